What follows belongs to an exercise in optimizing a design on an open flow for small area, a short achievable clock period and few clock cycles per item; a production flow would make more cautious choices.
RTL that was checked went through simulation tests only; none was proved equivalent to the original.
Order is by start time. A run may have started before the one above it ended, and the first run may already hold edits.
Some runs may be left out. An edit can pass the tests and still lose a function that they never use.
The RTL of runs 2 to 8, 18 to 22, 25, 29, 30, 34, 47 and 48 was laid out without a check of its function.
No activity file was given, so power comes from the tool's default toggle rates.

==> flow/design.v <==
`timescale 1ns / 1ps
module Final_p(quotient, remainder, done, rowk, columnk, equal, clk, rst);
output[15:0] quotient,remainder;
output done;
input equal,clk,rst;
input[3:0] rowk, columnk;
wire[3:0] value;
wire[15:0] dividend, divisor;
wire enable;
keypad keypad_main(value ,enable ,rowk ,columnk ,clk ,rst);
FSM FSM_main(dividend, divisor, enable, value, clk, rst);
divider divider_main(dividend, divisor, quotient,remainder,done, clk, rst, equal);
endmodule
module FSM(out_dividend, out_divisor, keyevent, keyvalue, clk, rst);
output reg [15:0] out_dividend, out_divisor ;
input[3:0]keyvalue;
input keyevent,clk,rst;
reg[3:0]state;
reg[4:0]keycount;
reg[3:0]buffer[7:0];
integer i ;
parameter init 		= 2'd0;
parameter waitkey 	= 2'd1;
parameter checkinput = 2'd2;
parameter out_value	= 2'd3;
always@(posedge clk or posedge rst)begin
	if(rst)begin
		state <= init;
		keycount <= 4'd0;
		for(i = 0;i<8;i = i+1)
			buffer[i]<=4'd0;
	end
	else begin
		case(state)
			init:begin
					state<=waitkey;
				end
			waitkey:begin
				if(keyevent)begin
					buffer[keycount] <= keyvalue;
					keycount <= keycount+1;
					state<=checkinput;
				end
				else
					state <= waitkey;
			end
			checkinput:begin
				if(keycount < 4'd8 && ~keyevent)
					state<=waitkey;
				else if(keycount == 4'd8)begin
					state<=out_value;
					keycount <= 4'd0;
				end
				else
					state<=checkinput;
				end
			out_value:begin
				state<=checkinput;
				end
			default:begin
				keycount <= 4'd0;
			end
		endcase
	end
end
always@(posedge clk)begin
	case(state)
		out_value:begin
			out_dividend <= {buffer[0],buffer[1],buffer[2],buffer[3]};
			out_divisor <= {buffer[4],buffer[5],buffer[6],buffer[7]};
			end
		init, waitkey, checkinput: ;
		default:begin
			out_dividend <= 16'd0;
			out_divisor	<= 16'd0;
		end
	endcase
end
endmodule
module keypad(value ,enable ,rowk ,columnk ,clk ,rst);
output reg[3:0] value;
output reg enable;
input [3:0] rowk,columnk;
input clk,rst;
always@(posedge clk or posedge rst)
begin
	if(rst)begin
		value <= 4'd0;
		enable <= 1'd0;
	end
	else begin
		case(rowk)
		4'd8:begin
			case(columnk)
				4'd8:begin value<=4'd15; enable<=1; end
				4'd4:begin value<=4'd14; enable<=1; end
				4'd2:begin value<=4'd13; enable<=1; end
				4'd1:begin value<=4'd12; enable<=1; end
				default:begin value<=4'd0; enable<=0; end
			endcase
		end
		4'd4:begin
			case(columnk)
				4'd8:begin value<=4'd11; enable<=1; end
				4'd4:begin value<=4'd10; enable<=1; end
				4'd2:begin value<=4'd0; enable<=1; end
				4'd1:begin value<=4'd9; enable<=1; end
				default:begin value<=4'd0; enable<=0; end
			endcase
		end
		4'd2:begin
			case(columnk)
				4'd8:begin value<=4'd8; enable<=1; end
				4'd4:begin value<=4'd7; enable<=1; end
				4'd2:begin value<=4'd6; enable<=1; end
				4'd1:begin value<=4'd5; enable<=1; end
				default:begin value<=4'd0; enable<=0; end
			endcase
		end
		4'd1:begin
			case(columnk)
				4'd8:begin value<=4'd4; enable<=1; end
				4'd4:begin value<=4'd3; enable<=1; end
				4'd2:begin value<=4'd2; enable<=1; end
				4'd1:begin value<=4'd1; enable<=1; end
				default:begin value<=4'd0; enable<=0; end
			endcase
		end
		default:
			begin
				value<=value;
				enable<=0;
			end
		endcase
	end
end
endmodule
module divider(dividend, divisor, quotient,remainder,done, clk, rst, equal);
input clk,rst,equal;
input [15:0] divisor;								 
input [15:0] dividend;								 
output reg[15:0] quotient,remainder;
output done;
reg[32:0] reg_remainder;
reg[3:0] c_state;
reg[3:0] n_state;
reg[4:0] counter_r;
parameter Idle          =4'd0;
parameter Set				=4'd1;
parameter Prepare			=4'd2;
parameter SUB           =4'd3;
parameter Control_R0_S	=4'd4;
parameter ADD           =4'd5;
parameter Control_R0_A	=4'd6;
parameter Finish        =4'd7;
parameter Load        	=4'd8;
assign done = (c_state == Load);
always@(*)begin
		case(c_state)
			Idle:begin	
				if(equal)
					n_state = Set;
				else
					n_state = c_state;
			end
			Set:begin	
				n_state = Prepare;
			end
			Prepare:begin
				n_state = SUB;
			end
			SUB:begin
				if(reg_remainder[32])
					n_state = ADD;
				else
					n_state = Control_R0_S	;
			end	
			Control_R0_S:begin
				if(counter_r == 16)
					n_state = Finish;
				else
					n_state = SUB;
			end
			ADD:begin
				n_state = Control_R0_A;
			end
			Control_R0_A:begin
				if(counter_r == 16)
					n_state = Finish;
				else
					n_state = SUB;
			end
			Finish:begin
					n_state = Load;
			end
			Load:begin
				if(~equal)
					n_state = Idle;
				else
					n_state = c_state;
			end
			default: n_state = Idle;
		endcase
end
always@(posedge clk or posedge rst)begin
	if(rst)begin
		c_state <= Idle;
		reg_remainder <= 33'd0;
		counter_r <= 5'd0;
		remainder <= 16'd0;
		quotient <= 16'd0;
	end
	else begin
	c_state <= n_state;
	if(n_state != c_state)
	case(n_state)
		Idle:begin	
			reg_remainder <= 33'd0;
			counter_r <= 5'd0;
			remainder <= 16'd0;
			quotient <= 16'd0;
		end
		Set:begin	
			reg_remainder <= reg_remainder + {17'd0, dividend};
		end
		Prepare:begin
			reg_remainder <= reg_remainder<<1;
		end
		SUB:begin
			reg_remainder[32:16] <= reg_remainder[32:16] - {1'b0, divisor};
		end
		Control_R0_S:begin
			reg_remainder <= {reg_remainder[31:0] , 1'b1};
			counter_r <= counter_r + 1;
		end
		ADD:begin
			reg_remainder[32:16] <= reg_remainder[32:16] + {1'b0, divisor};
		end
		Control_R0_A:begin
			reg_remainder <= {reg_remainder[31:0] , 1'b0};
			counter_r <= counter_r + 1;
		end
		Finish:begin
			reg_remainder[32:16] <= reg_remainder[32:16]>>1;
		end
		Load:begin
			remainder <= reg_remainder[31:16];
			quotient <= reg_remainder[15:0];
		end
		default:begin
			remainder <= 16'd0;
			quotient <= 16'd0;
		end
	endcase
	end
end
endmodule
==> flow/run.sh <==
#!/bin/bash
# synth_recipe.tcl (not shown) runs the flow's synth.tcl, then flattens the netlist and writes it again
# the make line also repeats each setting of config.mk as NAME=value (left out here)
make -C /OpenROAD-flow-scripts/flow DESIGN_CONFIG=/design/flow/config.mk WORK_HOME=/design/flow/orfs CLKGATE_MAP_FILE= SYNTH_SCRIPT=/design/flow/synth_recipe.tcl finish
==> flow/config.mk <==
export PLATFORM = sky130hd
export DESIGN_NAME = Final_p
export DESIGN_NICKNAME = Final_p
export VERILOG_FILES = /design/flow/design.v
export SDC_FILE = /design/flow/constraint.sdc
export NUM_CORES = 4
export LEC_CHECK = 0
export CAP_MARGIN = 20
export CORE_MARGIN = 2
export CORE_UTILIZATION = 40
export SLEW_MARGIN = 20
==> flow/constraint.sdc <==
create_clock -name core_clock -period 4.0 [get_ports {clk}]
set_input_delay 0.8000 -clock core_clock [delete_from_list [all_inputs] [get_ports {clk}]]
set_output_delay 0.8000 -clock core_clock [all_outputs]
set_load 0.01 [all_outputs]
==> results.json, run 1 <==
{
  "status": "complete, no violations",
  "final_common_cell": "nand2_1",
  "crit_top_cell": "a21oi_1",
  "hold_path_class": "flip-flop to flip-flop",
  "drt_iter0_markers": 621,
  "regToRegSetupSlack_ps": 400,
  "synth-seq-cells": 150,
  "layout-drive-gt1-share_pct": 8.85,
  "cts_hold_buf": 0,
  "crit_chain": "nor2b_1 -> and3_1 -> a21oi_1 -> xor2_1 -> ha_1 -> a21oi_1 -> o22ai_1 -> a311o_1 -> a41oi_1 -> or4b_1 -> nand4_1 -> or3_1",
  "setup_viol": 0,
  "final-instance-count-excl-fill": 1263,
  "syn2layout_area_growth_pct": 14.5,
  "synth.net_count": 1009,
  "cts_tree": "done",
  "hpwl_um": 14600,
  "cts_buffer_depth": 2,
  "hold_slack_ps": 472,
  "core-area_sq_mm": 0.0219,
  "cts_buffers": 17,
  "slew_viol_final": 0,
  "start_util_pct": 41.0,
  "synth_cells": 951,
  "fin_area_sq_mm": 0.0103,
  "worstPathMaxFanout": 8,
  "synth_edf_count": 32,
  "synth_top_area_share_pct": 32.9,
  "ir_drop_mv": 0.388,
  "gr-usage-all-layers_pct": 18.2,
  "period_minus_slack_ps": 3600,
  "wirelength_um": 20500,
  "synthArstFlopShare_pct": 78.7,
  "fin_crit_sh_pct": 90.0,
  "syn_area_sq_mm": 0.00896,
  "p_per_area_mw_per_mm2": 709,
  "r2r_start": "divider_main.c_state[0]",
  "rr_worst_depth": 12,
  "design.die.area_sq_mm": 0.0236,
  "die_x_um": 154,
  "grt_remaining_overflow": 0,
  "yosysWarnings": 4,
  "min_to": "FSM_main.buffer[6][1]",
  "synth_area_per_cell_sq_um": 9.43,
  "drv_cap": 0,
  "fin_tns_setup_ps": 0,
  "rsz0062_at_grt": "no",
  "htreeDepth": 4,
  "worst_ep_required_time_ps": 4310,
  "slew-limit-headroom_pct": 45.3,
  "skew_ps": 9.90,
  "worst_setup_path_end_kind": "flip-flop",
  "critPathArrivalTime_ps": 3900,
  "post_drt_wl_per_cell_um": 16.2,
  "globalplace.congestion": 0.877,
  "clkTransAtPathRegs_ps": 60,
  "antenna_found_initial": 0,
  "drc": 0,
  "cts_root_buffer": "clkbuf_16",
  "max_freq_mhz": 278,
  "multiInputGateArea_sq_mm": 0.00478,
  "area.sequential_sq_mm": 0.00391,
  "grt_pass1_wl_um": 35400,
  "post_cts_buffers": 0,
  "min_from": "FSM_main.buffer[6][1]",
  "cts_sinks": 150,
  "synth_cell_types": 69,
  "io_buffers": 43,
  "startpoint_type": "flip-flop",
  "cp_slowest_stage_delay_ps": 490,
  "clk_latency_ps": 430,
  "grt_start_max_net_pins": 66,
  "diodes": 0,
  "holdPathStages": 2,
  "ant_nets": 0,
  "nNetsFinal": 1028,
  "crit_slowest_cell": "dfrtp_1",
  "crit_type": "flip-flop to flip-flop",
  "synth_flop_cell": "dfrtp_1",
  "fill_cells": 2065,
  "worst_pin_slew_ps": 819,
  "io_pins": 44,
  "grt_pass1_vias": 6814,
  "leakage_nw": 4.26,
  "post_cts_resized": 0,
  "synth_largest_area_cell": "dfrtp_1",
  "via_per_inst": 5.64,
  "placed_area_sq_mm": 0.00967,
  "seq_area_frac_synth_pct": 43.7,
  "row_count": 54,
  "r2r_end": "divider_main.reg_remainder[29]",
  "hold_viol_final": 0,
  "dr.pass1.iters": 5,
  "die_h_um": 154,
  "vias": 7122,
  "dp.cells": 1231,
  "final_cell_mix": "nand2_1 (127), dfrtp_1 (118), o21ai_0 (93), a21oi_1 (46), ha_1 (44)",
  "synth_area_leaders": "dfrtp_1 (33%), edfxtp_1 (11%), ha_1 (6.3%)"
}
-- through the flow --
step	power (W)	setup slack [ps]	utilization (%)
finish	0.00728	401	46.9
global route	0.00785	52.3	46.9
CTS	0.00729	426	46.9
detailed placement	0.00564	436	44.2
global placement	0.00562	557	44.2
floorplan	0.00466	70.9	-
-- worst max-delay path: cells and delay by family (launching register included) --
family                   cells  cell delay [ps]
AO/OA/AOI/OAI                5             1210
XOR/XNOR                     1              160
adder cells (fa/ha/maj)      1              330
flip-flops                   1              490
AND/OR/NAND/NOR              5             1300
-- metal layers --
metal | vias to the layer above | GRT usage, % | wire, um
met3 | 24 | 2.40 | 774
met2 | 186 | 28.4 | 9300
li1 | 3529 | - | -
met1 | 3383 | 26.4 | 10100
met4 | 0 | 5.85 | 306
met5 | - | 0 | 0
-- state kept, by name (all words and copies together), names as in the netlist --
| name | flops |
|---|---|
| divider_main.reg_remainder | 33 |
| FSM_main.buffer | 32 |
| FSM_main.out_dividend | 16 |
| FSM_main.out_divisor | 16 |
| divider_main.quotient | 16 |
| divider_main.remainder | 16 |
| FSM_main.keycount | 5 |
| divider_main.counter_r | 5 |
| divider_main.c_state | 4 |
| keypad_main.value | 4 |
| FSM_main.state | 2 |
| keypad_main.enable | 1 |
-- cells by family (layout without fill, tap and decap cells) --
logic type	after synthesis	in the layout	synth area share, %
adders and majority gates	47	47	6.73
xor gates and xnor gates	50	50	4.88
DFF	150	150	43.7
buffers and inverters	81	113	3.41
and+or+nand+nor	312	312	17.0
AOI/OAI and AO/OA	277	277	20.2
muxes	34	34	4.15
-- Yosys cell counts (4+ instances only) --
cell	instances
mux2i_1	9
a222oi_1	10
a22oi_1	21
buf_1	4
or2_2	4
a311o_1	4
nand3_1	26
a31oi_1	13
o21ai_0	93
o22ai_1	4
a22o_1	5
o21bai_1	4
ha_1	45
and3_1	10
a211oi_1	6
xor2_1	20
xnor2_1	30
nor3_1	19
nand2_1	127
dfrtp_1	118
nor2b_1	11
or3_1	4
o21a_1	7
a21o_1	9
a21oi_1	46
o31ai_1	9
o211ai_1	9
inv_1	25
edfxtp_1	32
and2_1	38
nor2_1	44
nand4_1	12
clkbuf_1	51
a221o_1	4
mux2_2	25
-- worst max-delay path by stage --
stage	from	end	cells after the start
detailed placement	divider_main.c_state[0]	divider_main.reg_remainder[29]	12
global placement	divider_main.c_state[0]	divider_main.reg_remainder[29]	12
global route	divider_main.c_state[0]	divider_main.reg_remainder[29]	11
floorplan	rst	FSM_main.buffer[0][0]	1
finish	divider_main.c_state[0]	divider_main.reg_remainder[29]	12
CTS	divider_main.c_state[0]	divider_main.reg_remainder[29]	12
-- report_power, final --
part / switching, W / internal (W)
clock: 0.000691 / 0.000935
combinational: 0.00185 / 0.00139
sequential: 0.000464 / 0.00195
-- cell type report --
class                      instances  area share, %
timing repair buffer              56           5.26
clock buffer                      17           4.14
multi-input combinational        720           46.5
clock inverter                    15           1.62
tap                              280           3.41
sequential                       150           38.1
inverter                          25          0.938
Testbench counts, summed over its fixed seeds: cycles 86,862, divisions 1,600.
==> run 2: changes to the inputs <==
==> flow/design.v (replaced) <==
`timescale 1ns / 1ps
module Final_p(quotient, remainder, done, rowk, columnk, equal, clk, rst);
output [15:0] quotient, remainder;
output done;
input equal, clk, rst;
input [3:0] rowk, columnk;
wire row_ok = (rowk == 4'd1) | (rowk == 4'd2) | (rowk == 4'd4) | (rowk == 4'd8);
wire col_ok = (columnk == 4'd1) | (columnk == 4'd2) | (columnk == 4'd4) | (columnk == 4'd8);
wire kv = row_ok & col_ok;
wire [1:0] ri = {rowk[3] | rowk[2], rowk[3] | rowk[1]};
wire [1:0] ci = {columnk[3] | columnk[2], columnk[3] | columnk[1]};
reg [3:0] d;
always @(*) begin
	case ({ri, ci})
		4'b1111: d = 4'd15;
		4'b1110: d = 4'd14;
		4'b1101: d = 4'd13;
		4'b1100: d = 4'd12;
		4'b1011: d = 4'd11;
		4'b1010: d = 4'd10;
		4'b1001: d = 4'd0;
		4'b1000: d = 4'd9;
		4'b0111: d = 4'd8;
		4'b0110: d = 4'd7;
		4'b0101: d = 4'd6;
		4'b0100: d = 4'd5;
		4'b0011: d = 4'd4;
		4'b0010: d = 4'd3;
		4'b0001: d = 4'd2;
		default: d = 4'd1;
	endcase
end
reg prev_kv;
wire press = kv & ~prev_kv;
reg [2:0] cnt;		 
reg full;		 
reg [15:0] r;		 
reg [15:0] dv;		 
reg [15:0] q;		 
reg [4:0] p;		 
reg nz;			 
reg [4:0] wa;
integer k;
always @(*) begin
	wa = 5'd0;
	for (k = 0; k < 16; k = k + 1)
		if (r[k]) wa = k + 1;
end
wire [2:0] bl = d[3] ? 3'd4 : d[2] ? 3'd3 : d[1] ? 3'd2 : d[0] ? 3'd1 : 3'd0;
wire [3:0] nd = d[3] ? d : d[2] ? {d[2:0], 1'b0} : d[1] ? {d[1:0], 2'b0} : {d[0], 3'b0};
wire first = (cnt == 3'd4);
wire nzp = nz & ~first;					 
wire [3:0] val = nzp ? d : nd;
wire [4:0] off = nzp ? p : (wa - 5'd4);			 
wire [4:0] ro = nzp ? p : (wa - {2'b0, bl});		 
reg [15:0] placed;
integer i, j;
always @(*) begin
	placed = 16'd0;
	for (i = 0; i < 16; i = i + 1)
		for (j = 0; j < 4; j = j + 1)
			if (off == ((i - j) & 31))
				placed[i] = placed[i] | val[j];
end
wire nz_n = nzp | (d != 4'd0);
wire step = full & nz & ~p[4];
wire [16:0] diff = {1'b0, r} - {1'b0, dv};
wire ge = ~diff[16];
assign done = equal & full & ~(nz & ~p[4]);
assign quotient = q;
assign remainder = r;
always @(posedge clk or posedge rst) begin
	if (rst) begin
		prev_kv <= 1'b0;
		cnt <= 3'd0;
		full <= 1'b0;
	end
	else begin
		prev_kv <= kv;
		if (press) begin
			cnt <= cnt + 3'd1;
			full <= (cnt == 3'd7);
		end
	end
end
always @(posedge clk) begin
	if (press & ~cnt[2])
		r <= {r[11:0], d};
	else if (step & ge)
		r <= diff[15:0];
	if (press & cnt[2]) begin
		dv <= (first ? 16'd0 : dv) | placed;
		nz <= nz_n;
		p <= (cnt == 3'd7) ? ro : ro - 5'd4;
		if (cnt == 3'd7)
			q <= {16{~nz_n}};
	end
	else if (step) begin
		dv <= {1'b0, dv[15:1]};
		p <= p - 5'd1;
		q <= {q[14:0], ge};
	end
end
endmodule
==> run 2 against run 1 <==
Global-route usage is 3.5 points higher. Hold slack improved by 31 ps. Clock power fell by 51%. Sequential share of layout area shrank 7.3 points. Flip-flop and latch count is 91 lower. Sequential power down 66%. First-iteration DRC count down 59%. Core utilization grew 3.1 points. Worst setup slack got worse by 210 ps. Maximum frequency is 5.4% lower. Cell count decreased by 41%.
==> results.json, run 2 <==
{
  "hold_viol_final": 0,
  "syn2layout_area_growth_pct": 22.7,
  "worst_ep_required_time_ps": 4080,
  "post_drt_wl_per_cell_um": 17.3,
  "rr_worst_depth": 10,
  "grt_start_max_net_pins": 44,
  "hold_path_class": "flip-flop to flip-flop",
  "synth_flop_cell": "edfxtp_1",
  "final_cell_mix": "nand2_1 (65), edfxtp_1 (54), o21ai_0 (45), clkdlybuf4s50_1 (43), inv_1 (42)",
  "cts_root_buffer": "clkbuf_16",
  "sw_frac_of_total_pct": 34.5,
  "fin_crit_sh_pct": 95.1,
  "dr.pass1.iters": 4,
  "setup_viol": 0,
  "worst_setup_path_end_kind": "flip-flop",
  "worstPathMaxFanout": 4,
  "antenna_found_initial": 0,
  "min_to": "cnt[0]",
  "globalplace.congestion": 0.860,
  "critPathArrivalTime_ps": 3890,
  "die_x_um": 111,
  "final_core_util_pct": 50.0,
  "crit_chain": "clkdlybuf4s50_1 -> or2_2 -> ha_4 -> nor3b_2 -> o21bai_1 -> nand2_1 -> a21oi_1 -> nor2_1 -> ha_1 -> fa_2 -> xor2_1 -> nand2_1 -> o21ai_0 -> ha_1 -> nor2_1 -> a211oi_2 -> a21oi_1",
  "synth_cells": 529,
  "start_util_pct": 40.8,
  "synth_common_cells": "nand2_1 (65), edfxtp_1 (54), o21ai_0 (48), inv_1 (42), a21oi_1 (32)",
  "ir_drop_mv": 0.233,
  "synthArstFlopShare_pct": 8.47,
  "top_regs": "dv x16, q x16, r x16",
  "cts_hold_buf": 0,
  "nNetsFinal": 631,
  "r2r_start": "r[9]",
  "drv_cap": 0,
  "syn_area_sq_mm": 0.00462,
  "skew_ps": 7.60,
  "slew_viol_final": 0,
  "diodes": 0,
  "crit_slowest_cell": "clkdlybuf4s50_1",
  "min_from": "cnt[0]",
  "grt_pass1_wl_um": 21200,
  "holdPathStages": 1,
  "hpwl_um": 9480,
  "clkTransAtPathRegs_ps": 60,
  "synth-seq-cells": 59,
  "p_per_area_mw_per_mm2": 420,
  "slew-limit-headroom_pct": 27.6,
  "synth_top_area_share_pct": 35.1,
  "period_minus_slack_ps": 3810,
  "row_count": 39,
  "design.die.area_sq_mm": 0.0124,
  "p_int_w": 0.00156,
  "wirelength_um": 12800,
  "seq_power_share_pct": 34.2,
  "hold_slack_ps": 503,
  "cts_tree": "done",
  "combinationalPowerShare_pct": 32.0,
  "drc": 0,
  "synth_area_leaders": "edfxtp_1 (35%), ha_1 (7.3%), nand2_1 (5.3%)",
  "cp_slowest_stage_delay_ps": 440,
  "cpLargestDelayFamily": "adder cells",
  "cts_buffers": 9,
  "startpoint_type": "input pin",
  "yosysWarnings": 1,
  "pwr-share-clk_pct": 33.7,
  "crit_type": "input pin to flip-flop",
  "htreeDepth": 3,
  "status": "complete, no violations",
  "fin_ws_ps": 195,
  "switchingPower_w": 0.000821,
  "seq_area_frac_synth_pct": 37.8,
  "regToRegSetupSlack_ps": 530,
  "synth.net_count": 569,
  "ant_nets": 0,
  "leakage_nw": 2.26,
  "grt_remaining_overflow": 0,
  "clk_latency_ps": 350,
  "synth.most_common_cell": "nand2_1",
  "layout-drive-gt1-share_pct": 11.1,
  "grt_pass1_vias": 4123,
  "cts_buffer_depth": 2,
  "max_freq_mhz": 263,
  "synth_largest_area_cell": "edfxtp_1",
  "drt_iter0_markers": 252,
  "core-area_sq_mm": 0.0113,
  "worst_pin_slew_ps": 1070,
  "die_h_um": 111,
  "synth_edf_count": 54,
  "io_buffers": 43,
  "fin_tns_setup_ps": 0,
  "place_ws_ps": -254,
  "synth_area_per_cell_sq_um": 8.73,
  "gr-usage-all-layers_pct": 21.7,
  "cts_sinks": 59,
  "vias": 4170,
  "cp.buffers_inverters": 1,
  "fill_cells": 1109,
  "io_pins": 44,
  "via_per_inst": 5.64,
  "r2r_end": "dv[6]",
  "synth_cell_types": 66,
  "final_common_cell": "nand2_1"
}
## run 2: layer usage
layer	vias to the layer above	track usage [%]	routed length, um
met2	103	34.8	6070
met5	-	0	0
li1	2060	-	-
met4	0	7.16	238
met3	15	4.41	547
met1	1992	29.6	5900
## run 2: worst max path at each step
stage / from / slack, ps / cells past startpoint / end
3_3_place_gp: columnk[3] / -130 / 17 / p[3]
3_5_place_dp: columnk[3] / -250 / 17 / p[3]
6_report: columnk[3] / 190 / 17 / p[3]
5_1_grt: columnk[3] / -10 / 17 / p[3]
2_1_floorplan: r[0] / 280 / 10 / r[0]
4_1_cts: columnk[3] / 110 / 17 / p[3]
## run 2: cell type report
class / instances / area, sq um / share of cell area [%]
Clock buffer: 9 / 225 / 3.98
Multi-Input combinational cell: 404 / 2600 / 46.0
Inverter: 44 / 165 / 2.92
Clock inverter: 7 / 76.3 / 1.35
Timing Repair Buffer: 73 / 668 / 11.8
Sequential cell: 59 / 1750 / 30.8
Tap cell: 143 / 179 / 3.16
## run 2: kinds of logic after synthesis
logic type	Yosys count	share of synthesized area (%)
and+or+nand+nor	186	19.4
AOI/OAI and AO/OA	158	21.8
buffers and inverters	66	6.48
DFF	59	37.8
adders and majority gates	29	8.19
xor gates and xnor gates	24	4.55
muxes	7	1.65
## run 2: timing repair
item	4_1_cts	5_1_grt
gates resized for setup	0	7
setup endpoints to repair	0	2
buffers inserted	0	1
## run 2: worst reg2reg max path, stage by stage (launching register included)
cell      delay [ps]
edfxtp_1         500
or4_1            610
or2_2            320
a21o_1           200
ha_1             210
xnor2_1          230
nand3_1          140
nand2_1          220
nor4b_1          530
a31oi_1          190
o22ai_1          180
## run 2: power by group through the flow
| stage | clock network [W] | registers, W | logic [W] |
|---|---|---|---|
| 2_1_floorplan | 0 | 0.000818 | 0.000496 |
| 3_3_place_gp | 0 | 0.000825 | 0.000732 |
| 3_5_place_dp | 0 | 0.000827 | 0.000745 |
| 4_1_cts | 0.000820 | 0.000815 | 0.000750 |
| 5_1_grt | 0.000847 | 0.000822 | 0.000851 |
| 6_report | 0.000802 | 0.000814 | 0.000761 |
## run 2: per-stage QoR
step / power (W) / std cells / area [sq um]
floorplan: 0.00131 / 529 / 4620
global placement: 0.00156 / 722 / 5320
detailed placement: 0.00157 / 722 / 5320
CTS: 0.00238 / 738 / 5620
global route: 0.00252 / 739 / 5660
finish: 0.00238 / 739 / 5660
==> run 3: changes to the inputs <==
--- a/flow/config.mk
+++ b/flow/config.mk
@@ -6,6 +6,8 @@
 export NUM_CORES = 4
 export LEC_CHECK = 0
+export ABC_CLOCK_PERIOD_IN_PS = 2000
 export CAP_MARGIN = 20
 export CORE_MARGIN = 2
 export CORE_UTILIZATION = 40
+export SETUP_SLACK_MARGIN = 1.8
 export SLEW_MARGIN = 20
==> run 3 against run 2 <==
Non-clock buffer count up 74. Global-route usage up 3.6 points. Total power up 10%. Synthesized cell count unchanged. Sequential power about the same. Count of clock-buffer cells in the layout up 4. Critical path type unchanged. Critical endpoint unchanged. Largest cell class unchanged. Highest routed layer unchanged.
==> results.json, run 3 <==
{
  "status": "complete, no violations",
  "final_common_cell": "buf_4",
  "switchingPower_w": 0.000951,
  "holdPathStages": 1,
  "cts_tree": "done",
  "worst_pin_slew_ps": 812,
  "start_util_pct": 40.8,
  "hold_viol_final": 0,
  "ir_drop_mv": 0.232,
  "fin_tns_setup_ps": 0,
  "cts_buffers": 9,
  "syn_area_sq_mm": 0.00462,
  "worstPathMaxFanout": 4,
  "synth_area_per_cell_sq_um": 8.73,
  "globalplace.congestion": 0.900,
  "grtUsageMet2_pct": 41.1,
  "cts_hold_buf": 0,
  "synth_top_area_share_pct": 35.1,
  "total_power_w": 0.00262,
  "rr_worst_depth": 14,
  "rsz0062_at_grt": "yes",
  "diodes": 0,
  "clkTransAtPathRegs_ps": 50,
  "layout-drive-gt1-share_pct": 36.4,
  "synth_cell_types": 66,
  "worst_setup_path_end_kind": "flip-flop",
  "yosysWarnings": 1,
  "top_regs": "dv x16, q x16, r x16",
  "r2r_end": "p[3]",
  "dr.pass1.iters": 5,
  "die_x_um": 111,
  "cts_buffer_depth": 2,
  "core-area_sq_mm": 0.0113,
  "synth_flop_cell": "edfxtp_1",
  "hold_slack_ps": 515,
  "min_from": "cnt[0]",
  "synth-seq-cells": 59,
  "gr-usage-all-layers_pct": 25.3,
  "met1_usage_pct": 34.1,
  "grt_start_max_net_pins": 26,
  "syn2layout_area_growth_pct": 53.6,
  "post_drt_wl_per_cell_um": 20.2,
  "startpoint_type": "input pin",
  "drc": 0,
  "drt_iter0_markers": 403,
  "vias": 4899,
  "final_core_util_pct": 62.6,
  "placed_area_sq_mm": 0.00538,
  "cts_sinks": 59,
  "hold_path_class": "flip-flop to flip-flop",
  "period_minus_slack_ps": 3360,
  "synth_common_cells": "nand2_1 (65), edfxtp_1 (54), o21ai_0 (48), inv_1 (42), a21oi_1 (32)",
  "clk_latency_ps": 330,
  "die_h_um": 111,
  "p_int_w": 0.00167,
  "crit_type": "input pin to flip-flop",
  "synth_area_leaders": "edfxtp_1 (35%), ha_1 (7.3%), nand2_1 (5.3%)",
  "synth_edf_count": 54,
  "setup_viol": 0,
  "hpwl_um": 9570,
  "fin_area_sq_mm": 0.00709,
  "slew_viol_final": 0,
  "design.die.area_sq_mm": 0.0124,
  "ant_nets": 0,
  "fill_cells": 922,
  "wirelength_um": 16600,
  "skew_ps": 7.92,
  "r2r_start": "r[1]",
  "synth_cells": 529,
  "nNetsFinal": 711,
  "slew-limit-headroom_pct": 45.3,
  "final_cell_mix": "buf_4 (71), nand2_1 (59), edfxtp_1 (54), inv_1 (38), buf_6 (26)",
  "critPathArrivalTime_ps": 3430,
  "io_buffers": 43,
  "p_per_area_mw_per_mm2": 369,
  "synth.net_count": 569,
  "grt_pass1_vias": 4738,
  "row_count": 39,
  "htreeDepth": 3,
  "grt_pass1_wl_um": 25000,
  "cts_root_buffer": "clkbuf_16",
  "sw_frac_of_total_pct": 36.3,
  "min_to": "cnt[0]",
  "regToRegSetupSlack_ps": 760,
  "leakage_nw": 2.95,
  "fin_crit_sh_pct": 83.9,
  "seq_power_share_pct": 31.2,
  "synth_largest_area_cell": "edfxtp_1",
  "top_usage_layer": "met2",
  "worst_ep_required_time_ps": 4080,
  "drv_cap": 0,
  "grt_remaining_overflow": 0,
  "max_freq_mhz": 298,
  "combinationalPowerShare_pct": 42.7,
  "via_per_inst": 5.98,
  "pwr-share-clk_pct": 26.2,
  "synth.most_common_cell": "nand2_1",
  "grt_use_met3_pct": 4.41,
  "antenna_found_initial": 0,
  "synthArstFlopShare_pct": 8.47,
  "io_pins": 44,
  "seq_area_frac_synth_pct": 37.8
}
[run 3: cell types whose count changed in the layout (fill, tap and decap cells not counted), sizes merged, moves of 3 or more]
cell	previous run	this run
clkdlybuf4s50	43	22
buf	30	109
nand2	65	68
dlymetal6s2s	0	5
clkbuf	9	15
dlygate4sd2	0	7
[run 3: cell families after synthesis]
logic type / share of synthesized area [%]
AND/OR/NAND/NOR: 19.4
AO/OA/AOI/OAI: 21.8
buffers and inverters: 6.48
flip-flops: 37.8
adder cells (fa/ha/maj): 8.19
XOR/XNOR: 4.55
multiplexers: 1.65
[run 3: power by group through the flow]
stage / registers [W] / logic, W / clock network, W
after floorplan: 0.000818 / 0.000543 / 0
after global placement: 0.000828 / 0.000760 / 0
after CTS: 0.000813 / 0.000974 / 0.000693
after detailed placement: 0.000831 / 0.000773 / 0
final: 0.000816 / 0.00112 / 0.000685
after global routing: 0.000824 / 0.00120 / 0.000716
[run 3: how the worst max path moves through the flow]
stage | slack, ps | start | end
finish | 640 | columnk[3] | p[3]
global route | 500 | columnk[3] | p[3]
CTS | 650 | columnk[2] | p[3]
detailed placement | -100 | columnk[3] | p[3]
global placement | 30 | columnk[3] | p[3]
floorplan | 580 | columnk[3] | p[3]
[run 3: critical path, cell delays in order]
cell and delay, ps:
buf_8 100, or2_4 280, ha_4 280, nor3b_2 40
o21bai_1 170, nand2_1 120, a21oi_2 140, nor2_1 50
ha_2 190, fa_2 370, xor2_2 160, nand2_1 100
o21ai_2 70, ha_1 280, nor2_1 40, a211oi_1 180
a21oi_1 60
[run 3: what timing repair did]
action	in CTS	in global routing
cloned	11	2
setup buffers	55	23
pin swaps	52	35
resized for setup	141	65
endpoints found under the setup margin	123	115
hold endpoints to repair	0	0
[run 3: layout make-up]
cell class              instances  area (sq um)  share of cell area [%]
clock buffers                  13           240                    3.39
clock inverters                 3          17.5                   0.247
inverters                      44           180                    2.54
multi-input cells             409          3270                    46.1
flip-flops and latches         59          1750                    24.6
well taps                     143           179                    2.52
repair buffers                147          1450                    20.4
repair inverters                1          11.3                   0.159
[run 3: routing by layer]
metal | wire length (um) | vias to the layer above | share of wire (%)
met4 | 380 | 0 | 2.3
met3 | 1290 | 51 | 7.8
met2 | 8020 | 241 | 48
li1 | - | 2242 | -
met1 | 6870 | 2365 | 41
met5 | 0 | - | 0
[run 3: per-stage QoR]
| step | worst slack [ps] | std cells |
|---|---|---|
| floorplan | 580 | 529 |
| global placement | 26.2 | 712 |
| detailed placement | -105 | 712 |
| CTS | 655 | 794 |
| global route | 504 | 819 |
| finish | 643 | 819 |
==> run 4: changes to the inputs <==
--- a/flow/config.mk
+++ b/flow/config.mk
@@ -6,5 +6,4 @@
 export NUM_CORES = 4
 export LEC_CHECK = 0
-export ABC_CLOCK_PERIOD_IN_PS = 2000
 export CAP_MARGIN = 20
 export CORE_MARGIN = 2
==> run 4 against run 3 <==
Still clean on timing, DRC and antenna. First-iteration DRC count stayed put. Sequential power hardly changed. Total power stayed put. Critical path depth stayed put. Non-clock buffer count stayed put. Count of clock-buffer cells in the layout stayed put. Design area stayed put. Via count stayed put. Combinational power hardly changed. Global-route usage stayed put. Maximum frequency stayed put. Register-to-register slack hardly changed. Critical endpoint unchanged.
==> results.json, run 4 <==
{
  "synth_common_cells": "nand2_1 (65), edfxtp_1 (54), o21ai_0 (48), inv_1 (42), a21oi_1 (32)",
  "htreeDepth": 3,
  "slew-limit-headroom_pct": 45.3,
  "skew_ps": 7.92,
  "ant_nets": 0,
  "yosysWarnings": 1,
  "total_power_w": 0.00262,
  "core-area_sq_mm": 0.0113,
  "worstPathMaxFanout": 4,
  "io_buffers": 43,
  "final_core_util_pct": 62.6,
  "grt_pass1_vias": 4738,
  "design.die.area_sq_mm": 0.0124,
  "p_int_w": 0.00167,
  "worst_ep_required_time_ps": 4080,
  "crit_type": "input pin to flip-flop",
  "synth.most_common_cell": "nand2_1",
  "wirelength_um": 16600,
  "critPathArrivalTime_ps": 3430,
  "synthArstFlopShare_pct": 8.47,
  "clkTransAtPathRegs_ps": 50,
  "dr.pass1.iters": 5,
  "final-instance-count-excl-fill": 819,
  "nNetsFinal": 711,
  "hold_path_class": "flip-flop to flip-flop",
  "drt_iter0_markers": 403,
  "synth-seq-cells": 59,
  "globalplace.congestion": 0.900,
  "synth_largest_area_cell": "edfxtp_1",
  "synth_cell_types": 66,
  "startpoint_type": "input pin",
  "status": "complete, no violations",
  "cts_tree": "done",
  "cts_buffers": 9,
  "cts_hold_buf": 0,
  "place_ws_ps": -105,
  "final_common_cell": "buf_4",
  "hpwl_um": 9570,
  "fin_tns_setup_ps": 0,
  "post_drt_wl_per_cell_um": 20.2,
  "via_per_inst": 5.98,
  "row_count": 39,
  "syn2layout_area_growth_pct": 53.6,
  "seq_power_share_pct": 31.2,
  "max_freq_mhz": 298,
  "io_pins": 44,
  "leakage_nw": 2.95,
  "grt_remaining_overflow": 0,
  "rsz0062_at_grt": "yes",
  "fin_ws_ps": 643,
  "die_h_um": 111,
  "cts_root_buffer": "clkbuf_16",
  "antenna_found_initial": 0,
  "clk_latency_ps": 330,
  "worst_setup_path_end_kind": "flip-flop",
  "hold_viol_final": 0,
  "setup_viol": 0,
  "synth_edf_count": 54,
  "synth_area_leaders": "edfxtp_1 (35%), ha_1 (7.3%), nand2_1 (5.3%)",
  "pwr-share-clk_pct": 26.2,
  "p_per_area_mw_per_mm2": 369,
  "period_minus_slack_ps": 3360,
  "layout-drive-gt1-share_pct": 36.4,
  "seq_area_frac_synth_pct": 37.8,
  "dp.cells": 712,
  "cts_sinks": 59,
  "gr-usage-all-layers_pct": 25.3,
  "top_regs": "dv x16, q x16, r x16",
  "drc": 0,
  "drv_cap": 0,
  "slew_viol_final": 0,
  "grt_start_max_net_pins": 26,
  "synth_area_per_cell_sq_um": 8.73,
  "combinationalPowerShare_pct": 42.7,
  "synth.net_count": 569,
  "synth_top_area_share_pct": 35.1,
  "fin_crit_sh_pct": 83.9,
  "start_util_pct": 40.8,
  "synth_cells": 529,
  "vias": 4899,
  "ir_drop_mv": 0.232,
  "sw_frac_of_total_pct": 36.3,
  "fill_cells": 922,
  "syn_area_sq_mm": 0.00462,
  "final_cell_mix": "buf_4 (71), nand2_1 (59), edfxtp_1 (54), inv_1 (38), buf_6 (26)",
  "synth_flop_cell": "edfxtp_1",
  "die_x_um": 111,
  "cts_buffer_depth": 2,
  "worst_pin_slew_ps": 812,
  "grt_pass1_wl_um": 25000,
  "diodes": 0,
  "switchingPower_w": 0.000951
}
==> run 4: worst paths after layout <==
kind                            startpoint      end  slack (ps)  cells past startpoint
worst max-delay path            columnk[3]     p[3]         640                     17
worst min-delay path                cnt[0]   cnt[0]         510                      1
worst max register to register        r[1]     p[3]         760                     14
worst min register to register      cnt[0]   cnt[0]         510                      1
max in group asynchronous              rst     full        3170                      2
min in group asynchronous              rst  prev_kv         660                      2
==> run 4: kinds of logic (layout without fill, tap and decap cells) <==
logic type	Yosys count	count (layout)	synth area share, %
buffers and inverters	66	208	6.48
AND/OR/NAND/NOR	186	190	19.4
AO/OA/AOI/OAI	158	159	21.8
adder cells (fa/ha/maj)	29	29	8.19
flip-flops	59	59	37.8
multiplexers	7	7	1.65
XOR/XNOR	24	24	4.55
==> run 4: cell type report <==
cell class | instances | area (sq um) | share of cell area (%)
repair inverters | 1 | 11.3 | 0.159
clock inverters | 3 | 17.5 | 0.247
flip-flops and latches | 59 | 1750 | 24.6
multi-input cells | 409 | 3270 | 46.1
inverters | 44 | 180 | 2.54
repair buffers | 147 | 1450 | 20.4
well taps | 143 | 179 | 2.52
clock buffers | 13 | 240 | 3.39
==> run 4: layer usage <==
layer,global-route usage (%),share of wire (%)
met1,34.1,41
met2,41.1,48
met3,4.41,7.8
met4,9.05,2.3
met5,0,0
==> run 4: power by group through the flow <==
stage	Combinational (W)	Sequential, W	Clock (W)
after global placement	0.000760	0.000828	0
after global routing	0.00120	0.000824	0.000716
final	0.00112	0.000816	0.000685
after detailed placement	0.000773	0.000831	0
after floorplan	0.000543	0.000818	0
after CTS	0.000974	0.000813	0.000693
==> run 4: repair_timing <==
action / CTS / global route
endpoints found under the setup margin: 123 / 115
endpoints found under the hold margin: 0 / 0
setup buffers: 55 / 23
resized for setup: 141 / 65
gates cloned: 11 / 2
pin swaps: 52 / 35
==> run 4: through the flow <==
stage / cell area [sq um] / hold slack [ps]
after floorplan: 4830 / 473
after global placement: 5380 / 491
after detailed placement: 5380 / 506
after CTS: 6610 / 516
after global routing: 7090 / 545
final: 7090 / 515
==> run 4: worst max-delay path, cell delays in order <==
cell and delay, ps:
buf_8 100, or2_4 280, ha_4 280, nor3b_2 40, o21bai_1 170, nand2_1 120, a21oi_2 140, nor2_1 50
ha_2 190, fa_2 370, xor2_2 160, nand2_1 100, o21ai_2 70, ha_1 280, nor2_1 40, a211oi_1 180
a21oi_1 60
==> run 5: changes to the inputs <==
==> flow/design.v (replaced) <==
`timescale 1ns / 1ps
module Final_p(quotient, remainder, done, rowk, columnk, equal, clk, rst);
output [15:0] quotient, remainder;
output done;
input equal, clk, rst;
input [3:0] rowk, columnk;
function [4:0] dec5;			 
	input [4:0] x;
	integer n;
	reg b;
	begin
		b = 1'b1;
		for (n = 0; n < 5; n = n + 1) begin
			dec5[n] = x[n] ^ b;
			b = b & ~x[n];
		end
	end
endfunction
function [2:0] dec3;			 
	input [2:0] x;
	begin
		dec3 = {x[2] ^ ~(x[1] | x[0]), x[1] ^ ~x[0], ~x[0]};
	end
endfunction
function [2:0] inc3;			 
	input [2:0] x;
	begin
		inc3 = {x[2] ^ (x[1] & x[0]), x[1] ^ x[0], ~x[0]};
	end
endfunction
wire row_ok = (rowk == 4'd1) | (rowk == 4'd2) | (rowk == 4'd4) | (rowk == 4'd8);
wire col_ok = (columnk == 4'd1) | (columnk == 4'd2) | (columnk == 4'd4) | (columnk == 4'd8);
wire kv = row_ok & col_ok;
wire [1:0] ri = {rowk[3] | rowk[2], rowk[3] | rowk[1]};
wire [1:0] ci = {columnk[3] | columnk[2], columnk[3] | columnk[1]};
reg [3:0] d;
always @(*) begin
	case ({ri, ci})
		4'b1111: d = 4'd15;
		4'b1110: d = 4'd14;
		4'b1101: d = 4'd13;
		4'b1100: d = 4'd12;
		4'b1011: d = 4'd11;
		4'b1010: d = 4'd10;
		4'b1001: d = 4'd0;
		4'b1000: d = 4'd9;
		4'b0111: d = 4'd8;
		4'b0110: d = 4'd7;
		4'b0101: d = 4'd6;
		4'b0100: d = 4'd5;
		4'b0011: d = 4'd4;
		4'b0010: d = 4'd3;
		4'b0001: d = 4'd2;
		default: d = 4'd1;
	endcase
end
reg prev_kv;
wire press = kv & ~prev_kv;
reg [2:0] cnt;		 
reg full;		 
reg [15:0] r;		 
reg [15:0] dv;		 
reg [15:0] q;		 
reg [4:0] p;		 
reg nz;			 
wire dnz = (d != 4'd0);
wire first = (cnt == 3'd4);
wire last = (cnt == 3'd7);
wire nzp = nz & ~first;					 
wire [3:0] nd = d[3] ? d : d[2] ? {d[2:0], 1'b0} : d[1] ? {d[1:0], 2'b0} : {d[0], 3'b0};
wire [3:0] val = nzp ? d : nd;
wire [4:0] pm4 = {dec3(p[4:2]), p[1:0]};
wire [4:0] pb = last ? p : pm4;
wire [4:0] pb4 = {inc3(pb[4:2]), pb[1:0]};
wire [4:0] pb3 = dec5(pb4);
wire [4:0] pb2 = dec5(pb3);
wire [4:0] pb1 = dec5(pb2);
wire [4:0] pl = d[3] ? pb : d[2] ? pb1 : d[1] ? pb2 : pb3;
reg [4:0] pa;
always @(*) begin
	case ({cnt[1:0], d[3], d[2], d[1]})
		5'b00100, 5'b00101, 5'b00110, 5'b00111: pa = 5'd12;
		5'b00010, 5'b00011: pa = 5'd11;
		5'b00001: pa = 5'd10;
		5'b00000: pa = 5'd9;
		5'b01100, 5'b01101, 5'b01110, 5'b01111: pa = 5'd8;
		5'b01010, 5'b01011: pa = 5'd7;
		5'b01001: pa = 5'd6;
		5'b01000: pa = 5'd5;
		5'b10100, 5'b10101, 5'b10110, 5'b10111: pa = 5'd4;
		5'b10010, 5'b10011: pa = 5'd3;
		5'b10001: pa = 5'd2;
		5'b10000: pa = 5'd1;
		5'b11100, 5'b11101, 5'b11110, 5'b11111: pa = 5'd0;
		5'b11010, 5'b11011: pa = 5'd31;
		5'b11001: pa = 5'd30;
		default: pa = 5'd29;
	endcase
end
reg [15:0] placed;
integer i, j;
always @(*) begin
	placed = 16'd0;
	for (i = 0; i < 16; i = i + 1)
		for (j = 0; j < 4; j = j + 1)
			if (p == ((i - j) & 31))
				placed[i] = placed[i] | val[j];
end
wire run = nz & ~p[4];
wire step = full & run;
wire [16:0] diff = {1'b0, r} - {1'b0, dv};
wire ge = ~diff[16];
assign done = equal & full & ~run;
assign quotient = q;
assign remainder = r;
always @(posedge clk or posedge rst) begin
	if (rst) begin
		prev_kv <= 1'b0;
		cnt <= 3'd0;
		full <= 1'b0;
	end
	else begin
		prev_kv <= kv;
		if (press) begin
			cnt <= {cnt[2] ^ (cnt[1] & cnt[0]), cnt[1] ^ cnt[0], ~cnt[0]};
			full <= last;
		end
	end
end
always @(posedge clk) begin
	if (press & ~cnt[2])
		r <= {r[11:0], d};
	else if (step & ge)
		r <= diff[15:0];
	if (press) begin
		if (~cnt[2]) begin
			if (cnt[1:0] == 2'd0)
				p <= dnz ? pa : 5'b11100;
			else if (~nz & dnz)
				p <= pa;
			nz <= (nz & (cnt[1:0] != 2'd0)) | dnz;
		end
		else begin
			dv <= (first ? 16'd0 : dv) | placed;
			nz <= nzp | dnz;
			if (nzp)
				p <= pb;
			else if (dnz)
				p <= pl;
			if (last)
				q <= {16{~(nzp | dnz)}};
		end
	end
	else if (step) begin
		dv <= {1'b0, dv[15:1]};
		p <= dec5(p);
		q <= {q[14:0], ge};
	end
end
endmodule
==> flow/flow/run.sh (new file) <==
#!/bin/bash
# Standard ORFS layout, with plain buffers on the ports and the resizer free to
# swap any cell for another of the same function.
set -u
bash standard.sh finish \
  'BUFFER_PORTS_ARGS=-buffer_cell sky130_fd_sc_hd__buf_2' \
  MATCH_CELL_FOOTPRINT=0 > standard.log 2>&1
==> flow/standard.sh (new file) <==
#!/bin/bash
# synth_recipe.tcl (not shown) runs the flow's synth.tcl, then flattens the netlist and writes it again
# the make line also repeats each setting of config.mk as NAME=value (left out here)
make -C /OpenROAD-flow-scripts/flow DESIGN_CONFIG=/design/flow/config.mk WORK_HOME=/design/flow/orfs CLKGATE_MAP_FILE= SYNTH_SCRIPT=/design/flow/synth_recipe.tcl "${@:-finish}"
--- a/flow/config.mk
+++ b/flow/config.mk
@@ -9,4 +9,3 @@
 export CORE_MARGIN = 2
 export CORE_UTILIZATION = 40
-export SETUP_SLACK_MARGIN = 1.8
 export SLEW_MARGIN = 20
removed: flow/run.sh
==> run 5 against run 4 <==
Routed wire length decreased by 24%. Worst setup slack lost 340 ps. Register-to-register slack worse by 450 ps.
==> results.json, run 5 <==
{
  "synth_cells": 526,
  "critPathArrivalTime_ps": 3760,
  "rsz0062_at_grt": "no",
  "synthAdderAreaFrac_pct": 11.7,
  "cp_slowest_stage_delay_ps": 620,
  "leakage_nw": 2.25,
  "slew-limit-headroom_pct": 31.3,
  "cts_buffers": 9,
  "synth_top_family_by_area": "compound AO/OA/AOI/OAI gates",
  "fin_tns_setup_ps": 0,
  "dr.pass1.iters": 4,
  "synth_compound_area_share_pct": 26.2,
  "clk_latency_ps": 330,
  "synth_edf_count": 54,
  "grt_pass1_vias": 4191,
  "startpoint_type": "flip-flop",
  "crit_cells": 13,
  "syn2layout_area_growth_pct": 12.4,
  "worst_ep_required_time_ps": 4070,
  "top_regs": "dv x16, q x16, r x16",
  "cts_sinks": 59,
  "cts_hold_buf": 0,
  "fill_cells": 1155,
  "io_buffers": 43,
  "cp.buffers_inverters": 1,
  "setup_viol": 0,
  "seq_area_frac_synth_pct": 35.9,
  "drc": 0,
  "worstPathMaxFanout": 14,
  "worst_pin_slew_ps": 1000,
  "cts_buffer_depth": 2,
  "via_per_inst": 6.07,
  "skew_ps": 3.36,
  "fin_crit_sh_pct": 92.4,
  "p_per_area_mw_per_mm2": 427,
  "synth_top_area_share_pct": 33.3,
  "crit_chain": "ha_1 -> o21ai_0 -> ha_1 -> inv_1 -> ha_1 -> ha_1 -> ha_1 -> xor2_1 -> and2_1 -> o21ai_0 -> a31oi_1 -> xnor2_1 -> o221ai_1",
  "synth_largest_area_cell": "edfxtp_1",
  "design.die.area_sq_mm": 0.0131,
  "grt_remaining_overflow": 0,
  "crit_type": "flip-flop to flip-flop",
  "slew_viol_final": 0,
  "gr-usage-all-layers_pct": 20.0,
  "total_power_w": 0.00234,
  "globalplace.congestion": 0.972,
  "rr_worst_depth": 13,
  "vias": 4341,
  "hpwl_um": 9300,
  "post_cts_buffers": 0,
  "layout-drive-gt1-share_pct": 13.9,
  "synth_common_cells": "edfxtp_1 (54), nand2_1 (52), ha_1 (44), nor2_1 (36), inv_1 (33)",
  "hold_path_class": "input pin to async pin",
  "grt_start_max_net_pins": 33,
  "syn_area_sq_mm": 0.00486,
  "ir_drop_mv": 0.183,
  "synthSimpleGateAreaFrac_pct": 16.3,
  "crit_top_cell": "ha_1",
  "synth_flop_cell": "edfxtp_1",
  "muxShareOfSynthArea_pct": 1.08,
  "yosysWarnings": 1,
  "drv_cap": 0,
  "cpLargestDelayFamily": "adder cells",
  "cts_tree": "done",
  "synth_area_leaders": "edfxtp_1 (33%), ha_1 (11%), nand2_1 (4.0%)",
  "crit_slowest_cell": "dfrtp_1",
  "cts_root_buffer": "clkbuf_16",
  "period_minus_slack_ps": 3690,
  "diodes": 0,
  "synth.net_count": 582,
  "die_h_um": 114,
  "wirelength_um": 12600,
  "grt_pass1_wl_um": 20500,
  "synth-seq-cells": 59,
  "die_x_um": 114,
  "post_drt_wl_per_cell_um": 17.7,
  "synthArstFlopShare_pct": 8.47,
  "synth_area_per_cell_sq_um": 9.25,
  "nNetsFinal": 619,
  "clkTransAtPathRegs_ps": 60,
  "worst_setup_path_end_kind": "flip-flop",
  "core-area_sq_mm": 0.0120,
  "status": "complete, no violations",
  "drt_iter0_markers": 298,
  "htreeDepth": 3,
  "max_freq_mhz": 271,
  "final_common_cell": "edfxtp_1",
  "start_util_pct": 40.7,
  "hold_viol_final": 0,
  "ant_nets": 0,
  "antenna_found_initial": 0,
  "row_count": 40,
  "synth_cell_types": 71,
  "final_cell_mix": "edfxtp_1 (54), nand2_1 (52), ha_1 (44), buf_2 (43), nor2_1 (36)",
  "yosys.area_share.xor_xnor_pct": 3.60,
  "synth.most_common_cell": "edfxtp_1",
  "io_pins": 44,
  "post_cts_resized": 0
}
==> run 5: final timing paths <==
kind | from | to | slack (ps)
min | rst | prev_kv | 390
min reg2reg | full | full | 500
max reg2reg | cnt[2] | p[4] | 310
min in group core_clock | full | full | 500
max in group asynchronous | rst | cnt[1] | 3400
max | cnt[2] | p[4] | 310
==> run 5: layout make-up <==
class | instances | area [sq um] | share of cell area [%]
clock buffer | 9 | 225 | 4.12
clock inverter | 7 | 43.8 | 0.801
inverter | 35 | 131 | 2.40
multi-input combinational | 407 | 2860 | 52.4
sequential | 59 | 1750 | 31.9
tap | 147 | 184 | 3.36
timing repair buffer | 51 | 275 | 5.03
==> run 5: power breakdown <==
| group | switching, W | internal (W) | total, W |
|---|---|---|---|
| clock network | 0.000298 | 0.000415 | 0.000713 |
| registers | 0.0000664 | 0.000777 | 0.000843 |
| logic | 0.000469 | 0.000312 | 0.000781 |
==> run 5: per-stage QoR <==
| stage | cells | hold WS [ps] | util (%) | instance area (sq um) | setup slack (ps) |
|---|---|---|---|---|---|
| 5_1_grt | 715 | 398 | 45.7 | 5470 | 10.5 |
| 6_report | 715 | 388 | 45.7 | 5470 | 305 |
| 4_1_cts | 715 | 395 | 45.7 | 5470 | 329 |
| 3_3_place_gp | 699 | 483 | 43.5 | 5200 | 388 |
| 3_5_place_dp | 699 | 488 | 43.5 | 5200 | 362 |
| 2_1_floorplan | 526 | 460 | - | 4860 | 728 |
==> run 5: cells by family after synthesis <==
family | after synthesis
adders and majority gates | 45
muxes | 5
buffers and inverters | 60
and+or+nand+nor | 159
xor gates and xnor gates | 20
DFF | 59
AOI/OAI and AO/OA | 178
==> run 5: metal layers <==
metal / wire, um / GRT usage (%) / vias to the layer above
li1: - / - / 2071
met1: 5640 / 24.9 / 2079
met2: 6100 / 33.4 / 157
met3: 597 / 4.55 / 34
met4: 301 / 8.21 / 0
met5: 0 / 0 / -
==> run 6: changes to the inputs <==
==> flow/run.sh (new file) <==
#!/bin/bash
# synth_recipe.tcl (not shown) runs the flow's synth.tcl, then flattens the netlist and writes it again
# the make line also repeats each setting of config.mk as NAME=value (left out here)
make -C /OpenROAD-flow-scripts/flow DESIGN_CONFIG=/design/flow/config.mk WORK_HOME=/design/flow/orfs CLKGATE_MAP_FILE= SYNTH_SCRIPT=/design/flow/synth_recipe.tcl finish
removed: flow/flow/run.sh
removed: flow/standard.sh
==> run 6 against run 5 <==
Still clean on timing, DRC and antenna. Largest power group is now combinational logic. Total power is 9.2% higher. Combinational power grew 11%. Global-route usage rose by 1.7 points. Sequential share of layout area decreased by 2.0 points. First-iteration DRC count grew 37%. Die area unchanged. Cell count increased by 1.5%. Register-to-register slack better by 90 ps.
==> results.json, run 6 <==
{
  "synth_common_cells": "edfxtp_1 (54), nand2_1 (52), ha_1 (44), nor2_1 (36), inv_1 (33)",
  "slew-limit-headroom_pct": 63.7,
  "drc": 0,
  "design.die.area_sq_mm": 0.0131,
  "cts_sinks": 59,
  "top_usage_layer": "met2",
  "holdPathStages": 2,
  "clk_latency_ps": 350,
  "max_freq_mhz": 277,
  "cp_slowest_stage_delay_ps": 420,
  "row_count": 40,
  "regToRegSetupSlack_ps": 390,
  "die_h_um": 114,
  "critPathArrivalTime_ps": 3680,
  "worst_ep_required_time_ps": 4070,
  "synth_area_leaders": "edfxtp_1 (33%), ha_1 (11%), nand2_1 (4.0%)",
  "hpwl_um": 10200,
  "layout-drive-gt1-share_pct": 8.46,
  "status": "complete, no violations",
  "worst_setup_path_end_kind": "flip-flop",
  "synth_cell_types": 71,
  "vias": 4414,
  "drt_iter0_markers": 408,
  "htreeDepth": 3,
  "r2r_start": "cnt[0]",
  "p_per_area_mw_per_mm2": 437,
  "cts_buffers": 9,
  "top_regs": "dv x16, q x16, r x16",
  "ir_drop_mv": 0.220,
  "skew_ps": 6.98,
  "synth_edf_count": 54,
  "seq_area_frac_synth_pct": 35.9,
  "clkTransAtPathRegs_ps": 60,
  "synth_cells": 526,
  "crit_chain": "ha_1 -> ha_1 -> o21ai_0 -> ha_1 -> inv_1 -> ha_1 -> ha_1 -> ha_1 -> xor2_1 -> and2_1 -> o21ai_0 -> a31oi_1 -> xnor2_1 -> o221ai_1",
  "gr-usage-all-layers_pct": 21.6,
  "cts_tree": "done",
  "min_to": "full",
  "synth.most_common_cell": "edfxtp_1",
  "antenna_found_initial": 0,
  "crit_slowest_cell": "dfrtp_1",
  "final_cell_mix": "edfxtp_1 (54), nand2_1 (52), ha_1 (44), clkdlybuf4s50_1 (43), nor2_1 (36)",
  "final_common_cell": "edfxtp_1",
  "hold_path_class": "flip-flop to flip-flop",
  "fin_ws_ps": 391,
  "grt_start_max_net_pins": 28,
  "nNetsFinal": 630,
  "place_ws_ps": 329,
  "syn2layout_area_growth_pct": 20.0,
  "cpLargestDelayFamily": "adder cells",
  "hold_viol_final": 0,
  "synthArstFlopShare_pct": 8.47,
  "cts_buffer_depth": 2,
  "synth_largest_area_cell": "edfxtp_1",
  "worstPathMaxFanout": 6,
  "io_pins": 44,
  "crit_type": "flip-flop to flip-flop",
  "synth-seq-cells": 59,
  "worst_pin_slew_ps": 529,
  "io_buffers": 43,
  "grt_pass1_wl_um": 22000,
  "cts_hold_buf": 0,
  "setup_viol": 0,
  "start_util_pct": 40.7,
  "ant_nets": 0,
  "leakage_nw": 2.35,
  "rsz0062_at_grt": "no",
  "crit_top_cell": "ha_1",
  "via_per_inst": 6.08,
  "synth.net_count": 582,
  "post_cts_resized": 0,
  "r2r_end": "p[4]",
  "synth_top_area_share_pct": 33.3,
  "diodes": 0,
  "grt_remaining_overflow": 0,
  "wirelength_um": 13700,
  "post_drt_wl_per_cell_um": 18.8,
  "rr_worst_depth": 14,
  "synth_area_per_cell_sq_um": 9.25,
  "grt_pass1_vias": 4381,
  "dr.pass1.iters": 5,
  "syn_area_sq_mm": 0.00486,
  "fin_tns_setup_ps": 0,
  "period_minus_slack_ps": 3610,
  "globalplace.congestion": 0.945,
  "post_cts_buffers": 0,
  "startpoint_type": "flip-flop",
  "met1_usage_pct": 26.5,
  "grt_use_met3_pct": 4.82,
  "core-area_sq_mm": 0.0120,
  "cts_root_buffer": "clkbuf_16",
  "min_from": "full",
  "yosysWarnings": 1,
  "cp.buffers_inverters": 1,
  "slew_viol_final": 0,
  "drv_cap": 0,
  "die_x_um": 114,
  "fin_crit_sh_pct": 90.2,
  "synth_flop_cell": "edfxtp_1",
  "grtUsageMet2_pct": 35.5
}
run 6: worst max-delay path by stage:
stage               start     end  slack [ps]  depth (start not counted)
6_report           cnt[0]    p[4]         390                         14
2_1_floorplan     rowk[3]    q[0]         730                          9
3_3_place_gp   columnk[3]  dv[14]         380                         10
3_5_place_dp   columnk[3]  dv[14]         330                         10
5_1_grt            cnt[0]    p[4]         190                         14
4_1_cts            cnt[0]    p[4]         390                         14
run 6: logic make-up after synthesis:
family                     after synthesis  share of synthesized area, %
AOI/OAI and AO/OA                      178                          26.2
and+or+nand+nor                        159                          16.3
buffers and inverters                   60                          5.22
DFF                                     59                          35.9
adders and majority gates               45                          11.7
xor gates and xnor gates                20                          3.60
muxes                                    5                          1.08
run 6: power breakdown:
part	leakage [nW]	switching (W)	internal [W]
sequential	0.553	0.0000518	0.000777
combinational	1.63	0.000502	0.000363
clock	0.160	0.000311	0.000549
run 6: layer usage:
layer | share of wire, % | vias to the layer above
met5 | 0 | -
li1 | - | 2088
met2 | 47 | 178
met3 | 5.4 | 47
met4 | 4.0 | 0
met1 | 44 | 2101
run 6: worst min-delay path: cells and delay by family, from the launching register on:
| family | cells | cell delay [ps] |
|---|---|---|
| flip-flops | 1 | 360 |
| AND/OR/NAND/NOR | 2 | 120 |
run 6: area by class of cell:
class / count / area, sq um
Fill cell: 1112 / 6120
Multi-Input combinational cell: 407 / 2860
Tap cell: 147 / 184
Sequential cell: 59 / 1750
Timing Repair Buffer: 62 / 586
Inverter: 35 / 131
Clock buffer: 9 / 225
Clock inverter: 7 / 100
run 6: per-stage QoR:
step	util, %	instance area, sq um	hold slack [ps]	total power (W)	cells
finish	48.8	5840	510	0.00255	726
floorplan	-	4860	460	0.00143	526
global placement	46.1	5510	483	0.00168	710
global route	48.8	5840	563	0.00271	726
CTS	48.8	5840	509	0.00256	726
detailed placement	46.1	5510	496	0.00170	710
==> run 7: changes to the inputs <==
==> flow/flow/run.sh (new file) <==
#!/bin/bash
# Standard ORFS layout, with plain buffers on the ports and the resizer free to
# swap any cell for another of the same function.
set -u
bash standard.sh finish \
  'BUFFER_PORTS_ARGS=-buffer_cell sky130_fd_sc_hd__buf_2' \
  MATCH_CELL_FOOTPRINT=0 > standard.log 2>&1
==> flow/standard.sh (new file) <==
#!/bin/bash
# synth_recipe.tcl (not shown) runs the flow's synth.tcl, then flattens the netlist and writes it again
# the make line also repeats each setting of config.mk as NAME=value (left out here)
make -C /OpenROAD-flow-scripts/flow DESIGN_CONFIG=/design/flow/config.mk WORK_HOME=/design/flow/orfs CLKGATE_MAP_FILE= SYNTH_SCRIPT=/design/flow/synth_recipe.tcl "${@:-finish}"
--- a/flow/config.mk
+++ b/flow/config.mk
@@ -9,3 +9,4 @@
 export CORE_MARGIN = 2
 export CORE_UTILIZATION = 40
+export SETUP_SLACK_MARGIN = 2.0
 export SLEW_MARGIN = 20
removed: flow/run.sh
==> run 7 against run 6 <==
Still clean on timing, DRC and antenna. Worst setup slack improved by 550 ps. Design area increased by 25%. Combinational power increased by 53%. Sequential power about the same. Non-clock buffer count increased by 58. Maximum frequency increased by 18%. Clock power increased by 9.4%. Critical path depth unchanged. Largest cell class unchanged. Largest power group unchanged. Highest routed layer unchanged.
==> results.json, run 7 <==
{
  "die_x_um": 114,
  "period_minus_slack_ps": 3060,
  "core-area_sq_mm": 0.0120,
  "skew_ps": 7.93,
  "area.sequential_sq_mm": 0.00175,
  "setup_viol": 0,
  "wirelength_um": 16500,
  "synth_flop_cell": "edfxtp_1",
  "fin_tns_setup_ps": 0,
  "seq_area_frac_synth_pct": 35.9,
  "row_count": 40,
  "synth_largest_area_cell": "edfxtp_1",
  "fin_area_sq_mm": 0.00732,
  "drv_cap": 0,
  "synth_cells": 526,
  "r2r_end": "p[4]",
  "worst_ep_required_time_ps": 4060,
  "synth-seq-cells": 59,
  "grt_pass1_wl_um": 25300,
  "synth_cell_types": 71,
  "synthArstFlopShare_pct": 8.47,
  "io_pins": 44,
  "globalplace.congestion": 0.919,
  "final_common_cell": "edfxtp_1",
  "combinationalPowerShare_pct": 42.7,
  "crit_top_cell": "ha_4",
  "drt_iter0_markers": 454,
  "cp_slowest_stage_delay_ps": 420,
  "leakage_nw": 2.90,
  "io_buffers": 43,
  "worst_setup_path_end_kind": "flip-flop",
  "crit_slowest_cell": "dfrtp_2",
  "yosysWarnings": 1,
  "cts_root_buffer": "clkbuf_16",
  "synth.net_count": 582,
  "syn2layout_area_growth_pct": 50.4,
  "start_util_pct": 40.7,
  "gr-usage-all-layers_pct": 25.0,
  "top_usage_layer": "met2",
  "top_regs": "dv x16, q x16, r x16",
  "cts_tree": "done",
  "synth_top_area_share_pct": 33.3,
  "post_drt_wl_per_cell_um": 20.8,
  "via_per_inst": 6.18,
  "crit_type": "flip-flop to flip-flop",
  "regToRegSetupSlack_ps": 940,
  "grt_remaining_overflow": 0,
  "crit_chain": "ha_4 -> ha_4 -> xnor2_4 -> ha_1 -> inv_2 -> ha_4 -> ha_4 -> ha_4 -> xor2_1 -> and2_1 -> o21ai_2 -> a31oi_2 -> xnor2_1 -> o221ai_1",
  "worst_pin_slew_ps": 668,
  "synth_edf_count": 54,
  "critPathArrivalTime_ps": 3120,
  "grt_use_met3_pct": 5.19,
  "slew-limit-headroom_pct": 55.2,
  "grtUsageMet2_pct": 41.0,
  "rsz0062_at_grt": "yes",
  "dr.pass1.iters": 6,
  "cts_sinks": 59,
  "htreeDepth": 3,
  "layout-drive-gt1-share_pct": 43.6,
  "startpoint_type": "flip-flop",
  "drc": 0,
  "seq_power_share_pct": 26.9,
  "ant_nets": 0,
  "r2r_start": "cnt[0]",
  "clkTransAtPathRegs_ps": 60,
  "fill_cells": 937,
  "cts_buffers": 9,
  "syn_area_sq_mm": 0.00486,
  "hpwl_um": 9750,
  "p_per_area_mw_per_mm2": 423,
  "synth.most_common_cell": "edfxtp_1",
  "multiInputGateArea_sq_mm": 0.00382,
  "clk_latency_ps": 330,
  "rr_worst_depth": 14,
  "slew_viol_final": 0,
  "fin_crit_sh_pct": 76.5,
  "grt_pass1_vias": 4835,
  "placed_area_sq_mm": 0.00557,
  "final_cell_mix": "edfxtp_1 (54), buf_4 (49), nand2_1 (38), buf_2 (37), inv_1 (26)",
  "nNetsFinal": 697,
  "max_freq_mhz": 327,
  "antenna_found_initial": 0,
  "design.die.area_sq_mm": 0.0131,
  "met1_usage_pct": 31.9,
  "vias": 4893,
  "synth_common_cells": "edfxtp_1 (54), nand2_1 (52), ha_1 (44), nor2_1 (36), inv_1 (33)",
  "ir_drop_mv": 0.314,
  "hold_viol_final": 0,
  "cts_buffer_depth": 2,
  "switchingPower_w": 0.00105,
  "sw_frac_of_total_pct": 33.8,
  "worstPathMaxFanout": 4,
  "die_h_um": 114,
  "status": "complete, no violations",
  "grt_start_max_net_pins": 24,
  "diodes": 0,
  "p_int_w": 0.00205,
  "synth_area_per_cell_sq_um": 9.25,
  "pwr-share-clk_pct": 30.4,
  "synth_area_leaders": "edfxtp_1 (33%), ha_1 (11%), nand2_1 (4.0%)",
  "hold_path_class": "input pin to async pin"
}
[run 7: worst max-delay path, delay by kind of cell, from the launching register on]
kind                       cells  cell delay, ps
and+or+nand+nor                1             160
xor gates and xnor gates       3             510
buffers and inverters          1              40
adders and majority gates      6            1280
DFF                            1             420
AOI/OAI and AO/OA              3             380
[run 7: routing by layer]
metal	wire (um)	vias to the layer above
li1	-	2245
met4	605	0
met3	1190	62
met1	6740	2341
met5	0	-
met2	7920	245
[run 7: worst max-delay path by stage]
stage,startpoint,slack (ps),end
floorplan,cnt[0],1110,p[4]
global placement,p[2],800,p[4]
detailed placement,p[2],720,p[4]
CTS,cnt[0],880,p[4]
global route,cnt[1],850,p[4]
finish,cnt[0],940,p[4]
[run 7: repair_timing]
| action | in CTS | in global routing |
|---|---|---|
| pin swaps | 47 | 36 |
| setup endpoints to repair | 113 | 113 |
| buffers inserted | 53 | 15 |
| cloned | 10 | 1 |
| hold buffers | 0 | 0 |
| endpoints found under the hold margin | 0 | 0 |
| gates resized for setup | 102 | 63 |
[run 7: cells by family (layout without fill, tap and decap cells)]
group                    after synthesis  count (layout)  synth area share (%)
XOR/XNOR                              20              20                  3.60
flip-flops                            59              59                  35.9
AND/OR/NAND/NOR                      159             162                  16.3
adder cells (fa/ha/maj)               45              45                  11.7
buffers and inverters                 60             172                  5.22
multiplexers                           5               6                  1.08
AO/OA/AOI/OAI                        178             181                  26.2
[run 7: metrics by stage]
| stage | total power, W | cells | setup slack, ps | util [%] | hold WS [ps] |
|---|---|---|---|---|---|
| 5_1_grt | 0.00324 | 792 | 847 | 61.2 | 404 |
| 4_1_cts | 0.00298 | 776 | 884 | 57.8 | 392 |
| 3_3_place_gp | 0.00175 | 698 | 803 | 46.5 | 484 |
| 3_5_place_dp | 0.00177 | 698 | 724 | 46.5 | 493 |
| 6_report | 0.00309 | 792 | 939 | 61.2 | 383 |
| 2_1_floorplan | 0.00157 | 526 | 1110 | - | 457 |
[run 7: power by group through the flow]
| stage | sequential, W | clock (W) | combinational (W) |
|---|---|---|---|
| 3_3_place_gp | 0.000853 | 0 | 0.000898 |
| 6_report | 0.000831 | 0.000941 | 0.00132 |
| 4_1_cts | 0.000829 | 0.000953 | 0.00120 |
| 5_1_grt | 0.000839 | 0.000971 | 0.00143 |
| 3_5_place_dp | 0.000855 | 0 | 0.000918 |
| 2_1_floorplan | 0.000854 | 0 | 0.000715 |
[run 7: layout make-up]
| cell class | instances | area share, % |
|---|---|---|
| Multi-Input combinational cell | 414 | 52.2 |
| Inverter | 35 | 2.19 |
| Timing Repair Buffer | 120 | 14.0 |
| Timing Repair inverter | 2 | 0.376 |
| Tap cell | 147 | 2.51 |
| Clock buffer | 9 | 3.08 |
| Clock inverter | 6 | 1.76 |
| Sequential cell | 59 | 23.9 |
==> run 8: changes to the inputs <==
--- a/flow/config.mk
+++ b/flow/config.mk
@@ -9,4 +9,4 @@
 export CORE_MARGIN = 2
 export CORE_UTILIZATION = 40
-export SETUP_SLACK_MARGIN = 2.0
+export SETUP_SLACK_MARGIN = 1.5
 export SLEW_MARGIN = 20
==> run 8 against run 7 <==
Area after synthesis did not move. Register-to-register slack better by 30 ps. Cell count fell by 0.63%. Design area decreased by 5.1%. Total power decreased by 7.5%. Count of clock-buffer cells in the layout increased by 2. Via count decreased by 2.9%. Still clean on timing, DRC and antenna. Routed wire length is 6.6% lower. Worst setup slack improved by 33 ps. Clock power down 11%. First-iteration DRC count down 13%. Critical path type unchanged. Synthesized cell count unchanged.
==> results.json, run 8 <==
{
  "crit_type": "flip-flop to flip-flop",
  "synth_top_family_by_area": "compound AO/OA/AOI/OAI gates",
  "synth.net_count": 582,
  "wirelength_um": 15400,
  "endpoint": "p[4]",
  "fin_crit_sh_pct": 75.7,
  "diodes": 0,
  "place_ws_ps": 672,
  "synth_flop_cell": "edfxtp_1",
  "die_x_um": 114,
  "syn_area_sq_mm": 0.00486,
  "slew-limit-headroom_pct": 63.6,
  "grt_remaining_overflow": 0,
  "cts_hold_buf": 0,
  "crit_slowest_cell": "dfrtp_2",
  "globalplace.congestion": 0.911,
  "nNetsFinal": 691,
  "grt_pass1_wl_um": 23900,
  "regToRegSetupSlack_ps": 970,
  "cts_sinks": 59,
  "crit_chain": "ha_4 -> ha_4 -> xnor2_4 -> ha_4 -> inv_2 -> ha_4 -> ha_4 -> ha_4 -> xor2_1 -> and2_1 -> o21ai_2 -> a31oi_2 -> xnor2_1 -> o221ai_1",
  "grt_start_max_net_pins": 21,
  "hold_path_class": "input pin to async pin",
  "cts_tree": "done",
  "synth_edf_count": 54,
  "io_buffers": 43,
  "io_pins": 44,
  "synthSimpleGateAreaFrac_pct": 16.3,
  "drc": 0,
  "synth-seq-cells": 59,
  "synth_cells": 526,
  "synthAdderAreaFrac_pct": 11.7,
  "dr.pass1.iters": 5,
  "die_h_um": 114,
  "syn2layout_area_growth_pct": 42.7,
  "clk_latency_ps": 350,
  "grt_pass1_vias": 4520,
  "synth_common_cells": "edfxtp_1 (54), nand2_1 (52), ha_1 (44), nor2_1 (36), inv_1 (33)",
  "gr-usage-all-layers_pct": 23.7,
  "hpwl_um": 10100,
  "htreeDepth": 3,
  "crit_top_cell": "ha_4",
  "startpoint_type": "flip-flop",
  "worstPathMaxFanout": 4,
  "row_count": 40,
  "setup_viol": 0,
  "p_per_area_mw_per_mm2": 412,
  "ant_nets": 0,
  "fin_ws_ps": 972,
  "skew_ps": 6.60,
  "slew_viol_final": 0,
  "status": "complete, no violations",
  "final_common_cell": "edfxtp_1",
  "synth_top_area_share_pct": 33.3,
  "synth_cell_types": 71,
  "yosys.area_share.xor_xnor_pct": 3.60,
  "critPathArrivalTime_ps": 3110,
  "fin_tns_setup_ps": 0,
  "hold_viol_final": 0,
  "vias": 4751,
  "synth_area_leaders": "edfxtp_1 (33%), ha_1 (11%), nand2_1 (4.0%)",
  "drv_cap": 0,
  "start_util_pct": 40.7,
  "cts_buffers": 9,
  "synth_compound_area_share_pct": 26.2,
  "post_drt_wl_per_cell_um": 19.5,
  "drt_iter0_markers": 396,
  "top_regs": "dv x16, q x16, r x16",
  "seq_area_frac_synth_pct": 35.9,
  "cts_root_buffer": "clkbuf_16",
  "cp_slowest_stage_delay_ps": 430,
  "max_freq_mhz": 330,
  "design.die.area_sq_mm": 0.0131,
  "yosysWarnings": 1,
  "worst_setup_path_end_kind": "flip-flop",
  "antenna_found_initial": 0,
  "leakage_nw": 2.77,
  "ir_drop_mv": 0.305,
  "via_per_inst": 6.04,
  "core-area_sq_mm": 0.0120,
  "r2r_end": "p[4]",
  "r2r_start": "cnt[1]",
  "critical_path.startpoint": "cnt[1]",
  "muxShareOfSynthArea_pct": 1.08,
  "synth_largest_area_cell": "edfxtp_1",
  "rsz0062_at_grt": "yes",
  "worst_pin_slew_ps": 544,
  "final_cell_mix": "edfxtp_1 (54), buf_4 (50), nand2_1 (44), buf_2 (40), a21oi_1 (30)",
  "worst_ep_required_time_ps": 4080,
  "rr_worst_depth": 14,
  "synth_area_per_cell_sq_um": 9.25,
  "cts_buffer_depth": 2,
  "period_minus_slack_ps": 3030,
  "clkTransAtPathRegs_ps": 60,
  "synthArstFlopShare_pct": 8.47,
  "layout-drive-gt1-share_pct": 37.2,
  "synth.most_common_cell": "edfxtp_1"
}
==> run 8: cell count changes in the layout (fill, tap and decap cells not counted), moves of 4 or more <==
cell | before | now
a21oi_1 | 25 | 30
a21oi_2 | 7 | 2
buf_8 | 5 | 1
ha_1 | 25 | 29
nand2_1 | 38 | 44
nand2_4 | 6 | 2
nand2b_4 | 6 | 2
nor2_4 | 12 | 7
o22ai_1 | 1 | 6
o22ai_2 | 9 | 2
==> run 8: cell type report <==
class	count	area, sq um
Clock inverter	5	77.6
Tap cell	147	184
Timing Repair Buffer	119	977
Fill cell	997	5020
Sequential cell	59	1750
Clock buffer	11	233
Multi-Input combinational cell	411	3580
Inverter	35	141
==> run 8: kinds of logic after synthesis <==
| kind of cell | count (synthesis) |
|---|---|
| adders and majority gates | 45 |
| muxes | 5 |
| buffers and inverters | 60 |
| and+or+nand+nor | 159 |
| AOI/OAI and AO/OA | 178 |
| xor gates and xnor gates | 20 |
| DFF | 59 |
==> run 8: repair_timing <==
action	4_1_cts	5_1_grt
buffers inserted	37	29
gates cloned	4	2
setup endpoints to repair	78	81
endpoints found under the hold margin	0	0
pin swaps	23	47
gates resized for setup	54	56
==> run 8: power by group <==
group	leakage [nW]	internal, W	switching [W]
Combinational	2.07	0.000541	0.000652
Clock	0.150	0.000543	0.000294
Sequential	0.551	0.000779	0.0000522
Total	2.77	0.00186	0.000998
==> run 8: per-layer routing <==
metal / global-route usage [%] / vias to the layer above / part of all wire (%)
li1: - / 2217 / -
met1: 29.0 / 2333 / 43
met2: 40.4 / 157 / 49
met3: 5.51 / 44 / 5.5
met4: 9.59 / 0 / 3.0
met5: 0 / - / 0
==> run 8: stage by stage <==
step	instance area, sq um	std cells	total power (W)	hold slack, ps	utilization [%]
2_1_floorplan	5200	526	0.00154	459	-
3_3_place_gp	5510	699	0.00174	481	46.1
3_5_place_dp	5510	699	0.00176	486	46.1
4_1_cts	6430	756	0.00274	377	53.7
5_1_grt	6940	787	0.00303	391	58.0
6_report	6940	787	0.00286	357	58.0
==> run 8: worst min-delay path by stage <==
stage	end	slack [ps]
floorplan	full	460
global placement	full	480
detailed placement	full	490
CTS	prev_kv	380
global route	prev_kv	390
finish	prev_kv	360
==> run 8: critical path: cells and delay by family (launching register included) <==
kind	cells	cell delay, ps
fa+ha+maj	6	1160
xor+xnor	3	570
flops	1	430
compound gates	3	380
simple gates	1	160
buf+inv	1	60
==> run 9: changes to the inputs <==
--- a/flow/design.v
+++ b/flow/design.v
@@ -5,26 +5,13 @@
 input equal, clk, rst;
 input [3:0] rowk, columnk;
-function [4:0] dec5;			 
+function [4:0] add5;
 	input [4:0] x;
-	integer n;
-	reg b;
+	input [4:0] k;
+	integer v;
 	begin
-		b = 1'b1;
-		for (n = 0; n < 5; n = n + 1) begin
-			dec5[n] = x[n] ^ b;
-			b = b & ~x[n];
-		end
-	end
-endfunction
-function [2:0] dec3;			 
-	input [2:0] x;
-	begin
-		dec3 = {x[2] ^ ~(x[1] | x[0]), x[1] ^ ~x[0], ~x[0]};
-	end
-endfunction
-function [2:0] inc3;			 
-	input [2:0] x;
-	begin
-		inc3 = {x[2] ^ (x[1] & x[0]), x[1] ^ x[0], ~x[0]};
+		add5 = 5'd0;
+		for (v = 0; v < 32; v = v + 1)
+			if (x == v)
+				add5 = v + k;
 	end
 endfunction
@@ -32,27 +19,11 @@
 wire col_ok = (columnk == 4'd1) | (columnk == 4'd2) | (columnk == 4'd4) | (columnk == 4'd8);
 wire kv = row_ok & col_ok;
-wire [1:0] ri = {rowk[3] | rowk[2], rowk[3] | rowk[1]};
-wire [1:0] ci = {columnk[3] | columnk[2], columnk[3] | columnk[1]};
-reg [3:0] d;
-always @(*) begin
-	case ({ri, ci})
-		4'b1111: d = 4'd15;
-		4'b1110: d = 4'd14;
-		4'b1101: d = 4'd13;
-		4'b1100: d = 4'd12;
-		4'b1011: d = 4'd11;
-		4'b1010: d = 4'd10;
-		4'b1001: d = 4'd0;
-		4'b1000: d = 4'd9;
-		4'b0111: d = 4'd8;
-		4'b0110: d = 4'd7;
-		4'b0101: d = 4'd6;
-		4'b0100: d = 4'd5;
-		4'b0011: d = 4'd4;
-		4'b0010: d = 4'd3;
-		4'b0001: d = 4'd2;
-		default: d = 4'd1;
-	endcase
-end
+wire [3:0] d;
+assign d[3] = rowk[3] | (rowk[2] & ~columnk[1]) | (rowk[1] & columnk[3]);
+assign d[2] = rowk[3] | (rowk[1] & ~columnk[3]) | (rowk[0] & columnk[3]);
+assign d[1] = ((rowk[3] | rowk[2]) & (columnk[3] | columnk[2])) |
+              ((rowk[1] | rowk[0]) & (columnk[2] | columnk[1]));
+assign d[0] = (rowk[3] & (columnk[3] | columnk[1])) | (rowk[2] & (columnk[3] | columnk[0])) |
+              ((rowk[1] | rowk[0]) & (columnk[2] | columnk[0]));
 reg prev_kv;
 wire press = kv & ~prev_kv;
@@ -69,12 +40,13 @@
 wire nzp = nz & ~first;					 
 wire [3:0] nd = d[3] ? d : d[2] ? {d[2:0], 1'b0} : d[1] ? {d[1:0], 2'b0} : {d[0], 3'b0};
-wire [3:0] val = nzp ? d : nd;
-wire [4:0] pm4 = {dec3(p[4:2]), p[1:0]};
-wire [4:0] pb = last ? p : pm4;
-wire [4:0] pb4 = {inc3(pb[4:2]), pb[1:0]};
-wire [4:0] pb3 = dec5(pb4);
-wire [4:0] pb2 = dec5(pb3);
-wire [4:0] pb1 = dec5(pb2);
-wire [4:0] pl = d[3] ? pb : d[2] ? pb1 : d[1] ? pb2 : pb3;
+wire [4:0] pm1 = add5(p, 5'd31);
+wire [4:0] pm2 = add5(p, 5'd30);
+wire [4:0] pm3 = add5(p, 5'd29);
+wire [4:0] pm4 = add5(p, 5'd28);
+wire [4:0] pp1 = add5(p, 5'd1);
+wire [4:0] pp2 = add5(p, 5'd2);
+wire [4:0] pp3 = add5(p, 5'd3);
+wire [4:0] pl = last ? (d[3] ? p : d[2] ? pp1 : d[1] ? pp2 : pp3)
+                     : (d[3] ? pm4 : d[2] ? pm3 : d[1] ? pm2 : pm1);
 reg [4:0] pa;
 always @(*) begin
@@ -105,5 +77,5 @@
 		for (j = 0; j < 4; j = j + 1)
 			if (p == ((i - j) & 31))
-				placed[i] = placed[i] | val[j];
+				placed[i] = placed[i] | (nzp ? d[j] : nd[j]);
 end
 wire run = nz & ~p[4];
@@ -133,4 +105,8 @@
 	else if (step & ge)
 		r <= diff[15:0];
+	if ((press & cnt[2]) | step)
+		dv <= cnt[2] ? ((first ? 16'd0 : dv) | placed) : {1'b0, dv[15:1]};
+	if ((press & last) | step)
+		q <= cnt[2] ? {16{~(nzp | dnz)}} : {q[14:0], ge};
 	if (press) begin
 		if (~cnt[2]) begin
@@ -142,19 +118,13 @@
 		end
 		else begin
-			dv <= (first ? 16'd0 : dv) | placed;
 			nz <= nzp | dnz;
 			if (nzp)
-				p <= pb;
+				p <= last ? p : pm4;
 			else if (dnz)
 				p <= pl;
-			if (last)
-				q <= {16{~(nzp | dnz)}};
 		end
 	end
-	else if (step) begin
-		dv <= {1'b0, dv[15:1]};
-		p <= dec5(p);
-		q <= {q[14:0], ge};
-	end
+	else if (step)
+		p <= pm1;
 end
 endmodule
--- a/flow/config.mk
+++ b/flow/config.mk
@@ -9,4 +9,4 @@
 export CORE_MARGIN = 2
 export CORE_UTILIZATION = 40
-export SETUP_SLACK_MARGIN = 1.5
+export SETUP_SLACK_MARGIN = 1.0
 export SLEW_MARGIN = 20
==> run 9 against run 8 <==
Routed wire length fell by 5.2%. First-iteration DRC count increased by 24%. Clock power fell by 2%. Combinational power up 13%. Clock skew up 1.3 ps. Critical endpoint is now dv[15].
==> results.json, run 9 <==
{
  "final_cell_mix": "nand2_1 (59), o21ai_0 (56), edfxtp_1 (54), inv_1 (51), buf_2 (43)",
  "seq_area_frac_synth_pct": 34.5,
  "cts_tree": "done",
  "rr_worst_depth": 8,
  "globalplace.congestion": 0.920,
  "fill_cells": 1257,
  "post_drt_wl_per_cell_um": 18.6,
  "gr-usage-all-layers_pct": 22.2,
  "wirelength_um": 14600,
  "worst_ep_required_time_ps": 4090,
  "top_regs": "dv x16, q x16, r x16",
  "synth_cell_types": 76,
  "post_cts_buffers": 0,
  "slew_viol_final": 0,
  "clk_latency_ps": 340,
  "cp.buffers_inverters": 1,
  "synth_area_leaders": "edfxtp_1 (32%), ha_1 (6.4%), o21ai_0 (5.6%)",
  "cts_root_buffer": "clkbuf_16",
  "crit_slowest_cell": "mux4_2",
  "fin_crit_sh_pct": 71.1,
  "syn_area_sq_mm": 0.00506,
  "drv_cap": 0,
  "io_buffers": 43,
  "io_pins": 44,
  "period_minus_slack_ps": 2840,
  "yosysWarnings": 1,
  "start_util_pct": 40.6,
  "nNetsFinal": 647,
  "regToRegSetupSlack_ps": 1180,
  "grt_remaining_overflow": 0,
  "worstPathMaxFanout": 12,
  "synth.most_common_cell": "nand2_1",
  "skew_ps": 7.94,
  "final_common_cell": "nand2_1",
  "crit_chain": "buf_2 -> mux2i_2 -> nand2_1 -> o22a_1 -> mux4_2 -> a32o_1",
  "max_freq_mhz": 352,
  "dr.pass1.iters": 8,
  "cts_hold_buf": 0,
  "vias": 4816,
  "hold_viol_final": 0,
  "row_count": 41,
  "cts_buffer_depth": 2,
  "critPathArrivalTime_ps": 2940,
  "crit_type": "input pin to flip-flop",
  "synth_cells": 587,
  "layout-drive-gt1-share_pct": 14.0,
  "setup_viol": 0,
  "hold_path_class": "input pin to async pin",
  "r2r_start": "cnt[0]",
  "synth.net_count": 625,
  "ir_drop_mv": 0.340,
  "antenna_found_initial": 0,
  "ant_nets": 0,
  "drc": 0,
  "synthArstFlopShare_pct": 8.47,
  "synth-seq-cells": 59,
  "startpoint_type": "input pin",
  "rsz0062_at_grt": "no",
  "synth_flop_cell": "edfxtp_1",
  "synth_edf_count": 54,
  "drt_iter0_markers": 491,
  "total_power_w": 0.00312,
  "grt_start_max_net_pins": 46,
  "htreeDepth": 3,
  "synth_area_per_cell_sq_um": 8.62,
  "cp_slowest_stage_delay_ps": 510,
  "cts_buffers": 9,
  "r2r_end": "dv[15]",
  "cpLargestDelayFamily": "multiplexers",
  "die_h_um": 117,
  "grt_pass1_vias": 4459,
  "hpwl_um": 10300,
  "core-area_sq_mm": 0.0125,
  "worst_setup_path_end_kind": "flip-flop",
  "status": "complete, no violations",
  "diodes": 0,
  "slew-limit-headroom_pct": 32.6,
  "fin_tns_setup_ps": 0,
  "syn2layout_area_growth_pct": 12.3,
  "grt_pass1_wl_um": 23300,
  "cts_sinks": 59,
  "die_x_um": 117,
  "synth_common_cells": "nand2_1 (59), o21ai_0 (57), edfxtp_1 (54), inv_1 (51), a21oi_1 (34)",
  "p_per_area_mw_per_mm2": 549,
  "leakage_nw": 2.17,
  "synth_top_area_share_pct": 32.0,
  "via_per_inst": 6.13,
  "worst_pin_slew_ps": 1000,
  "synth_largest_area_cell": "edfxtp_1",
  "design.die.area_sq_mm": 0.0136,
  "clkTransAtPathRegs_ps": 50
}
## run 9: where the power goes
| group | switching, W | total (W) | leakage [nW] | internal [W] |
|---|---|---|---|---|
| sequential | 0.0000846 | 0.000954 | 0.559 | 0.000869 |
| combinational | 0.000837 | 0.00135 | 1.46 | 0.000512 |
| clock | 0.000284 | 0.000820 | 0.146 | 0.000536 |
## run 9: cell families after synthesis
group / count (synthesis) / synth area share (%)
fa+ha+maj: 27 / 6.82
xor+xnor: 12 / 2.08
compound gates: 221 / 30.1
mux: 4 / 1.11
simple gates: 169 / 17.0
flops: 59 / 34.5
buf+inv: 95 / 8.43
## run 9: worst max path at each step
stage / slack (ps) / from / end / depth (start not counted)
global route: 1010 / columnk[3] / dv[13] / 6
floorplan: 1170 / columnk[3] / p[0] / 7
global placement: 870 / rowk[3] / dv[15] / 6
CTS: 1030 / r[0] / r[0] / 9
detailed placement: 830 / columnk[3] / dv[9] / 6
finish: 1160 / columnk[3] / dv[15] / 6
## run 9: through the flow
stage	hold WS, ps	instance area (sq um)	worst slack, ps	utilization [%]	instances
global placement	563	5340	869	42.8	769
floorplan	526	5060	1170	-	587
global route	369	5690	1010	45.6	786
detailed placement	577	5340	827	42.8	769
finish	355	5690	1160	45.6	786
CTS	352	5650	1030	45.4	785
## run 9: routing by layer
| metal | track usage [%] | part of all wire (%) | vias up |
|---|---|---|---|
| met4 | 8.73 | 2.4 | 0 |
| li1 | - | - | 2277 |
| met2 | 34.0 | 45 | 204 |
| met1 | 30.7 | 46 | 2306 |
| met3 | 4.72 | 7.0 | 29 |
| met5 | 0 | 0 | - |
## run 9: repair_timing
| action | CTS | global route |
|---|---|---|
| pin swaps | 0 | 1 |
| setup endpoints to repair | 16 | 24 |
| gates resized for setup | 1 | 7 |
| gates cloned | 0 | 1 |
## run 9: area by class of cell
type | instances | area [sq um] | share of cell area (%)
Multi-Input combinational cell | 434 | 2930 | 51.5
Sequential cell | 59 | 1750 | 30.7
Timing Repair Buffer | 53 | 290 | 5.11
Clock buffer | 9 | 225 | 3.96
Tap cell | 172 | 215 | 3.79
Inverter | 52 | 195 | 3.43
Clock inverter | 7 | 82.6 | 1.45
## run 9: worst register-to-register path: stages (launching register included)
cell and delay [ps]:
dfrtp_1 420, inv_1 120, ha_1 170, buf_4 250, a21bo_2 210, nand3_1 170, o21a_1 430, mux4_2 540
a32o_1 260
Testbench counts for the RTL of run 9, summed over its fixed seeds: cycles 9,363, divisions 1,600.
==> run 10: changes to the inputs <==
--- a/flow/config.mk
+++ b/flow/config.mk
@@ -9,4 +9,3 @@
 export CORE_MARGIN = 2
 export CORE_UTILIZATION = 40
-export SETUP_SLACK_MARGIN = 1.0
 export SLEW_MARGIN = 20
==> run 10 against run 9 <==
Count of clock-buffer cells in the layout grew 1. Critical path type is now flip-flop to flip-flop. Area after synthesis is the same. Via count decreased by 1.7%. Clock power up 8.0%. Hold slack better by 33 ps. Sequential share of layout area fell by 0.074 points. Highest routed layer unchanged. Still clean on timing, DRC and antenna. Critical path depth increased by 4. Clock skew fell by 1.6 ps. Global-route usage up 1.3 points. Worst setup slack got worse by 210 ps.
==> results.json, run 10 <==
{
  "status": "complete, no violations",
  "diodes": 0,
  "crit_type": "flip-flop to flip-flop",
  "globalplace.congestion": 0.941,
  "grt_pass1_wl_um": 24300,
  "slew-limit-headroom_pct": 40.2,
  "htreeDepth": 3,
  "grt_start_max_net_pins": 48,
  "syn2layout_area_growth_pct": 12.6,
  "synthArstFlopShare_pct": 8.47,
  "cts_sinks": 59,
  "fin_tns_setup_ps": 0,
  "rsz0062_at_grt": "no",
  "fill_cells": 1279,
  "cts_root_buffer": "clkbuf_16",
  "place_ws_ps": 778,
  "antenna_found_initial": 0,
  "synth_cells": 587,
  "synth_cell_types": 76,
  "top_regs": "dv x16, q x16, r x16",
  "synth_largest_area_cell": "edfxtp_1",
  "max_freq_mhz": 328,
  "cp.buffers_inverters": 2,
  "synth_flop_cell": "edfxtp_1",
  "crit_slowest_cell": "a2111o_1",
  "clk_latency_ps": 340,
  "yosysWarnings": 1,
  "final_cell_mix": "nand2_1 (59), o21ai_0 (57), edfxtp_1 (54), inv_1 (51), buf_2 (43)",
  "final_common_cell": "nand2_1",
  "ir_drop_mv": 0.198,
  "die_h_um": 117,
  "io_pins": 44,
  "crit_chain": "inv_1 -> ha_1 -> fa_1 -> nor2b_1 -> o21ai_0 -> a2111o_1 -> a21oi_1 -> o21a_1 -> o41a_1 -> buf_4",
  "fin_crit_sh_pct": 76.2,
  "row_count": 41,
  "dr.pass1.iters": 5,
  "drt_iter0_markers": 468,
  "cts_buffers": 9,
  "synth_area_leaders": "edfxtp_1 (32%), ha_1 (6.4%), o21ai_0 (5.6%)",
  "seq_area_frac_synth_pct": 34.5,
  "synth.most_common_cell": "nand2_1",
  "post_cts_buffers": 0,
  "gr-usage-all-layers_pct": 23.5,
  "die_x_um": 117,
  "io_buffers": 43,
  "cts_buffer_depth": 2,
  "start_util_pct": 40.6,
  "synth-seq-cells": 59,
  "p_per_area_mw_per_mm2": 560,
  "ant_nets": 0,
  "synth.net_count": 625,
  "core-area_sq_mm": 0.0125,
  "synth_edf_count": 54,
  "wirelength_um": 15100,
  "cp_slowest_stage_delay_ps": 440,
  "clkTransAtPathRegs_ps": 50,
  "drv_cap": 0,
  "worst_setup_path_end_kind": "flip-flop",
  "synth_common_cells": "nand2_1 (59), o21ai_0 (57), edfxtp_1 (54), inv_1 (51), a21oi_1 (34)",
  "worstPathMaxFanout": 16,
  "synth_area_per_cell_sq_um": 8.62,
  "via_per_inst": 6.00,
  "cts_hold_buf": 0,
  "worst_pin_slew_ps": 897,
  "cpLargestDelayFamily": "compound AO/OA/AOI/OAI gates",
  "hpwl_um": 10700,
  "fin_ws_ps": 950,
  "syn_area_sq_mm": 0.00506,
  "drc": 0,
  "grt_remaining_overflow": 0,
  "setup_viol": 0,
  "post_drt_wl_per_cell_um": 19.1,
  "layout-drive-gt1-share_pct": 13.9,
  "cts_tree": "done",
  "startpoint_type": "flip-flop",
  "critPathArrivalTime_ps": 3070,
  "slew_viol_final": 0,
  "period_minus_slack_ps": 3050,
  "skew_ps": 6.33,
  "nNetsFinal": 650,
  "worst_ep_required_time_ps": 4020,
  "vias": 4733,
  "post_cts_resized": 0,
  "leakage_nw": 2.20,
  "design.die.area_sq_mm": 0.0136,
  "hold_viol_final": 0,
  "grt_pass1_vias": 4466,
  "hold_path_class": "input pin to async pin",
  "synth_top_area_share_pct": 32.0
}
[run 10: cell families (layout without fill, tap and decap cells)]
family                   after synthesis  in the layout  synth area share (%)
multiplexers                           4              4                  1.11
AO/OA/AOI/OAI                        221            221                  30.1
adder cells (fa/ha/maj)               27             27                  6.82
buffers and inverters                 95            125                  8.43
AND/OR/NAND/NOR                      169            169                  17.0
XOR/XNOR                              12             12                  2.08
flip-flops                            59             59                  34.5
[run 10: path summary, 6_finish.rpt]
path	start	endpoint	slack [ps]	cells after the start
max in group asynchronous	rst	full	3420	2
min	rst	prev_kv	390	2
min reg2reg	dv[15]	dv[15]	580	1
min in group core_clock	dv[15]	dv[15]	580	1
max	r[0]	r[1]	950	10
max reg2reg	r[0]	r[1]	950	10
[run 10: final cells by class]
type | count | area [sq um] | area share (%)
Clock inverter | 6 | 104 | 1.82
Clock buffer | 10 | 229 | 4.02
Sequential cell | 59 | 1750 | 30.6
Multi-Input combinational cell | 433 | 2890 | 50.7
Inverter | 52 | 195 | 3.42
Tap cell | 172 | 215 | 3.78
Timing Repair Buffer | 57 | 320 | 5.62
[run 10: per-stage QoR]
stage | hold slack [ps] | instance area [sq um] | utilization [%] | std cells | power (W)
2_1_floorplan | 526 | 5060 | - | 587 | 0.00193
3_3_place_gp | 553 | 5370 | 43.0 | 773 | 0.00228
3_5_place_dp | 565 | 5370 | 43.0 | 773 | 0.00229
4_1_cts | 379 | 5700 | 45.7 | 789 | 0.00320
5_1_grt | 385 | 5700 | 45.7 | 789 | 0.00340
6_report | 388 | 5700 | 45.7 | 789 | 0.00319
[run 10: layer usage]
| layer | vias to the layer above | GRT usage (%) | share of wire [%] |
|---|---|---|---|
| met3 | 18 | 5.45 | 6.4 |
| met5 | - | 0 | 0 |
| li1 | 2275 | - | - |
| met2 | 167 | 34.7 | 43 |
| met1 | 2273 | 34.1 | 49 |
| met4 | 0 | 7.30 | 1.6 |
[run 10: power by group]
part | total [W] | internal, W | switching, W
Combinational | 0.00136 | 0.000513 | 0.000842
Clock | 0.000886 | 0.000604 | 0.000282
Sequential | 0.000948 | 0.000869 | 0.0000792
==> run 11: changes to the inputs <==
--- a/flow/flow/run.sh
+++ b/flow/flow/run.sh
@@ -4,4 +4,4 @@
 set -u
 bash standard.sh finish \
-  'BUFFER_PORTS_ARGS=-buffer_cell sky130_fd_sc_hd__buf_2' \
+  'BUFFER_PORTS_ARGS=-buffer_cell sky130_fd_sc_hd__buf_1' \
   MATCH_CELL_FOOTPRINT=0 > standard.log 2>&1
--- a/flow/config.mk
+++ b/flow/config.mk
@@ -9,3 +9,6 @@
 export CORE_MARGIN = 2
 export CORE_UTILIZATION = 40
+export CTS_BUF_LIST = sky130_fd_sc_hd__clkbuf_4
+export CTS_CLUSTER_DIAMETER = 200
+export CTS_CLUSTER_SIZE = 40
 export SLEW_MARGIN = 20
==> run 11 against run 10 <==
Clock skew up 13 ps. Die area unchanged. Hold slack lost 140 ps. Highest routed layer unchanged.
==> results.json, run 11 <==
{
  "synth_area_leaders": "edfxtp_1 (32%), ha_1 (6.4%), o21ai_0 (5.6%)",
  "combinationalPowerShare_pct": 49.9,
  "via_per_inst": 6.14,
  "grt_pass1_wl_um": 23300,
  "ant_nets": 0,
  "skew_ps": 19.2,
  "clk_latency_ps": 460,
  "sw_frac_of_total_pct": 44.2,
  "final_common_cell": "nand2_1",
  "synth_edf_count": 54,
  "worstPathMaxFanout": 12,
  "top_regs": "dv x16, q x16, r x16",
  "leakage_nw": 1.97,
  "fin_area_sq_mm": 0.00543,
  "seq_power_share_pct": 35.5,
  "synth_flop_cell": "edfxtp_1",
  "nNetsFinal": 651,
  "pwr-share-clk_pct": 14.5,
  "p_int_w": 0.00149,
  "fin_crit_sh_pct": 79.6,
  "worst_setup_path_end_kind": "flip-flop",
  "placed_area_sq_mm": 0.00532,
  "hold_viol_final": 0,
  "cts_buffer_depth": 2,
  "drv_cap": 0,
  "synth_largest_area_cell": "edfxtp_1",
  "antenna_found_initial": 0,
  "vias": 4847,
  "layout-drive-gt1-share_pct": 7.44,
  "rr_worst_depth": 8,
  "period_minus_slack_ps": 3180,
  "seq_area_frac_synth_pct": 34.5,
  "start_util_pct": 40.6,
  "synth.most_common_cell": "nand2_1",
  "startpoint_type": "flip-flop",
  "io_pins": 44,
  "htreeDepth": 3,
  "synth_cell_types": 76,
  "cts_hold_buf": 0,
  "die_x_um": 117,
  "synth_common_cells": "nand2_1 (59), o21ai_0 (57), edfxtp_1 (54), inv_1 (51), a21oi_1 (34)",
  "synthArstFlopShare_pct": 8.47,
  "switchingPower_w": 0.00118,
  "fin_ws_ps": 816,
  "fin_tns_setup_ps": 0,
  "core-area_sq_mm": 0.0125,
  "io_buffers": 43,
  "fill_cells": 1268,
  "synth_area_per_cell_sq_um": 8.62,
  "drt_iter0_markers": 629,
  "design.die.area_sq_mm": 0.0136,
  "clkTransAtPathRegs_ps": 130,
  "synth-seq-cells": 59,
  "row_count": 41,
  "grt_remaining_overflow": 0,
  "yosysWarnings": 1,
  "hpwl_um": 10600,
  "slew-limit-headroom_pct": 39.0,
  "status": "complete, no violations",
  "max_freq_mhz": 314,
  "die_h_um": 117,
  "synth_cells": 587,
  "p_per_area_mw_per_mm2": 492,
  "synth_top_area_share_pct": 32.0,
  "setup_viol": 0,
  "cts_buffers": 9,
  "dr.pass1.iters": 6,
  "synth.net_count": 625,
  "slew_viol_final": 0,
  "worst_ep_required_time_ps": 4230,
  "crit_type": "flip-flop to flip-flop",
  "total_power_w": 0.00267,
  "drc": 0,
  "post_drt_wl_per_cell_um": 18.7,
  "place_ws_ps": 613,
  "post_cts_resized": 0,
  "globalplace.congestion": 0.970,
  "hold_path_class": "input pin to async pin",
  "final_cell_mix": "nand2_1 (59), o21ai_0 (57), edfxtp_1 (54), inv_1 (51), buf_1 (43)",
  "cts_root_buffer": "clkbuf_4",
  "cts_tree": "done",
  "grt_start_max_net_pins": 48,
  "rsz0062_at_grt": "no",
  "critPathArrivalTime_ps": 3410,
  "cts_sinks": 59,
  "post_cts_buffers": 0,
  "worst_pin_slew_ps": 913,
  "syn2layout_area_growth_pct": 7.32,
  "ir_drop_mv": 0.198,
  "wirelength_um": 14800,
  "syn_area_sq_mm": 0.00506,
  "grt_pass1_vias": 4282,
  "gr-usage-all-layers_pct": 22.4,
  "diodes": 0,
  "final_core_util_pct": 43.6
}
[run 11: changes by cell type in the layout (fill, tap and decap cells not counted)]
cell,previous run,this run
buf_1,0,43
buf_2,43,0
clkbuf_16,9,0
clkbuf_4,0,9
clkinvlp_4,0,4
bufinv_16,3,0
buf_4,14,15
clkbuf_1,1,0
clkinv_1,2,1
clkinv_2,2,3
[run 11: worst paths after layout]
kind	slack, ps	to	from
setup / recovery	820	dv[15]	cnt[0]
hold / removal	250	prev_kv	rst
setup reg to reg	820	dv[15]	cnt[0]
hold reg to reg	590	dv[15]	dv[15]
max in group asynchronous	3480	full	rst
min in group core_clock	590	dv[15]	dv[15]
[run 11: kinds of logic (layout without fill, tap and decap cells)]
logic type,count (synthesis),in the layout,synth area share [%]
compound gates,221,221,30.1
xor+xnor,12,12,2.08
fa+ha+maj,27,27,6.82
buf+inv,95,126,8.43
flops,59,59,34.5
mux,4,4,1.11
simple gates,169,169,17.0
[run 11: worst max-delay path, cell delays in order (launching register included)]
cell       delay (ps)
dfrtp_1           430
inv_1              90
ha_1              220
a21boi_0          640
a2111oi_0         220
buf_4             200
o22a_1            360
mux4_2            520
a32o_1            260
[run 11: stage by stage]
step	std cells	hold WS (ps)
floorplan	587	526
global placement	774	555
detailed placement	774	561
CTS	790	222
global route	790	234
finish	790	252
[run 11: layout make-up]
type,instances,area [sq um],area share (%)
clock buffer,9,67.6,1.24
clock inverter,7,45.0,0.829
inverter,52,195,3.59
multi-input combinational,433,2890,53.2
sequential,59,1750,32.2
tap,172,215,3.96
timing repair buffer,58,274,5.04
[run 11: power groups by stage]
| stage | Sequential, W | Combinational, W | Clock [W] |
|---|---|---|---|
| 2_1_floorplan | 0.000947 | 0.000987 | 0 |
| 3_3_place_gp | 0.000960 | 0.00129 | 0 |
| 3_5_place_dp | 0.000962 | 0.00131 | 0 |
| 4_1_cts | 0.000949 | 0.00132 | 0.000401 |
| 5_1_grt | 0.000963 | 0.00149 | 0.000426 |
| 6_report | 0.000950 | 0.00134 | 0.000388 |
[run 11: per-layer routing]
| metal | up-vias | part of all wire, % | GRT usage (%) |
|---|---|---|---|
| met5 | - | 0 | 0 |
| li1 | 2265 | - | - |
| met3 | 37 | 8.5 | 5.35 |
| met2 | 235 | 42 | 31.7 |
| met4 | 0 | 2.3 | 7.86 |
| met1 | 2310 | 47 | 33.2 |
==> run 12: changes to the inputs <==
--- a/flow/flow/run.sh
+++ b/flow/flow/run.sh
@@ -4,4 +4,4 @@
 set -u
 bash standard.sh finish \
-  'BUFFER_PORTS_ARGS=-buffer_cell sky130_fd_sc_hd__buf_1' \
+  'BUFFER_PORTS_ARGS=-buffer_cell sky130_fd_sc_hd__buf_2' \
   MATCH_CELL_FOOTPRINT=0 > standard.log 2>&1
--- a/flow/config.mk
+++ b/flow/config.mk
@@ -9,6 +9,4 @@
 export CORE_MARGIN = 2
 export CORE_UTILIZATION = 40
-export CTS_BUF_LIST = sky130_fd_sc_hd__clkbuf_4
-export CTS_CLUSTER_DIAMETER = 200
-export CTS_CLUSTER_SIZE = 40
+export SETUP_SLACK_MARGIN = 1.5
 export SLEW_MARGIN = 20
==> run 12 against run 11 <==
Still clean. Global-route usage rose by 1.9 points. Synthesized cell count did not move. Area after synthesis did not move. Maximum frequency rose by 27%. Routed wire length rose by 9.9%. First-iteration DRC count fell by 17%. Count of clock-buffer cells in the layout did not move. Critical path depth fell by 1. Core utilization rose by 8.8 points. Largest power group unchanged.
==> results.json, run 12 <==
{
  "drt_iter0_markers": 523,
  "synth_area_per_cell_sq_um": 8.62,
  "syn_area_sq_mm": 0.00506,
  "synth_cells": 587,
  "worst_pin_slew_ps": 539,
  "period_minus_slack_ps": 2510,
  "synth_edf_count": 54,
  "synth_top_area_share_pct": 32.0,
  "worst_ep_required_time_ps": 4080,
  "synthArstFlopShare_pct": 8.47,
  "crit_chain": "ha_4 -> a21o_1 -> a21o_1 -> a221oi_2 -> a21oi_2 -> o21a_2 -> o41a_4",
  "p_per_area_mw_per_mm2": 527,
  "vias": 5004,
  "crit_top_cell": "a21o_1",
  "grt_start_max_net_pins": 28,
  "cts_buffers": 9,
  "leakage_nw": 2.46,
  "antenna_found_initial": 0,
  "wirelength_um": 16300,
  "critPathArrivalTime_ps": 2590,
  "synth_cell_types": 76,
  "die_h_um": 117,
  "status": "complete, no violations",
  "fin_crit_sh_pct": 62.7,
  "seq_area_frac_synth_pct": 34.5,
  "drc": 0,
  "diodes": 0,
  "r2r_start": "r[9]",
  "cts_hold_buf": 0,
  "via_per_inst": 6.04,
  "fill_cells": 1156,
  "grt_pass1_wl_um": 25100,
  "start_util_pct": 40.6,
  "design.die.area_sq_mm": 0.0136,
  "slew_viol_final": 0,
  "grt_remaining_overflow": 0,
  "cts_sinks": 59,
  "drv_cap": 0,
  "ir_drop_mv": 0.271,
  "final_cell_mix": "edfxtp_1 (54), o21ai_0 (53), nand2_1 (52), inv_1 (48), buf_4 (47)",
  "dr.pass1.iters": 5,
  "setup_viol": 0,
  "ant_nets": 0,
  "layout-drive-gt1-share_pct": 29.1,
  "hold_viol_final": 0,
  "crit_slowest_cell": "o41a_4",
  "hold_path_class": "input pin to async pin",
  "htreeDepth": 3,
  "max_freq_mhz": 398,
  "cts_buffer_depth": 2,
  "skew_ps": 7.65,
  "synth.net_count": 625,
  "clk_latency_ps": 350,
  "synth_area_leaders": "edfxtp_1 (32%), ha_1 (6.4%), o21ai_0 (5.6%)",
  "final_common_cell": "edfxtp_1",
  "clkTransAtPathRegs_ps": 60,
  "hold_slack_ps": 411,
  "rsz0062_at_grt": "yes",
  "gr-usage-all-layers_pct": 24.3,
  "core-area_sq_mm": 0.0125,
  "crit_type": "flip-flop to flip-flop",
  "synth.most_common_cell": "nand2_1",
  "worst_setup_path_end_kind": "flip-flop",
  "fin_tns_setup_ps": 0,
  "syn2layout_area_growth_pct": 29.1,
  "critical_path.startpoint": "r[9]",
  "slew-limit-headroom_pct": 63.7,
  "globalplace.congestion": 0.947,
  "nNetsFinal": 689,
  "top_regs": "dv x16, q x16, r x16",
  "cts_root_buffer": "clkbuf_16",
  "grt_pass1_vias": 4636,
  "io_pins": 44,
  "startpoint_type": "flip-flop",
  "synth_common_cells": "nand2_1 (59), o21ai_0 (57), edfxtp_1 (54), inv_1 (51), a21oi_1 (34)",
  "io_buffers": 43,
  "hpwl_um": 10900,
  "worstPathMaxFanout": 8,
  "synth_flop_cell": "edfxtp_1",
  "row_count": 41,
  "cp_slowest_stage_delay_ps": 520,
  "synth_largest_area_cell": "edfxtp_1",
  "synth-seq-cells": 59,
  "yosysWarnings": 1,
  "cts_tree": "done",
  "die_x_um": 117,
  "post_drt_wl_per_cell_um": 19.7
}
[run 12: what timing repair did]
item / 4_1_cts / 5_1_grt
endpoints found under the setup margin: 104 / 98
hold endpoints to repair: 0 / 0
setup buffers: 19 / 15
gates cloned: 1 / 1
pin swaps: 12 / 22
resized for setup: 57 / 49
[run 12: layout make-up]
type / count / area [sq um] / area share, %
sequential: 59 / 1750 / 26.8
multi-input combinational: 434 / 3370 / 51.6
clock buffer: 9 / 225 / 3.45
inverter: 52 / 195 / 2.99
clock inverter: 7 / 100 / 1.53
timing repair buffer: 95 / 674 / 10.3
tap: 172 / 215 / 3.29
[run 12: worst max-delay path: cells and delay by family, from the launching register on]
kind	cells	cell delay [ps]
AO/OA/AOI/OAI	6	1500
flip-flops	1	450
adder cells (fa/ha/maj)	1	290
[run 12: per-stage QoR]
step                worst slack [ps]  util (%)  std cells  total power, W  instance area (sq um)
CTS                             1430      49.5        812         0.00332                   6170
detailed placement               733      43.8        776         0.00230                   5460
global route                    1400      52.4        828         0.00364                   6530
finish                          1490      52.4        828         0.00344                   6530
floorplan                       1360         -        587         0.00195                   5150
global placement                 668      43.8        776         0.00228                   5460
[run 12: final timing paths]
check	endpoint	slack, ps	cells after the start
worst max register to register	r[3]	1490	7
max in group asynchronous	cnt[0]	3300	2
worst max-delay path	r[3]	1490	7
worst min-delay path	full	410	2
worst min register to register	dv[15]	580	1
min in group core_clock	dv[15]	580	1
[run 12: metal layers]
layer / vias up / share of wire [%] / track usage [%]
met5: - / 0 / 0
met4: 0 / 3.1 / 9.68
met3: 38 / 8.3 / 5.35
met2: 263 / 44 / 36.3
met1: 2346 / 44 / 34.1
li1: 2357 / - / -
[run 12: kinds of logic (layout without fill, tap and decap cells)]
family          Yosys count  count (layout)  share of synthesized area (%)
simple gates            169             169                           17.0
compound gates          221             222                           30.1
fa+ha+maj                27              27                           6.82
mux                       4               4                           1.11
flops                    59              59                           34.5
xor+xnor                 12              12                           2.08
buf+inv                  95             163                           8.43
[run 12: where the power goes]
group,leakage (nW),internal (W),switching [W]
clock network,0.160,0.000549,0.000321
logic,1.75,0.000662,0.000953
registers,0.557,0.000869,0.0000867
==> run 13: changes to the inputs <==
--- a/flow/flow/run.sh
+++ b/flow/flow/run.sh
@@ -4,4 +4,4 @@
 set -u
 bash standard.sh finish \
-  'BUFFER_PORTS_ARGS=-buffer_cell sky130_fd_sc_hd__buf_2' \
+  'BUFFER_PORTS_ARGS=-buffer_cell sky130_fd_sc_hd__buf_1' \
   MATCH_CELL_FOOTPRINT=0 > standard.log 2>&1
--- a/flow/config.mk
+++ b/flow/config.mk
@@ -9,4 +9,7 @@
 export CORE_MARGIN = 2
 export CORE_UTILIZATION = 40
+export CTS_BUF_LIST = sky130_fd_sc_hd__clkbuf_8
+export CTS_CLUSTER_DIAMETER = 200
+export CTS_CLUSTER_SIZE = 40
 export SETUP_SLACK_MARGIN = 1.5
 export SLEW_MARGIN = 20
==> run 13 against run 12 <==
Sequential share of layout area up 1.1 points. Core utilization down 2.1 points. Via count up 0.72%. Design area down 4.0%. Non-clock buffer count up 1. Worst setup slack worse by 63 ps. First-iteration DRC count down 1.1%. Sequential power up 0.4%. Total power down 9.9%. Critical path type is now input pin to flip-flop.
==> results.json, run 13 <==
{
  "skew_ps": 8.86,
  "final_cell_mix": "nand2_1 (54), edfxtp_1 (54), o21ai_0 (52), inv_1 (48), buf_4 (45)",
  "cts_sinks": 59,
  "post_drt_wl_per_cell_um": 19.6,
  "grt_pass1_wl_um": 25300,
  "crit_top_cell": "buf_4",
  "combinationalPowerShare_pct": 51.3,
  "crit_chain": "buf_4 -> mux2i_4 -> nand2_4 -> nor3_1 -> o21ai_1 -> buf_4 -> mux4_2 -> a32o_1",
  "r2r_start": "cnt[1]",
  "gr-usage-all-layers_pct": 24.1,
  "dp.cells": 774,
  "hpwl_um": 11000,
  "rr_worst_depth": 9,
  "synthArstFlopShare_pct": 8.47,
  "vias": 5040,
  "p_int_w": 0.00182,
  "crit_slowest_cell": "mux4_2",
  "crit_type": "input pin to flip-flop",
  "grt_pass1_vias": 4650,
  "synth_top_area_share_pct": 32.0,
  "die_x_um": 117,
  "synth_cells": 587,
  "via_per_inst": 6.08,
  "sw_frac_of_total_pct": 41.3,
  "seq_area_frac_synth_pct": 34.5,
  "synth.net_count": 625,
  "synth_flop_cell": "edfxtp_1",
  "drv_cap": 0,
  "cts_buffer_depth": 2,
  "antenna_found_initial": 0,
  "critical_path.startpoint": "columnk[3]",
  "synth_largest_area_cell": "edfxtp_1",
  "io_pins": 44,
  "synth_area_per_cell_sq_um": 8.62,
  "synth-seq-cells": 59,
  "grt_remaining_overflow": 0,
  "layout-drive-gt1-share_pct": 22.5,
  "cp_slowest_stage_delay_ps": 460,
  "start_util_pct": 40.6,
  "die_h_um": 117,
  "dr.pass1.iters": 6,
  "grt_start_max_net_pins": 38,
  "worst_pin_slew_ps": 609,
  "synth_area_leaders": "edfxtp_1 (32%), ha_1 (6.4%), o21ai_0 (5.6%)",
  "nNetsFinal": 690,
  "syn_area_sq_mm": 0.00506,
  "pwr-share-clk_pct": 17.7,
  "ant_nets": 0,
  "cts_buffers": 9,
  "core-area_sq_mm": 0.0125,
  "worstPathMaxFanout": 16,
  "startpoint_type": "input pin",
  "io_buffers": 43,
  "worst_setup_path_end_kind": "flip-flop",
  "diodes": 0,
  "regToRegSetupSlack_ps": 1450,
  "design.die.area_sq_mm": 0.0136,
  "rsz0062_at_grt": "yes",
  "period_minus_slack_ps": 2570,
  "seq_power_share_pct": 31.0,
  "synth_edf_count": 54,
  "status": "complete, no violations",
  "switchingPower_w": 0.00128,
  "hold_path_class": "input pin to async pin",
  "r2r_end": "dv[15]",
  "cts_tree": "done",
  "p_per_area_mw_per_mm2": 494,
  "cts_hold_buf": 0,
  "cts_root_buffer": "clkbuf_8",
  "clkTransAtPathRegs_ps": 70,
  "fin_ws_ps": 1430,
  "setup_viol": 0,
  "ir_drop_mv": 0.194,
  "hold_viol_final": 0,
  "worst_ep_required_time_ps": 4110,
  "slew-limit-headroom_pct": 58.9,
  "critPathArrivalTime_ps": 2680,
  "fin_crit_sh_pct": 64.3,
  "synth_common_cells": "nand2_1 (59), o21ai_0 (57), edfxtp_1 (54), inv_1 (51), a21oi_1 (34)",
  "total_power_w": 0.00310,
  "globalplace.congestion": 1.01,
  "place_ws_ps": 660,
  "synth.most_common_cell": "nand2_1",
  "top_regs": "dv x16, q x16, r x16",
  "drc": 0,
  "yosysWarnings": 1,
  "htreeDepth": 3,
  "slew_viol_final": 0,
  "drt_iter0_markers": 517,
  "wirelength_um": 16300,
  "max_freq_mhz": 389,
  "row_count": 41,
  "fin_tns_setup_ps": 0,
  "final-instance-count-excl-fill": 829,
  "clk_latency_ps": 350,
  "syn2layout_area_growth_pct": 23.9,
  "leakage_nw": 2.29,
  "synth_cell_types": 76
}
-- run 13: cell families (layout without fill, tap and decap cells) --
| kind of cell | after synthesis | count (layout) | synth area share [%] |
|---|---|---|---|
| XOR/XNOR | 12 | 12 | 2.08 |
| buffers and inverters | 95 | 164 | 8.43 |
| multiplexers | 4 | 4 | 1.11 |
| AND/OR/NAND/NOR | 169 | 169 | 17.0 |
| AO/OA/AOI/OAI | 221 | 222 | 30.1 |
| flip-flops | 59 | 59 | 34.5 |
| adder cells (fa/ha/maj) | 27 | 27 | 6.82 |
-- run 13: final cells by class --
type	count	area, sq um
fill	1170	6190
multi-input combinational	434	3270
sequential	59	1750
timing repair buffer	96	648
tap	172	215
inverter	52	199
clock buffer	10	138
clock inverter	6	55.1
-- run 13: how the worst max path moves through the flow --
stage,end,slack (ps),cells past startpoint
2_1_floorplan,r[0],1360,7
3_3_place_gp,dv[1],670,7
3_5_place_dp,dv[3],660,7
4_1_cts,dv[15],1380,8
5_1_grt,r[15],1340,8
6_report,dv[15],1430,8
-- run 13: metrics by stage --
| step | hold WS (ps) | utilization [%] | cell area (sq um) |
|---|---|---|---|
| after floorplan | 525 | - | 5150 |
| after global placement | 558 | 43.2 | 5390 |
| after detailed placement | 567 | 43.2 | 5390 |
| after CTS | 361 | 47.3 | 5900 |
| after global routing | 372 | 50.3 | 6270 |
| final | 381 | 50.3 | 6270 |
-- run 13: routing by layer --
metal	wire length (um)	vias up	GRT usage, %
li1	-	2350	-
met1	7360	2409	35.0
met2	7230	254	36.4
met3	1380	27	4.36
met4	285	0	7.78
met5	0	-	0
-- run 13: power by group through the flow --
stage	logic [W]	clock network (W)	registers (W)
4_1_cts	0.00144	0.000571	0.000968
2_1_floorplan	0.00101	0	0.000946
6_report	0.00159	0.000549	0.000960
5_1_grt	0.00174	0.000593	0.000973
3_3_place_gp	0.00128	0	0.000976
3_5_place_dp	0.00131	0	0.000978
-- run 13: worst max-delay path: cells and delay by family --
| family | cells | cell delay [ps] |
|---|---|---|
| buffers and inverters | 2 | 390 |
| AO/OA/AOI/OAI | 2 | 370 |
| AND/OR/NAND/NOR | 2 | 330 |
| multiplexers | 2 | 790 |
-- run 13: timing repair --
item | 4_1_cts | 5_1_grt
endpoints found under the hold margin | 0 | 0
endpoints found under the setup margin | 102 | 85
resized for setup | 51 | 47
gates cloned | 2 | 1
pin swaps | 11 | 6
buffers inserted | 15 | 21
==> run 14: changes to the inputs <==
==> flow/flow/run.sh (replaced) <==
#!/bin/bash
# ORFS layout with standard.sh.  Differences from the standard layout:
#  - synthesis maps the logic with flow/abc_map.script (ABC's delay-oriented
#    mapping without its buffering and upsizing passes; sizing is left to the
#    resizer later in the flow).  Registers are mapped exactly as before.
#  - plain buffers on the ports, and the resizer may swap any cell for
#    another of the same function.
set -u
here=$(pwd)
rm -rf "$here/scripts"
cp -r "$FLOW_HOME/scripts" "$here/scripts"
cp "$here/flow/abc_map.script" "$here/scripts/abc_speed.script"
bash standard.sh finish \
  SCRIPTS_DIR="$here/scripts" \
  'BUFFER_PORTS_ARGS=-buffer_cell sky130_fd_sc_hd__buf_2' \
  MATCH_CELL_FOOTPRINT=0 > standard.log 2>&1
==> flow/flow/abc_map.script (new file) <==
&get -n
&st
&dch
&nf
&st
&syn2
&if -g -K 6
&synch2
&nf
&st
&syn2
&if -g -K 6
&synch2
&nf
&st
&syn2
&if -g -K 6
&synch2
&nf
&st
&syn2
&if -g -K 6
&synch2
&nf
&st
&syn2
&if -g -K 6
&synch2
&nf
&put
topo
stime -c
dnsize -c
--- a/flow/config.mk
+++ b/flow/config.mk
@@ -9,7 +9,4 @@
 export CORE_MARGIN = 2
 export CORE_UTILIZATION = 40
-export CTS_BUF_LIST = sky130_fd_sc_hd__clkbuf_8
-export CTS_CLUSTER_DIAMETER = 200
-export CTS_CLUSTER_SIZE = 40
-export SETUP_SLACK_MARGIN = 1.5
+export SETUP_SLACK_MARGIN = 1.0
 export SLEW_MARGIN = 20
==> run 14 against run 13 <==
Design area is 10% lower. Critical endpoint unchanged. Hold slack worse by 62 ps. Largest power group unchanged. Global-route usage is 1.5 points lower. Count of clock-buffer cells in the layout is 1 higher. Sequential share of layout area is 3.1 points higher.
==> results.json, run 14 <==
{
  "synth-seq-cells": 59,
  "cp_slowest_stage_delay_ps": 450,
  "synth_cell_types": 60,
  "fill_cells": 1112,
  "synth.net_count": 582,
  "cts_buffers": 9,
  "drv_cap": 0,
  "hold_path_class": "input pin to async pin",
  "design.die.area_sq_mm": 0.0128,
  "worst_ep_required_time_ps": 4090,
  "antenna_found_initial": 0,
  "top_regs": "dv x16, q x16, r x16",
  "nNetsFinal": 649,
  "total_power_w": 0.00304,
  "cts_hold_buf": 0,
  "leakage_nw": 1.97,
  "synthArstFlopShare_pct": 8.47,
  "worst_pin_slew_ps": 962,
  "grt_remaining_overflow": 0,
  "final_cell_mix": "nand2_1 (57), o21ai_0 (57), clkinv_1 (54), edfxtp_1 (54), buf_2 (43)",
  "fin_crit_sh_pct": 71.9,
  "critPathArrivalTime_ps": 2970,
  "synth_common_cells": "nand2_1 (59), o21ai_0 (59), edfxtp_1 (54), clkinv_1 (52), a21oi_1 (35)",
  "ant_nets": 0,
  "crit_chain": "buf_2 -> o22ai_1 -> nand2_1 -> nor3_1 -> o21ai_0 -> buf_4 -> mux4_2 -> a32o_1",
  "die_x_um": 113,
  "layout-drive-gt1-share_pct": 13.5,
  "p_per_area_mw_per_mm2": 540,
  "slew-limit-headroom_pct": 35.3,
  "cts_root_buffer": "clkbuf_16",
  "grt_pass1_wl_um": 23000,
  "grt_pass1_vias": 4371,
  "wirelength_um": 14200,
  "cts_buffer_depth": 2,
  "cts_tree": "done",
  "dr.pass1.iters": 16,
  "max_freq_mhz": 348,
  "period_minus_slack_ps": 2880,
  "synth_flop_cell": "edfxtp_1",
  "synth_area_per_cell_sq_um": 8.78,
  "regToRegSetupSlack_ps": 1170,
  "seq_area_frac_synth_pct": 36.6,
  "core-area_sq_mm": 0.0115,
  "gr-usage-all-layers_pct": 22.7,
  "fin_tns_setup_ps": 0,
  "final_core_util_pct": 48.9,
  "clk_latency_ps": 340,
  "status": "complete, no violations",
  "ir_drop_mv": 0.461,
  "r2r_end": "r[9]",
  "grt_start_max_net_pins": 48,
  "slew_viol_final": 0,
  "globalplace.congestion": 0.943,
  "io_buffers": 43,
  "start_util_pct": 41.5,
  "synth_top_area_share_pct": 34.0,
  "syn2layout_area_growth_pct": 18.0,
  "drc": 0,
  "hpwl_um": 10200,
  "syn_area_sq_mm": 0.00478,
  "hold_viol_final": 0,
  "clkTransAtPathRegs_ps": 60,
  "cts_sinks": 59,
  "vias": 4763,
  "post_drt_wl_per_cell_um": 18.8,
  "worst_setup_path_end_kind": "flip-flop",
  "htreeDepth": 3,
  "rr_worst_depth": 9,
  "setup_viol": 0,
  "skew_ps": 9.33,
  "row_count": 39,
  "synth_area_leaders": "edfxtp_1 (34%), ha_1 (6.8%), o21ai_0 (6.2%)",
  "synth_edf_count": 54,
  "rsz0062_at_grt": "no",
  "r2r_start": "r[0]",
  "crit_type": "input pin to flip-flop",
  "worstPathMaxFanout": 16,
  "crit_slowest_cell": "mux4_2",
  "synth_cells": 544,
  "die_h_um": 113,
  "io_pins": 44,
  "diodes": 0,
  "via_per_inst": 6.28,
  "synth_largest_area_cell": "edfxtp_1",
  "yosysWarnings": 1,
  "drt_iter0_markers": 564,
  "startpoint_type": "input pin"
}
[run 14: cell count changes after synthesis, sizes merged]
cell,previous run,this run
clkinv,1,52
inv,51,0
clkbuf,23,0
buf,20,0
[run 14: timing repair]
| action | CTS | global route |
|---|---|---|
| pin swaps | 1 | 1 |
| setup endpoints to repair | 28 | 48 |
| gates cloned | 0 | 1 |
| resized for setup | 1 | 15 |
| setup buffers | 2 | 0 |
[run 14: how the worst max path moves through the flow]
stage                     from     end  slack [ps]  cells after the start
floorplan           columnk[3]  dv[15]        1000                      6
global placement    columnk[3]    p[2]         720                      6
detailed placement  columnk[3]    p[2]         630                      6
CTS                       r[0]    r[6]        1000                      9
global route           rowk[1]  dv[15]        1010                      8
finish                 rowk[3]  dv[15]        1120                      8
[run 14: power breakdown]
group / switching (W) / internal, W
logic: 0.000842 / 0.000513
registers: 0.0000738 / 0.000870
clock network: 0.000269 / 0.000472
[run 14: cell families after synthesis]
logic type | synth area share, %
AO/OA/AOI/OAI | 31.4
XOR/XNOR | 2.20
adder cells (fa/ha/maj) | 7.23
multiplexers | 1.10
buffers and inverters | 4.09
flip-flops | 36.6
AND/OR/NAND/NOR | 17.4
[run 14: worst max-delay path, delay by kind of cell]
family                 cells  cell delay (ps)
and+or+nand+nor            2              610
muxes                      1              450
AOI/OAI and AO/OA          3              730
buffers and inverters      2              360
[run 14: area by class of cell]
type,count,area [sq um],area share [%]
Multi-Input combinational cell,434,2920,51.8
Sequential cell,59,1750,31.0
Inverter,52,195,3.46
Tap cell,143,179,3.17
Clock buffer,11,233,4.13
Clock inverter,4,42.5,0.755
Timing Repair Buffer,55,318,5.64
[run 14: metal layers]
layer	vias to the layer above	share of wire [%]	global-route usage, %
li1	2279	-	-
met1	2233	47	33.0
met2	227	43	32.4
met3	24	7.6	5.41
met4	0	2.5	9.02
met5	-	0	0
[run 14: through the flow]
step           setup slack (ps)  cell area [sq um]  cells  hold WS, ps
3_5_place_dp                633               5290    740          567
4_1_cts                     999               5590    757          313
2_1_floorplan              1000               4820    544          526
3_3_place_gp                718               5290    740          561
6_report                   1120               5640    758          319
5_1_grt                    1010               5640    758          325
==> run 15: changes to the inputs <==
--- a/flow/config.mk
+++ b/flow/config.mk
@@ -9,4 +9,4 @@
 export CORE_MARGIN = 2
 export CORE_UTILIZATION = 40
-export SETUP_SLACK_MARGIN = 1.0
+export SETUP_SLACK_MARGIN = 1.5
 export SLEW_MARGIN = 20
==> run 15 against run 14 <==
Combinational power rose by 18%. Routed wire length increased by 6.5%. Synthesized cell count unchanged. Die area unchanged. Non-clock buffer count rose by 33. Global-route usage grew 0.92 points. Register-to-register slack improved by 310 ps. Largest cell class unchanged. Largest power group unchanged. Highest routed layer unchanged.
==> results.json, run 15 <==
{
  "synth.net_count": 582,
  "crit_type": "input pin to flip-flop",
  "final_cell_mix": "edfxtp_1 (54), nand2_1 (53), o21ai_0 (51), clkinv_1 (44), buf_2 (40)",
  "fin_crit_sh_pct": 64.6,
  "cts_sinks": 59,
  "antenna_found_initial": 0,
  "htreeDepth": 3,
  "io_buffers": 43,
  "post_drt_wl_per_cell_um": 19.1,
  "drc": 0,
  "design.die.area_sq_mm": 0.0128,
  "synth_area_per_cell_sq_um": 8.78,
  "grt_start_max_net_pins": 28,
  "p_int_w": 0.00196,
  "seq_power_share_pct": 28.7,
  "crit_chain": "buf_2 -> nor4b_1 -> a211oi_1 -> a311oi_4 -> and2_4 -> o41a_4",
  "placed_area_sq_mm": 0.00536,
  "fin_ws_ps": 1420,
  "switchingPower_w": 0.00134,
  "synth_top_area_share_pct": 34.0,
  "critPathArrivalTime_ps": 2650,
  "row_count": 39,
  "worst_ep_required_time_ps": 4060,
  "leakage_nw": 2.24,
  "startpoint_type": "input pin",
  "synth_cells": 544,
  "fin_area_sq_mm": 0.00632,
  "place_ws_ps": 848,
  "syn2layout_area_growth_pct": 32.4,
  "cts_root_buffer": "clkbuf_16",
  "layout-drive-gt1-share_pct": 26.7,
  "ant_nets": 0,
  "hpwl_um": 10200,
  "gr-usage-all-layers_pct": 23.6,
  "cts_hold_buf": 0,
  "wirelength_um": 15100,
  "die_x_um": 113,
  "start_util_pct": 41.5,
  "grt_remaining_overflow": 0,
  "globalplace.congestion": 0.928,
  "max_freq_mhz": 387,
  "p_per_area_mw_per_mm2": 521,
  "cp_slowest_stage_delay_ps": 580,
  "ir_drop_mv": 0.210,
  "worstPathMaxFanout": 27,
  "rsz0062_at_grt": "yes",
  "dr.pass1.iters": 16,
  "die_h_um": 113,
  "cts_buffer_depth": 2,
  "io_pins": 44,
  "fin_tns_setup_ps": 0,
  "yosysWarnings": 1,
  "grt_pass1_wl_um": 23900,
  "diodes": 0,
  "total_power_w": 0.00330,
  "slew_viol_final": 0,
  "synth-seq-cells": 59,
  "sw_frac_of_total_pct": 40.6,
  "drv_cap": 0,
  "drt_iter0_markers": 482,
  "combinationalPowerShare_pct": 48.9,
  "cts_tree": "done",
  "setup_viol": 0,
  "synth_cell_types": 60,
  "clk_latency_ps": 340,
  "synth_largest_area_cell": "edfxtp_1",
  "via_per_inst": 6.30,
  "hold_viol_final": 0,
  "grt_pass1_vias": 4555,
  "synth_area_leaders": "edfxtp_1 (34%), ha_1 (6.8%), o21ai_0 (6.2%)",
  "vias": 4990,
  "core-area_sq_mm": 0.0115,
  "clkTransAtPathRegs_ps": 60,
  "top_regs": "dv x16, q x16, r x16",
  "seq_area_frac_synth_pct": 36.6,
  "hold_path_class": "input pin to async pin",
  "status": "complete, no violations",
  "synth_flop_cell": "edfxtp_1",
  "syn_area_sq_mm": 0.00478,
  "synthArstFlopShare_pct": 8.47,
  "synth_edf_count": 54,
  "pwr-share-clk_pct": 22.4,
  "nNetsFinal": 682,
  "period_minus_slack_ps": 2580,
  "crit_slowest_cell": "o41a_4",
  "cts_buffers": 9,
  "worst_pin_slew_ps": 700,
  "synth_common_cells": "nand2_1 (59), o21ai_0 (59), edfxtp_1 (54), clkinv_1 (52), a21oi_1 (35)",
  "final_common_cell": "edfxtp_1",
  "slew-limit-headroom_pct": 53.0,
  "worst_setup_path_end_kind": "flip-flop",
  "skew_ps": 11.2
}
run 15: kinds of logic after synthesis:
group | synth area share, %
compound gates | 31.4
xor+xnor | 2.20
fa+ha+maj | 7.23
buf+inv | 4.09
flops | 36.6
mux | 1.10
simple gates | 17.4
run 15: critical path: cells and delay by family:
family | cells | cell delay, ps
AND/OR/NAND/NOR | 2 | 450
AO/OA/AOI/OAI | 3 | 1220
buffers and inverters | 1 | 170
run 15: what timing repair did:
| item | in CTS | in global routing |
|---|---|---|
| setup buffers | 13 | 24 |
| gates resized for setup | 54 | 38 |
| pin swaps | 13 | 10 |
| cloned | 1 | 0 |
| setup endpoints to repair | 94 | 56 |
run 15: final timing paths:
| check | start | end | depth (start not counted) | slack [ps] |
|---|---|---|---|---|
| max | rowk[1] | r[3] | 6 | 1420 |
| min | rst | prev_kv | 2 | 320 |
| max reg2reg | dv[0] | r[3] | 8 | 1480 |
| min reg2reg | full | full | 2 | 580 |
| max in group asynchronous | rst | cnt[1] | 2 | 3530 |
| min in group core_clock | full | full | 2 | 580 |
run 15: per-layer routing:
metal  vias up  track usage [%]  part of all wire [%]
li1       2361                -                     -
met4         0             10.3                   4.0
met1      2353             32.2                    44
met2       234             35.9                    45
met5         -                0                     0
met3        42             5.41                   7.2
run 15: power by group through the flow:
stage	combinational (W)	sequential (W)	clock, W
floorplan	0.000894	0.00101	0
global placement	0.00128	0.000982	0
detailed placement	0.00129	0.000984	0
CTS	0.00147	0.000952	0.000754
global route	0.00176	0.000959	0.000781
finish	0.00161	0.000946	0.000739
run 15: area by class of cell:
type                    instances  area [sq um]
well taps                     143           179
inverters                      52           199
fillers                      1023          5190
repair buffers                 88           591
flip-flops and latches         59          1750
clock inverters                 7          58.8
multi-input cells             434          3320
clock buffers                   9           225
run 15: metrics by stage:
step / std cells / hold WS [ps] / util (%)
after floorplan: 544 / 526 / -
after global placement: 738 / 565 / 46.5
after detailed placement: 738 / 574 / 46.5
after CTS: 768 / 318 / 51.9
after global routing: 792 / 329 / 54.9
final: 792 / 319 / 54.9
==> run 16: changes to the inputs <==
--- a/flow/design.v
+++ b/flow/design.v
@@ -44,9 +44,5 @@
 wire [4:0] pm3 = add5(p, 5'd29);
 wire [4:0] pm4 = add5(p, 5'd28);
-wire [4:0] pp1 = add5(p, 5'd1);
-wire [4:0] pp2 = add5(p, 5'd2);
-wire [4:0] pp3 = add5(p, 5'd3);
-wire [4:0] pl = last ? (d[3] ? p : d[2] ? pp1 : d[1] ? pp2 : pp3)
-                     : (d[3] ? pm4 : d[2] ? pm3 : d[1] ? pm2 : pm1);
+wire [4:0] pl = d[3] ? pm4 : d[2] ? pm3 : d[1] ? pm2 : pm1;
 reg [4:0] pa;
 always @(*) begin
@@ -79,5 +75,5 @@
 				placed[i] = placed[i] | (nzp ? d[j] : nd[j]);
 end
-wire run = nz & ~p[4];
+wire run = nz & ~((p[4:2] == 3'b011) | (p[4:2] == 3'b100) | (p[4:2] == 3'b101) | (p[4:2] == 3'b110));
 wire step = full & run;
 wire [16:0] diff = {1'b0, r} - {1'b0, dv};
@@ -120,5 +116,5 @@
 			nz <= nzp | dnz;
 			if (nzp)
-				p <= last ? p : pm4;
+				p <= pm4;
 			else if (dnz)
 				p <= pl;
==> flow/flow/run.sh (replaced) <==
#!/bin/bash
# Standard ORFS layout, with plain buffers on the ports and the resizer free to
# swap any cell for another of the same function.
set -u
bash standard.sh finish \
  'BUFFER_PORTS_ARGS=-buffer_cell sky130_fd_sc_hd__buf_2' \
  MATCH_CELL_FOOTPRINT=0 > standard.log 2>&1
--- a/flow/config.mk
+++ b/flow/config.mk
@@ -9,4 +9,4 @@
 export CORE_MARGIN = 2
 export CORE_UTILIZATION = 40
-export SETUP_SLACK_MARGIN = 1.5
+export SETUP_SLACK_MARGIN = 1.0
 export SLEW_MARGIN = 20
removed: flow/flow/abc_map.script
==> run 16 against run 15 <==
Routed wire length down 22%. Worst setup slack got worse by 310 ps. Area after synthesis fell by 3.6%. Clock power grew 29%. Cell count shrank 12%. Flip-flop and latch count stayed put. Via count decreased by 19%. Critical path depth is 4 higher. Combinational power shrank 32%. Count of clock-buffer cells in the layout unchanged. Hold slack improved by 40 ps. Critical path type unchanged. Highest routed layer unchanged.
==> results.json, run 16 <==
{
  "status": "complete, no violations",
  "dr.pass1.iters": 5,
  "startpoint_type": "input pin",
  "slew_viol_final": 0,
  "period_minus_slack_ps": 2890,
  "vias": 4048,
  "cts_buffers": 9,
  "grt_start_max_net_pins": 63,
  "crit_slowest_cell": "or4_1",
  "fin_tns_setup_ps": 0,
  "via_per_inst": 5.80,
  "layout-drive-gt1-share_pct": 18.0,
  "hold_viol_final": 0,
  "cts_tree": "done",
  "p_per_area_mw_per_mm2": 553,
  "drv_cap": 0,
  "synth.most_common_cell": "edfxtp_1",
  "top_regs": "dv x16, q x16, r x16",
  "synth_common_cells": "edfxtp_1 (54), nor2_1 (51), inv_1 (46), o21ai_0 (42), nand2_1 (39)",
  "fin_crit_sh_pct": 72.4,
  "synth_flop_cell": "edfxtp_1",
  "syn2layout_area_growth_pct": 16.4,
  "rsz0062_at_grt": "no",
  "start_util_pct": 40.7,
  "final_common_cell": "edfxtp_1",
  "worstPathMaxFanout": 25,
  "drt_iter0_markers": 323,
  "antenna_found_initial": 0,
  "hpwl_um": 8310,
  "synth_largest_area_cell": "edfxtp_1",
  "cts_root_buffer": "clkbuf_16",
  "synth.net_count": 553,
  "syn_area_sq_mm": 0.00460,
  "crit_chain": "buf_2 -> inv_1 -> or4_1 -> a221oi_2 -> buf_6 -> nor2b_1 -> buf_6 -> nor4b_1 -> a211oi_1 -> nand2_1",
  "worst_ep_required_time_ps": 4080,
  "seq_area_frac_synth_pct": 37.9,
  "globalplace.congestion": 0.846,
  "synth-seq-cells": 59,
  "synth_cell_types": 71,
  "gr-usage-all-layers_pct": 19.4,
  "clk_latency_ps": 330,
  "io_buffers": 43,
  "final-instance-count-excl-fill": 698,
  "max_freq_mhz": 345,
  "leakage_nw": 2.12,
  "synthArstFlopShare_pct": 8.47,
  "grt_pass1_vias": 3856,
  "worst_setup_path_end_kind": "flip-flop",
  "core-area_sq_mm": 0.0113,
  "grt_pass1_wl_um": 19500,
  "crit_type": "input pin to flip-flop",
  "htreeDepth": 3,
  "dp.cells": 678,
  "diodes": 0,
  "synth_top_area_share_pct": 35.2,
  "wirelength_um": 11800,
  "synth_edf_count": 54,
  "die_h_um": 111,
  "cts_sinks": 59,
  "skew_ps": 4.11,
  "drc": 0,
  "critPathArrivalTime_ps": 2980,
  "clkTransAtPathRegs_ps": 50,
  "io_pins": 44,
  "worst_pin_slew_ps": 934,
  "slew-limit-headroom_pct": 37.7,
  "design.die.area_sq_mm": 0.0124,
  "synth_area_leaders": "edfxtp_1 (35%), ha_1 (6.8%), o21ai_0 (4.6%)",
  "row_count": 39,
  "ant_nets": 0,
  "synth_cells": 516,
  "setup_viol": 0,
  "grt_remaining_overflow": 0,
  "crit_top_cell": "buf_6",
  "post_drt_wl_per_cell_um": 16.9,
  "cp_slowest_stage_delay_ps": 570,
  "nNetsFinal": 587,
  "cts_buffer_depth": 2,
  "yosysWarnings": 1,
  "hold_path_class": "input pin to async pin",
  "synth_area_per_cell_sq_um": 8.92,
  "die_x_um": 111,
  "final_cell_mix": "edfxtp_1 (54), nor2_1 (51), inv_1 (46), buf_2 (43), o21ai_0 (42)",
  "ir_drop_mv": 0.213
}
run 16: changes by cell type after synthesis, moves of 12 or more:
cell | previous run | this run
clkinv_1 | 52 | 0
nand2_1 | 59 | 39
inv_1 | 0 | 46
o21ai_0 | 59 | 42
clkbuf_1 | 0 | 21
o221ai_1 | 3 | 15
a221oi_1 | 13 | 1
nor2_1 | 28 | 51
run 16: stage by stage:
| stage | utilization, % | hold slack (ps) | instance area [sq um] | power, W | worst slack, ps |
|---|---|---|---|---|---|
| after CTS | 47.1 | 366 | 5330 | 0.00297 | 1060 |
| after global placement | 43.5 | 536 | 4930 | 0.00197 | 780 |
| after floorplan | - | 522 | 4620 | 0.00173 | 1020 |
| after global routing | 47.3 | 378 | 5360 | 0.00315 | 1010 |
| final | 47.3 | 359 | 5360 | 0.00297 | 1110 |
| after detailed placement | 43.5 | 550 | 4930 | 0.00199 | 715 |
run 16: final cells by class:
class	count	area, sq um
well taps	143	179
flip-flops and latches	59	1750
fillers	1098	5960
inverters	46	173
repair buffers	56	337
multi-input cells	378	2560
clock inverters	7	140
clock buffers	9	225
run 16: worst paths after layout:
check,start,end,slack [ps],depth (start not counted)
worst min register to register,dv[14],dv[13],570,1
worst max-delay path,columnk[0],r[15],1110,10
max in group asynchronous,rst,full,3460,2
worst min-delay path,rst,prev_kv,360,2
min in group core_clock,dv[14],dv[13],570,1
worst max register to register,r[0],r[8],1210,11
run 16: metal layers:
metal | global-route usage (%) | wire length, um
met5 | 0 | 0
met4 | 7.49 | 265
met3 | 3.77 | 686
met2 | 29.2 | 5400
met1 | 27.6 | 5420
run 16: where the power goes:
| part | total, W | internal [W] | switching (W) |
|---|---|---|---|
| logic | 0.00109 | 0.000452 | 0.000639 |
| registers | 0.000917 | 0.000841 | 0.0000755 |
| clock network | 0.000957 | 0.000670 | 0.000287 |
run 16: cell families after synthesis:
family          after synthesis  synth area share [%]
compound gates              171                  25.4
buf+inv                      79                  7.09
fa+ha+maj                    26                  7.23
flops                        59                  37.9
xor+xnor                     16                  3.04
simple gates                154                  16.5
mux                          11                  2.77
run 16: critical path: cells and delay by family:
kind / cells / cell delay (ps)
AND/OR/NAND/NOR: 4 / 910
AO/OA/AOI/OAI: 2 / 620
buffers and inverters: 4 / 630
run 16: repair_timing:
| item | in CTS | in global routing |
|---|---|---|
| setup buffers | 4 | 0 |
| resized for setup | 0 | 7 |
| hold buffers | 0 | 0 |
| cloned | 0 | 0 |
| pin swaps | 2 | 2 |
| endpoints found under the setup margin | 20 | 29 |
Testbench counts for the RTL of run 16, summed over its fixed seeds: cycles 9,363, divisions 1,600.
==> run 17: changes to the inputs <==
--- a/flow/flow/run.sh
+++ b/flow/flow/run.sh
@@ -4,4 +4,4 @@
 set -u
 bash standard.sh finish \
-  'BUFFER_PORTS_ARGS=-buffer_cell sky130_fd_sc_hd__buf_2' \
+  'BUFFER_PORTS_ARGS=-buffer_cell sky130_fd_sc_hd__buf_1' \
   MATCH_CELL_FOOTPRINT=0 > standard.log 2>&1
--- a/flow/config.mk
+++ b/flow/config.mk
@@ -9,4 +9,7 @@
 export CORE_MARGIN = 2
 export CORE_UTILIZATION = 40
-export SETUP_SLACK_MARGIN = 1.0
+export CTS_BUF_LIST = sky130_fd_sc_hd__clkbuf_8
+export CTS_CLUSTER_DIAMETER = 200
+export CTS_CLUSTER_SIZE = 40
+export SETUP_SLACK_MARGIN = 1.2
 export SLEW_MARGIN = 20
==> run 17 against run 16 <==
Design area about the same. Critical endpoint is now q[1]. Largest power group unchanged. Via count up 2.3%. Non-clock buffer count up 10. Highest routed layer unchanged. Die area unchanged. Largest cell class unchanged. Critical path type unchanged.
==> results.json, run 17 <==
{
  "final_cell_mix": "edfxtp_1 (54), nor2_1 (51), inv_1 (46), o21ai_0 (41), buf_1 (41)",
  "fin_tns_setup_ps": 0,
  "synthArstFlopShare_pct": 8.47,
  "cts_buffers": 9,
  "status": "complete, no violations",
  "layout-drive-gt1-share_pct": 14.0,
  "hold_slack_ps": 299,
  "syn2layout_area_growth_pct": 16.5,
  "synth_cells": 516,
  "synth_largest_area_cell": "edfxtp_1",
  "start_util_pct": 40.7,
  "skew_ps": 10.6,
  "grt_remaining_overflow": 0,
  "worst_ep_required_time_ps": 4010,
  "leakage_nw": 2.05,
  "diodes": 0,
  "synthSimpleGateAreaFrac_pct": 16.5,
  "synth_cell_types": 71,
  "rsz0062_at_grt": "yes",
  "ant_nets": 0,
  "synth_compound_area_share_pct": 25.4,
  "regToRegSetupSlack_ps": 1370,
  "syn_area_sq_mm": 0.00460,
  "cts_root_buffer": "clkbuf_8",
  "worst_setup_path_end_kind": "flip-flop",
  "grt_start_max_net_pins": 63,
  "design.die.area_sq_mm": 0.0124,
  "yosys.area_share.xor_xnor_pct": 3.04,
  "r2r_end": "r[6]",
  "core-area_sq_mm": 0.0113,
  "gr-usage-all-layers_pct": 20.1,
  "synth_top_family_by_area": "compound AO/OA/AOI/OAI gates",
  "cts_buffer_depth": 2,
  "clkTransAtPathRegs_ps": 70,
  "crit_type": "input pin to flip-flop",
  "cts_sinks": 59,
  "hpwl_um": 8310,
  "dr.pass1.iters": 5,
  "synth-seq-cells": 59,
  "vias": 4140,
  "die_x_um": 111,
  "synth_area_per_cell_sq_um": 8.92,
  "post_drt_wl_per_cell_um": 17.3,
  "grt_pass1_wl_um": 20100,
  "drt_iter0_markers": 306,
  "setup_viol": 0,
  "synth_edf_count": 54,
  "rr_worst_depth": 11,
  "globalplace.congestion": 0.872,
  "final_core_util_pct": 47.4,
  "fin_crit_sh_pct": 69.4,
  "fill_cells": 1119,
  "synth_flop_cell": "edfxtp_1",
  "ir_drop_mv": 0.256,
  "slew_viol_final": 0,
  "via_per_inst": 5.85,
  "top_regs": "dv x16, q x16, r x16",
  "hold_path_class": "input pin to async pin",
  "clk_latency_ps": 360,
  "antenna_found_initial": 0,
  "max_freq_mhz": 360,
  "r2r_start": "r[0]",
  "area.sequential_sq_mm": 0.00175,
  "final_common_cell": "edfxtp_1",
  "io_pins": 44,
  "place_ws_ps": 573,
  "cts_hold_buf": 0,
  "htreeDepth": 3,
  "multiInputGateArea_sq_mm": 0.00261,
  "final-instance-count-excl-fill": 708,
  "muxShareOfSynthArea_pct": 2.77,
  "row_count": 39,
  "io_buffers": 43,
  "synth_top_area_share_pct": 35.2,
  "synthAdderAreaFrac_pct": 7.23,
  "wirelength_um": 12300,
  "drc": 0,
  "seq_area_frac_synth_pct": 37.9,
  "dp.cells": 678,
  "hold_viol_final": 0,
  "synth_area_leaders": "edfxtp_1 (35%), ha_1 (6.8%), o21ai_0 (4.6%)",
  "cts_tree": "done",
  "period_minus_slack_ps": 2770,
  "startpoint_type": "input pin",
  "nNetsFinal": 597,
  "worstPathMaxFanout": 16,
  "slew-limit-headroom_pct": 39.7,
  "critPathArrivalTime_ps": 2790,
  "drv_cap": 0,
  "synth.most_common_cell": "edfxtp_1",
  "synth_common_cells": "edfxtp_1 (54), nor2_1 (51), inv_1 (46), o21ai_0 (42), nand2_1 (39)",
  "synth.net_count": 553,
  "grt_pass1_vias": 3926,
  "p_per_area_mw_per_mm2": 516,
  "worst_pin_slew_ps": 904,
  "yosysWarnings": 1,
  "die_h_um": 111,
  "fin_ws_ps": 1230
}
-- run 17: how the worst max path moves through the flow --
stage / startpoint / endpoint / slack, ps / cells past startpoint
2_1_floorplan: columnk[3] / q[0] / 1210 / 7
3_3_place_gp: columnk[0] / r[1] / 670 / 7
3_5_place_dp: columnk[0] / r[5] / 570 / 7
4_1_cts: columnk[0] / r[15] / 1180 / 10
5_1_grt: columnk[0] / r[15] / 1140 / 10
6_report: columnk[0] / q[1] / 1230 / 9
-- run 17: through the flow --
step	cell area, sq um	total power (W)
finish	5360	0.00277
global route	5360	0.00295
CTS	5270	0.00275
detailed placement	4870	0.00197
global placement	4870	0.00196
floorplan	4620	0.00174
-- run 17: cell families (layout without fill, tap and decap cells) --
kind of cell / count (synthesis) / after routing
compound gates: 171 / 171
xor+xnor: 16 / 16
flops: 59 / 59
fa+ha+maj: 26 / 26
simple gates: 154 / 154
mux: 11 / 11
buf+inv: 79 / 128
-- run 17: routing by layer --
| metal | up-vias | wire length, um | global-route usage (%) |
|---|---|---|---|
| li1 | 1992 | - | - |
| met1 | 1978 | 5590 | 27.0 |
| met2 | 146 | 5720 | 32.1 |
| met3 | 24 | 635 | 3.88 |
| met4 | 0 | 304 | 7.82 |
| met5 | - | 0 | 0 |
-- run 17: final cells by class --
class	instances	share of cell area, %
inverters	46	3.22
multi-input cells	378	48.7
clock buffers	9	2.31
well taps	143	3.34
clock inverters	7	2.61
flip-flops and latches	59	32.6
repair buffers	66	7.23
-- run 17: timing repair --
item,CTS,global route
setup buffers,7,5
gates cloned,2,0
pin swaps,4,3
endpoints found under the setup margin,18,49
gates resized for setup,6,18
-- run 17: power breakdown --
group	internal [W]	switching (W)
Clock	0.000475	0.000259
Combinational	0.000464	0.000653
Sequential	0.000840	0.0000767
Total	0.00178	0.000989
-- run 17: critical path: stages --
cell      delay, ps
buf_1           130
inv_1            70
or4_4           560
a221oi_4        420
buf_6           160
buf_4           130
buf_4           120
nand2_1          80
nand2_2         310
==> run 18: changes to the inputs <==
--- a/flow/design.v
+++ b/flow/design.v
@@ -1,3 +1,4 @@
 `timescale 1ns / 1ps
+`default_nettype none
 module Final_p(quotient, remainder, done, rowk, columnk, equal, clk, rst);
 output [15:0] quotient, remainder;
@@ -66,18 +67,30 @@
 	endcase
 end
-reg [15:0] placed;
-integer i, j;
-always @(*) begin
-	placed = 16'd0;
-	for (i = 0; i < 16; i = i + 1)
-		for (j = 0; j < 4; j = j + 1)
-			if (p == ((i - j) & 31))
-				placed[i] = placed[i] | (nzp ? d[j] : nd[j]);
-end
-wire run = nz & ~((p[4:2] == 3'b011) | (p[4:2] == 3'b100) | (p[4:2] == 3'b101) | (p[4:2] == 3'b110));
-wire step = full & run;
+wire [3:0] val = nzp ? d : nd;
+wire [6:0] t = {3'b000, val} << p[1:0];
+wire [4:0] nib;				 
+assign nib[0] = (p[4:2] == 3'b111);
+assign nib[1] = (p[4:2] == 3'b000);
+assign nib[2] = (p[4:2] == 3'b001);
+assign nib[3] = (p[4:2] == 3'b010);
+assign nib[4] = (p[4:2] == 3'b011);
+wire [15:0] placed;
+genvar gi;
+generate
+	for (gi = 0; gi < 16; gi = gi + 1) begin : pl_bits
+		if (gi % 4 == 3) begin : hi
+			assign placed[gi] = nib[gi / 4 + 1] & t[3];
+		end
+		else begin : lo
+			assign placed[gi] = (nib[gi / 4 + 1] & t[gi % 4]) | (nib[gi / 4] & t[gi % 4 + 4]);
+		end
+	end
+endgenerate
+wire run = ~((p[4:2] == 3'b011) | (p[4:2] == 3'b100) | (p[4:2] == 3'b101) | (p[4:2] == 3'b110));
+reg busy;
+wire step = full & busy & run;
 wire [16:0] diff = {1'b0, r} - {1'b0, dv};
 wire ge = ~diff[16];
-assign done = equal & full & ~run;
+assign done = equal & full & ~busy;
 assign quotient = q;
 assign remainder = r;
@@ -103,6 +116,10 @@
 	if ((press & cnt[2]) | step)
 		dv <= cnt[2] ? ((first ? 16'd0 : dv) | placed) : {1'b0, dv[15:1]};
-	if ((press & last) | step)
-		q <= cnt[2] ? {16{~(nzp | dnz)}} : {q[14:0], ge};
+	if (cnt[2] | step | (full & ~nz))
+		q <= cnt[2] ? 16'd0 : nz ? {q[14:0], ge} : 16'hFFFF;
+	if (press & last)
+		busy <= nzp | dnz;
+	else if (full)
+		busy <= busy & run & (p != 5'b11100);
 	if (press) begin
 		if (~cnt[2]) begin
@@ -125,2 +142,3 @@
 end
 endmodule
+`default_nettype wire
==> run 18 against run 17 <==
Still clean. Worst setup slack better by 30 ps. Design area shrank 6.4%. Cell count fell by 5.4%. Synthesized cell count shrank 5.2%. Critical path type is now flip-flop to flip-flop. Critical endpoint is now r[11].
==> results.json, run 18 <==
{
  "drt_iter0_markers": 273,
  "cts_tree": "done",
  "crit_slowest_cell": "edfxtp_1",
  "rsz0062_at_grt": "yes",
  "antenna_found_initial": 0,
  "startpoint_type": "flip-flop",
  "worst_ep_required_time_ps": 4070,
  "ir_drop_mv": 0.242,
  "grt_start_max_net_pins": 34,
  "post_drt_wl_per_cell_um": 17.0,
  "max_freq_mhz": 364,
  "vias": 3874,
  "fin_area_sq_mm": 0.00502,
  "synth_top_area_share_pct": 37.2,
  "synth-seq-cells": 60,
  "final_cell_mix": "edfxtp_1 (55), o21ai_0 (47), a21oi_1 (45), buf_1 (42), inv_1 (35)",
  "cts_sinks": 60,
  "hold_path_class": "input pin to async pin",
  "synth_area_leaders": "edfxtp_1 (37%), ha_1 (7.1%), o21ai_0 (5.6%)",
  "p_per_area_mw_per_mm2": 572,
  "synth.most_common_cell": "edfxtp_1",
  "leakage_nw": 1.88,
  "syn_area_sq_mm": 0.00443,
  "cts_hold_buf": 0,
  "dr.pass1.iters": 5,
  "worst_pin_slew_ps": 622,
  "hpwl_um": 8130,
  "critPathArrivalTime_ps": 2820,
  "period_minus_slack_ps": 2740,
  "slew_viol_final": 0,
  "critical_path.startpoint": "dv[0]",
  "fin_crit_sh_pct": 68.6,
  "top_regs": "dv x16, q x16, r x16",
  "grt_pass1_vias": 3579,
  "design.die.area_sq_mm": 0.0119,
  "nNetsFinal": 562,
  "clkTransAtPathRegs_ps": 70,
  "wirelength_um": 11400,
  "grt_remaining_overflow": 0,
  "htreeDepth": 3,
  "row_count": 38,
  "cp_slowest_stage_delay_ps": 400,
  "skew_ps": 11.1,
  "synthArstFlopShare_pct": 8.33,
  "die_x_um": 109,
  "synth_edf_count": 55,
  "r2r_start": "dv[0]",
  "synth_cells": 489,
  "start_util_pct": 40.9,
  "drc": 0,
  "place_ws_ps": 847,
  "io_buffers": 43,
  "gr-usage-all-layers_pct": 19.6,
  "cp.buffers_inverters": 1,
  "die_h_um": 109,
  "final_common_cell": "edfxtp_1",
  "status": "complete, no violations",
  "crit_type": "flip-flop to flip-flop",
  "seq_area_frac_synth_pct": 40.1,
  "placed_area_sq_mm": 0.00468,
  "via_per_inst": 5.78,
  "fin_ws_ps": 1260,
  "setup_viol": 0,
  "synth.net_count": 526,
  "synth_cell_types": 58,
  "cts_root_buffer": "clkbuf_8",
  "synth_area_per_cell_sq_um": 9.07,
  "crit_chain": "ha_2 -> fa_2 -> nor2b_1 -> o21a_1 -> o21ai_2 -> a211o_1 -> a211oi_2 -> o22ai_2 -> o21ai_4 -> clkbuf_16",
  "slew-limit-headroom_pct": 58.2,
  "syn2layout_area_growth_pct": 13.2,
  "core-area_sq_mm": 0.0108,
  "cpLargestDelayFamily": "compound AO/OA/AOI/OAI gates",
  "cts_buffers": 9,
  "synth_largest_area_cell": "edfxtp_1",
  "fin_tns_setup_ps": 0,
  "synth_common_cells": "edfxtp_1 (55), o21ai_0 (50), a21oi_1 (45), inv_1 (33), nand2_1 (32)",
  "diodes": 0,
  "clk_latency_ps": 350,
  "synth_flop_cell": "edfxtp_1",
  "hold_viol_final": 0,
  "drv_cap": 0,
  "layout-drive-gt1-share_pct": 9.06,
  "worst_setup_path_end_kind": "flip-flop",
  "yosysWarnings": 1,
  "globalplace.congestion": 0.906,
  "grt_pass1_wl_um": 17900,
  "worstPathMaxFanout": 6,
  "io_pins": 44,
  "ant_nets": 0,
  "cts_buffer_depth": 2
}
run 18: layout make-up:
class / instances / area (sq um)
clock inverter: 7 / 83.8
inverter: 34 / 128
tap: 140 / 175
timing repair buffer: 54 / 279
fill: 1064 / 5820
multi-input combinational: 366 / 2450
clock buffer: 9 / 124
sequential: 60 / 1780
run 18: kinds of logic after synthesis:
family | Yosys count | share of synthesized area (%)
multiplexers | 7 | 1.69
adder cells (fa/ha/maj) | 26 | 7.51
XOR/XNOR | 15 | 2.96
AO/OA/AOI/OAI | 193 | 27.6
buffers and inverters | 63 | 5.95
flip-flops | 60 | 40.1
AND/OR/NAND/NOR | 125 | 14.2
run 18: per-stage QoR:
| step | utilization (%) | hold slack, ps | total power, W | instances |
|---|---|---|---|---|
| global route | 46.3 | 338 | 0.00308 | 670 |
| finish | 46.3 | 319 | 0.00287 | 670 |
| detailed placement | 43.2 | 535 | 0.00222 | 647 |
| floorplan | - | 541 | 0.00190 | 489 |
| CTS | 46.0 | 318 | 0.00287 | 668 |
| global placement | 43.2 | 526 | 0.00219 | 647 |
run 18: final timing paths:
kind,end,slack [ps],cells after the start
worst max register to register,r[11],1260,10
max in group asynchronous,full,3490,2
worst max-delay path,r[11],1260,10
worst min register to register,q[8],550,1
worst min-delay path,prev_kv,320,2
min in group core_clock,q[8],550,1
run 18: report_power, final:
group	internal (W)	switching [W]
Clock	0.000343	0.000252
Sequential	0.000947	0.0000960
Combinational	0.000472	0.000764
run 18: metal layers:
| metal | routed length (um) | global-route usage (%) |
|---|---|---|
| met1 | 5070 | 24.3 |
| met2 | 5420 | 32.2 |
| met3 | 518 | 4.51 |
| met4 | 393 | 9.22 |
| met5 | 0 | 0 |
run 18: timing repair:
action                     4_1_cts  5_1_grt
gates resized for setup          8        8
pin swaps                        3        5
cloned                           1        0
setup endpoints to repair       32       49
buffers inserted                 4        2
==> run 19: changes to the inputs <==
--- a/flow/config.mk
+++ b/flow/config.mk
@@ -12,4 +12,4 @@
 export CTS_CLUSTER_DIAMETER = 200
 export CTS_CLUSTER_SIZE = 40
-export SETUP_SLACK_MARGIN = 1.2
+export SETUP_SLACK_MARGIN = 1.5
 export SLEW_MARGIN = 20
==> run 19 against run 18 <==
Register-to-register slack improved by 60 ps. Total power is 0.49% lower. Still clean. Worst setup slack better by 62 ps. Clock power shrank 22%. First-iteration DRC count rose by 23%. Combinational power up 6%. Core utilization grew 1.8 points. Synthesized cell count unchanged. Critical path depth unchanged. Highest routed layer unchanged.
==> results.json, run 19 <==
{
  "status": "complete, no violations",
  "grt_pass1_vias": 3769,
  "synth_cell_types": 58,
  "hold_path_class": "input pin to async pin",
  "grt_pass1_wl_um": 19400,
  "grt_remaining_overflow": 0,
  "leakage_nw": 1.97,
  "synth.net_count": 526,
  "synth_area_leaders": "edfxtp_1 (37%), ha_1 (7.1%), o21ai_0 (5.6%)",
  "max_freq_mhz": 373,
  "seq_area_frac_synth_pct": 40.1,
  "wirelength_um": 12200,
  "top_regs": "dv x16, q x16, r x16",
  "die_x_um": 109,
  "synthArstFlopShare_pct": 8.33,
  "synth_area_per_cell_sq_um": 9.07,
  "syn_area_sq_mm": 0.00443,
  "drc": 0,
  "final_common_cell": "edfxtp_1",
  "setup_viol": 0,
  "startpoint_type": "flip-flop",
  "cts_sinks": 60,
  "slew-limit-headroom_pct": 45.0,
  "hold_viol_final": 0,
  "crit_type": "flip-flop to flip-flop",
  "area.sequential_sq_mm": 0.00178,
  "multiInputGateArea_sq_mm": 0.00261,
  "final_cell_mix": "edfxtp_1 (55), o21ai_0 (43), a21oi_1 (41), buf_1 (39)",
  "io_pins": 44,
  "fin_crit_sh_pct": 67.1,
  "ir_drop_mv": 0.234,
  "io_buffers": 43,
  "p_per_area_mw_per_mm2": 548,
  "cts_buffers": 9,
  "clkTransAtPathRegs_ps": 70,
  "regToRegSetupSlack_ps": 1320,
  "worst_ep_required_time_ps": 4060,
  "critPathArrivalTime_ps": 2740,
  "synth_edf_count": 55,
  "antenna_found_initial": 0,
  "dr.pass1.iters": 7,
  "skew_ps": 4.94,
  "htreeDepth": 3,
  "synth_common_cells": "edfxtp_1 (55), o21ai_0 (50), a21oi_1 (45), inv_1 (33), nand2_1 (32)",
  "start_util_pct": 40.9,
  "synth-seq-cells": 60,
  "nNetsFinal": 574,
  "diodes": 0,
  "hpwl_um": 8710,
  "row_count": 38,
  "worst_pin_slew_ps": 819,
  "synth_cells": 489,
  "drt_iter0_markers": 336,
  "cts_root_buffer": "clkbuf_8",
  "rsz0062_at_grt": "yes",
  "cts_hold_buf": 0,
  "layout-drive-gt1-share_pct": 17.2,
  "vias": 4031,
  "worstPathMaxFanout": 16,
  "placed_area_sq_mm": 0.00479,
  "globalplace.congestion": 0.885,
  "synth_largest_area_cell": "edfxtp_1",
  "drv_cap": 0,
  "synth_top_area_share_pct": 37.2,
  "fin_tns_setup_ps": 0,
  "synth_flop_cell": "edfxtp_1",
  "design.die.area_sq_mm": 0.0119,
  "fin_area_sq_mm": 0.00522,
  "synth.most_common_cell": "edfxtp_1",
  "core-area_sq_mm": 0.0108,
  "grt_start_max_net_pins": 35,
  "period_minus_slack_ps": 2680,
  "ant_nets": 0,
  "via_per_inst": 5.91,
  "yosysWarnings": 1,
  "worst_setup_path_end_kind": "flip-flop",
  "cts_tree": "done",
  "fill_cells": 1037,
  "slew_viol_final": 0,
  "syn2layout_area_growth_pct": 17.7,
  "cts_buffer_depth": 2,
  "post_drt_wl_per_cell_um": 17.8,
  "rr_worst_depth": 10,
  "gr-usage-all-layers_pct": 21.0,
  "die_h_um": 109,
  "clk_latency_ps": 340
}
run 19: cell counts after synthesis:
Identical to the previous run, type by type.
run 19: area by class of cell:
class	instances	share of cell area, %
clock buffers	9	2.37
clock inverters	7	0.671
inverters	34	2.45
multi-input cells	366	50.0
flip-flops and latches	60	34.1
well taps	140	3.36
repair buffers	66	7.07
run 19: layer usage:
metal	track usage, %	routed length (um)	vias to the layer above
met1	28.0	5520	1957
li1	-	-	1924
met2	33.9	5790	133
met4	8.41	239	0
met3	3.68	622	17
met5	0	0	-
run 19: repair_timing:
action / 4_1_cts / 5_1_grt
resized for setup: 16 / 30
pin swaps: 2 / 6
endpoints found under the setup margin: 62 / 61
setup buffers: 4 / 12
run 19: per-stage QoR:
step	hold WS, ps	std cells	worst slack (ps)	util [%]	total power (W)
2_1_floorplan	541	489	1390	-	0.00194
3_3_place_gp	527	650	912	44.2	0.00226
3_5_place_dp	535	650	864	44.2	0.00229
4_1_cts	340	670	1290	46.4	0.00278
5_1_grt	356	682	1230	48.1	0.00305
6_report	336	682	1320	48.1	0.00286
run 19: cell families after synthesis:
kind of cell             after synthesis  share of synthesized area [%]
adder cells (fa/ha/maj)               26                           7.51
buffers and inverters                 63                           5.95
multiplexers                           7                           1.69
AND/OR/NAND/NOR                      125                           14.2
flip-flops                            60                           40.1
AO/OA/AOI/OAI                        193                           27.6
XOR/XNOR                              15                           2.96
run 19: critical path: stages (launching register included):
cell and delay [ps]:
edfxtp_1 420, ha_2 210, fa_2 360, nor2b_1 120, o21a_1 190, o21ai_2 90
a211o_1 320, a211oi_2 220, o22ai_2 140, o21ai_4 160, buf_12 170
run 19: where the power goes:
part | switching, W | leakage, nW | total (W) | internal, W
clock | 0.000246 | 0.0890 | 0.000462 | 0.000216
sequential | 0.000125 | 0.569 | 0.00107 | 0.000948
combinational | 0.000802 | 1.31 | 0.00132 | 0.000523
total | 0.00117 | 1.97 | 0.00286 | 0.00169
run 19: final timing paths:
check	start	to
hold reg to reg	q[6]	q[7]
setup / recovery	dv[0]	r[5]
max in group asynchronous	rst	cnt[2]
setup reg to reg	dv[0]	r[5]
hold / removal	rst	prev_kv
min in group core_clock	q[6]	q[7]
==> run 20: changes to the inputs <==
--- a/flow/config.mk
+++ b/flow/config.mk
@@ -12,4 +12,4 @@
 export CTS_CLUSTER_DIAMETER = 200
 export CTS_CLUSTER_SIZE = 40
-export SETUP_SLACK_MARGIN = 1.5
+export SETUP_SLACK_MARGIN = 1.8
 export SLEW_MARGIN = 20
==> run 20 against run 19 <==
Still clean on timing, DRC and antenna. Area after synthesis unchanged. Critical path depth unchanged. Register-to-register slack got worse by 40 ps. Total power up 9.7%. First-iteration DRC count decreased by 16%. Non-clock buffer count is 48 higher. Hold slack got worse by 15 ps. Die area unchanged. Critical path type unchanged.
==> results.json, run 20 <==
{
  "cts_root_buffer": "clkbuf_8",
  "cts_sinks": 60,
  "die_x_um": 109,
  "crit_chain": "ha_2 -> fa_2 -> nor2b_1 -> o21a_1 -> o21ai_2 -> a211o_1 -> a211oi_2 -> o22ai_2 -> o21ai_4 -> clkbuf_16",
  "wirelength_um": 13200,
  "grt_start_max_net_pins": 22,
  "design.die.area_sq_mm": 0.0119,
  "synth_largest_area_cell": "edfxtp_1",
  "ir_drop_mv": 0.207,
  "drv_cap": 0,
  "drc": 0,
  "worst_pin_slew_ps": 675,
  "pwr-share-clk_pct": 15.0,
  "cts_hold_buf": 0,
  "p_per_area_mw_per_mm2": 517,
  "crit_type": "flip-flop to flip-flop",
  "cp.buffers_inverters": 1,
  "grt_pass1_wl_um": 19400,
  "grt_remaining_overflow": 0,
  "dr.pass1.iters": 4,
  "leakage_nw": 2.34,
  "fill_cells": 937,
  "cts_tree": "done",
  "io_pins": 44,
  "hold_viol_final": 0,
  "seq_area_frac_synth_pct": 40.1,
  "slew_viol_final": 0,
  "crit_slowest_cell": "edfxtp_1",
  "startpoint_type": "flip-flop",
  "synth_common_cells": "edfxtp_1 (55), o21ai_0 (50), a21oi_1 (45), inv_1 (33), nand2_1 (32)",
  "synth_cell_types": 58,
  "synth_area_leaders": "edfxtp_1 (37%), ha_1 (7.1%), o21ai_0 (5.6%)",
  "fin_ws_ps": 1280,
  "skew_ps": 13.4,
  "globalplace.congestion": 0.867,
  "layout-drive-gt1-share_pct": 32.7,
  "final-instance-count-excl-fill": 730,
  "top_regs": "dv x16, q x16, r x16",
  "yosysWarnings": 1,
  "combinationalPowerShare_pct": 51.2,
  "syn_area_sq_mm": 0.00443,
  "core-area_sq_mm": 0.0108,
  "htreeDepth": 3,
  "period_minus_slack_ps": 2720,
  "io_buffers": 43,
  "worstPathMaxFanout": 8,
  "ant_nets": 0,
  "grt_pass1_vias": 3946,
  "total_power_w": 0.00314,
  "synth_top_area_share_pct": 37.2,
  "rsz0062_at_grt": "yes",
  "place_ws_ps": 950,
  "diodes": 0,
  "seq_power_share_pct": 33.7,
  "cts_buffer_depth": 2,
  "fin_crit_sh_pct": 68.0,
  "gr-usage-all-layers_pct": 21.2,
  "fin_area_sq_mm": 0.00606,
  "hpwl_um": 8360,
  "via_per_inst": 5.79,
  "critPathArrivalTime_ps": 2790,
  "cp_slowest_stage_delay_ps": 410,
  "setup_viol": 0,
  "nNetsFinal": 622,
  "final_common_cell": "buf_4",
  "synth.net_count": 526,
  "placed_area_sq_mm": 0.00483,
  "status": "complete, no violations",
  "cts_buffers": 9,
  "synth_cells": 489,
  "antenna_found_initial": 0,
  "start_util_pct": 40.9,
  "dp.cells": 651,
  "synth-seq-cells": 60,
  "max_freq_mhz": 367,
  "sw_frac_of_total_pct": 40.6,
  "row_count": 38,
  "p_int_w": 0.00186,
  "worst_setup_path_end_kind": "flip-flop",
  "post_drt_wl_per_cell_um": 18.1,
  "clkTransAtPathRegs_ps": 80,
  "synth_area_per_cell_sq_um": 9.07,
  "synth_edf_count": 55,
  "die_h_um": 109,
  "synthArstFlopShare_pct": 8.33,
  "cpLargestDelayFamily": "compound AO/OA/AOI/OAI gates",
  "vias": 4227,
  "slew-limit-headroom_pct": 54.6,
  "switchingPower_w": 0.00127,
  "syn2layout_area_growth_pct": 36.7,
  "synth_flop_cell": "edfxtp_1",
  "worst_ep_required_time_ps": 4070,
  "hold_path_class": "input pin to async pin",
  "fin_tns_setup_ps": 0,
  "drt_iter0_markers": 283,
  "final_cell_mix": "buf_4 (60), edfxtp_1 (55), a21oi_1 (39), buf_1 (35)",
  "synth.most_common_cell": "edfxtp_1",
  "clk_latency_ps": 360
}
==> run 20: cell counts after synthesis <==
No cell type changed its count.
==> run 20: timing repair <==
| item | in CTS | in global routing |
|---|---|---|
| setup endpoints to repair | 94 | 92 |
| endpoints found under the hold margin | 0 | 0 |
| buffers inserted | 31 | 30 |
| gates cloned | 2 | 0 |
| pin swaps | 13 | 21 |
| resized for setup | 65 | 93 |
==> run 20: path summary, 6_finish.rpt <==
path | from | to | slack, ps | cells after the start
min | rst | prev_kv | 320 | 2
min in group core_clock | q[4] | q[5] | 550 | 1
max in group asynchronous | rst | cnt[2] | 3440 | 2
min reg2reg | q[4] | q[5] | 550 | 1
max reg2reg | dv[0] | r[11] | 1280 | 10
max | dv[0] | r[11] | 1280 | 10
==> run 20: worst register-to-register path, stage by stage (launching register included) <==
cell	delay, ps
edfxtp_1	410
ha_2	200
fa_2	340
nor2b_1	130
o21a_1	170
o21ai_2	80
a211o_1	320
a211oi_2	230
o22ai_2	130
o21ai_4	210
clkbuf_16	200
==> run 20: metal layers <==
| metal | share of wire (%) | track usage [%] | up-vias |
|---|---|---|---|
| li1 | - | - | 2025 |
| met5 | 0 | 0 | - |
| met3 | 5.3 | 4.86 | 35 |
| met4 | 3.2 | 10.4 | 0 |
| met1 | 41 | 26.0 | 2028 |
| met2 | 51 | 35.0 | 139 |
==> run 20: cell families (layout without fill, tap and decap cells) <==
family	after synthesis	count (layout)	synth area share (%)
buffers and inverters	63	164	5.95
adders and majority gates	26	26	7.51
AOI/OAI and AO/OA	193	193	27.6
DFF	60	60	40.1
and+or+nand+nor	125	125	14.2
muxes	7	7	1.69
xor gates and xnor gates	15	15	2.96
==> run 20: layout make-up <==
type	instances	area [sq um]	area share (%)
sequential	60	1780	29.3
timing repair buffer	114	837	13.8
clock inverter	7	35.0	0.578
multi-input combinational	366	2980	49.2
tap	140	175	2.89
inverter	34	128	2.11
clock buffer	9	124	2.04
==> run 20: per-stage QoR <==
step | util [%] | hold slack (ps)
after detailed placement | 44.6 | 537
after floorplan | - | 541
after global routing | 55.9 | 351
after global placement | 44.6 | 525
after CTS | 50.7 | 326
final | 55.9 | 320
==> run 20: power groups by stage <==
stage,clock network (W),registers [W],logic [W]
5_1_grt,0.000506,0.00107,0.00176
3_5_place_dp,0,0.00108,0.00120
4_1_cts,0.000482,0.00105,0.00138
3_3_place_gp,0,0.00107,0.00118
6_report,0.000472,0.00106,0.00161
2_1_floorplan,0,0.00107,0.000877
==> run 21: changes to the inputs <==
==> flow/flow/run.sh (replaced) <==
#!/bin/bash
# The standard layout (standard.sh), with three make settings changed:
#  - ADDER_MAP_FILE empty: synthesis skips extract_fa and the adder cell
#    mapping, so ABC maps the arithmetic as plain logic.  Everything else in
#    synthesis (synth_recipe.tcl, flip-flop mapping, flatten, renames) is as in
#    the standard synthesis, so the registers come out the same.
#  - plain sky130_fd_sc_hd__buf_1 cells as the port buffers (every port still gets one).
#  - MATCH_CELL_FOOTPRINT=0: the resizer may swap a cell for any other of the
#    same function.
# The full make output goes to standard.log.
set -u
bash standard.sh finish \
  ADDER_MAP_FILE= \
  'BUFFER_PORTS_ARGS=-buffer_cell sky130_fd_sc_hd__buf_1' \
  MATCH_CELL_FOOTPRINT=0 > standard.log 2>&1
--- a/flow/config.mk
+++ b/flow/config.mk
@@ -12,4 +12,4 @@
 export CTS_CLUSTER_DIAMETER = 200
 export CTS_CLUSTER_SIZE = 40
-export SETUP_SLACK_MARGIN = 1.8
+export SETUP_SLACK_MARGIN = 1.5
 export SLEW_MARGIN = 20
==> run 21 against run 20 <==
Still clean. Non-clock buffer count shrank 10. Routed wire length shrank 14%. Global-route usage shrank 1.1 points. Combinational power shrank 13%. Hold slack lost 20 ps. Count of clock-buffer cells in the layout is the same. Area after synthesis shrank 6.4%. Total power grew 1.2%. Critical endpoint is now r[6].
==> results.json, run 21 <==
{
  "crit_top_cell": "buf_4",
  "syn2layout_area_growth_pct": 32.8,
  "multiInputGateArea_sq_mm": 0.00260,
  "grt_pass1_wl_um": 17800,
  "globalplace.congestion": 0.849,
  "worst_ep_required_time_ps": 4120,
  "slew_viol_final": 0,
  "ir_drop_mv": 0.240,
  "die_h_um": 106,
  "fin_tns_setup_ps": 0,
  "crit_type": "flip-flop to flip-flop",
  "top_regs": "dv x16, q x16, r x16",
  "diodes": 0,
  "design.die.area_sq_mm": 0.0112,
  "yosysWarnings": 1,
  "synth-seq-cells": 60,
  "cts_sinks": 60,
  "rsz0062_at_grt": "yes",
  "start_util_pct": 40.7,
  "grt_pass1_vias": 3628,
  "layout-drive-gt1-share_pct": 28.5,
  "synth.most_common_cell": "edfxtp_1",
  "worstPathMaxFanout": 16,
  "status": "complete, no violations",
  "synthArstFlopShare_pct": 8.33,
  "antenna_found_initial": 0,
  "final_cell_mix": "edfxtp_1 (55), buf_4 (54), nand2_1 (48), nor2_1 (37), buf_1 (37)",
  "skew_ps": 6.50,
  "nNetsFinal": 561,
  "cts_root_buffer": "clkbuf_8",
  "period_minus_slack_ps": 2900,
  "syn_area_sq_mm": 0.00415,
  "crit_slowest_cell": "edfxtp_1",
  "die_x_um": 106,
  "drc": 0,
  "synth_common_cells": "edfxtp_1 (55), nand2_1 (50), nor2_1 (43), o21ai_0 (43), a21oi_1 (33)",
  "final_common_cell": "edfxtp_1",
  "cts_buffers": 9,
  "synth_cells": 462,
  "startpoint_type": "flip-flop",
  "p_per_area_mw_per_mm2": 575,
  "seq_area_frac_synth_pct": 42.8,
  "hold_path_class": "input pin to async pin",
  "drv_cap": 0,
  "cts_buffer_depth": 2,
  "hold_slack_ps": 301,
  "synth_area_leaders": "edfxtp_1 (40%), xnor2_1 (5.5%), o21ai_0 (5.2%)",
  "clk_latency_ps": 350,
  "htreeDepth": 3,
  "synth_edf_count": 55,
  "max_freq_mhz": 344,
  "cts_tree": "done",
  "row_count": 37,
  "worst_pin_slew_ps": 772,
  "worst_setup_path_end_kind": "flip-flop",
  "via_per_inst": 5.54,
  "drt_iter0_markers": 202,
  "synth_top_area_share_pct": 39.8,
  "area.sequential_sq_mm": 0.00178,
  "hpwl_um": 7140,
  "clkTransAtPathRegs_ps": 80,
  "core-area_sq_mm": 0.0102,
  "fill_cells": 917,
  "fin_crit_sh_pct": 72.6,
  "synth_cell_types": 54,
  "slew-limit-headroom_pct": 48.1,
  "critPathArrivalTime_ps": 3020,
  "wirelength_um": 11300,
  "gr-usage-all-layers_pct": 20.1,
  "synth_largest_area_cell": "edfxtp_1",
  "hold_viol_final": 0,
  "grt_start_max_net_pins": 33,
  "cp_slowest_stage_delay_ps": 400,
  "crit_chain": "nand2b_4 -> maj3_2 -> o21a_1 -> o41ai_4 -> buf_4 -> nor3_4 -> o211ai_1 -> a2111oi_2 -> o41ai_2 -> buf_4 -> o21bai_4 -> buf_12",
  "post_drt_wl_per_cell_um": 16.4,
  "vias": 3826,
  "io_buffers": 43,
  "ant_nets": 0,
  "leakage_nw": 2.03,
  "io_pins": 44,
  "setup_viol": 0,
  "synth.net_count": 473,
  "dr.pass1.iters": 5,
  "grt_remaining_overflow": 0,
  "synth_flop_cell": "edfxtp_1",
  "synth_area_per_cell_sq_um": 8.98
}
## run 21: cell types whose count changed after synthesis, sizes merged, moves of 8 or more
cell,previous run,this run
o21ai,54,45
nor2,31,43
xnor2,7,26
a21oi,45,33
ha,25,0
maj3,0,10
nand2,33,50
nand2b,4,12
inv,33,17
## run 21: final timing paths
| check | from | to | slack, ps | depth (start not counted) |
|---|---|---|---|---|
| max | r[0] | r[6] | 1100 | 12 |
| min | rst | prev_kv | 300 | 2 |
| max reg2reg | r[0] | r[6] | 1100 | 12 |
| min reg2reg | q[6] | q[7] | 550 | 1 |
| max in group asynchronous | rst | cnt[2] | 3500 | 2 |
| min in group core_clock | q[6] | q[7] | 550 | 1 |
## run 21: kinds of logic (layout without fill, tap and decap cells)
family	count (synthesis)	in the layout	synth area share [%]
AO/OA/AOI/OAI	152	152	24.1
XOR/XNOR	40	40	8.44
adder cells (fa/ha/maj)	10	10	2.53
buffers and inverters	46	138	4.19
flip-flops	60	60	42.8
multiplexers	4	4	1.03
AND/OR/NAND/NOR	150	151	16.9
## run 21: what timing repair did
item                                    in CTS  in global routing
resized for setup                           37                 57
hold buffers                                 0                  0
pin swaps                                   13                 15
endpoints found under the setup margin      48                 59
cloned                                       0                  1
setup buffers                               25                 30
## run 21: where the power goes
group	switching [W]	internal [W]	leakage (nW)
Combinational	0.000765	0.000633	1.34
Clock	0.000285	0.000354	0.110
Sequential	0.000168	0.000966	0.587
## run 21: per-stage QoR
stage	area [sq um]	cells	power [W]	util (%)	worst slack, ps
after CTS	5030	660	0.00300	49.4	1150
after detailed placement	4490	619	0.00223	44.1	660
final	5510	691	0.00317	54.1	1100
after global routing	5510	691	0.00338	54.1	979
after floorplan	4250	462	0.00195	-	1080
after global placement	4490	619	0.00221	44.1	906
## run 21: area by class of cell
| type | instances | share of cell area [%] |
|---|---|---|
| Multi-Input combinational cell | 357 | 47.2 |
| Sequential cell | 60 | 32.3 |
| Timing Repair Buffer | 104 | 12.1 |
| Tap cell | 136 | 3.09 |
| Clock buffer | 9 | 2.25 |
| Clock inverter | 7 | 1.79 |
| Inverter | 18 | 1.23 |
## run 21: critical path: cells and delay by family, from the launching register on
kind | cells | cell delay [ps]
flops | 1 | 400
fa+ha+maj | 1 | 340
buf+inv | 3 | 550
simple gates | 2 | 210
compound gates | 6 | 1150
## run 21: routing by layer
metal	wire length, um	GRT usage [%]	vias up
met3	515	3.77	18
li1	-	-	1862
met5	0	0	-
met2	5540	34.0	101
met1	5090	26.0	1845
met4	196	6.30	0
==> run 22: changes to the inputs <==
--- a/flow/config.mk
+++ b/flow/config.mk
@@ -12,4 +12,4 @@
 export CTS_CLUSTER_DIAMETER = 200
 export CTS_CLUSTER_SIZE = 40
-export SETUP_SLACK_MARGIN = 1.5
+export SETUP_SLACK_MARGIN = 1.2
 export SLEW_MARGIN = 20
==> run 22 against run 21 <==
Critical path depth is 1 higher. Clock skew rose by 7.4 ps. Clock power is 9.5% lower. Combinational power is 14% lower. Die area is the same. Via count is 4.8% lower. Cell count decreased by 3.6%. Design area fell by 8.7%. Sequential power about the same. Global-route usage decreased by 0.27 points. Flip-flop and latch count stayed put.
==> results.json, run 22 <==
{
  "worst_pin_slew_ps": 830,
  "muxShareOfSynthArea_pct": 1.03,
  "gr-usage-all-layers_pct": 19.8,
  "slew_viol_final": 0,
  "top_regs": "dv x16, q x16, r x16",
  "synth_common_cells": "edfxtp_1 (55), nand2_1 (50), nor2_1 (43), o21ai_0 (43), a21oi_1 (33)",
  "die_x_um": 106,
  "synth_flop_cell": "edfxtp_1",
  "synth_cell_types": 54,
  "core-area_sq_mm": 0.0102,
  "hold_viol_final": 0,
  "crit_type": "flip-flop to flip-flop",
  "synth_compound_area_share_pct": 24.1,
  "seq_area_frac_synth_pct": 42.8,
  "via_per_inst": 5.47,
  "placed_area_sq_mm": 0.00448,
  "vias": 3643,
  "slew-limit-headroom_pct": 44.1,
  "io_pins": 44,
  "yosys.area_share.xor_xnor_pct": 8.44,
  "p_per_area_mw_per_mm2": 581,
  "synth.net_count": 473,
  "die_h_um": 106,
  "cts_buffers": 9,
  "synth.most_common_cell": "edfxtp_1",
  "rr_worst_depth": 13,
  "clkTransAtPathRegs_ps": 80,
  "drt_iter0_markers": 177,
  "setup_viol": 0,
  "regToRegSetupSlack_ps": 1070,
  "grt_pass1_wl_um": 17500,
  "grt_remaining_overflow": 0,
  "r2r_start": "dv[6]",
  "startpoint_type": "flip-flop",
  "ir_drop_mv": 0.256,
  "leakage_nw": 1.80,
  "final_common_cell": "edfxtp_1",
  "drc": 0,
  "max_freq_mhz": 341,
  "hpwl_um": 7290,
  "cts_buffer_depth": 2,
  "antenna_found_initial": 0,
  "synth_top_family_by_area": "compound AO/OA/AOI/OAI gates",
  "grt_pass1_vias": 3604,
  "dr.pass1.iters": 5,
  "wirelength_um": 10600,
  "cts_sinks": 60,
  "cts_hold_buf": 0,
  "row_count": 37,
  "synth_top_area_share_pct": 39.8,
  "fin_area_sq_mm": 0.00503,
  "post_drt_wl_per_cell_um": 16.0,
  "synthSimpleGateAreaFrac_pct": 16.9,
  "globalplace.congestion": 0.869,
  "hold_path_class": "input pin to async pin",
  "dp.cells": 622,
  "io_buffers": 43,
  "syn2layout_area_growth_pct": 21.3,
  "cts_root_buffer": "clkbuf_8",
  "synthArstFlopShare_pct": 8.33,
  "drv_cap": 0,
  "worstPathMaxFanout": 9,
  "ant_nets": 0,
  "synthAdderAreaFrac_pct": 2.53,
  "synth-seq-cells": 60,
  "diodes": 0,
  "start_util_pct": 40.7,
  "worst_ep_required_time_ps": 4070,
  "cts_tree": "done",
  "yosysWarnings": 1,
  "rsz0062_at_grt": "yes",
  "layout-drive-gt1-share_pct": 16.6,
  "grt_start_max_net_pins": 30,
  "clk_latency_ps": 360,
  "status": "complete, no violations",
  "synth_area_per_cell_sq_um": 8.98,
  "nNetsFinal": 536,
  "synth_area_leaders": "edfxtp_1 (40%), xnor2_1 (5.5%), o21ai_0 (5.2%)",
  "period_minus_slack_ps": 2930,
  "fin_crit_sh_pct": 73.2,
  "r2r_end": "r[5]",
  "htreeDepth": 3,
  "critPathArrivalTime_ps": 3000,
  "synth_edf_count": 55,
  "fin_tns_setup_ps": 0,
  "syn_area_sq_mm": 0.00415,
  "final_cell_mix": "edfxtp_1 (55), nand2_1 (49), nor2_1 (42), buf_1 (41), o21ai_0 (40)",
  "synth_cells": 462,
  "skew_ps": 13.9,
  "final-instance-count-excl-fill": 666,
  "design.die.area_sq_mm": 0.0112,
  "synth_largest_area_cell": "edfxtp_1",
  "worst_setup_path_end_kind": "flip-flop"
}
==> run 22: cell types whose count changed in the layout (fill, tap and decap cells not counted), sizes merged <==
| cell | delta |
|---|---|
| clkinvlp | +1 |
| clkinv | -2 |
| and2 | -1 |
| clkbuf | -4 |
| inv | +2 |
| buf | -20 |
| bufinv | -1 |
==> run 22: where the power goes <==
| part | switching, W | internal [W] |
|---|---|---|
| Combinational | 0.000685 | 0.000523 |
| Clock | 0.000284 | 0.000295 |
| Sequential | 0.000174 | 0.000964 |
==> run 22: per-layer routing <==
metal / wire length, um / track usage (%)
met1: 4900 / 25.4
met2: 5180 / 33.5
met3: 401 / 4.08
met5: 0 / 0
met4: 150 / 6.39
==> run 22: how the worst max path moves through the flow <==
stage	from	cells past startpoint	slack, ps	to
CTS	dv[0]	11	1150	r[5]
finish	dv[6]	13	1070	r[5]
detailed placement	r[0]	9	560	r[6]
floorplan	r[0]	9	1080	r[0]
global route	dv[6]	13	920	r[5]
global placement	r[0]	9	600	r[7]
==> run 22: worst max-delay path, stage by stage, from the launching register on <==
cell and delay (ps):
edfxtp_1 470, nor2b_4 170, o31ai_1 250, or3_4 190, o41ai_4 60, buf_4 170, nor3_4 280, o211ai_1 120
buf_4 160, a2111oi_4 190, o41ai_2 100, buf_4 150, o21bai_4 180, buf_12 160
==> run 22: cells by family (layout without fill, tap and decap cells) <==
kind of cell	count (synthesis)	count (layout)
AO/OA/AOI/OAI	152	152
multiplexers	4	4
AND/OR/NAND/NOR	150	150
XOR/XNOR	40	40
buffers and inverters	46	114
flip-flops	60	60
adder cells (fa/ha/maj)	10	10
==> run 22: final cells by class <==
cell class,instances,area [sq um]
Sequential cell,60,1780
Tap cell,136,170
Timing Repair Buffer,80,470
Clock buffer,9,124
Fill cell,973,5150
Multi-Input combinational cell,356,2340
Clock inverter,7,80.1
Inverter,18,67.6
==> run 22: what timing repair did <==
item	4_1_cts	5_1_grt
pin swaps	6	5
setup endpoints to repair	19	42
resized for setup	11	19
cloned	0	0
buffers inserted	21	7
==> run 22: stage by stage <==
step | setup slack [ps] | utilization [%] | hold slack (ps) | total power, W
2_1_floorplan | 1080 | - | 554 | 0.00194
3_3_place_gp | 602 | 44.0 | 525 | 0.00222
3_5_place_dp | 562 | 44.0 | 531 | 0.00224
4_1_cts | 1150 | 48.3 | 340 | 0.00289
5_1_grt | 919 | 49.4 | 344 | 0.00313
6_report | 1070 | 49.4 | 345 | 0.00292
==> run 23: changes to the inputs <==
--- a/flow/design.v
+++ b/flow/design.v
@@ -87,10 +87,9 @@
 	end
 endgenerate
-wire run = ~((p[4:2] == 3'b011) | (p[4:2] == 3'b100) | (p[4:2] == 3'b101) | (p[4:2] == 3'b110));
-reg busy;
-wire step = full & busy & run;
+wire run = nz & ~((p[4:2] == 3'b011) | (p[4:2] == 3'b100) | (p[4:2] == 3'b101) | (p[4:2] == 3'b110));
+wire step = full & run;
 wire [16:0] diff = {1'b0, r} - {1'b0, dv};
 wire ge = ~diff[16];
-assign done = equal & full & ~busy;
+assign done = equal & full & ~run;
 assign quotient = q;
 assign remainder = r;
@@ -116,10 +115,6 @@
 	if ((press & cnt[2]) | step)
 		dv <= cnt[2] ? ((first ? 16'd0 : dv) | placed) : {1'b0, dv[15:1]};
-	if (cnt[2] | step | (full & ~nz))
-		q <= cnt[2] ? 16'd0 : nz ? {q[14:0], ge} : 16'hFFFF;
-	if (press & last)
-		busy <= nzp | dnz;
-	else if (full)
-		busy <= busy & run & (p != 5'b11100);
+	if ((press & last) | step)
+		q <= cnt[2] ? {16{~(nzp | dnz)}} : {q[14:0], ge};
 	if (press) begin
 		if (~cnt[2]) begin
==> flow/flow/run.sh (replaced) <==
#!/bin/bash
# Standard ORFS layout, with plain buffers on the ports and the resizer free to
# swap any cell for another of the same function.
set -u
bash standard.sh finish \
  'BUFFER_PORTS_ARGS=-buffer_cell sky130_fd_sc_hd__buf_1' \
  MATCH_CELL_FOOTPRINT=0 > standard.log 2>&1
==> run 23 against run 22 <==
Still clean. Critical path depth is 3 lower. Count of clock-buffer cells in the layout stayed put. Synthesized cell count is 7.1% higher. Register-to-register slack better by 210 ps.
==> results.json, run 23 <==
{
  "slew-limit-headroom_pct": 50.3,
  "yosys.area_share.xor_xnor_pct": 2.98,
  "yosysWarnings": 1,
  "die_x_um": 109,
  "crit_chain": "ha_4 -> fa_2 -> nor2b_4 -> o2111ai_4 -> a21oi_2 -> o22ai_2 -> o21ai_2 -> a31oi_4 -> o21ai_4 -> clkbuf_16",
  "drt_iter0_markers": 373,
  "fin_area_sq_mm": 0.00500,
  "cts_hold_buf": 0,
  "clk_latency_ps": 360,
  "worst_pin_slew_ps": 745,
  "worstPathMaxFanout": 8,
  "max_freq_mhz": 368,
  "hpwl_um": 8220,
  "startpoint_type": "flip-flop",
  "grt_pass1_wl_um": 18600,
  "synth_top_family_by_area": "compound AO/OA/AOI/OAI gates",
  "hold_path_class": "input pin to async pin",
  "vias": 3923,
  "synthAdderAreaFrac_pct": 7.55,
  "synth_common_cells": "o21ai_0 (62), edfxtp_1 (54), a21oi_1 (51), inv_1 (51), nand2_1 (39)",
  "setup_viol": 0,
  "synth_compound_area_share_pct": 27.1,
  "final_common_cell": "o21ai_0",
  "syn2layout_area_growth_pct": 13.5,
  "nNetsFinal": 566,
  "cp_slowest_stage_delay_ps": 430,
  "grt_pass1_vias": 3660,
  "dr.pass1.iters": 6,
  "grt_start_max_net_pins": 45,
  "antenna_found_initial": 0,
  "cts_tree": "done",
  "worst_ep_required_time_ps": 4070,
  "synth_edf_count": 54,
  "synth_top_area_share_pct": 36.8,
  "slew_viol_final": 0,
  "row_count": 38,
  "synth.most_common_cell": "o21ai_0",
  "seq_area_frac_synth_pct": 39.6,
  "grt_remaining_overflow": 0,
  "period_minus_slack_ps": 2720,
  "synth_flop_cell": "edfxtp_1",
  "cts_root_buffer": "clkbuf_8",
  "muxShareOfSynthArea_pct": 1.14,
  "leakage_nw": 1.93,
  "synth_cell_types": 66,
  "wirelength_um": 11500,
  "placed_area_sq_mm": 0.00463,
  "hold_slack_ps": 291,
  "fin_crit_sh_pct": 68.0,
  "via_per_inst": 5.82,
  "core-area_sq_mm": 0.0108,
  "drv_cap": 0,
  "io_pins": 44,
  "worst_setup_path_end_kind": "flip-flop",
  "layout-drive-gt1-share_pct": 9.74,
  "p_per_area_mw_per_mm2": 574,
  "synthArstFlopShare_pct": 8.47,
  "synth-seq-cells": 59,
  "diodes": 0,
  "status": "complete, no violations",
  "synth_largest_area_cell": "edfxtp_1",
  "cp.buffers_inverters": 1,
  "htreeDepth": 3,
  "critPathArrivalTime_ps": 2800,
  "synth.net_count": 532,
  "clkTransAtPathRegs_ps": 80,
  "synth_area_per_cell_sq_um": 8.90,
  "synthSimpleGateAreaFrac_pct": 13.9,
  "rsz0062_at_grt": "yes",
  "die_h_um": 109,
  "skew_ps": 11.8,
  "post_drt_wl_per_cell_um": 17.1,
  "cts_buffer_depth": 2,
  "synth_cells": 495,
  "start_util_pct": 40.8,
  "syn_area_sq_mm": 0.00441,
  "ant_nets": 0,
  "io_buffers": 43,
  "drc": 0,
  "ir_drop_mv": 0.315,
  "cts_sinks": 59,
  "cpLargestDelayFamily": "compound AO/OA/AOI/OAI gates",
  "synth_area_leaders": "edfxtp_1 (37%), ha_1 (7.1%), o21ai_0 (7.0%)",
  "top_regs": "dv x16, q x16, r x16",
  "design.die.area_sq_mm": 0.0119,
  "globalplace.congestion": 0.914,
  "hold_viol_final": 0,
  "cts_buffers": 9,
  "final_cell_mix": "o21ai_0 (59), edfxtp_1 (54), inv_1 (50), a21oi_1 (50), buf_1 (43)",
  "crit_slowest_cell": "edfxtp_1",
  "crit_type": "flip-flop to flip-flop",
  "gr-usage-all-layers_pct": 20.0,
  "fin_tns_setup_ps": 0
}
-- run 23: cell count changes in the layout (fill, tap and decap cells not counted), moves of 7 or more --
cell	change
ha_1	+24
o21ai_0	+19
xnor2_1	-18
inv_1	+34
nand2_1	-13
nor2_1	-15
xor2_1	-7
nand2b_1	-7
o211ai_1	-9
o21a_1	-12
a21oi_1	+18
buf_4	-28
-- run 23: kinds of logic (layout without fill, tap and decap cells) --
family	after synthesis	after routing
AO/OA/AOI/OAI	191	191
buffers and inverters	79	118
adder cells (fa/ha/maj)	26	26
AND/OR/NAND/NOR	120	120
multiplexers	5	5
XOR/XNOR	15	15
flip-flops	59	59
-- run 23: path summary, 6_finish.rpt --
path / start / to / slack [ps] / cells after the start
setup reg to reg: dv[0] / r[7] / 1280 / 10
hold reg to reg: dv[4] / dv[3] / 600 / 2
min in group core_clock: dv[4] / dv[3] / 600 / 2
hold / removal: rst / cnt[0] / 290 / 2
max in group asynchronous: rst / cnt[1] / 3530 / 2
setup / recovery: dv[0] / r[7] / 1280 / 10
-- run 23: what timing repair did --
action                     4_1_cts  5_1_grt
pin swaps                        1        5
setup endpoints to repair       16       67
gates resized for setup          1       18
gates cloned                     0        1
buffers inserted                 1        3
-- run 23: worst reg2reg max path, cell delays in order, from the launching register on --
cell and delay (ps):
edfxtp_1 430, ha_4 190, fa_2 410, nor2b_4 160
o2111ai_4 130, a21oi_2 190, o22ai_2 100, o21ai_2 240
a31oi_4 140, o21ai_4 240, clkbuf_16 210
-- run 23: metal layers --
metal | track usage [%] | vias up | share of wire [%]
li1 | - | 1899 | -
met1 | 26.9 | 1861 | 45
met2 | 32.6 | 140 | 47
met3 | 2.99 | 23 | 5.5
met4 | 7.33 | 0 | 2.0
met5 | 0 | - | 0
-- run 23: area by class of cell --
type,count,area (sq um)
fillers,1064,5790
multi-input cells,357,2410
flip-flops and latches,59,1750
repair buffers,51,251
inverters,51,191
well taps,140,175
clock buffers,9,124
clock inverters,7,103
-- run 23: report_power, final --
group          switching [W]  internal (W)  leakage (nW)  total, W
Clock               0.000281      0.000355         0.110  0.000636
Combinational       0.000788      0.000478          1.26   0.00127
Sequential         0.0000842      0.000884         0.556  0.000968
Total                0.00115       0.00172          1.93   0.00287
-- run 23: per-stage QoR --
step / total power, W / util [%] / instances / setup slack (ps)
after global placement: 0.00215 / 42.9 / 653 / 962
after CTS: 0.00281 / 45.2 / 670 / 1250
after global routing: 0.00308 / 46.4 / 674 / 1160
after detailed placement: 0.00217 / 42.9 / 653 / 886
after floorplan: 0.00187 / - / 495 / 1240
final: 0.00287 / 46.4 / 674 / 1280
Testbench counts for the RTL of run 23, summed over its fixed seeds: cycles 9,363, divisions 1,600.
==> run 24: changes to the inputs <==
--- a/flow/config.mk
+++ b/flow/config.mk
@@ -8,8 +8,9 @@
 export CAP_MARGIN = 20
 export CORE_MARGIN = 2
-export CORE_UTILIZATION = 40
+export CORE_UTILIZATION = 65
 export CTS_BUF_LIST = sky130_fd_sc_hd__clkbuf_8
 export CTS_CLUSTER_DIAMETER = 200
 export CTS_CLUSTER_SIZE = 40
+export PLACE_DENSITY = 0.8
 export SETUP_SLACK_MARGIN = 1.2
 export SLEW_MARGIN = 20
==> run 24 against run 23 <==
Maximum frequency up 1.5%. Non-clock buffer count fell by 3. Via count increased by 0.84%. Total power fell by 4.4%. Still clean on timing, DRC and antenna.
==> results.json, run 24 <==
{
  "die_h_um": 86.3,
  "wirelength_um": 10900,
  "hpwl_um": 7620,
  "globalplace.congestion": 0.970,
  "synth_area_leaders": "edfxtp_1 (37%), ha_1 (7.1%), o21ai_0 (7.0%)",
  "synth_area_per_cell_sq_um": 8.90,
  "core-area_sq_mm": 0.00668,
  "setup_viol": 0,
  "vias": 3956,
  "dp.cells": 593,
  "fin_tns_setup_ps": 0,
  "period_minus_slack_ps": 2680,
  "synth_common_cells": "o21ai_0 (62), edfxtp_1 (54), a21oi_1 (51), inv_1 (51), nand2_1 (39)",
  "post_drt_wl_per_cell_um": 17.8,
  "final-instance-count-excl-fill": 611,
  "crit_type": "flip-flop to flip-flop",
  "cts_tree": "done",
  "p_per_area_mw_per_mm2": 572,
  "cts_buffers": 9,
  "regToRegSetupSlack_ps": 1320,
  "drc": 0,
  "synth_cells": 495,
  "crit_chain": "ha_1 -> a21oi_1 -> o21ai_0 -> a211o_1 -> o22ai_1 -> o21ai_2 -> a31oi_2 -> o21ai_4 -> buf_12",
  "startpoint_type": "flip-flop",
  "row_count": 30,
  "synth_flop_cell": "edfxtp_1",
  "syn2layout_area_growth_pct": 8.94,
  "fill_cells": 520,
  "slew_viol_final": 0,
  "rsz0062_at_grt": "no",
  "htreeDepth": 3,
  "worst_ep_required_time_ps": 4120,
  "slew-limit-headroom_pct": 48.9,
  "nNetsFinal": 563,
  "cts_buffer_depth": 2,
  "synth_edf_count": 54,
  "via_per_inst": 6.47,
  "grt_remaining_overflow": 0,
  "area.sequential_sq_mm": 0.00175,
  "synth_largest_area_cell": "edfxtp_1",
  "cts_hold_buf": 0,
  "layout-drive-gt1-share_pct": 8.29,
  "hold_path_class": "input pin to async pin",
  "multiInputGateArea_sq_mm": 0.00237,
  "synth.most_common_cell": "o21ai_0",
  "ir_drop_mv": 0.311,
  "yosysWarnings": 1,
  "worst_setup_path_end_kind": "flip-flop",
  "antenna_found_initial": 0,
  "hold_viol_final": 0,
  "cp_slowest_stage_delay_ps": 430,
  "synth_cell_types": 66,
  "synth_top_area_share_pct": 36.8,
  "synth-seq-cells": 59,
  "drv_cap": 0,
  "worst_pin_slew_ps": 766,
  "syn_area_sq_mm": 0.00441,
  "grt_pass1_wl_um": 16900,
  "dr.pass1.iters": 5,
  "grt_pass1_vias": 3497,
  "design.die.area_sq_mm": 0.00745,
  "max_freq_mhz": 373,
  "start_util_pct": 66.0,
  "critical_path.startpoint": "r[9]",
  "cts_root_buffer": "clkbuf_8",
  "final_cell_mix": "o21ai_0 (59), edfxtp_1 (54), inv_1 (52), a21oi_1 (50), buf_1 (43)",
  "synth.net_count": 532,
  "r2r_start": "r[9]",
  "diodes": 0,
  "worstPathMaxFanout": 16,
  "io_buffers": 43,
  "synthArstFlopShare_pct": 8.47,
  "crit_slowest_cell": "edfxtp_1",
  "leakage_nw": 1.89,
  "fin_crit_sh_pct": 67.0,
  "ant_nets": 0,
  "grt_start_max_net_pins": 26,
  "clkTransAtPathRegs_ps": 70,
  "hold_slack_ps": 309,
  "io_pins": 44,
  "die_x_um": 86.3,
  "clk_latency_ps": 360,
  "top_regs": "dv x16, q x16, r x16",
  "cts_sinks": 59,
  "gr-usage-all-layers_pct": 29.2,
  "status": "complete, no violations",
  "final_common_cell": "o21ai_0",
  "seq_area_frac_synth_pct": 39.6,
  "critPathArrivalTime_ps": 2800,
  "skew_ps": 12.8,
  "drt_iter0_markers": 361
}
## run 24: kinds of logic (layout without fill, tap and decap cells)
group / Yosys count / count (layout) / share of synthesized area (%)
fa+ha+maj: 26 / 26 / 7.55
compound gates: 191 / 191 / 27.1
mux: 5 / 5 / 1.14
buf+inv: 79 / 115 / 7.64
flops: 59 / 59 / 39.6
simple gates: 120 / 120 / 13.9
xor+xnor: 15 / 15 / 2.98
## run 24: cell type report
class / instances / share of cell area [%]
inverters: 51 / 3.99
multi-input cells: 357 / 49.3
repair buffers: 48 / 4.40
flip-flops and latches: 59 / 36.4
clock inverters: 7 / 1.25
well taps: 80 / 2.08
clock buffers: 9 / 2.58
## run 24: routing by layer
metal  vias to the layer above  global-route usage [%]  part of all wire [%]
li1                       1891                       -                     -
met1                      1823                    40.6                    43
met2                       210                    44.4                    46
met3                        32                    7.52                   8.3
met4                         0                    10.4                   2.3
met5                         -                       0                     0
## run 24: what timing repair did
item	4_1_cts	5_1_grt
setup endpoints to repair	16	45
pin swaps	1	2
setup buffers	1	1
resized for setup	2	10
## run 24: final timing paths
| kind | to | cells past startpoint |
|---|---|---|
| min in group core_clock | full | 2 |
| worst min register to register | full | 2 |
| max in group asynchronous | cnt[2] | 2 |
| worst min-delay path | prev_kv | 2 |
| worst max register to register | r[6] | 9 |
| worst max-delay path | r[6] | 9 |
## run 24: worst max-delay path, delay by kind of cell (launching register included)
family	cells	cell delay (ps)
flops	1	430
buf+inv	1	170
compound gates	7	1440
fa+ha+maj	1	390
## run 24: where the power goes
group	switching (W)	total, W	internal [W]
Sequential	0.000106	0.000990	0.000884
Clock	0.000254	0.000534	0.000280
Combinational	0.000765	0.00122	0.000456
Total	0.00112	0.00274	0.00162
## run 24: through the flow
step | cell area, sq um | util [%] | setup slack (ps) | total power (W)
global placement | 4560 | 68.2 | 1020 | 0.00212
detailed placement | 4560 | 68.2 | 839 | 0.00215
global route | 4800 | 71.9 | 1120 | 0.00291
floorplan | 4420 | - | 1240 | 0.00187
finish | 4800 | 71.9 | 1320 | 0.00274
CTS | 4760 | 71.3 | 1230 | 0.00269
==> run 25: changes to the inputs <==
--- a/flow/design.v
+++ b/flow/design.v
@@ -87,9 +87,10 @@
 	end
 endgenerate
-wire run = nz & ~((p[4:2] == 3'b011) | (p[4:2] == 3'b100) | (p[4:2] == 3'b101) | (p[4:2] == 3'b110));
-wire step = full & run;
+wire run = ~((p[4:2] == 3'b011) | (p[4:2] == 3'b100) | (p[4:2] == 3'b101) | (p[4:2] == 3'b110));
+reg busy;
+wire step = full & busy & run;
 wire [16:0] diff = {1'b0, r} - {1'b0, dv};
 wire ge = ~diff[16];
-assign done = equal & full & ~run;
+assign done = equal & full & ~busy;
 assign quotient = q;
 assign remainder = r;
@@ -115,6 +116,10 @@
 	if ((press & cnt[2]) | step)
 		dv <= cnt[2] ? ((first ? 16'd0 : dv) | placed) : {1'b0, dv[15:1]};
-	if ((press & last) | step)
-		q <= cnt[2] ? {16{~(nzp | dnz)}} : {q[14:0], ge};
+	if (cnt[2] | step | (full & ~nz))
+		q <= cnt[2] ? 16'd0 : nz ? {q[14:0], ge} : 16'hFFFF;
+	if (press & last)
+		busy <= nzp | dnz;
+	else if (full)
+		busy <= busy & run & (p != 5'b11100);
 	if (press) begin
 		if (~cnt[2]) begin
--- a/flow/config.mk
+++ b/flow/config.mk
@@ -13,4 +13,4 @@
 export CTS_CLUSTER_SIZE = 40
 export PLACE_DENSITY = 0.8
-export SETUP_SLACK_MARGIN = 1.2
+export SETUP_SLACK_MARGIN = 1.3
 export SLEW_MARGIN = 20
==> run 25 against run 24 <==
Synthesized cell count is 1.2% lower. Sequential power is 7% higher. Highest routed layer unchanged. Clock skew is 4.3 ps higher. Area after synthesis is 0.62% higher. Register-to-register slack worse by 130 ps. First-iteration DRC count is 16% lower. Largest cell class unchanged. Largest power group unchanged. Die area is 0.59% higher. Still clean on timing, DRC and antenna. Clock power is 5.2% higher. Worst setup slack worse by 130 ps. Sequential share of layout area is 0.65 points lower. Core utilization is 2.6 points higher.
==> results.json, run 25 <==
{
  "area.sequential_sq_mm": 0.00178,
  "synth_edf_count": 55,
  "top_regs": "dv x16, q x16, r x16",
  "worst_setup_path_end_kind": "flip-flop",
  "total_power_w": 0.00286,
  "die_x_um": 86.6,
  "ant_nets": 0,
  "worst_ep_required_time_ps": 4070,
  "post_drt_wl_per_cell_um": 18.1,
  "slew-limit-headroom_pct": 58.8,
  "synthSimpleGateAreaFrac_pct": 14.2,
  "hpwl_um": 7680,
  "status": "complete, no violations",
  "cts_buffer_depth": 2,
  "diodes": 0,
  "p_int_w": 0.00172,
  "fin_crit_sh_pct": 70.2,
  "synth_compound_area_share_pct": 27.6,
  "seq_power_share_pct": 37.1,
  "period_minus_slack_ps": 2810,
  "synth-seq-cells": 60,
  "start_util_pct": 66.4,
  "design.die.area_sq_mm": 0.00750,
  "cts_root_buffer": "clkbuf_8",
  "slew_viol_final": 0,
  "synth_common_cells": "edfxtp_1 (55), o21ai_0 (50), a21oi_1 (45), inv_1 (33), nand2_1 (32)",
  "synth.net_count": 526,
  "core-area_sq_mm": 0.00668,
  "antenna_found_initial": 0,
  "grt_remaining_overflow": 0,
  "ir_drop_mv": 0.333,
  "worst_pin_slew_ps": 614,
  "nNetsFinal": 564,
  "hold_viol_final": 0,
  "globalplace.congestion": 0.919,
  "worstPathMaxFanout": 8,
  "synth.most_common_cell": "edfxtp_1",
  "pwr-share-clk_pct": 19.7,
  "synth_top_area_share_pct": 37.2,
  "synthAdderAreaFrac_pct": 7.51,
  "drt_iter0_markers": 305,
  "leakage_nw": 1.90,
  "syn_area_sq_mm": 0.00443,
  "synth_cell_types": 58,
  "sw_frac_of_total_pct": 39.9,
  "grt_pass1_vias": 3652,
  "yosys.area_share.xor_xnor_pct": 2.96,
  "wirelength_um": 11100,
  "p_per_area_mw_per_mm2": 575,
  "critPathArrivalTime_ps": 2880,
  "dr.pass1.iters": 6,
  "skew_ps": 17.0,
  "clk_latency_ps": 350,
  "placed_area_sq_mm": 0.00462,
  "syn2layout_area_growth_pct": 12.1,
  "synth_area_per_cell_sq_um": 9.07,
  "fin_ws_ps": 1190,
  "synth_flop_cell": "edfxtp_1",
  "combinationalPowerShare_pct": 43.3,
  "htreeDepth": 3,
  "cts_tree": "done",
  "place_ws_ps": 827,
  "synth_largest_area_cell": "edfxtp_1",
  "grt_pass1_wl_um": 17400,
  "seq_area_frac_synth_pct": 40.1,
  "setup_viol": 0,
  "via_per_inst": 6.51,
  "fin_tns_setup_ps": 0,
  "crit_type": "flip-flop to flip-flop",
  "vias": 3985,
  "clkTransAtPathRegs_ps": 80,
  "yosysWarnings": 1,
  "layout-drive-gt1-share_pct": 10.9,
  "io_pins": 44,
  "final_common_cell": "edfxtp_1",
  "synth_area_leaders": "edfxtp_1 (37%), ha_1 (7.1%), o21ai_0 (5.6%)",
  "muxShareOfSynthArea_pct": 1.69,
  "synthArstFlopShare_pct": 8.33,
  "die_h_um": 86.6,
  "cts_buffers": 9,
  "multiInputGateArea_sq_mm": 0.00248,
  "fin_area_sq_mm": 0.00497,
  "hold_path_class": "input pin to async pin",
  "synth_top_family_by_area": "compound AO/OA/AOI/OAI gates",
  "gr-usage-all-layers_pct": 29.9,
  "max_freq_mhz": 356,
  "fill_cells": 489,
  "drv_cap": 0,
  "cts_sinks": 60,
  "rsz0062_at_grt": "yes",
  "io_buffers": 43,
  "startpoint_type": "flip-flop",
  "final_cell_mix": "edfxtp_1 (55), o21ai_0 (47), a21oi_1 (45), buf_1 (41), inv_1 (33)",
  "synth_cells": 489,
  "grt_start_max_net_pins": 34,
  "row_count": 30,
  "switchingPower_w": 0.00114,
  "drc": 0
}
## run 25: changes by cell type after synthesis, sizes merged, moves of 4 or more
cell    previous run  this run
clkbuf            17        22
nand2             39        33
nand3              9        13
o21a               5        22
inv               51        33
a21oi             51        45
nor2b              6        10
o21ai             69        54
buf               11         7
nor2              27        31
nor3               5        13
## run 25: worst max-delay path: stages, from the launching register on
cell       delay, ps
edfxtp_1         420
ha_2             210
fa_2             350
nor2b_1          140
o21a_1           170
o21ai_2           80
a211o_1          330
a211oi_2         240
o22ai_2          140
o21ai_4          250
clkbuf_16        210
## run 25: area by class of cell
type                       count  area share, %
tap                           80           2.01
multi-input combinational    366           49.8
inverter                      34           2.57
clock inverter                 7           1.51
timing repair buffer          56           5.86
clock buffer                   9           2.49
sequential                    60           35.7
## run 25: path summary, 6_finish.rpt
check | from | endpoint | slack, ps | cells past startpoint
max | dv[0] | r[3] | 1190 | 10
min | rst | cnt[0] | 330 | 2
max reg2reg | dv[0] | r[3] | 1190 | 10
min reg2reg | q[1] | q[2] | 550 | 1
max in group asynchronous | rst | prev_kv | 3440 | 2
min in group core_clock | q[1] | q[2] | 550 | 1
## run 25: repair_timing
| action | 4_1_cts | 5_1_grt |
|---|---|---|
| hold buffers | 0 | 0 |
| setup buffers | 5 | 3 |
| resized for setup | 6 | 11 |
| gates cloned | 1 | 0 |
| setup endpoints to repair | 48 | 59 |
| pin swaps | 3 | 0 |
## run 25: cells by family (layout without fill, tap and decap cells)
| group | Yosys count | after routing |
|---|---|---|
| buf+inv | 63 | 106 |
| mux | 7 | 7 |
| compound gates | 193 | 193 |
| simple gates | 125 | 125 |
| fa+ha+maj | 26 | 26 |
| xor+xnor | 15 | 15 |
| flops | 60 | 60 |
## run 25: routing by layer
layer | GRT usage, % | vias up | wire, um
li1 | - | 1903 | -
met1 | 38.9 | 1863 | 4540
met2 | 49.0 | 184 | 5470
met3 | 5.33 | 35 | 740
met4 | 13.5 | 0 | 358
met5 | 0 | - | 0
## run 25: power groups by stage
stage | Clock, W | Combinational, W | Sequential [W]
6_report | 0.000562 | 0.00124 | 0.00106
5_1_grt | 0.000585 | 0.00136 | 0.00108
4_1_cts | 0.000562 | 0.00118 | 0.00106
3_5_place_dp | 0 | 0.00113 | 0.00107
3_3_place_gp | 0 | 0.00109 | 0.00107
2_1_floorplan | 0 | 0.000835 | 0.00107
## run 25: metrics by stage
step                util (%)  std cells  hold slack [ps]
global placement        69.2        587              525
detailed placement      69.2        587              537
floorplan                  -        489              541
finish                  74.4        612              329
global route            74.4        612              343
CTS                     73.6        609              327
==> run 26: changes to the inputs <==
--- a/flow/design.v
+++ b/flow/design.v
@@ -87,10 +87,9 @@
 	end
 endgenerate
-wire run = ~((p[4:2] == 3'b011) | (p[4:2] == 3'b100) | (p[4:2] == 3'b101) | (p[4:2] == 3'b110));
-reg busy;
-wire step = full & busy & run;
+wire run = nz & ~((p[4:2] == 3'b011) | (p[4:2] == 3'b100) | (p[4:2] == 3'b101) | (p[4:2] == 3'b110));
+wire step = full & run;
 wire [16:0] diff = {1'b0, r} - {1'b0, dv};
 wire ge = ~diff[16];
-assign done = equal & full & ~busy;
+assign done = equal & full & ~run;
 assign quotient = q;
 assign remainder = r;
@@ -116,10 +115,6 @@
 	if ((press & cnt[2]) | step)
 		dv <= cnt[2] ? ((first ? 16'd0 : dv) | placed) : {1'b0, dv[15:1]};
-	if (cnt[2] | step | (full & ~nz))
-		q <= cnt[2] ? 16'd0 : nz ? {q[14:0], ge} : 16'hFFFF;
-	if (press & last)
-		busy <= nzp | dnz;
-	else if (full)
-		busy <= busy & run & (p != 5'b11100);
+	if ((press & last) | step)
+		q <= cnt[2] ? {16{~(nzp | dnz)}} : {q[14:0], ge};
 	if (press) begin
 		if (~cnt[2]) begin
--- a/flow/config.mk
+++ b/flow/config.mk
@@ -9,8 +9,8 @@
 export CORE_MARGIN = 2
 export CORE_UTILIZATION = 65
-export CTS_BUF_LIST = sky130_fd_sc_hd__clkbuf_8
-export CTS_CLUSTER_DIAMETER = 200
-export CTS_CLUSTER_SIZE = 40
+export CTS_BUF_LIST = sky130_fd_sc_hd__clkbuf_16
+export CTS_CLUSTER_DIAMETER = 500
+export CTS_CLUSTER_SIZE = 100
 export PLACE_DENSITY = 0.8
-export SETUP_SLACK_MARGIN = 1.3
+export SETUP_SLACK_MARGIN = 1.2
 export SLEW_MARGIN = 20
==> run 26 against run 25 <==
Still clean on timing, DRC and antenna. Critical path depth decreased by 3. Worst setup slack gained 120 ps. Sequential power fell by 7%. Sequential share of layout area fell by 0.15 points. Total power grew 3.7%. Critical path type is now input pin to flip-flop. Critical endpoint is now p[3].
==> results.json, run 26 <==
{
  "worst_pin_slew_ps": 739,
  "crit_type": "input pin to flip-flop",
  "ant_nets": 0,
  "cts_buffer_depth": 2,
  "switchingPower_w": 0.00115,
  "p_per_area_mw_per_mm2": 604,
  "ir_drop_mv": 0.385,
  "vias": 3970,
  "die_x_um": 86.3,
  "dr.pass1.iters": 7,
  "grt_pass1_vias": 3562,
  "synth.net_count": 532,
  "critPathArrivalTime_ps": 2650,
  "fin_crit_sh_pct": 67.3,
  "synth_largest_area_cell": "edfxtp_1",
  "top_regs": "dv x16, q x16, r x16",
  "fill_cells": 498,
  "skew_ps": 8.50,
  "via_per_inst": 6.50,
  "clkTransAtPathRegs_ps": 50,
  "combinationalPowerShare_pct": 41.6,
  "synth_flop_cell": "edfxtp_1",
  "clk_latency_ps": 330,
  "p_int_w": 0.00182,
  "synth_edf_count": 54,
  "syn_area_sq_mm": 0.00441,
  "synth_top_area_share_pct": 36.8,
  "max_freq_mhz": 371,
  "hold_path_class": "input pin to async pin",
  "layout-drive-gt1-share_pct": 8.47,
  "design.die.area_sq_mm": 0.00745,
  "synth_area_per_cell_sq_um": 8.90,
  "cts_tree": "done",
  "hpwl_um": 7620,
  "row_count": 30,
  "hold_viol_final": 0,
  "drt_iter0_markers": 367,
  "leakage_nw": 1.94,
  "synth_area_leaders": "edfxtp_1 (37%), ha_1 (7.1%), o21ai_0 (7.0%)",
  "place_ws_ps": 839,
  "nNetsFinal": 563,
  "cp_slowest_stage_delay_ps": 520,
  "synth-seq-cells": 59,
  "post_drt_wl_per_cell_um": 17.8,
  "syn2layout_area_growth_pct": 11.4,
  "io_pins": 44,
  "sw_frac_of_total_pct": 38.7,
  "globalplace.congestion": 0.970,
  "diodes": 0,
  "worstPathMaxFanout": 8,
  "final_core_util_pct": 73.5,
  "final_cell_mix": "o21ai_0 (59), edfxtp_1 (54), inv_1 (52), a21oi_1 (50), buf_1 (43)",
  "startpoint_type": "input pin",
  "slew-limit-headroom_pct": 50.7,
  "cts_hold_buf": 0,
  "rsz0062_at_grt": "no",
  "status": "complete, no violations",
  "yosysWarnings": 1,
  "io_buffers": 43,
  "htreeDepth": 3,
  "slew_viol_final": 0,
  "grt_remaining_overflow": 0,
  "cts_sinks": 59,
  "start_util_pct": 66.0,
  "worst_setup_path_end_kind": "flip-flop",
  "drv_cap": 0,
  "seq_area_frac_synth_pct": 39.6,
  "synth_common_cells": "o21ai_0 (62), edfxtp_1 (54), a21oi_1 (51), inv_1 (51), nand2_1 (39)",
  "crit_slowest_cell": "mux2i_1",
  "grt_start_max_net_pins": 26,
  "die_h_um": 86.3,
  "wirelength_um": 10900,
  "gr-usage-all-layers_pct": 29.5,
  "pwr-share-clk_pct": 25.0,
  "fin_tns_setup_ps": 0,
  "core-area_sq_mm": 0.00668,
  "synthArstFlopShare_pct": 8.47,
  "drc": 0,
  "cts_buffers": 9,
  "fin_ws_ps": 1310,
  "cts_root_buffer": "clkbuf_16",
  "worst_ep_required_time_ps": 3960,
  "grt_pass1_wl_um": 17200,
  "final_common_cell": "o21ai_0",
  "setup_viol": 0,
  "synth_cell_types": 66,
  "crit_chain": "buf_1 -> o21ai_0 -> and3_1 -> nand4_4 -> a21o_1 -> a21oi_1 -> mux2i_1",
  "synth.most_common_cell": "o21ai_0",
  "seq_power_share_pct": 33.4,
  "antenna_found_initial": 0,
  "synth_cells": 495,
  "period_minus_slack_ps": 2690,
  "total_power_w": 0.00296
}
run 26: cell count changes after synthesis, sizes merged, moves of 5 or more:
cell / previous run / this run
inv: 33 / 51
o21a: 22 / 5
o21ai: 54 / 69
nor3: 13 / 5
a21oi: 45 / 51
nand2: 33 / 39
clkbuf: 22 / 17
run 26: layout make-up:
class                   instances  area [sq um]  share of cell area, %
multi-input cells             357          2370                   48.4
flip-flops and latches         59          1750                   35.6
clock buffers                   9           225                   4.59
repair buffers                 48           211                   4.31
inverters                      51           191                   3.90
well taps                      80           100                   2.04
clock inverters                 7          60.1                   1.22
run 26: worst max-delay path: cells and delay by family:
kind | cells | cell delay (ps)
multiplexers | 1 | 520
buffers and inverters | 1 | 260
AO/OA/AOI/OAI | 3 | 620
AND/OR/NAND/NOR | 2 | 440
run 26: routing by layer:
metal / wire length (um) / track usage (%)
met1: 4700 / 40.3
met2: 5130 / 46.0
met3: 835 / 6.29
met4: 231 / 11.5
met5: 0 / 0
run 26: cells by family after synthesis:
family	synth area share (%)
AO/OA/AOI/OAI	27.1
AND/OR/NAND/NOR	13.9
buffers and inverters	7.64
flip-flops	39.6
adder cells (fa/ha/maj)	7.55
XOR/XNOR	2.98
multiplexers	1.14
run 26: stage by stage:
step	instance area (sq um)	cells	hold slack [ps]
2_1_floorplan	4420	495	528
3_3_place_gp	4560	593	553
3_5_place_dp	4560	593	553
4_1_cts	4870	610	353
5_1_grt	4910	611	376
6_report	4910	611	347
run 26: power groups by stage:
stage               Clock [W]  Combinational, W  Sequential [W]
floorplan                   0          0.000896        0.000975
global placement            0           0.00112        0.000995
detailed placement          0           0.00116        0.000998
CTS                  0.000746           0.00118        0.000988
global route         0.000772           0.00136         0.00100
finish               0.000741           0.00123        0.000990
run 26: final timing paths:
path                            startpoint       to  slack, ps  depth (start not counted)
worst max-delay path               rowk[3]     p[3]       1310                          7
worst min-delay path                   rst  prev_kv        350                          2
worst max register to register       dv[0]     r[0]       1320                         10
worst min register to register        full     full        560                          2
max in group asynchronous              rst   cnt[2]       3470                          2
min in group core_clock               full     full        560                          2
run 26: what timing repair did:
item,in CTS,in global routing
pin swaps,1,2
resized for setup,3,10
hold endpoints to repair,0,0
setup endpoints to repair,16,46
setup buffers,1,1
Testbench counts for the RTL of run 26, summed over its fixed seeds: cycles 9,363, divisions 1,600.
==> run 27: changes to the inputs <==
==> flow/flow/run.sh (replaced) <==
#!/bin/bash
# The standard layout (standard.sh), with three make settings changed:
#  - ADDER_MAP_FILE empty: synthesis skips extract_fa and the adder cell
#    mapping, so ABC maps the arithmetic as plain logic.  Everything else in
#    synthesis (synth_recipe.tcl, flip-flop mapping, flatten, renames) is as in
#    the standard synthesis, so the registers come out the same.
#  - plain sky130_fd_sc_hd__buf_1 cells as the port buffers (every port still gets one).
#  - MATCH_CELL_FOOTPRINT=0: the resizer may swap a cell for any other of the
#    same function.
# The full make output goes to standard.log.
set -u
bash standard.sh finish \
  ADDER_MAP_FILE= \
  'BUFFER_PORTS_ARGS=-buffer_cell sky130_fd_sc_hd__buf_1' \
  MATCH_CELL_FOOTPRINT=0 > standard.log 2>&1
--- a/flow/config.mk
+++ b/flow/config.mk
@@ -9,7 +9,7 @@
 export CORE_MARGIN = 2
 export CORE_UTILIZATION = 65
-export CTS_BUF_LIST = sky130_fd_sc_hd__clkbuf_16
-export CTS_CLUSTER_DIAMETER = 500
-export CTS_CLUSTER_SIZE = 100
+export CTS_BUF_LIST = sky130_fd_sc_hd__clkbuf_8
+export CTS_CLUSTER_DIAMETER = 200
+export CTS_CLUSTER_SIZE = 40
 export PLACE_DENSITY = 0.8
 export SETUP_SLACK_MARGIN = 1.2
==> run 27 against run 26 <==
Clock power is 17% lower. Critical endpoint is now r[8]. Core utilization is 3.6 points higher. Clock skew is 2.5 ps higher. Critical path type is now flip-flop to flip-flop. Critical path depth is 2 higher. Hold slack worse by 38 ps. Largest power group is now registers. Maximum frequency is 10% lower. Register-to-register slack worse by 320 ps. Still clean. Global-route usage is 1.4 points higher. Sequential power is 12% lower.
==> results.json, run 27 <==
{
  "status": "complete, no violations",
  "synth_largest_area_cell": "edfxtp_1",
  "grt_pass1_wl_um": 17200,
  "die_x_um": 83.6,
  "placed_area_sq_mm": 0.00434,
  "drv_cap": 0,
  "synth-seq-cells": 59,
  "die_h_um": 83.6,
  "wirelength_um": 11000,
  "seq_area_frac_synth_pct": 42.4,
  "diodes": 0,
  "clkTransAtPathRegs_ps": 70,
  "p_per_area_mw_per_mm2": 461,
  "cts_buffer_depth": 2,
  "cpLargestDelayFamily": "simple AND/OR/NAND/NOR gates",
  "startpoint_type": "flip-flop",
  "worst_setup_path_end_kind": "flip-flop",
  "leakage_nw": 1.81,
  "io_buffers": 43,
  "critPathArrivalTime_ps": 3050,
  "total_power_w": 0.00222,
  "worst_pin_slew_ps": 810,
  "crit_type": "flip-flop to flip-flop",
  "cts_root_buffer": "clkbuf_8",
  "vias": 3946,
  "synth_top_area_share_pct": 39.3,
  "synth_cell_types": 59,
  "grt_start_max_net_pins": 52,
  "rsz0062_at_grt": "yes",
  "syn_area_sq_mm": 0.00412,
  "nNetsFinal": 539,
  "core-area_sq_mm": 0.00624,
  "clk_latency_ps": 340,
  "hold_viol_final": 0,
  "r2r_end": "r[8]",
  "worstPathMaxFanout": 8,
  "hold_path_class": "input pin to async pin",
  "gr-usage-all-layers_pct": 30.8,
  "fin_crit_sh_pct": 75.0,
  "hpwl_um": 7210,
  "synthSimpleGateAreaFrac_pct": 20.1,
  "r2r_start": "dv[2]",
  "rr_worst_depth": 9,
  "final_cell_mix": "edfxtp_1 (54), nand2_1 (48), o21ai_0 (44), buf_1 (42), nor2_1 (39)",
  "yosysWarnings": 1,
  "cts_buffers": 9,
  "slew_viol_final": 0,
  "synth_area_per_cell_sq_um": 8.72,
  "start_util_pct": 66.1,
  "grt_remaining_overflow": 0,
  "muxShareOfSynthArea_pct": 1.46,
  "synthAdderAreaFrac_pct": 2.06,
  "grt_pass1_vias": 3489,
  "worst_ep_required_time_ps": 4050,
  "synth_area_leaders": "edfxtp_1 (39%), o21ai_0 (5.5%), nand2_1 (4.7%)",
  "synth.most_common_cell": "edfxtp_1",
  "cts_tree": "done",
  "htreeDepth": 3,
  "dp.cells": 571,
  "io_pins": 44,
  "via_per_inst": 6.47,
  "synthArstFlopShare_pct": 8.47,
  "max_freq_mhz": 333,
  "row_count": 29,
  "design.die.area_sq_mm": 0.00700,
  "regToRegSetupSlack_ps": 1000,
  "top_regs": "dv x16, q x16, r x16",
  "ant_nets": 0,
  "dr.pass1.iters": 6,
  "synth_flop_cell": "edfxtp_1",
  "crit_chain": "buf_4 -> nor2b_1 -> or4b_4 -> a31oi_4 -> maj3_4 -> a221o_1 -> nand2_2 -> o41ai_4 -> buf_6",
  "synth_compound_area_share_pct": 21.7,
  "syn2layout_area_growth_pct": 16.7,
  "period_minus_slack_ps": 3000,
  "synth_edf_count": 54,
  "fin_area_sq_mm": 0.00481,
  "fin_tns_setup_ps": 0,
  "synth_top_family_by_area": "compound AO/OA/AOI/OAI gates",
  "synth_cells": 473,
  "drc": 0,
  "setup_viol": 0,
  "crit_slowest_cell": "or4b_4",
  "globalplace.congestion": 0.888,
  "cts_sinks": 59,
  "ir_drop_mv": 0.328,
  "synth.net_count": 484,
  "final-instance-count-excl-fill": 610,
  "post_drt_wl_per_cell_um": 18.0,
  "layout-drive-gt1-share_pct": 13.1,
  "slew-limit-headroom_pct": 45.9,
  "final_common_cell": "edfxtp_1",
  "antenna_found_initial": 0,
  "yosys.area_share.xor_xnor_pct": 7.01,
  "drt_iter0_markers": 464,
  "skew_ps": 11.0,
  "synth_common_cells": "edfxtp_1 (54), nand2_1 (52), o21ai_0 (45), nor2_1 (42), a21oi_1 (36)",
  "cp_slowest_stage_delay_ps": 570,
  "cp.buffers_inverters": 2
}
run 27: cell count changes after synthesis, moves of 10 or more:
cell and change:
xnor2_1 +10, nor2_1 +15, inv_1 -21, nand2_1 +13, o21ai_0 -17, nand2b_1 +17, ha_1 -25, a21oi_1 -15
run 27: cell families (layout without fill, tap and decap cells):
group	after synthesis	after routing
AOI/OAI and AO/OA	141	141
buffers and inverters	58	118
DFF	59	59
xor gates and xnor gates	33	33
adders and majority gates	8	8
and+or+nand+nor	168	168
muxes	6	6
run 27: worst max path at each step:
stage                     from    end  slack (ps)  cells past startpoint
detailed placement  columnk[3]   p[1]         740                     11
CTS                       r[0]  r[15]        1110                      9
finish                   dv[2]   r[8]        1000                      9
global route             dv[2]   r[8]         920                      9
floorplan                 r[1]   r[0]         990                      8
global placement       rowk[3]  r[13]         830                     10
run 27: area by class of cell:
class / instances / area, sq um
tap: 77 / 96.3
timing repair buffer: 72 / 395
multi-input combinational: 356 / 2240
clock inverter: 6 / 80.1
sequential: 59 / 1750
inverter: 30 / 113
fill: 433 / 1430
clock buffer: 10 / 138
run 27: through the flow:
stage | util, % | hold slack [ps] | worst slack, ps
2_1_floorplan | - | 518 | 987
3_3_place_gp | 69.6 | 553 | 829
3_5_place_dp | 69.6 | 572 | 742
4_1_cts | 74.7 | 307 | 1110
5_1_grt | 77.1 | 336 | 923
6_report | 77.1 | 309 | 998
run 27: worst reg2reg max path, cell delays in order (launching register included):
cell,delay (ps)
edfxtp_1,500
buf_4,190
nor2b_1,140
or4b_4,570
a31oi_4,220
maj3_4,240
a221o_1,260
nand2_2,110
o41ai_4,280
buf_6,200
run 27: what timing repair did:
item                       4_1_cts  5_1_grt
resized for setup                7       17
buffers inserted                10       13
pin swaps                        2        4
setup endpoints to repair       52       69
hold buffers                     0        0
run 27: where the power goes:
part / leakage [nW] / switching [W] / internal, W
combinational: 1.14 / 0.000449 / 0.000290
clock: 0.111 / 0.000249 / 0.000362
sequential: 0.555 / 0.0000833 / 0.000785
total: 1.81 / 0.000782 / 0.00144
run 27: layer usage:
metal,track usage [%],routed length (um),vias up
met2,48.7,5190,259
met4,10.1,240,0
li1,-,-,1806
met1,43.2,4380,1848
met5,0,0,-
met3,5.93,1150,33
==> run 28: changes to the inputs <==
==> flow/flow/run.sh (replaced) <==
#!/bin/bash
# The standard layout (standard.sh), with these make settings changed:
#  - plain sky130_fd_sc_hd__buf_1 cells as the port buffers (every port still gets one);
#  - MATCH_CELL_FOOTPRINT=0: the resizer may swap a cell for any other of the
#    same function;
#  - CTS_ARGS: clock tree synthesis without dummy loads.
# Synthesis is the standard one.  The full make output goes to standard.log.
set -u
bash standard.sh finish \
  'BUFFER_PORTS_ARGS=-buffer_cell sky130_fd_sc_hd__buf_1' \
  MATCH_CELL_FOOTPRINT=0 \
  'CTS_ARGS=-sink_clustering_enable -repair_clock_nets -dont_use_dummy_load -buf_list sky130_fd_sc_hd__clkbuf_8 -sink_clustering_size 40 -sink_clustering_max_diameter 200' > standard.log 2>&1
--- a/flow/config.mk
+++ b/flow/config.mk
@@ -9,7 +9,4 @@
 export CORE_MARGIN = 2
 export CORE_UTILIZATION = 65
-export CTS_BUF_LIST = sky130_fd_sc_hd__clkbuf_8
-export CTS_CLUSTER_DIAMETER = 200
-export CTS_CLUSTER_SIZE = 40
 export PLACE_DENSITY = 0.8
 export SETUP_SLACK_MARGIN = 1.2
==> run 28 against run 27 <==
Maximum frequency grew 12%. Clock skew rose by 6.1 ps. Cell count down 0.98%. Register-to-register slack better by 320 ps. Clock power fell by 33%. Combinational power rose by 64%. Global-route usage shrank 1.9 points. Critical path depth did not move. First-iteration DRC count shrank 23%. Synthesized cell count increased by 4.7%. Critical endpoint is now r[0].
==> results.json, run 28 <==
{
  "yosys.area_share.xor_xnor_pct": 2.98,
  "status": "complete, no violations",
  "pwr-share-clk_pct": 15.7,
  "switchingPower_w": 0.00107,
  "io_buffers": 43,
  "worst_setup_path_end_kind": "flip-flop",
  "wirelength_um": 10600,
  "start_util_pct": 66.0,
  "htreeDepth": 3,
  "crit_slowest_cell": "edfxtp_1",
  "seq_power_share_pct": 37.8,
  "top_regs": "dv x16, q x16, r x16",
  "rr_worst_depth": 9,
  "sw_frac_of_total_pct": 41.0,
  "synth_top_area_share_pct": 36.8,
  "synth-seq-cells": 59,
  "synth_area_per_cell_sq_um": 8.90,
  "hold_path_class": "input pin to async pin",
  "hold_viol_final": 0,
  "setup_viol": 0,
  "drt_iter0_markers": 357,
  "combinationalPowerShare_pct": 46.4,
  "grt_start_max_net_pins": 26,
  "rsz0062_at_grt": "no",
  "crit_type": "flip-flop to flip-flop",
  "fin_crit_sh_pct": 67.1,
  "yosysWarnings": 1,
  "p_int_w": 0.00154,
  "core-area_sq_mm": 0.00668,
  "synthAdderAreaFrac_pct": 7.55,
  "synth.net_count": 532,
  "synth_compound_area_share_pct": 27.1,
  "vias": 3909,
  "io_pins": 44,
  "clkTransAtPathRegs_ps": 60,
  "max_freq_mhz": 373,
  "seq_area_frac_synth_pct": 39.6,
  "antenna_found_initial": 0,
  "grt_remaining_overflow": 0,
  "synth_largest_area_cell": "edfxtp_1",
  "r2r_end": "r[0]",
  "crit_chain": "ha_1 -> a21oi_1 -> o21ai_0 -> a211o_1 -> o22ai_1 -> o21ai_2 -> a31oi_2 -> o21ai_4 -> buf_12",
  "syn_area_sq_mm": 0.00441,
  "synth_cell_types": 66,
  "drc": 0,
  "p_per_area_mw_per_mm2": 551,
  "synth_common_cells": "o21ai_0 (62), edfxtp_1 (54), a21oi_1 (51), inv_1 (51), nand2_1 (39)",
  "slew_viol_final": 0,
  "gr-usage-all-layers_pct": 29.0,
  "cts_buffer_depth": 2,
  "synth.most_common_cell": "o21ai_0",
  "globalplace.congestion": 0.970,
  "synth_area_leaders": "edfxtp_1 (37%), ha_1 (7.1%), o21ai_0 (7.0%)",
  "slew-limit-headroom_pct": 50.1,
  "critical_path.startpoint": "r[9]",
  "synth_cells": 495,
  "leakage_nw": 1.85,
  "synth_edf_count": 54,
  "ant_nets": 0,
  "row_count": 30,
  "synth_top_family_by_area": "compound AO/OA/AOI/OAI gates",
  "startpoint_type": "flip-flop",
  "grt_pass1_wl_um": 16800,
  "final_common_cell": "o21ai_0",
  "die_h_um": 86.3,
  "fin_tns_setup_ps": 0,
  "die_x_um": 86.3,
  "via_per_inst": 6.47,
  "syn2layout_area_growth_pct": 7.58,
  "total_power_w": 0.00261,
  "nNetsFinal": 563,
  "post_drt_wl_per_cell_um": 17.5,
  "multiInputGateArea_sq_mm": 0.00237,
  "muxShareOfSynthArea_pct": 1.14,
  "final_cell_mix": "o21ai_0 (59), edfxtp_1 (54), inv_1 (51), a21oi_1 (50), buf_1 (43)",
  "fill_cells": 531,
  "cts_buffers": 9,
  "grt_pass1_vias": 3493,
  "hold_slack_ps": 334,
  "clk_latency_ps": 340,
  "design.die.area_sq_mm": 0.00745,
  "synthSimpleGateAreaFrac_pct": 13.9,
  "drv_cap": 0,
  "worst_ep_required_time_ps": 4100,
  "skew_ps": 17.1,
  "dr.pass1.iters": 5,
  "layout-drive-gt1-share_pct": 7.44,
  "regToRegSetupSlack_ps": 1320,
  "critPathArrivalTime_ps": 2780,
  "cts_root_buffer": "clkbuf_8",
  "synth_flop_cell": "edfxtp_1",
  "hpwl_um": 7620,
  "area.sequential_sq_mm": 0.00175,
  "diodes": 0,
  "cp_slowest_stage_delay_ps": 430,
  "ir_drop_mv": 0.303,
  "cts_tree": "done",
  "r2r_start": "r[9]",
  "worst_pin_slew_ps": 748,
  "worstPathMaxFanout": 16,
  "cts_sinks": 59,
  "synthArstFlopShare_pct": 8.47,
  "period_minus_slack_ps": 2680
}
-- run 28: cell count changes after synthesis, moves of 6 or more --
| cell | previous run | this run |
|---|---|---|
| a21oi_1 | 36 | 51 |
| clkbuf_1 | 24 | 17 |
| ha_1 | 0 | 25 |
| inv_1 | 30 | 51 |
| maj3_1 | 6 | 0 |
| nand2_1 | 52 | 39 |
| nand2b_1 | 21 | 4 |
| nor2_1 | 42 | 27 |
| nor2b_1 | 12 | 6 |
| o21ai_0 | 45 | 62 |
| xnor2_1 | 18 | 8 |
| xor2_1 | 15 | 7 |
-- run 28: final cells by class --
class	instances	share of cell area (%)
clock buffer	9	2.61
inverter	51	4.04
multi-input combinational	357	49.9
sequential	59	36.8
tap	80	2.11
timing repair buffer	48	4.46
-- run 28: repair_timing --
action	in CTS	in global routing
setup endpoints to repair	16	46
pin swaps	1	2
hold buffers	0	0
setup buffers	1	1
resized for setup	2	10
-- run 28: per-layer routing --
layer	track usage, %	wire length [um]	up-vias
li1	-	-	1890
met1	40.5	4620	1805
met2	44.1	4920	185
met3	7.05	792	29
met4	10.5	219	0
met5	0	0	-
-- run 28: cells by family (layout without fill, tap and decap cells) --
kind of cell / after synthesis / count (layout)
xor+xnor: 15 / 15
flops: 59 / 59
fa+ha+maj: 26 / 26
compound gates: 191 / 191
buf+inv: 79 / 108
simple gates: 120 / 120
mux: 5 / 5
-- run 28: worst max path at each step --
stage          cells after the start  endpoint
3_5_place_dp                       9      r[3]
6_report                           9      r[0]
5_1_grt                            9      r[0]
3_3_place_gp                       6      r[1]
2_1_floorplan                      8      q[0]
4_1_cts                           10      r[0]
-- run 28: worst max-delay path: cells and delay by family (launching register included) --
family | cells | cell delay (ps)
compound gates | 7 | 1430
fa+ha+maj | 1 | 390
buf+inv | 1 | 170
flops | 1 | 430
-- run 28: power groups by stage --
stage | logic, W | clock network [W] | registers, W
floorplan | 0.000896 | 0 | 0.000975
global placement | 0.00112 | 0 | 0.000995
detailed placement | 0.00116 | 0 | 0.000998
CTS | 0.00117 | 0.000416 | 0.000987
global route | 0.00135 | 0.000439 | 0.00100
finish | 0.00121 | 0.000411 | 0.000988
-- run 28: stage by stage --
stage	worst slack, ps	cell area [sq um]	utilization, %	std cells
after floorplan	1240	4420	-	495
after global placement	1020	4560	68.2	593
after detailed placement	839	4560	68.2	593
after CTS	1230	4700	70.4	603
after global routing	1110	4740	71.0	604
final	1320	4740	71.0	604
==> run 29: changes to the inputs <==
--- a/flow/design.v
+++ b/flow/design.v
@@ -87,9 +87,10 @@
 	end
 endgenerate
-wire run = nz & ~((p[4:2] == 3'b011) | (p[4:2] == 3'b100) | (p[4:2] == 3'b101) | (p[4:2] == 3'b110));
-wire step = full & run;
+wire run = ~((p[4:2] == 3'b011) | (p[4:2] == 3'b100) | (p[4:2] == 3'b101) | (p[4:2] == 3'b110));
+reg busy;
+wire step = full & busy & run;
 wire [16:0] diff = {1'b0, r} - {1'b0, dv};
 wire ge = ~diff[16];
-assign done = equal & full & ~run;
+assign done = equal & full & ~busy;
 assign quotient = q;
 assign remainder = r;
@@ -115,6 +116,10 @@
 	if ((press & cnt[2]) | step)
 		dv <= cnt[2] ? ((first ? 16'd0 : dv) | placed) : {1'b0, dv[15:1]};
-	if ((press & last) | step)
-		q <= cnt[2] ? {16{~(nzp | dnz)}} : {q[14:0], ge};
+	if (cnt[2] | step | (full & ~nz))
+		q <= cnt[2] ? 16'd0 : nz ? {q[14:0], ge} : 16'hFFFF;
+	if (press & last)
+		busy <= nzp | dnz;
+	else if (full)
+		busy <= busy & run & (p != 5'b11100);
 	if (press) begin
 		if (~cnt[2]) begin
==> flow/flow/run.sh (replaced) <==
#!/bin/bash
# Standard ORFS layout, with plain buffers on the ports and the resizer free to
# swap any cell for another of the same function.
set -u
bash standard.sh finish \
  'BUFFER_PORTS_ARGS=-buffer_cell sky130_fd_sc_hd__buf_1' \
  MATCH_CELL_FOOTPRINT=0 > standard.log 2>&1
--- a/flow/config.mk
+++ b/flow/config.mk
@@ -9,4 +9,7 @@
 export CORE_MARGIN = 2
 export CORE_UTILIZATION = 65
+export CTS_BUF_LIST = sky130_fd_sc_hd__clkbuf_8
+export CTS_CLUSTER_DIAMETER = 200
+export CTS_CLUSTER_SIZE = 40
 export PLACE_DENSITY = 0.8
 export SETUP_SLACK_MARGIN = 1.2
==> run 29 against run 28 <==
Clock power increased by 35%. Flip-flop and latch count increased by 1. Clock skew decreased by 8.3 ps. Combinational power about the same. Routed wire length increased by 2.5%. Global-route usage decreased by 0.14 points. Largest cell class unchanged.
==> results.json, run 29 <==
{
  "synth_common_cells": "edfxtp_1 (55), o21ai_0 (50), a21oi_1 (45), inv_1 (33), nand2_1 (32)",
  "synth_area_leaders": "edfxtp_1 (37%), ha_1 (7.1%), o21ai_0 (5.6%)",
  "rsz0062_at_grt": "yes",
  "core-area_sq_mm": 0.00668,
  "clkTransAtPathRegs_ps": 70,
  "final_core_util_pct": 73.8,
  "synth_top_area_share_pct": 37.2,
  "drt_iter0_markers": 379,
  "synth_cell_types": 58,
  "cts_hold_buf": 0,
  "grt_remaining_overflow": 0,
  "syn2layout_area_growth_pct": 11.2,
  "fin_ws_ps": 1230,
  "layout-drive-gt1-share_pct": 9.62,
  "synth.net_count": 526,
  "total_power_w": 0.00281,
  "fin_crit_sh_pct": 69.3,
  "row_count": 30,
  "vias": 3991,
  "globalplace.congestion": 0.881,
  "hold_viol_final": 0,
  "drc": 0,
  "worst_pin_slew_ps": 615,
  "synthArstFlopShare_pct": 8.33,
  "antenna_found_initial": 0,
  "crit_chain": "ha_2 -> fa_2 -> nor2b_1 -> o21a_1 -> o21ai_2 -> a211o_1 -> a211oi_2 -> o22ai_2 -> o21ai_4 -> clkbuf_16",
  "period_minus_slack_ps": 2770,
  "io_buffers": 43,
  "synth_area_per_cell_sq_um": 9.07,
  "fin_tns_setup_ps": 0,
  "drv_cap": 0,
  "cp_slowest_stage_delay_ps": 400,
  "critPathArrivalTime_ps": 2840,
  "hold_path_class": "input pin to async pin",
  "hpwl_um": 7690,
  "cts_sinks": 60,
  "synth-seq-cells": 60,
  "worstPathMaxFanout": 8,
  "ir_drop_mv": 0.228,
  "gr-usage-all-layers_pct": 28.8,
  "cts_tree": "done",
  "final_common_cell": "edfxtp_1",
  "crit_slowest_cell": "edfxtp_1",
  "max_freq_mhz": 361,
  "nNetsFinal": 562,
  "cpLargestDelayFamily": "compound AO/OA/AOI/OAI gates",
  "post_drt_wl_per_cell_um": 17.7,
  "final_cell_mix": "edfxtp_1 (55), o21ai_0 (48), a21oi_1 (45), buf_1 (42), inv_1 (33)",
  "yosysWarnings": 1,
  "diodes": 0,
  "leakage_nw": 1.87,
  "cp.buffers_inverters": 1,
  "clk_latency_ps": 340,
  "htreeDepth": 3,
  "p_per_area_mw_per_mm2": 571,
  "skew_ps": 8.75,
  "worst_setup_path_end_kind": "flip-flop",
  "via_per_inst": 6.54,
  "cts_root_buffer": "clkbuf_8",
  "worst_ep_required_time_ps": 4070,
  "grt_start_max_net_pins": 35,
  "place_ws_ps": 864,
  "dr.pass1.iters": 6,
  "die_x_um": 86.6,
  "grt_pass1_vias": 3559,
  "die_h_um": 86.6,
  "cts_buffer_depth": 2,
  "cts_buffers": 9,
  "synth_largest_area_cell": "edfxtp_1",
  "slew-limit-headroom_pct": 57.9,
  "crit_type": "flip-flop to flip-flop",
  "grt_pass1_wl_um": 16900,
  "ant_nets": 0,
  "synth_flop_cell": "edfxtp_1",
  "synth_cells": 489,
  "wirelength_um": 10800,
  "design.die.area_sq_mm": 0.00750,
  "startpoint_type": "flip-flop",
  "seq_area_frac_synth_pct": 40.1,
  "synth_edf_count": 55,
  "start_util_pct": 66.4,
  "io_pins": 44,
  "syn_area_sq_mm": 0.00443,
  "setup_viol": 0,
  "slew_viol_final": 0,
  "top_regs": "dv x16, q x16, r x16",
  "status": "complete, no violations",
  "synth.most_common_cell": "edfxtp_1"
}
run 29: logic make-up (layout without fill, tap and decap cells):
group	after synthesis	in the layout	synth area share [%]
buffers and inverters	63	104	5.95
DFF	60	60	40.1
xor gates and xnor gates	15	15	2.96
adders and majority gates	26	26	7.51
muxes	7	7	1.69
and+or+nand+nor	125	125	14.2
AOI/OAI and AO/OA	193	193	27.6
run 29: stage by stage:
step / cell area [sq um] / hold slack (ps) / instances
floorplan: 4450 / 541 / 489
finish: 4930 / 355 / 610
CTS: 4880 / 361 / 607
detailed placement: 4600 / 540 / 586
global placement: 4600 / 526 / 586
global route: 4930 / 377 / 610
run 29: final timing paths:
check | startpoint | endpoint | slack (ps) | depth (start not counted)
max in group asynchronous | rst | prev_kv | 3410 | 2
min reg2reg | q[10] | q[11] | 550 | 1
min | rst | cnt[2] | 360 | 2
max | dv[0] | r[6] | 1230 | 10
min in group core_clock | q[10] | q[11] | 550 | 1
max reg2reg | dv[0] | r[6] | 1230 | 10
run 29: layout make-up:
cell class / instances / area, sq um
Fill cell: 514 / 1750
Multi-Input combinational cell: 366 / 2450
Sequential cell: 60 / 1780
Clock inverter: 7 / 75.1
Inverter: 34 / 128
Tap cell: 80 / 100
Timing Repair Buffer: 54 / 275
Clock buffer: 9 / 124
run 29: worst reg2reg max path, cell delays in order (launching register included):
cell and delay, ps:
edfxtp_1 400, ha_2 200, fa_2 340, nor2b_1 120, o21a_1 180, o21ai_2 80
a211o_1 340, a211oi_2 250, o22ai_2 140, o21ai_4 240, clkbuf_16 210
run 29: per-layer routing:
layer	up-vias	GRT usage, %	wire, um
li1	1896	-	-
met1	1874	36.4	4350
met2	195	49.0	5380
met3	26	4.86	825
met4	0	12.4	267
met5	-	0	0
run 29: report_power, final:
| part | internal [W] | switching (W) | leakage [nW] |
|---|---|---|---|
| sequential | 0.000946 | 0.000107 | 0.570 |
| clock | 0.000292 | 0.000263 | 0.104 |
| combinational | 0.000465 | 0.000743 | 1.20 |
| total | 0.00170 | 0.00111 | 1.87 |
run 29: repair_timing:
item                                    in CTS  in global routing
buffers inserted                             4                  3
gates cloned                                 1                  0
gates resized for setup                      5                  9
pin swaps                                    4                  1
endpoints found under the setup margin      31                 60
==> run 30: changes to the inputs <==
--- a/flow/design.v
+++ b/flow/design.v
@@ -87,10 +87,10 @@
 	end
 endgenerate
-wire run = ~((p[4:2] == 3'b011) | (p[4:2] == 3'b100) | (p[4:2] == 3'b101) | (p[4:2] == 3'b110));
-reg busy;
-wire step = full & busy & run;
+wire run = nz & ~((p[4:2] == 3'b011) | (p[4:2] == 3'b100) | (p[4:2] == 3'b101) | (p[4:2] == 3'b110));
+wire step = full & run;
 wire [16:0] diff = {1'b0, r} - {1'b0, dv};
-wire ge = ~diff[16];
-assign done = equal & full & ~busy;
+wire ge;
+cmp16 u_cmp(.a(r), .b(dv), .ge(ge));		 
+assign done = equal & full & ~run;
 assign quotient = q;
 assign remainder = r;
@@ -116,10 +116,6 @@
 	if ((press & cnt[2]) | step)
 		dv <= cnt[2] ? ((first ? 16'd0 : dv) | placed) : {1'b0, dv[15:1]};
-	if (cnt[2] | step | (full & ~nz))
-		q <= cnt[2] ? 16'd0 : nz ? {q[14:0], ge} : 16'hFFFF;
-	if (press & last)
-		busy <= nzp | dnz;
-	else if (full)
-		busy <= busy & run & (p != 5'b11100);
+	if ((press & last) | step)
+		q <= cnt[2] ? {16{~(nzp | dnz)}} : {q[14:0], ge};
 	if (press) begin
 		if (~cnt[2]) begin
@@ -142,3 +138,28 @@
 end
 endmodule
+module cmp16(a, b, ge);
+input [15:0] a, b;
+output ge;
+wire [15:0] g0 = a & ~b;
+wire [15:0] e0 = ~(a ^ b);
+wire [7:0] g1, e1;
+wire [3:0] g2, e2;
+wire [1:0] g3, e3;
+genvar i;
+generate
+	for (i = 0; i < 8; i = i + 1) begin : l1
+		assign g1[i] = g0[2*i+1] | (e0[2*i+1] & g0[2*i]);
+		assign e1[i] = e0[2*i+1] & e0[2*i];
+	end
+	for (i = 0; i < 4; i = i + 1) begin : l2
+		assign g2[i] = g1[2*i+1] | (e1[2*i+1] & g1[2*i]);
+		assign e2[i] = e1[2*i+1] & e1[2*i];
+	end
+	for (i = 0; i < 2; i = i + 1) begin : l3
+		assign g3[i] = g2[2*i+1] | (e2[2*i+1] & g2[2*i]);
+		assign e3[i] = e2[2*i+1] & e2[2*i];
+	end
+endgenerate
+assign ge = g3[1] | (e3[1] & (g3[0] | e3[0]));
+endmodule
 `default_nettype wire
==> run 30 against run 29 <==
Still clean. Core utilization barely moved. Count of clock-buffer cells in the layout did not move. Synthesized cell count rose by 19%. Critical path type is now flip-flop to primary output. Critical endpoint is now done. Hold slack got worse by 30 ps. Sequential share of layout area fell by 3.4 points. Flip-flop and latch count fell by 1. Clock power rose by 13%. Highest routed layer unchanged. Largest cell class unchanged. Sequential power fell by 6%. Area after synthesis rose by 9.7%. Largest power group unchanged.
==> results.json, run 30 <==
{
  "status": "complete, no violations",
  "synth.net_count": 621,
  "sw_frac_of_total_pct": 40.7,
  "ant_nets": 0,
  "globalplace.congestion": 0.966,
  "final_common_cell": "o21ai_0",
  "seq_area_frac_synth_pct": 35.9,
  "vias": 4677,
  "synth-seq-cells": 59,
  "post_drt_wl_per_cell_um": 17.8,
  "clkTransAtPathRegs_ps": 70,
  "period_minus_slack_ps": 2780,
  "nNetsFinal": 640,
  "synth_edf_count": 54,
  "dp.cells": 688,
  "start_util_pct": 67.1,
  "area.sequential_sq_mm": 0.00175,
  "syn_area_sq_mm": 0.00486,
  "synth_flop_cell": "edfxtp_1",
  "cpLargestDelayFamily": "flip-flops",
  "hold_viol_final": 0,
  "dr.pass1.iters": 5,
  "cts_sinks": 59,
  "synth_area_leaders": "edfxtp_1 (33%), o21ai_0 (6.9%), ha_1 (6.7%)",
  "multiInputGateArea_sq_mm": 0.00284,
  "p_per_area_mw_per_mm2": 545,
  "final-instance-count-excl-fill": 706,
  "critical_path.startpoint": "p[2]",
  "slew-limit-headroom_pct": 36.5,
  "design.die.area_sq_mm": 0.00819,
  "grt_use_met3_pct": 4.67,
  "cts_buffer_depth": 2,
  "synth_cells": 583,
  "crit_chain": "inv_1 -> ha_2 -> or3_1 -> a21oi_2 -> a21oi_1 -> buf_1",
  "critPathArrivalTime_ps": 1980,
  "grt_remaining_overflow": 0,
  "layout-drive-gt1-share_pct": 10.0,
  "cts_tree": "done",
  "grt_pass1_vias": 4241,
  "die_h_um": 90.5,
  "grtUsageMet2_pct": 50.6,
  "slew_viol_final": 0,
  "fin_crit_sh_pct": 69.4,
  "ir_drop_mv": 0.634,
  "cts_buffers": 9,
  "io_pins": 44,
  "core-area_sq_mm": 0.00725,
  "crit_type": "flip-flop to primary output",
  "fin_tns_setup_ps": 0,
  "seq_power_share_pct": 33.7,
  "fill_cells": 587,
  "cts_root_buffer": "clkbuf_8",
  "grt_pass1_wl_um": 20600,
  "setup_viol": 0,
  "syn2layout_area_growth_pct": 10.1,
  "pwr-share-clk_pct": 21.4,
  "synth_top_area_share_pct": 33.3,
  "top_usage_layer": "met2",
  "grt_start_max_net_pins": 74,
  "worstPathMaxFanout": 12,
  "hpwl_um": 8700,
  "via_per_inst": 6.62,
  "htreeDepth": 3,
  "p_int_w": 0.00173,
  "startpoint_type": "flip-flop",
  "r2r_start": "p[2]",
  "synth_common_cells": "o21ai_0 (67), edfxtp_1 (54), a21oi_1 (49), inv_1 (48), nor2_1 (48)",
  "die_x_um": 90.5,
  "cp_slowest_stage_delay_ps": 410,
  "top_regs": "dv x16, q x16, r x16",
  "synth_area_per_cell_sq_um": 8.34,
  "diodes": 0,
  "drt_iter0_markers": 550,
  "final_cell_mix": "o21ai_0 (65), edfxtp_1 (54), inv_1 (48), nor2_1 (48), a21oi_1 (48)",
  "yosysWarnings": 1,
  "leakage_nw": 2.06,
  "combinationalPowerShare_pct": 44.9,
  "synth.most_common_cell": "o21ai_0",
  "rsz0062_at_grt": "yes",
  "skew_ps": 9.50,
  "antenna_found_initial": 0,
  "max_freq_mhz": 360,
  "drv_cap": 0,
  "synth_largest_area_cell": "edfxtp_1",
  "worst_ep_required_time_ps": 3200,
  "io_buffers": 43,
  "synth_cell_types": 69,
  "clk_latency_ps": 350,
  "wirelength_um": 12600,
  "switchingPower_w": 0.00119,
  "worst_setup_path_end_kind": "primary output",
  "crit_slowest_cell": "edfxtp_1",
  "cp.buffers_inverters": 2,
  "worst_pin_slew_ps": 952,
  "gr-usage-all-layers_pct": 30.7,
  "synthArstFlopShare_pct": 8.47,
  "row_count": 31,
  "hold_path_class": "input pin to async pin",
  "cts_hold_buf": 0,
  "drc": 0,
  "met1_usage_pct": 41.3
}
[run 30: path summary, 6_finish.rpt]
path / end / slack [ps] / cells past startpoint
setup / recovery: done / 1220 / 6
hold / removal: cnt[1] / 330 / 2
setup reg to reg: r[1] / 1320 / 7
hold reg to reg: full / 570 / 2
max in group asynchronous: cnt[2] / 3470 / 2
min in group core_clock: full / 570 / 2
[run 30: what timing repair did]
action                     in CTS  in global routing
setup endpoints to repair      42                 79
buffers inserted                1                  0
gates resized for setup         5                 16
pin swaps                       1                  1
gates cloned                    0                  1
[run 30: power by group through the flow]
stage	clock network, W	logic (W)	registers, W
after floorplan	0	0.000993	0.000964
after global placement	0	0.00121	0.000987
after detailed placement	0	0.00126	0.000992
after CTS	0.000630	0.00128	0.000979
after global routing	0.000658	0.00147	0.000997
final	0.000625	0.00131	0.000983
[run 30: cell families after synthesis]
family | after synthesis | share of synthesized area, %
flip-flops | 59 | 35.9
AND/OR/NAND/NOR | 180 | 18.8
buffers and inverters | 93 | 8.13
XOR/XNOR | 7 | 1.26
AO/OA/AOI/OAI | 211 | 27.3
multiplexers | 6 | 1.54
adder cells (fa/ha/maj) | 27 | 7.10
[run 30: worst reg2reg max path: stages (launching register included)]
cell and delay (ps):
edfxtp_1 410, inv_1 100, ha_2 260, or3_1 410
a21oi_2 220, nand3_1 390, o31ai_4 400, buf_12 190
[run 30: final cells by class]
class,instances,share of cell area [%]
clock buffers,9,2.31
repair buffers,51,4.49
flip-flops and latches,59,32.6
multi-input cells,432,52.9
clock inverters,7,1.87
well taps,99,2.31
inverters,49,3.43
[run 30: metrics by stage]
stage	power, W	instance area, sq um	util, %	setup slack (ps)	hold slack, ps
floorplan	0.00196	4880	-	1240	528
global placement	0.00220	5020	69.2	921	551
detailed placement	0.00225	5020	69.2	776	563
CTS	0.00289	5280	72.8	1100	325
global route	0.00312	5360	73.8	1180	340
finish	0.00292	5360	73.8	1220	325
[run 30: routing by layer]
layer / share of wire (%) / vias to the layer above / wire, um
met5: 0 / - / 0
met4: 2.8 / 0 / 350
met3: 6.4 / 37 / 807
met2: 49 / 219 / 6160
met1: 42 / 2237 / 5240
li1: - / 2184 / -
==> run 31: changes to the inputs <==
--- a/flow/design.v
+++ b/flow/design.v
@@ -90,6 +90,5 @@
 wire step = full & run;
 wire [16:0] diff = {1'b0, r} - {1'b0, dv};
-wire ge;
-cmp16 u_cmp(.a(r), .b(dv), .ge(ge));		 
+wire ge = ~diff[16];
 assign done = equal & full & ~run;
 assign quotient = q;
@@ -138,28 +137,3 @@
 end
 endmodule
-module cmp16(a, b, ge);
-input [15:0] a, b;
-output ge;
-wire [15:0] g0 = a & ~b;
-wire [15:0] e0 = ~(a ^ b);
-wire [7:0] g1, e1;
-wire [3:0] g2, e2;
-wire [1:0] g3, e3;
-genvar i;
-generate
-	for (i = 0; i < 8; i = i + 1) begin : l1
-		assign g1[i] = g0[2*i+1] | (e0[2*i+1] & g0[2*i]);
-		assign e1[i] = e0[2*i+1] & e0[2*i];
-	end
-	for (i = 0; i < 4; i = i + 1) begin : l2
-		assign g2[i] = g1[2*i+1] | (e1[2*i+1] & g1[2*i]);
-		assign e2[i] = e1[2*i+1] & e1[2*i];
-	end
-	for (i = 0; i < 2; i = i + 1) begin : l3
-		assign g3[i] = g2[2*i+1] | (e2[2*i+1] & g2[2*i]);
-		assign e3[i] = e2[2*i+1] & e2[2*i];
-	end
-endgenerate
-assign ge = g3[1] | (e3[1] & (g3[0] | e3[0]));
-endmodule
 `default_nettype wire
==> flow/flow/run.sh (replaced) <==
#!/bin/bash
# The standard layout (standard.sh), with these make settings changed:
#  - plain sky130_fd_sc_hd__buf_1 cells as the port buffers (every port still gets one);
#  - MATCH_CELL_FOOTPRINT=0: the resizer may swap a cell for any other of the
#    same function;
#  - CTS_ARGS: clock tree synthesis without dummy loads.
# Synthesis is the standard one.  The full make output goes to standard.log.
set -u
bash standard.sh finish \
  'BUFFER_PORTS_ARGS=-buffer_cell sky130_fd_sc_hd__buf_1' \
  MATCH_CELL_FOOTPRINT=0 \
  'CTS_ARGS=-sink_clustering_enable -repair_clock_nets -dont_use_dummy_load -buf_list sky130_fd_sc_hd__clkbuf_8 -sink_clustering_size 40 -sink_clustering_max_diameter 200' > standard.log 2>&1
--- a/flow/config.mk
+++ b/flow/config.mk
@@ -9,8 +9,5 @@
 export CORE_MARGIN = 2
 export CORE_UTILIZATION = 65
-export CTS_BUF_LIST = sky130_fd_sc_hd__clkbuf_8
-export CTS_CLUSTER_DIAMETER = 200
-export CTS_CLUSTER_SIZE = 40
 export PLACE_DENSITY = 0.8
-export SETUP_SLACK_MARGIN = 1.2
+export SETUP_SLACK_MARGIN = 1.4
 export SLEW_MARGIN = 20
==> run 31 against run 30 <==
Clock skew up 2.4 ps. Sequential power up 1%. Worst setup slack improved by 36 ps. Non-clock buffer count grew 14. Combinational power up 5%. Die area shrank 9.0%. Largest cell class unchanged.
==> results.json, run 31 <==
{
  "core-area_sq_mm": 0.00668,
  "rsz0062_at_grt": "yes",
  "synth_flop_cell": "edfxtp_1",
  "slew_viol_final": 0,
  "cts_sinks": 59,
  "htreeDepth": 3,
  "synth_area_per_cell_sq_um": 8.90,
  "nNetsFinal": 581,
  "hold_path_class": "input pin to async pin",
  "io_pins": 44,
  "critical_path.startpoint": "r[1]",
  "io_buffers": 43,
  "cpLargestDelayFamily": "compound AO/OA/AOI/OAI gates",
  "via_per_inst": 6.59,
  "worst_ep_required_time_ps": 4060,
  "clkTransAtPathRegs_ps": 60,
  "synth_cells": 495,
  "hold_viol_final": 0,
  "synth_common_cells": "o21ai_0 (62), edfxtp_1 (54), a21oi_1 (51), inv_1 (51), nand2_1 (39)",
  "vias": 4101,
  "final_common_cell": "o21ai_0",
  "fill_cells": 486,
  "synth_largest_area_cell": "edfxtp_1",
  "synthArstFlopShare_pct": 8.47,
  "place_ws_ps": 966,
  "clk_latency_ps": 340,
  "grt_remaining_overflow": 0,
  "synth_edf_count": 54,
  "fin_crit_sh_pct": 68.5,
  "leakage_nw": 1.98,
  "setup_viol": 0,
  "synth_top_area_share_pct": 36.8,
  "p_per_area_mw_per_mm2": 551,
  "cts_buffers": 9,
  "crit_slowest_cell": "edfxtp_1",
  "fin_ws_ps": 1260,
  "grt_pass1_wl_um": 17800,
  "die_x_um": 86.3,
  "slew-limit-headroom_pct": 48.2,
  "period_minus_slack_ps": 2740,
  "cp_slowest_stage_delay_ps": 480,
  "gr-usage-all-layers_pct": 30.4,
  "seq_area_frac_synth_pct": 39.6,
  "dr.pass1.iters": 5,
  "skew_ps": 11.9,
  "final_cell_mix": "o21ai_0 (59), edfxtp_1 (54), inv_1 (49), a21oi_1 (47), buf_1 (40)",
  "synth_area_leaders": "edfxtp_1 (37%), ha_1 (7.1%), o21ai_0 (7.0%)",
  "die_h_um": 86.3,
  "syn_area_sq_mm": 0.00441,
  "synth.most_common_cell": "o21ai_0",
  "grt_start_max_net_pins": 25,
  "critPathArrivalTime_ps": 2800,
  "ant_nets": 0,
  "hpwl_um": 7820,
  "post_drt_wl_per_cell_um": 18.9,
  "layout-drive-gt1-share_pct": 15.7,
  "grt_pass1_vias": 3639,
  "drt_iter0_markers": 472,
  "startpoint_type": "flip-flop",
  "globalplace.congestion": 0.952,
  "cts_root_buffer": "clkbuf_8",
  "drv_cap": 0,
  "ir_drop_mv": 0.327,
  "r2r_start": "r[1]",
  "crit_type": "flip-flop to flip-flop",
  "drc": 0,
  "cp.buffers_inverters": 2,
  "row_count": 30,
  "worst_pin_slew_ps": 777,
  "design.die.area_sq_mm": 0.00745,
  "cts_tree": "done",
  "wirelength_um": 11700,
  "yosysWarnings": 1,
  "top_regs": "dv x16, q x16, r x16",
  "max_freq_mhz": 365,
  "worst_setup_path_end_kind": "flip-flop",
  "syn2layout_area_growth_pct": 15.1,
  "crit_chain": "inv_1 -> fa_2 -> nor2b_4 -> o2111ai_4 -> a21oi_2 -> o22ai_2 -> o21ai_2 -> a31oi_4 -> o21ai_4 -> clkbuf_16",
  "diodes": 0,
  "status": "complete, no violations",
  "synth_cell_types": 66,
  "fin_tns_setup_ps": 0,
  "cts_buffer_depth": 2,
  "start_util_pct": 66.0,
  "worstPathMaxFanout": 8,
  "synth.net_count": 532,
  "antenna_found_initial": 0,
  "synth-seq-cells": 59
}
==> run 31: changes by cell type in the layout (fill, tap and decap cells not counted), moves of 6 or more <==
| cell | before | now |
|---|---|---|
| a221oi_1 | 6 | 13 |
| nand2_1 | 44 | 35 |
| nand2b_1 | 11 | 4 |
| or2_2 | 7 | 1 |
| o21ai_0 | 65 | 59 |
| buf_4 | 6 | 19 |
| nor2_1 | 48 | 26 |
==> run 31: routing by layer <==
metal	global-route usage [%]	up-vias	part of all wire [%]
met4	12.2	0	2.5
met1	42.8	1901	44
li1	-	1919	-
met2	46.9	251	46
met3	5.33	30	7.6
met5	0	-	0
==> run 31: metrics by stage <==
stage	std cells	utilization, %	area, sq um	hold WS [ps]	power (W)
6_report	622	75.9	5070	332	0.00279
5_1_grt	622	75.9	5070	355	0.00295
4_1_cts	611	72.3	4830	336	0.00264
3_5_place_dp	595	68.6	4580	570	0.00217
3_3_place_gp	595	68.6	4580	567	0.00213
2_1_floorplan	495	-	4430	528	0.00188
==> run 31: logic make-up (layout without fill, tap and decap cells) <==
group / Yosys count / after routing / share of synthesized area [%]
and+or+nand+nor: 120 / 120 / 13.9
muxes: 5 / 5 / 1.14
DFF: 59 / 59 / 39.6
buffers and inverters: 79 / 125 / 7.64
xor gates and xnor gates: 15 / 15 / 2.98
adders and majority gates: 26 / 26 / 7.55
AOI/OAI and AO/OA: 191 / 192 / 27.1
==> run 31: final timing paths <==
path	to	slack, ps	depth (start not counted)
max	r[10]	1260	10
min	prev_kv	330	2
max reg2reg	r[10]	1260	10
min reg2reg	full	580	2
max in group asynchronous	full	3490	2
min in group core_clock	full	580	2
==> run 31: what timing repair did <==
action	in CTS	in global routing
gates cloned	1	1
pin swaps	3	10
gates resized for setup	11	35
setup buffers	6	10
hold buffers	0	0
hold endpoints to repair	0	0
setup endpoints to repair	38	43
==> run 31: layout make-up <==
cell class	count	area (sq um)	area share, %
clock buffer	9	124	2.44
inverter	51	191	3.77
multi-input combinational	358	2540	50.2
sequential	59	1750	34.4
tap	80	100	1.97
timing repair buffer	65	364	7.18
==> run 31: power by group <==
group          internal [W]  total [W]  switching (W)
registers          0.000885   0.000996       0.000111
clock network      0.000200   0.000414       0.000214
logic              0.000548    0.00138       0.000836
total               0.00163    0.00279        0.00116
Testbench counts for the RTL of run 31, summed over its fixed seeds: cycles 9,363, divisions 1,600.
==> run 32: changes to the inputs <==
--- a/flow/config.mk
+++ b/flow/config.mk
@@ -8,6 +8,6 @@
 export CAP_MARGIN = 20
 export CORE_MARGIN = 2
-export CORE_UTILIZATION = 65
-export PLACE_DENSITY = 0.8
-export SETUP_SLACK_MARGIN = 1.4
+export CORE_UTILIZATION = 70
+export PLACE_DENSITY = 0.85
+export SETUP_SLACK_MARGIN = 1.2
 export SLEW_MARGIN = 20
==> run 32 against run 31 <==
Register-to-register slack better by 70 ps. Worst setup slack improved by 70 ps. Count of clock-buffer cells in the layout did not move. Non-clock buffer count decreased by 14. Critical path depth is the same. Core utilization rose by 3.6 points. Global-route usage increased by 1.7 points. Sequential power hardly changed. Critical endpoint is now r[2]. Largest cell class unchanged.
==> results.json, run 32 <==
{
  "hold_path_class": "input pin to async pin",
  "start_util_pct": 73.6,
  "synth_cells": 495,
  "row_count": 28,
  "synthAdderAreaFrac_pct": 7.55,
  "cp_slowest_stage_delay_ps": 410,
  "syn_area_sq_mm": 0.00441,
  "synth.net_count": 532,
  "final-instance-count-excl-fill": 602,
  "drc": 0,
  "cts_buffer_depth": 2,
  "slew_viol_final": 0,
  "synth_flop_cell": "edfxtp_1",
  "synth_area_per_cell_sq_um": 8.90,
  "worst_setup_path_end_kind": "flip-flop",
  "synth_area_leaders": "edfxtp_1 (37%), ha_1 (7.1%), o21ai_0 (7.0%)",
  "leakage_nw": 1.87,
  "post_drt_wl_per_cell_um": 18.3,
  "drv_cap": 0,
  "p_per_area_mw_per_mm2": 556,
  "top_regs": "dv x16, q x16, r x16",
  "grt_pass1_vias": 3699,
  "die_x_um": 83.3,
  "cts_buffers": 9,
  "crit_chain": "ha_1 -> fa_2 -> nor2b_2 -> o2111ai_2 -> a21oi_2 -> o22ai_2 -> o21ai_1 -> a31oi_2 -> o21ai_4 -> buf_12",
  "status": "complete, no violations",
  "yosys.area_share.xor_xnor_pct": 2.98,
  "ir_drop_mv": 0.345,
  "worst_pin_slew_ps": 703,
  "fin_crit_sh_pct": 66.8,
  "period_minus_slack_ps": 2670,
  "gr-usage-all-layers_pct": 32.1,
  "synth.most_common_cell": "o21ai_0",
  "antenna_found_initial": 0,
  "fin_tns_setup_ps": 0,
  "synth_top_area_share_pct": 36.8,
  "nNetsFinal": 566,
  "cts_hold_buf": 0,
  "critPathArrivalTime_ps": 2710,
  "dr.pass1.iters": 8,
  "grt_pass1_wl_um": 18000,
  "design.die.area_sq_mm": 0.00695,
  "worstPathMaxFanout": 16,
  "syn2layout_area_growth_pct": 8.12,
  "grt_start_max_net_pins": 28,
  "layout-drive-gt1-share_pct": 8.16,
  "grt_remaining_overflow": 0,
  "crit_type": "flip-flop to flip-flop",
  "cts_sinks": 59,
  "hold_viol_final": 0,
  "wirelength_um": 11000,
  "seq_area_frac_synth_pct": 39.6,
  "startpoint_type": "flip-flop",
  "final_cell_mix": "o21ai_0 (60), edfxtp_1 (54), inv_1 (51), a21oi_1 (50), buf_1 (43)",
  "synthArstFlopShare_pct": 8.47,
  "worst_ep_required_time_ps": 4040,
  "synth_common_cells": "o21ai_0 (62), edfxtp_1 (54), a21oi_1 (51), inv_1 (51), nand2_1 (39)",
  "multiInputGateArea_sq_mm": 0.00237,
  "clkTransAtPathRegs_ps": 70,
  "muxShareOfSynthArea_pct": 1.14,
  "dp.cells": 590,
  "cts_root_buffer": "clkbuf_8",
  "setup_viol": 0,
  "htreeDepth": 3,
  "io_pins": 44,
  "io_buffers": 43,
  "core-area_sq_mm": 0.00599,
  "total_power_w": 0.00265,
  "via_per_inst": 6.76,
  "skew_ps": 12.8,
  "synth_cell_types": 66,
  "die_h_um": 83.3,
  "synth_compound_area_share_pct": 27.1,
  "area.sequential_sq_mm": 0.00175,
  "slew-limit-headroom_pct": 53.2,
  "ant_nets": 0,
  "clk_latency_ps": 340,
  "synth-seq-cells": 59,
  "final_core_util_pct": 79.5,
  "drt_iter0_markers": 501,
  "synth_top_family_by_area": "compound AO/OA/AOI/OAI gates",
  "fill_cells": 413,
  "crit_slowest_cell": "edfxtp_1",
  "synthSimpleGateAreaFrac_pct": 13.9,
  "diodes": 0,
  "synth_edf_count": 54,
  "final_common_cell": "o21ai_0",
  "cts_tree": "done",
  "globalplace.congestion": 0.909,
  "rsz0062_at_grt": "no",
  "hpwl_um": 7800,
  "synth_largest_area_cell": "edfxtp_1",
  "yosysWarnings": 1,
  "vias": 4072,
  "max_freq_mhz": 374
}
[run 32: final cells by class]
class	count	area share, %
clock buffer	9	2.60
inverter	51	4.02
multi-input combinational	357	49.8
sequential	59	36.7
tap	75	1.97
timing repair buffer	51	4.91
[run 32: through the flow]
stage / setup WS, ps / hold slack [ps] / instance area, sq um
floorplan: 1240 / 528 / 4420
global placement: 1010 / 571 / 4570
detailed placement: 860 / 580 / 4570
CTS: 1210 / 342 / 4720
global route: 1180 / 370 / 4760
finish: 1330 / 328 / 4760
[run 32: final timing paths]
path / startpoint / to / slack (ps) / cells after the start
setup / recovery: dv[0] / r[2] / 1330 / 10
min in group core_clock: full / full / 590 / 2
max in group asynchronous: rst / cnt[2] / 3450 / 2
hold / removal: rst / cnt[1] / 330 / 2
hold reg to reg: full / full / 590 / 2
setup reg to reg: dv[0] / r[2] / 1330 / 10
[run 32: repair_timing]
item                                    CTS  global route
cloned                                    0             0
setup buffers                             2             1
hold endpoints to repair                  0             0
endpoints found under the setup margin   16            47
pin swaps                                 3             2
resized for setup                         1            11
[run 32: per-layer routing]
layer / vias up / GRT usage, % / share of wire (%)
met5: - / 0 / 0
met3: 45 / 6.16 / 9.6
met1: 1877 / 45.0 / 41
met4: 0 / 9.99 / 2.6
li1: 1899 / - / -
met2: 251 / 50.7 / 46
[run 32: kinds of logic (layout without fill, tap and decap cells)]
group           count (synthesis)  after routing
compound gates                191            191
flops                          59             59
xor+xnor                       15             15
mux                             5              5
fa+ha+maj                      26             26
buf+inv                        79            111
simple gates                  120            120
[run 32: where the power goes]
part | total (W) | switching, W | internal (W) | leakage, nW
registers | 0.00100 | 0.000115 | 0.000886 | 0.555
clock network | 0.000412 | 0.000212 | 0.000200 | 0.0647
logic | 0.00124 | 0.000768 | 0.000469 | 1.25
total | 0.00265 | 0.00109 | 0.00156 | 1.87
[run 32: critical path: cells and delay by family (launching register included)]
family,cells,cell delay (ps)
buf+inv,1,180
simple gates,1,170
compound gates,6,1000
flops,1,410
fa+ha+maj,2,610
==> run 33: changes to the inputs <==
--- a/flow/config.mk
+++ b/flow/config.mk
@@ -8,6 +8,6 @@
 export CAP_MARGIN = 20
 export CORE_MARGIN = 2
-export CORE_UTILIZATION = 70
-export PLACE_DENSITY = 0.85
-export SETUP_SLACK_MARGIN = 1.2
+export CORE_UTILIZATION = 65
+export PLACE_DENSITY = 0.8
+export SETUP_SLACK_MARGIN = 1.1
 export SLEW_MARGIN = 20
==> run 33 against run 32 <==
Register-to-register slack lost 100 ps. Sequential power about the same. Critical path depth increased by 1. Die area is 7.3% higher. Maximum frequency is 3.7% lower. Sequential share of layout area is essentially flat. Design area about the same. Flip-flop and latch count unchanged. Highest routed layer unchanged. Worst setup slack got worse by 100 ps.
==> results.json, run 33 <==
{
  "nNetsFinal": 566,
  "crit_type": "flip-flop to flip-flop",
  "synth_largest_area_cell": "edfxtp_1",
  "synth_top_area_share_pct": 36.8,
  "synth_cells": 495,
  "die_x_um": 86.3,
  "clkTransAtPathRegs_ps": 60,
  "grt_pass1_wl_um": 17800,
  "r2r_start": "r[0]",
  "top_regs": "dv x16, q x16, r x16",
  "cts_buffer_depth": 2,
  "design.die.area_sq_mm": 0.00745,
  "slew_viol_final": 0,
  "final_core_util_pct": 71.3,
  "worst_setup_path_end_kind": "flip-flop",
  "hpwl_um": 7910,
  "die_h_um": 86.3,
  "io_pins": 44,
  "final_common_cell": "o21ai_0",
  "io_buffers": 43,
  "drv_cap": 0,
  "start_util_pct": 66.0,
  "ir_drop_mv": 0.278,
  "critPathArrivalTime_ps": 2840,
  "synth_area_leaders": "edfxtp_1 (37%), ha_1 (7.1%), o21ai_0 (7.0%)",
  "placed_area_sq_mm": 0.00457,
  "worstPathMaxFanout": 8,
  "diodes": 0,
  "synth.net_count": 532,
  "grt_remaining_overflow": 0,
  "synth_flop_cell": "edfxtp_1",
  "p_per_area_mw_per_mm2": 555,
  "syn2layout_area_growth_pct": 8.18,
  "fin_crit_sh_pct": 69.4,
  "synthArstFlopShare_pct": 8.47,
  "leakage_nw": 1.88,
  "total_power_w": 0.00264,
  "synth_edf_count": 54,
  "yosysWarnings": 1,
  "cts_buffers": 9,
  "clk_latency_ps": 340,
  "synth_area_per_cell_sq_um": 8.90,
  "grt_start_max_net_pins": 24,
  "ant_nets": 0,
  "period_minus_slack_ps": 2770,
  "worst_pin_slew_ps": 715,
  "synth_cell_types": 66,
  "antenna_found_initial": 0,
  "rsz0062_at_grt": "no",
  "dr.pass1.iters": 5,
  "status": "complete, no violations",
  "fin_tns_setup_ps": 0,
  "via_per_inst": 6.66,
  "hold_slack_ps": 333,
  "grt_pass1_vias": 3588,
  "drc": 0,
  "gr-usage-all-layers_pct": 30.3,
  "cts_tree": "done",
  "wirelength_um": 11000,
  "synth.most_common_cell": "o21ai_0",
  "final_cell_mix": "o21ai_0 (60), edfxtp_1 (54), inv_1 (51), a21oi_1 (50), buf_1 (43)",
  "skew_ps": 18.0,
  "cts_sinks": 59,
  "layout-drive-gt1-share_pct": 7.40,
  "hold_viol_final": 0,
  "synth_common_cells": "o21ai_0 (62), edfxtp_1 (54), a21oi_1 (51), inv_1 (51), nand2_1 (39)",
  "critical_path.startpoint": "r[0]",
  "post_drt_wl_per_cell_um": 18.1,
  "syn_area_sq_mm": 0.00441,
  "row_count": 30,
  "drt_iter0_markers": 454,
  "cts_root_buffer": "clkbuf_8",
  "slew-limit-headroom_pct": 52.2,
  "htreeDepth": 3,
  "globalplace.congestion": 0.965,
  "seq_area_frac_synth_pct": 39.6,
  "synth-seq-cells": 59,
  "worst_ep_required_time_ps": 4070,
  "max_freq_mhz": 360,
  "startpoint_type": "flip-flop",
  "hold_path_class": "input pin to async pin",
  "vias": 4045,
  "setup_viol": 0,
  "core-area_sq_mm": 0.00668,
  "fin_area_sq_mm": 0.00477
}
==> run 33: where the power goes <==
group / switching [W] / internal [W]
registers: 0.000109 / 0.000886
logic: 0.000770 / 0.000469
clock network: 0.000210 / 0.000199
total: 0.00109 / 0.00155
==> run 33: path summary, 6_finish.rpt <==
path | to | slack [ps] | cells after the start
hold reg to reg | full | 580 | 2
setup / recovery | r[0] | 1230 | 11
min in group core_clock | full | 580 | 2
max in group asynchronous | full | 3470 | 2
hold / removal | cnt[1] | 330 | 2
setup reg to reg | r[0] | 1230 | 11
==> run 33: cell type report <==
cell class	count	area [sq um]
clock buffer	9	124
fill	553	1910
inverter	51	191
multi-input combinational	357	2360
sequential	59	1750
tap	80	100
timing repair buffer	51	246
==> run 33: logic make-up (layout without fill, tap and decap cells) <==
logic type,count (synthesis),in the layout,share of synthesized area [%]
adder cells (fa/ha/maj),26,26,7.55
multiplexers,5,5,1.14
AO/OA/AOI/OAI,191,191,27.1
XOR/XNOR,15,15,2.98
AND/OR/NAND/NOR,120,120,13.9
buffers and inverters,79,111,7.64
flip-flops,59,59,39.6
==> run 33: what timing repair did <==
item | CTS | global route
pin swaps | 0 | 3
endpoints found under the setup margin | 16 | 16
setup buffers | 0 | 1
gates resized for setup | 3 | 7
cloned | 0 | 1
hold buffers | 0 | 0
==> run 33: routing by layer <==
layer	track usage, %	vias to the layer above	wire length [um]
met2	47.0	231	4940
met1	42.5	1897	4890
met4	10.2	0	281
li1	-	1884	-
met5	0	-	0
met3	6.19	33	870
==> run 33: through the flow <==
step	worst slack (ps)	cells
final	1230	607
after global routing	1110	607
after CTS	1140	605
after detailed placement	955	596
after global placement	1010	596
after floorplan	1160	495
==> run 33: critical path: stages, from the launching register on <==
cell and delay [ps]:
edfxtp_1 360, inv_1 60, ha_1 220, fa_2 370, nor2b_2 160, o2111ai_2 170
a21oi_2 220, o22ai_2 110, o21ai_2 190, a31oi_2 150, o21ai_2 260, clkbuf_16 220
==> run 34: changes to the inputs <==
--- a/flow/design.v
+++ b/flow/design.v
@@ -6,15 +6,4 @@
 input equal, clk, rst;
 input [3:0] rowk, columnk;
-function [4:0] add5;
-	input [4:0] x;
-	input [4:0] k;
-	integer v;
-	begin
-		add5 = 5'd0;
-		for (v = 0; v < 32; v = v + 1)
-			if (x == v)
-				add5 = v + k;
-	end
-endfunction
 wire row_ok = (rowk == 4'd1) | (rowk == 4'd2) | (rowk == 4'd4) | (rowk == 4'd8);
 wire col_ok = (columnk == 4'd1) | (columnk == 4'd2) | (columnk == 4'd4) | (columnk == 4'd8);
@@ -41,30 +30,15 @@
 wire nzp = nz & ~first;					 
 wire [3:0] nd = d[3] ? d : d[2] ? {d[2:0], 1'b0} : d[1] ? {d[1:0], 2'b0} : {d[0], 3'b0};
-wire [4:0] pm1 = add5(p, 5'd31);
-wire [4:0] pm2 = add5(p, 5'd30);
-wire [4:0] pm3 = add5(p, 5'd29);
-wire [4:0] pm4 = add5(p, 5'd28);
-wire [4:0] pl = d[3] ? pm4 : d[2] ? pm3 : d[1] ? pm2 : pm1;
-reg [4:0] pa;
+wire [4:0] pbase = (press & (cnt == 3'd0)) ? 5'd12 : p;
+reg [2:0] pdec;
 always @(*) begin
-	case ({cnt[1:0], d[3], d[2], d[1]})
-		5'b00100, 5'b00101, 5'b00110, 5'b00111: pa = 5'd12;
-		5'b00010, 5'b00011: pa = 5'd11;
-		5'b00001: pa = 5'd10;
-		5'b00000: pa = 5'd9;
-		5'b01100, 5'b01101, 5'b01110, 5'b01111: pa = 5'd8;
-		5'b01010, 5'b01011: pa = 5'd7;
-		5'b01001: pa = 5'd6;
-		5'b01000: pa = 5'd5;
-		5'b10100, 5'b10101, 5'b10110, 5'b10111: pa = 5'd4;
-		5'b10010, 5'b10011: pa = 5'd3;
-		5'b10001: pa = 5'd2;
-		5'b10000: pa = 5'd1;
-		5'b11100, 5'b11101, 5'b11110, 5'b11111: pa = 5'd0;
-		5'b11010, 5'b11011: pa = 5'd31;
-		5'b11001: pa = 5'd30;
-		default: pa = 5'd29;
-	endcase
+	if (press & ~cnt[2])
+		pdec = d[3] ? 3'd0 : d[2] ? 3'd1 : d[1] ? 3'd2 : d[0] ? 3'd3 : 3'd4;
+	else if (press)
+		pdec = (nzp | d[3]) ? 3'd4 : d[2] ? 3'd3 : d[1] ? 3'd2 : 3'd1;
+	else
+		pdec = 3'd1;
 end
+wire [4:0] pn = pbase - {2'b00, pdec};
 wire [3:0] val = nzp ? d : nd;
 wire [6:0] t = {3'b000, val} << p[1:0];
@@ -119,20 +93,16 @@
 	if (press) begin
 		if (~cnt[2]) begin
-			if (cnt[1:0] == 2'd0)
-				p <= dnz ? pa : 5'b11100;
-			else if (~nz & dnz)
-				p <= pa;
+			if ((cnt[1:0] == 2'd0) | ~nz)
+				p <= pn;
 			nz <= (nz & (cnt[1:0] != 2'd0)) | dnz;
 		end
 		else begin
 			nz <= nzp | dnz;
-			if (nzp)
-				p <= pm4;
-			else if (dnz)
-				p <= pl;
+			if (nzp | dnz)
+				p <= pn;
 		end
 	end
 	else if (step)
-		p <= pm1;
+		p <= pn;
 end
 endmodule
--- a/flow/config.mk
+++ b/flow/config.mk
@@ -10,4 +10,4 @@
 export CORE_UTILIZATION = 65
 export PLACE_DENSITY = 0.8
-export SETUP_SLACK_MARGIN = 1.1
+export SETUP_SLACK_MARGIN = 1.2
 export SLEW_MARGIN = 20
==> run 34 against run 33 <==
Routed wire length fell by 7.6%. Via count fell by 6.9%. Maximum frequency fell by 2.5%. Non-clock buffer count rose by 9. Critical endpoint is now p[4]. Count of clock-buffer cells in the layout did not move. Largest cell class unchanged. Area after synthesis fell by 5.1%. Sequential power fell by 8.0%.
==> results.json, run 34 <==
{
  "design.die.area_sq_mm": 0.00709,
  "place_ws_ps": 602,
  "regToRegSetupSlack_ps": 1260,
  "synth.most_common_cell": "o21ai_0",
  "cts_buffers": 9,
  "p_per_area_mw_per_mm2": 491,
  "io_pins": 44,
  "cts_buffer_depth": 2,
  "wirelength_um": 10100,
  "htreeDepth": 3,
  "worst_pin_slew_ps": 849,
  "drc": 0,
  "start_util_pct": 66.6,
  "skew_ps": 18.5,
  "slew_viol_final": 0,
  "sw_frac_of_total_pct": 38.6,
  "die_h_um": 84.2,
  "crit_type": "input pin to flip-flop",
  "p_int_w": 0.00143,
  "post_drt_wl_per_cell_um": 17.1,
  "synth_cells": 470,
  "yosysWarnings": 1,
  "nNetsFinal": 554,
  "syn_area_sq_mm": 0.00418,
  "fin_crit_sh_pct": 71.2,
  "worst_setup_path_end_kind": "flip-flop",
  "grt_start_max_net_pins": 67,
  "synth_largest_area_cell": "edfxtp_1",
  "row_count": 29,
  "top_regs": "dv x16, q x16, r x16",
  "synth_cell_types": 57,
  "io_buffers": 43,
  "final_cell_mix": "o21ai_0 (55), edfxtp_1 (54), a21oi_1 (45), inv_1 (44), nor2_1 (44)",
  "synth-seq-cells": 59,
  "vias": 3766,
  "drv_cap": 0,
  "switchingPower_w": 0.000901,
  "startpoint_type": "input pin",
  "die_x_um": 84.2,
  "dp.cells": 574,
  "setup_viol": 0,
  "synth_area_leaders": "edfxtp_1 (39%), ha_1 (6.6%), o21ai_0 (6.6%)",
  "synth_common_cells": "o21ai_0 (55), edfxtp_1 (54), a21oi_1 (47), nor2_1 (46), inv_1 (45)",
  "fin_ws_ps": 1150,
  "final-instance-count-excl-fill": 594,
  "rsz0062_at_grt": "yes",
  "endpoint": "p[4]",
  "antenna_found_initial": 0,
  "gr-usage-all-layers_pct": 29.1,
  "via_per_inst": 6.34,
  "pwr-share-clk_pct": 17.9,
  "slew-limit-headroom_pct": 43.3,
  "r2r_end": "p[4]",
  "hold_path_class": "input pin to async pin",
  "hpwl_um": 7000,
  "core-area_sq_mm": 0.00628,
  "seq_area_frac_synth_pct": 41.8,
  "grt_pass1_vias": 3292,
  "hold_viol_final": 0,
  "dr.pass1.iters": 5,
  "globalplace.congestion": 0.926,
  "grt_pass1_wl_um": 16200,
  "grt_remaining_overflow": 0,
  "critical_path.startpoint": "columnk[3]",
  "max_freq_mhz": 351,
  "synth_top_area_share_pct": 38.8,
  "layout-drive-gt1-share_pct": 13.2,
  "synthArstFlopShare_pct": 8.47,
  "synth_flop_cell": "edfxtp_1",
  "diodes": 0,
  "fin_tns_setup_ps": 0,
  "final_common_cell": "o21ai_0",
  "cts_sinks": 59,
  "critPathArrivalTime_ps": 2930,
  "clk_latency_ps": 350,
  "worstPathMaxFanout": 4,
  "cts_root_buffer": "clkbuf_8",
  "clkTransAtPathRegs_ps": 60,
  "seq_power_share_pct": 39.2,
  "ant_nets": 0,
  "worst_ep_required_time_ps": 4090,
  "hold_slack_ps": 319,
  "combinationalPowerShare_pct": 42.9,
  "rr_worst_depth": 10,
  "period_minus_slack_ps": 2850,
  "syn2layout_area_growth_pct": 13.6,
  "synth_edf_count": 54,
  "drt_iter0_markers": 384,
  "leakage_nw": 1.83,
  "cts_tree": "done",
  "synth_area_per_cell_sq_um": 8.90,
  "synth.net_count": 505,
  "r2r_start": "cnt[0]",
  "status": "complete, no violations",
  "ir_drop_mv": 0.433,
  "total_power_w": 0.00233
}
run 34: cell count changes in the layout (fill, tap and decap cells not counted), moves of 5 or more:
| cell | change |
|---|---|
| o211ai_1 | +6 |
| o21ai_0 | -5 |
| buf_1 | -8 |
| nor2_1 | +17 |
| inv_1 | -7 |
| a221oi_1 | -12 |
| a21oi_1 | -5 |
| nand3_1 | +5 |
| ha_1 | -5 |
| buf_4 | +9 |
run 34: worst min-delay path by stage:
stage               startpoint  endpoint  slack (ps)
floorplan                 full      full         530
global placement          full      full         550
detailed placement        full      full         550
CTS                        rst      full         320
global route               rst      full         330
finish                     rst   prev_kv         320
run 34: cell type report:
| cell class | instances | area [sq um] |
|---|---|---|
| Tap cell | 77 | 96.3 |
| Fill cell | 478 | 1530 |
| Multi-Input combinational cell | 344 | 2280 |
| Sequential cell | 59 | 1750 |
| Timing Repair Buffer | 60 | 334 |
| Inverter | 45 | 169 |
| Clock buffer | 9 | 124 |
run 34: what timing repair did:
action / in CTS / in global routing
buffers inserted: 8 / 2
gates resized for setup: 29 / 12
hold buffers: 0 / 0
pin swaps: 4 / 2
cloned: 0 / 1
setup endpoints to repair: 19 / 37
run 34: layer usage:
layer  share of wire (%)  up-vias  GRT usage (%)
li1                    -     1787              -
met1                  44     1806           41.9
met2                  49      159           45.3
met3                 6.3       14           5.80
met4                 1.4        0           8.06
met5                   0        -              0
run 34: through the flow:
| step | area (sq um) | util [%] |
|---|---|---|
| floorplan | 4220 | - |
| global placement | 4410 | 70.2 |
| finish | 4750 | 75.6 |
| CTS | 4680 | 74.5 |
| global route | 4750 | 75.6 |
| detailed placement | 4410 | 70.2 |
run 34: cell families after synthesis:
kind of cell / after synthesis / share of synthesized area, %
compound gates: 162 / 24.0
xor+xnor: 15 / 3.14
fa+ha+maj: 24 / 7.54
buf+inv: 67 / 6.52
flops: 59 / 41.8
mux: 6 / 1.50
simple gates: 137 / 15.6
run 34: power groups by stage:
stage | sequential, W | combinational (W) | clock [W]
CTS | 0.000913 | 0.000959 | 0.000418
detailed placement | 0.000925 | 0.000935 | 0
global route | 0.000928 | 0.00112 | 0.000438
global placement | 0.000921 | 0.000907 | 0
finish | 0.000915 | 0.00100 | 0.000417
floorplan | 0.000915 | 0.000725 | 0
run 34: critical path, cell delays in order:
cell	delay (ps)
buf_8	110
xnor2_2	120
or3_4	360
a2111oi_4	330
nand2_1	110
nand2_1	80
ha_2	170
inv_2	40
fa_2	390
a211oi_2	220
xnor2_1	140
a21oi_1	50
==> run 35: changes to the inputs <==
--- a/flow/design.v
+++ b/flow/design.v
@@ -30,15 +30,27 @@
 wire nzp = nz & ~first;					 
 wire [3:0] nd = d[3] ? d : d[2] ? {d[2:0], 1'b0} : d[1] ? {d[1:0], 2'b0} : {d[0], 3'b0};
-wire [4:0] pbase = (press & (cnt == 3'd0)) ? 5'd12 : p;
-reg [2:0] pdec;
+wire [2:0] pdec = ~cnt[2] ? 3'd1 : (nzp | d[3]) ? 3'd4 : d[2] ? 3'd3 : d[1] ? 3'd2 : 3'd1;
+wire [4:0] pn = p - {2'b00, pdec};
+reg [4:0] pa;
 always @(*) begin
-	if (press & ~cnt[2])
-		pdec = d[3] ? 3'd0 : d[2] ? 3'd1 : d[1] ? 3'd2 : d[0] ? 3'd3 : 3'd4;
-	else if (press)
-		pdec = (nzp | d[3]) ? 3'd4 : d[2] ? 3'd3 : d[1] ? 3'd2 : 3'd1;
-	else
-		pdec = 3'd1;
+	case ({cnt[1:0], d[3], d[2], d[1]})
+		5'b00100, 5'b00101, 5'b00110, 5'b00111: pa = 5'd12;
+		5'b00010, 5'b00011: pa = 5'd11;
+		5'b00001: pa = 5'd10;
+		5'b00000: pa = 5'd9;
+		5'b01100, 5'b01101, 5'b01110, 5'b01111: pa = 5'd8;
+		5'b01010, 5'b01011: pa = 5'd7;
+		5'b01001: pa = 5'd6;
+		5'b01000: pa = 5'd5;
+		5'b10100, 5'b10101, 5'b10110, 5'b10111: pa = 5'd4;
+		5'b10010, 5'b10011: pa = 5'd3;
+		5'b10001: pa = 5'd2;
+		5'b10000: pa = 5'd1;
+		5'b11100, 5'b11101, 5'b11110, 5'b11111: pa = 5'd0;
+		5'b11010, 5'b11011: pa = 5'd31;
+		5'b11001: pa = 5'd30;
+		default: pa = 5'd29;
+	endcase
 end
-wire [4:0] pn = pbase - {2'b00, pdec};
 wire [3:0] val = nzp ? d : nd;
 wire [6:0] t = {3'b000, val} << p[1:0];
@@ -93,6 +105,8 @@
 	if (press) begin
 		if (~cnt[2]) begin
-			if ((cnt[1:0] == 2'd0) | ~nz)
-				p <= pn;
+			if (cnt[1:0] == 2'd0)
+				p <= dnz ? pa : 5'b11100;
+			else if (~nz & dnz)
+				p <= pa;
 			nz <= (nz & (cnt[1:0] != 2'd0)) | dnz;
 		end
==> run 35 against run 34 <==
Still clean. Sequential share of layout area rose by 0.98 points. Via count decreased by 3.8%. Cell count shrank 3.5%. Design area fell by 2.7%. Count of clock-buffer cells in the layout unchanged. Critical path type is now flip-flop to flip-flop. Largest cell class unchanged.
==> results.json, run 35 <==
{
  "ant_nets": 0,
  "synth_cell_types": 64,
  "syn2layout_area_growth_pct": 11.1,
  "vias": 3624,
  "wirelength_um": 9890,
  "grt_remaining_overflow": 0,
  "die_h_um": 84,
  "synthArstFlopShare_pct": 8.47,
  "synth_flop_cell": "edfxtp_1",
  "crit_cells": 10,
  "cp_slowest_stage_delay_ps": 450,
  "total_power_w": 0.00233,
  "io_pins": 44,
  "cts_sinks": 59,
  "rsz0062_at_grt": "yes",
  "gr-usage-all-layers_pct": 28.9,
  "drc": 0,
  "setup_viol": 0,
  "fin_area_sq_mm": 0.00462,
  "syn_area_sq_mm": 0.00416,
  "drt_iter0_markers": 329,
  "design.die.area_sq_mm": 0.00706,
  "startpoint_type": "flip-flop",
  "via_per_inst": 6.32,
  "cp.buffers_inverters": 2,
  "cpLargestDelayFamily": "compound AO/OA/AOI/OAI gates",
  "status": "complete, no violations",
  "diodes": 0,
  "seq_area_frac_synth_pct": 42.0,
  "htreeDepth": 3,
  "hold_viol_final": 0,
  "final_common_cell": "edfxtp_1",
  "start_util_pct": 66.3,
  "crit_type": "flip-flop to flip-flop",
  "synth_area_leaders": "edfxtp_1 (39%), ha_1 (7.5%), o21ai_0 (5.9%)",
  "cts_buffers": 9,
  "synth_area_per_cell_sq_um": 9.16,
  "cts_tree": "done",
  "p_int_w": 0.00144,
  "synth_cells": 454,
  "clk_latency_ps": 350,
  "switchingPower_w": 0.000894,
  "skew_ps": 24.1,
  "fin_crit_sh_pct": 68.0,
  "top_regs": "dv x16, q x16, r x16",
  "yosysWarnings": 1,
  "grt_start_max_net_pins": 62,
  "pwr-share-clk_pct": 17.9,
  "core-area_sq_mm": 0.00628,
  "seq_power_share_pct": 39.0,
  "hpwl_um": 7100,
  "slew_viol_final": 0,
  "worst_setup_path_end_kind": "flip-flop",
  "synth_edf_count": 54,
  "drv_cap": 0,
  "worstPathMaxFanout": 16,
  "nNetsFinal": 536,
  "fill_cells": 479,
  "routed-wl-met3_um": 816,
  "fin_tns_setup_ps": 0,
  "row_count": 29,
  "clkTransAtPathRegs_ps": 60,
  "synth.net_count": 492,
  "antenna_found_initial": 0,
  "synth-seq-cells": 59,
  "top_layer": "met4",
  "die_x_um": 84,
  "synth.most_common_cell": "edfxtp_1",
  "globalplace.congestion": 0.977,
  "cts_root_buffer": "clkbuf_8",
  "rr_worst_depth": 10,
  "crit_slowest_cell": "o41ai_4",
  "hold_path_class": "input pin to async pin",
  "grt_pass1_vias": 3428,
  "combinationalPowerShare_pct": 43.1,
  "layout-drive-gt1-share_pct": 8.87,
  "dr_wl_met2_um": 4640,
  "worst_pin_slew_ps": 760,
  "slew-limit-headroom_pct": 49.2,
  "ir_drop_mv": 0.291,
  "p_per_area_mw_per_mm2": 504,
  "synth_top_area_share_pct": 39.0,
  "max_freq_mhz": 368,
  "cts_buffer_depth": 2,
  "synth_common_cells": "edfxtp_1 (54), o21ai_0 (49), inv_1 (45), nand2_1 (40), a21oi_1 (33)",
  "final_core_util_pct": 73.6,
  "placed_area_sq_mm": 0.00436,
  "critPathArrivalTime_ps": 2810,
  "post_drt_wl_per_cell_um": 17.3,
  "dr.pass1.iters": 5,
  "final_cell_mix": "edfxtp_1 (54), o21ai_0 (48), inv_1 (44), buf_1 (42), nand2_1 (39)",
  "crit_chain": "inv_1 -> ha_4 -> nor2b_2 -> o31a_1 -> o41ai_4 -> o221ai_1 -> a21o_1 -> nand2_2 -> a21oi_4 -> buf_12",
  "io_buffers": 43,
  "leakage_nw": 1.83,
  "period_minus_slack_ps": 2720,
  "sw_frac_of_total_pct": 38.4,
  "worst_ep_required_time_ps": 4090,
  "grt_pass1_wl_um": 16100,
  "wl_met1_um": 4270,
  "synth_largest_area_cell": "edfxtp_1"
}
## run 35: cell count changes after synthesis, moves of 4 or more
| cell | before | now |
|---|---|---|
| a31oi_1 | 5 | 10 |
| nor3_1 | 7 | 11 |
| or3_1 | 2 | 6 |
| nor2_1 | 46 | 31 |
| xor2_1 | 3 | 9 |
| a21oi_1 | 47 | 33 |
| nor3b_1 | 5 | 0 |
| o22ai_1 | 8 | 4 |
| o21ai_0 | 55 | 49 |
## run 35: cells by family (layout without fill, tap and decap cells)
kind of cell	after synthesis	after routing	synth area share, %
flops	59	59	42.0
xor+xnor	18	18	3.79
buf+inv	67	109	6.50
mux	3	3	0.752
compound gates	152	152	23.6
simple gates	128	128	14.9
fa+ha+maj	27	27	8.48
## run 35: metrics by stage
stage / std cells / worst slack, ps / hold WS [ps]
finish: 573 / 1280 / 320
global route: 573 / 1180 / 339
CTS: 567 / 1230 / 323
detailed placement: 557 / 761 / 556
global placement: 557 / 865 / 551
floorplan: 454 / 1200 / 525
## run 35: power groups by stage
stage / combinational, W / clock (W) / sequential, W
3_5_place_dp: 0.000925 / 0 / 0.000919
3_3_place_gp: 0.000888 / 0 / 0.000915
6_report: 0.00100 / 0.000418 / 0.000909
2_1_floorplan: 0.000707 / 0 / 0.000907
4_1_cts: 0.000952 / 0.000413 / 0.000906
5_1_grt: 0.00111 / 0.000438 / 0.000920
## run 35: layout make-up
type | count | area [sq um] | share of cell area, %
timing repair buffer | 54 | 262 | 5.66
inverter | 46 | 173 | 3.74
tap | 77 | 96.3 | 2.08
clock buffer | 9 | 124 | 2.68
sequential | 59 | 1750 | 37.8
multi-input combinational | 328 | 2220 | 48.1
## run 35: per-layer routing
metal  global-route usage, %  up-vias
met4                    9.38        0
met2                    46.3      186
met3                    6.33       21
li1                        -     1735
met1                    39.2     1682
met5                       0        -
## run 35: path summary, 6_finish.rpt
check                          end  slack (ps)   from
max                           r[3]        1280  dv[2]
min                        prev_kv         320    rst
max reg2reg                   r[3]        1280  dv[2]
min reg2reg                   full         570   full
max in group asynchronous     full        3520    rst
min in group core_clock       full         570   full
## run 35: worst register-to-register path, stage by stage, from the launching register on
cell and delay (ps):
edfxtp_1 370, inv_1 160, ha_4 240, nor2b_2 160, o31a_1 320, o41ai_4 450, o221ai_1 210, a21o_1 220
nand2_2 110, a21oi_4 70, buf_12 170
## run 35: what timing repair did
action	CTS	global route
pin swaps	1	6
buffers inserted	1	6
endpoints found under the setup margin	17	36
resized for setup	5	10
hold buffers	0	0
Testbench counts for the RTL of run 35, summed over its fixed seeds: cycles 9,363, divisions 1,600.
==> run 36: changes to the inputs <==
--- a/flow/config.mk
+++ b/flow/config.mk
@@ -10,4 +10,4 @@
 export CORE_UTILIZATION = 65
 export PLACE_DENSITY = 0.8
-export SETUP_SLACK_MARGIN = 1.2
+export SETUP_SLACK_MARGIN = 1.3
 export SLEW_MARGIN = 20
==> run 36 against run 35 <==
Still clean on timing, DRC and antenna. Via count increased by 1.2%. Flip-flop and latch count unchanged. First-iteration DRC count decreased by 6.4%. Combinational power about the same. Routed wire length increased by 0.73%. Clock skew about the same. Die area unchanged. Critical path type unchanged.
==> results.json, run 36 <==
{
  "grt_pass1_wl_um": 16000,
  "cts_root_buffer": "clkbuf_8",
  "pwr-share-clk_pct": 17.5,
  "drt_iter0_markers": 308,
  "vias": 3667,
  "switchingPower_w": 0.000889,
  "core-area_sq_mm": 0.00628,
  "cp.buffers_inverters": 2,
  "ant_nets": 0,
  "cts_sinks": 59,
  "worstPathMaxFanout": 3,
  "rr_worst_depth": 11,
  "die_h_um": 84,
  "skew_ps": 23.7,
  "cts_tree": "done",
  "design.die.area_sq_mm": 0.00706,
  "fin_tns_setup_ps": 0,
  "status": "complete, no violations",
  "crit_type": "flip-flop to flip-flop",
  "globalplace.congestion": 0.936,
  "gr-usage-all-layers_pct": 28.3,
  "syn2layout_area_growth_pct": 13.3,
  "cts_buffers": 9,
  "placed_area_sq_mm": 0.00441,
  "grt_pass1_vias": 3317,
  "syn_area_sq_mm": 0.00416,
  "synthArstFlopShare_pct": 8.47,
  "diodes": 0,
  "max_freq_mhz": 372,
  "worst_setup_path_end_kind": "flip-flop",
  "p_per_area_mw_per_mm2": 497,
  "hold_viol_final": 0,
  "antenna_found_initial": 0,
  "via_per_inst": 6.37,
  "grt_remaining_overflow": 0,
  "synth_edf_count": 54,
  "clk_latency_ps": 340,
  "fill_cells": 458,
  "seq_power_share_pct": 38.5,
  "die_x_um": 84,
  "synth_cells": 454,
  "final_common_cell": "edfxtp_1",
  "fin_crit_sh_pct": 67.1,
  "hold_path_class": "input pin to async pin",
  "nNetsFinal": 539,
  "worst_pin_slew_ps": 724,
  "combinationalPowerShare_pct": 44.0,
  "period_minus_slack_ps": 2690,
  "synth.most_common_cell": "edfxtp_1",
  "slew_viol_final": 0,
  "final_cell_mix": "edfxtp_1 (54), o21ai_0 (48), inv_1 (43), buf_1 (40), nand2_1 (37)",
  "synth_common_cells": "edfxtp_1 (54), o21ai_0 (49), inv_1 (45), nand2_1 (40), a21oi_1 (33)",
  "synth_flop_cell": "edfxtp_1",
  "cp_slowest_stage_delay_ps": 440,
  "htreeDepth": 3,
  "synth-seq-cells": 59,
  "hpwl_um": 6840,
  "top_regs": "dv x16, q x16, r x16",
  "sw_frac_of_total_pct": 37.9,
  "rsz0062_at_grt": "yes",
  "grt_start_max_net_pins": 62,
  "crit_cells": 11,
  "drc": 0,
  "leakage_nw": 1.88,
  "setup_viol": 0,
  "ir_drop_mv": 0.336,
  "synth.net_count": 492,
  "startpoint_type": "flip-flop",
  "crit_slowest_cell": "o41ai_4",
  "critPathArrivalTime_ps": 2760,
  "worst_ep_required_time_ps": 4070,
  "p_int_w": 0.00146,
  "post_drt_wl_per_cell_um": 17.3,
  "wirelength_um": 9970,
  "start_util_pct": 66.3,
  "synth_largest_area_cell": "edfxtp_1",
  "clkTransAtPathRegs_ps": 80,
  "fin_area_sq_mm": 0.00471,
  "crit_chain": "inv_2 -> ha_2 -> fa_2 -> nor2b_2 -> o31a_1 -> o41ai_4 -> o221ai_2 -> a21o_1 -> buf_4 -> xnor2_1 -> o21ai_0",
  "slew-limit-headroom_pct": 51.7,
  "yosysWarnings": 1,
  "layout-drive-gt1-share_pct": 12.2,
  "synth_area_per_cell_sq_um": 9.16,
  "row_count": 29,
  "synth_area_leaders": "edfxtp_1 (39%), ha_1 (7.5%), o21ai_0 (5.9%)",
  "synth_cell_types": 64,
  "seq_area_frac_synth_pct": 42.0,
  "cts_buffer_depth": 2,
  "dr.pass1.iters": 5,
  "synth_top_area_share_pct": 39.0,
  "io_buffers": 43,
  "io_pins": 44,
  "cpLargestDelayFamily": "compound AO/OA/AOI/OAI gates",
  "drv_cap": 0
}
run 36: cell counts after synthesis:
Identical to the previous run, type by type.
run 36: layout make-up:
class / count / area, sq um / area share (%)
Multi-Input combinational cell: 328 / 2290 / 48.5
Inverter: 46 / 173 / 3.66
Clock buffer: 9 / 124 / 2.63
Timing Repair Buffer: 57 / 287 / 6.08
Tap cell: 77 / 96.3 / 2.04
Sequential cell: 59 / 1750 / 37.0
run 36: per-stage QoR:
step / total power [W] / setup slack (ps) / hold slack [ps] / std cells / utilization, %
floorplan: 0.00163 / 1310 / 525 / 454 / -
global placement: 0.00180 / 925 / 563 / 557 / 70.3
detailed placement: 0.00184 / 866 / 569 / 557 / 70.3
CTS: 0.00227 / 1300 / 319 / 569 / 73.2
global route: 0.00251 / 1250 / 325 / 576 / 75.1
finish: 0.00235 / 1310 / 311 / 576 / 75.1
run 36: worst register-to-register path: stages, from the launching register on:
cell and delay [ps]:
edfxtp_1 400, inv_2 90, ha_2 210, fa_2 230, nor2b_2 50, o31a_1 290, o41ai_4 450, o221ai_2 160
a21o_1 200, buf_4 140, xnor2_1 130, o21ai_0 90
run 36: routing by layer:
metal | GRT usage, % | part of all wire (%) | vias up | wire length [um]
met3 | 5.24 | 7.2 | 19 | 715
met1 | 41.3 | 44 | 1728 | 4430
met2 | 44.4 | 47 | 170 | 4700
met5 | 0 | 0 | - | 0
li1 | - | - | 1750 | -
met4 | 6.30 | 1.2 | 0 | 122
run 36: final timing paths:
path,from,endpoint,slack (ps)
hold reg to reg,cnt[0],cnt[0],580
setup / recovery,r[0],r[14],1310
setup reg to reg,r[0],r[14],1310
hold / removal,rst,full,310
min in group core_clock,cnt[0],cnt[0],580
max in group asynchronous,rst,cnt[2],3510
run 36: cell families (layout without fill, tap and decap cells):
family / after synthesis / after routing / share of synthesized area, %
AND/OR/NAND/NOR: 128 / 128 / 14.9
buffers and inverters: 67 / 112 / 6.50
AO/OA/AOI/OAI: 152 / 152 / 23.6
XOR/XNOR: 18 / 18 / 3.79
adder cells (fa/ha/maj): 27 / 27 / 8.48
flip-flops: 59 / 59 / 42.0
multiplexers: 3 / 3 / 0.752
run 36: timing repair:
item	in CTS	in global routing
hold buffers	0	0
cloned	0	0
gates resized for setup	5	18
buffers inserted	3	7
pin swaps	3	6
endpoints found under the setup margin	19	56
run 36: power by group through the flow:
stage / Combinational [W] / Sequential (W) / Clock [W]
final: 0.00103 / 0.000904 / 0.000410
after global routing: 0.00115 / 0.000913 / 0.000441
after CTS: 0.000954 / 0.000906 / 0.000410
after detailed placement: 0.000920 / 0.000918 / 0
after global placement: 0.000889 / 0.000914 / 0
after floorplan: 0.000717 / 0.000910 / 0
==> run 37: changes to the inputs <==
--- a/flow/config.mk
+++ b/flow/config.mk
@@ -12,2 +12,3 @@
 export SETUP_SLACK_MARGIN = 1.3
 export SLEW_MARGIN = 20
+export TNS_END_PERCENT = 10
==> run 37 against run 36 <==
Still clean. Design area rose by 0.29%. Worst setup slack improved by 45 ps. Maximum frequency rose by 1.7%. Core utilization rose by 0.22 points. Total power barely moved. Combinational power barely moved. Via count fell by 0.82%. Routed wire length fell by 1.6%. Synthesized cell count did not move. Count of clock-buffer cells in the layout did not move. Critical endpoint is now r[0]. Largest cell class unchanged.
==> results.json, run 37 <==
{
  "status": "complete, no violations",
  "max_freq_mhz": 379,
  "switchingPower_w": 0.000881,
  "top_usage_layer": "met2",
  "syn_area_sq_mm": 0.00416,
  "synth.most_common_cell": "edfxtp_1",
  "cpLargestDelayFamily": "compound AO/OA/AOI/OAI gates",
  "sw_frac_of_total_pct": 37.5,
  "yosysWarnings": 1,
  "crit_slowest_cell": "edfxtp_1",
  "io_buffers": 43,
  "htreeDepth": 3,
  "post_drt_wl_per_cell_um": 17.0,
  "combinationalPowerShare_pct": 43.0,
  "grt_remaining_overflow": 0,
  "crit_cells": 9,
  "synth_area_per_cell_sq_um": 9.16,
  "ir_drop_mv": 0.287,
  "vias": 3637,
  "rsz0062_at_grt": "yes",
  "synthArstFlopShare_pct": 8.47,
  "cts_sinks": 59,
  "top_regs": "dv x16, q x16, r x16",
  "hold_slack_ps": 330,
  "clkTransAtPathRegs_ps": 60,
  "worstPathMaxFanout": 16,
  "worst_ep_required_time_ps": 4080,
  "crit_type": "flip-flop to flip-flop",
  "core-area_sq_mm": 0.00628,
  "hpwl_um": 6870,
  "die_x_um": 84,
  "ant_nets": 0,
  "hold_viol_final": 0,
  "die_h_um": 84,
  "grt_pass1_wl_um": 16000,
  "worst_pin_slew_ps": 720,
  "grt_use_met3_pct": 4.65,
  "rr_worst_depth": 9,
  "nNetsFinal": 541,
  "antenna_found_initial": 0,
  "synth_common_cells": "edfxtp_1 (54), o21ai_0 (49), inv_1 (45), nand2_1 (40), a21oi_1 (33)",
  "synth_top_area_share_pct": 39.0,
  "startpoint_type": "flip-flop",
  "regToRegSetupSlack_ps": 1360,
  "wirelength_um": 9810,
  "slew-limit-headroom_pct": 51.9,
  "synth_edf_count": 54,
  "synth_flop_cell": "edfxtp_1",
  "grt_start_max_net_pins": 43,
  "cts_root_buffer": "clkbuf_8",
  "globalplace.congestion": 0.924,
  "p_int_w": 0.00147,
  "synth_cells": 454,
  "hold_path_class": "input pin to async pin",
  "crit_chain": "ha_4 -> nor2b_2 -> o31a_1 -> o41ai_4 -> o221ai_2 -> a21o_1 -> nand2_2 -> a21oi_4 -> buf_12",
  "clk_latency_ps": 340,
  "final_cell_mix": "edfxtp_1 (54), o21ai_0 (48), inv_1 (42), buf_1 (40), nand2_1 (38)",
  "cp.buffers_inverters": 1,
  "synth_area_leaders": "edfxtp_1 (39%), ha_1 (7.5%), o21ai_0 (5.9%)",
  "cp_slowest_stage_delay_ps": 470,
  "final-instance-count-excl-fill": 578,
  "met1_usage_pct": 40.1,
  "cts_tree": "done",
  "design.die.area_sq_mm": 0.00706,
  "fill_cells": 466,
  "skew_ps": 20.9,
  "seq_power_share_pct": 39.7,
  "worst_setup_path_end_kind": "flip-flop",
  "syn2layout_area_growth_pct": 13.7,
  "dr.pass1.iters": 5,
  "drc": 0,
  "period_minus_slack_ps": 2640,
  "synth-seq-cells": 59,
  "diodes": 0,
  "dp.cells": 557,
  "synth_largest_area_cell": "edfxtp_1",
  "row_count": 29,
  "drv_cap": 0,
  "slew_viol_final": 0,
  "fin_tns_setup_ps": 0,
  "synth.net_count": 492,
  "grt_pass1_vias": 3335,
  "critPathArrivalTime_ps": 2720,
  "setup_viol": 0,
  "cts_buffer_depth": 2,
  "seq_area_frac_synth_pct": 42.0,
  "gr-usage-all-layers_pct": 28.4,
  "drt_iter0_markers": 314,
  "fin_ws_ps": 1360,
  "leakage_nw": 1.89,
  "layout-drive-gt1-share_pct": 12.6,
  "start_util_pct": 66.3,
  "grtUsageMet2_pct": 43.8,
  "io_pins": 44,
  "place_ws_ps": 686,
  "via_per_inst": 6.29,
  "final_common_cell": "edfxtp_1",
  "p_per_area_mw_per_mm2": 496,
  "pwr-share-clk_pct": 17.2,
  "cts_buffers": 9,
  "fin_crit_sh_pct": 66.0,
  "synth_cell_types": 64,
  "cts_hold_buf": 0
}
[run 37: metal layers]
| layer | up-vias | share of wire (%) |
|---|---|---|
| li1 | 1749 | - |
| met2 | 158 | 47 |
| met1 | 1711 | 45 |
| met4 | 0 | 1.6 |
| met5 | - | 0 |
| met3 | 19 | 6.7 |
[run 37: repair_timing]
action | CTS | global route
resized for setup | 5 | 21
buffers inserted | 3 | 9
endpoints found under the setup margin | 19 | 49
pin swaps | 3 | 9
[run 37: final timing paths]
check,startpoint,endpoint
max in group asynchronous,rst,cnt[2]
min in group core_clock,full,full
worst min-delay path,rst,prev_kv
worst min register to register,full,full
worst max register to register,r[2],r[0]
worst max-delay path,r[2],r[0]
[run 37: worst reg2reg max path, stage by stage, from the launching register on]
cell	delay, ps
edfxtp_1	470
ha_4	290
nor2b_2	160
o31a_1	290
o41ai_4	430
o221ai_2	170
a21o_1	220
nand2_2	110
a21oi_4	70
buf_12	160
[run 37: stage by stage]
| stage | util (%) | area, sq um | total power, W |
|---|---|---|---|
| 5_1_grt | 75.3 | 4730 | 0.00250 |
| 3_3_place_gp | 70.1 | 4400 | 0.00181 |
| 4_1_cts | 73.0 | 4580 | 0.00227 |
| 2_1_floorplan | - | 4210 | 0.00162 |
| 6_report | 75.3 | 4730 | 0.00235 |
| 3_5_place_dp | 70.1 | 4400 | 0.00184 |
[run 37: logic make-up (layout without fill, tap and decap cells)]
| family | Yosys count | count (layout) | share of synthesized area, % |
|---|---|---|---|
| mux | 3 | 3 | 0.752 |
| xor+xnor | 18 | 18 | 3.79 |
| simple gates | 128 | 128 | 14.9 |
| buf+inv | 67 | 114 | 6.50 |
| compound gates | 152 | 152 | 23.6 |
| fa+ha+maj | 27 | 27 | 8.48 |
| flops | 59 | 59 | 42.0 |
[run 37: area by class of cell]
cell class / instances / area [sq um] / area share, %
Tap cell: 77 / 96.3 / 2.04
Clock buffer: 9 / 124 / 2.62
Timing Repair Buffer: 59 / 302 / 6.38
Multi-Input combinational cell: 328 / 2290 / 48.3
Sequential cell: 59 / 1750 / 37.0
Inverter: 46 / 173 / 3.65
[run 37: power by group through the flow]
| stage | logic [W] | registers, W | clock network (W) |
|---|---|---|---|
| global route | 0.00112 | 0.000944 | 0.000437 |
| finish | 0.00101 | 0.000933 | 0.000404 |
| detailed placement | 0.000901 | 0.000939 | 0 |
| global placement | 0.000873 | 0.000936 | 0 |
| floorplan | 0.000715 | 0.000907 | 0 |
| CTS | 0.000932 | 0.000928 | 0.000411 |
==> run 38: changes to the inputs <==
--- a/flow/design.v
+++ b/flow/design.v
@@ -73,5 +73,5 @@
 	end
 endgenerate
-wire run = nz & ~((p[4:2] == 3'b011) | (p[4:2] == 3'b100) | (p[4:2] == 3'b101) | (p[4:2] == 3'b110));
+wire run = ~((p[4:2] == 3'b011) | (p[4:2] == 3'b100) | (p[4:2] == 3'b101) | (p[4:2] == 3'b110));
 wire step = full & run;
 wire [16:0] diff = {1'b0, r} - {1'b0, dv};
@@ -102,5 +102,5 @@
 		dv <= cnt[2] ? ((first ? 16'd0 : dv) | placed) : {1'b0, dv[15:1]};
 	if ((press & last) | step)
-		q <= cnt[2] ? {16{~(nzp | dnz)}} : {q[14:0], ge};
+		q <= cnt[2] ? 16'd0 : {q[14:0], ge};
 	if (press) begin
 		if (~cnt[2]) begin
@@ -115,4 +115,6 @@
 			if (nzp | dnz)
 				p <= pn;
+			else if (last)
+				p <= 5'd11;		 
 		end
 	end
--- a/flow/config.mk
+++ b/flow/config.mk
@@ -10,5 +10,4 @@
 export CORE_UTILIZATION = 65
 export PLACE_DENSITY = 0.8
-export SETUP_SLACK_MARGIN = 1.3
+export SETUP_SLACK_MARGIN = 1.2
 export SLEW_MARGIN = 20
-export TNS_END_PERCENT = 10
==> run 38 against run 37 <==
Still clean. Routed wire length is 2.9% lower. Worst setup slack worse by 35 ps. Core utilization up 1.0 points. Sequential power rose by 17%. Hold slack improved by 5.7 ps. Combinational power rose by 64%. First-iteration DRC count up 12%.
==> results.json, run 38 <==
{
  "slew_viol_final": 0,
  "grt_pass1_vias": 3198,
  "fin_crit_sh_pct": 66.9,
  "htreeDepth": 3,
  "crit_slowest_cell": "fa_2",
  "dp.cells": 534,
  "synth_area_per_cell_sq_um": 9.47,
  "hold_viol_final": 0,
  "synthArstFlopShare_pct": 8.47,
  "syn_area_sq_mm": 0.00408,
  "synth_largest_area_cell": "edfxtp_1",
  "ir_drop_mv": 0.475,
  "rsz0062_at_grt": "no",
  "synth_edf_count": 54,
  "io_pins": 44,
  "hold_path_class": "input pin to async pin",
  "globalplace.congestion": 0.860,
  "ant_nets": 0,
  "fin_tns_setup_ps": 0,
  "diodes": 0,
  "yosysWarnings": 1,
  "drv_cap": 0,
  "antenna_found_initial": 0,
  "top_regs": "dv x16, q x16, r x16",
  "worst_pin_slew_ps": 850,
  "cts_root_buffer": "clkbuf_8",
  "period_minus_slack_ps": 2670,
  "skew_ps": 24.9,
  "slew-limit-headroom_pct": 42.8,
  "cts_sinks": 59,
  "clk_latency_ps": 350,
  "fill_cells": 449,
  "seq_area_frac_synth_pct": 42.8,
  "clkTransAtPathRegs_ps": 60,
  "fin_area_sq_mm": 0.00457,
  "synth_flop_cell": "edfxtp_1",
  "placed_area_sq_mm": 0.00427,
  "synth_cell_types": 57,
  "crit_top_cell": "ha_4",
  "gr-usage-all-layers_pct": 27.3,
  "vias": 3449,
  "design.die.area_sq_mm": 0.00693,
  "synth.most_common_cell": "edfxtp_1",
  "leakage_nw": 1.78,
  "dr.pass1.iters": 5,
  "r2r_end": "p[4]",
  "post_drt_wl_per_cell_um": 17.3,
  "worstPathMaxFanout": 12,
  "row_count": 28,
  "core-area_sq_mm": 0.00599,
  "hpwl_um": 6590,
  "layout-drive-gt1-share_pct": 11.1,
  "r2r_start": "cnt[0]",
  "drc": 0,
  "cts_buffer_depth": 2,
  "synth.net_count": 469,
  "final_common_cell": "edfxtp_1",
  "fin_ws_ps": 1330,
  "grt_start_max_net_pins": 61,
  "final-instance-count-excl-fill": 552,
  "cts_hold_buf": 0,
  "wirelength_um": 9530,
  "final_cell_mix": "edfxtp_1 (54), nor2_1 (51), buf_1 (40), a21oi_1 (35), o21ai_0 (34)",
  "crit_type": "flip-flop to flip-flop",
  "rr_worst_depth": 13,
  "setup_viol": 0,
  "grt_pass1_wl_um": 15100,
  "synth_common_cells": "edfxtp_1 (54), nor2_1 (51), a21oi_1 (37), o21ai_0 (36), inv_1 (29)",
  "nNetsFinal": 517,
  "cts_buffers": 9,
  "syn2layout_area_growth_pct": 12.0,
  "die_h_um": 83.3,
  "cp_slowest_stage_delay_ps": 370,
  "p_per_area_mw_per_mm2": 693,
  "io_buffers": 43,
  "cts_tree": "done",
  "max_freq_mhz": 374,
  "synth_top_area_share_pct": 39.7,
  "synth-seq-cells": 59,
  "die_x_um": 83.3,
  "synth_area_leaders": "edfxtp_1 (40%), ha_1 (7.7%), nor2_1 (4.7%)",
  "critical_path.startpoint": "cnt[0]",
  "status": "complete, no violations",
  "synth_cells": 431,
  "drt_iter0_markers": 351,
  "regToRegSetupSlack_ps": 1330,
  "startpoint_type": "flip-flop",
  "worst_setup_path_end_kind": "flip-flop",
  "place_ws_ps": 789,
  "cpLargestDelayFamily": "adder cells",
  "crit_chain": "inv_2 -> ha_4 -> buf_12 -> a21bo_4 -> and3_4 -> o21ai_1 -> nand2_1 -> ha_4 -> fa_2 -> nor2b_1 -> nor3_1 -> xor2_1 -> o2bb2ai_1",
  "grt_remaining_overflow": 0,
  "critPathArrivalTime_ps": 2740,
  "via_per_inst": 6.25,
  "start_util_pct": 68.1,
  "cp.buffers_inverters": 2,
  "worst_ep_required_time_ps": 4070
}
==> run 38: cells by family after synthesis <==
group | count (synthesis) | share of synthesized area (%)
and+or+nand+nor | 143 | 17.3
AOI/OAI and AO/OA | 125 | 19.1
DFF | 59 | 42.8
buffers and inverters | 49 | 5.36
adders and majority gates | 27 | 8.64
xor gates and xnor gates | 19 | 4.08
muxes | 9 | 2.79
==> run 38: repair_timing <==
item | CTS | global route
resized for setup | 6 | 18
hold endpoints to repair | 0 | 0
endpoints found under the setup margin | 18 | 20
cloned | 0 | 1
buffers inserted | 4 | 4
pin swaps | 1 | 3
==> run 38: per-stage QoR <==
stage               total power, W  util, %  hold WS (ps)
floorplan                  0.00222        -           528
global placement           0.00251     71.2           542
detailed placement         0.00257     71.2           555
CTS                        0.00303     74.3           336
global route               0.00340     76.4           351
finish                     0.00317     76.4           335
==> run 38: how the worst max path moves through the flow <==
| stage | slack [ps] | depth (start not counted) | endpoint |
|---|---|---|---|
| finish | 1330 | 13 | p[4] |
| detailed placement | 790 | 11 | p[4] |
| floorplan | 1240 | 11 | p[4] |
| CTS | 1210 | 13 | p[4] |
| global placement | 860 | 11 | p[4] |
| global route | 1180 | 11 | r[2] |
==> run 38: worst register-to-register path: stages, from the launching register on <==
cell	delay (ps)
dfrtp_1	360
inv_2	70
ha_4	170
buf_12	140
a21bo_4	230
and3_4	200
o21ai_1	80
nand2_1	110
ha_4	220
fa_2	370
nor2b_1	110
nor3_1	60
xor2_1	150
o2bb2ai_1	140
==> run 38: layout make-up <==
cell class / instances / area [sq um] / area share, %
Multi-Input combinational cell: 323 / 2190 / 47.9
Sequential cell: 59 / 1750 / 38.2
Tap cell: 75 / 93.8 / 2.05
Inverter: 30 / 113 / 2.46
Clock buffer: 9 / 124 / 2.71
Timing Repair Buffer: 56 / 305 / 6.67
==> run 38: power breakdown <==
group          switching (W)  internal (W)
Clock               0.000217      0.000200
Sequential          0.000121      0.000972
Combinational       0.000952      0.000709
==> run 38: routing by layer <==
layer	routed length (um)	track usage (%)
met2	4570	43.4
met3	597	5.57
met1	4130	36.3
met5	0	0
met4	225	11.8
Testbench counts for the RTL of run 38, summed over its fixed seeds: cycles 9,363, divisions 1,600.
==> run 39: changes to the inputs <==
--- a/flow/config.mk
+++ b/flow/config.mk
@@ -10,4 +10,5 @@
 export CORE_UTILIZATION = 65
 export PLACE_DENSITY = 0.8
-export SETUP_SLACK_MARGIN = 1.2
+export SETUP_SLACK_MARGIN = 1.3
 export SLEW_MARGIN = 20
+export TNS_END_PERCENT = 10
==> run 39 against run 38 <==
Still clean. Maximum frequency increased by 1.0%. Routed wire length down 1.3%. Die area unchanged. Sequential power about the same. First-iteration DRC count up 19%. Combinational power shrank 3%. Worst setup slack gained 27 ps. Non-clock buffer count fell by 4. Total power fell by 1.6%. Via count up 0.26%. Cell count shrank 0.72%. Critical endpoint unchanged.
==> results.json, run 39 <==
{
  "p_per_area_mw_per_mm2": 687,
  "layout-drive-gt1-share_pct": 10.4,
  "clkTransAtPathRegs_ps": 60,
  "synth_edf_count": 54,
  "rr_worst_depth": 13,
  "switchingPower_w": 0.00127,
  "syn2layout_area_growth_pct": 11.2,
  "leakage_nw": 1.75,
  "synth_top_area_share_pct": 39.7,
  "pwr-share-clk_pct": 13.2,
  "max_freq_mhz": 378,
  "drc": 0,
  "critical_path.startpoint": "cnt[1]",
  "grt_start_max_net_pins": 61,
  "startpoint_type": "flip-flop",
  "crit_slowest_cell": "dfrtp_1",
  "dr.pass1.iters": 5,
  "fin_area_sq_mm": 0.00454,
  "seq_area_frac_synth_pct": 42.8,
  "grt_pass1_vias": 3268,
  "r2r_end": "p[4]",
  "p_int_w": 0.00185,
  "diodes": 0,
  "post_drt_wl_per_cell_um": 17.2,
  "htreeDepth": 3,
  "skew_ps": 20.1,
  "via_per_inst": 6.31,
  "combinationalPowerShare_pct": 51.7,
  "antenna_found_initial": 0,
  "drv_cap": 0,
  "cts_sinks": 59,
  "hold_path_class": "input pin to async pin",
  "slew-limit-headroom_pct": 41.3,
  "worst_setup_path_end_kind": "flip-flop",
  "nNetsFinal": 513,
  "syn_area_sq_mm": 0.00408,
  "hold_viol_final": 0,
  "cpLargestDelayFamily": "adder cells",
  "wirelength_um": 9410,
  "die_x_um": 83.3,
  "cts_buffers": 9,
  "io_pins": 44,
  "ir_drop_mv": 0.584,
  "synth_flop_cell": "edfxtp_1",
  "placed_area_sq_mm": 0.00428,
  "worstPathMaxFanout": 24,
  "regToRegSetupSlack_ps": 1350,
  "final_cell_mix": "edfxtp_1 (54), nor2_1 (51), buf_1 (42), o21ai_0 (35), a21oi_1 (34)",
  "synth.most_common_cell": "edfxtp_1",
  "yosysWarnings": 1,
  "critPathArrivalTime_ps": 2730,
  "gr-usage-all-layers_pct": 26.8,
  "crit_top_cell": "ha_2",
  "io_buffers": 43,
  "fin_crit_sh_pct": 66.2,
  "cts_root_buffer": "clkbuf_8",
  "clk_latency_ps": 340,
  "cts_buffer_depth": 2,
  "vias": 3458,
  "synth.net_count": 469,
  "die_h_um": 83.3,
  "final_common_cell": "edfxtp_1",
  "top_regs": "dv x16, q x16, r x16",
  "hpwl_um": 6680,
  "grt_pass1_wl_um": 15000,
  "cts_hold_buf": 0,
  "globalplace.congestion": 0.887,
  "rsz0062_at_grt": "yes",
  "design.die.area_sq_mm": 0.00693,
  "synth_cells": 431,
  "slew_viol_final": 0,
  "row_count": 28,
  "drt_iter0_markers": 416,
  "synthArstFlopShare_pct": 8.47,
  "start_util_pct": 68.1,
  "status": "complete, no violations",
  "period_minus_slack_ps": 2650,
  "grt_remaining_overflow": 0,
  "sw_frac_of_total_pct": 40.7,
  "fin_tns_setup_ps": 0,
  "synth_largest_area_cell": "edfxtp_1",
  "seq_power_share_pct": 35.1,
  "core-area_sq_mm": 0.00599,
  "synth-seq-cells": 59,
  "cp.buffers_inverters": 2,
  "worst_ep_required_time_ps": 4090,
  "crit_cells": 13,
  "cp_slowest_stage_delay_ps": 350,
  "worst_pin_slew_ps": 873,
  "crit_chain": "inv_1 -> ha_2 -> buf_12 -> a21bo_2 -> and3_4 -> o21ai_0 -> nand2_1 -> ha_2 -> fa_2 -> nor2b_1 -> nor3_1 -> xor2_1 -> o2bb2ai_1",
  "cts_tree": "done",
  "r2r_start": "cnt[1]",
  "synth_common_cells": "edfxtp_1 (54), nor2_1 (51), a21oi_1 (37), o21ai_0 (36), inv_1 (29)",
  "synth_cell_types": 57,
  "ant_nets": 0,
  "crit_type": "flip-flop to flip-flop",
  "synth_area_per_cell_sq_um": 9.47,
  "synth_area_leaders": "edfxtp_1 (40%), ha_1 (7.7%), nor2_1 (4.7%)",
  "setup_viol": 0
}
==> run 39: cell types whose count changed in the layout (fill, tap and decap cells not counted), moves of 2 or more <==
cell / change
buf_1: +2
ha_4: -2
buf_4: -4
ha_2: +2
==> run 39: worst max-delay path by stage <==
stage	to	slack, ps
after floorplan	p[4]	1290
after global placement	p[4]	930
after detailed placement	p[4]	870
after CTS	r[2]	1260
after global routing	dv[0]	1170
final	p[4]	1350
==> run 39: layer usage <==
layer	routed length, um	up-vias	track usage, %
li1	-	1635	-
met2	4690	140	46.3
met3	500	21	3.68
met1	3980	1662	33.6
met4	238	0	11.3
met5	0	-	0
==> run 39: area by class of cell <==
class / count / area (sq um)
Multi-Input combinational cell: 323 / 2190
Sequential cell: 59 / 1750
Fill cell: 432 / 1450
Timing Repair Buffer: 52 / 273
Clock buffer: 9 / 124
Inverter: 30 / 113
Tap cell: 75 / 93.8
==> run 39: cell families after synthesis <==
group           synth area share (%)
fa+ha+maj                       8.64
flops                           42.8
mux                             2.79
compound gates                  19.1
buf+inv                         5.36
xor+xnor                        4.08
simple gates                    17.3
==> run 39: power by group through the flow <==
stage / clock [W] / sequential (W) / combinational, W
after CTS: 0.000412 / 0.00109 / 0.00152
after detailed placement: 0 / 0.00111 / 0.00146
after global placement: 0 / 0.00110 / 0.00141
after global routing: 0.000431 / 0.00111 / 0.00178
after floorplan: 0 / 0.00109 / 0.00114
final: 0.000413 / 0.00109 / 0.00161
==> run 39: repair_timing <==
action	4_1_cts	5_1_grt
buffers inserted	3	1
endpoints found under the hold margin	0	0
resized for setup	7	11
pin swaps	1	4
endpoints found under the setup margin	18	52
gates cloned	0	1
==> run 39: metrics by stage <==
step | total power [W] | instances | hold slack (ps) | utilization [%] | worst slack (ps)
2_1_floorplan | 0.00223 | 431 | 528 | - | 1290
3_3_place_gp | 0.00251 | 534 | 540 | 71.4 | 932
3_5_place_dp | 0.00257 | 534 | 549 | 71.4 | 874
4_1_cts | 0.00303 | 546 | 324 | 74.4 | 1260
5_1_grt | 0.00333 | 548 | 352 | 75.8 | 1170
6_report | 0.00312 | 548 | 323 | 75.8 | 1350
==> run 40: changes to the inputs <==
--- a/flow/flow/run.sh
+++ b/flow/flow/run.sh
@@ -10,3 +10,3 @@
   'BUFFER_PORTS_ARGS=-buffer_cell sky130_fd_sc_hd__buf_1' \
   MATCH_CELL_FOOTPRINT=0 \
-  'CTS_ARGS=-sink_clustering_enable -repair_clock_nets -dont_use_dummy_load -buf_list sky130_fd_sc_hd__clkbuf_8 -sink_clustering_size 40 -sink_clustering_max_diameter 200' > standard.log 2>&1
+  'CTS_ARGS=-sink_clustering_enable -repair_clock_nets -dont_use_dummy_load -buf_list sky130_fd_sc_hd__clkbuf_4 -sink_clustering_size 40 -sink_clustering_max_diameter 200' > standard.log 2>&1
==> run 40 against run 39 <==
Still clean. Area after synthesis is the same. Global-route usage shrank 0.085 points. Design area shrank 1.4%. First-iteration DRC count shrank 0.96%. Combinational power is essentially flat. Clock power shrank 26%. Flip-flop and latch count is the same. Non-clock buffer count grew 1. Critical path depth shrank 2. Maximum frequency shrank 1.8%. Synthesized cell count is the same. Critical path type is now input pin to flip-flop.
==> results.json, run 40 <==
{
  "cts_tree": "done",
  "p_int_w": 0.00174,
  "synth_area_per_cell_sq_um": 9.47,
  "drc": 0,
  "cts_buffers": 9,
  "worstPathMaxFanout": 7,
  "pwr-share-clk_pct": 10.2,
  "start_util_pct": 68.1,
  "synth_flop_cell": "edfxtp_1",
  "synth_cells": 431,
  "synth-seq-cells": 59,
  "row_count": 28,
  "dr.pass1.iters": 5,
  "clk_latency_ps": 410,
  "drv_cap": 0,
  "core-area_sq_mm": 0.00599,
  "globalplace.congestion": 0.887,
  "status": "complete, no violations",
  "crit_slowest_cell": "fa_2",
  "hpwl_um": 6680,
  "post_drt_wl_per_cell_um": 17.2,
  "top_regs": "dv x16, q x16, r x16",
  "seq_power_share_pct": 36.4,
  "synth_common_cells": "edfxtp_1 (54), nor2_1 (51), a21oi_1 (37), o21ai_0 (36), inv_1 (29)",
  "htreeDepth": 3,
  "gr-usage-all-layers_pct": 26.7,
  "worst_ep_required_time_ps": 4150,
  "hold_path_class": "input pin to async pin",
  "drt_iter0_markers": 412,
  "die_x_um": 83.3,
  "syn_area_sq_mm": 0.00408,
  "ir_drop_mv": 0.521,
  "vias": 3447,
  "cts_buffer_depth": 2,
  "clkTransAtPathRegs_ps": 100,
  "final-instance-count-excl-fill": 549,
  "seq_area_frac_synth_pct": 42.8,
  "nNetsFinal": 514,
  "synth_cell_types": 57,
  "wirelength_um": 9420,
  "synth_largest_area_cell": "edfxtp_1",
  "critPathArrivalTime_ps": 2850,
  "synthArstFlopShare_pct": 8.47,
  "design.die.area_sq_mm": 0.00693,
  "cp_slowest_stage_delay_ps": 350,
  "layout-drive-gt1-share_pct": 10.3,
  "slew_viol_final": 0,
  "skew_ps": 33.1,
  "period_minus_slack_ps": 2700,
  "rsz0062_at_grt": "yes",
  "worst_setup_path_end_kind": "flip-flop",
  "fin_tns_setup_ps": 0,
  "cts_sinks": 59,
  "synth_area_leaders": "edfxtp_1 (40%), ha_1 (7.7%), nor2_1 (4.7%)",
  "crit_chain": "buf_1 -> mux2i_4 -> nand2_2 -> o21ai_0 -> nand2_1 -> ha_2 -> fa_2 -> nor2b_1 -> nor3_1 -> xor2_1 -> o2bb2ai_1",
  "p_per_area_mw_per_mm2": 669,
  "synth.net_count": 469,
  "via_per_inst": 6.28,
  "setup_viol": 0,
  "worst_pin_slew_ps": 892,
  "ant_nets": 0,
  "fin_crit_sh_pct": 67.4,
  "grt_remaining_overflow": 0,
  "leakage_nw": 1.73,
  "synth.most_common_cell": "edfxtp_1",
  "switchingPower_w": 0.00125,
  "slew-limit-headroom_pct": 40.0,
  "sw_frac_of_total_pct": 41.8,
  "synth_edf_count": 54,
  "startpoint_type": "input pin",
  "io_pins": 44,
  "synth_top_area_share_pct": 39.7,
  "final_cell_mix": "edfxtp_1 (54), nor2_1 (51), buf_1 (43), o21ai_0 (35), a21oi_1 (34)",
  "die_h_um": 83.3,
  "diodes": 0,
  "cts_root_buffer": "clkbuf_4",
  "yosysWarnings": 1,
  "max_freq_mhz": 371,
  "grt_pass1_wl_um": 14900,
  "final_common_cell": "edfxtp_1",
  "dp.cells": 534,
  "hold_slack_ps": 251,
  "combinationalPowerShare_pct": 53.4,
  "grt_start_max_net_pins": 61,
  "io_buffers": 43,
  "crit_type": "input pin to flip-flop",
  "syn2layout_area_growth_pct": 9.62,
  "antenna_found_initial": 0,
  "hold_viol_final": 0,
  "grt_pass1_vias": 3247
}
==> run 40: power groups by stage <==
stage	Combinational, W	Clock, W	Sequential (W)
after detailed placement	0.00146	0	0.00111
after floorplan	0.00114	0	0.00109
final	0.00160	0.000304	0.00109
after global routing	0.00177	0.000324	0.00111
after global placement	0.00141	0	0.00110
after CTS	0.00152	0.000303	0.00109
==> run 40: path summary, 6_finish.rpt <==
kind | start | to | slack, ps | depth (start not counted)
max in group asynchronous | rst | prev_kv | 3540 | 2
max | columnk[3] | p[4] | 1300 | 11
min | rst | cnt[2] | 250 | 2
min in group core_clock | full | full | 560 | 2
max reg2reg | cnt[1] | p[4] | 1300 | 13
min reg2reg | full | full | 560 | 2
==> run 40: area by class of cell <==
| type | count | area (sq um) |
|---|---|---|
| timing repair buffer | 53 | 274 |
| fill | 449 | 1520 |
| clock buffer | 9 | 67.6 |
| tap | 75 | 93.8 |
| inverter | 30 | 113 |
| multi-input combinational | 323 | 2180 |
| sequential | 59 | 1750 |
==> run 40: critical path, delay by kind of cell <==
kind	cells	cell delay [ps]
AOI/OAI and AO/OA	2	300
xor gates and xnor gates	1	160
adders and majority gates	2	560
buffers and inverters	1	310
muxes	1	330
and+or+nand+nor	4	390
==> run 40: stage by stage <==
stage               setup slack, ps  area [sq um]  utilization [%]  power, W
floorplan                      1290          4100                -   0.00223
global placement                932          4280             71.4   0.00251
detailed placement              874          4280             71.4   0.00257
CTS                            1260          4400             73.4   0.00291
global route                   1120          4480             74.7   0.00320
finish                         1300          4480             74.7   0.00300
==> run 40: timing repair <==
| action | in CTS | in global routing |
|---|---|---|
| gates cloned | 0 | 1 |
| pin swaps | 1 | 4 |
| hold buffers | 0 | 0 |
| endpoints found under the hold margin | 0 | 0 |
| buffers inserted | 3 | 2 |
| setup endpoints to repair | 18 | 55 |
| gates resized for setup | 5 | 11 |
==> run 40: per-layer routing <==
metal	GRT usage (%)	wire length (um)	part of all wire, %
met3	3.88	502	5.3
met1	34.2	4000	42
met4	10.4	191	2.0
met2	45.7	4730	50
met5	0	0	0
==> run 40: cell families (layout without fill, tap and decap cells) <==
family | after synthesis | count (layout) | share of synthesized area, %
adders and majority gates | 27 | 27 | 8.64
AOI/OAI and AO/OA | 125 | 125 | 19.1
xor gates and xnor gates | 19 | 19 | 4.08
muxes | 9 | 9 | 2.79
DFF | 59 | 59 | 42.8
buffers and inverters | 49 | 92 | 5.36
and+or+nand+nor | 143 | 143 | 17.3
==> run 41: changes to the inputs <==
--- a/flow/config.mk
+++ b/flow/config.mk
@@ -10,5 +10,5 @@
 export CORE_UTILIZATION = 65
 export PLACE_DENSITY = 0.8
-export SETUP_SLACK_MARGIN = 1.3
+export SETUP_SLACK_MARGIN = 1.4
 export SLEW_MARGIN = 20
 export TNS_END_PERCENT = 10
==> run 41 against run 40 <==
Still clean. Critical endpoint unchanged. Critical path type unchanged. Routed wire length barely moved. Core utilization rose by 2.0 points. Combinational power rose by 6%. Largest power group unchanged. Critical path depth did not move.
==> results.json, run 41 <==
{
  "status": "complete, no violations",
  "die_h_um": 83.3,
  "placed_area_sq_mm": 0.00428,
  "synth.net_count": 469,
  "final_common_cell": "edfxtp_1",
  "slew_viol_final": 0,
  "synth_common_cells": "edfxtp_1 (54), nor2_1 (51), a21oi_1 (37), o21ai_0 (36), inv_1 (29)",
  "p_per_area_mw_per_mm2": 672,
  "vias": 3410,
  "final_cell_mix": "edfxtp_1 (54), nor2_1 (51), buf_1 (43), a21oi_1 (34), o21ai_0 (33)",
  "grt_pass1_vias": 3144,
  "wirelength_um": 9430,
  "hpwl_um": 6390,
  "synth_cells": 431,
  "gr-usage-all-layers_pct": 26.7,
  "synthArstFlopShare_pct": 8.47,
  "worst_setup_path_end_kind": "flip-flop",
  "fill_cells": 426,
  "worst_ep_required_time_ps": 4160,
  "start_util_pct": 68.1,
  "yosysWarnings": 1,
  "combinationalPowerShare_pct": 54.9,
  "dr.pass1.iters": 5,
  "rr_worst_depth": 13,
  "diodes": 0,
  "rsz0062_at_grt": "yes",
  "cts_hold_buf": 0,
  "startpoint_type": "input pin",
  "grt_pass1_wl_um": 14800,
  "syn2layout_area_growth_pct": 12.5,
  "hold_path_class": "input pin to async pin",
  "globalplace.congestion": 0.848,
  "top_regs": "dv x16, q x16, r x16",
  "critical_path.startpoint": "columnk[3]",
  "fin_crit_sh_pct": 66.3,
  "fin_tns_setup_ps": 0,
  "switchingPower_w": 0.00128,
  "synth_area_leaders": "edfxtp_1 (40%), ha_1 (7.7%), nor2_1 (4.7%)",
  "drv_cap": 0,
  "io_pins": 44,
  "design.die.area_sq_mm": 0.00693,
  "r2r_start": "cnt[0]",
  "post_drt_wl_per_cell_um": 17.0,
  "pwr-share-clk_pct": 9.5,
  "ir_drop_mv": 0.410,
  "layout-drive-gt1-share_pct": 13.0,
  "skew_ps": 50.5,
  "synth_largest_area_cell": "edfxtp_1",
  "antenna_found_initial": 1,
  "p_int_w": 0.00181,
  "area.sequential_sq_mm": 0.00175,
  "nNetsFinal": 518,
  "period_minus_slack_ps": 2650,
  "grt_remaining_overflow": 0,
  "row_count": 28,
  "htreeDepth": 3,
  "seq_area_frac_synth_pct": 42.8,
  "clk_latency_ps": 420,
  "cts_tree": "done",
  "hold_viol_final": 0,
  "sw_frac_of_total_pct": 41.4,
  "ant_nets": 0,
  "cts_buffer_depth": 2,
  "drt_iter0_markers": 347,
  "worst_pin_slew_ps": 886,
  "synth.most_common_cell": "edfxtp_1",
  "worstPathMaxFanout": 7,
  "via_per_inst": 6.17,
  "drc": 0,
  "synth_edf_count": 54,
  "seq_power_share_pct": 35.6,
  "cts_buffers": 9,
  "synth_flop_cell": "edfxtp_1",
  "grt_start_max_net_pins": 61,
  "clkTransAtPathRegs_ps": 90,
  "critPathArrivalTime_ps": 2810,
  "synth_top_area_share_pct": 39.7,
  "core-area_sq_mm": 0.00599,
  "io_buffers": 43,
  "syn_area_sq_mm": 0.00408,
  "synth_area_per_cell_sq_um": 9.47,
  "leakage_nw": 1.75,
  "cts_sinks": 59,
  "die_x_um": 83.3,
  "synth-seq-cells": 59,
  "cts_root_buffer": "clkbuf_4",
  "multiInputGateArea_sq_mm": 0.00226,
  "crit_type": "input pin to flip-flop",
  "synth_cell_types": 57,
  "max_freq_mhz": 377,
  "slew-limit-headroom_pct": 40.4,
  "setup_viol": 0,
  "fin_area_sq_mm": 0.00459
}
## run 41: cell counts after synthesis
Identical to the previous run, type by type.
## run 41: logic make-up (layout without fill, tap and decap cells)
| family | Yosys count | in the layout | synth area share [%] |
|---|---|---|---|
| buffers and inverters | 49 | 96 | 5.36 |
| muxes | 9 | 9 | 2.79 |
| DFF | 59 | 59 | 42.8 |
| adders and majority gates | 27 | 27 | 8.64 |
| xor gates and xnor gates | 19 | 19 | 4.08 |
| and+or+nand+nor | 143 | 143 | 17.3 |
| AOI/OAI and AO/OA | 125 | 125 | 19.1 |
## run 41: metrics by stage
stage / std cells / hold WS, ps / utilization (%) / worst slack [ps] / power (W)
floorplan: 431 / 528 / - / 1350 / 0.00223
global placement: 534 / 540 / 71.4 / 1000 / 0.00251
detailed placement: 534 / 553 / 71.4 / 941 / 0.00256
CTS: 547 / 239 / 73.8 / 1350 / 0.00291
global route: 553 / 258 / 76.7 / 1210 / 0.00331
finish: 553 / 260 / 76.7 / 1350 / 0.00308
## run 41: worst max-delay path, stage by stage
cell       delay, ps
buf_1            310
mux2i_4          330
nand2_2          130
o21ai_2          130
nand2_1           70
ha_2             210
fa_2             350
nor2b_1          120
nor3_1            60
xor2_1           170
o2bb2ai_1        140
## run 41: final cells by class
cell class,instances,area share [%]
multi-input cells,323,49.3
flip-flops and latches,59,38.0
inverters,30,2.45
well taps,75,2.04
repair buffers,57,6.73
clock buffers,9,1.47
## run 41: worst paths after layout
check,slack (ps),endpoint
min,260,cnt[1]
max in group asynchronous,3560,full
max reg2reg,1350,p[4]
max,1350,p[4]
min reg2reg,550,q[8]
min in group core_clock,550,q[8]
## run 41: power by group through the flow
stage               clock network [W]  logic (W)  registers [W]
floorplan                           0    0.00114        0.00109
global placement                    0    0.00141        0.00110
detailed placement                  0    0.00145        0.00111
CTS                          0.000297    0.00153        0.00109
global route                 0.000324    0.00187        0.00112
finish                       0.000293    0.00169        0.00110
## run 41: repair_timing
item,in CTS,in global routing
gates resized for setup,9,19
setup buffers,4,5
cloned,0,1
setup endpoints to repair,49,79
pin swaps,2,4
## run 41: metal layers
metal  up-vias  GRT usage (%)  part of all wire, %
li1       1651              -                    -
met1      1604           35.6                   43
met2       136           43.3                   49
met3        17           6.76                  6.2
met5         -              0                 0.37
met4         2           7.45                  1.7
==> run 42: changes to the inputs <==
--- a/flow/config.mk
+++ b/flow/config.mk
@@ -10,5 +10,4 @@
 export CORE_UTILIZATION = 65
 export PLACE_DENSITY = 0.8
-export SETUP_SLACK_MARGIN = 1.4
+export SETUP_SLACK_MARGIN = 1.2
 export SLEW_MARGIN = 20
-export TNS_END_PERCENT = 10
==> run 42 against run 41 <==
Still clean on timing, DRC and antenna. Combinational power is 2% lower. Global-route usage is 0.27 points higher. Flip-flop and latch count stayed put. Maximum frequency is 0.52% lower. Register-to-register slack hardly changed. Count of clock-buffer cells in the layout stayed put. Sequential power hardly changed. Worst setup slack worse by 14 ps. Die area stayed put. Total power is 1.3% lower. Largest cell class unchanged. Highest routed layer is now met4.
==> results.json, run 42 <==
{
  "dr_wl_met2_um": 4560,
  "p_int_w": 0.00177,
  "drv_cap": 0,
  "fin_ws_ps": 1330,
  "skew_ps": 38.8,
  "vias": 3423,
  "grt_pass1_wl_um": 14900,
  "final_common_cell": "edfxtp_1",
  "synth_area_leaders": "edfxtp_1 (40%), ha_1 (7.7%), nor2_1 (4.7%)",
  "crit_type": "flip-flop to flip-flop",
  "final_core_util_pct": 75.3,
  "rsz0062_at_grt": "no",
  "clkTransAtPathRegs_ps": 100,
  "cts_buffers": 9,
  "slew-limit-headroom_pct": 43.1,
  "die_h_um": 83.3,
  "core-area_sq_mm": 0.00599,
  "htreeDepth": 3,
  "slew_viol_final": 0,
  "drc": 0,
  "synth_top_area_share_pct": 39.7,
  "cts_hold_buf": 0,
  "fill_cells": 463,
  "wl_met1_um": 4100,
  "synth-seq-cells": 59,
  "combinationalPowerShare_pct": 54.3,
  "design.die.area_sq_mm": 0.00693,
  "gr-usage-all-layers_pct": 26.9,
  "routed-wl-met3_um": 559,
  "fin_tns_setup_ps": 0,
  "switchingPower_w": 0.00127,
  "syn2layout_area_growth_pct": 10.5,
  "final_cell_mix": "edfxtp_1 (54), nor2_1 (51), buf_1 (42), a21oi_1 (35), o21ai_0 (34)",
  "synth_cells": 431,
  "synth.most_common_cell": "edfxtp_1",
  "cts_tree": "done",
  "top_layer": "met4",
  "syn_area_sq_mm": 0.00408,
  "hpwl_um": 6590,
  "setup_viol": 0,
  "sw_frac_of_total_pct": 41.7,
  "die_x_um": 83.3,
  "place_ws_ps": 789,
  "ir_drop_mv": 0.399,
  "worst_pin_slew_ps": 846,
  "startpoint_type": "flip-flop",
  "cp_slowest_stage_delay_ps": 370,
  "total_power_w": 0.00305,
  "synth.net_count": 469,
  "crit_slowest_cell": "dfrtp_1",
  "worstPathMaxFanout": 12,
  "clk_latency_ps": 410,
  "synth_edf_count": 54,
  "fin_crit_sh_pct": 66.7,
  "row_count": 28,
  "period_minus_slack_ps": 2670,
  "seq_area_frac_synth_pct": 42.8,
  "placed_area_sq_mm": 0.00427,
  "grt_remaining_overflow": 0,
  "via_per_inst": 6.21,
  "top_regs": "dv x16, q x16, r x16",
  "hold_viol_final": 0,
  "layout-drive-gt1-share_pct": 10.5,
  "synth_cell_types": 57,
  "synthArstFlopShare_pct": 8.47,
  "worst_setup_path_end_kind": "flip-flop",
  "fin_area_sq_mm": 0.00451,
  "globalplace.congestion": 0.860,
  "crit_top_cell": "ha_4",
  "synth_flop_cell": "edfxtp_1",
  "hold_path_class": "input pin to async pin",
  "critPathArrivalTime_ps": 2770,
  "pwr-share-clk_pct": 10.0,
  "leakage_nw": 1.74,
  "start_util_pct": 68.1,
  "diodes": 0,
  "seq_power_share_pct": 35.7,
  "io_buffers": 43,
  "io_pins": 44,
  "synth_area_per_cell_sq_um": 9.47,
  "antenna_found_initial": 0,
  "synth_largest_area_cell": "edfxtp_1",
  "worst_ep_required_time_ps": 4110,
  "status": "complete, no violations",
  "ant_nets": 0,
  "wirelength_um": 9390,
  "synth_common_cells": "edfxtp_1 (54), nor2_1 (51), a21oi_1 (37), o21ai_0 (36), inv_1 (29)",
  "grt_pass1_vias": 3138,
  "max_freq_mhz": 375,
  "cts_buffer_depth": 2,
  "dr.pass1.iters": 5,
  "nNetsFinal": 516,
  "p_per_area_mw_per_mm2": 675,
  "post_drt_wl_per_cell_um": 17.0,
  "drt_iter0_markers": 273,
  "cts_root_buffer": "clkbuf_4",
  "yosysWarnings": 1,
  "cts_sinks": 59,
  "grt_start_max_net_pins": 61,
  "crit_chain": "inv_2 -> ha_4 -> buf_12 -> a21bo_4 -> and3_4 -> o21ai_2 -> nand2_1 -> ha_4 -> fa_2 -> nor2b_1 -> nor3_1 -> xor2_1 -> o2bb2ai_1"
}
==> run 42: stage by stage <==
stage	std cells	hold WS [ps]
after floorplan	431	528
after CTS	547	249
after detailed placement	534	555
final	551	267
after global placement	534	542
after global routing	551	257
==> run 42: timing repair <==
item	CTS	global route
hold endpoints to repair	0	0
resized for setup	7	14
gates cloned	0	1
pin swaps	1	2
buffers inserted	4	3
endpoints found under the setup margin	18	20
==> run 42: layout make-up <==
| class | count | area [sq um] | area share (%) |
|---|---|---|---|
| multi-input combinational | 323 | 2190 | 48.6 |
| sequential | 59 | 1750 | 38.7 |
| timing repair buffer | 55 | 295 | 6.55 |
| inverter | 30 | 113 | 2.50 |
| tap | 75 | 93.8 | 2.08 |
| clock buffer | 9 | 67.6 | 1.50 |
==> run 42: power groups by stage <==
stage          Sequential, W  Clock (W)  Combinational [W]
4_1_cts              0.00108   0.000308            0.00152
6_report             0.00109   0.000304            0.00165
3_5_place_dp         0.00111          0            0.00146
2_1_floorplan        0.00109          0            0.00113
3_3_place_gp         0.00110          0            0.00141
5_1_grt              0.00111   0.000337            0.00183
==> run 42: logic make-up after synthesis <==
| kind of cell | after synthesis | share of synthesized area [%] |
|---|---|---|
| simple gates | 143 | 17.3 |
| fa+ha+maj | 27 | 8.64 |
| flops | 59 | 42.8 |
| mux | 9 | 2.79 |
| buf+inv | 49 | 5.36 |
| xor+xnor | 19 | 4.08 |
| compound gates | 125 | 19.1 |
==> run 42: critical path: cells and delay by family, from the launching register on <==
kind,cells,cell delay [ps]
buffers and inverters,2,210
AND/OR/NAND/NOR,4,490
AO/OA/AOI/OAI,3,410
adder cells (fa/ha/maj),3,760
XOR/XNOR,1,150
flip-flops,1,370
==> run 42: path summary, 6_finish.rpt <==
kind,startpoint,to,slack [ps],depth (start not counted)
min in group core_clock,dv[12],dv[11],560,2
min reg2reg,dv[12],dv[11],560,2
max in group asynchronous,rst,prev_kv,3520,2
min,rst,cnt[1],270,2
max,cnt[0],p[4],1330,13
max reg2reg,cnt[0],p[4],1330,13
==> run 42: routing by layer <==
layer / up-vias / track usage (%)
met3: 19 / 4.97
met2: 135 / 42.7
met4: 0 / 11.0
met5: - / 0
met1: 1625 / 36.6
li1: 1644 / -
==> run 43: changes to the inputs <==
==> flow/flow/run.sh (replaced) <==
#!/bin/bash
set -u
bash standard.sh finish \
  ADDER_MAP_FILE= \
  'BUFFER_PORTS_ARGS=-buffer_cell sky130_fd_sc_hd__buf_1' \
  MATCH_CELL_FOOTPRINT=0 \
  'CTS_ARGS=-sink_clustering_enable -repair_clock_nets -dont_use_dummy_load -buf_list sky130_fd_sc_hd__clkbuf_4 -sink_clustering_size 40 -sink_clustering_max_diameter 200' > standard.log 2>&1
==> run 43 against run 42 <==
Register-to-register slack got worse by 70 ps. Sequential power shrank 6%. Non-clock buffer count is 8 higher. Die area down 2.6%. First-iteration DRC count grew 27%. Synthesized cell count up 0.70%. Largest power group unchanged.
==> results.json, run 43 <==
{
  "yosysWarnings": 1,
  "grt_pass1_wl_um": 14800,
  "startpoint_type": "flip-flop",
  "drt_iter0_markers": 348,
  "status": "complete, no violations",
  "drc": 0,
  "post_drt_wl_per_cell_um": 17.1,
  "leakage_nw": 1.58,
  "synth_cells": 434,
  "syn_area_sq_mm": 0.00397,
  "hold_slack_ps": 257,
  "cts_tree": "done",
  "dr.pass1.iters": 8,
  "globalplace.congestion": 0.838,
  "clkTransAtPathRegs_ps": 90,
  "io_pins": 44,
  "period_minus_slack_ps": 2740,
  "seq_area_frac_synth_pct": 44.0,
  "synth_area_leaders": "edfxtp_1 (41%), xnor2_1 (5.5%), nor2_1 (5.4%)",
  "vias": 3473,
  "worst_ep_required_time_ps": 4090,
  "worst_setup_path_end_kind": "flip-flop",
  "worstPathMaxFanout": 16,
  "fill_cells": 433,
  "nNetsFinal": 496,
  "synth_area_per_cell_sq_um": 9.14,
  "setup_viol": 0,
  "synth_flop_cell": "edfxtp_1",
  "endpoint": "r[0]",
  "start_util_pct": 67.0,
  "hpwl_um": 6210,
  "cts_sinks": 59,
  "synth.most_common_cell": "nor2_1",
  "placed_area_sq_mm": 0.00417,
  "p_per_area_mw_per_mm2": 559,
  "io_buffers": 43,
  "synth_cell_types": 55,
  "cts_buffers": 9,
  "hold_path_class": "input pin to async pin",
  "fin_tns_setup_ps": 0,
  "rr_worst_depth": 11,
  "crit_chain": "buf_4 -> xnor2_2 -> nand4_1 -> o2bb2ai_4 -> nor4_4 -> o31ai_4 -> a31oi_4 -> o21ai_2 -> a21oi_2 -> o21ai_4 -> buf_12",
  "drv_cap": 0,
  "via_per_inst": 6.22,
  "r2r_start": "r[4]",
  "worst_pin_slew_ps": 842,
  "synthArstFlopShare_pct": 8.47,
  "regToRegSetupSlack_ps": 1260,
  "max_freq_mhz": 365,
  "crit_type": "flip-flop to flip-flop",
  "slew_viol_final": 0,
  "synth_common_cells": "nor2_1 (57), edfxtp_1 (54), nand2_1 (52), nor2b_1 (28), o21ai_0 (27)",
  "cp.buffers_inverters": 2,
  "cts_hold_buf": 0,
  "grt_pass1_vias": 3136,
  "grt_start_max_net_pins": 53,
  "antenna_found_initial": 0,
  "synth_edf_count": 54,
  "diodes": 0,
  "cp_slowest_stage_delay_ps": 470,
  "ant_nets": 0,
  "core-area_sq_mm": 0.00592,
  "cts_buffer_depth": 2,
  "fin_area_sq_mm": 0.00446,
  "final_common_cell": "nor2_1",
  "die_x_um": 82.1,
  "design.die.area_sq_mm": 0.00675,
  "crit_cells": 11,
  "slew-limit-headroom_pct": 43.7,
  "grt_remaining_overflow": 0,
  "routed-wl-met3_um": 575,
  "clk_latency_ps": 400,
  "top_layer": "met4",
  "die_h_um": 82.1,
  "synth_largest_area_cell": "edfxtp_1",
  "cpLargestDelayFamily": "compound AO/OA/AOI/OAI gates",
  "htreeDepth": 3,
  "final_cell_mix": "nor2_1 (57), edfxtp_1 (54), nand2_1 (51), buf_1 (41), nor2b_1 (28)",
  "fin_crit_sh_pct": 68.5,
  "synth-seq-cells": 59,
  "wl_met1_um": 4150,
  "synth_top_area_share_pct": 40.9,
  "gr-usage-all-layers_pct": 29.0,
  "crit_slowest_cell": "edfxtp_1",
  "critPathArrivalTime_ps": 2830,
  "skew_ps": 22.3,
  "cts_root_buffer": "clkbuf_4",
  "r2r_end": "r[0]",
  "ir_drop_mv": 0.310,
  "top_regs": "dv x16, q x16, r x16",
  "syn2layout_area_growth_pct": 12.3,
  "hold_viol_final": 0,
  "rsz0062_at_grt": "no",
  "layout-drive-gt1-share_pct": 12.4,
  "wirelength_um": 9520,
  "dr_wl_met2_um": 4660,
  "synth.net_count": 445,
  "row_count": 28,
  "critical_path.startpoint": "r[4]"
}
[run 43: cell count changes after synthesis, moves of 9 or more]
cell / before / now
xnor2_1: 10 / 25
ha_1: 25 / 0
clkbuf_1: 10 / 19
a21oi_1: 37 / 24
nor2b_1: 16 / 28
inv_1: 29 / 15
nand2_1: 24 / 52
o21ai_0: 36 / 27
[run 43: worst reg2reg max path, delay by kind of cell, from the launching register on]
kind / cells / cell delay, ps
buf+inv: 2 / 350
simple gates: 2 / 270
flops: 1 / 470
compound gates: 6 / 1160
xor+xnor: 1 / 180
[run 43: how the worst min path moves through the flow]
stage                     start  endpoint  slack (ps)  depth (start not counted)
final                       rst   prev_kv         260                          2
after global routing        rst    cnt[2]         270                          2
after CTS                   rst   prev_kv         240                          2
after detailed placement   q[9]     q[10]         550                          1
after global placement    q[11]     q[12]         540                          1
after floorplan            full      full         530                          2
[run 43: repair_timing]
| item | 4_1_cts | 5_1_grt |
|---|---|---|
| endpoints found under the setup margin | 18 | 43 |
| resized for setup | 5 | 13 |
| cloned | 0 | 1 |
| buffers inserted | 4 | 12 |
| pin swaps | 3 | 8 |
[run 43: power by group]
| part | leakage (nW) | switching, W | internal, W |
|---|---|---|---|
| Sequential | 0.556 | 0.000142 | 0.000878 |
| Clock | 0.0414 | 0.000198 | 0.000105 |
| Combinational | 0.980 | 0.000684 | 0.000487 |
[run 43: logic make-up after synthesis]
| family | count (synthesis) | share of synthesized area (%) |
|---|---|---|
| xor gates and xnor gates | 36 | 7.94 |
| DFF | 59 | 44.0 |
| and+or+nand+nor | 175 | 20.7 |
| adders and majority gates | 7 | 1.86 |
| AOI/OAI and AO/OA | 111 | 20.0 |
| muxes | 6 | 1.54 |
| buffers and inverters | 40 | 3.91 |
[run 43: through the flow]
stage                     cells  utilization (%)  setup slack (ps)  total power (W)
after floorplan             434                -              1270          0.00184
after global placement      532             70.4               823          0.00202
after detailed placement    532             70.4               748          0.00206
after CTS                   545             72.8              1220          0.00239
after global routing        558             75.3              1140          0.00266
final                       558             75.3              1260          0.00249
[run 43: final cells by class]
cell class	instances	area (sq um)	area share (%)
tap	75	93.8	2.10
clock buffer	9	67.6	1.52
timing repair buffer	63	327	7.33
multi-input combinational	336	2160	48.5
inverter	16	60.1	1.35
sequential	59	1750	39.2
[run 43: routing by layer]
| metal | up-vias | GRT usage [%] |
|---|---|---|
| met5 | - | 0 |
| met4 | 0 | 11.0 |
| met2 | 151 | 46.7 |
| li1 | 1656 | - |
| met3 | 18 | 5.76 |
| met1 | 1648 | 38.9 |
==> run 44: changes to the inputs <==
--- a/flow/flow/run.sh
+++ b/flow/flow/run.sh
@@ -1,6 +1,11 @@
 #!/bin/bash
+# The standard layout (standard.sh), with these make settings changed:
+#  - plain sky130_fd_sc_hd__buf_1 cells as the port buffers (every port still gets one);
+#  - MATCH_CELL_FOOTPRINT=0: the resizer may swap a cell for any other of the
+#    same function;
+#  - CTS_ARGS: clock tree synthesis without dummy loads.
+# Synthesis is the standard one.  The full make output goes to standard.log.
 set -u
 bash standard.sh finish \
-  ADDER_MAP_FILE= \
   'BUFFER_PORTS_ARGS=-buffer_cell sky130_fd_sc_hd__buf_1' \
   MATCH_CELL_FOOTPRINT=0 \
--- a/flow/config.mk
+++ b/flow/config.mk
@@ -9,4 +9,5 @@
 export CORE_MARGIN = 2
 export CORE_UTILIZATION = 65
+export GPL_ROUTABILITY_DRIVEN = 0
 export PLACE_DENSITY = 0.8
 export SETUP_SLACK_MARGIN = 1.2
==> run 44 against run 43 <==
First-iteration DRC count fell by 22%. Total power rose by 22%. Cell count fell by 1.3%. Combinational power rose by 41%. Flip-flop and latch count did not move. Via count fell by 1.4%. Largest cell class unchanged.
==> results.json, run 44 <==
{
  "cp.buffers_inverters": 2,
  "synth_area_per_cell_sq_um": 9.47,
  "synth_cell_types": 57,
  "via_per_inst": 6.21,
  "p_int_w": 0.00177,
  "diodes": 0,
  "vias": 3423,
  "p_per_area_mw_per_mm2": 675,
  "r2r_end": "p[4]",
  "cts_buffers": 9,
  "synth_top_area_share_pct": 39.7,
  "fin_tns_setup_ps": 0,
  "rsz0062_at_grt": "no",
  "combinationalPowerShare_pct": 54.3,
  "synth_common_cells": "edfxtp_1 (54), nor2_1 (51), a21oi_1 (37), o21ai_0 (36), inv_1 (29)",
  "rr_worst_depth": 13,
  "r2r_start": "cnt[0]",
  "max_freq_mhz": 375,
  "seq_power_share_pct": 35.7,
  "core-area_sq_mm": 0.00599,
  "hold_viol_final": 0,
  "sw_frac_of_total_pct": 41.7,
  "crit_type": "flip-flop to flip-flop",
  "post_drt_wl_per_cell_um": 17.0,
  "grt_start_max_net_pins": 61,
  "die_x_um": 83.3,
  "top_regs": "dv x16, q x16, r x16",
  "antenna_found_initial": 0,
  "clk_latency_ps": 410,
  "synth_cells": 431,
  "die_h_um": 83.3,
  "synth_flop_cell": "edfxtp_1",
  "cp_slowest_stage_delay_ps": 370,
  "grt_pass1_vias": 3138,
  "pwr-share-clk_pct": 10.0,
  "crit_chain": "inv_2 -> ha_4 -> buf_12 -> a21bo_4 -> and3_4 -> o21ai_2 -> nand2_1 -> ha_4 -> fa_2 -> nor2b_1 -> nor3_1 -> xor2_1 -> o2bb2ai_1",
  "drc": 0,
  "synth_largest_area_cell": "edfxtp_1",
  "row_count": 28,
  "worst_setup_path_end_kind": "flip-flop",
  "skew_ps": 38.8,
  "worst_pin_slew_ps": 846,
  "crit_slowest_cell": "dfrtp_1",
  "synth_area_leaders": "edfxtp_1 (40%), ha_1 (7.7%), nor2_1 (4.7%)",
  "io_pins": 44,
  "io_buffers": 43,
  "cpLargestDelayFamily": "adder cells",
  "yosysWarnings": 1,
  "hold_path_class": "input pin to async pin",
  "slew-limit-headroom_pct": 43.1,
  "critPathArrivalTime_ps": 2770,
  "seq_area_frac_synth_pct": 42.8,
  "final_common_cell": "edfxtp_1",
  "syn2layout_area_growth_pct": 10.5,
  "layout-drive-gt1-share_pct": 10.5,
  "synth.net_count": 469,
  "htreeDepth": 3,
  "worst_ep_required_time_ps": 4110,
  "clkTransAtPathRegs_ps": 100,
  "regToRegSetupSlack_ps": 1330,
  "crit_cells": 13,
  "drt_iter0_markers": 273,
  "cts_buffer_depth": 2,
  "design.die.area_sq_mm": 0.00693,
  "cts_sinks": 59,
  "worstPathMaxFanout": 12,
  "gr-usage-all-layers_pct": 26.9,
  "total_power_w": 0.00305,
  "grt_pass1_wl_um": 14900,
  "switchingPower_w": 0.00127,
  "ir_drop_mv": 0.399,
  "wirelength_um": 9390,
  "grt_remaining_overflow": 0,
  "drv_cap": 0,
  "fin_crit_sh_pct": 66.7,
  "setup_viol": 0,
  "syn_area_sq_mm": 0.00408,
  "status": "complete, no violations",
  "hpwl_um": 6590,
  "final_cell_mix": "edfxtp_1 (54), nor2_1 (51), buf_1 (42), a21oi_1 (35), o21ai_0 (34)",
  "synth_edf_count": 54,
  "startpoint_type": "flip-flop",
  "nNetsFinal": 516,
  "dr.pass1.iters": 5,
  "cts_root_buffer": "clkbuf_4",
  "synth-seq-cells": 59,
  "leakage_nw": 1.74,
  "slew_viol_final": 0,
  "ant_nets": 0,
  "cts_tree": "done",
  "start_util_pct": 68.1,
  "period_minus_slack_ps": 2670,
  "synth.most_common_cell": "edfxtp_1",
  "crit_top_cell": "ha_4",
  "synthArstFlopShare_pct": 8.47
}
## run 44: changes by cell type after synthesis, sizes merged, moves of 11 or more
| cell | delta |
|---|---|
| inv | +14 |
| nand2 | -27 |
| nor2b | -11 |
| a21oi | +13 |
| xnor2 | -15 |
| ha | +25 |
## run 44: worst reg2reg max path, stage by stage, from the launching register on
cell and delay (ps):
dfrtp_1 370, inv_2 70, ha_4 170, buf_12 140
a21bo_4 230, and3_4 210, o21ai_2 60, nand2_1 100
ha_4 220, fa_2 370, nor2b_1 120, nor3_1 60
xor2_1 150, o2bb2ai_1 140
## run 44: cell type report
class | count | area [sq um]
multi-input cells | 323 | 2190
flip-flops and latches | 59 | 1750
fillers | 463 | 1480
repair buffers | 55 | 295
inverters | 30 | 113
well taps | 75 | 93.8
clock buffers | 9 | 67.6
## run 44: worst max path at each step
stage,endpoint,start
after floorplan,p[4],columnk[3]
after global placement,p[4],columnk[3]
after detailed placement,p[4],columnk[3]
after CTS,r[1],r[5]
after global routing,r[2],r[0]
final,p[4],cnt[0]
## run 44: power by group through the flow
| stage | logic (W) | registers (W) | clock network (W) |
|---|---|---|---|
| floorplan | 0.00113 | 0.00109 | 0 |
| global placement | 0.00141 | 0.00110 | 0 |
| detailed placement | 0.00146 | 0.00111 | 0 |
| CTS | 0.00152 | 0.00108 | 0.000308 |
| global route | 0.00183 | 0.00111 | 0.000337 |
| finish | 0.00165 | 0.00109 | 0.000304 |
## run 44: cells by family (layout without fill, tap and decap cells)
group	after synthesis	after routing	synth area share [%]
mux	9	9	2.79
fa+ha+maj	27	27	8.64
compound gates	125	125	19.1
buf+inv	49	94	5.36
simple gates	143	143	17.3
xor+xnor	19	19	4.08
flops	59	59	42.8
## run 44: per-layer routing
layer  up-vias  routed length, um  track usage (%)
li1       1644                  -                -
met1      1625               4100             36.6
met2       135               4560             42.7
met3        19                559             4.97
met4         0                169             11.0
met5         -                  0                0
## run 44: what timing repair did
| action | CTS | global route |
|---|---|---|
| gates cloned | 0 | 1 |
| gates resized for setup | 7 | 14 |
| setup endpoints to repair | 18 | 20 |
| hold buffers | 0 | 0 |
| setup buffers | 4 | 3 |
| pin swaps | 1 | 2 |
## run 44: stage by stage
stage	utilization, %	setup WS [ps]	std cells	instance area [sq um]	hold WS (ps)
global route	75.3	1170	551	4510	257
finish	75.3	1330	551	4510	267
CTS	73.5	1210	547	4400	249
global placement	71.2	864	534	4270	542
floorplan	-	1240	431	4090	528
detailed placement	71.2	789	534	4270	555
==> run 45: changes to the inputs <==
--- a/flow/config.mk
+++ b/flow/config.mk
@@ -8,7 +8,6 @@
 export CAP_MARGIN = 20
 export CORE_MARGIN = 2
-export CORE_UTILIZATION = 65
-export GPL_ROUTABILITY_DRIVEN = 0
-export PLACE_DENSITY = 0.8
+export CORE_UTILIZATION = 60
+export PLACE_DENSITY = 0.75
 export SETUP_SLACK_MARGIN = 1.2
 export SLEW_MARGIN = 20
==> run 45 against run 44 <==
Still clean. Synthesized cell count did not move. Cell count rose by 0.91%. Sequential share of layout area rose by 0.29 points. Flip-flop and latch count did not move. Global-route usage fell by 2.1 points. Maximum frequency fell by 0.17%. Combinational power fell by 4%. Critical path type unchanged. Largest cell class unchanged.
==> results.json, run 45 <==
{
  "die_h_um": 86.5,
  "clkTransAtPathRegs_ps": 90,
  "synth_top_area_share_pct": 39.7,
  "final_cell_mix": "edfxtp_1 (54), nor2_1 (51), buf_1 (42), o21ai_0 (35), a21oi_1 (35)",
  "rr_worst_depth": 13,
  "synth_cell_types": 57,
  "muxShareOfSynthArea_pct": 2.79,
  "combinationalPowerShare_pct": 53.5,
  "ant_nets": 0,
  "hold_viol_final": 0,
  "post_drt_wl_per_cell_um": 16.2,
  "cts_buffer_depth": 2,
  "synthArstFlopShare_pct": 8.47,
  "hpwl_um": 6640,
  "synth_top_family_by_area": "compound AO/OA/AOI/OAI gates",
  "synth_area_per_cell_sq_um": 9.47,
  "switchingPower_w": 0.00123,
  "die_x_um": 86.5,
  "antenna_found_initial": 0,
  "io_buffers": 43,
  "worst_setup_path_end_kind": "flip-flop",
  "htreeDepth": 3,
  "startpoint_type": "flip-flop",
  "seq_power_share_pct": 36.7,
  "leakage_nw": 1.74,
  "setup_viol": 0,
  "gr-usage-all-layers_pct": 24.8,
  "cts_hold_buf": 0,
  "sw_frac_of_total_pct": 41.4,
  "synth.net_count": 469,
  "crit_type": "flip-flop to flip-flop",
  "ir_drop_mv": 0.444,
  "grt_pass1_vias": 3068,
  "cts_tree": "done",
  "critPathArrivalTime_ps": 2820,
  "drv_cap": 0,
  "synth_cells": 431,
  "yosys.area_share.xor_xnor_pct": 4.08,
  "grt_pass1_wl_um": 14400,
  "fill_cells": 570,
  "core-area_sq_mm": 0.00668,
  "cts_root_buffer": "clkbuf_4",
  "pwr-share-clk_pct": 9.8,
  "placed_area_sq_mm": 0.00428,
  "max_freq_mhz": 374,
  "fin_area_sq_mm": 0.00448,
  "dp.cells": 540,
  "r2r_start": "cnt[0]",
  "fin_crit_sh_pct": 66.8,
  "cts_buffers": 9,
  "clk_latency_ps": 400,
  "final-instance-count-excl-fill": 556,
  "hold_path_class": "input pin to async pin",
  "worst_pin_slew_ps": 867,
  "slew_viol_final": 0,
  "synth_flop_cell": "edfxtp_1",
  "grt_remaining_overflow": 0,
  "synth.most_common_cell": "edfxtp_1",
  "grt_start_max_net_pins": 61,
  "fin_tns_setup_ps": 0,
  "seq_area_frac_synth_pct": 42.8,
  "dr.pass1.iters": 5,
  "place_ws_ps": 818,
  "synthSimpleGateAreaFrac_pct": 17.3,
  "slew-limit-headroom_pct": 41.6,
  "synth_common_cells": "edfxtp_1 (54), nor2_1 (51), a21oi_1 (37), o21ai_0 (36), inv_1 (29)",
  "rsz0062_at_grt": "no",
  "cts_sinks": 59,
  "worstPathMaxFanout": 24,
  "hold_slack_ps": 261,
  "drc": 0,
  "period_minus_slack_ps": 2670,
  "design.die.area_sq_mm": 0.00748,
  "skew_ps": 36.7,
  "diodes": 0,
  "row_count": 30,
  "drt_iter0_markers": 256,
  "syn2layout_area_growth_pct": 9.62,
  "nNetsFinal": 516,
  "synth_edf_count": 54,
  "synth_compound_area_share_pct": 19.1,
  "syn_area_sq_mm": 0.00408,
  "wirelength_um": 9030,
  "p_per_area_mw_per_mm2": 665,
  "synth_largest_area_cell": "edfxtp_1",
  "vias": 3326,
  "final_common_cell": "edfxtp_1",
  "layout-drive-gt1-share_pct": 10.5,
  "top_regs": "dv x16, q x16, r x16",
  "yosysWarnings": 1,
  "io_pins": 44,
  "globalplace.congestion": 0.922,
  "status": "complete, no violations",
  "p_int_w": 0.00175,
  "regToRegSetupSlack_ps": 1330,
  "synth_area_leaders": "edfxtp_1 (40%), ha_1 (7.7%), nor2_1 (4.7%)",
  "start_util_pct": 61.1,
  "worst_ep_required_time_ps": 4150,
  "synthAdderAreaFrac_pct": 8.64,
  "via_per_inst": 5.98,
  "r2r_end": "p[4]",
  "synth-seq-cells": 59,
  "fin_ws_ps": 1330
}
[run 45: cell counts after synthesis]
No cell type changed its count.
[run 45: area by class of cell]
| class | instances | area (sq um) | share of cell area, % |
|---|---|---|---|
| Timing Repair Buffer | 55 | 269 | 6.01 |
| Clock buffer | 9 | 67.6 | 1.51 |
| Sequential cell | 59 | 1750 | 39.0 |
| Inverter | 30 | 113 | 2.52 |
| Tap cell | 80 | 100 | 2.24 |
| Multi-Input combinational cell | 323 | 2180 | 48.7 |
[run 45: kinds of logic (layout without fill, tap and decap cells)]
logic type	Yosys count	after routing
muxes	9	9
xor gates and xnor gates	19	19
buffers and inverters	49	94
AOI/OAI and AO/OA	125	125
DFF	59	59
and+or+nand+nor	143	143
adders and majority gates	27	27
[run 45: critical path, cell delays in order, from the launching register on]
cell and delay [ps]:
dfrtp_1 380, inv_2 60, ha_2 190, buf_12 150
a21bo_4 230, and3_4 200, o21ai_0 80, nand2_1 80
ha_2 210, fa_2 360, nor2b_1 120, nor3_1 70
xor2_1 150, o2bb2ai_1 130
[run 45: through the flow]
step | util [%] | power (W)
floorplan | - | 0.00222
global placement | 64.0 | 0.00253
detailed placement | 64.0 | 0.00258
CTS | 65.7 | 0.00290
global route | 67.0 | 0.00321
finish | 67.0 | 0.00298
[run 45: worst max-delay path by stage]
stage | cells past startpoint | endpoint | startpoint | slack (ps)
finish | 13 | p[4] | cnt[0] | 1330
global placement | 11 | p[4] | columnk[3] | 860
global route | 13 | p[4] | cnt[1] | 1190
CTS | 11 | r[4] | r[0] | 1200
detailed placement | 11 | p[4] | columnk[3] | 820
floorplan | 11 | p[4] | columnk[3] | 1240
[run 45: power groups by stage]
stage / logic (W) / registers, W / clock network [W]
global placement: 0.00143 / 0.00110 / 0
global route: 0.00178 / 0.00111 / 0.000313
detailed placement: 0.00146 / 0.00111 / 0
finish: 0.00159 / 0.00109 / 0.000291
floorplan: 0.00113 / 0.00109 / 0
CTS: 0.00152 / 0.00109 / 0.000296
[run 45: per-layer routing]
layer	GRT usage (%)	routed length [um]
met1	32.9	3980
met2	42.1	4430
met3	3.14	441
met4	8.81	176
met5	0	0
[run 45: timing repair]
action,in CTS,in global routing
buffers inserted,3,3
resized for setup,6,14
pin swaps,1,3
endpoints found under the setup margin,18,49
cloned,0,1
==> run 46: changes to the inputs <==
--- a/flow/config.mk
+++ b/flow/config.mk
@@ -8,6 +8,6 @@
 export CAP_MARGIN = 20
 export CORE_MARGIN = 2
-export CORE_UTILIZATION = 60
-export PLACE_DENSITY = 0.75
-export SETUP_SLACK_MARGIN = 1.2
+export CORE_UTILIZATION = 65
+export PLACE_DENSITY = 0.8
+export SETUP_SLACK_MARGIN = 1.25
 export SLEW_MARGIN = 20
==> run 46 against run 45 <==
Still clean. Via count is 3.0% higher. Worst setup slack better by 82 ps. Sequential power hardly changed. Flip-flop and latch count stayed put. Area after synthesis stayed put. Largest cell class unchanged.
==> results.json, run 46 <==
{
  "hold_path_class": "input pin to async pin",
  "worst_ep_required_time_ps": 4160,
  "met1_usage_pct": 35.8,
  "cts_tree": "done",
  "synth.net_count": 469,
  "grt_start_max_net_pins": 61,
  "globalplace.congestion": 0.880,
  "synth_area_per_cell_sq_um": 9.47,
  "hold_slack_ps": 257,
  "gr-usage-all-layers_pct": 27.6,
  "layout-drive-gt1-share_pct": 11.1,
  "startpoint_type": "flip-flop",
  "synth.most_common_cell": "edfxtp_1",
  "period_minus_slack_ps": 2590,
  "cts_buffer_depth": 2,
  "multiInputGateArea_sq_mm": 0.00219,
  "leakage_nw": 1.75,
  "fin_tns_setup_ps": 0,
  "ant_nets": 0,
  "htreeDepth": 3,
  "synth-seq-cells": 59,
  "synth_area_leaders": "edfxtp_1 (40%), ha_1 (7.7%), nor2_1 (4.7%)",
  "fin_ws_ps": 1410,
  "die_x_um": 83.3,
  "place_ws_ps": 765,
  "synth_edf_count": 54,
  "drt_iter0_markers": 279,
  "wirelength_um": 9740,
  "final_cell_mix": "edfxtp_1 (54), nor2_1 (51), buf_1 (42), a21oi_1 (35), o21ai_0 (34)",
  "synth_flop_cell": "edfxtp_1",
  "slew_viol_final": 0,
  "hpwl_um": 6760,
  "cts_root_buffer": "clkbuf_4",
  "synth_largest_area_cell": "edfxtp_1",
  "grt_pass1_vias": 3269,
  "hold_viol_final": 0,
  "cts_hold_buf": 0,
  "nNetsFinal": 516,
  "rsz0062_at_grt": "no",
  "crit_type": "flip-flop to flip-flop",
  "antenna_found_initial": 0,
  "row_count": 28,
  "regToRegSetupSlack_ps": 1410,
  "setup_viol": 0,
  "final_common_cell": "edfxtp_1",
  "cts_sinks": 59,
  "seq_area_frac_synth_pct": 42.8,
  "worst_setup_path_end_kind": "flip-flop",
  "max_freq_mhz": 386,
  "fill_cells": 438,
  "clkTransAtPathRegs_ps": 110,
  "die_h_um": 83.3,
  "synthArstFlopShare_pct": 8.47,
  "slew-limit-headroom_pct": 43.0,
  "syn_area_sq_mm": 0.00408,
  "core-area_sq_mm": 0.00599,
  "area.sequential_sq_mm": 0.00175,
  "yosysWarnings": 1,
  "drc": 0,
  "post_drt_wl_per_cell_um": 17.7,
  "io_buffers": 43,
  "worstPathMaxFanout": 14,
  "grtUsageMet2_pct": 45.4,
  "grt_pass1_wl_um": 15300,
  "skew_ps": 34.9,
  "synth_common_cells": "edfxtp_1 (54), nor2_1 (51), a21oi_1 (37), o21ai_0 (36), inv_1 (29)",
  "worst_pin_slew_ps": 848,
  "start_util_pct": 68.1,
  "critPathArrivalTime_ps": 2750,
  "cts_buffers": 9,
  "status": "complete, no violations",
  "top_regs": "dv x16, q x16, r x16",
  "p_per_area_mw_per_mm2": 683,
  "vias": 3425,
  "ir_drop_mv": 0.409,
  "synth_cells": 431,
  "fin_crit_sh_pct": 64.7,
  "top_usage_layer": "met2",
  "dr.pass1.iters": 7,
  "grt_use_met3_pct": 5.37,
  "synth_top_area_share_pct": 39.7,
  "io_pins": 44,
  "clk_latency_ps": 410,
  "via_per_inst": 6.22,
  "diodes": 0,
  "design.die.area_sq_mm": 0.00693,
  "grt_remaining_overflow": 0,
  "syn2layout_area_growth_pct": 10.5,
  "synth_cell_types": 57,
  "drv_cap": 0
}
[run 46: logic make-up after synthesis]
family	Yosys count	share of synthesized area (%)
AO/OA/AOI/OAI	125	19.1
XOR/XNOR	19	4.08
adder cells (fa/ha/maj)	27	8.64
buffers and inverters	49	5.36
flip-flops	59	42.8
multiplexers	9	2.79
AND/OR/NAND/NOR	143	17.3
[run 46: cell type report]
class,count,area share [%]
inverters,30,2.50
flip-flops and latches,59,38.7
repair buffers,55,6.55
clock buffers,9,1.50
well taps,75,2.08
multi-input cells,323,48.7
[run 46: routing by layer]
metal	vias up	wire (um)	part of all wire [%]
li1	1645	-	-
met1	1617	4060	42
met5	-	0	0
met3	28	646	6.6
met2	135	4770	49
met4	0	264	2.7
[run 46: power breakdown]
group / internal, W / leakage [nW] / total, W / switching (W)
combinational: 0.000711 / 1.15 / 0.00168 / 0.000968
sequential: 0.000970 / 0.557 / 0.00109 / 0.000123
clock: 0.000105 / 0.0414 / 0.000307 / 0.000203
total: 0.00179 / 1.75 / 0.00308 / 0.00129
[run 46: final timing paths]
| check | start | endpoint | cells after the start |
|---|---|---|---|
| worst max-delay path | r[8] | r[12] | 9 |
| worst min register to register | dv[2] | dv[1] | 1 |
| min in group core_clock | dv[2] | dv[1] | 1 |
| worst min-delay path | rst | full | 2 |
| max in group asynchronous | rst | prev_kv | 2 |
| worst max register to register | r[8] | r[12] | 9 |
[run 46: critical path: stages, from the launching register on]
cell,delay (ps)
edfxtp_1,440
ha_1,380
a21oi_1,190
o211ai_1,150
a21oi_2,190
o21bai_1,100
or3_1,370
a31oi_4,260
o21ai_4,90
buf_12,170
[run 46: through the flow]
stage	total power, W	std cells	instance area, sq um	utilization [%]
4_1_cts	0.00294	546	4400	73.5
5_1_grt	0.00329	551	4510	75.3
2_1_floorplan	0.00222	431	4090	-
3_3_place_gp	0.00251	533	4260	71.1
6_report	0.00308	551	4510	75.3
3_5_place_dp	0.00258	533	4260	71.1
[run 46: repair_timing]
action,CTS,global route
resized for setup,8,14
setup buffers,4,4
pin swaps,1,4
cloned,0,1
setup endpoints to repair,23,63
==> run 47: changes to the inputs <==
--- a/flow/design.v
+++ b/flow/design.v
@@ -53,5 +53,5 @@
 	endcase
 end
-wire [3:0] val = nzp ? d : nd;
+wire [3:0] val = press ? (nzp ? d : nd) : 4'd0;
 wire [6:0] t = {3'b000, val} << p[1:0];
 wire [4:0] nib;				 
@@ -99,6 +99,8 @@
 	else if (step & ge)
 		r <= diff[15:0];
-	if ((press & cnt[2]) | step)
-		dv <= cnt[2] ? ((first ? 16'd0 : dv) | placed) : {1'b0, dv[15:1]};
+	if (cnt[2])
+		dv <= ((press & first) ? 16'd0 : dv) | placed;
+	else
+		dv <= {1'b0, dv[15:1]};
 	if ((press & last) | step)
 		q <= cnt[2] ? 16'd0 : {q[14:0], ge};
==> run 47 against run 46 <==
Clock skew shrank 3.6 ps. Largest power group unchanged. Cell count grew 4.0%. Combinational power grew 12%. Highest routed layer unchanged. Critical path type is now input pin to flip-flop. Sequential share of layout area shrank 3.6 points. Still clean on timing, DRC and antenna.
==> results.json, run 47 <==
{
  "fin_crit_sh_pct": 66.7,
  "start_util_pct": 67.3,
  "skew_ps": 31.3,
  "globalplace.congestion": 0.906,
  "syn2layout_area_growth_pct": 12.9,
  "synth_edf_count": 38,
  "top_regs": "dv x16, q x16, r x16",
  "drv_cap": 0,
  "hold_viol_final": 0,
  "worstPathMaxFanout": 9,
  "core-area_sq_mm": 0.00596,
  "seq_area_frac_synth_pct": 39.6,
  "fin_area_sq_mm": 0.00453,
  "cts_sinks": 59,
  "via_per_inst": 6.50,
  "synth.net_count": 491,
  "ant_nets": 0,
  "fin_tns_setup_ps": 0,
  "synth_compound_area_share_pct": 23.0,
  "nNetsFinal": 538,
  "clkTransAtPathRegs_ps": 80,
  "critPathArrivalTime_ps": 2930,
  "io_buffers": 43,
  "synth-seq-cells": 59,
  "max_freq_mhz": 375,
  "antenna_found_initial": 0,
  "io_pins": 44,
  "period_minus_slack_ps": 2670,
  "placed_area_sq_mm": 0.00422,
  "synth_area_leaders": "edfxtp_1 (28%), dfxtp_1 (8.0%), ha_1 (7.8%)",
  "worst_ep_required_time_ps": 4260,
  "rr_worst_depth": 8,
  "htreeDepth": 3,
  "crit_type": "input pin to flip-flop",
  "grt_remaining_overflow": 0,
  "cts_root_buffer": "clkbuf_4",
  "yosys.area_share.xor_xnor_pct": 3.93,
  "synth_top_area_share_pct": 28.5,
  "vias": 3726,
  "synth_largest_area_cell": "edfxtp_1",
  "yosysWarnings": 1,
  "syn_area_sq_mm": 0.00401,
  "setup_viol": 0,
  "worst_setup_path_end_kind": "flip-flop",
  "gr-usage-all-layers_pct": 30.7,
  "synthAdderAreaFrac_pct": 8.80,
  "die_x_um": 82.5,
  "slew-limit-headroom_pct": 42.6,
  "multiInputGateArea_sq_mm": 0.00236,
  "grt_pass1_wl_um": 15700,
  "grt_pass1_vias": 3302,
  "r2r_start": "r[5]",
  "die_h_um": 82.5,
  "synth.most_common_cell": "nand2_1",
  "synth_common_cells": "nand2_1 (51), edfxtp_1 (38), o21ai_0 (38), a21oi_1 (33), nor2_1 (32)",
  "synthSimpleGateAreaFrac_pct": 19.4,
  "muxShareOfSynthArea_pct": 0,
  "status": "complete, no violations",
  "final_common_cell": "nand2_1",
  "leakage_nw": 1.70,
  "drc": 0,
  "wirelength_um": 10200,
  "synth_cells": 453,
  "synthArstFlopShare_pct": 8.47,
  "rsz0062_at_grt": "no",
  "synth_top_family_by_area": "compound AO/OA/AOI/OAI gates",
  "cts_buffers": 9,
  "total_power_w": 0.00327,
  "layout-drive-gt1-share_pct": 10.0,
  "slew_viol_final": 0,
  "dr.pass1.iters": 5,
  "p_per_area_mw_per_mm2": 724,
  "drt_iter0_markers": 410,
  "diodes": 0,
  "grt_start_max_net_pins": 62,
  "design.die.area_sq_mm": 0.00681,
  "post_drt_wl_per_cell_um": 17.8,
  "regToRegSetupSlack_ps": 1340,
  "ir_drop_mv": 0.573,
  "worst_pin_slew_ps": 859,
  "r2r_end": "r[12]",
  "area.sequential_sq_mm": 0.00159,
  "synth_cell_types": 60,
  "cts_buffer_depth": 2,
  "hpwl_um": 7200,
  "final_cell_mix": "nand2_1 (50), buf_1 (42), edfxtp_1 (38), o21ai_0 (33)",
  "fill_cells": 465,
  "synth_area_per_cell_sq_um": 8.85,
  "row_count": 28,
  "startpoint_type": "input pin",
  "clk_latency_ps": 420,
  "synth_flop_cell": "edfxtp_1",
  "hold_path_class": "input pin to async pin",
  "cts_tree": "done"
}
[run 47: metal layers]
metal / track usage [%] / vias to the layer above / wire length (um)
met5: 0 / - / 0
met4: 13.0 / 0 / 316
met3: 5.33 / 37 / 808
met2: 49.2 / 191 / 4750
met1: 41.1 / 1744 / 4310
li1: - / 1754 / -
[run 47: layout make-up]
cell class / count / share of cell area (%)
timing repair buffer: 56 / 6.41
inverter: 32 / 2.71
tap: 75 / 2.07
multi-input combinational: 342 / 52.2
sequential: 59 / 35.1
clock buffer: 9 / 1.49
[run 47: what timing repair did]
item	4_1_cts	5_1_grt
hold buffers	0	0
setup endpoints to repair	64	47
resized for setup	14	20
gates cloned	1	0
pin swaps	4	1
setup buffers	3	5
[run 47: worst max-delay path: stages]
cell      delay (ps)
buf_1            170
o22ai_1          450
nand2_1          240
a21oi_1          490
nor2_1            80
o211ai_1         500
o221ai_1         200
[run 47: logic make-up (layout without fill, tap and decap cells)]
family,count (synthesis),in the layout
simple gates,156,156
compound gates,141,141
flops,59,59
buf+inv,52,97
fa+ha+maj,27,27
xor+xnor,18,18
[run 47: power breakdown]
part	switching, W	total [W]	internal, W
clock network	0.000200	0.000304	0.000104
logic	0.00109	0.00188	0.000793
registers	0.000148	0.00109	0.000942
total	0.00143	0.00327	0.00184
[run 47: worst max-delay path by stage]
stage | end | from | slack, ps
global route | r[12] | r[0] | 1260
finish | dv[14] | rowk[1] | 1330
floorplan | r[0] | rowk[1] | 1230
CTS | r[12] | r[0] | 1260
global placement | r[0] | columnk[3] | 670
detailed placement | r[0] | columnk[3] | 570
[run 47: through the flow]
stage               utilization, %  setup WS (ps)  hold slack [ps]  std cells
floorplan                        -           1230              454        453
global placement              70.9            669              484        555
detailed placement            70.9            571              484        555
CTS                           73.8           1260              263        568
global route                  76.0           1260              273        573
finish                        76.0           1330              260        573
==> run 48: changes to the inputs <==
--- a/flow/flow/run.sh
+++ b/flow/flow/run.sh
@@ -10,3 +10,3 @@
   'BUFFER_PORTS_ARGS=-buffer_cell sky130_fd_sc_hd__buf_1' \
   MATCH_CELL_FOOTPRINT=0 \
-  'CTS_ARGS=-sink_clustering_enable -repair_clock_nets -dont_use_dummy_load -buf_list sky130_fd_sc_hd__clkbuf_4 -sink_clustering_size 40 -sink_clustering_max_diameter 200' > standard.log 2>&1
+  'CTS_ARGS=-sink_clustering_enable -repair_clock_nets -dont_use_dummy_load -buf_list sky130_fd_sc_hd__clkbuf_8 -sink_clustering_size 40 -sink_clustering_max_diameter 200' > standard.log 2>&1
==> run 48 against run 47 <==
Clock power increased by 35%. Core utilization grew 2.0 points. Total power rose by 4.5%. Largest cell class unchanged. Largest power group unchanged. Die area unchanged. Routed wire length rose by 0.83%. Register-to-register slack got worse by 30 ps. Via count down 1.5%. Highest routed layer unchanged. Still clean. Worst setup slack worse by 31 ps. First-iteration DRC count down 13%. Design area is 2.6% higher. Critical path depth grew 1. Clock skew decreased by 13 ps.
==> results.json, run 48 <==
{
  "status": "complete, no violations",
  "syn2layout_area_growth_pct": 15.8,
  "synth.net_count": 491,
  "synth_edf_count": 38,
  "slew-limit-headroom_pct": 44.1,
  "synth_top_area_share_pct": 28.5,
  "r2r_start": "r[0]",
  "critical_path.startpoint": "columnk[2]",
  "skew_ps": 17.9,
  "rr_worst_depth": 11,
  "worst_pin_slew_ps": 837,
  "die_x_um": 82.5,
  "synth_common_cells": "nand2_1 (51), edfxtp_1 (38), o21ai_0 (38), a21oi_1 (33), nor2_1 (32)",
  "synth_area_per_cell_sq_um": 8.85,
  "grt_pass1_vias": 3284,
  "grt_remaining_overflow": 0,
  "cts_hold_buf": 0,
  "via_per_inst": 6.39,
  "post_drt_wl_per_cell_um": 17.9,
  "slew_viol_final": 0,
  "nNetsFinal": 539,
  "cts_buffers": 9,
  "fill_cells": 438,
  "area.sequential_sq_mm": 0.00159,
  "fin_crit_sh_pct": 67.5,
  "vias": 3670,
  "drt_iter0_markers": 358,
  "drc": 0,
  "cts_tree": "done",
  "fin_ws_ps": 1300,
  "p_per_area_mw_per_mm2": 737,
  "die_h_um": 82.5,
  "crit_type": "input pin to flip-flop",
  "wirelength_um": 10300,
  "clk_latency_ps": 340,
  "ir_drop_mv": 0.552,
  "grt_start_max_net_pins": 62,
  "synthArstFlopShare_pct": 8.47,
  "critPathArrivalTime_ps": 2750,
  "seq_area_frac_synth_pct": 39.6,
  "io_buffers": 43,
  "layout-drive-gt1-share_pct": 11.4,
  "htreeDepth": 3,
  "gr-usage-all-layers_pct": 30.7,
  "synth_largest_area_cell": "edfxtp_1",
  "multiInputGateArea_sq_mm": 0.00241,
  "fin_tns_setup_ps": 0,
  "synth-seq-cells": 59,
  "yosysWarnings": 1,
  "worstPathMaxFanout": 19,
  "hpwl_um": 7200,
  "synth_cells": 453,
  "setup_viol": 0,
  "globalplace.congestion": 0.906,
  "top_regs": "dv x16, q x16, r x16",
  "design.die.area_sq_mm": 0.00681,
  "row_count": 28,
  "drv_cap": 0,
  "max_freq_mhz": 370,
  "final_cell_mix": "nand2_1 (50), buf_1 (41), edfxtp_1 (38), o21ai_0 (34), nor2_1 (32)",
  "regToRegSetupSlack_ps": 1310,
  "syn_area_sq_mm": 0.00401,
  "endpoint": "r[10]",
  "r2r_end": "r[10]",
  "io_pins": 44,
  "core-area_sq_mm": 0.00596,
  "worst_setup_path_end_kind": "flip-flop",
  "synth.most_common_cell": "nand2_1",
  "cts_buffer_depth": 2,
  "synth_flop_cell": "edfxtp_1",
  "dr.pass1.iters": 7,
  "place_ws_ps": 571,
  "cts_sinks": 59,
  "final_common_cell": "nand2_1",
  "startpoint_type": "input pin",
  "worst_ep_required_time_ps": 4050,
  "start_util_pct": 67.3,
  "hold_path_class": "input pin to async pin",
  "hold_viol_final": 0,
  "diodes": 0,
  "synth_area_leaders": "edfxtp_1 (28%), dfxtp_1 (8.0%), ha_1 (7.8%)",
  "leakage_nw": 1.74,
  "period_minus_slack_ps": 2700,
  "ant_nets": 0,
  "rsz0062_at_grt": "yes",
  "antenna_found_initial": 0,
  "synth_cell_types": 60,
  "cts_root_buffer": "clkbuf_8",
  "grt_pass1_wl_um": 15700,
  "clkTransAtPathRegs_ps": 60
}
[run 48: cell types whose count changed in the layout (fill, tap and decap cells not counted), moves of 2 or more]
cell,before,now
clkbuf_4,9,0
clkbuf_8,0,9
ha_4,3,5
o21ai_1,4,2
[run 48: final cells by class]
| cell class | count | share of cell area [%] |
|---|---|---|
| Tap cell | 75 | 2.02 |
| Multi-Input combinational cell | 342 | 52.0 |
| Inverter | 32 | 2.64 |
| Sequential cell | 59 | 34.2 |
| Timing Repair Buffer | 57 | 6.44 |
| Clock buffer | 9 | 2.67 |
[run 48: worst min-delay path by stage]
stage | from | to | slack [ps]
6_report | rst | cnt[0] | 330
5_1_grt | rst | cnt[0] | 360
4_1_cts | rst | cnt[0] | 330
3_5_place_dp | dv[6] | dv[5] | 480
3_3_place_gp | dv[6] | dv[5] | 480
2_1_floorplan | dv[14] | dv[13] | 450
[run 48: report_power, final]
group | total (W) | leakage (nW) | switching, W | internal [W]
logic | 0.00191 | 1.13 | 0.00110 | 0.000813
registers | 0.00110 | 0.544 | 0.000153 | 0.000944
clock network | 0.000411 | 0.0647 | 0.000211 | 0.000200
[run 48: through the flow]
stage                     instances  area, sq um  utilization, %  power, W  hold WS, ps
after floorplan                 453         4020               -   0.00237          454
after global placement          555         4220            70.9   0.00269          484
after detailed placement        555         4220            70.9   0.00278          484
after CTS                       568         4450            74.8   0.00327          334
after global routing            574         4640            77.9   0.00368          355
final                           574         4640            77.9   0.00342          331
[run 48: what timing repair did]
action,4_1_cts,5_1_grt
pin swaps,4,5
cloned,1,0
endpoints found under the setup margin,65,57
resized for setup,15,26
buffers inserted,3,6
endpoints found under the hold margin,0,0
[run 48: routing by layer]
metal	up-vias	part of all wire, %	GRT usage (%)
met1	1760	44	41.5
met3	20	5.9	4.35
met2	137	48	49.1
li1	1753	-	-
met5	-	0	0
met4	0	1.9	13.1
[run 48: cells by family after synthesis]
family | Yosys count | synth area share [%]
simple gates | 156 | 19.4
compound gates | 141 | 23.0
flops | 59 | 39.6
buf+inv | 52 | 5.21
fa+ha+maj | 27 | 8.80
xor+xnor | 18 | 3.93
[run 48: worst max-delay path, stage by stage]
cell	delay (ps)
buf_1	240
xnor2_1	100
or3_1	350
a211o_4	450
inv_4	200
nand2_4	190
o31ai_4	160
clkbuf_16	240

[port drivers added, routing unchanged]
No port has a modelled driver above. Below, the same layouts with a new extraction and two added sets of constraints. Step 1: set_driving_cell puts a clkbuf_16 on clk and a buf_2 on each other input, an assumption about the parent block. Step 2 also shifts input and output timing later by t, the mid clock arrival at the registers, as if the neighbouring blocks saw the same clock. Slacks: ideal ports / drivers / drivers and shift; pairs: ideal ports / drivers.
run | t (ns) | slack for setup (ns) | worst data-port slew with drivers (ns)
run 1 | 0.471 | 0.401 / 0.401 / 0.401 | 0.03
run 2 | 0.380 | 0.195 / 0.213 / -0.167 | 0.03
run 3 | 0.368 | 0.643 / 0.646 / 0.278 | 0.05
run 4 | 0.368 | 0.643 / 0.646 / 0.278 | 0.05
run 5 | 0.374 | 0.305 / 0.305 / 0.305 | 0.04
run 6 | 0.385 | 0.391 / 0.391 / 0.294 | 0.04
run 7 | 0.368 | 0.939 / 0.939 / 0.841 | 0.05
run 8 | 0.379 | 0.972 / 0.972 / 0.867 | 0.06
run 9 | 0.378 | 1.156 / 1.171 / 0.793 | 0.03
run 10 | 0.376 | 0.950 / 0.950 / 0.752 | 0.03
run 11 | 0.479 | 0.816 / 0.816 / 0.584 | 0.03
run 12 | 0.385 | 1.490 / 1.490 / 1.133 | 0.06
run 13 | 0.384 | 1.428 / 1.435 / 1.052 | 0.03
run 14 | 0.376 | 1.124 / 1.144 / 0.768 | 0.03
run 15 | 0.376 | 1.418 / 1.441 / 1.066 | 0.05
run 16 | 0.366 | 1.105 / 1.120 / 0.754 | 0.03
run 17 | 0.388 | 1.225 / 1.238 / 0.850 | 0.03
run 18 | 0.377 | 1.255 / 1.255 / 1.054 | 0.03
run 19 | 0.376 | 1.317 / 1.317 / 1.205 | 0.03
run 20 | 0.386 | 1.279 / 1.279 / 1.279 | 0.06
run 21 | 0.384 | 1.096 / 1.096 / 1.096 | 0.03
run 22 | 0.384 | 1.070 / 1.070 / 1.070 | 0.03
run 23 | 0.382 | 1.279 / 1.279 / 1.045 | 0.03
run 24 | 0.387 | 1.320 / 1.320 / 1.004 | 0.03
run 25 | 0.377 | 1.190 / 1.190 / 1.114 | 0.03
run 26 | 0.359 | 1.308 / 1.318 / 0.962 | 0.03
run 27 | 0.370 | 0.998 / 0.998 / 0.900 | 0.03
run 28 | 0.363 | 1.318 / 1.318 / 0.996 | 0.03
run 29 | 0.369 | 1.229 / 1.229 / 0.970 | 0.03
run 30 | 0.379 | 1.222 / 1.190 / 0.946 | 0.03
run 31 | 0.364 | 1.258 / 1.258 / 0.983 | 0.03
run 32 | 0.368 | 1.328 / 1.301 / 0.971 | 0.04
run 33 | 0.369 | 1.225 / 1.225 / 0.990 | 0.03
run 34 | 0.369 | 1.154 / 1.145 / 0.775 | 0.05
run 35 | 0.367 | 1.281 / 1.281 / 0.936 | 0.03
run 36 | 0.361 | 1.315 / 1.315 / 1.062 | 0.03
run 37 | 0.360 | 1.360 / 1.360 / 1.027 | 0.03
run 38 | 0.365 | 1.325 / 1.325 / 1.014 | 0.03
run 39 | 0.363 | 1.352 / 1.352 / 1.013 | 0.03
run 40 | 0.423 | 1.304 / 1.305 / 0.887 | 0.03
run 41 | 0.419 | 1.347 / 1.354 / 0.934 | 0.03
run 42 | 0.420 | 1.333 / 1.333 / 0.957 | 0.03
run 43 | 0.415 | 1.260 / 1.260 / 0.915 | 0.03
run 44 | 0.420 | 1.333 / 1.333 / 0.957 | 0.03
run 45 | 0.410 | 1.328 / 1.328 / 1.000 | 0.03
run 46 | 0.419 | 1.410 / 1.410 / 1.036 | 0.03
run 47 | 0.431 | 1.330 / 1.336 / 0.905 | 0.03
run 48 | 0.362 | 1.299 / 1.307 / 0.945 | 0.03
With both steps, setup timing fails in run 2, where it was met with ideal ports. For run 47, which loses most, drivers alone change the setup slack by +0.006 ns; drivers and shift together by -0.425 ns.
